What follows belongs to an exercise in optimizing a design on an open flow for small area, a short achievable clock period and few clock cycles per item; a production flow would make more cautious choices.
At most, simulation tests tie the RTL to the original design; equivalence was not proved.
The runs stand in the order in which they began. Some may have run side by side, so a run need not build on the results above it, and the first need not be the original design.
The series may have gaps, and a smaller design here may also do less where the tests do not look.
The RTL of run 14 was laid out without a check of its function.

`design/flow/run.sh`:
```
#!/bin/bash
# synth_recipe.tcl (not shown) runs the flow's synth.tcl, then flattens the netlist and writes it again
# the make line also repeats each setting of config.mk as NAME=value (left out here)
make -C /OpenROAD-flow-scripts/flow DESIGN_CONFIG=/design/flow/config.mk WORK_HOME=/design/flow/orfs CLKGATE_MAP_FILE= SYNTH_SCRIPT=/design/flow/synth_recipe.tcl finish
```
`design/flow/config.mk`:
```
export PLATFORM = sky130hd
export DESIGN_NAME = murmur_multi
export DESIGN_NICKNAME = murmur_multi
export VERILOG_FILES = /design/flow/design.v
export SDC_FILE = /design/flow/constraint.sdc
export NUM_CORES = 4
export LEC_CHECK = 0
export CAP_MARGIN = 20
export CORE_MARGIN = 2
export CORE_UTILIZATION = 40
export SLEW_MARGIN = 20
```
`design/flow/constraint.sdc`:
```
create_clock -name core_clock -period 8.0 [get_ports {clk}]
set_input_delay 1.6000 -clock core_clock [delete_from_list [all_inputs] [get_ports {clk}]]
set_output_delay 1.6000 -clock core_clock [all_outputs]
set_load 0.01 [all_outputs]
```
`design/flow/design.v`:
```
module murmur (
    input logic clk,
    input logic resetn,
    output logic in_ready,
    input logic [63:0] in_data,
    input logic in_valid,
    input logic in_last_processed,
    input logic [63:0] in_serialnum,
    input logic out_ready,
    output logic [95:0] out_data,
    output logic out_valid,
    output logic out_last_processed,
    output logic [63:0] out_serialnum
);
logic [31:0] h0, h1, h2, h3, h4;
logic [31:0] h2_q;
logic [63:0] data_q;
assign h0 = in_data[31:0] ^ (in_data[31:0] >> 16);
assign h1 = h0 * 32'h85ebca6b;
assign h2 = h1 ^ (h1 >> 13);
always_ff @(posedge clk) begin
    if (~resetn)
        out_valid <= 1'b0;
    else if (out_ready)
        out_valid <= in_valid;
end
always_ff @(posedge clk) begin
    if (out_ready) begin
        h2_q <= h2;
        data_q <= in_data;
        out_last_processed <= in_last_processed;
        out_serialnum <= in_serialnum;
    end
end
assign h3 = h2_q * 32'hc2b2ae35;
assign h4 = h3 ^ (h3 >> 16);
assign in_ready = out_ready;
assign out_data = {h4, data_q};
endmodule
module murmur_multi#(
    parameter NUM_HASHER = 4
)(
    input logic clk,
    input logic resetn,
    output logic [NUM_HASHER-1:0] in_ready,
    input logic [NUM_HASHER-1:0] [63:0] in_data,
    input logic [NUM_HASHER-1:0] in_valid,
    input logic [NUM_HASHER-1:0] in_last_processed,
    input logic [NUM_HASHER-1:0] [63:0] in_serialnum,
    input logic [NUM_HASHER-1:0] out_ready,
    output logic [NUM_HASHER-1:0] [63:0] out_tuple,
    output logic [NUM_HASHER-1:0] [31:0] out_tag,
    output logic [NUM_HASHER-1:0] out_valid,
    output logic [NUM_HASHER-1:0] out_last_processed,
    output logic [NUM_HASHER-1:0] [63:0] out_serialnum
    );
for (genvar i = 0; i < NUM_HASHER; i = i + 1) begin : lane
    logic [95:0] out_data;
    murmur murmur_inst (
            .clk(clk),
            .resetn(resetn),
            .in_ready(in_ready[i]),
            .in_data(in_data[i]),
            .in_valid(in_valid[i]),
            .in_last_processed(in_last_processed[i]),
            .in_serialnum(in_serialnum[i]),
            .out_ready(out_ready[i]),
            .out_valid(out_valid[i]),
            .out_data(out_data),
            .out_last_processed(out_last_processed[i]),
            .out_serialnum(out_serialnum[i])
        );
    assign out_tuple[i] = out_data[63:0];
    assign out_tag[i] = out_data[95:64];
end
endmodule
```
==> metrics.yaml, run 1 <==
cap_violations: 0
grt_pass1_wl_mm: 492
cts_tree: "built"
clock_latency_ns: 0.72
drt-total-wl_mm: 340
fmaxAchievable_ghz: 0.112
synth.most_common_cell: "inv_1"
hpwl_mm: 302
fin_skew_ns: 0
worst_path_most_repeated_cell: "fa_1"
cts_hold_buffers: 0
first_global_vias: 74500
die_h_um: 479
overflow: 0
core_um2: 225000
critPathCaptureType: "output port"
setup_violations: 125
drive_above_1_share_pct: 25.2
status: "complete, but fails checks"
synth-async-reset-ratio_pct: 0
antenna_found_initial: 56
port_buffers: 1177
multi_input_area_um2: 66100
cts_made_buffers: 82
cts_buffer_depth: 3
antenna_left: 0
postSynthCellCount: 7732
holdWs_ns: 0.520
drc: 0
critPathBufInv: 8
synth.avg_cell_area_um2: 11.7
clkTransAtPathRegs_ns: 0.06
hold_path.class: "reg -> reg"
synth_seq_cells: 648
critPathMaxFanout: 3
slowest_stage: "fa_1"
cts_sinks: 648
drt_iter0_drc: 3575
start_util_pct: 40.2
worstSetupPathType: "reg -> out"
setup_ws_ns: -0.934
ys_seq_area_share_pct: 21.5
vias_per_cell: 4.76
syn2layout_area_growth_pct: 40.5
synth_edf_count: 644
max_slew.worst_pin.slew_ns: 1.07
io_pins: 1178
drtPass1Iterations: 5
post-route-min-period_ns: 8.93
cts-root-buf: "clkbuf_16"
dieArea_um2: 230000
fin_crit_sh_pct: 112
nNetsFinal: 14400
yosys_most_used_dff: "edfxtp_1"
routedWlPerCell_um: 24.5
fillers: 19200
required_ns: 6.40
yosys.area.top_type_share_pct: 34.8
maxSlewHeadroom_pct: 28.7
synth_cell_types: 79
final_hold_viol_count: 0
crit_arrival_ns: 7.33
syn-cell-area_um2: 90300
cts.htree.levels: 3
slowest_delay_ns: 0.55
slew_violations: 0
crit_family: "adder cells"
final_util_pct: 56.5
violations: "negative setup slack"
critical_path.startpoint_type: "flop"
synth_commonest_cells: "inv_1 (2398), fa_1 (1569), ha_1 (1512)"
regArea_um2: 19400
ys_top_cells_by_area: "fa_1 (35%), edfxtp_1 (21%), ha_1 (21%)"
track_usage_pct: 29.6
ys_warn_count: 1
placementRows: 174
pre_cts_slack_ns: -0.931
die_x_um: 479
rsz0062_at_grt: "yes"
globalplace.congestion: 0.994
grt_max_degree: 81
via_count: 66200
synth_top_cell_by_area: "fa_1"
==> through the flow <==
step                      TNS, ns  cell area (um^2)  std cells
after floorplan           -0.0625             90500       7732
after global placement    -105.22            118000      13500
after detailed placement  -115.48            118000      13500
after CTS                  -73.62            125000      13800
after global routing       -97.25            127000      13900
final                      -65.58            127000      13900
==> state kept, by name (all words and copies together), names as in the netlist <==
signal                               cells
lane.murmur_inst.data_q                256
lane.murmur_inst.out_serialnum         256
lane.murmur_inst.h2_q                  128
lane.murmur_inst.out_last_processed      4
lane.murmur_inst.out_valid               4
==> routing by layer <==
layer	up-vias	global-route usage, %	share of wire (%)
li1	30100	-	-
met1	33700	35.6	39
met2	1824	50.3	49
met3	490	5.51	5.6
met4	24	15.9	6.2
met5	-	0	0.045
==> kinds of logic after synthesis <==
| logic type | count (synthesis) | share of synthesized area, % |
|---|---|---|
| mux | 4 | 0.0443 |
| flops | 648 | 21.5 |
| xor+xnor | 695 | 6.85 |
| fa+ha+maj | 3082 | 55.7 |
| compound gates | 526 | 3.84 |
| buf+inv | 2416 | 10.1 |
| simple gates | 361 | 1.97 |
==> worst reg2reg max path: stages, from the launching register on <==
cell and delay (ns):
dfxtp_1 0.50, mux2i_1 0.12, nor2b_1 0.11
==> what timing repair did <==
action / in CTS / in global routing
setup endpoints to repair: 129 / 197
pin swaps: 361 / 282
buffers inserted: 192 / 88
resized for setup: 1171 / 359
==> layout by cell type (no fill, tap or decap), types with 63 or more instances in the layout <==
cell type        instances
clkdlybuf4s50_1       1033
nor2_1                 100
a21oi_1                105
edfxtp_1               644
fa_1                  1488
fa_2                    81
xnor2_1                399
ha_4                   135
buf_6                  206
buf_4                 1693
inv_2                   94
xor2_1                 184
inv_1                 2301
clkbuf_16               83
a21o_1                  89
ha_1                  1365
xnor2_2                 63
==> cell type report <==
cell class	count	area share (%)
clock inverter	54	0.467
clock buffer	93	1.67
timing repair buffer	3006	20.4
sequential	648	15.3
inverter	2401	7.11
multi-input combinational	4668	52.0
tap	2992	2.95
antenna	32	0.0631
==> path summary, 6_finish.rpt <==
check / start / end / slack, ns / cells after the start
setup / recovery: lane[2].murmur_inst.h2_q[14] / out_tag[79] / -0.93 / 25
hold / removal: lane[3].murmur_inst.out_valid / lane[3].murmur_inst.out_valid / 0.52 / 2
setup reg to reg: lane[1].murmur_inst.out_valid / lane[1].murmur_inst.out_valid / 7.21 / 2
hold reg to reg: lane[3].murmur_inst.out_valid / lane[3].murmur_inst.out_valid / 0.52 / 2
Testbench counts, summed over its fixed seeds: cycles 12,008, items 48,000.
Power of run 1 is left out: the tool's default activity adds up to more than one toggle a clock period on the data nets, which glitch-free logic cannot reach.
==> run 2, diff against run 1 <==
--- a/design/flow/design.v
+++ b/design/flow/design.v
@@ -16,7 +16,7 @@
 logic [31:0] h2_q;
 logic [63:0] data_q;
 assign h0 = in_data[31:0] ^ (in_data[31:0] >> 16);
-assign h1 = h0 * 32'h85ebca6b;
+murmur_mul1 mul1 (.x(h0), .y(h1));
 assign h2 = h1 ^ (h1 >> 13);
 always_ff @(posedge clk) begin
     if (~resetn)
@@ -32,11 +32,1063 @@
         out_serialnum <= in_serialnum;
     end
 end
-assign h3 = h2_q * 32'hc2b2ae35;
+murmur_mul2 mul2 (.x(h2_q), .y(h3));
 assign h4 = h3 ^ (h3 >> 16);
 assign in_ready = out_ready;
 assign out_data = {h4, data_q};
 endmodule
+module murmur_mul1 (
+    input logic [31:0] x,
+    output logic [31:0] y
+);
+logic [31:0] nx;
+assign nx = ~x;
+logic p_w1;
+logic p_w2;
+logic p_w4;
+logic p_w5;
+logic p_w7;
+logic p_w8;
+logic p_w10;
+logic p_w11;
+logic p_w13;
+logic p_w14;
+logic p_w16;
+logic p_w17;
+logic p_w19;
+logic p_w20;
+logic p_w22;
+logic p_w23;
+logic p_w25;
+logic p_w26;
+logic p_w28;
+logic p_w29;
+logic p_w31;
+logic p_w32;
+logic p_w34;
+logic p_w35;
+logic p_w37;
+logic p_w38;
+logic p_w40;
+logic p_w41;
+logic p_w43;
+logic p_w44;
+logic p_w46;
+logic p_w47;
+logic p_w49;
+logic p_w50;
+logic p_w52;
+logic p_w53;
+logic p_w55;
+logic p_w56;
+logic p_w58;
+logic p_w59;
+logic p_w61;
+logic p_w62;
+logic p_w64;
+logic p_w65;
+logic p_w67;
+logic p_w68;
+logic p_w70;
+logic p_w71;
+logic p_w73;
+logic p_w74;
+logic p_w76;
+logic p_w77;
+logic p_w79;
+logic p_w80;
+logic p_w82;
+logic p_w83;
+logic p_w85;
+logic p_w86;
+logic p_w88;
+logic p_w89;
+logic p_w91;
+logic p_w92;
+logic p_w94;
+logic p_w95;
+logic p_w97;
+logic p_w98;
+logic p_w100;
+logic p_w101;
+logic p_w103;
+logic p_w104;
+logic p_w106;
+logic p_w107;
+logic p_w109;
+logic p_w110;
+logic p_w112;
+logic p_w113;
+logic p_w115;
+logic p_w116;
+logic p_w118;
+logic p_w119;
+logic p_w121;
+logic p_w122;
+logic p_w124;
+logic p_w125;
+logic p_w127;
+logic p_w128;
+logic p_w130;
+logic p_w131;
+logic p_w133;
+logic p_w134;
+logic p_w136;
+logic p_w137;
+logic p_w139;
+logic p_w140;
+logic p_w142;
+logic p_w143;
+logic p_w145;
+logic p_w146;
+logic p_w148;
+logic p_w149;
+logic p_w151;
+logic p_w152;
+logic p_w154;
+logic p_w155;
+logic p_w157;
+logic p_w158;
+logic p_w160;
+logic p_w161;
+logic p_w163;
+logic p_w164;
+logic p_w166;
+logic p_w167;
+logic p_w169;
+logic p_w170;
+logic p_w172;
+logic p_w173;
+logic p_w175;
+logic p_w176;
+logic p_w178;
+logic p_w179;
+logic p_w181;
+logic p_w182;
+logic p_w184;
+logic p_w185;
+logic p_w187;
+logic p_w188;
+logic p_w190;
+logic p_w191;
+logic p_w193;
+logic p_w194;
+logic p_w196;
+logic p_w197;
+logic p_w199;
+logic p_w200;
+logic p_w202;
+logic p_w203;
+logic p_w205;
+logic p_w206;
+logic p_w208;
+logic p_w209;
+logic p_w211;
+logic p_w212;
+logic p_w214;
+logic p_w215;
+logic p_w217;
+logic p_w218;
+logic p_w220;
+logic p_w221;
+logic p_w223;
+logic p_w224;
+logic p_w226;
+logic p_w227;
+logic p_w229;
+logic p_w230;
+logic p_w232;
+logic p_w233;
+logic p_w235;
+logic p_w236;
+logic p_w238;
+logic p_w239;
+logic p_w241;
+logic p_w242;
+logic p_w244;
+logic p_w245;
+logic p_w247;
+logic p_w248;
+logic p_w250;
+logic p_w251;
+logic p_w253;
+logic p_w254;
+logic p_w256;
+logic p_w257;
+logic p_w259;
+logic p_w260;
+logic p_w262;
+logic p_w263;
+logic p_w265;
+logic p_w266;
+logic p_w268;
+logic p_w269;
+logic p_w271;
+logic p_w272;
+logic p_w274;
+logic p_w275;
+logic p_w277;
+logic p_w278;
+logic p_w280;
+logic p_w281;
+logic p_w283;
+logic p_w284;
+logic p_w286;
+logic p_w287;
+logic p_w289;
+logic p_w290;
+logic p_w292;
+logic p_w293;
+logic p_w295;
+logic p_w296;
+logic p_w298;
+logic p_w299;
+logic p_w301;
+logic p_w302;
+logic p_w304;
+logic p_w305;
+logic p_w307;
+logic p_w308;
+logic p_w310;
+logic p_w311;
+logic p_w313;
+logic p_w314;
+logic p_w316;
+logic p_w317;
+logic p_w319;
+logic p_w320;
+logic p_w322;
+logic p_w323;
+logic p_w325;
+logic p_w326;
+logic p_w328;
+logic p_w329;
+logic p_w331;
+logic p_w332;
+logic p_w334;
+logic p_w335;
+logic p_w337;
+logic p_w338;
+logic p_w340;
+logic p_w341;
+logic p_w343;
+logic p_w344;
+logic p_w346;
+logic p_w347;
+logic p_w349;
+logic p_w350;
+logic p_w352;
+logic p_w353;
+logic p_w355;
+logic p_w356;
+logic p_w358;
+logic p_w359;
+logic p_w361;
+logic p_w362;
+logic p_w364;
+logic p_w365;
+logic p_w367;
+logic p_w368;
+logic p_w370;
+logic p_w371;
+logic p_w373;
+logic p_w374;
+logic p_w376;
+logic p_w377;
+logic p_w379;
+logic p_w380;
+logic p_w382;
+logic p_w383;
+logic p_w385;
+logic p_w386;
+logic p_w388;
+logic p_w389;
+logic p_w391;
+logic p_w392;
+logic p_w394;
+logic p_w395;
+logic p_w397;
+logic p_w398;
+logic p_w400;
+logic p_w401;
+logic p_w403;
+logic p_w404;
+logic p_w406;
+logic p_w407;
+logic p_w409;
+logic p_w410;
+logic p_w412;
+logic p_w413;
+logic p_w415;
+logic p_w416;
+logic p_w418;
+logic p_w419;
+logic p_w421;
+logic p_w422;
+logic p_w424;
+logic p_w425;
+logic p_w427;
+logic p_w428;
+logic p_w430;
+logic p_w431;
+logic p_w433;
+logic p_w434;
+logic p_w436;
+logic p_w437;
+logic p_w439;
+logic p_w440;
+logic p_w442;
+logic p_w443;
+logic p_w445;
+logic p_w446;
+logic p_w448;
+logic p_w449;
+logic p_w451;
+logic p_w452;
+logic p_w454;
+logic p_w455;
+logic p_w457;
+logic p_w458;
+logic p_w460;
+logic p_w461;
+logic p_w463;
+logic p_w464;
+logic p_w466;
+logic p_w467;
+logic p_w469;
+logic p_w470;
+logic p_w472;
+logic p_w473;
+logic p_w475;
+logic p_w476;
+murmur_fa p_fa3 (.a(1'b1), .b(nx[2]), .c(nx[0]), .s(p_w1), .co(p_w2));
+murmur_fa p_fa6 (.a(nx[3]), .b(nx[1]), .c(p_w2), .s(p_w4), .co(p_w5));
+murmur_fa p_fa9 (.a(1'b1), .b(nx[4]), .c(nx[2]), .s(p_w7), .co(p_w8));
+murmur_fa p_fa12 (.a(nx[0]), .b(p_w7), .c(p_w5), .s(p_w10), .co(p_w11));
+murmur_fa p_fa15 (.a(nx[5]), .b(nx[3]), .c(nx[1]), .s(p_w13), .co(p_w14));
+murmur_fa p_fa18 (.a(p_w8), .b(p_w13), .c(p_w11), .s(p_w16), .co(p_w17));
+murmur_fa p_fa21 (.a(nx[6]), .b(nx[4]), .c(nx[2]), .s(p_w19), .co(p_w20));
+murmur_fa p_fa24 (.a(p_w14), .b(p_w19), .c(p_w17), .s(p_w22), .co(p_w23));
+murmur_fa p_fa27 (.a(nx[7]), .b(nx[5]), .c(nx[3]), .s(p_w25), .co(p_w26));
+murmur_fa p_fa30 (.a(x[0]), .b(p_w20), .c(p_w25), .s(p_w28), .co(p_w29));
+murmur_fa p_fa33 (.a(nx[8]), .b(nx[6]), .c(nx[4]), .s(p_w31), .co(p_w32));
+murmur_fa p_fa36 (.a(x[1]), .b(p_w26), .c(p_w31), .s(p_w34), .co(p_w35));
+murmur_fa p_fa39 (.a(nx[9]), .b(nx[7]), .c(nx[5]), .s(p_w37), .co(p_w38));
+murmur_fa p_fa42 (.a(x[2]), .b(x[0]), .c(p_w32), .s(p_w40), .co(p_w41));
+murmur_fa p_fa45 (.a(p_w37), .b(p_w35), .c(p_w40), .s(p_w43), .co(p_w44));
+murmur_fa p_fa48 (.a(nx[10]), .b(nx[8]), .c(nx[6]), .s(p_w46), .co(p_w47));
+murmur_fa p_fa51 (.a(x[3]), .b(x[1]), .c(p_w38), .s(p_w49), .co(p_w50));
+murmur_fa p_fa54 (.a(p_w46), .b(p_w41), .c(p_w49), .s(p_w52), .co(p_w53));
+murmur_fa p_fa57 (.a(nx[11]), .b(nx[9]), .c(nx[7]), .s(p_w55), .co(p_w56));
+murmur_fa p_fa60 (.a(x[4]), .b(x[2]), .c(x[0]), .s(p_w58), .co(p_w59));
+murmur_fa p_fa63 (.a(p_w47), .b(p_w55), .c(p_w58), .s(p_w61), .co(p_w62));
+murmur_fa p_fa66 (.a(p_w50), .b(p_w61), .c(p_w53), .s(p_w64), .co(p_w65));
+murmur_fa p_fa69 (.a(nx[12]), .b(nx[10]), .c(nx[8]), .s(p_w67), .co(p_w68));
+murmur_fa p_fa72 (.a(x[5]), .b(x[3]), .c(x[1]), .s(p_w70), .co(p_w71));
+murmur_fa p_fa75 (.a(p_w56), .b(p_w59), .c(p_w67), .s(p_w73), .co(p_w74));
+murmur_fa p_fa78 (.a(p_w70), .b(p_w62), .c(p_w73), .s(p_w76), .co(p_w77));
+murmur_fa p_fa81 (.a(nx[13]), .b(nx[11]), .c(nx[9]), .s(p_w79), .co(p_w80));
+murmur_fa p_fa84 (.a(x[6]), .b(x[4]), .c(x[2]), .s(p_w82), .co(p_w83));
+murmur_fa p_fa87 (.a(p_w68), .b(p_w71), .c(p_w79), .s(p_w85), .co(p_w86));
+murmur_fa p_fa90 (.a(p_w82), .b(p_w74), .c(p_w85), .s(p_w88), .co(p_w89));
+murmur_fa p_fa93 (.a(1'b1), .b(nx[14]), .c(nx[12]), .s(p_w91), .co(p_w92));
+murmur_fa p_fa96 (.a(nx[10]), .b(x[7]), .c(x[5]), .s(p_w94), .co(p_w95));
+murmur_fa p_fa99 (.a(x[3]), .b(nx[0]), .c(p_w80), .s(p_w97), .co(p_w98));
+murmur_fa p_fa102 (.a(p_w83), .b(p_w91), .c(p_w94), .s(p_w100), .co(p_w101));
+murmur_fa p_fa105 (.a(p_w86), .b(p_w97), .c(p_w100), .s(p_w103), .co(p_w104));
+murmur_fa p_fa108 (.a(nx[15]), .b(nx[13]), .c(nx[11]), .s(p_w106), .co(p_w107));
+murmur_fa p_fa111 (.a(x[8]), .b(x[6]), .c(x[4]), .s(p_w109), .co(p_w110));
+murmur_fa p_fa114 (.a(nx[1]), .b(p_w92), .c(p_w95), .s(p_w112), .co(p_w113));
+murmur_fa p_fa117 (.a(p_w106), .b(p_w109), .c(p_w98), .s(p_w115), .co(p_w116));
+murmur_fa p_fa120 (.a(p_w101), .b(p_w112), .c(p_w115), .s(p_w118), .co(p_w119));
+murmur_fa p_fa123 (.a(nx[16]), .b(nx[14]), .c(nx[12]), .s(p_w121), .co(p_w122));
+murmur_fa p_fa126 (.a(x[9]), .b(x[7]), .c(x[5]), .s(p_w124), .co(p_w125));
+murmur_fa p_fa129 (.a(nx[2]), .b(p_w107), .c(p_w110), .s(p_w127), .co(p_w128));
+murmur_fa p_fa132 (.a(p_w121), .b(p_w124), .c(p_w113), .s(p_w130), .co(p_w131));
+murmur_fa p_fa135 (.a(p_w127), .b(p_w116), .c(p_w130), .s(p_w133), .co(p_w134));
+murmur_fa p_fa138 (.a(nx[17]), .b(nx[15]), .c(nx[13]), .s(p_w136), .co(p_w137));
+murmur_fa p_fa141 (.a(x[10]), .b(x[8]), .c(x[6]), .s(p_w139), .co(p_w140));
+murmur_fa p_fa144 (.a(nx[3]), .b(p_w122), .c(p_w125), .s(p_w142), .co(p_w143));
+murmur_fa p_fa147 (.a(p_w136), .b(p_w139), .c(p_w128), .s(p_w145), .co(p_w146));
+murmur_fa p_fa150 (.a(p_w142), .b(p_w131), .c(p_w145), .s(p_w148), .co(p_w149));
+murmur_fa p_fa153 (.a(1'b1), .b(nx[18]), .c(nx[16]), .s(p_w151), .co(p_w152));
+murmur_fa p_fa156 (.a(nx[14]), .b(x[11]), .c(x[9]), .s(p_w154), .co(p_w155));
+murmur_fa p_fa159 (.a(x[7]), .b(nx[4]), .c(nx[0]), .s(p_w157), .co(p_w158));
+murmur_fa p_fa162 (.a(p_w137), .b(p_w140), .c(p_w151), .s(p_w160), .co(p_w161));
+murmur_fa p_fa165 (.a(p_w154), .b(p_w157), .c(p_w143), .s(p_w163), .co(p_w164));
+murmur_fa p_fa168 (.a(p_w160), .b(p_w146), .c(p_w163), .s(p_w166), .co(p_w167));
+murmur_fa p_fa171 (.a(nx[19]), .b(nx[17]), .c(nx[15]), .s(p_w169), .co(p_w170));
+murmur_fa p_fa174 (.a(x[12]), .b(x[10]), .c(x[8]), .s(p_w172), .co(p_w173));
+murmur_fa p_fa177 (.a(nx[5]), .b(nx[1]), .c(p_w152), .s(p_w175), .co(p_w176));
+murmur_fa p_fa180 (.a(p_w155), .b(p_w158), .c(p_w169), .s(p_w178), .co(p_w179));
+murmur_fa p_fa183 (.a(p_w172), .b(p_w161), .c(p_w175), .s(p_w181), .co(p_w182));
+murmur_fa p_fa186 (.a(p_w178), .b(p_w164), .c(p_w181), .s(p_w184), .co(p_w185));
+murmur_fa p_fa189 (.a(1'b1), .b(nx[20]), .c(nx[18]), .s(p_w187), .co(p_w188));
+murmur_fa p_fa192 (.a(nx[16]), .b(x[13]), .c(x[11]), .s(p_w190), .co(p_w191));
+murmur_fa p_fa195 (.a(x[9]), .b(nx[6]), .c(nx[2]), .s(p_w193), .co(p_w194));
+murmur_fa p_fa198 (.a(nx[0]), .b(p_w170), .c(p_w173), .s(p_w196), .co(p_w197));
+murmur_fa p_fa201 (.a(p_w187), .b(p_w190), .c(p_w193), .s(p_w199), .co(p_w200));
+murmur_fa p_fa204 (.a(p_w176), .b(p_w179), .c(p_w196), .s(p_w202), .co(p_w203));
+murmur_fa p_fa207 (.a(p_w199), .b(p_w182), .c(p_w202), .s(p_w205), .co(p_w206));
+murmur_fa p_fa210 (.a(nx[21]), .b(nx[19]), .c(nx[17]), .s(p_w208), .co(p_w209));
+murmur_fa p_fa213 (.a(x[14]), .b(x[12]), .c(x[10]), .s(p_w211), .co(p_w212));
+murmur_fa p_fa216 (.a(nx[7]), .b(nx[3]), .c(nx[1]), .s(p_w214), .co(p_w215));
+murmur_fa p_fa219 (.a(p_w188), .b(p_w191), .c(p_w194), .s(p_w217), .co(p_w218));
+murmur_fa p_fa222 (.a(p_w208), .b(p_w211), .c(p_w214), .s(p_w220), .co(p_w221));
+murmur_fa p_fa225 (.a(p_w197), .b(p_w200), .c(p_w217), .s(p_w223), .co(p_w224));
+murmur_fa p_fa228 (.a(p_w220), .b(p_w203), .c(p_w223), .s(p_w226), .co(p_w227));
+murmur_fa p_fa231 (.a(nx[22]), .b(nx[20]), .c(nx[18]), .s(p_w229), .co(p_w230));
+murmur_fa p_fa234 (.a(x[15]), .b(x[13]), .c(x[11]), .s(p_w232), .co(p_w233));
+murmur_fa p_fa237 (.a(nx[8]), .b(nx[4]), .c(nx[2]), .s(p_w235), .co(p_w236));
+murmur_fa p_fa240 (.a(p_w209), .b(p_w212), .c(p_w215), .s(p_w238), .co(p_w239));
+murmur_fa p_fa243 (.a(p_w229), .b(p_w232), .c(p_w235), .s(p_w241), .co(p_w242));
+murmur_fa p_fa246 (.a(p_w218), .b(p_w221), .c(p_w238), .s(p_w244), .co(p_w245));
+murmur_fa p_fa249 (.a(p_w241), .b(p_w224), .c(p_w244), .s(p_w247), .co(p_w248));
+murmur_fa p_fa252 (.a(nx[23]), .b(nx[21]), .c(nx[19]), .s(p_w250), .co(p_w251));
+murmur_fa p_fa255 (.a(x[16]), .b(x[14]), .c(x[12]), .s(p_w253), .co(p_w254));
+murmur_fa p_fa258 (.a(nx[9]), .b(nx[5]), .c(nx[3]), .s(p_w256), .co(p_w257));
+murmur_fa p_fa261 (.a(p_w230), .b(p_w233), .c(p_w236), .s(p_w259), .co(p_w260));
+murmur_fa p_fa264 (.a(p_w250), .b(p_w253), .c(p_w256), .s(p_w262), .co(p_w263));
+murmur_fa p_fa267 (.a(p_w239), .b(p_w242), .c(p_w259), .s(p_w265), .co(p_w266));
+murmur_fa p_fa270 (.a(p_w262), .b(p_w245), .c(p_w265), .s(p_w268), .co(p_w269));
+murmur_fa p_fa273 (.a(nx[24]), .b(nx[22]), .c(nx[20]), .s(p_w271), .co(p_w272));
+murmur_fa p_fa276 (.a(x[17]), .b(x[15]), .c(x[13]), .s(p_w274), .co(p_w275));
+murmur_fa p_fa279 (.a(nx[10]), .b(nx[6]), .c(nx[4]), .s(p_w277), .co(p_w278));
+murmur_fa p_fa282 (.a(p_w251), .b(p_w254), .c(p_w257), .s(p_w280), .co(p_w281));
+murmur_fa p_fa285 (.a(p_w271), .b(p_w274), .c(p_w277), .s(p_w283), .co(p_w284));
+murmur_fa p_fa288 (.a(p_w260), .b(p_w263), .c(p_w280), .s(p_w286), .co(p_w287));
+murmur_fa p_fa291 (.a(p_w283), .b(p_w266), .c(p_w286), .s(p_w289), .co(p_w290));
+murmur_fa p_fa294 (.a(1'b1), .b(nx[25]), .c(nx[23]), .s(p_w292), .co(p_w293));
+murmur_fa p_fa297 (.a(nx[21]), .b(x[18]), .c(x[16]), .s(p_w295), .co(p_w296));
+murmur_fa p_fa300 (.a(x[14]), .b(nx[11]), .c(nx[7]), .s(p_w298), .co(p_w299));
+murmur_fa p_fa303 (.a(nx[5]), .b(nx[0]), .c(p_w272), .s(p_w301), .co(p_w302));
+murmur_fa p_fa306 (.a(p_w275), .b(p_w278), .c(p_w292), .s(p_w304), .co(p_w305));
+murmur_fa p_fa309 (.a(p_w295), .b(p_w298), .c(p_w281), .s(p_w307), .co(p_w308));
+murmur_fa p_fa312 (.a(p_w284), .b(p_w301), .c(p_w304), .s(p_w310), .co(p_w311));
+murmur_fa p_fa315 (.a(p_w287), .b(p_w307), .c(p_w310), .s(p_w313), .co(p_w314));
+murmur_fa p_fa318 (.a(nx[26]), .b(nx[24]), .c(nx[22]), .s(p_w316), .co(p_w317));
+murmur_fa p_fa321 (.a(x[19]), .b(x[17]), .c(x[15]), .s(p_w319), .co(p_w320));
+murmur_fa p_fa324 (.a(nx[12]), .b(nx[8]), .c(nx[6]), .s(p_w322), .co(p_w323));
+murmur_fa p_fa327 (.a(nx[1]), .b(p_w293), .c(p_w296), .s(p_w325), .co(p_w326));
+murmur_fa p_fa330 (.a(p_w299), .b(p_w316), .c(p_w319), .s(p_w328), .co(p_w329));
+murmur_fa p_fa333 (.a(p_w322), .b(p_w302), .c(p_w305), .s(p_w331), .co(p_w332));
+murmur_fa p_fa336 (.a(p_w325), .b(p_w328), .c(p_w308), .s(p_w334), .co(p_w335));
+murmur_fa p_fa339 (.a(p_w311), .b(p_w331), .c(p_w334), .s(p_w337), .co(p_w338));
+murmur_fa p_fa342 (.a(nx[27]), .b(nx[25]), .c(nx[23]), .s(p_w340), .co(p_w341));
+murmur_fa p_fa345 (.a(x[20]), .b(x[18]), .c(x[16]), .s(p_w343), .co(p_w344));
+murmur_fa p_fa348 (.a(nx[13]), .b(nx[9]), .c(nx[7]), .s(p_w346), .co(p_w347));
+murmur_fa p_fa351 (.a(nx[2]), .b(x[0]), .c(p_w317), .s(p_w349), .co(p_w350));
+murmur_fa p_fa354 (.a(p_w320), .b(p_w323), .c(p_w340), .s(p_w352), .co(p_w353));
+murmur_fa p_fa357 (.a(p_w343), .b(p_w346), .c(p_w326), .s(p_w355), .co(p_w356));
+murmur_fa p_fa360 (.a(p_w329), .b(p_w349), .c(p_w352), .s(p_w358), .co(p_w359));
+murmur_fa p_fa363 (.a(p_w332), .b(p_w355), .c(p_w358), .s(p_w361), .co(p_w362));
+murmur_fa p_fa366 (.a(p_w335), .b(p_w361), .c(p_w338), .s(p_w364), .co(p_w365));
+murmur_fa p_fa369 (.a(nx[28]), .b(nx[26]), .c(nx[24]), .s(p_w367), .co(p_w368));
+murmur_fa p_fa372 (.a(x[21]), .b(x[19]), .c(x[17]), .s(p_w370), .co(p_w371));
+murmur_fa p_fa375 (.a(nx[14]), .b(nx[10]), .c(nx[8]), .s(p_w373), .co(p_w374));
+murmur_fa p_fa378 (.a(nx[3]), .b(x[1]), .c(p_w341), .s(p_w376), .co(p_w377));
+murmur_fa p_fa381 (.a(p_w344), .b(p_w347), .c(p_w367), .s(p_w379), .co(p_w380));
+murmur_fa p_fa384 (.a(p_w370), .b(p_w373), .c(p_w350), .s(p_w382), .co(p_w383));
+murmur_fa p_fa387 (.a(p_w353), .b(p_w376), .c(p_w379), .s(p_w385), .co(p_w386));
+murmur_fa p_fa390 (.a(p_w356), .b(p_w382), .c(p_w359), .s(p_w388), .co(p_w389));
+murmur_fa p_fa393 (.a(p_w385), .b(p_w362), .c(p_w388), .s(p_w391), .co(p_w392));
+murmur_fa p_fa396 (.a(nx[29]), .b(nx[27]), .c(nx[25]), .s(p_w394), .co(p_w395));
+murmur_fa p_fa399 (.a(x[22]), .b(x[20]), .c(x[18]), .s(p_w397), .co(p_w398));
+murmur_fa p_fa402 (.a(nx[15]), .b(nx[11]), .c(nx[9]), .s(p_w400), .co(p_w401));
+murmur_fa p_fa405 (.a(nx[4]), .b(x[2]), .c(p_w368), .s(p_w403), .co(p_w404));
+murmur_fa p_fa408 (.a(p_w371), .b(p_w374), .c(p_w394), .s(p_w406), .co(p_w407));
+murmur_fa p_fa411 (.a(p_w397), .b(p_w400), .c(p_w377), .s(p_w409), .co(p_w410));
+murmur_fa p_fa414 (.a(p_w380), .b(p_w403), .c(p_w406), .s(p_w412), .co(p_w413));
+murmur_fa p_fa417 (.a(p_w383), .b(p_w409), .c(p_w386), .s(p_w415), .co(p_w416));
+murmur_fa p_fa420 (.a(p_w412), .b(p_w389), .c(p_w415), .s(p_w418), .co(p_w419));
+murmur_fa p_fa423 (.a(nx[30]), .b(nx[28]), .c(nx[26]), .s(p_w421), .co(p_w422));
+murmur_fa p_fa426 (.a(x[23]), .b(x[21]), .c(x[19]), .s(p_w424), .co(p_w425));
+murmur_fa p_fa429 (.a(nx[16]), .b(nx[12]), .c(nx[10]), .s(p_w427), .co(p_w428));
+murmur_fa p_fa432 (.a(nx[5]), .b(x[3]), .c(p_w395), .s(p_w430), .co(p_w431));
+murmur_fa p_fa435 (.a(p_w398), .b(p_w401), .c(p_w421), .s(p_w433), .co(p_w434));
+murmur_fa p_fa438 (.a(p_w424), .b(p_w427), .c(p_w404), .s(p_w436), .co(p_w437));
+murmur_fa p_fa441 (.a(p_w407), .b(p_w430), .c(p_w433), .s(p_w439), .co(p_w440));
+murmur_fa p_fa444 (.a(p_w410), .b(p_w436), .c(p_w413), .s(p_w442), .co(p_w443));
+murmur_fa p_fa447 (.a(p_w439), .b(p_w416), .c(p_w442), .s(p_w445), .co(p_w446));
+murmur_fa p_fa450 (.a(nx[31]), .b(nx[29]), .c(nx[27]), .s(p_w448), .co(p_w449));
+murmur_fa p_fa453 (.a(x[24]), .b(x[22]), .c(x[20]), .s(p_w451), .co(p_w452));
+murmur_fa p_fa456 (.a(nx[17]), .b(nx[13]), .c(nx[11]), .s(p_w454), .co(p_w455));
+murmur_fa p_fa459 (.a(nx[6]), .b(x[4]), .c(x[0]), .s(p_w457), .co(p_w458));
+murmur_fa p_fa462 (.a(p_w422), .b(p_w425), .c(p_w428), .s(p_w460), .co(p_w461));
+murmur_fa p_fa465 (.a(p_w448), .b(p_w451), .c(p_w454), .s(p_w463), .co(p_w464));
+murmur_fa p_fa468 (.a(p_w457), .b(p_w431), .c(p_w434), .s(p_w466), .co(p_w467));
+murmur_fa p_fa471 (.a(p_w460), .b(p_w463), .c(p_w437), .s(p_w469), .co(p_w470));
+murmur_fa p_fa474 (.a(p_w440), .b(p_w466), .c(p_w469), .s(p_w472), .co(p_w473));
+murmur_fa p_fa477 (.a(p_w443), .b(p_w472), .c(p_w446), .s(p_w475), .co(p_w476));
+assign y = {p_w475, p_w419, p_w392, p_w391, p_w364, p_w314, p_w290, p_w269, p_w248, p_w227, p_w206, p_w185, p_w167, p_w149, p_w134, p_w119, p_w104, p_w89, p_w77, p_w76, p_w64, p_w44, p_w43, p_w29, p_w28, p_w22, p_w16, p_w10, p_w4, p_w1, nx[1], 1'b1} + {1'b0, p_w445, p_w418, p_w365, 1'b0, p_w337, p_w313, p_w289, p_w268, p_w247, p_w226, p_w205, p_w184, p_w166, p_w148, p_w133, p_w118, p_w103, p_w88, p_w65, 1'b0, p_w52, 1'b0, p_w34, p_w23, 1'b0, 1'b0, 1'b0, 1'b0, 1'b0, 1'b0, nx[0]};
+endmodule
+module murmur_mul2 (
+    input logic [31:0] x,
+    output logic [31:0] y
+);
+logic [31:0] nx;
+assign nx = ~x;
+logic p_w1;
+logic p_w2;
+logic p_w4;
+logic p_w5;
+logic p_w7;
+logic p_w8;
+logic p_w10;
+logic p_w11;
+logic p_w13;
+logic p_w14;
+logic p_w16;
+logic p_w17;
+logic p_w19;
+logic p_w20;
+logic p_w22;
+logic p_w23;
+logic p_w25;
+logic p_w26;
+logic p_w28;
+logic p_w29;
+logic p_w31;
+logic p_w32;
+logic p_w34;
+logic p_w35;
+logic p_w37;
+logic p_w38;
+logic p_w40;
+logic p_w41;
+logic p_w43;
+logic p_w44;
+logic p_w46;
+logic p_w47;
+logic p_w49;
+logic p_w50;
+logic p_w52;
+logic p_w53;
+logic p_w55;
+logic p_w56;
+logic p_w58;
+logic p_w59;
+logic p_w61;
+logic p_w62;
+logic p_w64;
+logic p_w65;
+logic p_w67;
+logic p_w68;
+logic p_w70;
+logic p_w71;
+logic p_w73;
+logic p_w74;
+logic p_w76;
+logic p_w77;
+logic p_w79;
+logic p_w80;
+logic p_w82;
+logic p_w83;
+logic p_w85;
+logic p_w86;
+logic p_w88;
+logic p_w89;
+logic p_w91;
+logic p_w92;
+logic p_w94;
+logic p_w95;
+logic p_w97;
+logic p_w98;
+logic p_w100;
+logic p_w101;
+logic p_w103;
+logic p_w104;
+logic p_w106;
+logic p_w107;
+logic p_w109;
+logic p_w110;
+logic p_w112;
+logic p_w113;
+logic p_w115;
+logic p_w116;
+logic p_w118;
+logic p_w119;
+logic p_w121;
+logic p_w122;
+logic p_w124;
+logic p_w125;
+logic p_w127;
+logic p_w128;
+logic p_w130;
+logic p_w131;
+logic p_w133;
+logic p_w134;
+logic p_w136;
+logic p_w137;
+logic p_w139;
+logic p_w140;
+logic p_w142;
+logic p_w143;
+logic p_w145;
+logic p_w146;
+logic p_w148;
+logic p_w149;
+logic p_w151;
+logic p_w152;
+logic p_w154;
+logic p_w155;
+logic p_w157;
+logic p_w158;
+logic p_w160;
+logic p_w161;
+logic p_w163;
+logic p_w164;
+logic p_w166;
+logic p_w167;
+logic p_w169;
+logic p_w170;
+logic p_w172;
+logic p_w173;
+logic p_w175;
+logic p_w176;
+logic p_w178;
+logic p_w179;
+logic p_w181;
+logic p_w182;
+logic p_w184;
+logic p_w185;
+logic p_w187;
+logic p_w188;
+logic p_w190;
+logic p_w191;
+logic p_w193;
+logic p_w194;
+logic p_w196;
+logic p_w197;
+logic p_w199;
+logic p_w200;
+logic p_w202;
+logic p_w203;
+logic p_w205;
+logic p_w206;
+logic p_w208;
+logic p_w209;
+logic p_w211;
+logic p_w212;
+logic p_w214;
+logic p_w215;
+logic p_w217;
+logic p_w218;
+logic p_w220;
+logic p_w221;
+logic p_w223;
+logic p_w224;
+logic p_w226;
+logic p_w227;
+logic p_w229;
+logic p_w230;
+logic p_w232;
+logic p_w233;
+logic p_w235;
+logic p_w236;
+logic p_w238;
+logic p_w239;
+logic p_w241;
+logic p_w242;
+logic p_w244;
+logic p_w245;
+logic p_w247;
+logic p_w248;
+logic p_w250;
+logic p_w251;
+logic p_w253;
+logic p_w254;
+logic p_w256;
+logic p_w257;
+logic p_w259;
+logic p_w260;
+logic p_w262;
+logic p_w263;
+logic p_w265;
+logic p_w266;
+logic p_w268;
+logic p_w269;
+logic p_w271;
+logic p_w272;
+logic p_w274;
+logic p_w275;
+logic p_w277;
+logic p_w278;
+logic p_w280;
+logic p_w281;
+logic p_w283;
+logic p_w284;
+logic p_w286;
+logic p_w287;
+logic p_w289;
+logic p_w290;
+logic p_w292;
+logic p_w293;
+logic p_w295;
+logic p_w296;
+logic p_w298;
+logic p_w299;
+logic p_w301;
+logic p_w302;
+logic p_w304;
+logic p_w305;
+logic p_w307;
+logic p_w308;
+logic p_w310;
+logic p_w311;
+logic p_w313;
+logic p_w314;
+logic p_w316;
+logic p_w317;
+logic p_w319;
+logic p_w320;
+logic p_w322;
+logic p_w323;
+logic p_w325;
+logic p_w326;
+logic p_w328;
+logic p_w329;
+logic p_w331;
+logic p_w332;
+logic p_w334;
+logic p_w335;
+logic p_w337;
+logic p_w338;
+logic p_w340;
+logic p_w341;
+logic p_w343;
+logic p_w344;
+logic p_w346;
+logic p_w347;
+logic p_w349;
+logic p_w350;
+logic p_w352;
+logic p_w353;
+logic p_w355;
+logic p_w356;
+logic p_w358;
+logic p_w359;
+logic p_w361;
+logic p_w362;
+logic p_w364;
+logic p_w365;
+logic p_w367;
+logic p_w368;
+logic p_w370;
+logic p_w371;
+logic p_w373;
+logic p_w374;
+logic p_w376;
+logic p_w377;
+logic p_w379;
+logic p_w380;
+logic p_w382;
+logic p_w383;
+logic p_w385;
+logic p_w386;
+logic p_w388;
+logic p_w389;
+logic p_w391;
+logic p_w392;
+logic p_w394;
+logic p_w395;
+logic p_w397;
+logic p_w398;
+logic p_w400;
+logic p_w401;
+logic p_w403;
+logic p_w404;
+logic p_w406;
+logic p_w407;
+logic p_w409;
+logic p_w410;
+logic p_w412;
+logic p_w413;
+logic p_w415;
+logic p_w416;
+logic p_w418;
+logic p_w419;
+logic p_w421;
+logic p_w422;
+logic p_w424;
+logic p_w425;
+logic p_w427;
+logic p_w428;
+logic p_w430;
+logic p_w431;
+logic p_w433;
+logic p_w434;
+logic p_w436;
+logic p_w437;
+logic p_w439;
+logic p_w440;
+logic p_w442;
+logic p_w443;
+logic p_w445;
+logic p_w446;
+logic p_w448;
+logic p_w449;
+logic p_w451;
+logic p_w452;
+logic p_w454;
+logic p_w455;
+logic p_w457;
+logic p_w458;
+logic p_w460;
+logic p_w461;
+logic p_w463;
+logic p_w464;
+logic p_w466;
+logic p_w467;
+logic p_w469;
+logic p_w470;
+logic p_w472;
+logic p_w473;
+logic p_w475;
+logic p_w476;
+logic p_w478;
+logic p_w479;
+logic p_w481;
+logic p_w482;
+logic p_w484;
+logic p_w485;
+logic p_w487;
+logic p_w488;
+logic p_w490;
+logic p_w491;
+logic p_w493;
+logic p_w494;
+logic p_w496;
+logic p_w497;
+logic p_w499;
+logic p_w500;
+logic p_w502;
+logic p_w503;
+logic p_w505;
+logic p_w506;
+logic p_w508;
+logic p_w509;
+logic p_w511;
+logic p_w512;
+logic p_w514;
+logic p_w515;
+logic p_w517;
+logic p_w518;
+logic p_w520;
+logic p_w521;
+logic p_w523;
+logic p_w524;
+logic p_w526;
+logic p_w527;
+logic p_w529;
+logic p_w530;
+logic p_w532;
+logic p_w533;
+logic p_w535;
+logic p_w536;
+logic p_w538;
+logic p_w539;
+logic p_w541;
+logic p_w542;
+logic p_w544;
+logic p_w545;
+logic p_w547;
+logic p_w548;
+murmur_fa p_fa3 (.a(1'b1), .b(x[4]), .c(x[2]), .s(p_w1), .co(p_w2));
+murmur_fa p_fa6 (.a(x[5]), .b(x[3]), .c(nx[1]), .s(p_w4), .co(p_w5));
+murmur_fa p_fa9 (.a(x[6]), .b(x[4]), .c(nx[2]), .s(p_w7), .co(p_w8));
+murmur_fa p_fa12 (.a(x[0]), .b(p_w5), .c(p_w7), .s(p_w10), .co(p_w11));
+murmur_fa p_fa15 (.a(x[7]), .b(x[5]), .c(nx[3]), .s(p_w13), .co(p_w14));
+murmur_fa p_fa18 (.a(x[1]), .b(p_w8), .c(p_w13), .s(p_w16), .co(p_w17));
+murmur_fa p_fa21 (.a(x[8]), .b(x[6]), .c(nx[4]), .s(p_w19), .co(p_w20));
+murmur_fa p_fa24 (.a(x[2]), .b(p_w14), .c(p_w19), .s(p_w22), .co(p_w23));
+murmur_fa p_fa27 (.a(1'b1), .b(x[9]), .c(x[7]), .s(p_w25), .co(p_w26));
+murmur_fa p_fa30 (.a(nx[5]), .b(x[3]), .c(nx[0]), .s(p_w28), .co(p_w29));
+murmur_fa p_fa33 (.a(p_w20), .b(p_w25), .c(p_w28), .s(p_w31), .co(p_w32));
+murmur_fa p_fa36 (.a(x[10]), .b(x[8]), .c(nx[6]), .s(p_w34), .co(p_w35));
+murmur_fa p_fa39 (.a(x[4]), .b(nx[1]), .c(p_w26), .s(p_w37), .co(p_w38));
+murmur_fa p_fa42 (.a(p_w29), .b(p_w34), .c(p_w32), .s(p_w40), .co(p_w41));
+murmur_fa p_fa45 (.a(x[11]), .b(x[9]), .c(nx[7]), .s(p_w43), .co(p_w44));
+murmur_fa p_fa48 (.a(x[5]), .b(nx[2]), .c(p_w35), .s(p_w46), .co(p_w47));
+murmur_fa p_fa51 (.a(p_w43), .b(p_w38), .c(p_w46), .s(p_w49), .co(p_w50));
+murmur_fa p_fa54 (.a(1'b1), .b(x[12]), .c(x[10]), .s(p_w52), .co(p_w53));
+murmur_fa p_fa57 (.a(nx[8]), .b(x[6]), .c(nx[3]), .s(p_w55), .co(p_w56));
+murmur_fa p_fa60 (.a(nx[0]), .b(p_w44), .c(p_w52), .s(p_w58), .co(p_w59));
+murmur_fa p_fa63 (.a(p_w55), .b(p_w47), .c(p_w58), .s(p_w61), .co(p_w62));
+murmur_fa p_fa66 (.a(x[13]), .b(x[11]), .c(nx[9]), .s(p_w64), .co(p_w65));
+murmur_fa p_fa69 (.a(x[7]), .b(nx[4]), .c(nx[1]), .s(p_w67), .co(p_w68));
+murmur_fa p_fa72 (.a(p_w53), .b(p_w56), .c(p_w64), .s(p_w70), .co(p_w71));
+murmur_fa p_fa75 (.a(p_w67), .b(p_w59), .c(p_w70), .s(p_w73), .co(p_w74));
+murmur_fa p_fa78 (.a(1'b1), .b(x[14]), .c(x[12]), .s(p_w76), .co(p_w77));
+murmur_fa p_fa81 (.a(nx[10]), .b(x[8]), .c(nx[5]), .s(p_w79), .co(p_w80));
+murmur_fa p_fa84 (.a(nx[2]), .b(nx[0]), .c(p_w65), .s(p_w82), .co(p_w83));
+murmur_fa p_fa87 (.a(p_w68), .b(p_w76), .c(p_w79), .s(p_w85), .co(p_w86));
+murmur_fa p_fa90 (.a(p_w71), .b(p_w82), .c(p_w85), .s(p_w88), .co(p_w89));
+murmur_fa p_fa93 (.a(x[15]), .b(x[13]), .c(nx[11]), .s(p_w91), .co(p_w92));
+murmur_fa p_fa96 (.a(x[9]), .b(nx[6]), .c(nx[3]), .s(p_w94), .co(p_w95));
+murmur_fa p_fa99 (.a(nx[1]), .b(p_w77), .c(p_w80), .s(p_w97), .co(p_w98));
+murmur_fa p_fa102 (.a(p_w91), .b(p_w94), .c(p_w83), .s(p_w100), .co(p_w101));
+murmur_fa p_fa105 (.a(p_w86), .b(p_w97), .c(p_w100), .s(p_w103), .co(p_w104));
+murmur_fa p_fa108 (.a(1'b1), .b(x[16]), .c(x[14]), .s(p_w106), .co(p_w107));
+murmur_fa p_fa111 (.a(nx[12]), .b(x[10]), .c(nx[7]), .s(p_w109), .co(p_w110));
+murmur_fa p_fa114 (.a(nx[4]), .b(nx[2]), .c(nx[0]), .s(p_w112), .co(p_w113));
+murmur_fa p_fa117 (.a(p_w92), .b(p_w95), .c(p_w106), .s(p_w115), .co(p_w116));
+murmur_fa p_fa120 (.a(p_w109), .b(p_w112), .c(p_w98), .s(p_w118), .co(p_w119));
+murmur_fa p_fa123 (.a(p_w115), .b(p_w101), .c(p_w118), .s(p_w121), .co(p_w122));
+murmur_fa p_fa126 (.a(x[17]), .b(x[15]), .c(nx[13]), .s(p_w124), .co(p_w125));
+murmur_fa p_fa129 (.a(x[11]), .b(nx[8]), .c(nx[5]), .s(p_w127), .co(p_w128));
+murmur_fa p_fa132 (.a(nx[3]), .b(nx[1]), .c(p_w107), .s(p_w130), .co(p_w131));
+murmur_fa p_fa135 (.a(p_w110), .b(p_w113), .c(p_w124), .s(p_w133), .co(p_w134));
+murmur_fa p_fa138 (.a(p_w127), .b(p_w116), .c(p_w130), .s(p_w136), .co(p_w137));
+murmur_fa p_fa141 (.a(p_w133), .b(p_w119), .c(p_w136), .s(p_w139), .co(p_w140));
+murmur_fa p_fa144 (.a(x[18]), .b(x[16]), .c(nx[14]), .s(p_w142), .co(p_w143));
+murmur_fa p_fa147 (.a(x[12]), .b(nx[9]), .c(nx[6]), .s(p_w145), .co(p_w146));
+murmur_fa p_fa150 (.a(nx[4]), .b(nx[2]), .c(x[0]), .s(p_w148), .co(p_w149));
+murmur_fa p_fa153 (.a(p_w125), .b(p_w128), .c(p_w142), .s(p_w151), .co(p_w152));
+murmur_fa p_fa156 (.a(p_w145), .b(p_w148), .c(p_w131), .s(p_w154), .co(p_w155));
+murmur_fa p_fa159 (.a(p_w134), .b(p_w151), .c(p_w137), .s(p_w157), .co(p_w158));
+murmur_fa p_fa162 (.a(p_w154), .b(p_w157), .c(p_w140), .s(p_w160), .co(p_w161));
+murmur_fa p_fa165 (.a(x[19]), .b(x[17]), .c(nx[15]), .s(p_w163), .co(p_w164));
+murmur_fa p_fa168 (.a(x[13]), .b(nx[10]), .c(nx[7]), .s(p_w166), .co(p_w167));
+murmur_fa p_fa171 (.a(nx[5]), .b(nx[3]), .c(x[1]), .s(p_w169), .co(p_w170));
+murmur_fa p_fa174 (.a(p_w143), .b(p_w146), .c(p_w149), .s(p_w172), .co(p_w173));
+murmur_fa p_fa177 (.a(p_w163), .b(p_w166), .c(p_w169), .s(p_w175), .co(p_w176));
+murmur_fa p_fa180 (.a(p_w152), .b(p_w172), .c(p_w175), .s(p_w178), .co(p_w179));
+murmur_fa p_fa183 (.a(p_w155), .b(p_w178), .c(p_w158), .s(p_w181), .co(p_w182));
+murmur_fa p_fa186 (.a(1'b1), .b(x[20]), .c(x[18]), .s(p_w184), .co(p_w185));
+murmur_fa p_fa189 (.a(nx[16]), .b(x[14]), .c(nx[11]), .s(p_w187), .co(p_w188));
+murmur_fa p_fa192 (.a(nx[8]), .b(nx[6]), .c(nx[4]), .s(p_w190), .co(p_w191));
+murmur_fa p_fa195 (.a(x[2]), .b(nx[0]), .c(p_w164), .s(p_w193), .co(p_w194));
+murmur_fa p_fa198 (.a(p_w167), .b(p_w170), .c(p_w184), .s(p_w196), .co(p_w197));
+murmur_fa p_fa201 (.a(p_w187), .b(p_w190), .c(p_w173), .s(p_w199), .co(p_w200));
+murmur_fa p_fa204 (.a(p_w176), .b(p_w193), .c(p_w196), .s(p_w202), .co(p_w203));
+murmur_fa p_fa207 (.a(p_w199), .b(p_w179), .c(p_w202), .s(p_w205), .co(p_w206));
+murmur_fa p_fa210 (.a(x[21]), .b(x[19]), .c(nx[17]), .s(p_w208), .co(p_w209));
+murmur_fa p_fa213 (.a(x[15]), .b(nx[12]), .c(nx[9]), .s(p_w211), .co(p_w212));
+murmur_fa p_fa216 (.a(nx[7]), .b(nx[5]), .c(x[3]), .s(p_w214), .co(p_w215));
+murmur_fa p_fa219 (.a(nx[1]), .b(p_w185), .c(p_w188), .s(p_w217), .co(p_w218));
+murmur_fa p_fa222 (.a(p_w191), .b(p_w208), .c(p_w211), .s(p_w220), .co(p_w221));
+murmur_fa p_fa225 (.a(p_w214), .b(p_w194), .c(p_w197), .s(p_w223), .co(p_w224));
+murmur_fa p_fa228 (.a(p_w217), .b(p_w220), .c(p_w200), .s(p_w226), .co(p_w227));
+murmur_fa p_fa231 (.a(p_w203), .b(p_w223), .c(p_w226), .s(p_w229), .co(p_w230));
+murmur_fa p_fa234 (.a(1'b1), .b(x[22]), .c(x[20]), .s(p_w232), .co(p_w233));
+murmur_fa p_fa237 (.a(nx[18]), .b(x[16]), .c(nx[13]), .s(p_w235), .co(p_w236));
+murmur_fa p_fa240 (.a(nx[10]), .b(nx[8]), .c(nx[6]), .s(p_w238), .co(p_w239));
+murmur_fa p_fa243 (.a(x[4]), .b(nx[2]), .c(nx[0]), .s(p_w241), .co(p_w242));
+murmur_fa p_fa246 (.a(p_w209), .b(p_w212), .c(p_w215), .s(p_w244), .co(p_w245));
+murmur_fa p_fa249 (.a(p_w232), .b(p_w235), .c(p_w238), .s(p_w247), .co(p_w248));
+murmur_fa p_fa252 (.a(p_w241), .b(p_w218), .c(p_w221), .s(p_w250), .co(p_w251));
+murmur_fa p_fa255 (.a(p_w244), .b(p_w247), .c(p_w224), .s(p_w253), .co(p_w254));
+murmur_fa p_fa258 (.a(p_w250), .b(p_w227), .c(p_w253), .s(p_w256), .co(p_w257));
+murmur_fa p_fa261 (.a(x[23]), .b(x[21]), .c(nx[19]), .s(p_w259), .co(p_w260));
+murmur_fa p_fa264 (.a(x[17]), .b(nx[14]), .c(nx[11]), .s(p_w262), .co(p_w263));
+murmur_fa p_fa267 (.a(nx[9]), .b(nx[7]), .c(x[5]), .s(p_w265), .co(p_w266));
+murmur_fa p_fa270 (.a(nx[3]), .b(nx[1]), .c(p_w233), .s(p_w268), .co(p_w269));
+murmur_fa p_fa273 (.a(p_w236), .b(p_w239), .c(p_w242), .s(p_w271), .co(p_w272));
+murmur_fa p_fa276 (.a(p_w259), .b(p_w262), .c(p_w265), .s(p_w274), .co(p_w275));
+murmur_fa p_fa279 (.a(p_w245), .b(p_w248), .c(p_w268), .s(p_w277), .co(p_w278));
+murmur_fa p_fa282 (.a(p_w271), .b(p_w274), .c(p_w251), .s(p_w280), .co(p_w281));
+murmur_fa p_fa285 (.a(p_w277), .b(p_w254), .c(p_w280), .s(p_w283), .co(p_w284));
+murmur_fa p_fa288 (.a(1'b1), .b(x[24]), .c(x[22]), .s(p_w286), .co(p_w287));
+murmur_fa p_fa291 (.a(nx[20]), .b(x[18]), .c(nx[15]), .s(p_w289), .co(p_w290));
+murmur_fa p_fa294 (.a(nx[12]), .b(nx[10]), .c(nx[8]), .s(p_w292), .co(p_w293));
+murmur_fa p_fa297 (.a(x[6]), .b(nx[4]), .c(nx[2]), .s(p_w295), .co(p_w296));
+murmur_fa p_fa300 (.a(nx[0]), .b(p_w260), .c(p_w263), .s(p_w298), .co(p_w299));
+murmur_fa p_fa303 (.a(p_w266), .b(p_w286), .c(p_w289), .s(p_w301), .co(p_w302));
+murmur_fa p_fa306 (.a(p_w292), .b(p_w295), .c(p_w269), .s(p_w304), .co(p_w305));
+murmur_fa p_fa309 (.a(p_w272), .b(p_w275), .c(p_w298), .s(p_w307), .co(p_w308));
+murmur_fa p_fa312 (.a(p_w301), .b(p_w278), .c(p_w304), .s(p_w310), .co(p_w311));
+murmur_fa p_fa315 (.a(p_w307), .b(p_w281), .c(p_w310), .s(p_w313), .co(p_w314));
+murmur_fa p_fa318 (.a(x[25]), .b(x[23]), .c(nx[21]), .s(p_w316), .co(p_w317));
+murmur_fa p_fa321 (.a(x[19]), .b(nx[16]), .c(nx[13]), .s(p_w319), .co(p_w320));
+murmur_fa p_fa324 (.a(nx[11]), .b(nx[9]), .c(x[7]), .s(p_w322), .co(p_w323));
+murmur_fa p_fa327 (.a(nx[5]), .b(nx[3]), .c(nx[1]), .s(p_w325), .co(p_w326));
+murmur_fa p_fa330 (.a(p_w287), .b(p_w290), .c(p_w293), .s(p_w328), .co(p_w329));
+murmur_fa p_fa333 (.a(p_w296), .b(p_w316), .c(p_w319), .s(p_w331), .co(p_w332));
+murmur_fa p_fa336 (.a(p_w322), .b(p_w325), .c(p_w299), .s(p_w334), .co(p_w335));
+murmur_fa p_fa339 (.a(p_w302), .b(p_w328), .c(p_w331), .s(p_w337), .co(p_w338));
+murmur_fa p_fa342 (.a(p_w305), .b(p_w308), .c(p_w334), .s(p_w340), .co(p_w341));
+murmur_fa p_fa345 (.a(p_w337), .b(p_w311), .c(p_w340), .s(p_w343), .co(p_w344));
+murmur_fa p_fa348 (.a(x[26]), .b(x[24]), .c(nx[22]), .s(p_w346), .co(p_w347));
+murmur_fa p_fa351 (.a(x[20]), .b(nx[17]), .c(nx[14]), .s(p_w349), .co(p_w350));
+murmur_fa p_fa354 (.a(nx[12]), .b(nx[10]), .c(x[8]), .s(p_w352), .co(p_w353));
+murmur_fa p_fa357 (.a(nx[6]), .b(nx[4]), .c(nx[2]), .s(p_w355), .co(p_w356));
+murmur_fa p_fa360 (.a(x[0]), .b(p_w317), .c(p_w320), .s(p_w358), .co(p_w359));
+murmur_fa p_fa363 (.a(p_w323), .b(p_w326), .c(p_w346), .s(p_w361), .co(p_w362));
+murmur_fa p_fa366 (.a(p_w349), .b(p_w352), .c(p_w355), .s(p_w364), .co(p_w365));
+murmur_fa p_fa369 (.a(p_w329), .b(p_w332), .c(p_w358), .s(p_w367), .co(p_w368));
+murmur_fa p_fa372 (.a(p_w361), .b(p_w364), .c(p_w335), .s(p_w370), .co(p_w371));
+murmur_fa p_fa375 (.a(p_w338), .b(p_w367), .c(p_w341), .s(p_w373), .co(p_w374));
+murmur_fa p_fa378 (.a(p_w370), .b(p_w344), .c(p_w373), .s(p_w376), .co(p_w377));
+murmur_fa p_fa381 (.a(x[27]), .b(x[25]), .c(nx[23]), .s(p_w379), .co(p_w380));
+murmur_fa p_fa384 (.a(x[21]), .b(nx[18]), .c(nx[15]), .s(p_w382), .co(p_w383));
+murmur_fa p_fa387 (.a(nx[13]), .b(nx[11]), .c(x[9]), .s(p_w385), .co(p_w386));
+murmur_fa p_fa390 (.a(nx[7]), .b(nx[5]), .c(nx[3]), .s(p_w388), .co(p_w389));
+murmur_fa p_fa393 (.a(x[1]), .b(p_w347), .c(p_w350), .s(p_w391), .co(p_w392));
+murmur_fa p_fa396 (.a(p_w353), .b(p_w356), .c(p_w379), .s(p_w394), .co(p_w395));
+murmur_fa p_fa399 (.a(p_w382), .b(p_w385), .c(p_w388), .s(p_w397), .co(p_w398));
+murmur_fa p_fa402 (.a(p_w359), .b(p_w362), .c(p_w365), .s(p_w400), .co(p_w401));
+murmur_fa p_fa405 (.a(p_w391), .b(p_w394), .c(p_w397), .s(p_w403), .co(p_w404));
+murmur_fa p_fa408 (.a(p_w368), .b(p_w400), .c(p_w403), .s(p_w406), .co(p_w407));
+murmur_fa p_fa411 (.a(p_w371), .b(p_w406), .c(p_w374), .s(p_w409), .co(p_w410));
+murmur_fa p_fa414 (.a(x[28]), .b(x[26]), .c(nx[24]), .s(p_w412), .co(p_w413));
+murmur_fa p_fa417 (.a(x[22]), .b(nx[19]), .c(nx[16]), .s(p_w415), .co(p_w416));
+murmur_fa p_fa420 (.a(nx[14]), .b(nx[12]), .c(x[10]), .s(p_w418), .co(p_w419));
+murmur_fa p_fa423 (.a(nx[8]), .b(nx[6]), .c(nx[4]), .s(p_w421), .co(p_w422));
+murmur_fa p_fa426 (.a(x[2]), .b(p_w380), .c(p_w383), .s(p_w424), .co(p_w425));
+murmur_fa p_fa429 (.a(p_w386), .b(p_w389), .c(p_w412), .s(p_w427), .co(p_w428));
+murmur_fa p_fa432 (.a(p_w415), .b(p_w418), .c(p_w421), .s(p_w430), .co(p_w431));
+murmur_fa p_fa435 (.a(p_w392), .b(p_w395), .c(p_w398), .s(p_w433), .co(p_w434));
+murmur_fa p_fa438 (.a(p_w424), .b(p_w427), .c(p_w430), .s(p_w436), .co(p_w437));
+murmur_fa p_fa441 (.a(p_w401), .b(p_w404), .c(p_w433), .s(p_w439), .co(p_w440));
+murmur_fa p_fa444 (.a(p_w436), .b(p_w407), .c(p_w439), .s(p_w442), .co(p_w443));
+murmur_fa p_fa447 (.a(x[29]), .b(x[27]), .c(nx[25]), .s(p_w445), .co(p_w446));
+murmur_fa p_fa450 (.a(x[23]), .b(nx[20]), .c(nx[17]), .s(p_w448), .co(p_w449));
+murmur_fa p_fa453 (.a(nx[15]), .b(nx[13]), .c(x[11]), .s(p_w451), .co(p_w452));
+murmur_fa p_fa456 (.a(nx[9]), .b(nx[7]), .c(nx[5]), .s(p_w454), .co(p_w455));
+murmur_fa p_fa459 (.a(x[3]), .b(p_w413), .c(p_w416), .s(p_w457), .co(p_w458));
+murmur_fa p_fa462 (.a(p_w419), .b(p_w422), .c(p_w445), .s(p_w460), .co(p_w461));
+murmur_fa p_fa465 (.a(p_w448), .b(p_w451), .c(p_w454), .s(p_w463), .co(p_w464));
+murmur_fa p_fa468 (.a(p_w425), .b(p_w428), .c(p_w431), .s(p_w466), .co(p_w467));
+murmur_fa p_fa471 (.a(p_w457), .b(p_w460), .c(p_w463), .s(p_w469), .co(p_w470));
+murmur_fa p_fa474 (.a(p_w434), .b(p_w437), .c(p_w466), .s(p_w472), .co(p_w473));
+murmur_fa p_fa477 (.a(p_w469), .b(p_w440), .c(p_w472), .s(p_w475), .co(p_w476));
+murmur_fa p_fa480 (.a(1'b1), .b(x[30]), .c(x[28]), .s(p_w478), .co(p_w479));
+murmur_fa p_fa483 (.a(nx[26]), .b(x[24]), .c(nx[21]), .s(p_w481), .co(p_w482));
+murmur_fa p_fa486 (.a(nx[18]), .b(nx[16]), .c(nx[14]), .s(p_w484), .co(p_w485));
+murmur_fa p_fa489 (.a(x[12]), .b(nx[10]), .c(nx[8]), .s(p_w487), .co(p_w488));
+murmur_fa p_fa492 (.a(nx[6]), .b(x[4]), .c(nx[0]), .s(p_w490), .co(p_w491));
+murmur_fa p_fa495 (.a(p_w446), .b(p_w449), .c(p_w452), .s(p_w493), .co(p_w494));
+murmur_fa p_fa498 (.a(p_w455), .b(p_w478), .c(p_w481), .s(p_w496), .co(p_w497));
+murmur_fa p_fa501 (.a(p_w484), .b(p_w487), .c(p_w490), .s(p_w499), .co(p_w500));
+murmur_fa p_fa504 (.a(p_w458), .b(p_w461), .c(p_w464), .s(p_w502), .co(p_w503));
+murmur_fa p_fa507 (.a(p_w493), .b(p_w496), .c(p_w499), .s(p_w505), .co(p_w506));
+murmur_fa p_fa510 (.a(p_w467), .b(p_w470), .c(p_w502), .s(p_w508), .co(p_w509));
+murmur_fa p_fa513 (.a(p_w505), .b(p_w473), .c(p_w508), .s(p_w511), .co(p_w512));
+murmur_fa p_fa516 (.a(x[31]), .b(x[29]), .c(nx[27]), .s(p_w514), .co(p_w515));
+murmur_fa p_fa519 (.a(x[25]), .b(nx[22]), .c(nx[19]), .s(p_w517), .co(p_w518));
+murmur_fa p_fa522 (.a(nx[17]), .b(nx[15]), .c(x[13]), .s(p_w520), .co(p_w521));
+murmur_fa p_fa525 (.a(nx[11]), .b(nx[9]), .c(nx[7]), .s(p_w523), .co(p_w524));
+murmur_fa p_fa528 (.a(x[5]), .b(nx[1]), .c(p_w479), .s(p_w526), .co(p_w527));
+murmur_fa p_fa531 (.a(p_w482), .b(p_w485), .c(p_w488), .s(p_w529), .co(p_w530));
+murmur_fa p_fa534 (.a(p_w491), .b(p_w514), .c(p_w517), .s(p_w532), .co(p_w533));
+murmur_fa p_fa537 (.a(p_w520), .b(p_w523), .c(p_w494), .s(p_w535), .co(p_w536));
+murmur_fa p_fa540 (.a(p_w497), .b(p_w500), .c(p_w526), .s(p_w538), .co(p_w539));
+murmur_fa p_fa543 (.a(p_w529), .b(p_w532), .c(p_w503), .s(p_w541), .co(p_w542));
+murmur_fa p_fa546 (.a(p_w535), .b(p_w506), .c(p_w538), .s(p_w544), .co(p_w545));
+murmur_fa p_fa549 (.a(p_w541), .b(p_w509), .c(p_w544), .s(p_w547), .co(p_w548));
+assign y = {p_w512, p_w476, p_w443, p_w442, p_w377, p_w376, p_w314, p_w284, p_w257, p_w230, p_w206, p_w205, p_w161, p_w160, p_w122, p_w104, p_w89, p_w74, p_w62, p_w50, p_w41, p_w37, p_w23, p_w17, p_w11, p_w10, p_w2, nx[0], x[3], x[2], x[1], x[0]} + {p_w547, p_w511, p_w475, p_w410, p_w409, 1'b0, p_w343, p_w313, p_w283, p_w256, p_w229, p_w182, p_w181, 1'b0, p_w139, p_w121, p_w103, p_w88, p_w73, p_w61, p_w49, p_w40, p_w31, p_w22, p_w16, 1'b0, p_w4, p_w1, x[1], x[0], 1'b0, 1'b0};
+endmodule
+module murmur_fa (
+    input logic a,
+    input logic b,
+    input logic c,
+    output logic s,
+    output logic co
+);
+assign s = a ^ b ^ c;
+assign co = (a & b) | (a & c) | (b & c);
+endmodule
 module murmur_multi#(
     parameter NUM_HASHER = 4
 )(
--- a/design/flow/config.mk
+++ b/design/flow/config.mk
@@ -9,3 +9,5 @@
 export CORE_MARGIN = 2
 export CORE_UTILIZATION = 40
 export SLEW_MARGIN = 20
+export SYNTH_HIERARCHICAL = 1
+export SYNTH_MINIMUM_KEEP_SIZE = 0
==> metrics.yaml, run 2 <==
clkTransAtPathRegs_ns: 0.06  # about the same
slowest_delay_ns: 0.56  # about the same
cts.htree.levels: 3  # unchanged
critical_path.startpoint_type: "flop"
syn-cell-area_um2: 61000  # -32%
synth-async-reset-ratio_pct: 0  # unchanged
crit_arrival_ns: 6.24  # -1.09 ns
io_pins: 1178  # unchanged
routedWlPerCell_um: 27.0  # +10%
drtPass1Iterations: 6  # +1
synth_xor_area_share_pct: 5.97  # -0.87 points
wl_met3_mm: 15.6  # -18%
worst_path_most_repeated_cell: "fa_1"
synth_top_cell_by_area: "fa_1"
cp.depth: 17  # -32%
synth.most_common_cell: "fa_1"
yosys.area.top_type_share_pct: 45.0  # +10 points
critPathCaptureType: "output port"
crit_family: "adder cells"
placementRows: 143  # -18%
globalplace.congestion: 0.980  # -1.4%
grt_pass1_wl_mm: 305  # -38%
via_count: 40500  # -39%
status: "timing/DRC/antenna clean"
nNetsFinal: 7752  # -46%
antenna_found_initial: 22  # -61%
synth_seq_cells: 648  # unchanged
grt_max_degree: 84  # +3.7%
critPathBufInv: 4  # -4
cts_tree: "built"
clock_latency_ns: 0.68  # -0.04 ns
synth_top_family_by_area: "adder cells"
slowest_stage: "clkdlybuf4s50_1"
maxSlewHeadroom_pct: 26.6  # -2.1 points
hold_depth: 2  # unchanged
reg_top3: "lane.murmur_inst.data_q (256), lane.murmur_inst.out_serialnum (256), lane.murmur_inst.h2_q (128)"
cts_buffer_depth: 3  # unchanged
synth.avg_cell_area_um2: 15.0  # +28%
die_h_um: 394  # -18%
layout_common_cells: "fa_1 (1371), clkdlybuf4s50_1 (1163), edfxtp_1 (644), buf_4 (315), inv_1 (276)"
ys_top_cells_by_area: "fa_1 (45%), edfxtp_1 (32%), xor2_1 (4.0%)"
synth_edf_count: 644  # unchanged
setup_ws_ns: 0.165  # +1.10 ns
drt_iter0_drc: 3035  # -15%
pre_cts_slack_ns: 0.351  # +1.28 ns
drt-total-wl_mm: 209  # -38%
required_ns: 6.40  # about the same
wl_met1_mm: 85.0  # -36%
fin_skew_ns: 0  # unchanged
slew_violations: 0  # unchanged
drc: 0  # unchanged
cts_made_buffers: 77  # -6.1%
synth_commonest_cells: "fa_1 (1372), edfxtp_1 (644), inv_1 (312)"
cap_violations: 0  # unchanged
ys_warn_count: 7  # +6
hold_path.class: "reg -> reg"
worstSetupPathType: "reg -> out"
critPathMaxFanout: 6  # +3
postSynthCellCount: 4076  # -47%
layout_commonest_cell: "fa_1"
die_x_um: 394  # -18%
fmaxAchievable_ghz: 0.128  # +14%
port_buffers: 1177  # unchanged
vias_per_cell: 5.23  # +9.7%
track_usage_pct: 27.0  # -2.6 points
cts-root-buf: "clkbuf_16"
dieArea_um2: 156000  # -32%
core_um2: 152000  # -32%
yosys.area_share.simple_pct: 4.56  # +2.6 points
setup_violations: 0  # -100%
start_util_pct: 40.2  # about the same
final_hold_viol_count: 0  # unchanged
rsz0062_at_grt: "yes"
hpwl_mm: 179  # -40%
synth_fa_ha_area_share_pct: 49.0  # -6.7 points
yosys_most_used_dff: "edfxtp_1"
cts_sinks: 648  # unchanged
first_global_vias: 44300  # -41%
syn2layout_area_growth_pct: 32.1
r2r_cells: 2  # unchanged
overflow: 0  # unchanged
cts_hold_buffers: 0  # unchanged
crit_chain: "clkinvlp_4, buf_4, fa_1, fa_1, fa_1, fa_1, fa_1, fa_1, ha_2, a21o_1, a21oi_1, o211ai_1, a31oi_1, xnor2_1, xor2_1, buf_4, clkdlybuf4s50_1"
synth_compound_area_share_pct: 6.25  # +2.4 points
fin_crit_sh_pct: 97.9  # -14 points
max_slew.worst_pin.slew_ns: 1.10  # +0.0315 ns
post-route-min-period_ns: 7.84  # -1.10 ns
drive_above_1_share_pct: 9.89  # -15 points
synth_cell_types: 63  # -20%
yosys-mux-area-fraction_pct: 0.131  # +0.087 points
antenna_left: 0  # unchanged
ys_seq_area_share_pct: 31.8  # +10 points
met2WireLength_mm: 103  # -38%
top_layer: "met5"
## run 2: stage by stage
step	setup TNS, ns	hold slack (ns)	cell area (um^2)	instances	utilization (%)
6_report	0	0.527	80500	7757	53.1
2_1_floorplan	0	0.538	61200	4128	-
3_5_place_dp	0	0.514	76600	7475	50.5
3_3_place_gp	0	0.504	76600	7475	50.5
5_1_grt	-0.123	0.572	80500	7755	53.1
4_1_cts	0	0.533	79800	7690	52.6
## run 2: repair_timing
item,CTS,global route
gates cloned,0,0
gates resized for setup,40,57
pin swaps,2,8
buffers inserted,73,65
setup endpoints to repair,38,30
## run 2: cells by family (layout without fill, tap and decap cells)
kind of cell	count (synthesis)	after routing
AND/OR/NAND/NOR	536	536
buffers and inverters	344	1941
adder cells (fa/ha/maj)	1564	1564
other	8	62
AO/OA/AOI/OAI	552	552
multiplexers	8	8
XOR/XNOR	416	416
flip-flops	648	648
## run 2: Yosys stat by module, one instance, submodules excluded, excerpt
module       times used  cells
murmur                4    216
murmur_mul2           4    231
murmur_fa          1368      1
murmur_mul1           4    230
## run 2: area by class of cell
type / count / area [um^2]
Clock inverter: 52 / 499
Tap cell: 2030 / 2540
Fill cell: 12900 / 71200
Sequential cell: 648 / 19400
Clock buffer: 90 / 2000
Inverter: 312 / 1280
Timing Repair Buffer: 1487 / 14100
Antenna cell: 2 / 5.00
Multi-Input combinational cell: 3136 / 40700
## run 2: worst paths after layout
kind	start	endpoint	slack, ns
worst max register to register	lane[3].murmur_inst.out_valid	lane[3].murmur_inst.out_valid	7.38
worst min-delay path	lane[0].murmur_inst.out_valid	lane[0].murmur_inst.out_valid	0.53
worst min register to register	lane[0].murmur_inst.out_valid	lane[0].murmur_inst.out_valid	0.53
worst max-delay path	lane[1].murmur_inst.h2_q[9]	out_tag[47]	0.16
## run 2: metal layers
| layer | vias up | track usage (%) |
|---|---|---|
| met5 | - | 0 |
| met4 | 16 | 7.12 |
| met3 | 294 | 5.98 |
| met2 | 1776 | 45.1 |
| met1 | 21500 | 35.7 |
| li1 | 17000 | - |
## run 2: worst reg2reg max path: cells and delay by family (launching register included)
| kind | cells | cell delay (ns) |
|---|---|---|
| simple gates | 1 | 0.06 |
| mux | 1 | 0.13 |
| flops | 1 | 0.32 |
Testbench counts for the RTL of run 2, summed over its fixed seeds: cycles 12,008, items 48,000.
Power of run 2 is left out for the same reason.
==> run 3, diff against run 2 <==
==> design/flow/flow/run.sh (new file) <==
#!/bin/bash
# The standard layout, with plain buf_1 cells as the port buffers (buffer_ports
# otherwise picks clkdlybuf4s50_1 delay cells). Every port is still buffered.
set -euo pipefail
export BUFFER_PORTS_ARGS="-buffer_cell sky130_fd_sc_hd__buf_1"
bash standard.sh > standard.log 2>&1
==> design/flow/standard.sh (new file) <==
#!/bin/bash
# synth_recipe.tcl (not shown) runs the flow's synth.tcl, then flattens the netlist and writes it again
# the make line also repeats each setting of config.mk as NAME=value (left out here)
make -C /OpenROAD-flow-scripts/flow DESIGN_CONFIG=/design/flow/config.mk WORK_HOME=/design/flow/orfs CLKGATE_MAP_FILE= SYNTH_SCRIPT=/design/flow/synth_recipe.tcl "${@:-finish}"
removed: design/flow/run.sh
==> metrics.yaml, run 3 <==
fin_crit_sh_pct: 97.2  # -0.70 points
clkTransAtPathRegs_ns: 0.06  # about the same
synth_commonest_cells: "fa_1 (1372), edfxtp_1 (644), inv_1 (312)"
ys_warn_count: 7  # unchanged
synth_compound_area_share_pct: 6.25  # unchanged
cts_buffer_depth: 3  # unchanged
globalplace.congestion: 0.970  # -1.0%
synth_seq_cells: 648  # unchanged
overflow: 0  # unchanged
vias_per_cell: 5.21  # -0.32%
drt_iter0_drc: 3161  # +4.2%
ys_seq_area_share_pct: 31.8  # unchanged
synth_fa_ha_area_share_pct: 49.0  # unchanged
critPathBufInv: 3  # -1
worst_path_most_repeated_cell: "fa_1"
post_dp_cell_area_um2: 69000  # -10%
slowest_stage: "edfxtp_1"
cts-root-buf: "clkbuf_16"
yosys.area_share.simple_pct: 4.56  # unchanged
die_x_um: 394  # unchanged
drt-total-wl_mm: 201  # -4.1%
rr_endpoint: "lane[1].murmur_inst.out_valid"
final_util_pct: 47.9  # -5.2 points
max_slew.worst_pin.slew_ns: 1.05  # -0.0514 ns
critPathCaptureType: "output port"
min-delay-start: "lane[2].murmur_inst.out_valid"
required_ns: 6.40  # about the same
layout_common_cells: "fa_1 (1372), buf_1 (1171), edfxtp_1 (644), inv_1 (289), xor2_1 (277)"
critPathMaxFanout: 6  # unchanged
r2r_setup_slack_ns: 7.22  # -0.16 ns
synth_edf_count: 644  # unchanged
fillers: 13600  # +5.4%
drive_above_1_share_pct: 8.32  # -1.6 points
cts_made_buffers: 77  # unchanged
drc: 0  # unchanged
hpwl_mm: 172  # -4.2%
dieArea_um2: 156000  # unchanged
synth_top_family_by_area: "adder cells"
start_util_pct: 40.2  # unchanged
hold_end: "lane[2].murmur_inst.out_valid"
track_usage_pct: 25.7  # -1.3 points
cap_violations: 0  # unchanged
port_buffers: 1177  # unchanged
antenna_found_initial: 25  # +14%
synth_top_cell_by_area: "fa_1"
grt_max_degree: 81  # -3.6%
synth_cell_types: 63  # unchanged
io_pins: 1178  # unchanged
cts_tree: "built"
maxSlewHeadroom_pct: 30.0  # +3.4 points
slowest_delay_ns: 0.67  # +0.11 ns
rsz0062_at_grt: "yes"
reg_top3: "lane.murmur_inst.data_q (256), lane.murmur_inst.out_serialnum (256), lane.murmur_inst.h2_q (128)"
crit_arrival_ns: 6.18  # -0.06 ns
cts_hold_buffers: 0  # unchanged
antenna_left: 0  # unchanged
synth.avg_cell_area_um2: 15.0  # unchanged
post-route-min-period_ns: 7.78  # -0.0562 ns
worstSetupPathType: "reg -> out"
crit_chain: "clkinvlp_4, fa_1, fa_1, fa_1, fa_1, fa_1, fa_1, ha_1, o21a_1, o21ai_0, nand2b_1, a31oi_1, xnor2_1, xor2_1, buf_4, buf_1"
synth_xor_area_share_pct: 5.97  # unchanged
clock_latency_ns: 0.70  # +0.02 ns
die_h_um: 394  # unchanged
r2r_start: "lane[1].murmur_inst.out_valid"
cts_sinks: 648  # unchanged
fin_skew_ns: 0  # unchanged
synth.most_common_cell: "fa_1"
crit_family: "adder cells"
design_area_um2: 72700  # -9.8%
critical_path.startpoint_type: "flop"
hold_path.class: "reg -> reg"
setup_violations: 0  # unchanged
nNetsFinal: 7698  # -0.70%
multi_input_area_um2: 40500  # -0.56%
cp.depth: 16  # -1
regArea_um2: 19400  # unchanged
first_global_vias: 43300  # -2.2%
syn2layout_area_growth_pct: 19.1
core_um2: 152000  # unchanged
grt_pass1_wl_mm: 291  # -4.6%
r2r_cells: 2  # unchanged
hold_depth: 2  # unchanged
fmaxAchievable_ghz: 0.129  # +0.72%
yosys-mux-area-fraction_pct: 0.131  # unchanged
yosys_most_used_dff: "edfxtp_1"
cts.htree.levels: 3  # unchanged
postSynthCellCount: 4076  # unchanged
placementRows: 143  # unchanged
drtPass1Iterations: 5  # -1
ys_top_cells_by_area: "fa_1 (45%), edfxtp_1 (32%), xor2_1 (4.0%)"
final_hold_viol_count: 0  # unchanged
synth-async-reset-ratio_pct: 0  # unchanged
yosys.area.top_type_share_pct: 45.0  # unchanged
slew_violations: 0  # unchanged
routedWlPerCell_um: 26.0  # -3.5%
layout_commonest_cell: "fa_1"
status: "timing/DRC/antenna clean"
via_count: 40100  # -0.97%
syn-cell-area_um2: 61000  # unchanged
run 3: cell counts after synthesis:
No cell type changed its count.
run 3: kinds of logic (layout without fill, tap and decap cells):
kind of cell,count (synthesis),in the layout
mux,8,8
simple gates,536,536
buf+inv,344,1886
compound gates,552,552
flops,648,648
other cells,8,67
fa+ha+maj,1564,1564
xor+xnor,416,416
run 3: worst min-delay path, delay by kind of cell (launching register included):
family | cells | cell delay [ns]
muxes | 1 | 0.06
DFF | 1 | 0.32
and+or+nand+nor | 1 | 0.09
run 3: layout make-up:
class | count | share of cell area, %
Inverter | 312 | 1.73
Clock buffer | 86 | 2.70
Clock inverter | 55 | 0.877
Antenna cell | 7 | 0.0241
Sequential cell | 648 | 26.7
Multi-Input combinational cell | 3136 | 55.7
Timing Repair Buffer | 1433 | 8.76
Tap cell | 2030 | 3.50
run 3: Yosys stat by module (local to each module, per instance), excerpt:
module,cells inside,copies in the design,area [um^2]
murmur_mul1,230,4,1510
murmur_fa,1,1368,20.0
murmur,216,4,5330
murmur_mul2,231,4,1570
run 3: through the flow:
step,hold slack [ns],worst slack [ns],instances,setup TNS (ns)
3_5_place_dp,0.502,0.455,7436,0
6_report,0.512,0.221,7707,0
2_1_floorplan,0.538,1.48,4128,0
5_1_grt,0.587,-0.0956,7703,-0.136
4_1_cts,0.517,0.0162,7582,0
3_3_place_gp,0.492,0.514,7436,0
run 3: worst max-delay path by stage:
stage / from / to
3_5_place_dp: lane[1].murmur_inst.h2_q[6] / out_tag[42]
5_1_grt: lane[1].murmur_inst.h2_q[13] / out_tag[45]
3_3_place_gp: lane[1].murmur_inst.h2_q[6] / out_tag[38]
2_1_floorplan: in_data[16] / lane[0].murmur_inst.h2_q[13]
4_1_cts: lane[3].murmur_inst.h2_q[7] / out_tag[111]
6_report: lane[3].murmur_inst.h2_q[0] / out_tag[111]
run 3: metal layers:
metal  track usage, %  up-vias  part of all wire, %
met5                0        -                 0.11
met4             7.82       14                  3.3
met3             6.63      271                  8.4
met2             41.7     1857                   48
met1             34.1    21100                   40
li1                 -    16900                    -
run 3: repair_timing:
action	in CTS	in global routing
hold endpoints to repair	0	0
gates resized for setup	6	24
buffers inserted	5	118
gates cloned	0	0
setup endpoints to repair	6	26
Power of run 3 is left out for the same reason.
==> run 4, diff against run 3 <==
==> design/flow/design.v (replaced) <==
module murmur (
    input logic clk,
    input logic resetn,
    output logic in_ready,
    input logic [63:0] in_data,
    input logic in_valid,
    input logic in_last_processed,
    input logic [63:0] in_serialnum,
    input logic out_ready,
    output logic [95:0] out_data,
    output logic out_valid,
    output logic out_last_processed,
    output logic [63:0] out_serialnum
);
logic [31:0] h0, h1, h2, h3, h4;
logic [31:0] h2_q;
logic [63:0] data_q;
assign h0 = in_data[31:0] ^ (in_data[31:0] >> 16);
murmur_mul1 mul1 (.x(h0), .y(h1));
assign h2 = h1 ^ (h1 >> 13);
always_ff @(posedge clk) begin
    if (~resetn)
        out_valid <= 1'b0;
    else if (out_ready)
        out_valid <= in_valid;
end
always_ff @(posedge clk) begin
    if (out_ready) begin
        h2_q <= h2;
        data_q <= in_data;
        out_last_processed <= in_last_processed;
        out_serialnum <= in_serialnum;
    end
end
murmur_mul2 mul2 (.x(h2_q), .y(h3));
assign h4 = h3 ^ (h3 >> 16);
assign in_ready = out_ready;
assign out_data = {h4, data_q};
endmodule
module murmur_mul1 (
    input logic [31:0] x,
    output logic [31:0] y
);
logic [31:0] nx;
assign nx = ~x;
logic p_w1;
logic p_w2;
logic p_w3;
logic p_w4;
logic p_w6;
logic p_w7;
logic p_w8;
logic p_w9;
logic p_w11;
logic p_w12;
logic p_w14;
logic p_w15;
logic p_w17;
logic p_w18;
logic p_w20;
logic p_w21;
logic p_w23;
logic p_w24;
logic p_w26;
logic p_w27;
logic p_w29;
logic p_w30;
logic p_w32;
logic p_w33;
logic p_w35;
logic p_w36;
logic p_w38;
logic p_w39;
logic p_w41;
logic p_w42;
logic p_w44;
logic p_w45;
logic p_w47;
logic p_w48;
logic p_w50;
logic p_w51;
logic p_w53;
logic p_w54;
logic p_w56;
logic p_w57;
logic p_w59;
logic p_w60;
logic p_w62;
logic p_w63;
logic p_w65;
logic p_w66;
logic p_w68;
logic p_w69;
logic p_w71;
logic p_w72;
logic p_w74;
logic p_w75;
logic p_w77;
logic p_w78;
logic p_w80;
logic p_w81;
logic p_w83;
logic p_w84;
logic p_w86;
logic p_w87;
logic p_w89;
logic p_w90;
logic p_w91;
logic p_w92;
logic p_w94;
logic p_w95;
logic p_w97;
logic p_w98;
logic p_w100;
logic p_w101;
logic p_w103;
logic p_w104;
logic p_w106;
logic p_w107;
logic p_w109;
logic p_w110;
logic p_w112;
logic p_w113;
logic p_w115;
logic p_w116;
logic p_w118;
logic p_w119;
logic p_w121;
logic p_w122;
logic p_w124;
logic p_w125;
logic p_w127;
logic p_w128;
logic p_w130;
logic p_w131;
logic p_w133;
logic p_w134;
logic p_w136;
logic p_w137;
logic p_w139;
logic p_w140;
logic p_w142;
logic p_w143;
logic p_w145;
logic p_w146;
logic p_w148;
logic p_w149;
logic p_w150;
logic p_w151;
logic p_w153;
logic p_w154;
logic p_w156;
logic p_w157;
logic p_w159;
logic p_w160;
logic p_w162;
logic p_w163;
logic p_w165;
logic p_w166;
logic p_w168;
logic p_w169;
logic p_w171;
logic p_w172;
logic p_w174;
logic p_w175;
logic p_w177;
logic p_w178;
logic p_w180;
logic p_w181;
logic p_w183;
logic p_w184;
logic p_w185;
logic p_w186;
logic p_w188;
logic p_w189;
logic p_w191;
logic p_w192;
logic p_w194;
logic p_w195;
logic p_w197;
logic p_w198;
logic p_w200;
logic p_w201;
logic p_w203;
logic p_w204;
logic p_w206;
logic p_w207;
logic p_w209;
logic p_w210;
logic p_w212;
logic p_w213;
logic p_w215;
logic p_w216;
logic p_w218;
logic p_w219;
logic p_w221;
logic p_w222;
logic p_w224;
logic p_w225;
logic p_w227;
logic p_w228;
logic p_w230;
logic p_w231;
logic p_w233;
logic p_w234;
logic p_w236;
logic p_w237;
logic p_w239;
logic p_w240;
logic p_w242;
logic p_w243;
logic p_w245;
logic p_w246;
logic p_w248;
logic p_w249;
logic p_w251;
logic p_w252;
logic p_w254;
logic p_w255;
logic p_w257;
logic p_w258;
logic p_w260;
logic p_w261;
logic p_w263;
logic p_w264;
logic p_w266;
logic p_w267;
logic p_w269;
logic p_w270;
logic p_w272;
logic p_w273;
logic p_w275;
logic p_w276;
logic p_w278;
logic p_w279;
logic p_w281;
logic p_w282;
logic p_w284;
logic p_w285;
logic p_w287;
logic p_w288;
logic p_w289;
logic p_w290;
logic p_w292;
logic p_w293;
logic p_w295;
logic p_w296;
logic p_w298;
logic p_w299;
logic p_w301;
logic p_w302;
logic p_w304;
logic p_w305;
logic p_w307;
logic p_w308;
logic p_w310;
logic p_w311;
logic p_w313;
logic p_w314;
logic p_w316;
logic p_w317;
logic p_w319;
logic p_w320;
logic p_w322;
logic p_w323;
logic p_w325;
logic p_w326;
logic p_w328;
logic p_w329;
logic p_w331;
logic p_w332;
logic p_w334;
logic p_w335;
logic p_w337;
logic p_w338;
logic p_w340;
logic p_w341;
logic p_w343;
logic p_w344;
logic p_w346;
logic p_w347;
logic p_w349;
logic p_w350;
logic p_w352;
logic p_w353;
logic p_w355;
logic p_w356;
logic p_w358;
logic p_w359;
logic p_w361;
logic p_w362;
logic p_w364;
logic p_w365;
logic p_w367;
logic p_w368;
logic p_w370;
logic p_w371;
logic p_w373;
logic p_w374;
logic p_w376;
logic p_w377;
logic p_w379;
logic p_w380;
logic p_w382;
logic p_w383;
logic p_w385;
logic p_w386;
logic p_w388;
logic p_w389;
logic p_w391;
logic p_w392;
logic p_w394;
logic p_w395;
logic p_w397;
logic p_w398;
logic p_w400;
logic p_w401;
logic p_w403;
logic p_w404;
logic p_w406;
logic p_w407;
logic p_w409;
logic p_w410;
logic p_w412;
logic p_w413;
logic p_w415;
logic p_w416;
logic p_w418;
logic p_w419;
logic p_w421;
logic p_w422;
logic p_w424;
logic p_w425;
logic p_w427;
logic p_w428;
logic p_w430;
logic p_w431;
logic p_w433;
logic p_w434;
logic p_w436;
logic p_w437;
logic p_w439;
logic p_w440;
logic p_w442;
logic p_w443;
logic p_w445;
logic p_w446;
logic p_w448;
logic p_w449;
logic p_w451;
logic p_w452;
logic p_w454;
logic p_w455;
logic p_w457;
logic p_w458;
logic p_w460;
logic p_w461;
logic p_w463;
logic p_w464;
logic p_w466;
logic p_w467;
logic p_w469;
logic p_w470;
assign p_w1 = ~(nx[2] ^ nx[0]);
assign p_w2 = nx[2] | nx[0];
murmur_fa p_fa5 (.a(nx[3]), .b(nx[1]), .c(p_w2), .s(p_w3), .co(p_w4));
assign p_w6 = ~(nx[4] ^ nx[2]);
assign p_w7 = nx[4] | nx[2];
murmur_fa p_fa10 (.a(nx[0]), .b(p_w6), .c(p_w4), .s(p_w8), .co(p_w9));
murmur_fa p_fa13 (.a(nx[5]), .b(nx[3]), .c(nx[1]), .s(p_w11), .co(p_w12));
murmur_fa p_fa16 (.a(p_w7), .b(p_w11), .c(p_w9), .s(p_w14), .co(p_w15));
murmur_fa p_fa19 (.a(nx[6]), .b(nx[4]), .c(nx[2]), .s(p_w17), .co(p_w18));
murmur_fa p_fa22 (.a(p_w12), .b(p_w17), .c(p_w15), .s(p_w20), .co(p_w21));
murmur_fa p_fa25 (.a(x[0]), .b(nx[7]), .c(nx[5]), .s(p_w23), .co(p_w24));
murmur_fa p_fa28 (.a(nx[3]), .b(p_w18), .c(p_w23), .s(p_w26), .co(p_w27));
murmur_fa p_fa31 (.a(x[1]), .b(nx[8]), .c(nx[6]), .s(p_w29), .co(p_w30));
murmur_fa p_fa34 (.a(nx[4]), .b(p_w24), .c(p_w29), .s(p_w32), .co(p_w33));
murmur_fa p_fa37 (.a(x[2]), .b(x[0]), .c(nx[9]), .s(p_w35), .co(p_w36));
murmur_fa p_fa40 (.a(nx[7]), .b(nx[5]), .c(p_w30), .s(p_w38), .co(p_w39));
murmur_fa p_fa43 (.a(p_w35), .b(p_w33), .c(p_w38), .s(p_w41), .co(p_w42));
murmur_fa p_fa46 (.a(x[3]), .b(x[1]), .c(nx[10]), .s(p_w44), .co(p_w45));
murmur_fa p_fa49 (.a(nx[8]), .b(nx[6]), .c(p_w36), .s(p_w47), .co(p_w48));
murmur_fa p_fa52 (.a(p_w44), .b(p_w39), .c(p_w47), .s(p_w50), .co(p_w51));
murmur_fa p_fa55 (.a(x[4]), .b(x[2]), .c(x[0]), .s(p_w53), .co(p_w54));
murmur_fa p_fa58 (.a(nx[11]), .b(nx[9]), .c(nx[7]), .s(p_w56), .co(p_w57));
murmur_fa p_fa61 (.a(p_w53), .b(p_w45), .c(p_w56), .s(p_w59), .co(p_w60));
murmur_fa p_fa64 (.a(p_w48), .b(p_w59), .c(p_w51), .s(p_w62), .co(p_w63));
murmur_fa p_fa67 (.a(x[5]), .b(x[3]), .c(x[1]), .s(p_w65), .co(p_w66));
murmur_fa p_fa70 (.a(nx[12]), .b(nx[10]), .c(nx[8]), .s(p_w68), .co(p_w69));
murmur_fa p_fa73 (.a(p_w54), .b(p_w65), .c(p_w57), .s(p_w71), .co(p_w72));
murmur_fa p_fa76 (.a(p_w68), .b(p_w60), .c(p_w71), .s(p_w74), .co(p_w75));
murmur_fa p_fa79 (.a(x[6]), .b(x[4]), .c(x[2]), .s(p_w77), .co(p_w78));
murmur_fa p_fa82 (.a(nx[13]), .b(nx[11]), .c(nx[9]), .s(p_w80), .co(p_w81));
murmur_fa p_fa85 (.a(p_w66), .b(p_w77), .c(p_w69), .s(p_w83), .co(p_w84));
murmur_fa p_fa88 (.a(p_w80), .b(p_w72), .c(p_w83), .s(p_w86), .co(p_w87));
assign p_w89 = ~(x[7] ^ x[5]);
assign p_w90 = x[7] | x[5];
murmur_fa p_fa93 (.a(x[3]), .b(nx[14]), .c(nx[12]), .s(p_w91), .co(p_w92));
murmur_fa p_fa96 (.a(nx[10]), .b(nx[0]), .c(p_w78), .s(p_w94), .co(p_w95));
murmur_fa p_fa99 (.a(p_w89), .b(p_w81), .c(p_w91), .s(p_w97), .co(p_w98));
murmur_fa p_fa102 (.a(p_w94), .b(p_w84), .c(p_w97), .s(p_w100), .co(p_w101));
murmur_fa p_fa105 (.a(x[8]), .b(x[6]), .c(x[4]), .s(p_w103), .co(p_w104));
murmur_fa p_fa108 (.a(nx[15]), .b(nx[13]), .c(nx[11]), .s(p_w106), .co(p_w107));
murmur_fa p_fa111 (.a(nx[1]), .b(p_w90), .c(p_w103), .s(p_w109), .co(p_w110));
murmur_fa p_fa114 (.a(p_w92), .b(p_w106), .c(p_w95), .s(p_w112), .co(p_w113));
murmur_fa p_fa117 (.a(p_w109), .b(p_w98), .c(p_w112), .s(p_w115), .co(p_w116));
murmur_fa p_fa120 (.a(x[9]), .b(x[7]), .c(x[5]), .s(p_w118), .co(p_w119));
murmur_fa p_fa123 (.a(nx[16]), .b(nx[14]), .c(nx[12]), .s(p_w121), .co(p_w122));
murmur_fa p_fa126 (.a(nx[2]), .b(p_w104), .c(p_w118), .s(p_w124), .co(p_w125));
murmur_fa p_fa129 (.a(p_w107), .b(p_w121), .c(p_w110), .s(p_w127), .co(p_w128));
murmur_fa p_fa132 (.a(p_w124), .b(p_w113), .c(p_w127), .s(p_w130), .co(p_w131));
murmur_fa p_fa135 (.a(x[10]), .b(x[8]), .c(x[6]), .s(p_w133), .co(p_w134));
murmur_fa p_fa138 (.a(nx[17]), .b(nx[15]), .c(nx[13]), .s(p_w136), .co(p_w137));
murmur_fa p_fa141 (.a(nx[3]), .b(p_w119), .c(p_w133), .s(p_w139), .co(p_w140));
murmur_fa p_fa144 (.a(p_w122), .b(p_w136), .c(p_w125), .s(p_w142), .co(p_w143));
murmur_fa p_fa147 (.a(p_w139), .b(p_w128), .c(p_w142), .s(p_w145), .co(p_w146));
assign p_w148 = ~(x[11] ^ x[9]);
assign p_w149 = x[11] | x[9];
murmur_fa p_fa152 (.a(x[7]), .b(nx[18]), .c(nx[16]), .s(p_w150), .co(p_w151));
murmur_fa p_fa155 (.a(nx[14]), .b(nx[4]), .c(nx[0]), .s(p_w153), .co(p_w154));
murmur_fa p_fa158 (.a(p_w134), .b(p_w148), .c(p_w137), .s(p_w156), .co(p_w157));
murmur_fa p_fa161 (.a(p_w150), .b(p_w153), .c(p_w140), .s(p_w159), .co(p_w160));
murmur_fa p_fa164 (.a(p_w156), .b(p_w143), .c(p_w159), .s(p_w162), .co(p_w163));
murmur_fa p_fa167 (.a(x[12]), .b(x[10]), .c(x[8]), .s(p_w165), .co(p_w166));
murmur_fa p_fa170 (.a(nx[19]), .b(nx[17]), .c(nx[15]), .s(p_w168), .co(p_w169));
murmur_fa p_fa173 (.a(nx[5]), .b(nx[1]), .c(p_w149), .s(p_w171), .co(p_w172));
murmur_fa p_fa176 (.a(p_w165), .b(p_w151), .c(p_w154), .s(p_w174), .co(p_w175));
murmur_fa p_fa179 (.a(p_w168), .b(p_w171), .c(p_w157), .s(p_w177), .co(p_w178));
murmur_fa p_fa182 (.a(p_w174), .b(p_w160), .c(p_w177), .s(p_w180), .co(p_w181));
assign p_w183 = ~(x[13] ^ x[11]);
assign p_w184 = x[13] | x[11];
murmur_fa p_fa187 (.a(x[9]), .b(nx[20]), .c(nx[18]), .s(p_w185), .co(p_w186));
murmur_fa p_fa190 (.a(nx[16]), .b(nx[6]), .c(nx[2]), .s(p_w188), .co(p_w189));
murmur_fa p_fa193 (.a(nx[0]), .b(p_w166), .c(p_w183), .s(p_w191), .co(p_w192));
murmur_fa p_fa196 (.a(p_w169), .b(p_w185), .c(p_w188), .s(p_w194), .co(p_w195));
murmur_fa p_fa199 (.a(p_w172), .b(p_w191), .c(p_w175), .s(p_w197), .co(p_w198));
murmur_fa p_fa202 (.a(p_w194), .b(p_w178), .c(p_w197), .s(p_w200), .co(p_w201));
murmur_fa p_fa205 (.a(x[14]), .b(x[12]), .c(x[10]), .s(p_w203), .co(p_w204));
murmur_fa p_fa208 (.a(nx[21]), .b(nx[19]), .c(nx[17]), .s(p_w206), .co(p_w207));
murmur_fa p_fa211 (.a(nx[7]), .b(nx[3]), .c(nx[1]), .s(p_w209), .co(p_w210));
murmur_fa p_fa214 (.a(p_w184), .b(p_w203), .c(p_w186), .s(p_w212), .co(p_w213));
murmur_fa p_fa217 (.a(p_w189), .b(p_w206), .c(p_w209), .s(p_w215), .co(p_w216));
murmur_fa p_fa220 (.a(p_w192), .b(p_w195), .c(p_w212), .s(p_w218), .co(p_w219));
murmur_fa p_fa223 (.a(p_w215), .b(p_w198), .c(p_w218), .s(p_w221), .co(p_w222));
murmur_fa p_fa226 (.a(x[15]), .b(x[13]), .c(x[11]), .s(p_w224), .co(p_w225));
murmur_fa p_fa229 (.a(nx[22]), .b(nx[20]), .c(nx[18]), .s(p_w227), .co(p_w228));
murmur_fa p_fa232 (.a(nx[8]), .b(nx[4]), .c(nx[2]), .s(p_w230), .co(p_w231));
murmur_fa p_fa235 (.a(p_w204), .b(p_w224), .c(p_w207), .s(p_w233), .co(p_w234));
murmur_fa p_fa238 (.a(p_w210), .b(p_w227), .c(p_w230), .s(p_w236), .co(p_w237));
murmur_fa p_fa241 (.a(p_w213), .b(p_w216), .c(p_w233), .s(p_w239), .co(p_w240));
murmur_fa p_fa244 (.a(p_w236), .b(p_w219), .c(p_w239), .s(p_w242), .co(p_w243));
murmur_fa p_fa247 (.a(x[16]), .b(x[14]), .c(x[12]), .s(p_w245), .co(p_w246));
murmur_fa p_fa250 (.a(nx[23]), .b(nx[21]), .c(nx[19]), .s(p_w248), .co(p_w249));
murmur_fa p_fa253 (.a(nx[9]), .b(nx[5]), .c(nx[3]), .s(p_w251), .co(p_w252));
murmur_fa p_fa256 (.a(p_w225), .b(p_w245), .c(p_w228), .s(p_w254), .co(p_w255));
murmur_fa p_fa259 (.a(p_w231), .b(p_w248), .c(p_w251), .s(p_w257), .co(p_w258));
murmur_fa p_fa262 (.a(p_w234), .b(p_w237), .c(p_w254), .s(p_w260), .co(p_w261));
murmur_fa p_fa265 (.a(p_w257), .b(p_w240), .c(p_w260), .s(p_w263), .co(p_w264));
murmur_fa p_fa268 (.a(x[17]), .b(x[15]), .c(x[13]), .s(p_w266), .co(p_w267));
murmur_fa p_fa271 (.a(nx[24]), .b(nx[22]), .c(nx[20]), .s(p_w269), .co(p_w270));
murmur_fa p_fa274 (.a(nx[10]), .b(nx[6]), .c(nx[4]), .s(p_w272), .co(p_w273));
murmur_fa p_fa277 (.a(p_w246), .b(p_w266), .c(p_w249), .s(p_w275), .co(p_w276));
murmur_fa p_fa280 (.a(p_w252), .b(p_w269), .c(p_w272), .s(p_w278), .co(p_w279));
murmur_fa p_fa283 (.a(p_w255), .b(p_w258), .c(p_w275), .s(p_w281), .co(p_w282));
murmur_fa p_fa286 (.a(p_w278), .b(p_w261), .c(p_w281), .s(p_w284), .co(p_w285));
assign p_w287 = ~(x[18] ^ x[16]);
assign p_w288 = x[18] | x[16];
murmur_fa p_fa291 (.a(x[14]), .b(nx[25]), .c(nx[23]), .s(p_w289), .co(p_w290));
murmur_fa p_fa294 (.a(nx[21]), .b(nx[11]), .c(nx[7]), .s(p_w292), .co(p_w293));
murmur_fa p_fa297 (.a(nx[5]), .b(nx[0]), .c(p_w267), .s(p_w295), .co(p_w296));
murmur_fa p_fa300 (.a(p_w287), .b(p_w270), .c(p_w273), .s(p_w298), .co(p_w299));
murmur_fa p_fa303 (.a(p_w289), .b(p_w292), .c(p_w295), .s(p_w301), .co(p_w302));
murmur_fa p_fa306 (.a(p_w276), .b(p_w279), .c(p_w298), .s(p_w304), .co(p_w305));
murmur_fa p_fa309 (.a(p_w301), .b(p_w282), .c(p_w304), .s(p_w307), .co(p_w308));
murmur_fa p_fa312 (.a(x[19]), .b(x[17]), .c(x[15]), .s(p_w310), .co(p_w311));
murmur_fa p_fa315 (.a(nx[26]), .b(nx[24]), .c(nx[22]), .s(p_w313), .co(p_w314));
murmur_fa p_fa318 (.a(nx[12]), .b(nx[8]), .c(nx[6]), .s(p_w316), .co(p_w317));
murmur_fa p_fa321 (.a(nx[1]), .b(p_w288), .c(p_w310), .s(p_w319), .co(p_w320));
murmur_fa p_fa324 (.a(p_w290), .b(p_w293), .c(p_w313), .s(p_w322), .co(p_w323));
murmur_fa p_fa327 (.a(p_w316), .b(p_w296), .c(p_w319), .s(p_w325), .co(p_w326));
murmur_fa p_fa330 (.a(p_w299), .b(p_w322), .c(p_w302), .s(p_w328), .co(p_w329));
murmur_fa p_fa333 (.a(p_w325), .b(p_w305), .c(p_w328), .s(p_w331), .co(p_w332));
murmur_fa p_fa336 (.a(x[20]), .b(x[18]), .c(x[16]), .s(p_w334), .co(p_w335));
murmur_fa p_fa339 (.a(x[0]), .b(nx[27]), .c(nx[25]), .s(p_w337), .co(p_w338));
murmur_fa p_fa342 (.a(nx[23]), .b(nx[13]), .c(nx[9]), .s(p_w340), .co(p_w341));
murmur_fa p_fa345 (.a(nx[7]), .b(nx[2]), .c(p_w311), .s(p_w343), .co(p_w344));
murmur_fa p_fa348 (.a(p_w334), .b(p_w314), .c(p_w317), .s(p_w346), .co(p_w347));
murmur_fa p_fa351 (.a(p_w337), .b(p_w340), .c(p_w320), .s(p_w349), .co(p_w350));
murmur_fa p_fa354 (.a(p_w343), .b(p_w323), .c(p_w346), .s(p_w352), .co(p_w353));
murmur_fa p_fa357 (.a(p_w326), .b(p_w349), .c(p_w352), .s(p_w355), .co(p_w356));
murmur_fa p_fa360 (.a(p_w329), .b(p_w355), .c(p_w332), .s(p_w358), .co(p_w359));
murmur_fa p_fa363 (.a(x[21]), .b(x[19]), .c(x[17]), .s(p_w361), .co(p_w362));
murmur_fa p_fa366 (.a(x[1]), .b(nx[28]), .c(nx[26]), .s(p_w364), .co(p_w365));
murmur_fa p_fa369 (.a(nx[24]), .b(nx[14]), .c(nx[10]), .s(p_w367), .co(p_w368));
murmur_fa p_fa372 (.a(nx[8]), .b(nx[3]), .c(p_w335), .s(p_w370), .co(p_w371));
murmur_fa p_fa375 (.a(p_w361), .b(p_w338), .c(p_w341), .s(p_w373), .co(p_w374));
murmur_fa p_fa378 (.a(p_w364), .b(p_w367), .c(p_w344), .s(p_w376), .co(p_w377));
murmur_fa p_fa381 (.a(p_w370), .b(p_w347), .c(p_w373), .s(p_w379), .co(p_w380));
murmur_fa p_fa384 (.a(p_w350), .b(p_w376), .c(p_w353), .s(p_w382), .co(p_w383));
murmur_fa p_fa387 (.a(p_w379), .b(p_w382), .c(p_w356), .s(p_w385), .co(p_w386));
murmur_fa p_fa390 (.a(x[22]), .b(x[20]), .c(x[18]), .s(p_w388), .co(p_w389));
murmur_fa p_fa393 (.a(x[2]), .b(nx[29]), .c(nx[27]), .s(p_w391), .co(p_w392));
murmur_fa p_fa396 (.a(nx[25]), .b(nx[15]), .c(nx[11]), .s(p_w394), .co(p_w395));
murmur_fa p_fa399 (.a(nx[9]), .b(nx[4]), .c(p_w362), .s(p_w397), .co(p_w398));
murmur_fa p_fa402 (.a(p_w388), .b(p_w365), .c(p_w368), .s(p_w400), .co(p_w401));
murmur_fa p_fa405 (.a(p_w391), .b(p_w394), .c(p_w371), .s(p_w403), .co(p_w404));
murmur_fa p_fa408 (.a(p_w397), .b(p_w374), .c(p_w400), .s(p_w406), .co(p_w407));
murmur_fa p_fa411 (.a(p_w377), .b(p_w403), .c(p_w380), .s(p_w409), .co(p_w410));
murmur_fa p_fa414 (.a(p_w406), .b(p_w383), .c(p_w409), .s(p_w412), .co(p_w413));
murmur_fa p_fa417 (.a(x[23]), .b(x[21]), .c(x[19]), .s(p_w415), .co(p_w416));
murmur_fa p_fa420 (.a(x[3]), .b(nx[30]), .c(nx[28]), .s(p_w418), .co(p_w419));
murmur_fa p_fa423 (.a(nx[26]), .b(nx[16]), .c(nx[12]), .s(p_w421), .co(p_w422));
murmur_fa p_fa426 (.a(nx[10]), .b(nx[5]), .c(p_w389), .s(p_w424), .co(p_w425));
murmur_fa p_fa429 (.a(p_w415), .b(p_w392), .c(p_w395), .s(p_w427), .co(p_w428));
murmur_fa p_fa432 (.a(p_w418), .b(p_w421), .c(p_w398), .s(p_w430), .co(p_w431));
murmur_fa p_fa435 (.a(p_w424), .b(p_w401), .c(p_w427), .s(p_w433), .co(p_w434));
murmur_fa p_fa438 (.a(p_w404), .b(p_w430), .c(p_w407), .s(p_w436), .co(p_w437));
murmur_fa p_fa441 (.a(p_w433), .b(p_w410), .c(p_w436), .s(p_w439), .co(p_w440));
murmur_fa p_fa444 (.a(x[24]), .b(x[22]), .c(x[20]), .s(p_w442), .co(p_w443));
murmur_fa p_fa447 (.a(x[4]), .b(x[0]), .c(nx[31]), .s(p_w445), .co(p_w446));
murmur_fa p_fa450 (.a(nx[29]), .b(nx[27]), .c(nx[17]), .s(p_w448), .co(p_w449));
murmur_fa p_fa453 (.a(nx[13]), .b(nx[11]), .c(nx[6]), .s(p_w451), .co(p_w452));
murmur_fa p_fa456 (.a(p_w416), .b(p_w442), .c(p_w419), .s(p_w454), .co(p_w455));
murmur_fa p_fa459 (.a(p_w422), .b(p_w445), .c(p_w448), .s(p_w457), .co(p_w458));
murmur_fa p_fa462 (.a(p_w451), .b(p_w425), .c(p_w428), .s(p_w460), .co(p_w461));
murmur_fa p_fa465 (.a(p_w454), .b(p_w431), .c(p_w457), .s(p_w463), .co(p_w464));
murmur_fa p_fa468 (.a(p_w434), .b(p_w460), .c(p_w463), .s(p_w466), .co(p_w467));
murmur_fa p_fa471 (.a(p_w437), .b(p_w466), .c(p_w440), .s(p_w469), .co(p_w470));
assign y = {p_w469, p_w413, p_w386, p_w385, p_w358, p_w308, p_w285, p_w264, p_w243, p_w222, p_w201, p_w181, p_w163, p_w146, p_w131, p_w116, p_w101, p_w87, p_w75, p_w74, p_w62, p_w42, p_w41, p_w27, p_w26, p_w20, p_w14, p_w8, p_w3, p_w1, nx[1], 1'b1} + {1'b0, p_w439, p_w412, p_w359, 1'b0, p_w331, p_w307, p_w284, p_w263, p_w242, p_w221, p_w200, p_w180, p_w162, p_w145, p_w130, p_w115, p_w100, p_w86, p_w63, 1'b0, p_w50, 1'b0, p_w32, p_w21, 1'b0, 1'b0, 1'b0, 1'b0, 1'b0, 1'b0, nx[0]};
endmodule
module murmur_mul2 (
    input logic [31:0] x,
    output logic [31:0] y
);
logic [31:0] nx;
assign nx = ~x;
logic p_w1;
logic p_w2;
logic p_w3;
logic p_w4;
logic p_w6;
logic p_w7;
logic p_w9;
logic p_w10;
logic p_w12;
logic p_w13;
logic p_w15;
logic p_w16;
logic p_w18;
logic p_w19;
logic p_w21;
logic p_w22;
logic p_w24;
logic p_w25;
logic p_w26;
logic p_w27;
logic p_w29;
logic p_w30;
logic p_w32;
logic p_w33;
logic p_w35;
logic p_w36;
logic p_w38;
logic p_w39;
logic p_w41;
logic p_w42;
logic p_w44;
logic p_w45;
logic p_w47;
logic p_w48;
logic p_w50;
logic p_w51;
logic p_w52;
logic p_w53;
logic p_w55;
logic p_w56;
logic p_w58;
logic p_w59;
logic p_w61;
logic p_w62;
logic p_w64;
logic p_w65;
logic p_w67;
logic p_w68;
logic p_w70;
logic p_w71;
logic p_w73;
logic p_w74;
logic p_w75;
logic p_w76;
logic p_w78;
logic p_w79;
logic p_w81;
logic p_w82;
logic p_w84;
logic p_w85;
logic p_w87;
logic p_w88;
logic p_w90;
logic p_w91;
logic p_w93;
logic p_w94;
logic p_w96;
logic p_w97;
logic p_w99;
logic p_w100;
logic p_w102;
logic p_w103;
logic p_w104;
logic p_w105;
logic p_w107;
logic p_w108;
logic p_w110;
logic p_w111;
logic p_w113;
logic p_w114;
logic p_w116;
logic p_w117;
logic p_w119;
logic p_w120;
logic p_w122;
logic p_w123;
logic p_w125;
logic p_w126;
logic p_w128;
logic p_w129;
logic p_w131;
logic p_w132;
logic p_w134;
logic p_w135;
logic p_w137;
logic p_w138;
logic p_w140;
logic p_w141;
logic p_w143;
logic p_w144;
logic p_w146;
logic p_w147;
logic p_w149;
logic p_w150;
logic p_w152;
logic p_w153;
logic p_w155;
logic p_w156;
logic p_w158;
logic p_w159;
logic p_w161;
logic p_w162;
logic p_w164;
logic p_w165;
logic p_w167;
logic p_w168;
logic p_w170;
logic p_w171;
logic p_w173;
logic p_w174;
logic p_w176;
logic p_w177;
logic p_w179;
logic p_w180;
logic p_w181;
logic p_w182;
logic p_w184;
logic p_w185;
logic p_w187;
logic p_w188;
logic p_w190;
logic p_w191;
logic p_w193;
logic p_w194;
logic p_w196;
logic p_w197;
logic p_w199;
logic p_w200;
logic p_w202;
logic p_w203;
logic p_w205;
logic p_w206;
logic p_w208;
logic p_w209;
logic p_w211;
logic p_w212;
logic p_w214;
logic p_w215;
logic p_w217;
logic p_w218;
logic p_w220;
logic p_w221;
logic p_w223;
logic p_w224;
logic p_w226;
logic p_w227;
logic p_w228;
logic p_w229;
logic p_w231;
logic p_w232;
logic p_w234;
logic p_w235;
logic p_w237;
logic p_w238;
logic p_w240;
logic p_w241;
logic p_w243;
logic p_w244;
logic p_w246;
logic p_w247;
logic p_w249;
logic p_w250;
logic p_w252;
logic p_w253;
logic p_w255;
logic p_w256;
logic p_w258;
logic p_w259;
logic p_w261;
logic p_w262;
logic p_w264;
logic p_w265;
logic p_w267;
logic p_w268;
logic p_w270;
logic p_w271;
logic p_w273;
logic p_w274;
logic p_w276;
logic p_w277;
logic p_w279;
logic p_w280;
logic p_w281;
logic p_w282;
logic p_w284;
logic p_w285;
logic p_w287;
logic p_w288;
logic p_w290;
logic p_w291;
logic p_w293;
logic p_w294;
logic p_w296;
logic p_w297;
logic p_w299;
logic p_w300;
logic p_w302;
logic p_w303;
logic p_w305;
logic p_w306;
logic p_w308;
logic p_w309;
logic p_w311;
logic p_w312;
logic p_w314;
logic p_w315;
logic p_w317;
logic p_w318;
logic p_w320;
logic p_w321;
logic p_w323;
logic p_w324;
logic p_w326;
logic p_w327;
logic p_w329;
logic p_w330;
logic p_w332;
logic p_w333;
logic p_w335;
logic p_w336;
logic p_w338;
logic p_w339;
logic p_w341;
logic p_w342;
logic p_w344;
logic p_w345;
logic p_w347;
logic p_w348;
logic p_w350;
logic p_w351;
logic p_w353;
logic p_w354;
logic p_w356;
logic p_w357;
logic p_w359;
logic p_w360;
logic p_w362;
logic p_w363;
logic p_w365;
logic p_w366;
logic p_w368;
logic p_w369;
logic p_w371;
logic p_w372;
logic p_w374;
logic p_w375;
logic p_w377;
logic p_w378;
logic p_w380;
logic p_w381;
logic p_w383;
logic p_w384;
logic p_w386;
logic p_w387;
logic p_w389;
logic p_w390;
logic p_w392;
logic p_w393;
logic p_w395;
logic p_w396;
logic p_w398;
logic p_w399;
logic p_w401;
logic p_w402;
logic p_w404;
logic p_w405;
logic p_w407;
logic p_w408;
logic p_w410;
logic p_w411;
logic p_w413;
logic p_w414;
logic p_w416;
logic p_w417;
logic p_w419;
logic p_w420;
logic p_w422;
logic p_w423;
logic p_w425;
logic p_w426;
logic p_w428;
logic p_w429;
logic p_w431;
logic p_w432;
logic p_w434;
logic p_w435;
logic p_w437;
logic p_w438;
logic p_w440;
logic p_w441;
logic p_w443;
logic p_w444;
logic p_w446;
logic p_w447;
logic p_w449;
logic p_w450;
logic p_w452;
logic p_w453;
logic p_w455;
logic p_w456;
logic p_w458;
logic p_w459;
logic p_w461;
logic p_w462;
logic p_w464;
logic p_w465;
logic p_w467;
logic p_w468;
logic p_w470;
logic p_w471;
logic p_w472;
logic p_w473;
logic p_w475;
logic p_w476;
logic p_w478;
logic p_w479;
logic p_w481;
logic p_w482;
logic p_w484;
logic p_w485;
logic p_w487;
logic p_w488;
logic p_w490;
logic p_w491;
logic p_w493;
logic p_w494;
logic p_w496;
logic p_w497;
logic p_w499;
logic p_w500;
logic p_w502;
logic p_w503;
logic p_w505;
logic p_w506;
logic p_w508;
logic p_w509;
logic p_w511;
logic p_w512;
logic p_w514;
logic p_w515;
logic p_w517;
logic p_w518;
logic p_w520;
logic p_w521;
logic p_w523;
logic p_w524;
logic p_w526;
logic p_w527;
logic p_w529;
logic p_w530;
logic p_w532;
logic p_w533;
logic p_w535;
logic p_w536;
logic p_w538;
logic p_w539;
assign p_w1 = ~(x[4] ^ x[2]);
assign p_w2 = x[4] | x[2];
murmur_fa p_fa5 (.a(x[5]), .b(x[3]), .c(nx[1]), .s(p_w3), .co(p_w4));
murmur_fa p_fa8 (.a(x[6]), .b(x[4]), .c(x[0]), .s(p_w6), .co(p_w7));
murmur_fa p_fa11 (.a(nx[2]), .b(p_w6), .c(p_w4), .s(p_w9), .co(p_w10));
murmur_fa p_fa14 (.a(x[7]), .b(x[5]), .c(x[1]), .s(p_w12), .co(p_w13));
murmur_fa p_fa17 (.a(nx[3]), .b(p_w7), .c(p_w12), .s(p_w15), .co(p_w16));
murmur_fa p_fa20 (.a(x[8]), .b(x[6]), .c(x[2]), .s(p_w18), .co(p_w19));
murmur_fa p_fa23 (.a(nx[4]), .b(p_w13), .c(p_w18), .s(p_w21), .co(p_w22));
assign p_w24 = ~(x[9] ^ x[7]);
assign p_w25 = x[9] | x[7];
murmur_fa p_fa28 (.a(x[3]), .b(nx[5]), .c(nx[0]), .s(p_w26), .co(p_w27));
murmur_fa p_fa31 (.a(p_w19), .b(p_w24), .c(p_w26), .s(p_w29), .co(p_w30));
murmur_fa p_fa34 (.a(x[10]), .b(x[8]), .c(x[4]), .s(p_w32), .co(p_w33));
murmur_fa p_fa37 (.a(nx[6]), .b(nx[1]), .c(p_w25), .s(p_w35), .co(p_w36));
murmur_fa p_fa40 (.a(p_w32), .b(p_w27), .c(p_w35), .s(p_w38), .co(p_w39));
murmur_fa p_fa43 (.a(x[11]), .b(x[9]), .c(x[5]), .s(p_w41), .co(p_w42));
murmur_fa p_fa46 (.a(nx[7]), .b(nx[2]), .c(p_w33), .s(p_w44), .co(p_w45));
murmur_fa p_fa49 (.a(p_w41), .b(p_w36), .c(p_w44), .s(p_w47), .co(p_w48));
assign p_w50 = ~(x[12] ^ x[10]);
assign p_w51 = x[12] | x[10];
murmur_fa p_fa54 (.a(x[6]), .b(nx[8]), .c(nx[3]), .s(p_w52), .co(p_w53));
murmur_fa p_fa57 (.a(nx[0]), .b(p_w42), .c(p_w50), .s(p_w55), .co(p_w56));
murmur_fa p_fa60 (.a(p_w52), .b(p_w45), .c(p_w55), .s(p_w58), .co(p_w59));
murmur_fa p_fa63 (.a(x[13]), .b(x[11]), .c(x[7]), .s(p_w61), .co(p_w62));
murmur_fa p_fa66 (.a(nx[9]), .b(nx[4]), .c(nx[1]), .s(p_w64), .co(p_w65));
murmur_fa p_fa69 (.a(p_w51), .b(p_w61), .c(p_w53), .s(p_w67), .co(p_w68));
murmur_fa p_fa72 (.a(p_w64), .b(p_w56), .c(p_w67), .s(p_w70), .co(p_w71));
assign p_w73 = ~(x[14] ^ x[12]);
assign p_w74 = x[14] | x[12];
murmur_fa p_fa77 (.a(x[8]), .b(nx[10]), .c(nx[5]), .s(p_w75), .co(p_w76));
murmur_fa p_fa80 (.a(nx[2]), .b(nx[0]), .c(p_w62), .s(p_w78), .co(p_w79));
murmur_fa p_fa83 (.a(p_w73), .b(p_w65), .c(p_w75), .s(p_w81), .co(p_w82));
murmur_fa p_fa86 (.a(p_w78), .b(p_w68), .c(p_w81), .s(p_w84), .co(p_w85));
murmur_fa p_fa89 (.a(x[15]), .b(x[13]), .c(x[9]), .s(p_w87), .co(p_w88));
murmur_fa p_fa92 (.a(nx[11]), .b(nx[6]), .c(nx[3]), .s(p_w90), .co(p_w91));
murmur_fa p_fa95 (.a(nx[1]), .b(p_w74), .c(p_w87), .s(p_w93), .co(p_w94));
murmur_fa p_fa98 (.a(p_w76), .b(p_w90), .c(p_w79), .s(p_w96), .co(p_w97));
murmur_fa p_fa101 (.a(p_w93), .b(p_w82), .c(p_w96), .s(p_w99), .co(p_w100));
assign p_w102 = ~(x[16] ^ x[14]);
assign p_w103 = x[16] | x[14];
murmur_fa p_fa106 (.a(x[10]), .b(nx[12]), .c(nx[7]), .s(p_w104), .co(p_w105));
murmur_fa p_fa109 (.a(nx[4]), .b(nx[2]), .c(nx[0]), .s(p_w107), .co(p_w108));
murmur_fa p_fa112 (.a(p_w88), .b(p_w102), .c(p_w91), .s(p_w110), .co(p_w111));
murmur_fa p_fa115 (.a(p_w104), .b(p_w107), .c(p_w94), .s(p_w113), .co(p_w114));
murmur_fa p_fa118 (.a(p_w110), .b(p_w97), .c(p_w113), .s(p_w116), .co(p_w117));
murmur_fa p_fa121 (.a(x[17]), .b(x[15]), .c(x[11]), .s(p_w119), .co(p_w120));
murmur_fa p_fa124 (.a(nx[13]), .b(nx[8]), .c(nx[5]), .s(p_w122), .co(p_w123));
murmur_fa p_fa127 (.a(nx[3]), .b(nx[1]), .c(p_w103), .s(p_w125), .co(p_w126));
murmur_fa p_fa130 (.a(p_w119), .b(p_w105), .c(p_w108), .s(p_w128), .co(p_w129));
murmur_fa p_fa133 (.a(p_w122), .b(p_w125), .c(p_w111), .s(p_w131), .co(p_w132));
murmur_fa p_fa136 (.a(p_w128), .b(p_w114), .c(p_w131), .s(p_w134), .co(p_w135));
murmur_fa p_fa139 (.a(x[18]), .b(x[16]), .c(x[12]), .s(p_w137), .co(p_w138));
murmur_fa p_fa142 (.a(x[0]), .b(nx[14]), .c(nx[9]), .s(p_w140), .co(p_w141));
murmur_fa p_fa145 (.a(nx[6]), .b(nx[4]), .c(nx[2]), .s(p_w143), .co(p_w144));
murmur_fa p_fa148 (.a(p_w120), .b(p_w137), .c(p_w123), .s(p_w146), .co(p_w147));
murmur_fa p_fa151 (.a(p_w140), .b(p_w143), .c(p_w126), .s(p_w149), .co(p_w150));
murmur_fa p_fa154 (.a(p_w129), .b(p_w146), .c(p_w149), .s(p_w152), .co(p_w153));
murmur_fa p_fa157 (.a(p_w132), .b(p_w152), .c(p_w135), .s(p_w155), .co(p_w156));
murmur_fa p_fa160 (.a(x[19]), .b(x[17]), .c(x[13]), .s(p_w158), .co(p_w159));
murmur_fa p_fa163 (.a(x[1]), .b(nx[15]), .c(nx[10]), .s(p_w161), .co(p_w162));
murmur_fa p_fa166 (.a(nx[7]), .b(nx[5]), .c(nx[3]), .s(p_w164), .co(p_w165));
murmur_fa p_fa169 (.a(p_w138), .b(p_w158), .c(p_w141), .s(p_w167), .co(p_w168));
murmur_fa p_fa172 (.a(p_w144), .b(p_w161), .c(p_w164), .s(p_w170), .co(p_w171));
murmur_fa p_fa175 (.a(p_w147), .b(p_w167), .c(p_w150), .s(p_w173), .co(p_w174));
murmur_fa p_fa178 (.a(p_w170), .b(p_w153), .c(p_w173), .s(p_w176), .co(p_w177));
assign p_w179 = ~(x[20] ^ x[18]);
assign p_w180 = x[20] | x[18];
murmur_fa p_fa183 (.a(x[14]), .b(x[2]), .c(nx[16]), .s(p_w181), .co(p_w182));
murmur_fa p_fa186 (.a(nx[11]), .b(nx[8]), .c(nx[6]), .s(p_w184), .co(p_w185));
murmur_fa p_fa189 (.a(nx[4]), .b(nx[0]), .c(p_w159), .s(p_w187), .co(p_w188));
murmur_fa p_fa192 (.a(p_w179), .b(p_w162), .c(p_w165), .s(p_w190), .co(p_w191));
murmur_fa p_fa195 (.a(p_w181), .b(p_w184), .c(p_w187), .s(p_w193), .co(p_w194));
murmur_fa p_fa198 (.a(p_w168), .b(p_w171), .c(p_w190), .s(p_w196), .co(p_w197));
murmur_fa p_fa201 (.a(p_w193), .b(p_w174), .c(p_w196), .s(p_w199), .co(p_w200));
murmur_fa p_fa204 (.a(x[21]), .b(x[19]), .c(x[15]), .s(p_w202), .co(p_w203));
murmur_fa p_fa207 (.a(x[3]), .b(nx[17]), .c(nx[12]), .s(p_w205), .co(p_w206));
murmur_fa p_fa210 (.a(nx[9]), .b(nx[7]), .c(nx[5]), .s(p_w208), .co(p_w209));
murmur_fa p_fa213 (.a(nx[1]), .b(p_w180), .c(p_w202), .s(p_w211), .co(p_w212));
murmur_fa p_fa216 (.a(p_w182), .b(p_w185), .c(p_w205), .s(p_w214), .co(p_w215));
murmur_fa p_fa219 (.a(p_w208), .b(p_w188), .c(p_w211), .s(p_w217), .co(p_w218));
murmur_fa p_fa222 (.a(p_w191), .b(p_w214), .c(p_w194), .s(p_w220), .co(p_w221));
murmur_fa p_fa225 (.a(p_w217), .b(p_w197), .c(p_w220), .s(p_w223), .co(p_w224));
assign p_w226 = ~(x[22] ^ x[20]);
assign p_w227 = x[22] | x[20];
murmur_fa p_fa230 (.a(x[16]), .b(x[4]), .c(nx[18]), .s(p_w228), .co(p_w229));
murmur_fa p_fa233 (.a(nx[13]), .b(nx[10]), .c(nx[8]), .s(p_w231), .co(p_w232));
murmur_fa p_fa236 (.a(nx[6]), .b(nx[2]), .c(nx[0]), .s(p_w234), .co(p_w235));
murmur_fa p_fa239 (.a(p_w203), .b(p_w226), .c(p_w206), .s(p_w237), .co(p_w238));
murmur_fa p_fa242 (.a(p_w209), .b(p_w228), .c(p_w231), .s(p_w240), .co(p_w241));
murmur_fa p_fa245 (.a(p_w234), .b(p_w212), .c(p_w215), .s(p_w243), .co(p_w244));
murmur_fa p_fa248 (.a(p_w237), .b(p_w240), .c(p_w218), .s(p_w246), .co(p_w247));
murmur_fa p_fa251 (.a(p_w243), .b(p_w221), .c(p_w246), .s(p_w249), .co(p_w250));
murmur_fa p_fa254 (.a(x[23]), .b(x[21]), .c(x[17]), .s(p_w252), .co(p_w253));
murmur_fa p_fa257 (.a(x[5]), .b(nx[19]), .c(nx[14]), .s(p_w255), .co(p_w256));
murmur_fa p_fa260 (.a(nx[11]), .b(nx[9]), .c(nx[7]), .s(p_w258), .co(p_w259));
murmur_fa p_fa263 (.a(nx[3]), .b(nx[1]), .c(p_w227), .s(p_w261), .co(p_w262));
murmur_fa p_fa266 (.a(p_w252), .b(p_w229), .c(p_w232), .s(p_w264), .co(p_w265));
murmur_fa p_fa269 (.a(p_w235), .b(p_w255), .c(p_w258), .s(p_w267), .co(p_w268));
murmur_fa p_fa272 (.a(p_w261), .b(p_w238), .c(p_w241), .s(p_w270), .co(p_w271));
murmur_fa p_fa275 (.a(p_w264), .b(p_w267), .c(p_w244), .s(p_w273), .co(p_w274));
murmur_fa p_fa278 (.a(p_w270), .b(p_w247), .c(p_w273), .s(p_w276), .co(p_w277));
assign p_w279 = ~(x[24] ^ x[22]);
assign p_w280 = x[24] | x[22];
murmur_fa p_fa283 (.a(x[18]), .b(x[6]), .c(nx[20]), .s(p_w281), .co(p_w282));
murmur_fa p_fa286 (.a(nx[15]), .b(nx[12]), .c(nx[10]), .s(p_w284), .co(p_w285));
murmur_fa p_fa289 (.a(nx[8]), .b(nx[4]), .c(nx[2]), .s(p_w287), .co(p_w288));
murmur_fa p_fa292 (.a(nx[0]), .b(p_w253), .c(p_w279), .s(p_w290), .co(p_w291));
murmur_fa p_fa295 (.a(p_w256), .b(p_w259), .c(p_w281), .s(p_w293), .co(p_w294));
murmur_fa p_fa298 (.a(p_w284), .b(p_w287), .c(p_w262), .s(p_w296), .co(p_w297));
murmur_fa p_fa301 (.a(p_w290), .b(p_w265), .c(p_w268), .s(p_w299), .co(p_w300));
murmur_fa p_fa304 (.a(p_w293), .b(p_w296), .c(p_w271), .s(p_w302), .co(p_w303));
murmur_fa p_fa307 (.a(p_w299), .b(p_w274), .c(p_w302), .s(p_w305), .co(p_w306));
murmur_fa p_fa310 (.a(x[25]), .b(x[23]), .c(x[19]), .s(p_w308), .co(p_w309));
murmur_fa p_fa313 (.a(x[7]), .b(nx[21]), .c(nx[16]), .s(p_w311), .co(p_w312));
murmur_fa p_fa316 (.a(nx[13]), .b(nx[11]), .c(nx[9]), .s(p_w314), .co(p_w315));
murmur_fa p_fa319 (.a(nx[5]), .b(nx[3]), .c(nx[1]), .s(p_w317), .co(p_w318));
murmur_fa p_fa322 (.a(p_w280), .b(p_w308), .c(p_w282), .s(p_w320), .co(p_w321));
murmur_fa p_fa325 (.a(p_w285), .b(p_w288), .c(p_w311), .s(p_w323), .co(p_w324));
murmur_fa p_fa328 (.a(p_w314), .b(p_w317), .c(p_w291), .s(p_w326), .co(p_w327));
murmur_fa p_fa331 (.a(p_w294), .b(p_w320), .c(p_w297), .s(p_w329), .co(p_w330));
murmur_fa p_fa334 (.a(p_w323), .b(p_w326), .c(p_w300), .s(p_w332), .co(p_w333));
murmur_fa p_fa337 (.a(p_w329), .b(p_w303), .c(p_w332), .s(p_w335), .co(p_w336));
murmur_fa p_fa340 (.a(x[26]), .b(x[24]), .c(x[20]), .s(p_w338), .co(p_w339));
murmur_fa p_fa343 (.a(x[8]), .b(x[0]), .c(nx[22]), .s(p_w341), .co(p_w342));
murmur_fa p_fa346 (.a(nx[17]), .b(nx[14]), .c(nx[12]), .s(p_w344), .co(p_w345));
murmur_fa p_fa349 (.a(nx[10]), .b(nx[6]), .c(nx[4]), .s(p_w347), .co(p_w348));
murmur_fa p_fa352 (.a(nx[2]), .b(p_w309), .c(p_w338), .s(p_w350), .co(p_w351));
murmur_fa p_fa355 (.a(p_w312), .b(p_w315), .c(p_w318), .s(p_w353), .co(p_w354));
murmur_fa p_fa358 (.a(p_w341), .b(p_w344), .c(p_w347), .s(p_w356), .co(p_w357));
murmur_fa p_fa361 (.a(p_w350), .b(p_w321), .c(p_w324), .s(p_w359), .co(p_w360));
murmur_fa p_fa364 (.a(p_w353), .b(p_w356), .c(p_w327), .s(p_w362), .co(p_w363));
murmur_fa p_fa367 (.a(p_w330), .b(p_w359), .c(p_w362), .s(p_w365), .co(p_w366));
murmur_fa p_fa370 (.a(p_w333), .b(p_w365), .c(p_w336), .s(p_w368), .co(p_w369));
murmur_fa p_fa373 (.a(x[27]), .b(x[25]), .c(x[21]), .s(p_w371), .co(p_w372));
murmur_fa p_fa376 (.a(x[9]), .b(x[1]), .c(nx[23]), .s(p_w374), .co(p_w375));
murmur_fa p_fa379 (.a(nx[18]), .b(nx[15]), .c(nx[13]), .s(p_w377), .co(p_w378));
murmur_fa p_fa382 (.a(nx[11]), .b(nx[7]), .c(nx[5]), .s(p_w380), .co(p_w381));
murmur_fa p_fa385 (.a(nx[3]), .b(p_w339), .c(p_w371), .s(p_w383), .co(p_w384));
murmur_fa p_fa388 (.a(p_w342), .b(p_w345), .c(p_w348), .s(p_w386), .co(p_w387));
murmur_fa p_fa391 (.a(p_w374), .b(p_w377), .c(p_w380), .s(p_w389), .co(p_w390));
murmur_fa p_fa394 (.a(p_w351), .b(p_w383), .c(p_w354), .s(p_w392), .co(p_w393));
murmur_fa p_fa397 (.a(p_w357), .b(p_w386), .c(p_w389), .s(p_w395), .co(p_w396));
murmur_fa p_fa400 (.a(p_w360), .b(p_w392), .c(p_w363), .s(p_w398), .co(p_w399));
murmur_fa p_fa403 (.a(p_w395), .b(p_w366), .c(p_w398), .s(p_w401), .co(p_w402));
murmur_fa p_fa406 (.a(x[28]), .b(x[26]), .c(x[22]), .s(p_w404), .co(p_w405));
murmur_fa p_fa409 (.a(x[10]), .b(x[2]), .c(nx[24]), .s(p_w407), .co(p_w408));
murmur_fa p_fa412 (.a(nx[19]), .b(nx[16]), .c(nx[14]), .s(p_w410), .co(p_w411));
murmur_fa p_fa415 (.a(nx[12]), .b(nx[8]), .c(nx[6]), .s(p_w413), .co(p_w414));
murmur_fa p_fa418 (.a(nx[4]), .b(p_w372), .c(p_w404), .s(p_w416), .co(p_w417));
murmur_fa p_fa421 (.a(p_w375), .b(p_w378), .c(p_w381), .s(p_w419), .co(p_w420));
murmur_fa p_fa424 (.a(p_w407), .b(p_w410), .c(p_w413), .s(p_w422), .co(p_w423));
murmur_fa p_fa427 (.a(p_w384), .b(p_w416), .c(p_w387), .s(p_w425), .co(p_w426));
murmur_fa p_fa430 (.a(p_w390), .b(p_w419), .c(p_w422), .s(p_w428), .co(p_w429));
murmur_fa p_fa433 (.a(p_w393), .b(p_w425), .c(p_w396), .s(p_w431), .co(p_w432));
murmur_fa p_fa436 (.a(p_w428), .b(p_w399), .c(p_w431), .s(p_w434), .co(p_w435));
murmur_fa p_fa439 (.a(x[29]), .b(x[27]), .c(x[23]), .s(p_w437), .co(p_w438));
murmur_fa p_fa442 (.a(x[11]), .b(x[3]), .c(nx[25]), .s(p_w440), .co(p_w441));
murmur_fa p_fa445 (.a(nx[20]), .b(nx[17]), .c(nx[15]), .s(p_w443), .co(p_w444));
murmur_fa p_fa448 (.a(nx[13]), .b(nx[9]), .c(nx[7]), .s(p_w446), .co(p_w447));
murmur_fa p_fa451 (.a(nx[5]), .b(p_w405), .c(p_w437), .s(p_w449), .co(p_w450));
murmur_fa p_fa454 (.a(p_w408), .b(p_w411), .c(p_w414), .s(p_w452), .co(p_w453));
murmur_fa p_fa457 (.a(p_w440), .b(p_w443), .c(p_w446), .s(p_w455), .co(p_w456));
murmur_fa p_fa460 (.a(p_w417), .b(p_w449), .c(p_w420), .s(p_w458), .co(p_w459));
murmur_fa p_fa463 (.a(p_w423), .b(p_w452), .c(p_w455), .s(p_w461), .co(p_w462));
murmur_fa p_fa466 (.a(p_w426), .b(p_w458), .c(p_w429), .s(p_w464), .co(p_w465));
murmur_fa p_fa469 (.a(p_w461), .b(p_w432), .c(p_w464), .s(p_w467), .co(p_w468));
assign p_w470 = ~(x[30] ^ x[28]);
assign p_w471 = x[30] | x[28];
murmur_fa p_fa474 (.a(x[24]), .b(x[12]), .c(x[4]), .s(p_w472), .co(p_w473));
murmur_fa p_fa477 (.a(nx[26]), .b(nx[21]), .c(nx[18]), .s(p_w475), .co(p_w476));
murmur_fa p_fa480 (.a(nx[16]), .b(nx[14]), .c(nx[10]), .s(p_w478), .co(p_w479));
murmur_fa p_fa483 (.a(nx[8]), .b(nx[6]), .c(nx[0]), .s(p_w481), .co(p_w482));
murmur_fa p_fa486 (.a(p_w438), .b(p_w470), .c(p_w472), .s(p_w484), .co(p_w485));
murmur_fa p_fa489 (.a(p_w441), .b(p_w444), .c(p_w447), .s(p_w487), .co(p_w488));
murmur_fa p_fa492 (.a(p_w475), .b(p_w478), .c(p_w481), .s(p_w490), .co(p_w491));
murmur_fa p_fa495 (.a(p_w450), .b(p_w484), .c(p_w453), .s(p_w493), .co(p_w494));
murmur_fa p_fa498 (.a(p_w456), .b(p_w487), .c(p_w490), .s(p_w496), .co(p_w497));
murmur_fa p_fa501 (.a(p_w459), .b(p_w493), .c(p_w462), .s(p_w499), .co(p_w500));
murmur_fa p_fa504 (.a(p_w496), .b(p_w465), .c(p_w499), .s(p_w502), .co(p_w503));
murmur_fa p_fa507 (.a(x[31]), .b(x[29]), .c(x[25]), .s(p_w505), .co(p_w506));
murmur_fa p_fa510 (.a(x[13]), .b(x[5]), .c(nx[27]), .s(p_w508), .co(p_w509));
murmur_fa p_fa513 (.a(nx[22]), .b(nx[19]), .c(nx[17]), .s(p_w511), .co(p_w512));
murmur_fa p_fa516 (.a(nx[15]), .b(nx[11]), .c(nx[9]), .s(p_w514), .co(p_w515));
murmur_fa p_fa519 (.a(nx[7]), .b(nx[1]), .c(p_w471), .s(p_w517), .co(p_w518));
murmur_fa p_fa522 (.a(p_w473), .b(p_w505), .c(p_w476), .s(p_w520), .co(p_w521));
murmur_fa p_fa525 (.a(p_w479), .b(p_w482), .c(p_w508), .s(p_w523), .co(p_w524));
murmur_fa p_fa528 (.a(p_w511), .b(p_w514), .c(p_w485), .s(p_w526), .co(p_w527));
murmur_fa p_fa531 (.a(p_w517), .b(p_w488), .c(p_w491), .s(p_w529), .co(p_w530));
murmur_fa p_fa534 (.a(p_w520), .b(p_w523), .c(p_w526), .s(p_w532), .co(p_w533));
murmur_fa p_fa537 (.a(p_w494), .b(p_w497), .c(p_w529), .s(p_w535), .co(p_w536));
murmur_fa p_fa540 (.a(p_w532), .b(p_w500), .c(p_w535), .s(p_w538), .co(p_w539));
assign y = {p_w503, p_w468, p_w435, p_w402, p_w401, p_w368, p_w306, p_w277, p_w250, p_w224, p_w200, p_w177, p_w176, p_w155, p_w117, p_w100, p_w85, p_w71, p_w59, p_w48, p_w39, p_w30, p_w22, p_w16, p_w15, p_w9, p_w2, nx[0], x[3], x[2], x[1], x[0]} + {p_w538, p_w502, p_w467, p_w434, p_w369, 1'b0, p_w335, p_w305, p_w276, p_w249, p_w223, p_w199, p_w156, 1'b0, p_w134, p_w116, p_w99, p_w84, p_w70, p_w58, p_w47, p_w38, p_w29, p_w21, p_w10, 1'b0, p_w3, p_w1, x[1], x[0], 1'b0, 1'b0};
endmodule
module murmur_fa (
    input logic a,
    input logic b,
    input logic c,
    output logic s,
    output logic co
);
assign s = a ^ b ^ c;
assign co = (a & b) | (a & c) | (b & c);
endmodule
module murmur_multi#(
    parameter NUM_HASHER = 4
)(
    input logic clk,
    input logic resetn,
    output logic [NUM_HASHER-1:0] in_ready,
    input logic [NUM_HASHER-1:0] [63:0] in_data,
    input logic [NUM_HASHER-1:0] in_valid,
    input logic [NUM_HASHER-1:0] in_last_processed,
    input logic [NUM_HASHER-1:0] [63:0] in_serialnum,
    input logic [NUM_HASHER-1:0] out_ready,
    output logic [NUM_HASHER-1:0] [63:0] out_tuple,
    output logic [NUM_HASHER-1:0] [31:0] out_tag,
    output logic [NUM_HASHER-1:0] out_valid,
    output logic [NUM_HASHER-1:0] out_last_processed,
    output logic [NUM_HASHER-1:0] [63:0] out_serialnum
    );
for (genvar i = 0; i < NUM_HASHER; i = i + 1) begin : lane
    logic [95:0] out_data;
    murmur murmur_inst (
            .clk(clk),
            .resetn(resetn),
            .in_ready(in_ready[i]),
            .in_data(in_data[i]),
            .in_valid(in_valid[i]),
            .in_last_processed(in_last_processed[i]),
            .in_serialnum(in_serialnum[i]),
            .out_ready(out_ready[i]),
            .out_valid(out_valid[i]),
            .out_data(out_data),
            .out_last_processed(out_last_processed[i]),
            .out_serialnum(out_serialnum[i])
        );
    assign out_tuple[i] = out_data[63:0];
    assign out_tag[i] = out_data[95:64];
end
endmodule
==> metrics.yaml, run 4 <==
status: "timing/DRC/antenna clean"
cap_violations: 0  # unchanged
synth_xor_area_share_pct: 6.00  # +0.028 points
synth_compound_area_share_pct: 6.92  # +0.67 points
via_count: 40500  # +0.91%
antenna_left: 0  # unchanged
drc: 0  # unchanged
ys_warn_count: 7  # unchanged
fin_skew_ns: 0  # unchanged
final_util_pct: 47.7  # -0.16 points
drtPass1Iterations: 8  # +3
slew_violations: 0  # unchanged
final_hold_viol_count: 0  # unchanged
track_usage_pct: 26.0  # +0.24 points
yosys.area.top_type_share_pct: 42.9  # -2.2 points
core_um2: 152000  # +0.24%
rsz0062_at_grt: "yes"
cts_made_buffers: 76  # -1.3%
post-route-min-period_ns: 7.77  # -0.00709 ns
yosys_most_used_dff: "edfxtp_1"
antenna_found_initial: 18  # -28%
cts_buffer_depth: 3  # unchanged
critPathCaptureType: "output port"
setup_ws_ns: 0.228  # +0.00709 ns
syn2layout_area_growth_pct: 18.4
synth.most_common_cell: "fa_1"
ys_seq_area_share_pct: 31.7  # -0.16 points
drive_above_1_share_pct: 8.37  # +0.049 points
fmaxAchievable_ghz: 0.129  # about the same
io_pins: 1178  # unchanged
first_global_vias: 43500  # +0.45%
worstSetupPathType: "reg -> out"
grt_pass1_wl_mm: 294  # +1.3%
vias_per_cell: 5.20  # -0.15%
drt-total-wl_mm: 205  # +2.0%
clkTransAtPathRegs_ns: 0.06  # about the same
setup-tns-final_ns: 0  # unchanged
cts_sinks: 648  # unchanged
drt_iter0_drc: 3123  # -1.2%
multi_input_area_um2: 40000  # -1.1%
layout_common_cells: "fa_1 (1311), buf_1 (1173), edfxtp_1 (644), inv_1 (377), xor2_1 (278)"
layout_commonest_cell: "fa_1"
yosys-mux-area-fraction_pct: 0.0653  # -0.066 points
placementRows: 143  # unchanged
grt_max_degree: 75  # -7.4%
dieArea_um2: 156000  # +0.49%
yosys.area_share.simple_pct: 4.16  # -0.40 points
syn-cell-area_um2: 61300  # +0.49%
postSynthCellCount: 4240  # +4.0%
crit_arrival_ns: 6.17  # about the same
critical_path.startpoint_type: "flop"
regArea_um2: 19400  # unchanged
hpwl_mm: 177  # +2.9%
die_h_um: 395  # +0.24%
synth_fa_ha_area_share_pct: 48.1  # -0.89 points
maxSlewHeadroom_pct: 37.4  # +7.4 points
critPathMaxFanout: 8  # +2
synth_top_cell_by_area: "fa_1"
synth_edf_count: 644  # unchanged
ys_top_cells_by_area: "fa_1 (43%), edfxtp_1 (32%), ha_1 (5.2%)"
port_buffers: 1177  # unchanged
globalplace.congestion: 0.986  # +1.6%
synth_commonest_cells: "fa_1 (1312), edfxtp_1 (644), inv_1 (416)"
synth_cell_types: 62  # -1.6%
synth_top_family_by_area: "adder cells"
cts_tree: "built"
die_x_um: 395  # +0.24%
fillers: 13800  # +1.1%
required_ns: 6.40  # about the same
reg_top3: "lane.murmur_inst.data_q (256), lane.murmur_inst.out_serialnum (256), lane.murmur_inst.h2_q (128)"
pre_cts_slack_ns: 0.729  # +0.274 ns
synth.avg_cell_area_um2: 14.5  # -3.4%
cts-root-buf: "clkbuf_16"
overflow: 0  # unchanged
routedWlPerCell_um: 26.3  # +0.93%
hold_path.class: "reg -> reg"
max_slew.worst_pin.slew_ns: 0.939  # -0.110 ns
synth-async-reset-ratio_pct: 0  # unchanged
nNetsFinal: 7792  # +1.2%
synth_seq_cells: 648  # unchanged
setup_violations: 0  # unchanged
fin_crit_sh_pct: 97.1  # about the same
start_util_pct: 40.3  # +0.10 points
cts.htree.levels: 3  # unchanged
clock_latency_ns: 0.71  # about the same
## run 4: changes by cell type in the layout (fill, tap and decap cells not counted), sizes merged, moves of 16 or more
cell and change:
inv +83, a21o +16, clkinvlp +18, conb -60, ha +64, fa -60
nand2b -20, a21oi +24, nand2 +28
## run 4: area by class of cell
| class | instances | share of cell area [%] |
|---|---|---|
| multi-input combinational | 3116 | 55.1 |
| tap | 2030 | 3.50 |
| timing repair buffer | 1440 | 8.84 |
| clock buffer | 93 | 2.71 |
| antenna | 3 | 0.0103 |
| sequential | 648 | 26.8 |
| inverter | 416 | 2.35 |
| clock inverter | 43 | 0.726 |
## run 4: routing by layer
| metal | wire [um] | GRT usage, % | up-vias |
|---|---|---|---|
| li1 | - | - | 17200 |
| met2 | 97600 | 41.9 | 1836 |
| met5 | 91 | 0 | - |
| met1 | 81500 | 33.8 | 21100 |
| met4 | 8870 | 9.63 | 14 |
| met3 | 16600 | 6.71 | 315 |
## run 4: kinds of logic after synthesis
kind of cell,Yosys count
AOI/OAI and AO/OA,604
xor gates and xnor gates,420
adders and majority gates,1568
and+or+nand+nor,520
muxes,4
buffers and inverters,476
DFF,648
## run 4: per-module statistics from Yosys, one instance, submodules excluded, excerpt
module / cells / times used / area (um^2) / flops+latches
murmur: 216 / 4 / 5330 / 162
murmur_mul2: 295 / 4 / 1910 / 0
murmur_mul1: 222 / 4 / 1540 / 0
murmur_fa: 1 / 1308 / 20.0 / 0
## run 4: timing repair
action                                  CTS  global route
endpoints found under the setup margin    2            19
hold buffers                              0             0
hold endpoints to repair                  0             0
pin swaps                                 0             1
buffers inserted                          1           193
resized for setup                         4            39
## run 4: worst max-delay path, cell delays in order (launching register included)
cell	delay, ns
edfxtp_1	0.59
clkinvlp_4	0.17
buf_4	0.17
fa_1	0.44
fa_1	0.46
fa_1	0.42
fa_1	0.52
fa_1	0.42
ha_1	0.42
a21o_1	0.20
a21oi_1	0.27
nor2b_1	0.17
nand4_1	0.17
and4_1	0.27
a211oi_1	0.37
xor2_1	0.20
buf_1	0.21
## run 4: stage by stage
| step | hold WS (ns) | cell area (um^2) | cells |
|---|---|---|---|
| 2_1_floorplan | 0.538 | 61300 | 4240 |
| 3_3_place_gp | 0.504 | 68400 | 7456 |
| 3_5_place_dp | 0.517 | 68400 | 7456 |
| 4_1_cts | 0.528 | 71000 | 7593 |
| 5_1_grt | 0.580 | 72600 | 7787 |
| 6_report | 0.524 | 72600 | 7789 |
## run 4: worst paths after layout
check,startpoint,endpoint,slack (ns),cells after the start
worst max-delay path,lane[1].murmur_inst.h2_q[11],out_tag[46],0.23,16
worst min register to register,lane[0].murmur_inst.out_valid,lane[0].murmur_inst.out_valid,0.52,2
worst max register to register,lane[2].murmur_inst.out_valid,lane[2].murmur_inst.out_valid,7.35,2
worst min-delay path,lane[0].murmur_inst.out_valid,lane[0].murmur_inst.out_valid,0.52,2
Testbench counts for the RTL of run 4, summed over its fixed seeds: cycles 12,008, items 48,000.
Power of run 4 is left out for the same reason.
==> run 5, diff against run 4 <==
==> design/flow/design.v: back to that of run 2 <==
--- a/design/flow/config.mk
+++ b/design/flow/config.mk
@@ -7,7 +7,8 @@
 export LEC_CHECK = 0
 export CAP_MARGIN = 20
 export CORE_MARGIN = 2
-export CORE_UTILIZATION = 40
+export CORE_UTILIZATION = 55
+export SETUP_SLACK_MARGIN = 0.8
 export SLEW_MARGIN = 20
 export SYNTH_HIERARCHICAL = 1
 export SYNTH_MINIMUM_KEEP_SIZE = 0
==> metrics.yaml, run 5 <==
nNetsFinal: 7825  # +0.42%
setup-tns-final_ns: 0  # unchanged
synth_top_cell_by_area: "fa_1"
synth-async-reset-ratio_pct: 0  # unchanged
dieArea_um2: 114000  # -27%
clkTransAtPathRegs_ns: 0.06  # about the same
post-route-min-period_ns: 7.21  # -0.561 ns
io_pins: 1178  # unchanged
grt_max_degree: 146  # +95%
drtPass1Iterations: 5  # -3
synth.most_common_cell: "fa_1"
hold_depth: 2  # unchanged
crit_family: "adder cells"
drive_above_1_share_pct: 15.0  # +6.6 points
regArea_um2: 19400  # unchanged
r2r_setup_slack_ns: 7.30  # -0.05 ns
setup_violations: 0  # unchanged
vias_per_cell: 5.77  # +11%
port_buffers: 1177  # unchanged
fmaxAchievable_ghz: 0.139  # +7.8%
drt-total-wl_mm: 217  # +6.1%
rr_endpoint: "lane[0].murmur_inst.out_valid"
cts_tree: "built"
die_x_um: 337  # -15%
ys_warn_count: 7  # unchanged
synth_edf_count: 644  # unchanged
postSynthCellCount: 4076  # -3.9%
hold_path.class: "reg -> reg"
syn2layout_area_growth_pct: 22.0
via_count: 42100  # +4.0%
required_ns: 6.40  # about the same
start_util_pct: 55.3  # +15 points
ys_top_cells_by_area: "fa_1 (45%), edfxtp_1 (32%), xor2_1 (4.0%)"
rsz0062_at_grt: "yes"
r2r_cells: 2  # unchanged
worst_path_most_repeated_cell: "fa_1"
track_usage_pct: 38.5  # +13 points
slowest_stage: "fa_1"
globalplace.congestion: 1.02  # +3.5%
crit_arrival_ns: 5.61  # -0.56 ns
final_hold_viol_count: 0  # unchanged
cts_made_buffers: 72  # -5.3%
antenna_left: 0  # unchanged
fin_skew_ns: 0  # unchanged
hold_end: "lane[3].murmur_inst.out_valid"
grt_pass1_wl_mm: 306  # +3.8%
ys_seq_area_share_pct: 31.8  # +0.16 points
synth_commonest_cells: "fa_1 (1372), edfxtp_1 (644), inv_1 (312)"
drc: 0  # unchanged
hpwl_mm: 185  # +4.6%
multi_input_area_um2: 41800  # +4.5%
drt_iter0_drc: 3690  # +18%
syn-cell-area_um2: 61000  # -0.49%
fin_crit_sh_pct: 90.1  # -7.0 points
slew_violations: 0  # unchanged
min-delay-start: "lane[3].murmur_inst.out_valid"
cap_violations: 0  # unchanged
layout_common_cells: "fa_1 (1306), buf_1 (1148), edfxtp_1 (644), buf_4 (367), xor2_1 (266)"
core_um2: 110000  # -27%
synth.avg_cell_area_um2: 15.0  # +3.5%
critical_path.startpoint_type: "flop"
yosys.area.top_type_share_pct: 45.0  # +2.2 points
antenna_found_initial: 32  # +14
cts_hold_buffers: 0  # unchanged
synth_cell_types: 63  # +1.6%
die_h_um: 337  # -15%
overflow: 0  # unchanged
cts_sinks: 648  # unchanged
clock_latency_ns: 0.67  # -0.04 ns
fillers: 8262  # -40%
critPathCaptureType: "output port"
synth_seq_cells: 648  # unchanged
maxSlewHeadroom_pct: 27.5  # -9.9 points
critPathBufInv: 3  # unchanged
critPathMaxFanout: 6  # -2
first_global_vias: 43700  # +0.35%
routedWlPerCell_um: 29.8  # +13%
r2r_start: "lane[0].murmur_inst.out_valid"
cts.htree.levels: 3  # unchanged
worstSetupPathType: "reg -> out"
crit_chain: "clkinvlp_4, buf_4, fa_1, fa_1, fa_1, fa_1, ha_1, nand2_1, o31ai_1, or3_1, a31oi_1, xnor2_2, xor2_1, buf_1"
status: "timing/DRC/antenna clean"
max_slew.worst_pin.slew_ns: 1.08  # +0.140 ns
layout_commonest_cell: "fa_1"
slowest_delay_ns: 0.52  # -0.07 ns
cts_buffer_depth: 3  # unchanged
yosys_most_used_dff: "edfxtp_1"
cts-root-buf: "clkbuf_16"
placementRows: 122  # -15%
reg_top3: "lane.murmur_inst.data_q (256), lane.murmur_inst.out_serialnum (256), lane.murmur_inst.h2_q (128)"
-- run 5: worst max-delay path by stage --
stage	startpoint	to	slack, ns	depth (start not counted)
finish	lane[3].murmur_inst.h2_q[9]	out_tag[98]	0.79	14
floorplan	in_data[16]	lane[0].murmur_inst.h2_q[13]	1.48	14
detailed placement	in_data[153]	lane[2].murmur_inst.h2_q[17]	0.66	17
global placement	in_data[153]	lane[2].murmur_inst.h2_q[17]	0.71	17
global route	lane[2].murmur_inst.h2_q[5]	out_tag[79]	0.71	16
CTS	lane[3].murmur_inst.h2_q[6]	out_tag[105]	0.76	15
-- run 5: what timing repair did --
item,4_1_cts,5_1_grt
gates resized for setup,174,226
pin swaps,25,69
setup buffers,193,70
endpoints found under the setup margin,88,71
-- run 5: final cells by class --
cell class	count	area share, %
Multi-Input combinational cell	3136	56.2
Sequential cell	648	26.1
Timing Repair Buffer	1565	10.1
Clock buffer	84	2.51
Tap cell	1488	2.50
Inverter	312	1.81
Clock inverter	46	0.736
Antenna cell	21	0.0706
-- run 5: cells by family (layout without fill, tap and decap cells) --
kind of cell	after synthesis	count (layout)	share of synthesized area (%)
buffers and inverters	344	2007	2.22
AOI/OAI and AO/OA	552	552	6.25
and+or+nand+nor	536	536	4.56
xor gates and xnor gates	416	416	5.97
other	8	81	0.0492
adders and majority gates	1564	1564	49.0
muxes	8	8	0.131
DFF	648	648	31.8
-- run 5: modules after synthesis (local to each module, per instance), excerpt --
module,flip-flops and latches,copies in the design,area [um^2],cells inside
murmur,162,4,5330,216
murmur_fa,0,1368,20.0,1
murmur_mul2,0,4,1570,231
murmur_mul1,0,4,1510,230
-- run 5: metal layers --
metal	up-vias	global-route usage, %	part of all wire [%]
met4	8	16.9	5.2
met3	412	15.3	13
met1	22000	51.2	37
met5	-	1.66	0.14
li1	17100	-	-
met2	2579	56.2	45
-- run 5: per-stage QoR --
step | instance area, um^2 | util, % | setup slack, ns | cells | hold slack, ns
6_report | 74400 | 67.4 | 0.789 | 7300 | 0.541
5_1_grt | 74400 | 67.4 | 0.711 | 7291 | 0.566
4_1_cts | 72900 | 66.0 | 0.762 | 7209 | 0.540
3_5_place_dp | 68300 | 61.9 | 0.657 | 6886 | 0.523
3_3_place_gp | 68300 | 61.9 | 0.705 | 6886 | 0.508
2_1_floorplan | 61200 | - | 1.48 | 4128 | 0.538
-- run 5: tightest hold or removal path, delay by kind of cell (launching register included) --
kind | cells | cell delay (ns)
multiplexers | 1 | 0.07
AND/OR/NAND/NOR | 1 | 0.10
flip-flops | 1 | 0.33
Testbench counts for the RTL of run 5, summed over its fixed seeds: cycles 12,008, items 48,000.
Power of run 5 is left out for the same reason.
==> run 6, diff against run 5 <==
--- a/design/flow/config.mk
+++ b/design/flow/config.mk
@@ -8,7 +8,7 @@
 export CAP_MARGIN = 20
 export CORE_MARGIN = 2
 export CORE_UTILIZATION = 55
-export SETUP_SLACK_MARGIN = 0.8
+export SETUP_SLACK_MARGIN = 1.6
 export SLEW_MARGIN = 20
 export SYNTH_HIERARCHICAL = 1
 export SYNTH_MINIMUM_KEEP_SIZE = 0
==> metrics.yaml, run 6 <==
slowest_stage: "edfxtp_1"
setup-tns-final_ns: 0  # unchanged
fmaxAchievable_ghz: 0.140  # +1.1%
drtPass1Iterations: 6  # +1
crit_family: "adder cells"
syn-cell-area_um2: 61000  # unchanged
drc: 0  # unchanged
clkTransAtPathRegs_ns: 0.05  # about the same
synth_edf_count: 644  # unchanged
r2r_start: "lane[2].murmur_inst.out_valid"
ys_seq_area_share_pct: 31.8  # unchanged
routedWlPerCell_um: 30.4  # +2.2%
layout_commonest_cell: "fa_1"
critPathBufInv: 4  # +1
io_pins: 1178  # unchanged
layout_common_cells: "fa_1 (1183), buf_1 (1045), edfxtp_1 (644), buf_4 (508), inv_1 (232)"
via_count: 43600  # +3.4%
fin_skew_ns: 0  # unchanged
postSynthCellCount: 4076  # unchanged
required_ns: 6.40  # about the same
cts_made_buffers: 72  # unchanged
fin_crit_sh_pct: 89.2  # -0.94 points
fillers: 7499  # -9.2%
drive_above_1_share_pct: 25.6  # +11 points
synth-async-reset-ratio_pct: 0  # unchanged
overflow: 0  # unchanged
hold_end: "lane[3].murmur_inst.out_valid"
place_inst: 6884  # -0.029%
synth.avg_cell_area_um2: 15.0  # unchanged
synth_commonest_cells: "fa_1 (1372), edfxtp_1 (644), inv_1 (312)"
setup_violations: 0  # unchanged
slew_violations: 0  # unchanged
synth_cell_types: 63  # unchanged
ys_top_cells_by_area: "fa_1 (45%), edfxtp_1 (32%), xor2_1 (4.0%)"
drt_iter0_drc: 4307  # +17%
worst_path_most_repeated_cell: "fa_2"
globalplace.congestion: 1.05  # +2.8%
placementRows: 122  # unchanged
post-route-min-period_ns: 7.14  # -0.0755 ns
antenna_found_initial: 14  # -56%
r2r_setup_slack_ns: 7.37  # +0.07 ns
grt_pass1_wl_mm: 313  # +2.5%
die_h_um: 337  # unchanged
critPathMaxFanout: 5  # -1
crit_arrival_ns: 5.54  # -0.07 ns
start_util_pct: 55.3  # unchanged
cts.htree.levels: 3  # unchanged
first_global_vias: 44700  # +2.4%
hold_path.class: "reg -> reg"
critical_path.startpoint_type: "flop"
rsz0062_at_grt: "yes"
syn2layout_area_growth_pct: 30.0
cts_buffer_depth: 3  # unchanged
reg_top3: "lane.murmur_inst.data_q (256), lane.murmur_inst.out_serialnum (256), lane.murmur_inst.h2_q (128)"
final_hold_viol_count: 0  # unchanged
instances_no_fill: 7510  # +2.9%
status: "timing/DRC/antenna clean"
clock_latency_ns: 0.66  # about the same
rr_endpoint: "lane[2].murmur_inst.out_valid"
track_usage_pct: 39.4  # +0.92 points
yosys_most_used_dff: "edfxtp_1"
antenna_left: 0  # unchanged
r2r_cells: 2  # unchanged
synth.most_common_cell: "fa_1"
maxSlewHeadroom_pct: 28.4  # +0.83 points
nNetsFinal: 8049  # +2.9%
synth_top_cell_by_area: "fa_1"
synth_seq_cells: 648  # unchanged
max_slew.worst_pin.slew_ns: 1.07  # -0.00470 ns
die_x_um: 337  # unchanged
hpwl_mm: 187  # +0.88%
dieArea_um2: 114000  # unchanged
ys_warn_count: 7  # unchanged
cts-root-buf: "clkbuf_16"
cts_sinks: 648  # unchanged
critPathCaptureType: "output port"
slowest_delay_ns: 0.44  # -0.08 ns
port_buffers: 1177  # unchanged
min-delay-start: "lane[3].murmur_inst.out_valid"
worstSetupPathType: "reg -> out"
grt_max_degree: 143  # -2.1%
hold_depth: 2  # unchanged
drt-total-wl_mm: 228  # +5.1%
cts_tree: "built"
yosys.area.top_type_share_pct: 45.0  # unchanged
vias_per_cell: 5.80  # +0.47%
crit_chain: "clkinvlp_4, buf_4, fa_1, fa_2, fa_2, fa_1, fa_2, fa_2, ha_4, a21o_1, a21oi_2, buf_4, o21ai_2, a21oi_2, xnor2_2, xor2_2, buf_2"
cap_violations: 0  # unchanged
core_um2: 110000  # unchanged
-- run 6: cell count changes in the layout (fill, tap and decap cells not counted), sizes merged --
cell	delta
buf	+218
bufinv	-5
clkbuf	+13
clkinv	-6
clkinvlp	+9
diode	-8
inv	-11
-- run 6: area by class of cell --
cell class                 instances  area [um^2]  share of cell area [%]
inverter                         312         1390                    1.75
clock buffer                      91         1890                    2.39
tap                             1488         1860                    2.35
timing repair buffer            1789        10100                    12.7
antenna                           13         32.5                  0.0410
sequential                       648        19400                    24.5
multi-input combinational       3136        44300                    55.9
clock inverter                    33          349                   0.440
-- run 6: worst max path at each step --
stage                                       startpoint      endpoint  cells past startpoint
after floorplan            lane[3].murmur_inst.h2_q[6]  out_tag[111]                     14
after global placement     lane[3].murmur_inst.h2_q[4]  out_tag[111]                     15
after detailed placement   lane[3].murmur_inst.h2_q[4]  out_tag[111]                     15
after CTS                  lane[3].murmur_inst.h2_q[3]  out_tag[109]                     15
after global routing      lane[3].murmur_inst.h2_q[12]  out_tag[109]                     16
final                     lane[3].murmur_inst.h2_q[12]  out_tag[110]                     17
-- run 6: worst reg2reg max path, stage by stage, from the launching register on --
cell and delay, ns:
dfxtp_1 0.31, mux2i_1 0.14, nor2b_1 0.07
-- run 6: stage by stage --
| stage | utilization [%] | setup slack, ns | hold WS, ns | area (um^2) |
|---|---|---|---|---|
| final | 71.9 | 0.864 | 0.515 | 79300 |
| after global routing | 71.8 | 0.715 | 0.558 | 79300 |
| after CTS | 68.0 | 0.859 | 0.520 | 75100 |
| after detailed placement | 61.9 | 0.552 | 0.503 | 68300 |
| after global placement | 61.9 | 0.649 | 0.502 | 68300 |
| after floorplan | - | 1.59 | 0.538 | 61200 |
-- run 6: metal layers --
layer | vias to the layer above | global-route usage, % | part of all wire (%)
met3 | 528 | 17.8 | 14
met1 | 22800 | 51.6 | 36
met2 | 2732 | 57.1 | 44
met4 | 10 | 17.0 | 5.8
li1 | 17500 | - | -
met5 | - | 0 | 0.029
-- run 6: cell families (layout without fill, tap and decap cells) --
kind of cell    count (synthesis)  count (layout)  synth area share [%]
flops                         648             648                  31.8
other cells                     8              73                0.0492
buf+inv                       344            2225                  2.22
mux                             8               8                 0.131
fa+ha+maj                    1564            1564                  49.0
xor+xnor                      416             416                  5.97
simple gates                  536             536                  4.56
compound gates                552             552                  6.25
-- run 6: what timing repair did --
action,CTS,global route
hold buffers,0,0
gates resized for setup,528,700
setup buffers,288,201
setup endpoints to repair,143,196
pin swaps,179,326
-- run 6: Yosys stat by module, one instance, submodules excluded, a selection --
module       cells  copies in the design  flip-flops and latches
murmur         216                     4                     162
murmur_mul2    231                     4                       0
murmur_mul1    230                     4                       0
murmur_fa        1                  1368                       0
Power of run 6 is left out for the same reason.
==> run 7: too many edits to list; what changed since run 6 <==
design/flow/design.v: 1128 -> 1499 lines; modules unchanged: 3
  murmur_mul1: edited, 485 -> 847 lines, shown in part
  murmur_mul2: edited, 557 -> 566 lines
==> module murmur_mul1, changes in run 7, first 125 of 923 lines <==
@@ -6,64 +6,66 @@
 assign nx = ~x;
 logic p_w1;
 logic p_w2;
+logic p_w3;
 logic p_w4;
-logic p_w5;
+logic p_w6;
 logic p_w7;
 logic p_w8;
-logic p_w10;
+logic p_w9;
 logic p_w11;
-logic p_w13;
+logic p_w12;
 logic p_w14;
-logic p_w16;
+logic p_w15;
 logic p_w17;
-logic p_w19;
+logic p_w18;
 logic p_w20;
-logic p_w22;
+logic p_w21;
 logic p_w23;
-logic p_w25;
+logic p_w24;
 logic p_w26;
-logic p_w28;
+logic p_w27;
 logic p_w29;
-logic p_w31;
+logic p_w30;
 logic p_w32;
-logic p_w34;
+logic p_w33;
 logic p_w35;
-logic p_w37;
+logic p_w36;
 logic p_w38;
-logic p_w40;
+logic p_w39;
 logic p_w41;
-logic p_w43;
+logic p_w42;
 logic p_w44;
-logic p_w46;
+logic p_w45;
 logic p_w47;
-logic p_w49;
+logic p_w48;
 logic p_w50;
-logic p_w52;
+logic p_w51;
 logic p_w53;
-logic p_w55;
+logic p_w54;
 logic p_w56;
-logic p_w58;
+logic p_w57;
 logic p_w59;
-logic p_w61;
+logic p_w60;
 logic p_w62;
-logic p_w64;
+logic p_w63;
 logic p_w65;
-logic p_w67;
+logic p_w66;
 logic p_w68;
-logic p_w70;
+logic p_w69;
 logic p_w71;
-logic p_w73;
+logic p_w72;
 logic p_w74;
-logic p_w76;
+logic p_w75;
 logic p_w77;
-logic p_w79;
+logic p_w78;
 logic p_w80;
-logic p_w82;
+logic p_w81;
 logic p_w83;
-logic p_w85;
+logic p_w84;
 logic p_w86;
-logic p_w88;
+logic p_w87;
 logic p_w89;
+logic p_w90;
 logic p_w91;
 logic p_w92;
 logic p_w94;
@@ -104,98 +106,100 @@
 logic p_w146;
 logic p_w148;
 logic p_w149;
+logic p_w150;
 logic p_w151;
-logic p_w152;
+logic p_w153;
 logic p_w154;
-logic p_w155;
+logic p_w156;
 logic p_w157;
-logic p_w158;
+logic p_w159;
 logic p_w160;
-logic p_w161;
+logic p_w162;
 logic p_w163;
-logic p_w164;
+logic p_w165;
 logic p_w166;
-logic p_w167;
+logic p_w168;
 logic p_w169;
-logic p_w170;
+logic p_w171;
 logic p_w172;
-logic p_w173;
+logic p_w174;
 logic p_w175;
==> module murmur_mul2 as of run 7 <==
module murmur_mul2 (
    input logic [31:0] x,
    output logic [31:0] y
);
logic [31:0] nx;
assign nx = ~x;
logic p_w1;
logic p_w2;
logic p_w3;
logic p_w4;
logic p_w6;
logic p_w7;
logic p_w9;
logic p_w10;
logic p_w12;
logic p_w13;
logic p_w15;
logic p_w16;
logic p_w18;
logic p_w19;
logic p_w21;
logic p_w22;
logic p_w24;
logic p_w25;
logic p_w26;
logic p_w27;
logic p_w29;
logic p_w30;
logic p_w32;
logic p_w33;
logic p_w35;
logic p_w36;
logic p_w38;
logic p_w39;
logic p_w41;
logic p_w42;
logic p_w44;
logic p_w45;
logic p_w47;
logic p_w48;
logic p_w50;
logic p_w51;
logic p_w52;
logic p_w53;
logic p_w55;
logic p_w56;
logic p_w58;
logic p_w59;
logic p_w61;
logic p_w62;
logic p_w64;
logic p_w65;
logic p_w67;
logic p_w68;
logic p_w70;
logic p_w71;
logic p_w73;
logic p_w74;
logic p_w75;
logic p_w76;
logic p_w78;
logic p_w79;
logic p_w81;
logic p_w82;
logic p_w84;
logic p_w85;
logic p_w87;
logic p_w88;
logic p_w90;
logic p_w91;
logic p_w93;
logic p_w94;
logic p_w96;
logic p_w97;
logic p_w99;
logic p_w100;
logic p_w102;
logic p_w103;
logic p_w104;
logic p_w105;
logic p_w107;
logic p_w108;
logic p_w110;
logic p_w111;
logic p_w113;
logic p_w114;
logic p_w116;
logic p_w117;
logic p_w119;
logic p_w120;
logic p_w122;
logic p_w123;
logic p_w125;
logic p_w126;
logic p_w128;
logic p_w129;
logic p_w131;
logic p_w132;
logic p_w134;
logic p_w135;
logic p_w137;
logic p_w138;
logic p_w140;
logic p_w141;
logic p_w143;
logic p_w144;
logic p_w146;
logic p_w147;
logic p_w149;
logic p_w150;
logic p_w152;
logic p_w153;
logic p_w155;
logic p_w156;
logic p_w158;
logic p_w159;
logic p_w161;
logic p_w162;
logic p_w164;
logic p_w165;
logic p_w167;
logic p_w168;
logic p_w170;
logic p_w171;
logic p_w173;
logic p_w174;
logic p_w176;
logic p_w177;
logic p_w179;
logic p_w180;
logic p_w181;
logic p_w182;
logic p_w184;
logic p_w185;
logic p_w187;
logic p_w188;
logic p_w190;
logic p_w191;
logic p_w193;
logic p_w194;
logic p_w196;
logic p_w197;
logic p_w199;
logic p_w200;
logic p_w202;
logic p_w203;
logic p_w205;
logic p_w206;
logic p_w208;
logic p_w209;
logic p_w211;
logic p_w212;
logic p_w214;
logic p_w215;
logic p_w217;
logic p_w218;
logic p_w220;
logic p_w221;
logic p_w223;
logic p_w224;
logic p_w226;
logic p_w227;
logic p_w228;
logic p_w229;
logic p_w231;
logic p_w232;
logic p_w234;
logic p_w235;
logic p_w237;
logic p_w238;
logic p_w240;
logic p_w241;
logic p_w243;
logic p_w244;
logic p_w246;
logic p_w247;
logic p_w249;
logic p_w250;
logic p_w252;
logic p_w253;
logic p_w255;
logic p_w256;
logic p_w258;
logic p_w259;
logic p_w261;
logic p_w262;
logic p_w264;
logic p_w265;
logic p_w267;
logic p_w268;
logic p_w270;
logic p_w271;
logic p_w273;
logic p_w274;
logic p_w276;
logic p_w277;
logic p_w279;
logic p_w280;
logic p_w281;
logic p_w282;
logic p_w284;
logic p_w285;
logic p_w287;
logic p_w288;
logic p_w290;
logic p_w291;
logic p_w293;
logic p_w294;
logic p_w296;
logic p_w297;
logic p_w299;
logic p_w300;
logic p_w302;
logic p_w303;
logic p_w305;
logic p_w306;
logic p_w308;
logic p_w309;
logic p_w311;
logic p_w312;
logic p_w314;
logic p_w315;
logic p_w317;
logic p_w318;
logic p_w320;
logic p_w321;
logic p_w323;
logic p_w324;
logic p_w326;
logic p_w327;
logic p_w329;
logic p_w330;
logic p_w332;
logic p_w333;
logic p_w335;
logic p_w336;
logic p_w338;
logic p_w339;
logic p_w341;
logic p_w342;
logic p_w344;
logic p_w345;
logic p_w347;
logic p_w348;
logic p_w350;
logic p_w351;
logic p_w353;
logic p_w354;
logic p_w356;
logic p_w357;
logic p_w359;
logic p_w360;
logic p_w362;
logic p_w363;
logic p_w365;
logic p_w366;
logic p_w368;
logic p_w369;
logic p_w371;
logic p_w372;
logic p_w374;
logic p_w375;
logic p_w377;
logic p_w378;
logic p_w380;
logic p_w381;
logic p_w383;
logic p_w384;
logic p_w386;
logic p_w387;
logic p_w389;
logic p_w390;
logic p_w392;
logic p_w393;
logic p_w395;
logic p_w396;
logic p_w398;
logic p_w399;
logic p_w401;
logic p_w402;
logic p_w404;
logic p_w405;
logic p_w407;
logic p_w408;
logic p_w410;
logic p_w411;
logic p_w413;
logic p_w414;
logic p_w416;
logic p_w417;
logic p_w419;
logic p_w420;
logic p_w422;
logic p_w423;
logic p_w425;
logic p_w426;
logic p_w428;
logic p_w429;
logic p_w431;
logic p_w432;
logic p_w434;
logic p_w435;
logic p_w437;
logic p_w438;
logic p_w440;
logic p_w441;
logic p_w443;
logic p_w444;
logic p_w446;
logic p_w447;
logic p_w449;
logic p_w450;
logic p_w452;
logic p_w453;
logic p_w455;
logic p_w456;
logic p_w458;
logic p_w459;
logic p_w461;
logic p_w462;
logic p_w464;
logic p_w465;
logic p_w467;
logic p_w468;
logic p_w470;
logic p_w471;
logic p_w472;
logic p_w473;
logic p_w475;
logic p_w476;
logic p_w478;
logic p_w479;
logic p_w481;
logic p_w482;
logic p_w484;
logic p_w485;
logic p_w487;
logic p_w488;
logic p_w490;
logic p_w491;
logic p_w493;
logic p_w494;
logic p_w496;
logic p_w497;
logic p_w499;
logic p_w500;
logic p_w502;
logic p_w503;
logic p_w505;
logic p_w506;
logic p_w508;
logic p_w509;
logic p_w511;
logic p_w512;
logic p_w514;
logic p_w515;
logic p_w517;
logic p_w518;
logic p_w520;
logic p_w521;
logic p_w523;
logic p_w524;
logic p_w526;
logic p_w527;
logic p_w529;
logic p_w530;
logic p_w532;
logic p_w533;
logic p_w535;
logic p_w536;
logic p_w538;
logic p_w539;
assign p_w1 = ~(x[4] ^ x[2]);
assign p_w2 = x[4] | x[2];
murmur_fa p_fa5 (.a(x[5]), .b(x[3]), .c(nx[1]), .s(p_w3), .co(p_w4));
murmur_fa p_fa8 (.a(x[6]), .b(x[4]), .c(x[0]), .s(p_w6), .co(p_w7));
murmur_fa p_fa11 (.a(nx[2]), .b(p_w6), .c(p_w4), .s(p_w9), .co(p_w10));
murmur_fa p_fa14 (.a(x[7]), .b(x[5]), .c(x[1]), .s(p_w12), .co(p_w13));
murmur_fa p_fa17 (.a(nx[3]), .b(p_w7), .c(p_w12), .s(p_w15), .co(p_w16));
murmur_fa p_fa20 (.a(x[8]), .b(x[6]), .c(x[2]), .s(p_w18), .co(p_w19));
murmur_fa p_fa23 (.a(nx[4]), .b(p_w13), .c(p_w18), .s(p_w21), .co(p_w22));
assign p_w24 = ~(x[9] ^ x[7]);
assign p_w25 = x[9] | x[7];
murmur_fa p_fa28 (.a(x[3]), .b(nx[5]), .c(nx[0]), .s(p_w26), .co(p_w27));
murmur_fa p_fa31 (.a(p_w19), .b(p_w24), .c(p_w26), .s(p_w29), .co(p_w30));
murmur_fa p_fa34 (.a(x[10]), .b(x[8]), .c(x[4]), .s(p_w32), .co(p_w33));
murmur_fa p_fa37 (.a(nx[6]), .b(nx[1]), .c(p_w25), .s(p_w35), .co(p_w36));
murmur_fa p_fa40 (.a(p_w32), .b(p_w27), .c(p_w35), .s(p_w38), .co(p_w39));
murmur_fa p_fa43 (.a(x[11]), .b(x[9]), .c(x[5]), .s(p_w41), .co(p_w42));
murmur_fa p_fa46 (.a(nx[7]), .b(nx[2]), .c(p_w33), .s(p_w44), .co(p_w45));
murmur_fa p_fa49 (.a(p_w41), .b(p_w36), .c(p_w44), .s(p_w47), .co(p_w48));
assign p_w50 = ~(x[12] ^ x[10]);
assign p_w51 = x[12] | x[10];
murmur_fa p_fa54 (.a(x[6]), .b(nx[8]), .c(nx[3]), .s(p_w52), .co(p_w53));
murmur_fa p_fa57 (.a(nx[0]), .b(p_w42), .c(p_w50), .s(p_w55), .co(p_w56));
murmur_fa p_fa60 (.a(p_w52), .b(p_w45), .c(p_w55), .s(p_w58), .co(p_w59));
murmur_fa p_fa63 (.a(x[13]), .b(x[11]), .c(x[7]), .s(p_w61), .co(p_w62));
murmur_fa p_fa66 (.a(nx[9]), .b(nx[4]), .c(nx[1]), .s(p_w64), .co(p_w65));
murmur_fa p_fa69 (.a(p_w51), .b(p_w61), .c(p_w53), .s(p_w67), .co(p_w68));
murmur_fa p_fa72 (.a(p_w64), .b(p_w56), .c(p_w67), .s(p_w70), .co(p_w71));
assign p_w73 = ~(x[14] ^ x[12]);
assign p_w74 = x[14] | x[12];
murmur_fa p_fa77 (.a(x[8]), .b(nx[10]), .c(nx[5]), .s(p_w75), .co(p_w76));
murmur_fa p_fa80 (.a(nx[2]), .b(nx[0]), .c(p_w62), .s(p_w78), .co(p_w79));
murmur_fa p_fa83 (.a(p_w73), .b(p_w65), .c(p_w75), .s(p_w81), .co(p_w82));
murmur_fa p_fa86 (.a(p_w78), .b(p_w68), .c(p_w81), .s(p_w84), .co(p_w85));
murmur_fa p_fa89 (.a(x[15]), .b(x[13]), .c(x[9]), .s(p_w87), .co(p_w88));
murmur_fa p_fa92 (.a(nx[11]), .b(nx[6]), .c(nx[3]), .s(p_w90), .co(p_w91));
murmur_fa p_fa95 (.a(nx[1]), .b(p_w74), .c(p_w87), .s(p_w93), .co(p_w94));
murmur_fa p_fa98 (.a(p_w76), .b(p_w90), .c(p_w79), .s(p_w96), .co(p_w97));
murmur_fa p_fa101 (.a(p_w93), .b(p_w82), .c(p_w96), .s(p_w99), .co(p_w100));
assign p_w102 = ~(x[16] ^ x[14]);
assign p_w103 = x[16] | x[14];
murmur_fa p_fa106 (.a(x[10]), .b(nx[12]), .c(nx[7]), .s(p_w104), .co(p_w105));
murmur_fa p_fa109 (.a(nx[4]), .b(nx[2]), .c(nx[0]), .s(p_w107), .co(p_w108));
murmur_fa p_fa112 (.a(p_w88), .b(p_w102), .c(p_w91), .s(p_w110), .co(p_w111));
murmur_fa p_fa115 (.a(p_w104), .b(p_w107), .c(p_w94), .s(p_w113), .co(p_w114));
murmur_fa p_fa118 (.a(p_w110), .b(p_w97), .c(p_w113), .s(p_w116), .co(p_w117));
murmur_fa p_fa121 (.a(x[17]), .b(x[15]), .c(x[11]), .s(p_w119), .co(p_w120));
murmur_fa p_fa124 (.a(nx[13]), .b(nx[8]), .c(nx[5]), .s(p_w122), .co(p_w123));
murmur_fa p_fa127 (.a(nx[3]), .b(nx[1]), .c(p_w103), .s(p_w125), .co(p_w126));
murmur_fa p_fa130 (.a(p_w119), .b(p_w105), .c(p_w108), .s(p_w128), .co(p_w129));
murmur_fa p_fa133 (.a(p_w122), .b(p_w125), .c(p_w111), .s(p_w131), .co(p_w132));
murmur_fa p_fa136 (.a(p_w128), .b(p_w114), .c(p_w131), .s(p_w134), .co(p_w135));
murmur_fa p_fa139 (.a(x[18]), .b(x[16]), .c(x[12]), .s(p_w137), .co(p_w138));
murmur_fa p_fa142 (.a(x[0]), .b(nx[14]), .c(nx[9]), .s(p_w140), .co(p_w141));
murmur_fa p_fa145 (.a(nx[6]), .b(nx[4]), .c(nx[2]), .s(p_w143), .co(p_w144));
murmur_fa p_fa148 (.a(p_w120), .b(p_w137), .c(p_w123), .s(p_w146), .co(p_w147));
murmur_fa p_fa151 (.a(p_w140), .b(p_w143), .c(p_w126), .s(p_w149), .co(p_w150));
murmur_fa p_fa154 (.a(p_w129), .b(p_w146), .c(p_w149), .s(p_w152), .co(p_w153));
murmur_fa p_fa157 (.a(p_w132), .b(p_w152), .c(p_w135), .s(p_w155), .co(p_w156));
murmur_fa p_fa160 (.a(x[19]), .b(x[17]), .c(x[13]), .s(p_w158), .co(p_w159));
murmur_fa p_fa163 (.a(x[1]), .b(nx[15]), .c(nx[10]), .s(p_w161), .co(p_w162));
murmur_fa p_fa166 (.a(nx[7]), .b(nx[5]), .c(nx[3]), .s(p_w164), .co(p_w165));
murmur_fa p_fa169 (.a(p_w138), .b(p_w158), .c(p_w141), .s(p_w167), .co(p_w168));
murmur_fa p_fa172 (.a(p_w144), .b(p_w161), .c(p_w164), .s(p_w170), .co(p_w171));
murmur_fa p_fa175 (.a(p_w147), .b(p_w167), .c(p_w150), .s(p_w173), .co(p_w174));
murmur_fa p_fa178 (.a(p_w170), .b(p_w153), .c(p_w173), .s(p_w176), .co(p_w177));
assign p_w179 = ~(x[20] ^ x[18]);
assign p_w180 = x[20] | x[18];
murmur_fa p_fa183 (.a(x[14]), .b(x[2]), .c(nx[16]), .s(p_w181), .co(p_w182));
murmur_fa p_fa186 (.a(nx[11]), .b(nx[8]), .c(nx[6]), .s(p_w184), .co(p_w185));
murmur_fa p_fa189 (.a(nx[4]), .b(nx[0]), .c(p_w159), .s(p_w187), .co(p_w188));
murmur_fa p_fa192 (.a(p_w179), .b(p_w162), .c(p_w165), .s(p_w190), .co(p_w191));
murmur_fa p_fa195 (.a(p_w181), .b(p_w184), .c(p_w187), .s(p_w193), .co(p_w194));
murmur_fa p_fa198 (.a(p_w168), .b(p_w171), .c(p_w190), .s(p_w196), .co(p_w197));
murmur_fa p_fa201 (.a(p_w193), .b(p_w174), .c(p_w196), .s(p_w199), .co(p_w200));
murmur_fa p_fa204 (.a(x[21]), .b(x[19]), .c(x[15]), .s(p_w202), .co(p_w203));
murmur_fa p_fa207 (.a(x[3]), .b(nx[17]), .c(nx[12]), .s(p_w205), .co(p_w206));
murmur_fa p_fa210 (.a(nx[9]), .b(nx[7]), .c(nx[5]), .s(p_w208), .co(p_w209));
murmur_fa p_fa213 (.a(nx[1]), .b(p_w180), .c(p_w202), .s(p_w211), .co(p_w212));
murmur_fa p_fa216 (.a(p_w182), .b(p_w185), .c(p_w205), .s(p_w214), .co(p_w215));
murmur_fa p_fa219 (.a(p_w208), .b(p_w188), .c(p_w211), .s(p_w217), .co(p_w218));
murmur_fa p_fa222 (.a(p_w191), .b(p_w214), .c(p_w194), .s(p_w220), .co(p_w221));
murmur_fa p_fa225 (.a(p_w217), .b(p_w197), .c(p_w220), .s(p_w223), .co(p_w224));
assign p_w226 = ~(x[22] ^ x[20]);
assign p_w227 = x[22] | x[20];
murmur_fa p_fa230 (.a(x[16]), .b(x[4]), .c(nx[18]), .s(p_w228), .co(p_w229));
murmur_fa p_fa233 (.a(nx[13]), .b(nx[10]), .c(nx[8]), .s(p_w231), .co(p_w232));
murmur_fa p_fa236 (.a(nx[6]), .b(nx[2]), .c(nx[0]), .s(p_w234), .co(p_w235));
murmur_fa p_fa239 (.a(p_w203), .b(p_w226), .c(p_w206), .s(p_w237), .co(p_w238));
murmur_fa p_fa242 (.a(p_w209), .b(p_w228), .c(p_w231), .s(p_w240), .co(p_w241));
murmur_fa p_fa245 (.a(p_w234), .b(p_w212), .c(p_w215), .s(p_w243), .co(p_w244));
murmur_fa p_fa248 (.a(p_w237), .b(p_w240), .c(p_w218), .s(p_w246), .co(p_w247));
murmur_fa p_fa251 (.a(p_w243), .b(p_w221), .c(p_w246), .s(p_w249), .co(p_w250));
murmur_fa p_fa254 (.a(x[23]), .b(x[21]), .c(x[17]), .s(p_w252), .co(p_w253));
murmur_fa p_fa257 (.a(x[5]), .b(nx[19]), .c(nx[14]), .s(p_w255), .co(p_w256));
murmur_fa p_fa260 (.a(nx[11]), .b(nx[9]), .c(nx[7]), .s(p_w258), .co(p_w259));
murmur_fa p_fa263 (.a(nx[3]), .b(nx[1]), .c(p_w227), .s(p_w261), .co(p_w262));
murmur_fa p_fa266 (.a(p_w252), .b(p_w229), .c(p_w232), .s(p_w264), .co(p_w265));
murmur_fa p_fa269 (.a(p_w235), .b(p_w255), .c(p_w258), .s(p_w267), .co(p_w268));
murmur_fa p_fa272 (.a(p_w261), .b(p_w238), .c(p_w241), .s(p_w270), .co(p_w271));
murmur_fa p_fa275 (.a(p_w264), .b(p_w267), .c(p_w244), .s(p_w273), .co(p_w274));
murmur_fa p_fa278 (.a(p_w270), .b(p_w247), .c(p_w273), .s(p_w276), .co(p_w277));
assign p_w279 = ~(x[24] ^ x[22]);
assign p_w280 = x[24] | x[22];
murmur_fa p_fa283 (.a(x[18]), .b(x[6]), .c(nx[20]), .s(p_w281), .co(p_w282));
murmur_fa p_fa286 (.a(nx[15]), .b(nx[12]), .c(nx[10]), .s(p_w284), .co(p_w285));
murmur_fa p_fa289 (.a(nx[8]), .b(nx[4]), .c(nx[2]), .s(p_w287), .co(p_w288));
murmur_fa p_fa292 (.a(nx[0]), .b(p_w253), .c(p_w279), .s(p_w290), .co(p_w291));
murmur_fa p_fa295 (.a(p_w256), .b(p_w259), .c(p_w281), .s(p_w293), .co(p_w294));
murmur_fa p_fa298 (.a(p_w284), .b(p_w287), .c(p_w262), .s(p_w296), .co(p_w297));
murmur_fa p_fa301 (.a(p_w290), .b(p_w265), .c(p_w268), .s(p_w299), .co(p_w300));
murmur_fa p_fa304 (.a(p_w293), .b(p_w296), .c(p_w271), .s(p_w302), .co(p_w303));
murmur_fa p_fa307 (.a(p_w299), .b(p_w274), .c(p_w302), .s(p_w305), .co(p_w306));
murmur_fa p_fa310 (.a(x[25]), .b(x[23]), .c(x[19]), .s(p_w308), .co(p_w309));
murmur_fa p_fa313 (.a(x[7]), .b(nx[21]), .c(nx[16]), .s(p_w311), .co(p_w312));
murmur_fa p_fa316 (.a(nx[13]), .b(nx[11]), .c(nx[9]), .s(p_w314), .co(p_w315));
murmur_fa p_fa319 (.a(nx[5]), .b(nx[3]), .c(nx[1]), .s(p_w317), .co(p_w318));
murmur_fa p_fa322 (.a(p_w280), .b(p_w308), .c(p_w282), .s(p_w320), .co(p_w321));
murmur_fa p_fa325 (.a(p_w285), .b(p_w288), .c(p_w311), .s(p_w323), .co(p_w324));
murmur_fa p_fa328 (.a(p_w314), .b(p_w317), .c(p_w291), .s(p_w326), .co(p_w327));
murmur_fa p_fa331 (.a(p_w294), .b(p_w320), .c(p_w297), .s(p_w329), .co(p_w330));
murmur_fa p_fa334 (.a(p_w323), .b(p_w326), .c(p_w300), .s(p_w332), .co(p_w333));
murmur_fa p_fa337 (.a(p_w329), .b(p_w303), .c(p_w332), .s(p_w335), .co(p_w336));
murmur_fa p_fa340 (.a(x[26]), .b(x[24]), .c(x[20]), .s(p_w338), .co(p_w339));
murmur_fa p_fa343 (.a(x[8]), .b(x[0]), .c(nx[22]), .s(p_w341), .co(p_w342));
murmur_fa p_fa346 (.a(nx[17]), .b(nx[14]), .c(nx[12]), .s(p_w344), .co(p_w345));
murmur_fa p_fa349 (.a(nx[10]), .b(nx[6]), .c(nx[4]), .s(p_w347), .co(p_w348));
murmur_fa p_fa352 (.a(nx[2]), .b(p_w309), .c(p_w338), .s(p_w350), .co(p_w351));
murmur_fa p_fa355 (.a(p_w312), .b(p_w315), .c(p_w318), .s(p_w353), .co(p_w354));
murmur_fa p_fa358 (.a(p_w341), .b(p_w344), .c(p_w347), .s(p_w356), .co(p_w357));
murmur_fa p_fa361 (.a(p_w350), .b(p_w321), .c(p_w324), .s(p_w359), .co(p_w360));
murmur_fa p_fa364 (.a(p_w353), .b(p_w356), .c(p_w327), .s(p_w362), .co(p_w363));
murmur_fa p_fa367 (.a(p_w330), .b(p_w359), .c(p_w362), .s(p_w365), .co(p_w366));
murmur_fa p_fa370 (.a(p_w333), .b(p_w365), .c(p_w336), .s(p_w368), .co(p_w369));
murmur_fa p_fa373 (.a(x[27]), .b(x[25]), .c(x[21]), .s(p_w371), .co(p_w372));
murmur_fa p_fa376 (.a(x[9]), .b(x[1]), .c(nx[23]), .s(p_w374), .co(p_w375));
murmur_fa p_fa379 (.a(nx[18]), .b(nx[15]), .c(nx[13]), .s(p_w377), .co(p_w378));
murmur_fa p_fa382 (.a(nx[11]), .b(nx[7]), .c(nx[5]), .s(p_w380), .co(p_w381));
murmur_fa p_fa385 (.a(nx[3]), .b(p_w339), .c(p_w371), .s(p_w383), .co(p_w384));
murmur_fa p_fa388 (.a(p_w342), .b(p_w345), .c(p_w348), .s(p_w386), .co(p_w387));
murmur_fa p_fa391 (.a(p_w374), .b(p_w377), .c(p_w380), .s(p_w389), .co(p_w390));
murmur_fa p_fa394 (.a(p_w351), .b(p_w383), .c(p_w354), .s(p_w392), .co(p_w393));
murmur_fa p_fa397 (.a(p_w357), .b(p_w386), .c(p_w389), .s(p_w395), .co(p_w396));
murmur_fa p_fa400 (.a(p_w360), .b(p_w392), .c(p_w363), .s(p_w398), .co(p_w399));
murmur_fa p_fa403 (.a(p_w395), .b(p_w366), .c(p_w398), .s(p_w401), .co(p_w402));
murmur_fa p_fa406 (.a(x[28]), .b(x[26]), .c(x[22]), .s(p_w404), .co(p_w405));
murmur_fa p_fa409 (.a(x[10]), .b(x[2]), .c(nx[24]), .s(p_w407), .co(p_w408));
murmur_fa p_fa412 (.a(nx[19]), .b(nx[16]), .c(nx[14]), .s(p_w410), .co(p_w411));
murmur_fa p_fa415 (.a(nx[12]), .b(nx[8]), .c(nx[6]), .s(p_w413), .co(p_w414));
murmur_fa p_fa418 (.a(nx[4]), .b(p_w372), .c(p_w404), .s(p_w416), .co(p_w417));
murmur_fa p_fa421 (.a(p_w375), .b(p_w378), .c(p_w381), .s(p_w419), .co(p_w420));
murmur_fa p_fa424 (.a(p_w407), .b(p_w410), .c(p_w413), .s(p_w422), .co(p_w423));
murmur_fa p_fa427 (.a(p_w384), .b(p_w416), .c(p_w387), .s(p_w425), .co(p_w426));
murmur_fa p_fa430 (.a(p_w390), .b(p_w419), .c(p_w422), .s(p_w428), .co(p_w429));
murmur_fa p_fa433 (.a(p_w393), .b(p_w425), .c(p_w396), .s(p_w431), .co(p_w432));
murmur_fa p_fa436 (.a(p_w428), .b(p_w399), .c(p_w431), .s(p_w434), .co(p_w435));
murmur_fa p_fa439 (.a(x[29]), .b(x[27]), .c(x[23]), .s(p_w437), .co(p_w438));
murmur_fa p_fa442 (.a(x[11]), .b(x[3]), .c(nx[25]), .s(p_w440), .co(p_w441));
murmur_fa p_fa445 (.a(nx[20]), .b(nx[17]), .c(nx[15]), .s(p_w443), .co(p_w444));
murmur_fa p_fa448 (.a(nx[13]), .b(nx[9]), .c(nx[7]), .s(p_w446), .co(p_w447));
murmur_fa p_fa451 (.a(nx[5]), .b(p_w405), .c(p_w437), .s(p_w449), .co(p_w450));
murmur_fa p_fa454 (.a(p_w408), .b(p_w411), .c(p_w414), .s(p_w452), .co(p_w453));
murmur_fa p_fa457 (.a(p_w440), .b(p_w443), .c(p_w446), .s(p_w455), .co(p_w456));
murmur_fa p_fa460 (.a(p_w417), .b(p_w449), .c(p_w420), .s(p_w458), .co(p_w459));
murmur_fa p_fa463 (.a(p_w423), .b(p_w452), .c(p_w455), .s(p_w461), .co(p_w462));
murmur_fa p_fa466 (.a(p_w426), .b(p_w458), .c(p_w429), .s(p_w464), .co(p_w465));
murmur_fa p_fa469 (.a(p_w461), .b(p_w432), .c(p_w464), .s(p_w467), .co(p_w468));
assign p_w470 = ~(x[30] ^ x[28]);
assign p_w471 = x[30] | x[28];
murmur_fa p_fa474 (.a(x[24]), .b(x[12]), .c(x[4]), .s(p_w472), .co(p_w473));
murmur_fa p_fa477 (.a(nx[26]), .b(nx[21]), .c(nx[18]), .s(p_w475), .co(p_w476));
murmur_fa p_fa480 (.a(nx[16]), .b(nx[14]), .c(nx[10]), .s(p_w478), .co(p_w479));
murmur_fa p_fa483 (.a(nx[8]), .b(nx[6]), .c(nx[0]), .s(p_w481), .co(p_w482));
murmur_fa p_fa486 (.a(p_w438), .b(p_w470), .c(p_w472), .s(p_w484), .co(p_w485));
murmur_fa p_fa489 (.a(p_w441), .b(p_w444), .c(p_w447), .s(p_w487), .co(p_w488));
murmur_fa p_fa492 (.a(p_w475), .b(p_w478), .c(p_w481), .s(p_w490), .co(p_w491));
murmur_fa p_fa495 (.a(p_w450), .b(p_w484), .c(p_w453), .s(p_w493), .co(p_w494));
murmur_fa p_fa498 (.a(p_w456), .b(p_w487), .c(p_w490), .s(p_w496), .co(p_w497));
murmur_fa p_fa501 (.a(p_w459), .b(p_w493), .c(p_w462), .s(p_w499), .co(p_w500));
murmur_fa p_fa504 (.a(p_w496), .b(p_w465), .c(p_w499), .s(p_w502), .co(p_w503));
murmur_fa p_fa507 (.a(x[31]), .b(x[29]), .c(x[25]), .s(p_w505), .co(p_w506));
murmur_fa p_fa510 (.a(x[13]), .b(x[5]), .c(nx[27]), .s(p_w508), .co(p_w509));
murmur_fa p_fa513 (.a(nx[22]), .b(nx[19]), .c(nx[17]), .s(p_w511), .co(p_w512));
murmur_fa p_fa516 (.a(nx[15]), .b(nx[11]), .c(nx[9]), .s(p_w514), .co(p_w515));
murmur_fa p_fa519 (.a(nx[7]), .b(nx[1]), .c(p_w471), .s(p_w517), .co(p_w518));
murmur_fa p_fa522 (.a(p_w473), .b(p_w505), .c(p_w476), .s(p_w520), .co(p_w521));
murmur_fa p_fa525 (.a(p_w479), .b(p_w482), .c(p_w508), .s(p_w523), .co(p_w524));
murmur_fa p_fa528 (.a(p_w511), .b(p_w514), .c(p_w485), .s(p_w526), .co(p_w527));
murmur_fa p_fa531 (.a(p_w517), .b(p_w488), .c(p_w491), .s(p_w529), .co(p_w530));
murmur_fa p_fa534 (.a(p_w520), .b(p_w523), .c(p_w526), .s(p_w532), .co(p_w533));
murmur_fa p_fa537 (.a(p_w494), .b(p_w497), .c(p_w529), .s(p_w535), .co(p_w536));
murmur_fa p_fa540 (.a(p_w532), .b(p_w500), .c(p_w535), .s(p_w538), .co(p_w539));
assign y = {p_w503, p_w468, p_w435, p_w402, p_w401, p_w368, p_w306, p_w277, p_w250, p_w224, p_w200, p_w177, p_w176, p_w155, p_w117, p_w100, p_w85, p_w71, p_w59, p_w48, p_w39, p_w30, p_w22, p_w16, p_w15, p_w9, p_w2, nx[0], x[3], x[2], x[1], x[0]} + {p_w538, p_w502, p_w467, p_w434, p_w369, 1'b0, p_w335, p_w305, p_w276, p_w249, p_w223, p_w199, p_w156, 1'b0, p_w134, p_w116, p_w99, p_w84, p_w70, p_w58, p_w47, p_w38, p_w29, p_w21, p_w10, 1'b0, p_w3, p_w1, x[1], x[0], 1'b0, 1'b0};
endmodule
--- a/design/flow/config.mk
+++ b/design/flow/config.mk
@@ -8,7 +8,7 @@
 export CAP_MARGIN = 20
 export CORE_MARGIN = 2
 export CORE_UTILIZATION = 55
-export SETUP_SLACK_MARGIN = 1.6
+export SETUP_SLACK_MARGIN = 0.8
 export SLEW_MARGIN = 20
 export SYNTH_HIERARCHICAL = 1
 export SYNTH_MINIMUM_KEEP_SIZE = 0
==> metrics.yaml, run 7 <==
syn2layout_area_growth_pct: 22.7
synth_edf_count: 644  # unchanged
synth.avg_cell_area_um2: 15.3  # +2.1%
post-route-min-period_ns: 7.36  # +0.222 ns
hpwl_mm: 214  # +15%
ys_seq_area_share_pct: 32.4  # +0.54 points
routedWlPerCell_um: 35.5  # +17%
fmaxAchievable_ghz: 0.136  # -3.0%
hold_path.class: "reg -> reg"
start_util_pct: 55.2  # about the same
grt_max_degree: 163  # +14%
final_hold_viol_count: 0  # unchanged
cts_made_buffers: 72  # unchanged
drt_iter0_drc: 4831  # +12%
cts.htree.levels: 3  # unchanged
drtPass1Iterations: 5  # -1
drt-total-wl_mm: 251  # +9.7%
track_usage_pct: 45.1  # +5.7 points
cts_tree: "built"
fin_skew_ns: 0  # unchanged
globalplace.congestion: 1.25  # +19%
status: "timing/DRC/antenna clean"
critical_path.startpoint_type: "flop"
grt_pass1_wl_mm: 338  # +7.8%
synth.most_common_cell: "fa_1"
clkTransAtPathRegs_ns: 0.06  # about the same
synth-async-reset-ratio_pct: 0  # unchanged
slew_violations: 0  # unchanged
fin_crit_sh_pct: 92.0  # +2.8 points
overflow: 0  # unchanged
postSynthCellCount: 3924  # -3.7%
cts_buffer_depth: 3  # unchanged
placementRows: 121  # -0.82%
port_buffers: 1177  # unchanged
die_h_um: 334  # -0.84%
clock_latency_ns: 0.65  # about the same
r2r_cells: 2  # unchanged
syn-cell-area_um2: 60000  # -1.7%
hold_depth: 2  # unchanged
critPathCaptureType: "output port"
via_count: 41800  # -4.1%
rsz0062_at_grt: "yes"
dieArea_um2: 112000  # -1.7%
worstSetupPathType: "reg -> out"
first_global_vias: 43200  # -3.4%
vias_per_cell: 5.92  # +2.0%
die_x_um: 334  # -0.84%
multi_input_area_um2: 40100  # -9.4%
cts_sinks: 648  # unchanged
maxSlewHeadroom_pct: 26.0  # -2.4 points
synth_commonest_cells: "fa_1 (1360), edfxtp_1 (644), inv_1 (448)"
required_ns: 6.40  # about the same
nNetsFinal: 7711  # -4.2%
synth_cell_types: 56  # -11%
cap_violations: 0  # unchanged
setup_violations: 0  # unchanged
fillers: 7670  # +2.3%
max_slew.worst_pin.slew_ns: 1.11  # +0.0359 ns
critPathMaxFanout: 6  # +1
antenna_found_initial: 53  # +39
drive_above_1_share_pct: 16.4  # -9.2 points
layout_commonest_cell: "fa_1"
regArea_um2: 19400  # unchanged
synth_top_cell_by_area: "fa_1"
crit_arrival_ns: 5.76  # +0.22 ns
setup-tns-final_ns: 0  # unchanged
layout_common_cells: "fa_1 (1280), buf_1 (1139), edfxtp_1 (644), buf_4 (389), inv_1 (378)"
antenna_left: 0  # unchanged
ys_warn_count: 7  # unchanged
core_um2: 109000  # -1.6%
ys_top_cells_by_area: "fa_1 (45%), edfxtp_1 (32%), ha_1 (5.5%)"
yosys_most_used_dff: "edfxtp_1"
synth_seq_cells: 648  # unchanged
yosys.area.top_type_share_pct: 45.4  # +0.37 points
drc: 0  # unchanged
reg_top3: "lane.murmur_inst.data_q (256), lane.murmur_inst.out_serialnum (256), lane.murmur_inst.h2_q (128)"
io_pins: 1178  # unchanged
cts-root-buf: "clkbuf_16"
[run 7: cell count changes after synthesis, moves of 24 or more]
cell      previous run  this run
inv_1              312       448
ha_1               192       264
xnor2_1            136        80
a21oi_1            168       116
o21ai_0             88        48
a31oi_1             44        12
nor2_1             104        72
nand3_1             60        32
nand2b_1            36        12
o211ai_1            28         4
[run 7: logic make-up after synthesis]
kind of cell	Yosys count	synth area share [%]
compound gates	388	4.51
mux	8	0.142
buf+inv	484	3.13
simple gates	404	3.54
flops	648	32.4
xor+xnor	368	5.38
fa+ha+maj	1624	50.9
[run 7: worst max-delay path, cell delays in order, from the launching register on]
cell	delay, ns
edfxtp_1	0.46
buf_6	0.16
fa_2	0.60
fa_1	0.44
fa_2	0.35
fa_1	0.45
fa_1	0.54
ha_4	0.23
a21o_1	0.18
a21o_1	0.16
a41o_1	0.25
nor3b_2	0.30
buf_4	0.17
o21ai_2	0.05
o211ai_1	0.13
xnor2_2	0.15
buf_6	0.16
xor2_1	0.15
buf_2	0.15
[run 7: through the flow]
stage          hold WS [ns]  util, %  setup slack (ns)  std cells  instance area [um^2]
2_1_floorplan         0.538        -              1.39       3924                 60000
3_3_place_gp          0.497     61.4             0.652       6570                 66700
3_5_place_dp          0.511     61.4             0.615       6570                 66700
4_1_cts               0.527     66.3             0.597       6947                 72000
5_1_grt               0.551     67.7             0.567       7052                 73500
6_report              0.523     67.8             0.642       7064                 73600
[run 7: final cells by class]
class / instances / area share, %
inverter: 448 / 2.57
timing repair buffer: 1599 / 10.8
tap: 1414 / 2.41
antenna: 32 / 0.109
sequential: 648 / 26.4
clock buffer: 80 / 2.52
multi-input combinational: 2792 / 54.6
clock inverter: 51 / 0.660
[run 7: layer usage]
layer	track usage, %	wire length (um)
met1	55.9	87800
met2	58.2	98400
met3	36.4	53700
met4	14.3	9720
met5	7.43	870
[run 7: timing repair]
item | in CTS | in global routing
pin swaps | 39 | 105
gates resized for setup | 238 | 202
buffers inserted | 246 | 85
hold buffers | 0 | 0
endpoints found under the setup margin | 90 | 70
[run 7: final timing paths]
kind	startpoint	end	slack, ns
setup / recovery	lane[1].murmur_inst.h2_q[15]	out_tag[47]	0.64
hold / removal	lane[2].murmur_inst.out_valid	lane[2].murmur_inst.out_valid	0.52
setup reg to reg	lane[3].murmur_inst.out_valid	lane[3].murmur_inst.out_valid	7.38
hold reg to reg	lane[2].murmur_inst.out_valid	lane[2].murmur_inst.out_valid	0.52
[run 7: modules after synthesis, one instance, submodules excluded, a selection]
module | area [um^2] | times used | cells | flip-flops and latches
murmur | 5330 | 4 | 216 | 162
murmur_fa | 20.0 | 1308 | 1 | 0
murmur_mul1 | 1310 | 4 | 170 | 0
murmur_mul2 | 1810 | 4 | 268 | 0
Testbench counts for the RTL of run 7, summed over its fixed seeds: cycles 12,008, items 48,000.
Power of run 7 is left out for the same reason.
==> run 8, diff against run 7 <==
--- a/design/flow/config.mk
+++ b/design/flow/config.mk
@@ -7,7 +7,9 @@
 export LEC_CHECK = 0
 export CAP_MARGIN = 20
 export CORE_MARGIN = 2
-export CORE_UTILIZATION = 55
+export CORE_UTILIZATION = 65
+export CTS_BUF_LIST = sky130_fd_sc_hd__clkbuf_8
+export CTS_CLUSTER_SIZE = 30
 export SETUP_SLACK_MARGIN = 0.8
 export SLEW_MARGIN = 20
 export SYNTH_HIERARCHICAL = 1
==> metrics.yaml, run 8 <==
synth_top_family_by_area: "adder cells"
ys_top_cells_by_area: "fa_1 (45%), edfxtp_1 (32%), ha_1 (5.5%)"
status: "did not finish"
synth.most_common_cell: "fa_1"
syn-cell-area_um2: 60000  # unchanged
synth_compound_area_share_pct: 4.51  # unchanged
synth-async-reset-ratio_pct: 0  # unchanged
synth_fa_ha_area_share_pct: 50.9  # unchanged
start_util_pct: 65.5  # +10 points
yosys_most_used_dff: "edfxtp_1"
ys_warn_count: 7  # unchanged
postSynthCellCount: 3924  # unchanged
synth_cell_types: 56  # unchanged
synth_xor_area_share_pct: 5.38  # unchanged
yosys.area.top_type_share_pct: 45.4  # unchanged
yosys-mux-area-fraction_pct: 0.142  # unchanged
die_h_um: 308  # -7.9%
synth_top_cell_by_area: "fa_1"
yosys.area_share.simple_pct: 3.54  # unchanged
placementRows: 111  # -8.3%
ys_seq_area_share_pct: 32.4  # unchanged
stop_stage: "3_2_place_iop"
synth_commonest_cells: "fa_1 (1360), edfxtp_1 (644), inv_1 (448)"
error: "[ERROR PPL-0024] Number of IO pins (1178) exceeds maximum number of available positions (1110). Increase the die perimeter from 1230.86um to 1602.08um."
synth.avg_cell_area_um2: 15.3  # unchanged
die_x_um: 308  # -7.9%
synth_edf_count: 644  # unchanged
synth_seq_cells: 648  # unchanged
==> run 8: cell counts after synthesis <==
No cell type changed its count.
==> run 8: kinds of logic after synthesis <==
group                      count (synthesis)
DFF                                      648
muxes                                      8
adders and majority gates               1624
buffers and inverters                    484
and+or+nand+nor                          404
AOI/OAI and AO/OA                        388
xor gates and xnor gates                 368
==> run 8: Yosys stat by module, one instance, submodules excluded, a selection <==
module	copies in the design	cell area (um^2)
murmur	4	5330
murmur_mul2	4	1810
murmur_mul1	4	1310
murmur_fa	1308	20.0
==> run 9, diff against run 8 <==
--- a/design/flow/config.mk
+++ b/design/flow/config.mk
@@ -7,7 +7,7 @@
 export LEC_CHECK = 0
 export CAP_MARGIN = 20
 export CORE_MARGIN = 2
-export CORE_UTILIZATION = 65
+export CORE_UTILIZATION = 55
 export CTS_BUF_LIST = sky130_fd_sc_hd__clkbuf_8
 export CTS_CLUSTER_SIZE = 30
 export SETUP_SLACK_MARGIN = 0.8
==> metrics.yaml, run 9 <==
antenna_found_initial: 46
hold_path.class: "reg -> reg"
rr_endpoint: "lane[3].murmur_inst.out_valid"
synth_commonest_cells: "fa_1 (1360), edfxtp_1 (644), inv_1 (448)"
drive_above_1_share_pct: 18.9
ys_top_cells_by_area: "fa_1 (45%), edfxtp_1 (32%), ha_1 (5.5%)"
dieArea_um2: 112000
placementRows: 121  # +9.0%
drt-total-wl_mm: 253
port_buffers: 1177
max_slew.worst_pin.slew_ns: 1.16
synth_edf_count: 644  # unchanged
post-route-min-period_ns: 7.34
slew_violations: 0
yosys_most_used_dff: "edfxtp_1"
status: "timing/DRC/antenna clean"
start_util_pct: 55.2  # -10 points
r2r_cells: 2
rsz0062_at_grt: "yes"
yosys.area.top_type_share_pct: 45.4  # unchanged
slowest_delay_ns: 0.59
hpwl_mm: 214
first_global_vias: 43800
pre_cts_slack_ns: 0.615
setup_violations: 0
setup_ws_ns: 0.658
cap_violations: 0
syn2layout_area_growth_pct: 23.6
reg_top3: "lane.murmur_inst.data_q (256), lane.murmur_inst.out_serialnum (256), lane.murmur_inst.h2_q (128)"
grt_max_degree: 163
postSynthCellCount: 3924  # unchanged
required_ns: 6.40
grt_pass1_wl_mm: 340
die_h_um: 334  # +8.6%
drtPass1Iterations: 6
cts_hold_buffers: 0
synth_cell_types: 56  # unchanged
cts_buffer_depth: 3
critical_path.startpoint_type: "flop"
die_x_um: 334  # +8.6%
layout_common_cells: "fa_1 (1240), buf_1 (1128), edfxtp_1 (644), buf_4 (401), inv_1 (400)"
drc: 0
core_um2: 109000
track_usage_pct: 45.4
antenna_left: 0
hold_depth: 2
cts.htree.levels: 3
drt_iter0_drc: 4734
ys_warn_count: 7  # unchanged
cts_made_buffers: 109
vias_per_cell: 5.89
io_pins: 1178
r2r_start: "lane[3].murmur_inst.out_valid"
crit_chain: "clkinvlp_4, buf_6, fa_1, fa_1, fa_2, fa_1, fa_1, ha_4, a21o_1, a21oi_4, mux2_4, a311oi_4, xor2_1, buf_4, buf_6"
synth_seq_cells: 648  # unchanged
cts_tree: "built"
ys_seq_area_share_pct: 32.4  # unchanged
maxSlewHeadroom_pct: 21.8
nNetsFinal: 7777
fin_crit_sh_pct: 91.8
cts_sinks: 648
clkTransAtPathRegs_ns: 0.06
critPathMaxFanout: 3
overflow: 0
fin_skew_ns: 0
synth.most_common_cell: "fa_1"
globalplace.congestion: 1.25
crit_family: "adder cells"
synth-async-reset-ratio_pct: 0  # unchanged
via_count: 42300
synth_top_cell_by_area: "fa_1"
hold_end: "lane[2].murmur_inst.out_valid"
cts-root-buf: "clkbuf_8"
slowest_stage: "fa_1"
routedWlPerCell_um: 35.3
critPathBufInv: 4
clock_latency_ns: 0.78
worst_path_most_repeated_cell: "fa_1"
synth.avg_cell_area_um2: 15.3  # unchanged
crit_arrival_ns: 5.74
setup-tns-final_ns: 0
fmaxAchievable_ghz: 0.136
worstSetupPathType: "reg -> out"
min-delay-start: "lane[2].murmur_inst.out_valid"
syn-cell-area_um2: 60000  # unchanged
critPathCaptureType: "output port"
layout_commonest_cell: "fa_1"
r2r_setup_slack_ns: 7.38
final_hold_viol_count: 0
==> run 9: worst max-delay path by stage <==
| stage | startpoint | endpoint | slack [ns] | cells past startpoint |
|---|---|---|---|---|
| 3_3_place_gp | lane[2].murmur_inst.h2_q[5] | out_tag[78] | 0.65 | 14 |
| 2_1_floorplan | lane[3].murmur_inst.h2_q[8] | out_tag[110] | 1.39 | 13 |
| 3_5_place_dp | lane[1].murmur_inst.h2_q[2] | out_tag[46] | 0.61 | 15 |
| 5_1_grt | lane[0].murmur_inst.h2_q[13] | out_tag[14] | 0.55 | 15 |
| 4_1_cts | lane[2].murmur_inst.h2_q[6] | out_tag[78] | 0.61 | 15 |
| 6_report | lane[1].murmur_inst.h2_q[15] | out_tag[46] | 0.66 | 15 |
==> run 9: modules after synthesis, one instance, submodules excluded, excerpt <==
module / cells inside / cell area [um^2] / flops+latches / times used
murmur: 216 / 5330 / 162 / 4
murmur_fa: 1 / 20.0 / 0 / 1308
murmur_mul1: 170 / 1310 / 0 / 4
murmur_mul2: 268 / 1810 / 0 / 4
==> run 9: per-layer routing <==
metal | global-route usage (%) | wire length (um) | up-vias
met3 | 37.2 | 55100 | 566
li1 | - | - | 16500
met2 | 58.7 | 98900 | 3397
met4 | 15.1 | 10600 | 20
met5 | 7.77 | 1070 | -
met1 | 55.6 | 87400 | 21800
==> run 9: cell type report <==
type	count	area, um^2
repair buffers	1628	8240
inverters	448	1890
flip-flops and latches	648	19400
clock inverters	89	674
clock buffers	110	1510
well taps	1414	1770
diodes	41	103
multi-input cells	2792	40500
fillers	7629	34400
==> run 9: logic make-up after synthesis <==
logic type / after synthesis / synth area share, %
flip-flops: 648 / 32.4
AND/OR/NAND/NOR: 404 / 3.54
adder cells (fa/ha/maj): 1624 / 50.9
multiplexers: 8 / 0.142
buffers and inverters: 484 / 3.13
AO/OA/AOI/OAI: 388 / 4.51
XOR/XNOR: 368 / 5.38
==> run 9: tightest hold or removal path: cells and delay by family (launching register included) <==
family        cells  cell delay [ns]
flops             1             0.32
mux               1             0.07
simple gates      1             0.10
==> run 9: what timing repair did <==
action                                  4_1_cts  5_1_grt
gates cloned                                  0        0
buffers inserted                            276       84
endpoints found under the setup margin      101       79
resized for setup                           364      214
pin swaps                                    89      129
==> run 9: through the flow <==
stage          utilization [%]  instances  area, um^2  hold slack (ns)
4_1_cts                   66.9       7045       72600            0.527
3_3_place_gp              61.4       6570       66700            0.497
5_1_grt                   68.3       7160       74100            0.552
6_report                  68.3       7170       74100            0.527
2_1_floorplan                -       3924       60000            0.538
3_5_place_dp              61.4       6570       66700            0.511
Power of run 9 is left out for the same reason.
==> run 10, diff against run 9 <==
--- a/design/flow/config.mk
+++ b/design/flow/config.mk
@@ -8,9 +8,7 @@
 export CAP_MARGIN = 20
 export CORE_MARGIN = 2
 export CORE_UTILIZATION = 55
-export CTS_BUF_LIST = sky130_fd_sc_hd__clkbuf_8
-export CTS_CLUSTER_SIZE = 30
-export SETUP_SLACK_MARGIN = 0.8
+export SETUP_SLACK_MARGIN = 0.6
 export SLEW_MARGIN = 20
 export SYNTH_HIERARCHICAL = 1
 export SYNTH_MINIMUM_KEEP_SIZE = 0
==> metrics.yaml, run 10 <==
slew_violations: 0  # unchanged
worstSetupPathType: "reg -> out"
setup_violations: 0  # unchanged
antenna_left: 0  # unchanged
track_usage_pct: 44.8  # -0.65 points
synth.avg_cell_area_um2: 15.3  # unchanged
via_count: 41500  # -1.8%
status: "timing/DRC/antenna clean"
synth-async-reset-ratio_pct: 0  # unchanged
critPathBufInv: 4  # unchanged
critical_path.startpoint_type: "flop"
drtPass1Iterations: 6  # unchanged
synth_commonest_cells: "fa_1 (1360), edfxtp_1 (644), inv_1 (448)"
dieArea_um2: 112000  # unchanged
postSynthCellCount: 3924  # unchanged
start_util_pct: 55.2  # unchanged
layout_common_cells: "fa_1 (1339), buf_1 (1160), edfxtp_1 (644), inv_1 (378), buf_4 (332)"
crit_arrival_ns: 5.78  # +0.04 ns
cts-root-buf: "clkbuf_16"
synth_top_cell_by_area: "fa_1"
syn2layout_area_growth_pct: 20.3
worst_path_most_repeated_cell: "fa_1"
hold_path.class: "reg -> reg"
clkTransAtPathRegs_ns: 0.06  # about the same
critPathCaptureType: "output port"
yosys.area.top_type_share_pct: 45.4  # unchanged
drt_iter0_drc: 4887  # +3.2%
die_x_um: 334  # unchanged
clock_latency_ns: 0.65  # -0.13 ns
syn-cell-area_um2: 60000  # unchanged
die_h_um: 334  # unchanged
fmaxAchievable_ghz: 0.136  # -0.49%
cts_tree: "built"
cts.htree.levels: 3  # unchanged
cts_buffer_depth: 3  # unchanged
cts_made_buffers: 72  # -34%
synth_seq_cells: 648  # unchanged
drt-total-wl_mm: 248  # -2.0%
io_pins: 1178  # unchanged
crit_family: "adder cells"
hpwl_mm: 214  # unchanged
drive_above_1_share_pct: 12.8  # -6.0 points
synth_edf_count: 644  # unchanged
maxSlewHeadroom_pct: 25.7  # +3.9 points
nNetsFinal: 7639  # -1.8%
required_ns: 6.40  # about the same
core_um2: 109000  # unchanged
synth.most_common_cell: "fa_1"
overflow: 0  # unchanged
ys_top_cells_by_area: "fa_1 (45%), edfxtp_1 (32%), ha_1 (5.5%)"
slowest_stage: "edfxtp_1"
crit_chain: "buf_4, inv_2, fa_1, fa_1, fa_2, fa_1, fa_1, fa_2, ha_4, and3_4, and2_1, nor2_1, mux2_2, a311oi_2, buf_4, buf_1"
cap_violations: 0  # unchanged
drc: 0  # unchanged
max_slew.worst_pin.slew_ns: 1.11  # -0.0508 ns
post-route-min-period_ns: 7.38  # +0.0359 ns
vias_per_cell: 5.93  # +0.59%
slowest_delay_ns: 0.50  # -0.09 ns
globalplace.congestion: 1.25  # unchanged
critPathMaxFanout: 4  # +1
routedWlPerCell_um: 35.4  # +0.42%
grt_max_degree: 163  # unchanged
final_hold_viol_count: 0  # unchanged
placementRows: 121  # unchanged
setup-tns-final_ns: 0  # unchanged
yosys_most_used_dff: "edfxtp_1"
first_global_vias: 42800  # -2.3%
cts_sinks: 648  # unchanged
cts_hold_buffers: 0  # unchanged
ys_warn_count: 7  # unchanged
antenna_found_initial: 59  # +28%
synth_cell_types: 56  # unchanged
grt_pass1_wl_mm: 335  # -1.4%
fin_crit_sh_pct: 92.2  # +0.45 points
rsz0062_at_grt: "yes"
reg_top3: "lane.murmur_inst.data_q (256), lane.murmur_inst.out_serialnum (256), lane.murmur_inst.h2_q (128)"
fin_skew_ns: 0  # unchanged
port_buffers: 1177  # unchanged
layout_commonest_cell: "fa_1"
ys_seq_area_share_pct: 32.4  # unchanged
-- run 10: cell counts after synthesis --
No cell type changed its count.
-- run 10: layer usage --
| metal | vias to the layer above | GRT usage (%) | wire [um] |
|---|---|---|---|
| met5 | - | 8.12 | 1070 |
| met4 | 38 | 14.1 | 9660 |
| met3 | 490 | 36.4 | 53900 |
| met2 | 3135 | 57.5 | 96200 |
| met1 | 21700 | 55.6 | 87200 |
| li1 | 16200 | - | - |
-- run 10: repair_timing --
item / in CTS / in global routing
setup endpoints to repair: 64 / 52
pin swaps: 8 / 38
resized for setup: 113 / 128
setup buffers: 203 / 56
-- run 10: final timing paths --
check	end	cells past startpoint	slack (ns)	start
worst max-delay path	out_tag[126]	16	0.62	lane[3].murmur_inst.h2_q[19]
worst min-delay path	lane[2].murmur_inst.out_valid	2	0.53	lane[2].murmur_inst.out_valid
worst max register to register	lane[3].murmur_inst.out_valid	2	7.38	lane[3].murmur_inst.out_valid
worst min register to register	lane[2].murmur_inst.out_valid	2	0.53	lane[2].murmur_inst.out_valid
-- run 10: layout make-up --
cell class | count | area (um^2)
Antenna cell | 38 | 95.1
Clock buffer | 80 | 1850
Clock inverter | 51 | 485
Fill cell | 7921 | 36400
Inverter | 448 | 1890
Multi-Input combinational cell | 2792 | 39400
Sequential cell | 648 | 19400
Tap cell | 1414 | 1770
Timing Repair Buffer | 1527 | 7230
-- run 10: per-stage QoR --
stage	worst slack [ns]	instances	hold slack (ns)	area (um^2)	util, %
floorplan	1.39	3924	0.538	60000	-
global placement	0.652	6570	0.497	66700	61.4
detailed placement	0.615	6570	0.511	66700	61.4
CTS	0.540	6904	0.527	71100	65.5
global route	0.503	6989	0.551	72100	66.4
finish	0.622	6998	0.526	72100	66.5
-- run 10: logic make-up after synthesis --
logic type	after synthesis	share of synthesized area, %
AO/OA/AOI/OAI	388	4.51
buffers and inverters	484	3.13
multiplexers	8	0.142
adder cells (fa/ha/maj)	1624	50.9
flip-flops	648	32.4
XOR/XNOR	368	5.38
AND/OR/NAND/NOR	404	3.54
-- run 10: worst reg2reg max path, cell delays in order, from the launching register on --
cell and delay [ns]:
dfxtp_1 0.35, mux2i_1 0.08, nor2b_1 0.13
-- run 10: modules after synthesis (local to each module, per instance), excerpt --
module,times used,flops+latches,cells inside
murmur,4,162,216
murmur_fa,1308,0,1
murmur_mul1,4,0,170
murmur_mul2,4,0,268
Power of run 10 is left out for the same reason.
==> run 11, diff against run 10 <==
--- a/design/flow/config.mk
+++ b/design/flow/config.mk
@@ -12,3 +12,4 @@
 export SLEW_MARGIN = 20
 export SYNTH_HIERARCHICAL = 1
 export SYNTH_MINIMUM_KEEP_SIZE = 0
+export TNS_END_PERCENT = 10
==> metrics.yaml, run 11 <==
status: "timing/DRC/antenna clean"
critPathBufInv: 2  # -2
required_ns: 6.40  # about the same
antenna_left: 0  # unchanged
cts_buffer_depth: 3  # unchanged
critPathCaptureType: "output port"
track_usage_pct: 44.8  # about the same
port_buffers: 1177  # unchanged
synth-async-reset-ratio_pct: 0  # unchanged
synth_top_cell_by_area: "fa_1"
post-route-min-period_ns: 7.46  # +0.0839 ns
grt_pass1_wl_mm: 335  # -0.13%
clkTransAtPathRegs_ns: 0.06  # about the same
first_global_vias: 42800  # -0.14%
synth_edf_count: 644  # unchanged
ys_warn_count: 7  # unchanged
cts_sinks: 648  # unchanged
crit_arrival_ns: 5.86  # +0.08 ns
crit_chain: "buf_4, fa_1, fa_2, fa_1, fa_1, fa_1, ha_1, and2_2, a21oi_1, o21ai_1, a221oi_4, o21ai_2, xor2_1, xor2_1, buf_1"
antenna_found_initial: 58  # -1.7%
post_dp_cell_area_um2: 66700  # unchanged
ys_seq_area_share_pct: 32.4  # unchanged
overflow: 0  # unchanged
crit_family: "adder cells"
syn-cell-area_um2: 60000  # unchanged
start_util_pct: 55.2  # unchanged
slowest_stage: "edfxtp_1"
die_h_um: 334  # unchanged
max_slew.worst_pin.slew_ns: 1.10  # -0.0144 ns
drt-total-wl_mm: 247  # -0.23%
vias_per_cell: 5.90  # -0.47%
worstSetupPathType: "reg -> out"
clock_latency_ns: 0.65  # about the same
fin_skew_ns: 0  # unchanged
core_um2: 109000  # unchanged
yosys_most_used_dff: "edfxtp_1"
drive_above_1_share_pct: 12.2  # -0.63 points
routedWlPerCell_um: 35.4  # -0.17%
cts_tree: "built"
placementRows: 121  # unchanged
maxSlewHeadroom_pct: 26.7  # +0.96 points
globalplace.congestion: 1.25  # unchanged
layout_common_cells: "fa_1 (1348), buf_1 (1165), edfxtp_1 (644), inv_1 (378), buf_4 (330)"
rsz0062_at_grt: "yes"
fillers: 7940  # +0.24%
critPathMaxFanout: 7  # +3
layout_commonest_cell: "fa_1"
yosys.area.top_type_share_pct: 45.4  # unchanged
regArea_um2: 19400  # unchanged
die_x_um: 334  # unchanged
final_util_pct: 66.2  # -0.24 points
setup_violations: 0  # unchanged
grt_max_degree: 163  # unchanged
dieArea_um2: 112000  # unchanged
slowest_delay_ns: 0.51  # about the same
postSynthCellCount: 3924  # unchanged
cts_made_buffers: 72  # unchanged
drtPass1Iterations: 5  # -1
cts-root-buf: "clkbuf_16"
critical_path.startpoint_type: "flop"
via_count: 41300  # -0.53%
fmaxAchievable_ghz: 0.134  # -1.1%
reg_top3: "lane.murmur_inst.data_q (256), lane.murmur_inst.out_serialnum (256), lane.murmur_inst.h2_q (128)"
cts.htree.levels: 3  # unchanged
syn2layout_area_growth_pct: 19.9
setup-tns-final_ns: 0  # unchanged
final_hold_viol_count: 0  # unchanged
hpwl_mm: 214  # unchanged
drt_iter0_drc: 5042  # +3.2%
multi_input_area_um2: 39200  # -0.46%
synth_commonest_cells: "fa_1 (1360), edfxtp_1 (644), inv_1 (448)"
fin_crit_sh_pct: 93.3  # +1.0 points
worst_path_most_repeated_cell: "fa_1"
nNetsFinal: 7632  # -0.092%
ys_top_cells_by_area: "fa_1 (45%), edfxtp_1 (32%), ha_1 (5.5%)"
drc: 0  # unchanged
design_area_um2: 71900  # -0.36%
io_pins: 1178  # unchanged
slew_violations: 0  # unchanged
synth_cell_types: 56  # unchanged
synth.avg_cell_area_um2: 15.3  # unchanged
cap_violations: 0  # unchanged
synth_seq_cells: 648  # unchanged
hold_path.class: "reg -> reg"
holdWs_ns: 0.526  # -0.000312 ns
synth.most_common_cell: "fa_1"
-- run 11: worst paths after layout --
path	from	to	slack, ns	cells after the start
hold / removal	lane[2].murmur_inst.out_valid	lane[2].murmur_inst.out_valid	0.53	2
setup / recovery	lane[1].murmur_inst.h2_q[13]	out_tag[41]	0.54	15
setup reg to reg	lane[3].murmur_inst.out_valid	lane[3].murmur_inst.out_valid	7.38	2
hold reg to reg	lane[2].murmur_inst.out_valid	lane[2].murmur_inst.out_valid	0.53	2
-- run 11: logic make-up after synthesis --
logic type	after synthesis	share of synthesized area (%)
flip-flops	648	32.4
buffers and inverters	484	3.13
XOR/XNOR	368	5.38
AND/OR/NAND/NOR	404	3.54
AO/OA/AOI/OAI	388	4.51
adder cells (fa/ha/maj)	1624	50.9
multiplexers	8	0.142
-- run 11: worst register-to-register path: cells and delay by family, from the launching register on --
| kind | cells | cell delay, ns |
|---|---|---|
| muxes | 1 | 0.08 |
| DFF | 1 | 0.35 |
| and+or+nand+nor | 1 | 0.13 |
-- run 11: per-module statistics from Yosys (local to each module, per instance), excerpt --
module	cells inside	flops+latches	times used	area, um^2
murmur_mul1	170	0	4	1310
murmur_fa	1	0	1308	20.0
murmur_mul2	268	0	4	1810
murmur	216	162	4	5330
-- run 11: cell type report --
| type | count | share of cell area, % |
|---|---|---|
| multi-input combinational | 2792 | 54.6 |
| sequential | 648 | 27.0 |
| timing repair buffer | 1520 | 9.94 |
| inverter | 448 | 2.63 |
| clock buffer | 80 | 2.58 |
| tap | 1414 | 2.46 |
| clock inverter | 51 | 0.675 |
| antenna | 41 | 0.143 |
-- run 11: what timing repair did --
| item | CTS | global route |
|---|---|---|
| endpoints found under the setup margin | 64 | 54 |
| setup buffers | 192 | 60 |
| hold buffers | 0 | 0 |
| pin swaps | 6 | 20 |
| hold endpoints to repair | 0 | 0 |
| gates cloned | 0 | 0 |
| gates resized for setup | 101 | 99 |
-- run 11: metal layers --
metal,vias up,track usage [%],routed length [um]
li1,16100,-,-
met1,21500,55.9,88200
met2,3059,57.5,96000
met3,508,36.0,52800
met4,34,13.7,9390
met5,-,7.82,1010
-- run 11: per-stage QoR --
stage / setup WS (ns) / std cells
3_5_place_dp: 0.615 / 6570
5_1_grt: 0.500 / 6982
3_3_place_gp: 0.652 / 6570
2_1_floorplan: 1.39 / 3924
4_1_cts: 0.540 / 6893
6_report: 0.538 / 6994
Power of run 11 is left out for the same reason.
==> run 12, diff against run 11 <==
--- a/design/flow/config.mk
+++ b/design/flow/config.mk
@@ -7,9 +7,8 @@
 export LEC_CHECK = 0
 export CAP_MARGIN = 20
 export CORE_MARGIN = 2
-export CORE_UTILIZATION = 55
+export CORE_UTILIZATION = 58
 export SETUP_SLACK_MARGIN = 0.6
 export SLEW_MARGIN = 20
 export SYNTH_HIERARCHICAL = 1
 export SYNTH_MINIMUM_KEEP_SIZE = 0
-export TNS_END_PERCENT = 10
==> metrics.yaml, run 12 <==
synth.most_common_cell: "fa_1"
synth_top_cell_by_area: "fa_1"
synth_commonest_cells: "fa_1 (1360), edfxtp_1 (644), inv_1 (448)"
synth_edf_count: 644  # unchanged
stop_stage: "3_2_place_iop"
start_util_pct: 58.7  # +3.4 points
ys_warn_count: 7  # unchanged
yosys_most_used_dff: "edfxtp_1"
synth-async-reset-ratio_pct: 0  # unchanged
yosys.area.top_type_share_pct: 45.4  # unchanged
synth_cell_types: 56  # unchanged
syn-cell-area_um2: 60000  # unchanged
postSynthCellCount: 3924  # unchanged
status: "did not finish"
synth_seq_cells: 648  # unchanged
die_h_um: 326  # -2.6%
ys_seq_area_share_pct: 32.4  # unchanged
ys_top_cells_by_area: "fa_1 (45%), edfxtp_1 (32%), ha_1 (5.5%)"
error: "[ERROR PPL-0024] Number of IO pins (1178) exceeds maximum number of available positions (1174). Increase the die perimeter from 1302.08um to 1602.08um."
placementRows: 117  # -3.3%
die_x_um: 326  # -2.6%
synth.avg_cell_area_um2: 15.3  # unchanged
run 12: Yosys stat by module (local to each module, per instance), excerpt:
module / times used / flops+latches
murmur: 4 / 162
murmur_mul2: 4 / 0
murmur_fa: 1308 / 0
murmur_mul1: 4 / 0
run 12: cell families after synthesis:
family / Yosys count / synth area share (%)
AOI/OAI and AO/OA: 388 / 4.51
xor gates and xnor gates: 368 / 5.38
adders and majority gates: 1624 / 50.9
buffers and inverters: 484 / 3.13
DFF: 648 / 32.4
muxes: 8 / 0.142
and+or+nand+nor: 404 / 3.54
==> run 13, diff against run 12 <==
--- a/design/flow/config.mk
+++ b/design/flow/config.mk
@@ -7,8 +7,9 @@
 export LEC_CHECK = 0
 export CAP_MARGIN = 20
 export CORE_MARGIN = 2
-export CORE_UTILIZATION = 58
-export SETUP_SLACK_MARGIN = 0.6
+export CORE_UTILIZATION = 55
+export SETUP_SLACK_MARGIN = 0.9
 export SLEW_MARGIN = 20
 export SYNTH_HIERARCHICAL = 1
 export SYNTH_MINIMUM_KEEP_SIZE = 0
+export TNS_END_PERCENT = 10
==> metrics.yaml, run 13 <==
core_um2: 109000
via_count: 41800
io_pins: 1178
grt_pass1_wl_mm: 338
ys_top_cells_by_area: "fa_1 (45%), edfxtp_1 (32%), ha_1 (5.5%)"
drc: 0
fin_crit_sh_pct: 91.0
synth_edf_count: 644  # unchanged
synth_top_family_by_area: "adder cells"
crit_arrival_ns: 5.68
cts_tree: "built"
antenna_left: 0
dieArea_um2: 112000
track_usage_pct: 45.1
critical_path.startpoint_type: "flop"
worst_path_most_repeated_cell: "fa_1"
fmaxAchievable_ghz: 0.137
reg_top3: "lane.murmur_inst.data_q (256), lane.murmur_inst.out_serialnum (256), lane.murmur_inst.h2_q (128)"
globalplace.congestion: 1.25
r2r_start: "lane[3].murmur_inst.out_valid"
nNetsFinal: 7674
yosys.area.top_type_share_pct: 45.4  # unchanged
synth.avg_cell_area_um2: 15.3  # unchanged
crit_family: "adder cells"
status: "timing/DRC/antenna clean"
cap_violations: 0
critPathCaptureType: "output port"
critPathMaxFanout: 6
setup-tns-final_ns: 0
post-route-min-period_ns: 7.28
clkTransAtPathRegs_ns: 0.06
max_slew.worst_pin.slew_ns: 1.13
drive_above_1_share_pct: 15.0
first_global_vias: 43300
maxSlewHeadroom_pct: 24.8
grt_max_degree: 163
syn2layout_area_growth_pct: 21.8
cp.depth: 15
die_x_um: 334  # +2.7%
placementRows: 121  # +3.4%
r2r_cells: 2
synth_xor_area_share_pct: 5.38  # unchanged
cts-root-buf: "clkbuf_16"
synth-async-reset-ratio_pct: 0  # unchanged
hpwl_mm: 214
syn-cell-area_um2: 60000  # unchanged
synth.most_common_cell: "fa_1"
final_hold_viol_count: 0
synth_commonest_cells: "fa_1 (1360), edfxtp_1 (644), inv_1 (448)"
setup_violations: 0
crit_chain: "clkinvlp_4, fa_1, fa_2, fa_1, fa_1, fa_1, ha_4, and3_1, and2_2, a221oi_4, nand2_2, a311oi_4, xor2_1, buf_4, buf_6"
critPathBufInv: 3
cts_buffer_depth: 3
die_h_um: 334  # +2.7%
cts.htree.levels: 3
drt-total-wl_mm: 250
fin_skew_ns: 0
slowest_delay_ns: 0.53
routedWlPerCell_um: 35.4
drtPass1Iterations: 6
postSynthCellCount: 3924  # unchanged
vias_per_cell: 5.93
synth_cell_types: 56  # unchanged
hold_depth: 2
required_ns: 6.40
worstSetupPathType: "reg -> out"
start_util_pct: 55.2  # -3.4 points
yosys.area_share.simple_pct: 3.54  # unchanged
layout_common_cells: "fa_1 (1295), buf_1 (1156), edfxtp_1 (644), inv_1 (376), buf_4 (356)"
antenna_found_initial: 57
slowest_stage: "fa_1"
synth_fa_ha_area_share_pct: 50.9  # unchanged
min-delay-start: "lane[2].murmur_inst.out_valid"
yosys-mux-area-fraction_pct: 0.142  # unchanged
layout_commonest_cell: "fa_1"
synth_seq_cells: 648  # unchanged
slew_violations: 0
hold_path.class: "reg -> reg"
synth_compound_area_share_pct: 4.51  # unchanged
clock_latency_ns: 0.66
cts_made_buffers: 72
ys_warn_count: 7  # unchanged
ys_seq_area_share_pct: 32.4  # unchanged
yosys_most_used_dff: "edfxtp_1"
drt_iter0_drc: 4679
overflow: 0
synth_top_cell_by_area: "fa_1"
cts_sinks: 648
startpoint: "lane[1].murmur_inst.h2_q[13]"
port_buffers: 1177
rsz0062_at_grt: "yes"
==> run 13: metal layers <==
metal / wire (um) / track usage [%] / vias up / part of all wire (%)
met2: 97900 / 58.4 / 3329 / 39
li1: - / - / 16200 / -
met4: 9530 / 13.7 / 36 / 3.8
met3: 53000 / 35.9 / 529 / 21
met5: 1170 / 7.56 / - / 0.47
met1: 88100 / 56.4 / 21600 / 35
==> run 13: path summary, 6_finish.rpt <==
path	endpoint	slack (ns)
min	lane[2].murmur_inst.out_valid	0.53
max reg2reg	lane[3].murmur_inst.out_valid	7.38
min reg2reg	lane[2].murmur_inst.out_valid	0.53
max	out_tag[46]	0.72
==> run 13: modules after synthesis (local to each module, per instance), a selection <==
module | cell area, um^2 | flip-flops and latches | cells | copies in the design
murmur | 5330 | 162 | 216 | 4
murmur_fa | 20.0 | 0 | 1 | 1308
murmur_mul1 | 1310 | 0 | 170 | 4
murmur_mul2 | 1810 | 0 | 268 | 4
==> run 13: kinds of logic after synthesis <==
group                      count (synthesis)
AOI/OAI and AO/OA                        388
adders and majority gates               1624
xor gates and xnor gates                 368
and+or+nand+nor                          404
muxes                                      8
DFF                                      648
buffers and inverters                    484
==> run 13: stage by stage <==
stage | hold slack [ns] | utilization (%) | cell area, um^2 | std cells | setup WS [ns]
after global placement | 0.497 | 61.4 | 66700 | 6570 | 0.652
after floorplan | 0.538 | - | 60000 | 3924 | 1.39
after global routing | 0.551 | 67.2 | 73000 | 7025 | 0.617
after detailed placement | 0.511 | 61.4 | 66700 | 6570 | 0.615
after CTS | 0.527 | 66.5 | 72200 | 6955 | 0.736
final | 0.527 | 67.3 | 73000 | 7045 | 0.717
==> run 13: repair_timing <==
item                       in CTS  in global routing
pin swaps                      60                 54
setup endpoints to repair      98                 85
hold buffers                    0                  0
resized for setup             265                104
buffers inserted              254                 40
==> run 13: layout make-up <==
| type | instances | area [um^2] |
|---|---|---|
| fillers | 7776 | 35500 |
| flip-flops and latches | 648 | 19400 |
| well taps | 1414 | 1770 |
| clock buffers | 80 | 1850 |
| repair buffers | 1562 | 7570 |
| multi-input cells | 2792 | 39900 |
| diodes | 50 | 125 |
| clock inverters | 51 | 485 |
| inverters | 448 | 1890 |
==> run 13: tightest hold or removal path, stage by stage, from the launching register on <==
cell and delay (ns):
dfxtp_1 0.33, mux2i_1 0.07, nor2b_1 0.10
Power of run 13 is left out for the same reason.
==> run 14, diff against run 13 <==
--- a/design/flow/design.v
+++ b/design/flow/design.v
@@ -14,6 +14,7 @@
 );
 logic [31:0] h0, h1, h2, h3, h4;
 logic [31:0] h2_q;
+logic [15:0] nh2_q;
 logic [63:0] data_q;
 assign h0 = in_data[31:0] ^ (in_data[31:0] >> 16);
 murmur_mul1 mul1 (.x(h0), .y(h1));
@@ -27,12 +28,13 @@
 always_ff @(posedge clk) begin
     if (out_ready) begin
         h2_q <= h2;
+        nh2_q <= ~h2[15:0];
         data_q <= in_data;
         out_last_processed <= in_last_processed;
         out_serialnum <= in_serialnum;
     end
 end
-murmur_mul2 mul2 (.x(h2_q), .y(h3));
+murmur_mul2 mul2 (.x(h2_q), .nx({~h2_q[31:16], nh2_q}), .y(h3));
 assign h4 = h3 ^ (h3 >> 16);
 assign in_ready = out_ready;
 assign out_data = {h4, data_q};
@@ -886,10 +888,9 @@
 endmodule
 module murmur_mul2 (
     input logic [31:0] x,
+    input logic [31:0] nx,
     output logic [31:0] y
 );
-logic [31:0] nx;
-assign nx = ~x;
 logic p_w1;
 logic p_w2;
 logic p_w3;
@@ -1259,196 +1260,196 @@
 assign p_w1 = ~(x[4] ^ x[2]);
 assign p_w2 = x[4] | x[2];
 murmur_fa p_fa5 (.a(x[5]), .b(x[3]), .c(nx[1]), .s(p_w3), .co(p_w4));
-murmur_fa p_fa8 (.a(x[6]), .b(x[4]), .c(x[0]), .s(p_w6), .co(p_w7));
-murmur_fa p_fa11 (.a(nx[2]), .b(p_w6), .c(p_w4), .s(p_w9), .co(p_w10));
-murmur_fa p_fa14 (.a(x[7]), .b(x[5]), .c(x[1]), .s(p_w12), .co(p_w13));
-murmur_fa p_fa17 (.a(nx[3]), .b(p_w7), .c(p_w12), .s(p_w15), .co(p_w16));
-murmur_fa p_fa20 (.a(x[8]), .b(x[6]), .c(x[2]), .s(p_w18), .co(p_w19));
-murmur_fa p_fa23 (.a(nx[4]), .b(p_w13), .c(p_w18), .s(p_w21), .co(p_w22));
+murmur_fa p_fa8 (.a(x[6]), .b(x[4]), .c(nx[2]), .s(p_w6), .co(p_w7));
+murmur_fa p_fa11 (.a(x[0]), .b(p_w4), .c(p_w6), .s(p_w9), .co(p_w10));
+murmur_fa p_fa14 (.a(x[7]), .b(x[5]), .c(nx[3]), .s(p_w12), .co(p_w13));
+murmur_fa p_fa17 (.a(x[1]), .b(p_w7), .c(p_w12), .s(p_w15), .co(p_w16));
+murmur_fa p_fa20 (.a(x[8]), .b(x[6]), .c(nx[4]), .s(p_w18), .co(p_w19));
+murmur_fa p_fa23 (.a(x[2]), .b(p_w13), .c(p_w18), .s(p_w21), .co(p_w22));
 assign p_w24 = ~(x[9] ^ x[7]);
 assign p_w25 = x[9] | x[7];
-murmur_fa p_fa28 (.a(x[3]), .b(nx[5]), .c(nx[0]), .s(p_w26), .co(p_w27));
+murmur_fa p_fa28 (.a(nx[5]), .b(x[3]), .c(nx[0]), .s(p_w26), .co(p_w27));
 murmur_fa p_fa31 (.a(p_w19), .b(p_w24), .c(p_w26), .s(p_w29), .co(p_w30));
-murmur_fa p_fa34 (.a(x[10]), .b(x[8]), .c(x[4]), .s(p_w32), .co(p_w33));
-murmur_fa p_fa37 (.a(nx[6]), .b(nx[1]), .c(p_w25), .s(p_w35), .co(p_w36));
-murmur_fa p_fa40 (.a(p_w32), .b(p_w27), .c(p_w35), .s(p_w38), .co(p_w39));
-murmur_fa p_fa43 (.a(x[11]), .b(x[9]), .c(x[5]), .s(p_w41), .co(p_w42));
-murmur_fa p_fa46 (.a(nx[7]), .b(nx[2]), .c(p_w33), .s(p_w44), .co(p_w45));
+murmur_fa p_fa34 (.a(x[10]), .b(x[8]), .c(nx[6]), .s(p_w32), .co(p_w33));
+murmur_fa p_fa37 (.a(x[4]), .b(nx[1]), .c(p_w25), .s(p_w35), .co(p_w36));
+murmur_fa p_fa40 (.a(p_w27), .b(p_w32), .c(p_w30), .s(p_w38), .co(p_w39));
+murmur_fa p_fa43 (.a(x[11]), .b(x[9]), .c(nx[7]), .s(p_w41), .co(p_w42));
+murmur_fa p_fa46 (.a(x[5]), .b(nx[2]), .c(p_w33), .s(p_w44), .co(p_w45));
 murmur_fa p_fa49 (.a(p_w41), .b(p_w36), .c(p_w44), .s(p_w47), .co(p_w48));
 assign p_w50 = ~(x[12] ^ x[10]);
 assign p_w51 = x[12] | x[10];
-murmur_fa p_fa54 (.a(x[6]), .b(nx[8]), .c(nx[3]), .s(p_w52), .co(p_w53));
+murmur_fa p_fa54 (.a(nx[8]), .b(x[6]), .c(nx[3]), .s(p_w52), .co(p_w53));
 murmur_fa p_fa57 (.a(nx[0]), .b(p_w42), .c(p_w50), .s(p_w55), .co(p_w56));
 murmur_fa p_fa60 (.a(p_w52), .b(p_w45), .c(p_w55), .s(p_w58), .co(p_w59));
-murmur_fa p_fa63 (.a(x[13]), .b(x[11]), .c(x[7]), .s(p_w61), .co(p_w62));
-murmur_fa p_fa66 (.a(nx[9]), .b(nx[4]), .c(nx[1]), .s(p_w64), .co(p_w65));
-murmur_fa p_fa69 (.a(p_w51), .b(p_w61), .c(p_w53), .s(p_w67), .co(p_w68));
+murmur_fa p_fa63 (.a(x[13]), .b(x[11]), .c(nx[9]), .s(p_w61), .co(p_w62));
+murmur_fa p_fa66 (.a(x[7]), .b(nx[4]), .c(nx[1]), .s(p_w64), .co(p_w65));
+murmur_fa p_fa69 (.a(p_w51), .b(p_w53), .c(p_w61), .s(p_w67), .co(p_w68));
 murmur_fa p_fa72 (.a(p_w64), .b(p_w56), .c(p_w67), .s(p_w70), .co(p_w71));
 assign p_w73 = ~(x[14] ^ x[12]);
 assign p_w74 = x[14] | x[12];
-murmur_fa p_fa77 (.a(x[8]), .b(nx[10]), .c(nx[5]), .s(p_w75), .co(p_w76));
+murmur_fa p_fa77 (.a(nx[10]), .b(x[8]), .c(nx[5]), .s(p_w75), .co(p_w76));
 murmur_fa p_fa80 (.a(nx[2]), .b(nx[0]), .c(p_w62), .s(p_w78), .co(p_w79));
-murmur_fa p_fa83 (.a(p_w73), .b(p_w65), .c(p_w75), .s(p_w81), .co(p_w82));
-murmur_fa p_fa86 (.a(p_w78), .b(p_w68), .c(p_w81), .s(p_w84), .co(p_w85));
-murmur_fa p_fa89 (.a(x[15]), .b(x[13]), .c(x[9]), .s(p_w87), .co(p_w88));
-murmur_fa p_fa92 (.a(nx[11]), .b(nx[6]), .c(nx[3]), .s(p_w90), .co(p_w91));
-murmur_fa p_fa95 (.a(nx[1]), .b(p_w74), .c(p_w87), .s(p_w93), .co(p_w94));
-murmur_fa p_fa98 (.a(p_w76), .b(p_w90), .c(p_w79), .s(p_w96), .co(p_w97));
-murmur_fa p_fa101 (.a(p_w93), .b(p_w82), .c(p_w96), .s(p_w99), .co(p_w100));
+murmur_fa p_fa83 (.a(p_w65), .b(p_w73), .c(p_w75), .s(p_w81), .co(p_w82));
+murmur_fa p_fa86 (.a(p_w68), .b(p_w78), .c(p_w81), .s(p_w84), .co(p_w85));
+murmur_fa p_fa89 (.a(x[15]), .b(x[13]), .c(nx[11]), .s(p_w87), .co(p_w88));
+murmur_fa p_fa92 (.a(x[9]), .b(nx[6]), .c(nx[3]), .s(p_w90), .co(p_w91));
+murmur_fa p_fa95 (.a(nx[1]), .b(p_w74), .c(p_w76), .s(p_w93), .co(p_w94));
+murmur_fa p_fa98 (.a(p_w87), .b(p_w90), .c(p_w79), .s(p_w96), .co(p_w97));
+murmur_fa p_fa101 (.a(p_w82), .b(p_w93), .c(p_w96), .s(p_w99), .co(p_w100));
 assign p_w102 = ~(x[16] ^ x[14]);
 assign p_w103 = x[16] | x[14];
-murmur_fa p_fa106 (.a(x[10]), .b(nx[12]), .c(nx[7]), .s(p_w104), .co(p_w105));
+murmur_fa p_fa106 (.a(nx[12]), .b(x[10]), .c(nx[7]), .s(p_w104), .co(p_w105));
 murmur_fa p_fa109 (.a(nx[4]), .b(nx[2]), .c(nx[0]), .s(p_w107), .co(p_w108));
-murmur_fa p_fa112 (.a(p_w88), .b(p_w102), .c(p_w91), .s(p_w110), .co(p_w111));
+murmur_fa p_fa112 (.a(p_w88), .b(p_w91), .c(p_w102), .s(p_w110), .co(p_w111));
 murmur_fa p_fa115 (.a(p_w104), .b(p_w107), .c(p_w94), .s(p_w113), .co(p_w114));
 murmur_fa p_fa118 (.a(p_w110), .b(p_w97), .c(p_w113), .s(p_w116), .co(p_w117));
-murmur_fa p_fa121 (.a(x[17]), .b(x[15]), .c(x[11]), .s(p_w119), .co(p_w120));
-murmur_fa p_fa124 (.a(nx[13]), .b(nx[8]), .c(nx[5]), .s(p_w122), .co(p_w123));
+murmur_fa p_fa121 (.a(x[17]), .b(x[15]), .c(nx[13]), .s(p_w119), .co(p_w120));
+murmur_fa p_fa124 (.a(x[11]), .b(nx[8]), .c(nx[5]), .s(p_w122), .co(p_w123));
 murmur_fa p_fa127 (.a(nx[3]), .b(nx[1]), .c(p_w103), .s(p_w125), .co(p_w126));
-murmur_fa p_fa130 (.a(p_w119), .b(p_w105), .c(p_w108), .s(p_w128), .co(p_w129));
-murmur_fa p_fa133 (.a(p_w122), .b(p_w125), .c(p_w111), .s(p_w131), .co(p_w132));
+murmur_fa p_fa130 (.a(p_w105), .b(p_w108), .c(p_w119), .s(p_w128), .co(p_w129));
+murmur_fa p_fa133 (.a(p_w122), .b(p_w111), .c(p_w125), .s(p_w131), .co(p_w132));
 murmur_fa p_fa136 (.a(p_w128), .b(p_w114), .c(p_w131), .s(p_w134), .co(p_w135));
-murmur_fa p_fa139 (.a(x[18]), .b(x[16]), .c(x[12]), .s(p_w137), .co(p_w138));
-murmur_fa p_fa142 (.a(x[0]), .b(nx[14]), .c(nx[9]), .s(p_w140), .co(p_w141));
-murmur_fa p_fa145 (.a(nx[6]), .b(nx[4]), .c(nx[2]), .s(p_w143), .co(p_w144));
-murmur_fa p_fa148 (.a(p_w120), .b(p_w137), .c(p_w123), .s(p_w146), .co(p_w147));
+murmur_fa p_fa139 (.a(x[18]), .b(x[16]), .c(nx[14]), .s(p_w137), .co(p_w138));
+murmur_fa p_fa142 (.a(x[12]), .b(nx[9]), .c(nx[6]), .s(p_w140), .co(p_w141));
+murmur_fa p_fa145 (.a(nx[4]), .b(nx[2]), .c(x[0]), .s(p_w143), .co(p_w144));
+murmur_fa p_fa148 (.a(p_w120), .b(p_w123), .c(p_w137), .s(p_w146), .co(p_w147));
 murmur_fa p_fa151 (.a(p_w140), .b(p_w143), .c(p_w126), .s(p_w149), .co(p_w150));
-murmur_fa p_fa154 (.a(p_w129), .b(p_w146), .c(p_w149), .s(p_w152), .co(p_w153));
-murmur_fa p_fa157 (.a(p_w132), .b(p_w152), .c(p_w135), .s(p_w155), .co(p_w156));
-murmur_fa p_fa160 (.a(x[19]), .b(x[17]), .c(x[13]), .s(p_w158), .co(p_w159));
-murmur_fa p_fa163 (.a(x[1]), .b(nx[15]), .c(nx[10]), .s(p_w161), .co(p_w162));
-murmur_fa p_fa166 (.a(nx[7]), .b(nx[5]), .c(nx[3]), .s(p_w164), .co(p_w165));
-murmur_fa p_fa169 (.a(p_w138), .b(p_w158), .c(p_w141), .s(p_w167), .co(p_w168));
-murmur_fa p_fa172 (.a(p_w144), .b(p_w161), .c(p_w164), .s(p_w170), .co(p_w171));
-murmur_fa p_fa175 (.a(p_w147), .b(p_w167), .c(p_w150), .s(p_w173), .co(p_w174));
-murmur_fa p_fa178 (.a(p_w170), .b(p_w153), .c(p_w173), .s(p_w176), .co(p_w177));
+murmur_fa p_fa154 (.a(p_w129), .b(p_w146), .c(p_w132), .s(p_w152), .co(p_w153));
+murmur_fa p_fa157 (.a(p_w149), .b(p_w135), .c(p_w152), .s(p_w155), .co(p_w156));
+murmur_fa p_fa160 (.a(x[19]), .b(x[17]), .c(nx[15]), .s(p_w158), .co(p_w159));
+murmur_fa p_fa163 (.a(x[13]), .b(nx[10]), .c(nx[7]), .s(p_w161), .co(p_w162));
+murmur_fa p_fa166 (.a(nx[5]), .b(nx[3]), .c(x[1]), .s(p_w164), .co(p_w165));
+murmur_fa p_fa169 (.a(p_w138), .b(p_w141), .c(p_w144), .s(p_w167), .co(p_w168));
+murmur_fa p_fa172 (.a(p_w158), .b(p_w161), .c(p_w164), .s(p_w170), .co(p_w171));
+murmur_fa p_fa175 (.a(p_w147), .b(p_w167), .c(p_w170), .s(p_w173), .co(p_w174));
+murmur_fa p_fa178 (.a(p_w150), .b(p_w173), .c(p_w153), .s(p_w176), .co(p_w177));
 assign p_w179 = ~(x[20] ^ x[18]);
 assign p_w180 = x[20] | x[18];
-murmur_fa p_fa183 (.a(x[14]), .b(x[2]), .c(nx[16]), .s(p_w181), .co(p_w182));
-murmur_fa p_fa186 (.a(nx[11]), .b(nx[8]), .c(nx[6]), .s(p_w184), .co(p_w185));
-murmur_fa p_fa189 (.a(nx[4]), .b(nx[0]), .c(p_w159), .s(p_w187), .co(p_w188));
-murmur_fa p_fa192 (.a(p_w179), .b(p_w162), .c(p_w165), .s(p_w190), .co(p_w191));
-murmur_fa p_fa195 (.a(p_w181), .b(p_w184), .c(p_w187), .s(p_w193), .co(p_w194));
-murmur_fa p_fa198 (.a(p_w168), .b(p_w171), .c(p_w190), .s(p_w196), .co(p_w197));
+murmur_fa p_fa183 (.a(x[14]), .b(nx[11]), .c(nx[8]), .s(p_w181), .co(p_w182));
+murmur_fa p_fa186 (.a(nx[6]), .b(nx[4]), .c(x[2]), .s(p_w184), .co(p_w185));
+murmur_fa p_fa189 (.a(nx[0]), .b(nx[16]), .c(p_w159), .s(p_w187), .co(p_w188));
+murmur_fa p_fa192 (.a(p_w162), .b(p_w165), .c(p_w179), .s(p_w190), .co(p_w191));
+murmur_fa p_fa195 (.a(p_w181), .b(p_w184), .c(p_w168), .s(p_w193), .co(p_w194));
+murmur_fa p_fa198 (.a(p_w171), .b(p_w187), .c(p_w190), .s(p_w196), .co(p_w197));
 murmur_fa p_fa201 (.a(p_w193), .b(p_w174), .c(p_w196), .s(p_w199), .co(p_w200));
 murmur_fa p_fa204 (.a(x[21]), .b(x[19]), .c(x[15]), .s(p_w202), .co(p_w203));
-murmur_fa p_fa207 (.a(x[3]), .b(nx[17]), .c(nx[12]), .s(p_w205), .co(p_w206));
-murmur_fa p_fa210 (.a(nx[9]), .b(nx[7]), .c(nx[5]), .s(p_w208), .co(p_w209));
-murmur_fa p_fa213 (.a(nx[1]), .b(p_w180), .c(p_w202), .s(p_w211), .co(p_w212));
-murmur_fa p_fa216 (.a(p_w182), .b(p_w185), .c(p_w205), .s(p_w214), .co(p_w215));
-murmur_fa p_fa219 (.a(p_w208), .b(p_w188), .c(p_w211), .s(p_w217), .co(p_w218));
-murmur_fa p_fa222 (.a(p_w191), .b(p_w214), .c(p_w194), .s(p_w220), .co(p_w221));
-murmur_fa p_fa225 (.a(p_w217), .b(p_w197), .c(p_w220), .s(p_w223), .co(p_w224));
+murmur_fa p_fa207 (.a(nx[12]), .b(nx[9]), .c(nx[7]), .s(p_w205), .co(p_w206));
+murmur_fa p_fa210 (.a(nx[5]), .b(x[3]), .c(nx[1]), .s(p_w208), .co(p_w209));
+murmur_fa p_fa213 (.a(nx[17]), .b(p_w180), .c(p_w182), .s(p_w211), .co(p_w212));
+murmur_fa p_fa216 (.a(p_w185), .b(p_w202), .c(p_w205), .s(p_w214), .co(p_w215));
+murmur_fa p_fa219 (.a(p_w208), .b(p_w188), .c(p_w191), .s(p_w217), .co(p_w218));
+murmur_fa p_fa222 (.a(p_w211), .b(p_w214), .c(p_w194), .s(p_w220), .co(p_w221));
+murmur_fa p_fa225 (.a(p_w197), .b(p_w217), .c(p_w220), .s(p_w223), .co(p_w224));
 assign p_w226 = ~(x[22] ^ x[20]);
 assign p_w227 = x[22] | x[20];
-murmur_fa p_fa230 (.a(x[16]), .b(x[4]), .c(nx[18]), .s(p_w228), .co(p_w229));
-murmur_fa p_fa233 (.a(nx[13]), .b(nx[10]), .c(nx[8]), .s(p_w231), .co(p_w232));
-murmur_fa p_fa236 (.a(nx[6]), .b(nx[2]), .c(nx[0]), .s(p_w234), .co(p_w235));
-murmur_fa p_fa239 (.a(p_w203), .b(p_w226), .c(p_w206), .s(p_w237), .co(p_w238));
-murmur_fa p_fa242 (.a(p_w209), .b(p_w228), .c(p_w231), .s(p_w240), .co(p_w241));
+murmur_fa p_fa230 (.a(x[16]), .b(nx[13]), .c(nx[10]), .s(p_w228), .co(p_w229));
+murmur_fa p_fa233 (.a(nx[8]), .b(nx[6]), .c(x[4]), .s(p_w231), .co(p_w232));
+murmur_fa p_fa236 (.a(nx[2]), .b(nx[0]), .c(nx[18]), .s(p_w234), .co(p_w235));
+murmur_fa p_fa239 (.a(p_w203), .b(p_w206), .c(p_w209), .s(p_w237), .co(p_w238));
+murmur_fa p_fa242 (.a(p_w226), .b(p_w228), .c(p_w231), .s(p_w240), .co(p_w241));
 murmur_fa p_fa245 (.a(p_w234), .b(p_w212), .c(p_w215), .s(p_w243), .co(p_w244));
 murmur_fa p_fa248 (.a(p_w237), .b(p_w240), .c(p_w218), .s(p_w246), .co(p_w247));
 murmur_fa p_fa251 (.a(p_w243), .b(p_w221), .c(p_w246), .s(p_w249), .co(p_w250));
 murmur_fa p_fa254 (.a(x[23]), .b(x[21]), .c(x[17]), .s(p_w252), .co(p_w253));
-murmur_fa p_fa257 (.a(x[5]), .b(nx[19]), .c(nx[14]), .s(p_w255), .co(p_w256));
-murmur_fa p_fa260 (.a(nx[11]), .b(nx[9]), .c(nx[7]), .s(p_w258), .co(p_w259));
-murmur_fa p_fa263 (.a(nx[3]), .b(nx[1]), .c(p_w227), .s(p_w261), .co(p_w262));
-murmur_fa p_fa266 (.a(p_w252), .b(p_w229), .c(p_w232), .s(p_w264), .co(p_w265));
-murmur_fa p_fa269 (.a(p_w235), .b(p_w255), .c(p_w258), .s(p_w267), .co(p_w268));
-murmur_fa p_fa272 (.a(p_w261), .b(p_w238), .c(p_w241), .s(p_w270), .co(p_w271));
+murmur_fa p_fa257 (.a(nx[14]), .b(nx[11]), .c(nx[9]), .s(p_w255), .co(p_w256));
+murmur_fa p_fa260 (.a(nx[7]), .b(x[5]), .c(nx[3]), .s(p_w258), .co(p_w259));
+murmur_fa p_fa263 (.a(nx[1]), .b(nx[19]), .c(p_w227), .s(p_w261), .co(p_w262));
+murmur_fa p_fa266 (.a(p_w229), .b(p_w232), .c(p_w252), .s(p_w264), .co(p_w265));
+murmur_fa p_fa269 (.a(p_w255), .b(p_w258), .c(p_w235), .s(p_w267), .co(p_w268));
+murmur_fa p_fa272 (.a(p_w238), .b(p_w241), .c(p_w261), .s(p_w270), .co(p_w271));
 murmur_fa p_fa275 (.a(p_w264), .b(p_w267), .c(p_w244), .s(p_w273), .co(p_w274));
 murmur_fa p_fa278 (.a(p_w270), .b(p_w247), .c(p_w273), .s(p_w276), .co(p_w277));
 assign p_w279 = ~(x[24] ^ x[22]);
 assign p_w280 = x[24] | x[22];
-murmur_fa p_fa283 (.a(x[18]), .b(x[6]), .c(nx[20]), .s(p_w281), .co(p_w282));
-murmur_fa p_fa286 (.a(nx[15]), .b(nx[12]), .c(nx[10]), .s(p_w284), .co(p_w285));
-murmur_fa p_fa289 (.a(nx[8]), .b(nx[4]), .c(nx[2]), .s(p_w287), .co(p_w288));
-murmur_fa p_fa292 (.a(nx[0]), .b(p_w253), .c(p_w279), .s(p_w290), .co(p_w291));
-murmur_fa p_fa295 (.a(p_w256), .b(p_w259), .c(p_w281), .s(p_w293), .co(p_w294));
+murmur_fa p_fa283 (.a(x[18]), .b(nx[15]), .c(nx[12]), .s(p_w281), .co(p_w282));
+murmur_fa p_fa286 (.a(nx[10]), .b(nx[8]), .c(x[6]), .s(p_w284), .co(p_w285));
+murmur_fa p_fa289 (.a(nx[4]), .b(nx[2]), .c(nx[0]), .s(p_w287), .co(p_w288));
+murmur_fa p_fa292 (.a(nx[20]), .b(p_w253), .c(p_w256), .s(p_w290), .co(p_w291));
+murmur_fa p_fa295 (.a(p_w259), .b(p_w279), .c(p_w281), .s(p_w293), .co(p_w294));
 murmur_fa p_fa298 (.a(p_w284), .b(p_w287), .c(p_w262), .s(p_w296), .co(p_w297));
-murmur_fa p_fa301 (.a(p_w290), .b(p_w265), .c(p_w268), .s(p_w299), .co(p_w300));
-murmur_fa p_fa304 (.a(p_w293), .b(p_w296), .c(p_w271), .s(p_w302), .co(p_w303));
+murmur_fa p_fa301 (.a(p_w265), .b(p_w290), .c(p_w293), .s(p_w299), .co(p_w300));
+murmur_fa p_fa304 (.a(p_w268), .b(p_w271), .c(p_w296), .s(p_w302), .co(p_w303));
 murmur_fa p_fa307 (.a(p_w299), .b(p_w274), .c(p_w302), .s(p_w305), .co(p_w306));
 murmur_fa p_fa310 (.a(x[25]), .b(x[23]), .c(x[19]), .s(p_w308), .co(p_w309));
-murmur_fa p_fa313 (.a(x[7]), .b(nx[21]), .c(nx[16]), .s(p_w311), .co(p_w312));
-murmur_fa p_fa316 (.a(nx[13]), .b(nx[11]), .c(nx[9]), .s(p_w314), .co(p_w315));
-murmur_fa p_fa319 (.a(nx[5]), .b(nx[3]), .c(nx[1]), .s(p_w317), .co(p_w318));
-murmur_fa p_fa322 (.a(p_w280), .b(p_w308), .c(p_w282), .s(p_w320), .co(p_w321));
-murmur_fa p_fa325 (.a(p_w285), .b(p_w288), .c(p_w311), .s(p_w323), .co(p_w324));
+murmur_fa p_fa313 (.a(nx[13]), .b(nx[11]), .c(nx[9]), .s(p_w311), .co(p_w312));
+murmur_fa p_fa316 (.a(x[7]), .b(nx[5]), .c(nx[3]), .s(p_w314), .co(p_w315));
+murmur_fa p_fa319 (.a(nx[1]), .b(nx[21]), .c(nx[16]), .s(p_w317), .co(p_w318));
+murmur_fa p_fa322 (.a(p_w280), .b(p_w282), .c(p_w285), .s(p_w320), .co(p_w321));
+murmur_fa p_fa325 (.a(p_w288), .b(p_w308), .c(p_w311), .s(p_w323), .co(p_w324));
 murmur_fa p_fa328 (.a(p_w314), .b(p_w317), .c(p_w291), .s(p_w326), .co(p_w327));
-murmur_fa p_fa331 (.a(p_w294), .b(p_w320), .c(p_w297), .s(p_w329), .co(p_w330));
-murmur_fa p_fa334 (.a(p_w323), .b(p_w326), .c(p_w300), .s(p_w332), .co(p_w333));
+murmur_fa p_fa331 (.a(p_w294), .b(p_w320), .c(p_w323), .s(p_w329), .co(p_w330));
+murmur_fa p_fa334 (.a(p_w297), .b(p_w326), .c(p_w300), .s(p_w332), .co(p_w333));
 murmur_fa p_fa337 (.a(p_w329), .b(p_w303), .c(p_w332), .s(p_w335), .co(p_w336));
 murmur_fa p_fa340 (.a(x[26]), .b(x[24]), .c(x[20]), .s(p_w338), .co(p_w339));
-murmur_fa p_fa343 (.a(x[8]), .b(x[0]), .c(nx[22]), .s(p_w341), .co(p_w342));
-murmur_fa p_fa346 (.a(nx[17]), .b(nx[14]), .c(nx[12]), .s(p_w344), .co(p_w345));
-murmur_fa p_fa349 (.a(nx[10]), .b(nx[6]), .c(nx[4]), .s(p_w347), .co(p_w348));
-murmur_fa p_fa352 (.a(nx[2]), .b(p_w309), .c(p_w338), .s(p_w350), .co(p_w351));
-murmur_fa p_fa355 (.a(p_w312), .b(p_w315), .c(p_w318), .s(p_w353), .co(p_w354));
-murmur_fa p_fa358 (.a(p_w341), .b(p_w344), .c(p_w347), .s(p_w356), .co(p_w357));
-murmur_fa p_fa361 (.a(p_w350), .b(p_w321), .c(p_w324), .s(p_w359), .co(p_w360));
-murmur_fa p_fa364 (.a(p_w353), .b(p_w356), .c(p_w327), .s(p_w362), .co(p_w363));
+murmur_fa p_fa343 (.a(nx[14]), .b(nx[12]), .c(nx[10]), .s(p_w341), .co(p_w342));
+murmur_fa p_fa346 (.a(x[8]), .b(nx[6]), .c(nx[4]), .s(p_w344), .co(p_w345));
+murmur_fa p_fa349 (.a(nx[2]), .b(x[0]), .c(nx[22]), .s(p_w347), .co(p_w348));
+murmur_fa p_fa352 (.a(nx[17]), .b(p_w309), .c(p_w312), .s(p_w350), .co(p_w351));
+murmur_fa p_fa355 (.a(p_w315), .b(p_w338), .c(p_w341), .s(p_w353), .co(p_w354));
+murmur_fa p_fa358 (.a(p_w344), .b(p_w318), .c(p_w347), .s(p_w356), .co(p_w357));
+murmur_fa p_fa361 (.a(p_w321), .b(p_w324), .c(p_w350), .s(p_w359), .co(p_w360));
+murmur_fa p_fa364 (.a(p_w353), .b(p_w327), .c(p_w356), .s(p_w362), .co(p_w363));
 murmur_fa p_fa367 (.a(p_w330), .b(p_w359), .c(p_w362), .s(p_w365), .co(p_w366));
 murmur_fa p_fa370 (.a(p_w333), .b(p_w365), .c(p_w336), .s(p_w368), .co(p_w369));
 murmur_fa p_fa373 (.a(x[27]), .b(x[25]), .c(x[21]), .s(p_w371), .co(p_w372));
-murmur_fa p_fa376 (.a(x[9]), .b(x[1]), .c(nx[23]), .s(p_w374), .co(p_w375));
-murmur_fa p_fa379 (.a(nx[18]), .b(nx[15]), .c(nx[13]), .s(p_w377), .co(p_w378));
-murmur_fa p_fa382 (.a(nx[11]), .b(nx[7]), .c(nx[5]), .s(p_w380), .co(p_w381));
-murmur_fa p_fa385 (.a(nx[3]), .b(p_w339), .c(p_w371), .s(p_w383), .co(p_w384));
-murmur_fa p_fa388 (.a(p_w342), .b(p_w345), .c(p_w348), .s(p_w386), .co(p_w387));
-murmur_fa p_fa391 (.a(p_w374), .b(p_w377), .c(p_w380), .s(p_w389), .co(p_w390));
-murmur_fa p_fa394 (.a(p_w351), .b(p_w383), .c(p_w354), .s(p_w392), .co(p_w393));
-murmur_fa p_fa397 (.a(p_w357), .b(p_w386), .c(p_w389), .s(p_w395), .co(p_w396));
+murmur_fa p_fa376 (.a(nx[15]), .b(nx[13]), .c(nx[11]), .s(p_w374), .co(p_w375));
+murmur_fa p_fa379 (.a(x[9]), .b(nx[7]), .c(nx[5]), .s(p_w377), .co(p_w378));
+murmur_fa p_fa382 (.a(nx[3]), .b(x[1]), .c(nx[23]), .s(p_w380), .co(p_w381));
+murmur_fa p_fa385 (.a(nx[18]), .b(p_w339), .c(p_w342), .s(p_w383), .co(p_w384));
+murmur_fa p_fa388 (.a(p_w345), .b(p_w371), .c(p_w374), .s(p_w386), .co(p_w387));
+murmur_fa p_fa391 (.a(p_w377), .b(p_w348), .c(p_w380), .s(p_w389), .co(p_w390));
+murmur_fa p_fa394 (.a(p_w351), .b(p_w354), .c(p_w383), .s(p_w392), .co(p_w393));
+murmur_fa p_fa397 (.a(p_w386), .b(p_w357), .c(p_w389), .s(p_w395), .co(p_w396));
 murmur_fa p_fa400 (.a(p_w360), .b(p_w392), .c(p_w363), .s(p_w398), .co(p_w399));
-murmur_fa p_fa403 (.a(p_w395), .b(p_w366), .c(p_w398), .s(p_w401), .co(p_w402));
+murmur_fa p_fa403 (.a(p_w395), .b(p_w398), .c(p_w366), .s(p_w401), .co(p_w402));
 murmur_fa p_fa406 (.a(x[28]), .b(x[26]), .c(x[22]), .s(p_w404), .co(p_w405));
-murmur_fa p_fa409 (.a(x[10]), .b(x[2]), .c(nx[24]), .s(p_w407), .co(p_w408));
-murmur_fa p_fa412 (.a(nx[19]), .b(nx[16]), .c(nx[14]), .s(p_w410), .co(p_w411));
-murmur_fa p_fa415 (.a(nx[12]), .b(nx[8]), .c(nx[6]), .s(p_w413), .co(p_w414));
-murmur_fa p_fa418 (.a(nx[4]), .b(p_w372), .c(p_w404), .s(p_w416), .co(p_w417));
-murmur_fa p_fa421 (.a(p_w375), .b(p_w378), .c(p_w381), .s(p_w419), .co(p_w420));
-murmur_fa p_fa424 (.a(p_w407), .b(p_w410), .c(p_w413), .s(p_w422), .co(p_w423));
-murmur_fa p_fa427 (.a(p_w384), .b(p_w416), .c(p_w387), .s(p_w425), .co(p_w426));
-murmur_fa p_fa430 (.a(p_w390), .b(p_w419), .c(p_w422), .s(p_w428), .co(p_w429));
+murmur_fa p_fa409 (.a(nx[14]), .b(nx[12]), .c(x[10]), .s(p_w407), .co(p_w408));
+murmur_fa p_fa412 (.a(nx[8]), .b(nx[6]), .c(nx[4]), .s(p_w410), .co(p_w411));
+murmur_fa p_fa415 (.a(x[2]), .b(nx[24]), .c(nx[19]), .s(p_w413), .co(p_w414));
+murmur_fa p_fa418 (.a(nx[16]), .b(p_w372), .c(p_w375), .s(p_w416), .co(p_w417));
+murmur_fa p_fa421 (.a(p_w378), .b(p_w404), .c(p_w407), .s(p_w419), .co(p_w420));
+murmur_fa p_fa424 (.a(p_w410), .b(p_w381), .c(p_w413), .s(p_w422), .co(p_w423));
+murmur_fa p_fa427 (.a(p_w384), .b(p_w387), .c(p_w416), .s(p_w425), .co(p_w426));
+murmur_fa p_fa430 (.a(p_w419), .b(p_w390), .c(p_w422), .s(p_w428), .co(p_w429));
 murmur_fa p_fa433 (.a(p_w393), .b(p_w425), .c(p_w396), .s(p_w431), .co(p_w432));
 murmur_fa p_fa436 (.a(p_w428), .b(p_w399), .c(p_w431), .s(p_w434), .co(p_w435));
 murmur_fa p_fa439 (.a(x[29]), .b(x[27]), .c(x[23]), .s(p_w437), .co(p_w438));
-murmur_fa p_fa442 (.a(x[11]), .b(x[3]), .c(nx[25]), .s(p_w440), .co(p_w441));
-murmur_fa p_fa445 (.a(nx[20]), .b(nx[17]), .c(nx[15]), .s(p_w443), .co(p_w444));
-murmur_fa p_fa448 (.a(nx[13]), .b(nx[9]), .c(nx[7]), .s(p_w446), .co(p_w447));
-murmur_fa p_fa451 (.a(nx[5]), .b(p_w405), .c(p_w437), .s(p_w449), .co(p_w450));
-murmur_fa p_fa454 (.a(p_w408), .b(p_w411), .c(p_w414), .s(p_w452), .co(p_w453));
-murmur_fa p_fa457 (.a(p_w440), .b(p_w443), .c(p_w446), .s(p_w455), .co(p_w456));
-murmur_fa p_fa460 (.a(p_w417), .b(p_w449), .c(p_w420), .s(p_w458), .co(p_w459));
-murmur_fa p_fa463 (.a(p_w423), .b(p_w452), .c(p_w455), .s(p_w461), .co(p_w462));
+murmur_fa p_fa442 (.a(nx[15]), .b(nx[13]), .c(x[11]), .s(p_w440), .co(p_w441));
+murmur_fa p_fa445 (.a(nx[9]), .b(nx[7]), .c(nx[5]), .s(p_w443), .co(p_w444));
+murmur_fa p_fa448 (.a(x[3]), .b(nx[25]), .c(nx[20]), .s(p_w446), .co(p_w447));
+murmur_fa p_fa451 (.a(nx[17]), .b(p_w405), .c(p_w408), .s(p_w449), .co(p_w450));
+murmur_fa p_fa454 (.a(p_w411), .b(p_w437), .c(p_w440), .s(p_w452), .co(p_w453));
+murmur_fa p_fa457 (.a(p_w443), .b(p_w414), .c(p_w446), .s(p_w455), .co(p_w456));
+murmur_fa p_fa460 (.a(p_w417), .b(p_w420), .c(p_w449), .s(p_w458), .co(p_w459));
+murmur_fa p_fa463 (.a(p_w452), .b(p_w423), .c(p_w455), .s(p_w461), .co(p_w462));
 murmur_fa p_fa466 (.a(p_w426), .b(p_w458), .c(p_w429), .s(p_w464), .co(p_w465));
 murmur_fa p_fa469 (.a(p_w461), .b(p_w432), .c(p_w464), .s(p_w467), .co(p_w468));
 assign p_w470 = ~(x[30] ^ x[28]);
 assign p_w471 = x[30] | x[28];
-murmur_fa p_fa474 (.a(x[24]), .b(x[12]), .c(x[4]), .s(p_w472), .co(p_w473));
-murmur_fa p_fa477 (.a(nx[26]), .b(nx[21]), .c(nx[18]), .s(p_w475), .co(p_w476));
-murmur_fa p_fa480 (.a(nx[16]), .b(nx[14]), .c(nx[10]), .s(p_w478), .co(p_w479));
-murmur_fa p_fa483 (.a(nx[8]), .b(nx[6]), .c(nx[0]), .s(p_w481), .co(p_w482));
-murmur_fa p_fa486 (.a(p_w438), .b(p_w470), .c(p_w472), .s(p_w484), .co(p_w485));
-murmur_fa p_fa489 (.a(p_w441), .b(p_w444), .c(p_w447), .s(p_w487), .co(p_w488));
-murmur_fa p_fa492 (.a(p_w475), .b(p_w478), .c(p_w481), .s(p_w490), .co(p_w491));
-murmur_fa p_fa495 (.a(p_w450), .b(p_w484), .c(p_w453), .s(p_w493), .co(p_w494));
-murmur_fa p_fa498 (.a(p_w456), .b(p_w487), .c(p_w490), .s(p_w496), .co(p_w497));
+murmur_fa p_fa474 (.a(x[24]), .b(nx[14]), .c(x[12]), .s(p_w472), .co(p_w473));
+murmur_fa p_fa477 (.a(nx[10]), .b(nx[8]), .c(nx[6]), .s(p_w475), .co(p_w476));
+murmur_fa p_fa480 (.a(x[4]), .b(nx[0]), .c(nx[26]), .s(p_w478), .co(p_w479));
+murmur_fa p_fa483 (.a(nx[21]), .b(nx[18]), .c(nx[16]), .s(p_w481), .co(p_w482));
+murmur_fa p_fa486 (.a(p_w438), .b(p_w441), .c(p_w444), .s(p_w484), .co(p_w485));
+murmur_fa p_fa489 (.a(p_w470), .b(p_w472), .c(p_w475), .s(p_w487), .co(p_w488));
+murmur_fa p_fa492 (.a(p_w447), .b(p_w478), .c(p_w481), .s(p_w490), .co(p_w491));
+murmur_fa p_fa495 (.a(p_w450), .b(p_w453), .c(p_w484), .s(p_w493), .co(p_w494));
+murmur_fa p_fa498 (.a(p_w487), .b(p_w456), .c(p_w490), .s(p_w496), .co(p_w497));
 murmur_fa p_fa501 (.a(p_w459), .b(p_w493), .c(p_w462), .s(p_w499), .co(p_w500));
 murmur_fa p_fa504 (.a(p_w496), .b(p_w465), .c(p_w499), .s(p_w502), .co(p_w503));
 murmur_fa p_fa507 (.a(x[31]), .b(x[29]), .c(x[25]), .s(p_w505), .co(p_w506));
-murmur_fa p_fa510 (.a(x[13]), .b(x[5]), .c(nx[27]), .s(p_w508), .co(p_w509));
-murmur_fa p_fa513 (.a(nx[22]), .b(nx[19]), .c(nx[17]), .s(p_w511), .co(p_w512));
-murmur_fa p_fa516 (.a(nx[15]), .b(nx[11]), .c(nx[9]), .s(p_w514), .co(p_w515));
-murmur_fa p_fa519 (.a(nx[7]), .b(nx[1]), .c(p_w471), .s(p_w517), .co(p_w518));
-murmur_fa p_fa522 (.a(p_w473), .b(p_w505), .c(p_w476), .s(p_w520), .co(p_w521));
-murmur_fa p_fa525 (.a(p_w479), .b(p_w482), .c(p_w508), .s(p_w523), .co(p_w524));
-murmur_fa p_fa528 (.a(p_w511), .b(p_w514), .c(p_w485), .s(p_w526), .co(p_w527));
-murmur_fa p_fa531 (.a(p_w517), .b(p_w488), .c(p_w491), .s(p_w529), .co(p_w530));
-murmur_fa p_fa534 (.a(p_w520), .b(p_w523), .c(p_w526), .s(p_w532), .co(p_w533));
-murmur_fa p_fa537 (.a(p_w494), .b(p_w497), .c(p_w529), .s(p_w535), .co(p_w536));
+murmur_fa p_fa510 (.a(nx[15]), .b(x[13]), .c(nx[11]), .s(p_w508), .co(p_w509));
+murmur_fa p_fa513 (.a(nx[9]), .b(nx[7]), .c(x[5]), .s(p_w511), .co(p_w512));
+murmur_fa p_fa516 (.a(nx[1]), .b(nx[27]), .c(nx[22]), .s(p_w514), .co(p_w515));
+murmur_fa p_fa519 (.a(nx[19]), .b(nx[17]), .c(p_w471), .s(p_w517), .co(p_w518));
+murmur_fa p_fa522 (.a(p_w473), .b(p_w476), .c(p_w505), .s(p_w520), .co(p_w521));
+murmur_fa p_fa525 (.a(p_w508), .b(p_w511), .c(p_w479), .s(p_w523), .co(p_w524));
+murmur_fa p_fa528 (.a(p_w482), .b(p_w514), .c(p_w485), .s(p_w526), .co(p_w527));
+murmur_fa p_fa531 (.a(p_w488), .b(p_w517), .c(p_w520), .s(p_w529), .co(p_w530));
+murmur_fa p_fa534 (.a(p_w491), .b(p_w523), .c(p_w494), .s(p_w532), .co(p_w533));
+murmur_fa p_fa537 (.a(p_w526), .b(p_w529), .c(p_w497), .s(p_w535), .co(p_w536));
 murmur_fa p_fa540 (.a(p_w532), .b(p_w500), .c(p_w535), .s(p_w538), .co(p_w539));
-assign y = {p_w503, p_w468, p_w435, p_w402, p_w401, p_w368, p_w306, p_w277, p_w250, p_w224, p_w200, p_w177, p_w176, p_w155, p_w117, p_w100, p_w85, p_w71, p_w59, p_w48, p_w39, p_w30, p_w22, p_w16, p_w15, p_w9, p_w2, nx[0], x[3], x[2], x[1], x[0]} + {p_w538, p_w502, p_w467, p_w434, p_w369, 1'b0, p_w335, p_w305, p_w276, p_w249, p_w223, p_w199, p_w156, 1'b0, p_w134, p_w116, p_w99, p_w84, p_w70, p_w58, p_w47, p_w38, p_w29, p_w21, p_w10, 1'b0, p_w3, p_w1, x[1], x[0], 1'b0, 1'b0};
+assign y = {p_w503, p_w468, p_w435, p_w402, p_w401, p_w368, p_w306, p_w277, p_w250, p_w224, p_w200, p_w199, p_w156, p_w155, p_w117, p_w100, p_w85, p_w71, p_w59, p_w48, p_w39, p_w35, p_w22, p_w16, p_w10, p_w9, p_w2, nx[0], x[3], x[2], x[1], x[0]} + {p_w538, p_w502, p_w467, p_w434, p_w369, 1'b0, p_w335, p_w305, p_w276, p_w249, p_w223, p_w177, p_w176, 1'b0, p_w134, p_w116, p_w99, p_w84, p_w70, p_w58, p_w47, p_w38, p_w29, p_w21, p_w15, 1'b0, p_w3, p_w1, x[1], x[0], 1'b0, 1'b0};
 endmodule
 module murmur_fa (
     input logic a,
==> metrics.yaml, run 14 <==
cts-root-buf: "clkbuf_16"
syn-cell-area_um2: 62000  # +3.4%
grt_pass1_wl_mm: 329  # -2.7%
cts_tree: "built"
reg_top3: "lane.murmur_inst.data_q (256), lane.murmur_inst.out_serialnum (256), lane.murmur_inst.h2_q (128)"
start_util_pct: 55.2  # about the same
wl_met1_mm: 88.3  # +0.19%
fin_skew_ns: 0  # unchanged
met2WireLength_mm: 95.3  # -2.6%
clkTransAtPathRegs_ns: 0.06  # about the same
cap_violations: 0  # unchanged
rsz0062_at_grt: "yes"
worstSetupPathType: "reg -> out"
critical_path.startpoint_type: "flop"
vias_per_cell: 5.77  # -2.7%
top_layer: "met5"
layout_common_cells: "fa_1 (1323), buf_1 (1159), edfxtp_1 (708), inv_1 (507), buf_4 (299)"
port_buffers: 1177  # unchanged
antenna_left: 0  # unchanged
cts_sinks: 712  # +9.9%
startpoint: "lane[3].murmur_inst.h2_q[16]"
die_x_um: 340  # +1.7%
required_ns: 6.40  # about the same
overflow: 0  # unchanged
setup-tns-final_ns: 0  # unchanged
critPathCaptureType: "output port"
wl_met3_mm: 45.9  # -13%
hpwl_mm: 206  # -3.5%
nNetsFinal: 7727  # +0.69%
drt_iter0_drc: 4162  # -11%
slew_violations: 0  # unchanged
final_hold_viol_count: 0  # unchanged
ys_warn_count: 7  # unchanged
r2r_setup_slack_ns: 7.40  # +0.02 ns
antenna_found_initial: 44  # -23%
globalplace.congestion: 1.17  # -6.3%
routedWlPerCell_um: 33.5  # -5.5%
maxSlewHeadroom_pct: 26.2  # +1.4 points
layout_commonest_cell: "fa_1"
cts_hold_buffers: 0  # unchanged
pre_cts_slack_ns: 0.732  # +0.117 ns
r2r_start: "lane[0].murmur_inst.out_valid"
crit_arrival_ns: 5.60  # -0.08 ns
syn2layout_area_growth_pct: 19.5
synth.avg_cell_area_um2: 15.3  # +0.21%
io_pins: 1178  # unchanged
status: "timing/DRC/antenna clean"
placementRows: 123  # +1.7%
core_um2: 112000  # +3.4%
post-route-min-period_ns: 7.20  # -0.0798 ns
max_slew.worst_pin.slew_ns: 1.11  # -0.0206 ns
dieArea_um2: 115000  # +3.3%
drt-total-wl_mm: 240  # -3.9%
r2r_cells: 2  # unchanged
postSynthCellCount: 4048  # +3.2%
setup_violations: 0  # unchanged
cts_made_buffers: 79  # +9.7%
cts.htree.levels: 3  # unchanged
cts_buffer_depth: 3  # unchanged
fmaxAchievable_ghz: 0.139  # +1.1%
drtPass1Iterations: 6  # unchanged
die_h_um: 340  # +1.7%
via_count: 41300  # -1.0%
hold_path.class: "reg -> reg"
first_global_vias: 42700  # -1.3%
setup_ws_ns: 0.796  # +0.0798 ns
rr_endpoint: "lane[0].murmur_inst.out_valid"
critPathMaxFanout: 5  # -1
timing.critical_path.to: "out_tag[109]"
track_usage_pct: 41.9  # -3.2 points
grt_max_degree: 145  # -11%
drive_above_1_share_pct: 11.8  # -3.1 points
fin_crit_sh_pct: 90.0  # -1.0 points
clock_latency_ns: 0.67  # about the same
drc: 0  # unchanged
-- run 14: metrics by stage --
stage,util [%],hold WS [ns],std cells,area [um^2]
floorplan,-,0.538,4048,62000
global placement,61.0,0.498,6738,68500
detailed placement,61.0,0.509,6738,68500
CTS,65.1,0.525,7057,73000
global route,66.0,0.560,7155,74100
finish,66.0,0.526,7163,74100
-- run 14: critical path: stages (launching register included) --
cell and delay [ns]:
edfxtp_1 0.58, buf_4 0.18, inv_1 0.03, ha_1 0.27
inv_1 0.05, fa_1 0.39, fa_1 0.52, fa_1 0.45
fa_1 0.47, ha_4 0.32, nand3_2 0.12, nor4_1 0.35
o21ai_1 0.20, a41oi_2 0.22, xor2_2 0.27, xor2_2 0.29
buf_2 0.20
-- run 14: per-layer routing --
metal / vias up / GRT usage [%]
met5: - / 1.18
met2: 2790 / 54.7
met3: 477 / 28.8
met4: 36 / 14.2
met1: 21600 / 55.2
li1: 16400 / -
-- run 14: worst min path at each step --
stage / from / end / slack [ns] / cells past startpoint
4_1_cts: lane[1].murmur_inst.out_valid / lane[1].murmur_inst.out_valid / 0.53 / 2
5_1_grt: lane[0].murmur_inst.out_valid / lane[0].murmur_inst.out_valid / 0.56 / 2
6_report: lane[2].murmur_inst.out_valid / lane[2].murmur_inst.out_valid / 0.53 / 2
3_3_place_gp: lane[0].murmur_inst.out_valid / lane[0].murmur_inst.out_valid / 0.50 / 2
2_1_floorplan: lane[0].murmur_inst.out_valid / lane[0].murmur_inst.out_valid / 0.54 / 2
3_5_place_dp: lane[2].murmur_inst.out_valid / lane[2].murmur_inst.out_valid / 0.51 / 2
-- run 14: area by class of cell --
cell class,instances,area [um^2]
inverter,508,1910
tap,1500,1880
clock buffer,92,2060
clock inverter,53,611
antenna,18,45.0
timing repair buffer,1492,6990
fill,8257,38100
sequential,712,21300
multi-input combinational,2788,39300
-- run 14: timing repair --
action,in CTS,in global routing
gates cloned,0,0
buffers inserted,174,88
gates resized for setup,78,97
setup endpoints to repair,67,71
pin swaps,24,31
Power of run 14 is left out for the same reason.
==> run 15, diff against run 14 <==
--- a/design/flow/design.v
+++ b/design/flow/design.v
@@ -14,7 +14,6 @@
 );
 logic [31:0] h0, h1, h2, h3, h4;
 logic [31:0] h2_q;
-logic [15:0] nh2_q;
 logic [63:0] data_q;
 assign h0 = in_data[31:0] ^ (in_data[31:0] >> 16);
 murmur_mul1 mul1 (.x(h0), .y(h1));
@@ -28,13 +27,12 @@
 always_ff @(posedge clk) begin
     if (out_ready) begin
         h2_q <= h2;
-        nh2_q <= ~h2[15:0];
         data_q <= in_data;
         out_last_processed <= in_last_processed;
         out_serialnum <= in_serialnum;
     end
 end
-murmur_mul2 mul2 (.x(h2_q), .nx({~h2_q[31:16], nh2_q}), .y(h3));
+murmur_mul2 mul2 (.x(h2_q), .y(h3));
 assign h4 = h3 ^ (h3 >> 16);
 assign in_ready = out_ready;
 assign out_data = {h4, data_q};
@@ -888,9 +886,10 @@
 endmodule
 module murmur_mul2 (
     input logic [31:0] x,
-    input logic [31:0] nx,
     output logic [31:0] y
 );
+logic [31:0] nx;
+assign nx = ~x;
 logic p_w1;
 logic p_w2;
 logic p_w3;
@@ -1257,199 +1256,432 @@
 logic p_w536;
 logic p_w538;
 logic p_w539;
+logic p_w541;
+logic p_w542;
+logic p_w544;
+logic p_w545;
+logic p_w547;
+logic p_w548;
+logic p_w550;
+logic p_w551;
+logic p_w553;
+logic p_w554;
+logic p_w556;
+logic p_w557;
+logic p_w559;
+logic p_w560;
+logic p_w562;
+logic p_w563;
+logic p_w565;
+logic p_w566;
+logic p_w568;
+logic p_w569;
+logic p_w571;
+logic p_w572;
+logic p_w574;
+logic p_w575;
+logic p_w577;
+logic p_w578;
+logic p_w580;
+logic p_w581;
+logic p_w583;
+logic p_w584;
+logic p_w586;
+logic p_w587;
+logic p_w589;
+logic p_w590;
+logic p_w592;
+logic p_w593;
+logic p_w595;
+logic p_w596;
+logic p_w598;
+logic p_w599;
+logic p_w601;
+logic p_w602;
+logic p_w604;
+logic p_w605;
+logic p_w607;
+logic p_w608;
+logic p_w610;
+logic p_w611;
+logic p_w613;
+logic p_w614;
+logic p_w616;
+logic p_w617;
+logic p_w619;
+logic p_w620;
+logic p_w622;
+logic p_w624;
+logic p_w626;
+logic p_w628;
+logic p_w630;
+logic p_w632;
+logic p_w634;
+logic p_w636;
+logic p_w637;
+logic p_w639;
+logic p_w641;
+logic p_w642;
+logic p_w644;
+logic p_w646;
+logic p_w647;
+logic p_w649;
+logic p_w651;
+logic p_w652;
+logic p_w654;
+logic p_w656;
+logic p_w657;
+logic p_w659;
+logic p_w661;
+logic p_w662;
+logic p_w664;
+logic p_w666;
+logic p_w667;
+logic p_w669;
+logic p_w671;
+logic p_w672;
+logic p_w674;
+logic p_w676;
+logic p_w677;
+logic p_w679;
+logic p_w681;
+logic p_w682;
+logic p_w684;
+logic p_w686;
+logic p_w687;
+logic p_w689;
+logic p_w691;
+logic p_w692;
+logic p_w694;
+logic p_w696;
+logic p_w697;
+logic p_w699;
+logic p_w701;
+logic p_w702;
+logic p_w704;
+logic p_w705;
+logic p_w707;
+logic p_w709;
+logic p_w710;
+logic p_w712;
+logic p_w714;
+logic p_w715;
+logic p_w717;
+logic p_w719;
+logic p_w720;
+logic p_w722;
+logic p_w724;
+logic p_w725;
+logic p_w727;
+logic p_w728;
+logic p_w730;
+logic p_w732;
+logic p_w733;
+logic p_w735;
+logic p_w737;
+logic p_w738;
+logic p_w740;
+logic p_w742;
+logic p_w743;
+logic p_w745;
+logic p_w747;
+logic p_w748;
+logic p_w750;
+logic p_w751;
+logic p_w753;
+logic p_w755;
+logic p_w756;
+logic p_w758;
+logic p_w759;
+logic p_w761;
+logic p_w763;
+logic p_w764;
+logic p_w766;
+logic p_w767;
+logic p_w769;
+logic p_w770;
+logic p_w772;
 assign p_w1 = ~(x[4] ^ x[2]);
 assign p_w2 = x[4] | x[2];
 murmur_fa p_fa5 (.a(x[5]), .b(x[3]), .c(nx[1]), .s(p_w3), .co(p_w4));
-murmur_fa p_fa8 (.a(x[6]), .b(x[4]), .c(nx[2]), .s(p_w6), .co(p_w7));
-murmur_fa p_fa11 (.a(x[0]), .b(p_w4), .c(p_w6), .s(p_w9), .co(p_w10));
-murmur_fa p_fa14 (.a(x[7]), .b(x[5]), .c(nx[3]), .s(p_w12), .co(p_w13));
-murmur_fa p_fa17 (.a(x[1]), .b(p_w7), .c(p_w12), .s(p_w15), .co(p_w16));
-murmur_fa p_fa20 (.a(x[8]), .b(x[6]), .c(nx[4]), .s(p_w18), .co(p_w19));
-murmur_fa p_fa23 (.a(x[2]), .b(p_w13), .c(p_w18), .s(p_w21), .co(p_w22));
+murmur_fa p_fa8 (.a(x[6]), .b(x[4]), .c(x[0]), .s(p_w6), .co(p_w7));
+murmur_fa p_fa11 (.a(nx[2]), .b(p_w6), .c(p_w4), .s(p_w9), .co(p_w10));
+murmur_fa p_fa14 (.a(x[7]), .b(x[5]), .c(x[1]), .s(p_w12), .co(p_w13));
+murmur_fa p_fa17 (.a(nx[3]), .b(p_w7), .c(p_w12), .s(p_w15), .co(p_w16));
+murmur_fa p_fa20 (.a(x[8]), .b(x[6]), .c(x[2]), .s(p_w18), .co(p_w19));
+murmur_fa p_fa23 (.a(nx[4]), .b(p_w13), .c(p_w18), .s(p_w21), .co(p_w22));
 assign p_w24 = ~(x[9] ^ x[7]);
 assign p_w25 = x[9] | x[7];
-murmur_fa p_fa28 (.a(nx[5]), .b(x[3]), .c(nx[0]), .s(p_w26), .co(p_w27));
+murmur_fa p_fa28 (.a(x[3]), .b(nx[5]), .c(nx[0]), .s(p_w26), .co(p_w27));
 murmur_fa p_fa31 (.a(p_w19), .b(p_w24), .c(p_w26), .s(p_w29), .co(p_w30));
-murmur_fa p_fa34 (.a(x[10]), .b(x[8]), .c(nx[6]), .s(p_w32), .co(p_w33));
-murmur_fa p_fa37 (.a(x[4]), .b(nx[1]), .c(p_w25), .s(p_w35), .co(p_w36));
-murmur_fa p_fa40 (.a(p_w27), .b(p_w32), .c(p_w30), .s(p_w38), .co(p_w39));
-murmur_fa p_fa43 (.a(x[11]), .b(x[9]), .c(nx[7]), .s(p_w41), .co(p_w42));
-murmur_fa p_fa46 (.a(x[5]), .b(nx[2]), .c(p_w33), .s(p_w44), .co(p_w45));
+murmur_fa p_fa34 (.a(x[10]), .b(x[8]), .c(x[4]), .s(p_w32), .co(p_w33));
+murmur_fa p_fa37 (.a(nx[6]), .b(nx[1]), .c(p_w25), .s(p_w35), .co(p_w36));
+murmur_fa p_fa40 (.a(p_w32), .b(p_w27), .c(p_w35), .s(p_w38), .co(p_w39));
+murmur_fa p_fa43 (.a(x[11]), .b(x[9]), .c(x[5]), .s(p_w41), .co(p_w42));
+murmur_fa p_fa46 (.a(nx[7]), .b(nx[2]), .c(p_w33), .s(p_w44), .co(p_w45));
 murmur_fa p_fa49 (.a(p_w41), .b(p_w36), .c(p_w44), .s(p_w47), .co(p_w48));
 assign p_w50 = ~(x[12] ^ x[10]);
 assign p_w51 = x[12] | x[10];
-murmur_fa p_fa54 (.a(nx[8]), .b(x[6]), .c(nx[3]), .s(p_w52), .co(p_w53));
+murmur_fa p_fa54 (.a(x[6]), .b(nx[8]), .c(nx[3]), .s(p_w52), .co(p_w53));
 murmur_fa p_fa57 (.a(nx[0]), .b(p_w42), .c(p_w50), .s(p_w55), .co(p_w56));
 murmur_fa p_fa60 (.a(p_w52), .b(p_w45), .c(p_w55), .s(p_w58), .co(p_w59));
-murmur_fa p_fa63 (.a(x[13]), .b(x[11]), .c(nx[9]), .s(p_w61), .co(p_w62));
-murmur_fa p_fa66 (.a(x[7]), .b(nx[4]), .c(nx[1]), .s(p_w64), .co(p_w65));
-murmur_fa p_fa69 (.a(p_w51), .b(p_w53), .c(p_w61), .s(p_w67), .co(p_w68));
+murmur_fa p_fa63 (.a(x[13]), .b(x[11]), .c(x[7]), .s(p_w61), .co(p_w62));
+murmur_fa p_fa66 (.a(nx[9]), .b(nx[4]), .c(nx[1]), .s(p_w64), .co(p_w65));
+murmur_fa p_fa69 (.a(p_w51), .b(p_w61), .c(p_w53), .s(p_w67), .co(p_w68));
 murmur_fa p_fa72 (.a(p_w64), .b(p_w56), .c(p_w67), .s(p_w70), .co(p_w71));
 assign p_w73 = ~(x[14] ^ x[12]);
 assign p_w74 = x[14] | x[12];
-murmur_fa p_fa77 (.a(nx[10]), .b(x[8]), .c(nx[5]), .s(p_w75), .co(p_w76));
+murmur_fa p_fa77 (.a(x[8]), .b(nx[10]), .c(nx[5]), .s(p_w75), .co(p_w76));
 murmur_fa p_fa80 (.a(nx[2]), .b(nx[0]), .c(p_w62), .s(p_w78), .co(p_w79));
-murmur_fa p_fa83 (.a(p_w65), .b(p_w73), .c(p_w75), .s(p_w81), .co(p_w82));
-murmur_fa p_fa86 (.a(p_w68), .b(p_w78), .c(p_w81), .s(p_w84), .co(p_w85));
-murmur_fa p_fa89 (.a(x[15]), .b(x[13]), .c(nx[11]), .s(p_w87), .co(p_w88));
-murmur_fa p_fa92 (.a(x[9]), .b(nx[6]), .c(nx[3]), .s(p_w90), .co(p_w91));
-murmur_fa p_fa95 (.a(nx[1]), .b(p_w74), .c(p_w76), .s(p_w93), .co(p_w94));
-murmur_fa p_fa98 (.a(p_w87), .b(p_w90), .c(p_w79), .s(p_w96), .co(p_w97));
-murmur_fa p_fa101 (.a(p_w82), .b(p_w93), .c(p_w96), .s(p_w99), .co(p_w100));
+murmur_fa p_fa83 (.a(p_w73), .b(p_w65), .c(p_w75), .s(p_w81), .co(p_w82));
+murmur_fa p_fa86 (.a(p_w78), .b(p_w68), .c(p_w81), .s(p_w84), .co(p_w85));
+murmur_fa p_fa89 (.a(x[15]), .b(x[13]), .c(x[9]), .s(p_w87), .co(p_w88));
+murmur_fa p_fa92 (.a(nx[11]), .b(nx[6]), .c(nx[3]), .s(p_w90), .co(p_w91));
+murmur_fa p_fa95 (.a(nx[1]), .b(p_w74), .c(p_w87), .s(p_w93), .co(p_w94));
+murmur_fa p_fa98 (.a(p_w76), .b(p_w90), .c(p_w79), .s(p_w96), .co(p_w97));
+murmur_fa p_fa101 (.a(p_w93), .b(p_w82), .c(p_w96), .s(p_w99), .co(p_w100));
 assign p_w102 = ~(x[16] ^ x[14]);
 assign p_w103 = x[16] | x[14];
-murmur_fa p_fa106 (.a(nx[12]), .b(x[10]), .c(nx[7]), .s(p_w104), .co(p_w105));
+murmur_fa p_fa106 (.a(x[10]), .b(nx[12]), .c(nx[7]), .s(p_w104), .co(p_w105));
 murmur_fa p_fa109 (.a(nx[4]), .b(nx[2]), .c(nx[0]), .s(p_w107), .co(p_w108));
-murmur_fa p_fa112 (.a(p_w88), .b(p_w91), .c(p_w102), .s(p_w110), .co(p_w111));
+murmur_fa p_fa112 (.a(p_w88), .b(p_w102), .c(p_w91), .s(p_w110), .co(p_w111));
 murmur_fa p_fa115 (.a(p_w104), .b(p_w107), .c(p_w94), .s(p_w113), .co(p_w114));
 murmur_fa p_fa118 (.a(p_w110), .b(p_w97), .c(p_w113), .s(p_w116), .co(p_w117));
-murmur_fa p_fa121 (.a(x[17]), .b(x[15]), .c(nx[13]), .s(p_w119), .co(p_w120));
-murmur_fa p_fa124 (.a(x[11]), .b(nx[8]), .c(nx[5]), .s(p_w122), .co(p_w123));
+murmur_fa p_fa121 (.a(x[17]), .b(x[15]), .c(x[11]), .s(p_w119), .co(p_w120));
+murmur_fa p_fa124 (.a(nx[13]), .b(nx[8]), .c(nx[5]), .s(p_w122), .co(p_w123));
 murmur_fa p_fa127 (.a(nx[3]), .b(nx[1]), .c(p_w103), .s(p_w125), .co(p_w126));
-murmur_fa p_fa130 (.a(p_w105), .b(p_w108), .c(p_w119), .s(p_w128), .co(p_w129));
-murmur_fa p_fa133 (.a(p_w122), .b(p_w111), .c(p_w125), .s(p_w131), .co(p_w132));
+murmur_fa p_fa130 (.a(p_w119), .b(p_w105), .c(p_w108), .s(p_w128), .co(p_w129));
+murmur_fa p_fa133 (.a(p_w122), .b(p_w125), .c(p_w111), .s(p_w131), .co(p_w132));
 murmur_fa p_fa136 (.a(p_w128), .b(p_w114), .c(p_w131), .s(p_w134), .co(p_w135));
-murmur_fa p_fa139 (.a(x[18]), .b(x[16]), .c(nx[14]), .s(p_w137), .co(p_w138));
-murmur_fa p_fa142 (.a(x[12]), .b(nx[9]), .c(nx[6]), .s(p_w140), .co(p_w141));
-murmur_fa p_fa145 (.a(nx[4]), .b(nx[2]), .c(x[0]), .s(p_w143), .co(p_w144));
-murmur_fa p_fa148 (.a(p_w120), .b(p_w123), .c(p_w137), .s(p_w146), .co(p_w147));
+murmur_fa p_fa139 (.a(x[18]), .b(x[16]), .c(x[12]), .s(p_w137), .co(p_w138));
+murmur_fa p_fa142 (.a(x[0]), .b(nx[14]), .c(nx[9]), .s(p_w140), .co(p_w141));
+murmur_fa p_fa145 (.a(nx[6]), .b(nx[4]), .c(nx[2]), .s(p_w143), .co(p_w144));
+murmur_fa p_fa148 (.a(p_w120), .b(p_w137), .c(p_w123), .s(p_w146), .co(p_w147));
 murmur_fa p_fa151 (.a(p_w140), .b(p_w143), .c(p_w126), .s(p_w149), .co(p_w150));
-murmur_fa p_fa154 (.a(p_w129), .b(p_w146), .c(p_w132), .s(p_w152), .co(p_w153));
-murmur_fa p_fa157 (.a(p_w149), .b(p_w135), .c(p_w152), .s(p_w155), .co(p_w156));
-murmur_fa p_fa160 (.a(x[19]), .b(x[17]), .c(nx[15]), .s(p_w158), .co(p_w159));
-murmur_fa p_fa163 (.a(x[13]), .b(nx[10]), .c(nx[7]), .s(p_w161), .co(p_w162));
-murmur_fa p_fa166 (.a(nx[5]), .b(nx[3]), .c(x[1]), .s(p_w164), .co(p_w165));
-murmur_fa p_fa169 (.a(p_w138), .b(p_w141), .c(p_w144), .s(p_w167), .co(p_w168));
-murmur_fa p_fa172 (.a(p_w158), .b(p_w161), .c(p_w164), .s(p_w170), .co(p_w171));
-murmur_fa p_fa175 (.a(p_w147), .b(p_w167), .c(p_w170), .s(p_w173), .co(p_w174));
-murmur_fa p_fa178 (.a(p_w150), .b(p_w173), .c(p_w153), .s(p_w176), .co(p_w177));
+murmur_fa p_fa154 (.a(p_w129), .b(p_w146), .c(p_w149), .s(p_w152), .co(p_w153));
+murmur_fa p_fa157 (.a(p_w132), .b(p_w152), .c(p_w135), .s(p_w155), .co(p_w156));
+murmur_fa p_fa160 (.a(x[19]), .b(x[17]), .c(x[13]), .s(p_w158), .co(p_w159));
+murmur_fa p_fa163 (.a(x[1]), .b(nx[15]), .c(nx[10]), .s(p_w161), .co(p_w162));
+murmur_fa p_fa166 (.a(nx[7]), .b(nx[5]), .c(nx[3]), .s(p_w164), .co(p_w165));
+murmur_fa p_fa169 (.a(p_w138), .b(p_w158), .c(p_w141), .s(p_w167), .co(p_w168));
+murmur_fa p_fa172 (.a(p_w144), .b(p_w161), .c(p_w164), .s(p_w170), .co(p_w171));
+murmur_fa p_fa175 (.a(p_w147), .b(p_w167), .c(p_w150), .s(p_w173), .co(p_w174));
+murmur_fa p_fa178 (.a(p_w170), .b(p_w153), .c(p_w173), .s(p_w176), .co(p_w177));
 assign p_w179 = ~(x[20] ^ x[18]);
 assign p_w180 = x[20] | x[18];
-murmur_fa p_fa183 (.a(x[14]), .b(nx[11]), .c(nx[8]), .s(p_w181), .co(p_w182));
-murmur_fa p_fa186 (.a(nx[6]), .b(nx[4]), .c(x[2]), .s(p_w184), .co(p_w185));
-murmur_fa p_fa189 (.a(nx[0]), .b(nx[16]), .c(p_w159), .s(p_w187), .co(p_w188));
-murmur_fa p_fa192 (.a(p_w162), .b(p_w165), .c(p_w179), .s(p_w190), .co(p_w191));
-murmur_fa p_fa195 (.a(p_w181), .b(p_w184), .c(p_w168), .s(p_w193), .co(p_w194));
-murmur_fa p_fa198 (.a(p_w171), .b(p_w187), .c(p_w190), .s(p_w196), .co(p_w197));
+murmur_fa p_fa183 (.a(x[14]), .b(x[2]), .c(nx[16]), .s(p_w181), .co(p_w182));
+murmur_fa p_fa186 (.a(nx[11]), .b(nx[8]), .c(nx[6]), .s(p_w184), .co(p_w185));
+murmur_fa p_fa189 (.a(nx[4]), .b(nx[0]), .c(p_w159), .s(p_w187), .co(p_w188));
+murmur_fa p_fa192 (.a(p_w179), .b(p_w162), .c(p_w165), .s(p_w190), .co(p_w191));
+murmur_fa p_fa195 (.a(p_w181), .b(p_w184), .c(p_w187), .s(p_w193), .co(p_w194));
+murmur_fa p_fa198 (.a(p_w168), .b(p_w171), .c(p_w190), .s(p_w196), .co(p_w197));
 murmur_fa p_fa201 (.a(p_w193), .b(p_w174), .c(p_w196), .s(p_w199), .co(p_w200));
 murmur_fa p_fa204 (.a(x[21]), .b(x[19]), .c(x[15]), .s(p_w202), .co(p_w203));
-murmur_fa p_fa207 (.a(nx[12]), .b(nx[9]), .c(nx[7]), .s(p_w205), .co(p_w206));
-murmur_fa p_fa210 (.a(nx[5]), .b(x[3]), .c(nx[1]), .s(p_w208), .co(p_w209));
-murmur_fa p_fa213 (.a(nx[17]), .b(p_w180), .c(p_w182), .s(p_w211), .co(p_w212));
-murmur_fa p_fa216 (.a(p_w185), .b(p_w202), .c(p_w205), .s(p_w214), .co(p_w215));
-murmur_fa p_fa219 (.a(p_w208), .b(p_w188), .c(p_w191), .s(p_w217), .co(p_w218));
-murmur_fa p_fa222 (.a(p_w211), .b(p_w214), .c(p_w194), .s(p_w220), .co(p_w221));
-murmur_fa p_fa225 (.a(p_w197), .b(p_w217), .c(p_w220), .s(p_w223), .co(p_w224));
+murmur_fa p_fa207 (.a(x[3]), .b(nx[17]), .c(nx[12]), .s(p_w205), .co(p_w206));
+murmur_fa p_fa210 (.a(nx[9]), .b(nx[7]), .c(nx[5]), .s(p_w208), .co(p_w209));
+murmur_fa p_fa213 (.a(nx[1]), .b(p_w180), .c(p_w202), .s(p_w211), .co(p_w212));
+murmur_fa p_fa216 (.a(p_w182), .b(p_w185), .c(p_w205), .s(p_w214), .co(p_w215));
+murmur_fa p_fa219 (.a(p_w208), .b(p_w188), .c(p_w211), .s(p_w217), .co(p_w218));
+murmur_fa p_fa222 (.a(p_w191), .b(p_w214), .c(p_w194), .s(p_w220), .co(p_w221));
+murmur_fa p_fa225 (.a(p_w217), .b(p_w197), .c(p_w220), .s(p_w223), .co(p_w224));
 assign p_w226 = ~(x[22] ^ x[20]);
 assign p_w227 = x[22] | x[20];
-murmur_fa p_fa230 (.a(x[16]), .b(nx[13]), .c(nx[10]), .s(p_w228), .co(p_w229));
-murmur_fa p_fa233 (.a(nx[8]), .b(nx[6]), .c(x[4]), .s(p_w231), .co(p_w232));
-murmur_fa p_fa236 (.a(nx[2]), .b(nx[0]), .c(nx[18]), .s(p_w234), .co(p_w235));
-murmur_fa p_fa239 (.a(p_w203), .b(p_w206), .c(p_w209), .s(p_w237), .co(p_w238));
-murmur_fa p_fa242 (.a(p_w226), .b(p_w228), .c(p_w231), .s(p_w240), .co(p_w241));
+murmur_fa p_fa230 (.a(x[16]), .b(x[4]), .c(nx[18]), .s(p_w228), .co(p_w229));
+murmur_fa p_fa233 (.a(nx[13]), .b(nx[10]), .c(nx[8]), .s(p_w231), .co(p_w232));
+murmur_fa p_fa236 (.a(nx[6]), .b(nx[2]), .c(nx[0]), .s(p_w234), .co(p_w235));
+murmur_fa p_fa239 (.a(p_w203), .b(p_w226), .c(p_w206), .s(p_w237), .co(p_w238));
+murmur_fa p_fa242 (.a(p_w209), .b(p_w228), .c(p_w231), .s(p_w240), .co(p_w241));
 murmur_fa p_fa245 (.a(p_w234), .b(p_w212), .c(p_w215), .s(p_w243), .co(p_w244));
 murmur_fa p_fa248 (.a(p_w237), .b(p_w240), .c(p_w218), .s(p_w246), .co(p_w247));
 murmur_fa p_fa251 (.a(p_w243), .b(p_w221), .c(p_w246), .s(p_w249), .co(p_w250));
 murmur_fa p_fa254 (.a(x[23]), .b(x[21]), .c(x[17]), .s(p_w252), .co(p_w253));
-murmur_fa p_fa257 (.a(nx[14]), .b(nx[11]), .c(nx[9]), .s(p_w255), .co(p_w256));
-murmur_fa p_fa260 (.a(nx[7]), .b(x[5]), .c(nx[3]), .s(p_w258), .co(p_w259));
-murmur_fa p_fa263 (.a(nx[1]), .b(nx[19]), .c(p_w227), .s(p_w261), .co(p_w262));
-murmur_fa p_fa266 (.a(p_w229), .b(p_w232), .c(p_w252), .s(p_w264), .co(p_w265));
-murmur_fa p_fa269 (.a(p_w255), .b(p_w258), .c(p_w235), .s(p_w267), .co(p_w268));
-murmur_fa p_fa272 (.a(p_w238), .b(p_w241), .c(p_w261), .s(p_w270), .co(p_w271));
+murmur_fa p_fa257 (.a(x[5]), .b(nx[19]), .c(nx[14]), .s(p_w255), .co(p_w256));
+murmur_fa p_fa260 (.a(nx[11]), .b(nx[9]), .c(nx[7]), .s(p_w258), .co(p_w259));
+murmur_fa p_fa263 (.a(nx[3]), .b(nx[1]), .c(p_w227), .s(p_w261), .co(p_w262));
+murmur_fa p_fa266 (.a(p_w252), .b(p_w229), .c(p_w232), .s(p_w264), .co(p_w265));
+murmur_fa p_fa269 (.a(p_w235), .b(p_w255), .c(p_w258), .s(p_w267), .co(p_w268));
+murmur_fa p_fa272 (.a(p_w261), .b(p_w238), .c(p_w241), .s(p_w270), .co(p_w271));
 murmur_fa p_fa275 (.a(p_w264), .b(p_w267), .c(p_w244), .s(p_w273), .co(p_w274));
 murmur_fa p_fa278 (.a(p_w270), .b(p_w247), .c(p_w273), .s(p_w276), .co(p_w277));
 assign p_w279 = ~(x[24] ^ x[22]);
 assign p_w280 = x[24] | x[22];
-murmur_fa p_fa283 (.a(x[18]), .b(nx[15]), .c(nx[12]), .s(p_w281), .co(p_w282));
-murmur_fa p_fa286 (.a(nx[10]), .b(nx[8]), .c(x[6]), .s(p_w284), .co(p_w285));
-murmur_fa p_fa289 (.a(nx[4]), .b(nx[2]), .c(nx[0]), .s(p_w287), .co(p_w288));
-murmur_fa p_fa292 (.a(nx[20]), .b(p_w253), .c(p_w256), .s(p_w290), .co(p_w291));
-murmur_fa p_fa295 (.a(p_w259), .b(p_w279), .c(p_w281), .s(p_w293), .co(p_w294));
+murmur_fa p_fa283 (.a(x[18]), .b(x[6]), .c(nx[20]), .s(p_w281), .co(p_w282));
+murmur_fa p_fa286 (.a(nx[15]), .b(nx[12]), .c(nx[10]), .s(p_w284), .co(p_w285));
+murmur_fa p_fa289 (.a(nx[8]), .b(nx[4]), .c(nx[2]), .s(p_w287), .co(p_w288));
+murmur_fa p_fa292 (.a(nx[0]), .b(p_w253), .c(p_w279), .s(p_w290), .co(p_w291));
+murmur_fa p_fa295 (.a(p_w256), .b(p_w259), .c(p_w281), .s(p_w293), .co(p_w294));
 murmur_fa p_fa298 (.a(p_w284), .b(p_w287), .c(p_w262), .s(p_w296), .co(p_w297));
-murmur_fa p_fa301 (.a(p_w265), .b(p_w290), .c(p_w293), .s(p_w299), .co(p_w300));
-murmur_fa p_fa304 (.a(p_w268), .b(p_w271), .c(p_w296), .s(p_w302), .co(p_w303));
+murmur_fa p_fa301 (.a(p_w290), .b(p_w265), .c(p_w268), .s(p_w299), .co(p_w300));
+murmur_fa p_fa304 (.a(p_w293), .b(p_w296), .c(p_w271), .s(p_w302), .co(p_w303));
 murmur_fa p_fa307 (.a(p_w299), .b(p_w274), .c(p_w302), .s(p_w305), .co(p_w306));
 murmur_fa p_fa310 (.a(x[25]), .b(x[23]), .c(x[19]), .s(p_w308), .co(p_w309));
-murmur_fa p_fa313 (.a(nx[13]), .b(nx[11]), .c(nx[9]), .s(p_w311), .co(p_w312));
-murmur_fa p_fa316 (.a(x[7]), .b(nx[5]), .c(nx[3]), .s(p_w314), .co(p_w315));
-murmur_fa p_fa319 (.a(nx[1]), .b(nx[21]), .c(nx[16]), .s(p_w317), .co(p_w318));
-murmur_fa p_fa322 (.a(p_w280), .b(p_w282), .c(p_w285), .s(p_w320), .co(p_w321));
-murmur_fa p_fa325 (.a(p_w288), .b(p_w308), .c(p_w311), .s(p_w323), .co(p_w324));
+murmur_fa p_fa313 (.a(x[7]), .b(nx[21]), .c(nx[16]), .s(p_w311), .co(p_w312));
+murmur_fa p_fa316 (.a(nx[13]), .b(nx[11]), .c(nx[9]), .s(p_w314), .co(p_w315));
+murmur_fa p_fa319 (.a(nx[5]), .b(nx[3]), .c(nx[1]), .s(p_w317), .co(p_w318));
+murmur_fa p_fa322 (.a(p_w280), .b(p_w308), .c(p_w282), .s(p_w320), .co(p_w321));
+murmur_fa p_fa325 (.a(p_w285), .b(p_w288), .c(p_w311), .s(p_w323), .co(p_w324));
 murmur_fa p_fa328 (.a(p_w314), .b(p_w317), .c(p_w291), .s(p_w326), .co(p_w327));
-murmur_fa p_fa331 (.a(p_w294), .b(p_w320), .c(p_w323), .s(p_w329), .co(p_w330));
-murmur_fa p_fa334 (.a(p_w297), .b(p_w326), .c(p_w300), .s(p_w332), .co(p_w333));
+murmur_fa p_fa331 (.a(p_w294), .b(p_w320), .c(p_w297), .s(p_w329), .co(p_w330));
+murmur_fa p_fa334 (.a(p_w323), .b(p_w326), .c(p_w300), .s(p_w332), .co(p_w333));
 murmur_fa p_fa337 (.a(p_w329), .b(p_w303), .c(p_w332), .s(p_w335), .co(p_w336));
 murmur_fa p_fa340 (.a(x[26]), .b(x[24]), .c(x[20]), .s(p_w338), .co(p_w339));
-murmur_fa p_fa343 (.a(nx[14]), .b(nx[12]), .c(nx[10]), .s(p_w341), .co(p_w342));
-murmur_fa p_fa346 (.a(x[8]), .b(nx[6]), .c(nx[4]), .s(p_w344), .co(p_w345));
-murmur_fa p_fa349 (.a(nx[2]), .b(x[0]), .c(nx[22]), .s(p_w347), .co(p_w348));
-murmur_fa p_fa352 (.a(nx[17]), .b(p_w309), .c(p_w312), .s(p_w350), .co(p_w351));
-murmur_fa p_fa355 (.a(p_w315), .b(p_w338), .c(p_w341), .s(p_w353), .co(p_w354));
-murmur_fa p_fa358 (.a(p_w344), .b(p_w318), .c(p_w347), .s(p_w356), .co(p_w357));
-murmur_fa p_fa361 (.a(p_w321), .b(p_w324), .c(p_w350), .s(p_w359), .co(p_w360));
-murmur_fa p_fa364 (.a(p_w353), .b(p_w327), .c(p_w356), .s(p_w362), .co(p_w363));
+murmur_fa p_fa343 (.a(x[8]), .b(x[0]), .c(nx[22]), .s(p_w341), .co(p_w342));
+murmur_fa p_fa346 (.a(nx[17]), .b(nx[14]), .c(nx[12]), .s(p_w344), .co(p_w345));
+murmur_fa p_fa349 (.a(nx[10]), .b(nx[6]), .c(nx[4]), .s(p_w347), .co(p_w348));
+murmur_fa p_fa352 (.a(nx[2]), .b(p_w309), .c(p_w338), .s(p_w350), .co(p_w351));
+murmur_fa p_fa355 (.a(p_w312), .b(p_w315), .c(p_w318), .s(p_w353), .co(p_w354));
+murmur_fa p_fa358 (.a(p_w341), .b(p_w344), .c(p_w347), .s(p_w356), .co(p_w357));
+murmur_fa p_fa361 (.a(p_w350), .b(p_w321), .c(p_w324), .s(p_w359), .co(p_w360));
+murmur_fa p_fa364 (.a(p_w353), .b(p_w356), .c(p_w327), .s(p_w362), .co(p_w363));
 murmur_fa p_fa367 (.a(p_w330), .b(p_w359), .c(p_w362), .s(p_w365), .co(p_w366));
 murmur_fa p_fa370 (.a(p_w333), .b(p_w365), .c(p_w336), .s(p_w368), .co(p_w369));
 murmur_fa p_fa373 (.a(x[27]), .b(x[25]), .c(x[21]), .s(p_w371), .co(p_w372));
-murmur_fa p_fa376 (.a(nx[15]), .b(nx[13]), .c(nx[11]), .s(p_w374), .co(p_w375));
-murmur_fa p_fa379 (.a(x[9]), .b(nx[7]), .c(nx[5]), .s(p_w377), .co(p_w378));
-murmur_fa p_fa382 (.a(nx[3]), .b(x[1]), .c(nx[23]), .s(p_w380), .co(p_w381));
-murmur_fa p_fa385 (.a(nx[18]), .b(p_w339), .c(p_w342), .s(p_w383), .co(p_w384));
-murmur_fa p_fa388 (.a(p_w345), .b(p_w371), .c(p_w374), .s(p_w386), .co(p_w387));
-murmur_fa p_fa391 (.a(p_w377), .b(p_w348), .c(p_w380), .s(p_w389), .co(p_w390));
-murmur_fa p_fa394 (.a(p_w351), .b(p_w354), .c(p_w383), .s(p_w392), .co(p_w393));
-murmur_fa p_fa397 (.a(p_w386), .b(p_w357), .c(p_w389), .s(p_w395), .co(p_w396));
+murmur_fa p_fa376 (.a(x[9]), .b(x[1]), .c(nx[23]), .s(p_w374), .co(p_w375));
+murmur_fa p_fa379 (.a(nx[18]), .b(nx[15]), .c(nx[13]), .s(p_w377), .co(p_w378));
+murmur_fa p_fa382 (.a(nx[11]), .b(nx[7]), .c(nx[5]), .s(p_w380), .co(p_w381));
+murmur_fa p_fa385 (.a(nx[3]), .b(p_w339), .c(p_w371), .s(p_w383), .co(p_w384));
+murmur_fa p_fa388 (.a(p_w342), .b(p_w345), .c(p_w348), .s(p_w386), .co(p_w387));
+murmur_fa p_fa391 (.a(p_w374), .b(p_w377), .c(p_w380), .s(p_w389), .co(p_w390));
+murmur_fa p_fa394 (.a(p_w351), .b(p_w383), .c(p_w354), .s(p_w392), .co(p_w393));
+murmur_fa p_fa397 (.a(p_w357), .b(p_w386), .c(p_w389), .s(p_w395), .co(p_w396));
 murmur_fa p_fa400 (.a(p_w360), .b(p_w392), .c(p_w363), .s(p_w398), .co(p_w399));
-murmur_fa p_fa403 (.a(p_w395), .b(p_w398), .c(p_w366), .s(p_w401), .co(p_w402));
+murmur_fa p_fa403 (.a(p_w395), .b(p_w366), .c(p_w398), .s(p_w401), .co(p_w402));
 murmur_fa p_fa406 (.a(x[28]), .b(x[26]), .c(x[22]), .s(p_w404), .co(p_w405));
-murmur_fa p_fa409 (.a(nx[14]), .b(nx[12]), .c(x[10]), .s(p_w407), .co(p_w408));
-murmur_fa p_fa412 (.a(nx[8]), .b(nx[6]), .c(nx[4]), .s(p_w410), .co(p_w411));
-murmur_fa p_fa415 (.a(x[2]), .b(nx[24]), .c(nx[19]), .s(p_w413), .co(p_w414));
-murmur_fa p_fa418 (.a(nx[16]), .b(p_w372), .c(p_w375), .s(p_w416), .co(p_w417));
-murmur_fa p_fa421 (.a(p_w378), .b(p_w404), .c(p_w407), .s(p_w419), .co(p_w420));
-murmur_fa p_fa424 (.a(p_w410), .b(p_w381), .c(p_w413), .s(p_w422), .co(p_w423));
-murmur_fa p_fa427 (.a(p_w384), .b(p_w387), .c(p_w416), .s(p_w425), .co(p_w426));
-murmur_fa p_fa430 (.a(p_w419), .b(p_w390), .c(p_w422), .s(p_w428), .co(p_w429));
+murmur_fa p_fa409 (.a(x[10]), .b(x[2]), .c(nx[24]), .s(p_w407), .co(p_w408));
+murmur_fa p_fa412 (.a(nx[19]), .b(nx[16]), .c(nx[14]), .s(p_w410), .co(p_w411));
+murmur_fa p_fa415 (.a(nx[12]), .b(nx[8]), .c(nx[6]), .s(p_w413), .co(p_w414));
+murmur_fa p_fa418 (.a(nx[4]), .b(p_w372), .c(p_w404), .s(p_w416), .co(p_w417));
+murmur_fa p_fa421 (.a(p_w375), .b(p_w378), .c(p_w381), .s(p_w419), .co(p_w420));
+murmur_fa p_fa424 (.a(p_w407), .b(p_w410), .c(p_w413), .s(p_w422), .co(p_w423));
+murmur_fa p_fa427 (.a(p_w384), .b(p_w416), .c(p_w387), .s(p_w425), .co(p_w426));
+murmur_fa p_fa430 (.a(p_w390), .b(p_w419), .c(p_w422), .s(p_w428), .co(p_w429));
 murmur_fa p_fa433 (.a(p_w393), .b(p_w425), .c(p_w396), .s(p_w431), .co(p_w432));
 murmur_fa p_fa436 (.a(p_w428), .b(p_w399), .c(p_w431), .s(p_w434), .co(p_w435));
 murmur_fa p_fa439 (.a(x[29]), .b(x[27]), .c(x[23]), .s(p_w437), .co(p_w438));
-murmur_fa p_fa442 (.a(nx[15]), .b(nx[13]), .c(x[11]), .s(p_w440), .co(p_w441));
-murmur_fa p_fa445 (.a(nx[9]), .b(nx[7]), .c(nx[5]), .s(p_w443), .co(p_w444));
-murmur_fa p_fa448 (.a(x[3]), .b(nx[25]), .c(nx[20]), .s(p_w446), .co(p_w447));
-murmur_fa p_fa451 (.a(nx[17]), .b(p_w405), .c(p_w408), .s(p_w449), .co(p_w450));
-murmur_fa p_fa454 (.a(p_w411), .b(p_w437), .c(p_w440), .s(p_w452), .co(p_w453));
-murmur_fa p_fa457 (.a(p_w443), .b(p_w414), .c(p_w446), .s(p_w455), .co(p_w456));
-murmur_fa p_fa460 (.a(p_w417), .b(p_w420), .c(p_w449), .s(p_w458), .co(p_w459));
-murmur_fa p_fa463 (.a(p_w452), .b(p_w423), .c(p_w455), .s(p_w461), .co(p_w462));
+murmur_fa p_fa442 (.a(x[11]), .b(x[3]), .c(nx[25]), .s(p_w440), .co(p_w441));
+murmur_fa p_fa445 (.a(nx[20]), .b(nx[17]), .c(nx[15]), .s(p_w443), .co(p_w444));
+murmur_fa p_fa448 (.a(nx[13]), .b(nx[9]), .c(nx[7]), .s(p_w446), .co(p_w447));
+murmur_fa p_fa451 (.a(nx[5]), .b(p_w405), .c(p_w437), .s(p_w449), .co(p_w450));
+murmur_fa p_fa454 (.a(p_w408), .b(p_w411), .c(p_w414), .s(p_w452), .co(p_w453));
+murmur_fa p_fa457 (.a(p_w440), .b(p_w443), .c(p_w446), .s(p_w455), .co(p_w456));
+murmur_fa p_fa460 (.a(p_w417), .b(p_w449), .c(p_w420), .s(p_w458), .co(p_w459));
+murmur_fa p_fa463 (.a(p_w423), .b(p_w452), .c(p_w455), .s(p_w461), .co(p_w462));
 murmur_fa p_fa466 (.a(p_w426), .b(p_w458), .c(p_w429), .s(p_w464), .co(p_w465));
 murmur_fa p_fa469 (.a(p_w461), .b(p_w432), .c(p_w464), .s(p_w467), .co(p_w468));
 assign p_w470 = ~(x[30] ^ x[28]);
 assign p_w471 = x[30] | x[28];
-murmur_fa p_fa474 (.a(x[24]), .b(nx[14]), .c(x[12]), .s(p_w472), .co(p_w473));
-murmur_fa p_fa477 (.a(nx[10]), .b(nx[8]), .c(nx[6]), .s(p_w475), .co(p_w476));
-murmur_fa p_fa480 (.a(x[4]), .b(nx[0]), .c(nx[26]), .s(p_w478), .co(p_w479));
-murmur_fa p_fa483 (.a(nx[21]), .b(nx[18]), .c(nx[16]), .s(p_w481), .co(p_w482));
-murmur_fa p_fa486 (.a(p_w438), .b(p_w441), .c(p_w444), .s(p_w484), .co(p_w485));
-murmur_fa p_fa489 (.a(p_w470), .b(p_w472), .c(p_w475), .s(p_w487), .co(p_w488));
-murmur_fa p_fa492 (.a(p_w447), .b(p_w478), .c(p_w481), .s(p_w490), .co(p_w491));
-murmur_fa p_fa495 (.a(p_w450), .b(p_w453), .c(p_w484), .s(p_w493), .co(p_w494));
-murmur_fa p_fa498 (.a(p_w487), .b(p_w456), .c(p_w490), .s(p_w496), .co(p_w497));
+murmur_fa p_fa474 (.a(x[24]), .b(x[12]), .c(x[4]), .s(p_w472), .co(p_w473));
+murmur_fa p_fa477 (.a(nx[26]), .b(nx[21]), .c(nx[18]), .s(p_w475), .co(p_w476));
+murmur_fa p_fa480 (.a(nx[16]), .b(nx[14]), .c(nx[10]), .s(p_w478), .co(p_w479));
+murmur_fa p_fa483 (.a(nx[8]), .b(nx[6]), .c(nx[0]), .s(p_w481), .co(p_w482));
+murmur_fa p_fa486 (.a(p_w438), .b(p_w470), .c(p_w472), .s(p_w484), .co(p_w485));
+murmur_fa p_fa489 (.a(p_w441), .b(p_w444), .c(p_w447), .s(p_w487), .co(p_w488));
+murmur_fa p_fa492 (.a(p_w475), .b(p_w478), .c(p_w481), .s(p_w490), .co(p_w491));
+murmur_fa p_fa495 (.a(p_w450), .b(p_w484), .c(p_w453), .s(p_w493), .co(p_w494));
+murmur_fa p_fa498 (.a(p_w456), .b(p_w487), .c(p_w490), .s(p_w496), .co(p_w497));
 murmur_fa p_fa501 (.a(p_w459), .b(p_w493), .c(p_w462), .s(p_w499), .co(p_w500));
 murmur_fa p_fa504 (.a(p_w496), .b(p_w465), .c(p_w499), .s(p_w502), .co(p_w503));
 murmur_fa p_fa507 (.a(x[31]), .b(x[29]), .c(x[25]), .s(p_w505), .co(p_w506));
-murmur_fa p_fa510 (.a(nx[15]), .b(x[13]), .c(nx[11]), .s(p_w508), .co(p_w509));
-murmur_fa p_fa513 (.a(nx[9]), .b(nx[7]), .c(x[5]), .s(p_w511), .co(p_w512));
-murmur_fa p_fa516 (.a(nx[1]), .b(nx[27]), .c(nx[22]), .s(p_w514), .co(p_w515));
-murmur_fa p_fa519 (.a(nx[19]), .b(nx[17]), .c(p_w471), .s(p_w517), .co(p_w518));
-murmur_fa p_fa522 (.a(p_w473), .b(p_w476), .c(p_w505), .s(p_w520), .co(p_w521));
-murmur_fa p_fa525 (.a(p_w508), .b(p_w511), .c(p_w479), .s(p_w523), .co(p_w524));
-murmur_fa p_fa528 (.a(p_w482), .b(p_w514), .c(p_w485), .s(p_w526), .co(p_w527));
-murmur_fa p_fa531 (.a(p_w488), .b(p_w517), .c(p_w520), .s(p_w529), .co(p_w530));
-murmur_fa p_fa534 (.a(p_w491), .b(p_w523), .c(p_w494), .s(p_w532), .co(p_w533));
-murmur_fa p_fa537 (.a(p_w526), .b(p_w529), .c(p_w497), .s(p_w535), .co(p_w536));
+murmur_fa p_fa510 (.a(x[13]), .b(x[5]), .c(nx[27]), .s(p_w508), .co(p_w509));
+murmur_fa p_fa513 (.a(nx[22]), .b(nx[19]), .c(nx[17]), .s(p_w511), .co(p_w512));
+murmur_fa p_fa516 (.a(nx[15]), .b(nx[11]), .c(nx[9]), .s(p_w514), .co(p_w515));
+murmur_fa p_fa519 (.a(nx[7]), .b(nx[1]), .c(p_w471), .s(p_w517), .co(p_w518));
+murmur_fa p_fa522 (.a(p_w473), .b(p_w505), .c(p_w476), .s(p_w520), .co(p_w521));
+murmur_fa p_fa525 (.a(p_w479), .b(p_w482), .c(p_w508), .s(p_w523), .co(p_w524));
+murmur_fa p_fa528 (.a(p_w511), .b(p_w514), .c(p_w485), .s(p_w526), .co(p_w527));
+murmur_fa p_fa531 (.a(p_w517), .b(p_w488), .c(p_w491), .s(p_w529), .co(p_w530));
+murmur_fa p_fa534 (.a(p_w520), .b(p_w523), .c(p_w526), .s(p_w532), .co(p_w533));
+murmur_fa p_fa537 (.a(p_w494), .b(p_w497), .c(p_w529), .s(p_w535), .co(p_w536));
 murmur_fa p_fa540 (.a(p_w532), .b(p_w500), .c(p_w535), .s(p_w538), .co(p_w539));
-assign y = {p_w503, p_w468, p_w435, p_w402, p_w401, p_w368, p_w306, p_w277, p_w250, p_w224, p_w200, p_w199, p_w156, p_w155, p_w117, p_w100, p_w85, p_w71, p_w59, p_w48, p_w39, p_w35, p_w22, p_w16, p_w10, p_w9, p_w2, nx[0], x[3], x[2], x[1], x[0]} + {p_w538, p_w502, p_w467, p_w434, p_w369, 1'b0, p_w335, p_w305, p_w276, p_w249, p_w223, p_w177, p_w176, 1'b0, p_w134, p_w116, p_w99, p_w84, p_w70, p_w58, p_w47, p_w38, p_w29, p_w21, p_w15, 1'b0, p_w3, p_w1, x[1], x[0], 1'b0, 1'b0};
+murmur_ha p_ha543 (.a(x[2]), .b(x[0]), .s(p_w542), .co(p_w541));
+murmur_ha p_ha546 (.a(x[3]), .b(x[1]), .s(p_w545), .co(p_w544));
+murmur_ha p_ha549 (.a(nx[0]), .b(p_w1), .s(p_w548), .co(p_w547));
+murmur_ha p_ha552 (.a(p_w2), .b(p_w3), .s(p_w551), .co(p_w550));
+murmur_ha p_ha555 (.a(p_w15), .b(p_w10), .s(p_w554), .co(p_w553));
+murmur_ha p_ha558 (.a(p_w16), .b(p_w21), .s(p_w557), .co(p_w556));
+murmur_ha p_ha561 (.a(p_w22), .b(p_w29), .s(p_w560), .co(p_w559));
+murmur_ha p_ha564 (.a(p_w30), .b(p_w38), .s(p_w563), .co(p_w562));
+murmur_ha p_ha567 (.a(p_w39), .b(p_w47), .s(p_w566), .co(p_w565));
+murmur_ha p_ha570 (.a(p_w48), .b(p_w58), .s(p_w569), .co(p_w568));
+murmur_ha p_ha573 (.a(p_w59), .b(p_w70), .s(p_w572), .co(p_w571));
+murmur_ha p_ha576 (.a(p_w71), .b(p_w84), .s(p_w575), .co(p_w574));
+murmur_ha p_ha579 (.a(p_w85), .b(p_w99), .s(p_w578), .co(p_w577));
+murmur_ha p_ha582 (.a(p_w100), .b(p_w116), .s(p_w581), .co(p_w580));
+murmur_ha p_ha585 (.a(p_w117), .b(p_w134), .s(p_w584), .co(p_w583));
+murmur_ha p_ha588 (.a(p_w176), .b(p_w156), .s(p_w587), .co(p_w586));
+murmur_ha p_ha591 (.a(p_w177), .b(p_w199), .s(p_w590), .co(p_w589));
+murmur_ha p_ha594 (.a(p_w200), .b(p_w223), .s(p_w593), .co(p_w592));
+murmur_ha p_ha597 (.a(p_w224), .b(p_w249), .s(p_w596), .co(p_w595));
+murmur_ha p_ha600 (.a(p_w250), .b(p_w276), .s(p_w599), .co(p_w598));
+murmur_ha p_ha603 (.a(p_w277), .b(p_w305), .s(p_w602), .co(p_w601));
+murmur_ha p_ha606 (.a(p_w306), .b(p_w335), .s(p_w605), .co(p_w604));
+murmur_ha p_ha609 (.a(p_w401), .b(p_w369), .s(p_w608), .co(p_w607));
+murmur_ha p_ha612 (.a(p_w402), .b(p_w434), .s(p_w611), .co(p_w610));
+murmur_ha p_ha615 (.a(p_w435), .b(p_w467), .s(p_w614), .co(p_w613));
+murmur_ha p_ha618 (.a(p_w468), .b(p_w502), .s(p_w617), .co(p_w616));
+murmur_ha p_ha621 (.a(p_w503), .b(p_w538), .s(p_w620), .co(p_w619));
+murmur_g p_gg623 (.gh(1'b0), .ph(x[1]), .gl(1'b0), .g(p_w622));
+murmur_g p_gg625 (.gh(p_w541), .ph(p_w542), .gl(p_w622), .g(p_w624));
+murmur_g p_gg627 (.gh(p_w544), .ph(p_w545), .gl(p_w624), .g(p_w626));
+murmur_g p_gg629 (.gh(p_w547), .ph(p_w548), .gl(p_w626), .g(p_w628));
+murmur_g p_gg631 (.gh(p_w550), .ph(p_w551), .gl(p_w628), .g(p_w630));
+murmur_g p_gg633 (.gh(1'b0), .ph(p_w9), .gl(p_w630), .g(p_w632));
+murmur_g p_gg635 (.gh(p_w553), .ph(p_w554), .gl(p_w632), .g(p_w634));
+murmur_pg p_pg638 (.gh(p_w556), .ph(p_w557), .gl(p_w553), .pl(p_w554), .g(p_w636), .p(p_w637));
+murmur_g p_gg640 (.gh(p_w636), .ph(p_w637), .gl(p_w632), .g(p_w639));
+murmur_pg p_pg643 (.gh(p_w559), .ph(p_w560), .gl(p_w556), .pl(p_w557), .g(p_w641), .p(p_w642));
+murmur_g p_gg645 (.gh(p_w641), .ph(p_w642), .gl(p_w634), .g(p_w644));
+murmur_pg p_pg648 (.gh(p_w562), .ph(p_w563), .gl(p_w559), .pl(p_w560), .g(p_w646), .p(p_w647));
+murmur_g p_gg650 (.gh(p_w646), .ph(p_w647), .gl(p_w639), .g(p_w649));
+murmur_pg p_pg653 (.gh(p_w565), .ph(p_w566), .gl(p_w562), .pl(p_w563), .g(p_w651), .p(p_w652));
+murmur_g p_gg655 (.gh(p_w651), .ph(p_w652), .gl(p_w644), .g(p_w654));
+murmur_pg p_pg658 (.gh(p_w568), .ph(p_w569), .gl(p_w565), .pl(p_w566), .g(p_w656), .p(p_w657));
+murmur_g p_gg660 (.gh(p_w656), .ph(p_w657), .gl(p_w649), .g(p_w659));
+murmur_pg p_pg663 (.gh(p_w571), .ph(p_w572), .gl(p_w568), .pl(p_w569), .g(p_w661), .p(p_w662));
+murmur_g p_gg665 (.gh(p_w661), .ph(p_w662), .gl(p_w654), .g(p_w664));
+murmur_pg p_pg668 (.gh(p_w574), .ph(p_w575), .gl(p_w571), .pl(p_w572), .g(p_w666), .p(p_w667));
+murmur_g p_gg670 (.gh(p_w666), .ph(p_w667), .gl(p_w659), .g(p_w669));
+murmur_pg p_pg673 (.gh(p_w577), .ph(p_w578), .gl(p_w574), .pl(p_w575), .g(p_w671), .p(p_w672));
+murmur_g p_gg675 (.gh(p_w671), .ph(p_w672), .gl(p_w664), .g(p_w674));
+murmur_pg p_pg678 (.gh(p_w580), .ph(p_w581), .gl(p_w671), .pl(p_w672), .g(p_w676), .p(p_w677));
+murmur_g p_gg680 (.gh(p_w676), .ph(p_w677), .gl(p_w664), .g(p_w679));
+murmur_pg p_pg683 (.gh(p_w583), .ph(p_w584), .gl(p_w580), .pl(p_w581), .g(p_w681), .p(p_w682));
+murmur_g p_gg685 (.gh(p_w681), .ph(p_w682), .gl(p_w674), .g(p_w684));
+murmur_pg p_pg688 (.gh(1'b0), .ph(p_w155), .gl(p_w583), .pl(p_w584), .g(p_w686), .p(p_w687));
+murmur_g p_gg690 (.gh(p_w686), .ph(p_w687), .gl(p_w679), .g(p_w689));
+murmur_pg p_pg693 (.gh(p_w586), .ph(p_w587), .gl(1'b0), .pl(p_w155), .g(p_w691), .p(p_w692));
+murmur_g p_gg695 (.gh(p_w691), .ph(p_w692), .gl(p_w684), .g(p_w694));
+murmur_pg p_pg698 (.gh(p_w589), .ph(p_w590), .gl(p_w586), .pl(p_w587), .g(p_w696), .p(p_w697));
+murmur_g p_gg700 (.gh(p_w696), .ph(p_w697), .gl(p_w689), .g(p_w699));
+murmur_pg p_pg703 (.gh(p_w592), .ph(p_w593), .gl(p_w589), .pl(p_w590), .g(p_w701), .p(p_w702));
+murmur_pg p_pg706 (.gh(p_w701), .ph(p_w702), .gl(p_w586), .pl(p_w587), .g(p_w704), .p(p_w705));
+murmur_g p_gg708 (.gh(p_w704), .ph(p_w705), .gl(p_w689), .g(p_w707));
+murmur_pg p_pg711 (.gh(p_w595), .ph(p_w596), .gl(p_w701), .pl(p_w702), .g(p_w709), .p(p_w710));
+murmur_g p_gg713 (.gh(p_w709), .ph(p_w710), .gl(p_w694), .g(p_w712));
+murmur_pg p_pg716 (.gh(p_w598), .ph(p_w599), .gl(p_w595), .pl(p_w596), .g(p_w714), .p(p_w715));
+murmur_g p_gg718 (.gh(p_w714), .ph(p_w715), .gl(p_w707), .g(p_w717));
+murmur_pg p_pg721 (.gh(p_w601), .ph(p_w602), .gl(p_w714), .pl(p_w715), .g(p_w719), .p(p_w720));
+murmur_g p_gg723 (.gh(p_w719), .ph(p_w720), .gl(p_w707), .g(p_w722));
+murmur_pg p_pg726 (.gh(p_w604), .ph(p_w605), .gl(p_w601), .pl(p_w602), .g(p_w724), .p(p_w725));
+murmur_pg p_pg729 (.gh(p_w724), .ph(p_w725), .gl(p_w714), .pl(p_w715), .g(p_w727), .p(p_w728));
+murmur_g p_gg731 (.gh(p_w727), .ph(p_w728), .gl(p_w707), .g(p_w730));
+murmur_pg p_pg734 (.gh(1'b0), .ph(p_w368), .gl(p_w724), .pl(p_w725), .g(p_w732), .p(p_w733));
+murmur_g p_gg736 (.gh(p_w732), .ph(p_w733), .gl(p_w717), .g(p_w735));
+murmur_pg p_pg739 (.gh(p_w607), .ph(p_w608), .gl(1'b0), .pl(p_w368), .g(p_w737), .p(p_w738));
+murmur_g p_gg741 (.gh(p_w737), .ph(p_w738), .gl(p_w730), .g(p_w740));
+murmur_pg p_pg744 (.gh(p_w610), .ph(p_w611), .gl(p_w737), .pl(p_w738), .g(p_w742), .p(p_w743));
+murmur_g p_gg746 (.gh(p_w742), .ph(p_w743), .gl(p_w730), .g(p_w745));
+murmur_pg p_pg749 (.gh(p_w613), .ph(p_w614), .gl(p_w610), .pl(p_w611), .g(p_w747), .p(p_w748));
+murmur_pg p_pg752 (.gh(p_w747), .ph(p_w748), .gl(p_w737), .pl(p_w738), .g(p_w750), .p(p_w751));
+murmur_g p_gg754 (.gh(p_w750), .ph(p_w751), .gl(p_w730), .g(p_w753));
+murmur_pg p_pg757 (.gh(p_w616), .ph(p_w617), .gl(p_w747), .pl(p_w748), .g(p_w755), .p(p_w756));
+murmur_pg p_pg760 (.gh(p_w755), .ph(p_w756), .gl(p_w737), .pl(p_w738), .g(p_w758), .p(p_w759));
+murmur_g p_gg762 (.gh(p_w758), .ph(p_w759), .gl(p_w730), .g(p_w761));
+murmur_pg p_pg765 (.gh(p_w619), .ph(p_w620), .gl(p_w616), .pl(p_w617), .g(p_w763), .p(p_w764));
+murmur_pg p_pg768 (.gh(p_w763), .ph(p_w764), .gl(p_w747), .pl(p_w748), .g(p_w766), .p(p_w767));
+murmur_pg p_pg771 (.gh(p_w766), .ph(p_w767), .gl(p_w737), .pl(p_w738), .g(p_w769), .p(p_w770));
+murmur_g p_gg773 (.gh(p_w769), .ph(p_w770), .gl(p_w730), .g(p_w772));
+assign y = {(p_w620 ^ p_w761), (p_w617 ^ p_w753), (p_w614 ^ p_w745), (p_w611 ^ p_w740), (p_w608 ^ p_w735), (p_w368 ^ p_w730), (p_w605 ^ p_w722), (p_w602 ^ p_w717), (p_w599 ^ p_w712), (p_w596 ^ p_w707), (p_w593 ^ p_w699), (p_w590 ^ p_w694), (p_w587 ^ p_w689), (p_w155 ^ p_w684), (p_w584 ^ p_w679), (p_w581 ^ p_w674), (p_w578 ^ p_w669), (p_w575 ^ p_w664), (p_w572 ^ p_w659), (p_w569 ^ p_w654), (p_w566 ^ p_w649), (p_w563 ^ p_w644), (p_w560 ^ p_w639), (p_w557 ^ p_w634), (p_w554 ^ p_w632), (p_w9 ^ p_w630), (p_w551 ^ p_w628), (p_w548 ^ p_w626), (p_w545 ^ p_w624), (p_w542 ^ p_w622), (x[1] ^ 1'b0), x[0]};
 endmodule
 module murmur_fa (
     input logic a,
@@ -1461,6 +1693,34 @@
 assign s = a ^ b ^ c;
 assign co = (a & b) | (a & c) | (b & c);
 endmodule
+module murmur_ha (
+    input logic a,
+    input logic b,
+    output logic s,
+    output logic co
+);
+assign s = a ^ b;
+assign co = a & b;
+endmodule
+module murmur_pg (
+    input logic gh,
+    input logic ph,
+    input logic gl,
+    input logic pl,
+    output logic g,
+    output logic p
+);
+assign g = gh | (ph & gl);
+assign p = ph & pl;
+endmodule
+module murmur_g (
+    input logic gh,
+    input logic ph,
+    input logic gl,
+    output logic g
+);
+assign g = gh | (ph & gl);
+endmodule
 module murmur_multi#(
     parameter NUM_HASHER = 4
 )(
==> metrics.yaml, run 15 <==
status: "timing/DRC/antenna clean"
critPathMaxFanout: 7  # +2
fmaxAchievable_ghz: 0.141  # +1.5%
yosys_most_used_dff: "edfxtp_1"
synth_edf_count: 644
grt_pass1_wl_mm: 333  # +1.3%
post-route-min-period_ns: 7.10  # -0.104 ns
synth.most_common_cell: "fa_1"
rsz0062_at_grt: "yes"
ys_seq_area_share_pct: 33.0
setup_violations: 0  # unchanged
drc: 0  # unchanged
synth_cell_types: 38
hpwl_mm: 219  # +6.0%
crit_chain: "clkinvlp_4, buf_4, fa_1, fa_1, fa_2, fa_1, fa_1, ha_4, and2_1, and2_1, and2_1, a21o_1, xor2_2, xor2_1, buf_2"
cts_tree: "built"
slew_violations: 0  # unchanged
synth_top_cell_by_area: "fa_1"
worstSetupPathType: "reg -> out"
layout_commonest_cell: "fa_1"
dieArea_um2: 110000  # -5.1%
max_slew.worst_pin.slew_ns: 1.06  # -0.0443 ns
globalplace.congestion: 1.09  # -7.2%
synth_top_family_by_area: "adder cells"
drt-total-wl_mm: 252  # +4.9%
start_util_pct: 55.6  # +0.36 points
cts_sinks: 648  # -9.0%
antenna_left: 0  # unchanged
ys_warn_count: 7  # unchanged
routedWlPerCell_um: 37.2  # +11%
cts_buffer_depth: 3  # unchanged
synth_xor_area_share_pct: 5.72
clkTransAtPathRegs_ns: 0.06  # about the same
die_x_um: 331  # -2.6%
drive_above_1_share_pct: 13.0  # +1.1 points
synth_commonest_cells: "fa_1 (1356), edfxtp_1 (644), inv_1 (420)"
yosys.area_share.simple_pct: 2.27
synth-async-reset-ratio_pct: 0
maxSlewHeadroom_pct: 29.2  # +3.0 points
ys_top_cells_by_area: "fa_1 (46%), edfxtp_1 (33%), ha_1 (5.6%)"
placementRows: 119  # -3.3%
drtPass1Iterations: 5  # -1
synth.avg_cell_area_um2: 16.0  # +4.8%
vias_per_cell: 5.84  # +1.1%
io_pins: 1178  # unchanged
synth_compound_area_share_pct: 4.20
yosys-mux-area-fraction_pct: 0.0681
r2r_setup_slack_ns: 7.34  # -0.06 ns
worst_path_most_repeated_cell: "fa_1"
first_global_vias: 40900  # -4.3%
nNetsFinal: 7418  # -4.0%
synth_fa_ha_area_share_pct: 51.8
crit_arrival_ns: 5.50  # -0.10 ns
fin_crit_sh_pct: 88.7  # -1.3 points
drt_iter0_drc: 4244  # +2.0%
final_hold_viol_count: 0  # unchanged
setup-tns-final_ns: 0  # unchanged
port_buffers: 1177  # unchanged
cts.htree.levels: 3  # unchanged
syn-cell-area_um2: 58800  # -5.2%
slowest_delay_ns: 0.58  # about the same
layout_common_cells: "fa_1 (1318), buf_1 (1156), edfxtp_1 (644), xor2_1 (347), inv_1 (347)"
via_count: 39500  # -4.5%
cap_violations: 0  # unchanged
overflow: 0  # unchanged
antenna_found_initial: 65  # +48%
syn2layout_area_growth_pct: 21.2
cts_made_buffers: 74  # -6.3%
yosys.area.top_type_share_pct: 46.2
critPathCaptureType: "output port"
slowest_stage: "fa_1"
required_ns: 6.40  # about the same
hold_path.class: "reg -> reg"
critical_path.startpoint_type: "flop"
core_um2: 106000  # -5.8%
cts-root-buf: "clkbuf_16"
reg_top3: "lane.murmur_inst.data_q (256), lane.murmur_inst.out_serialnum (256), lane.murmur_inst.h2_q (128)"
die_h_um: 331  # -2.6%
fin_skew_ns: 0  # unchanged
synth_seq_cells: 648
clock_latency_ns: 0.68  # about the same
postSynthCellCount: 3664  # -9.5%
track_usage_pct: 46.6  # +4.7 points
grt_max_degree: 83  # -43%
run 15: changes by cell type in the layout (fill, tap and decap cells not counted), moves of 66 or more:
| cell | previous run | this run |
|---|---|---|
| xnor2_1 | 144 | 16 |
| inv_1 | 507 | 347 |
| and2_1 | 4 | 106 |
| nand2_1 | 120 | 24 |
| clkinvlp_4 | 3 | 69 |
| a21o_1 | 24 | 234 |
| xor2_1 | 203 | 347 |
run 15: what timing repair did:
| action | CTS | global route |
|---|---|---|
| buffers inserted | 196 | 66 |
| endpoints found under the setup margin | 63 | 48 |
| pin swaps | 5 | 30 |
| gates resized for setup | 92 | 118 |
| hold buffers | 0 | 0 |
run 15: layout make-up:
type,count,area [um^2]
antenna,41,103
clock buffer,87,1920
clock inverter,49,502
fill,7824,34500
inverter,420,1810
multi-input combinational,2604,38500
sequential,648,19400
tap,1391,1740
timing repair buffer,1524,7270
run 15: logic make-up after synthesis:
family          Yosys count
compound gates          340
xor+xnor                384
fa+ha+maj              1620
buf+inv                 436
flops                   648
mux                       4
other cells               4
simple gates            228
run 15: worst paths after layout:
| path | start | endpoint | cells after the start |
|---|---|---|---|
| setup reg to reg | lane[0].murmur_inst.out_valid | lane[0].murmur_inst.out_valid | 2 |
| hold / removal | lane[1].murmur_inst.out_valid | lane[1].murmur_inst.out_valid | 2 |
| setup / recovery | lane[1].murmur_inst.h2_q[8] | out_tag[47] | 15 |
| hold reg to reg | lane[1].murmur_inst.out_valid | lane[1].murmur_inst.out_valid | 2 |
run 15: metal layers:
metal	GRT usage [%]	wire (um)	vias to the layer above
met3	34.0	48800	633
met4	27.2	17800	46
met5	4.43	729	-
li1	-	-	15200
met1	55.8	84700	20800
met2	59.8	99700	2808
run 15: worst max-delay path: cells and delay by family, from the launching register on:
family | cells | cell delay, ns
flops | 1 | 0.56
simple gates | 3 | 0.50
buf+inv | 3 | 0.49
compound gates | 1 | 0.20
fa+ha+maj | 6 | 2.66
xor+xnor | 2 | 0.41
run 15: stage by stage:
| step | util [%] | setup slack [ns] | hold slack, ns | cells | instance area, um^2 |
|---|---|---|---|---|---|
| finish | 67.4 | 0.901 | 0.542 | 6764 | 71200 |
| global route | 67.4 | 0.834 | 0.567 | 6751 | 71200 |
| CTS | 66.2 | 0.819 | 0.536 | 6657 | 70000 |
| detailed placement | 62.0 | 0.785 | 0.522 | 6325 | 65600 |
| global placement | 62.0 | 0.890 | 0.505 | 6325 | 65600 |
| floorplan | - | 1.43 | 0.538 | 3688 | 58900 |
run 15: Yosys stat by module (local to each module, per instance), excerpt:
module       cells inside  area [um^2]  copies in the design  flip-flops and latches
murmur                216         5330                     4                     162
murmur_mul1           172         1320                     4                       0
murmur_mul2            90          574                     4                       0
murmur_fa               1         20.0                  1308                       0
murmur_pg               2         13.8                   108                       0
murmur_ha               1         12.5                   108                       0
murmur_g                1         7.51                   120                       0
Testbench counts for the RTL of run 15, summed over its fixed seeds: cycles 12,008, items 48,000.
Power of run 15 is left out for the same reason.
==> run 16, diff against run 15 <==
--- a/design/flow/config.mk
+++ b/design/flow/config.mk
@@ -8,7 +8,7 @@
 export CAP_MARGIN = 20
 export CORE_MARGIN = 2
 export CORE_UTILIZATION = 55
-export SETUP_SLACK_MARGIN = 0.9
+export SETUP_SLACK_MARGIN = 0.6
 export SLEW_MARGIN = 20
 export SYNTH_HIERARCHICAL = 1
 export SYNTH_MINIMUM_KEEP_SIZE = 0
==> metrics.yaml, run 16 <==
slew_violations: 0  # unchanged
ys_warn_count: 7  # unchanged
fin_crit_sh_pct: 92.5  # +3.7 points
antenna_left: 0  # unchanged
synth-async-reset-ratio_pct: 0  # unchanged
cts-root-buf: "clkbuf_16"
die_h_um: 331  # unchanged
syn-cell-area_um2: 58800  # unchanged
slowest_stage: "edfxtp_1"
maxSlewHeadroom_pct: 28.6  # -0.57 points
post_dp_cell_area_um2: 65600  # unchanged
syn2layout_area_growth_pct: 19.0
fillers: 8001  # +2.3%
required_ns: 6.40  # about the same
drt-total-wl_mm: 249  # -1.0%
routedWlPerCell_um: 37.2  # -0.18%
nNetsFinal: 7367  # -0.69%
cts_sinks: 648  # unchanged
synth_commonest_cells: "fa_1 (1356), edfxtp_1 (644), inv_1 (420)"
critPathCaptureType: "output port"
io_pins: 1178  # unchanged
worst_path_most_repeated_cell: "fa_1"
design_area_um2: 70000  # -1.8%
final_hold_viol_count: 0  # unchanged
die_x_um: 331  # unchanged
cts_made_buffers: 74  # unchanged
max_slew.worst_pin.slew_ns: 1.07  # +0.00852 ns
cap_violations: 0  # unchanged
ys_top_cells_by_area: "fa_1 (46%), edfxtp_1 (33%), ha_1 (5.6%)"
critPathMaxFanout: 4  # -3
rsz0062_at_grt: "yes"
start_util_pct: 55.6  # unchanged
setup-tns-final_ns: 0  # unchanged
fmaxAchievable_ghz: 0.135  # -4.0%
clkTransAtPathRegs_ns: 0.06  # about the same
globalplace.congestion: 1.09  # unchanged
layout_commonest_cell: "fa_1"
fin_skew_ns: 0  # unchanged
cts.htree.levels: 3  # unchanged
setup_ws_ns: 0.602  # -0.299 ns
synth.avg_cell_area_um2: 16.0  # unchanged
first_global_vias: 40200  # -1.6%
crit_arrival_ns: 5.80  # +0.30 ns
vias_per_cell: 5.80  # -0.62%
drtPass1Iterations: 6  # +1
yosys_most_used_dff: "edfxtp_1"
cts_buffer_depth: 3  # unchanged
post-route-min-period_ns: 7.40  # +0.299 ns
postSynthCellCount: 3664  # unchanged
drive_above_1_share_pct: 9.45  # -3.5 points
core_um2: 106000  # unchanged
synth_cell_types: 38  # unchanged
status: "timing/DRC/antenna clean"
dieArea_um2: 110000  # unchanged
yosys.area.top_type_share_pct: 46.2  # unchanged
track_usage_pct: 46.2  # -0.42 points
hold_path.class: "reg -> reg"
clock_latency_ns: 0.68  # about the same
overflow: 0  # unchanged
reg_top3: "lane.murmur_inst.data_q (256), lane.murmur_inst.out_serialnum (256), lane.murmur_inst.h2_q (128)"
synth_top_cell_by_area: "fa_1"
setup_violations: 0  # unchanged
slowest_delay_ns: 0.61  # +0.03 ns
grt_pass1_wl_mm: 330  # -0.96%
pre_cts_slack_ns: 0.785  # unchanged
synth.most_common_cell: "fa_1"
drc: 0  # unchanged
hpwl_mm: 219  # unchanged
layout_common_cells: "fa_1 (1356), buf_1 (1173), edfxtp_1 (644), inv_1 (371), xor2_1 (364)"
cts_tree: "built"
placementRows: 119  # unchanged
critical_path.startpoint_type: "flop"
worstSetupPathType: "reg -> out"
drt_iter0_drc: 4174  # -1.6%
crit_chain: "clkinvlp_4, fa_1, fa_1, fa_1, fa_1, fa_1, fa_1, ha_1, and2_1, and2_1, a21o_1, xor2_1, buf_1"
ys_seq_area_share_pct: 33.0  # unchanged
via_count: 38900  # -1.4%
synth_seq_cells: 648  # unchanged
grt_max_degree: 83  # unchanged
port_buffers: 1177  # unchanged
antenna_found_initial: 67  # +3.1%
synth_edf_count: 644  # unchanged
==> run 16: cell type report <==
type / count / area (um^2) / area share (%)
timing repair buffer: 1473 / 6760 / 9.65
sequential: 648 / 19400 / 27.7
multi-input combinational: 2604 / 37800 / 54.0
tap: 1391 / 1740 / 2.49
inverter: 420 / 1760 / 2.52
clock inverter: 49 / 502 / 0.717
clock buffer: 87 / 1920 / 2.75
antenna: 36 / 90.1 / 0.129
==> run 16: layer usage <==
layer / up-vias / share of wire (%) / GRT usage (%)
met2: 2776 / 40 / 59.3
met5: - / 0.37 / 5.87
li1: 15100 / - / -
met3: 573 / 19 / 33.3
met4: 46 / 6.9 / 26.1
met1: 20500 / 34 / 55.8
==> run 16: per-module statistics from Yosys (local to each module, per instance), a selection <==
| module | area, um^2 | flops+latches | cells | times used |
|---|---|---|---|---|
| murmur | 5330 | 162 | 216 | 4 |
| murmur_fa | 20.0 | 0 | 1 | 1308 |
| murmur_g | 7.51 | 0 | 1 | 120 |
| murmur_ha | 12.5 | 0 | 1 | 108 |
| murmur_mul1 | 1320 | 0 | 172 | 4 |
| murmur_mul2 | 574 | 0 | 90 | 4 |
| murmur_pg | 13.8 | 0 | 2 | 108 |
==> run 16: path summary, 6_finish.rpt <==
kind                              endpoint  depth (start not counted)  slack [ns]                           from
max                            out_tag[93]                         13        0.60   lane[2].murmur_inst.h2_q[10]
min          lane[1].murmur_inst.out_valid                          2        0.54  lane[1].murmur_inst.out_valid
max reg2reg  lane[0].murmur_inst.out_valid                          2        7.33  lane[0].murmur_inst.out_valid
min reg2reg  lane[1].murmur_inst.out_valid                          2        0.54  lane[1].murmur_inst.out_valid
==> run 16: cells by family (layout without fill, tap and decap cells) <==
group                    Yosys count  after routing  synth area share, %
AO/OA/AOI/OAI                    340            340                 4.20
XOR/XNOR                         384            384                 5.72
AND/OR/NAND/NOR                  228            228                 2.27
other                              4             64               0.0255
multiplexers                       4              4               0.0681
buffers and inverters            436           2029                 2.89
adder cells (fa/ha/maj)         1620           1620                 51.8
flip-flops                       648            648                 33.0
==> run 16: metrics by stage <==
stage / hold WS (ns) / util [%] / instances
detailed placement: 0.522 / 62.0 / 6325
global placement: 0.505 / 62.0 / 6325
CTS: 0.536 / 65.1 / 6552
finish: 0.544 / 66.2 / 6708
floorplan: 0.538 / - / 3688
global route: 0.567 / 66.2 / 6695
==> run 16: critical path: cells and delay by family, from the launching register on <==
family / cells / cell delay [ns]
compound gates: 1 / 0.18
buf+inv: 2 / 0.64
fa+ha+maj: 7 / 2.97
xor+xnor: 1 / 0.35
simple gates: 2 / 0.37
flops: 1 / 0.61
==> run 16: repair_timing <==
item,4_1_cts,5_1_grt
pin swaps,0,0
hold buffers,0,0
setup endpoints to repair,31,29
buffers inserted,91,120
resized for setup,32,21
Power of run 16 is left out for the same reason.
==> run 17, diff against run 16 <==
--- a/design/flow/config.mk
+++ b/design/flow/config.mk
@@ -8,7 +8,7 @@
 export CAP_MARGIN = 20
 export CORE_MARGIN = 2
 export CORE_UTILIZATION = 55
-export SETUP_SLACK_MARGIN = 0.6
+export SETUP_SLACK_MARGIN = 1.2
 export SLEW_MARGIN = 20
 export SYNTH_HIERARCHICAL = 1
 export SYNTH_MINIMUM_KEEP_SIZE = 0
==> metrics.yaml, run 17 <==
start_util_pct: 55.6  # unchanged
worstSetupPathType: "reg -> out"
first_global_vias: 41200  # +2.4%
dieArea_um2: 110000  # unchanged
syn-cell-area_um2: 58800  # unchanged
postSynthCellCount: 3664  # unchanged
cts_made_buffers: 74  # unchanged
overflow: 0  # unchanged
synth_edf_count: 644  # unchanged
via_count: 39600  # +1.9%
setup_ws_ns: 0.907  # +0.305 ns
yosys.area.top_type_share_pct: 46.2  # unchanged
holdWs_ns: 0.546  # +0.00223 ns
port_buffers: 1177  # unchanged
layout_common_cells: "fa_1 (1288), buf_1 (1154), edfxtp_1 (644), xor2_1 (345), buf_4 (345)"
track_usage_pct: 46.8  # +0.63 points
cts-root-buf: "clkbuf_16"
setup_violations: 0  # unchanged
vias_per_cell: 5.83  # +0.57%
hold_path.class: "reg -> reg"
synth.most_common_cell: "fa_1"
antenna_left: 0  # unchanged
cts_sinks: 648  # unchanged
clock_latency_ns: 0.68  # about the same
post-route-min-period_ns: 7.09  # -0.305 ns
crit_arrival_ns: 5.49  # -0.31 ns
ys_warn_count: 7  # unchanged
antenna_found_initial: 70  # +4.5%
max_slew.worst_pin.slew_ns: 1.07  # -0.000594 ns
io_pins: 1178  # unchanged
grt_max_degree: 83  # unchanged
drtPass1Iterations: 6  # unchanged
final_hold_viol_count: 0  # unchanged
layout_commonest_cell: "fa_1"
required_ns: 6.40  # about the same
maxSlewHeadroom_pct: 28.6  # +0.040 points
setup-tns-final_ns: 0  # unchanged
fin_skew_ns: 0  # unchanged
drt_iter0_drc: 4143  # -0.74%
status: "timing/DRC/antenna clean"
clkTransAtPathRegs_ns: 0.07  # about the same
hold_depth: 2  # unchanged
critPathCaptureType: "output port"
synth_seq_cells: 648  # unchanged
cts.htree.levels: 3  # unchanged
cts_tree: "built"
routedWlPerCell_um: 37.1  # about the same
critical_path.startpoint_type: "flop"
drive_above_1_share_pct: 14.2  # +4.8 points
grt_pass1_wl_mm: 335  # +1.5%
rsz0062_at_grt: "yes"
synth.avg_cell_area_um2: 16.0  # unchanged
die_x_um: 331  # unchanged
critPathMaxFanout: 5  # +1
fmaxAchievable_ghz: 0.141  # +4.3%
cts_buffer_depth: 3  # unchanged
fin_crit_sh_pct: 88.7  # -3.8 points
ys_top_cells_by_area: "fa_1 (46%), edfxtp_1 (33%), ha_1 (5.6%)"
pre_cts_slack_ns: 0.785  # unchanged
drt-total-wl_mm: 252  # +1.2%
die_h_um: 331  # unchanged
core_um2: 106000  # unchanged
cap_violations: 0  # unchanged
syn2layout_area_growth_pct: 22.0
ys_seq_area_share_pct: 33.0  # unchanged
r2r_cells: 2  # unchanged
drc: 0  # unchanged
synth_commonest_cells: "fa_1 (1356), edfxtp_1 (644), inv_1 (420)"
synth_cell_types: 38  # unchanged
placementRows: 119  # unchanged
slew_violations: 0  # unchanged
synth_top_cell_by_area: "fa_1"
reg_top3: "lane.murmur_inst.data_q (256), lane.murmur_inst.out_serialnum (256), lane.murmur_inst.h2_q (128)"
cts_hold_buffers: 0  # unchanged
nNetsFinal: 7445  # +1.1%
yosys_most_used_dff: "edfxtp_1"
hpwl_mm: 219  # unchanged
globalplace.congestion: 1.09  # unchanged
synth-async-reset-ratio_pct: 0  # unchanged
run 17: cell counts after synthesis:
Identical to the previous run, type by type.
run 17: cells by family (layout without fill, tap and decap cells):
logic type	Yosys count	after routing	share of synthesized area, %
buffers and inverters	436	2107	2.89
multiplexers	4	4	0.0681
AO/OA/AOI/OAI	340	340	4.20
XOR/XNOR	384	384	5.72
AND/OR/NAND/NOR	228	228	2.27
flip-flops	648	648	33.0
other	4	74	0.0255
adder cells (fa/ha/maj)	1620	1620	51.8
run 17: per-module statistics from Yosys, one instance, submodules excluded, excerpt:
module	flip-flops and latches	cells	times used
murmur_fa	0	1	1308
murmur_pg	0	2	108
murmur_ha	0	1	108
murmur_mul2	0	90	4
murmur_g	0	1	120
murmur	162	216	4
murmur_mul1	0	172	4
run 17: cell type report:
class | count | area, um^2
clock inverters | 49 | 502
clock buffers | 87 | 1920
multi-input cells | 2604 | 38600
flip-flops and latches | 648 | 19400
well taps | 1391 | 1740
fillers | 7768 | 34000
diodes | 46 | 115
inverters | 420 | 1820
repair buffers | 1551 | 7530
run 17: per-stage QoR:
step / utilization, % / cell area [um^2] / instances
finish: 67.8 / 71700 / 6796
CTS: 67.2 / 71100 / 6718
detailed placement: 62.0 / 65600 / 6325
global route: 67.8 / 71600 / 6774
floorplan: - / 58900 / 3688
global placement: 62.0 / 65600 / 6325
run 17: final timing paths:
check,startpoint,slack [ns],to
max reg2reg,lane[0].murmur_inst.out_valid,7.35,lane[0].murmur_inst.out_valid
min reg2reg,lane[1].murmur_inst.out_valid,0.55,lane[1].murmur_inst.out_valid
max,lane[1].murmur_inst.h2_q[6],0.91,out_tag[47]
min,lane[1].murmur_inst.out_valid,0.55,lane[1].murmur_inst.out_valid
run 17: critical path, cell delays in order (launching register included):
cell	delay, ns
edfxtp_1	0.52
clkinvlp_4	0.19
buf_6	0.17
fa_1	0.52
fa_1	0.49
fa_2	0.38
fa_1	0.49
fa_1	0.56
ha_4	0.22
a21o_1	0.17
a21o_1	0.18
a21o_1	0.15
a21o_1	0.18
xor2_2	0.28
xor2_1	0.17
buf_2	0.15
run 17: layer usage:
layer	track usage, %	up-vias	part of all wire (%)
met4	27.4	44	7.0
li1	-	15200	-
met1	55.7	21000	34
met5	6.39	-	0.33
met2	60.1	2823	40
met3	34.4	595	20
run 17: timing repair:
action / CTS / global route
resized for setup: 216 / 48
setup buffers: 257 / 32
setup endpoints to repair: 96 / 86
pin swaps: 52 / 24
cloned: 0 / 0
Power of run 17 is left out for the same reason.
==> run 18, diff against run 17 <==
--- a/design/flow/config.mk
+++ b/design/flow/config.mk
@@ -8,7 +8,7 @@
 export CAP_MARGIN = 20
 export CORE_MARGIN = 2
 export CORE_UTILIZATION = 55
-export SETUP_SLACK_MARGIN = 1.2
+export SETUP_SLACK_MARGIN = 1.05
 export SLEW_MARGIN = 20
 export SYNTH_HIERARCHICAL = 1
 export SYNTH_MINIMUM_KEEP_SIZE = 0
==> metrics.yaml, run 18 <==
synth_cell_types: 38  # unchanged
cts_sinks: 648  # unchanged
rsz0062_at_grt: "yes"
core_um2: 106000  # unchanged
holdWs_ns: 0.540  # -0.00607 ns
synth_top_cell_by_area: "fa_1"
min-delay-start: "lane[1].murmur_inst.out_valid"
synth_commonest_cells: "fa_1 (1356), edfxtp_1 (644), inv_1 (420)"
track_usage_pct: 46.8  # about the same
fin_crit_sh_pct: 88.7  # about the same
antenna_found_initial: 69  # -1.4%
r2r_cells: 2  # unchanged
antenna_left: 0  # unchanged
nNetsFinal: 7430  # -0.20%
yosys_most_used_dff: "edfxtp_1"
cts-root-buf: "clkbuf_16"
required_ns: 6.40  # about the same
status: "timing/DRC/antenna clean"
hpwl_mm: 219  # unchanged
syn-cell-area_um2: 58800  # unchanged
synth_seq_cells: 648  # unchanged
critPathMaxFanout: 3  # -2
drt-total-wl_mm: 252  # -0.11%
critical_path.startpoint_type: "flop"
cts.htree.levels: 3  # unchanged
synth.most_common_cell: "fa_1"
drc: 0  # unchanged
r2r_setup_slack_ns: 7.34  # about the same
globalplace.congestion: 1.09  # unchanged
drt_iter0_drc: 4111  # -0.77%
grt_max_degree: 83  # unchanged
via_count: 39400  # -0.53%
fin_skew_ns: 0  # unchanged
routedWlPerCell_um: 37.2  # +0.24%
placementRows: 119  # unchanged
reg_top3: "lane.murmur_inst.data_q (256), lane.murmur_inst.out_serialnum (256), lane.murmur_inst.h2_q (128)"
io_pins: 1178  # unchanged
maxSlewHeadroom_pct: 28.4  # -0.25 points
hold_depth: 2  # unchanged
vias_per_cell: 5.82  # -0.18%
drtPass1Iterations: 6  # unchanged
setup_violations: 0  # unchanged
layout_common_cells: "fa_1 (1302), buf_1 (1157), edfxtp_1 (644), xor2_1 (347), inv_1 (344)"
ys_top_cells_by_area: "fa_1 (46%), edfxtp_1 (33%), ha_1 (5.6%)"
worstSetupPathType: "reg -> out"
hold_path.class: "reg -> reg"
die_x_um: 331  # unchanged
rr_endpoint: "lane[0].murmur_inst.out_valid"
synth_edf_count: 644  # unchanged
dieArea_um2: 110000  # unchanged
start_util_pct: 55.6  # unchanged
clock_latency_ns: 0.68  # about the same
fmaxAchievable_ghz: 0.141  # about the same
port_buffers: 1177  # unchanged
cts_buffer_depth: 3  # unchanged
post-route-min-period_ns: 7.09  # +0.00179 ns
cts_tree: "built"
postSynthCellCount: 3664  # unchanged
synth-async-reset-ratio_pct: 0  # unchanged
ys_seq_area_share_pct: 33.0  # unchanged
slew_violations: 0  # unchanged
overflow: 0  # unchanged
clkTransAtPathRegs_ns: 0.07  # about the same
setup-tns-final_ns: 0  # unchanged
first_global_vias: 41200  # +0.053%
drive_above_1_share_pct: 13.6  # -0.62 points
crit_arrival_ns: 5.49  # about the same
cts_made_buffers: 74  # unchanged
cap_violations: 0  # unchanged
synth.avg_cell_area_um2: 16.0  # unchanged
hold_end: "lane[1].murmur_inst.out_valid"
layout_commonest_cell: "fa_1"
final_hold_viol_count: 0  # unchanged
ys_warn_count: 7  # unchanged
syn2layout_area_growth_pct: 21.6
r2r_start: "lane[0].murmur_inst.out_valid"
cts_hold_buffers: 0  # unchanged
critPathCaptureType: "output port"
die_h_um: 331  # unchanged
max_slew.worst_pin.slew_ns: 1.07  # +0.00382 ns
yosys.area.top_type_share_pct: 46.2  # unchanged
grt_pass1_wl_mm: 335  # about the same
run 18: cell counts after synthesis:
No cell type changed its count.
run 18: cell type report:
type                    count  area, um^2
multi-input cells        2604       38600
fillers                  7788       34200
flip-flops and latches    648       19400
repair buffers           1536        7420
clock buffers              87        1920
inverters                 420        1820
well taps                1391        1740
clock inverters            49         502
diodes                     37        92.6
run 18: routing by layer:
| layer | vias to the layer above | track usage, % | share of wire [%] |
|---|---|---|---|
| li1 | 15200 | - | - |
| met1 | 20700 | 55.6 | 33 |
| met2 | 2836 | 59.9 | 40 |
| met3 | 638 | 34.5 | 20 |
| met4 | 56 | 27.8 | 7.2 |
| met5 | - | 6.00 | 0.55 |
run 18: metrics by stage:
step | cells | cell area [um^2] | setup slack, ns | utilization [%]
finish | 6772 | 71500 | 0.905 | 67.6
global route | 6759 | 71400 | 0.808 | 67.6
CTS | 6704 | 70900 | 0.922 | 67.0
detailed placement | 6325 | 65600 | 0.785 | 62.0
global placement | 6325 | 65600 | 0.890 | 62.0
floorplan | 3688 | 58900 | 1.43 | -
run 18: how the worst max path moves through the flow:
stage / startpoint / to / slack (ns) / cells after the start
global placement: in_data[81] / lane[1].murmur_inst.h2_q[6] / 0.89 / 17
floorplan: in_data[16] / lane[0].murmur_inst.h2_q[17] / 1.43 / 15
detailed placement: in_data[24] / lane[0].murmur_inst.h2_q[17] / 0.78 / 16
global route: lane[3].murmur_inst.h2_q[3] / out_tag[109] / 0.81 / 15
finish: lane[0].murmur_inst.h2_q[6] / out_tag[15] / 0.91 / 15
CTS: lane[0].murmur_inst.h2_q[11] / out_tag[12] / 0.92 / 15
run 18: cells by family after synthesis:
kind of cell               count (synthesis)  share of synthesized area (%)
buffers and inverters                    436                           2.89
xor gates and xnor gates                 384                           5.72
and+or+nand+nor                          228                           2.27
AOI/OAI and AO/OA                        340                           4.20
muxes                                      4                         0.0681
other                                      4                         0.0255
DFF                                      648                           33.0
adders and majority gates               1620                           51.8
run 18: Yosys stat by module (local to each module, per instance), a selection:
module | cells | cell area, um^2 | times used
murmur | 216 | 5330 | 4
murmur_mul1 | 172 | 1320 | 4
murmur_mul2 | 90 | 574 | 4
murmur_fa | 1 | 20.0 | 1308
murmur_pg | 2 | 13.8 | 108
murmur_ha | 1 | 12.5 | 108
murmur_g | 1 | 7.51 | 120
run 18: repair_timing:
| item | 4_1_cts | 5_1_grt |
|---|---|---|
| pin swaps | 35 | 18 |
| endpoints found under the setup margin | 81 | 59 |
| setup buffers | 243 | 31 |
| resized for setup | 185 | 52 |
run 18: worst max-delay path, cell delays in order (launching register included):
cell,delay (ns)
edfxtp_1,0.46
clkinvlp_4,0.18
buf_4,0.19
fa_1,0.49
fa_1,0.53
fa_1,0.41
fa_1,0.46
fa_1,0.52
ha_2,0.32
a21o_1,0.19
a21o_1,0.18
a21o_1,0.15
a21o_1,0.17
xor2_2,0.21
xor2_1,0.17
buf_2,0.15
Power of run 18 is left out for the same reason.
==> run 19, diff against run 18 <==
--- a/design/flow/config.mk
+++ b/design/flow/config.mk
@@ -7,8 +7,8 @@
 export LEC_CHECK = 0
 export CAP_MARGIN = 20
 export CORE_MARGIN = 2
-export CORE_UTILIZATION = 55
-export SETUP_SLACK_MARGIN = 1.05
+export CORE_UTILIZATION = 50
+export SETUP_SLACK_MARGIN = 0.9
 export SLEW_MARGIN = 20
 export SYNTH_HIERARCHICAL = 1
 export SYNTH_MINIMUM_KEEP_SIZE = 0
==> metrics.yaml, run 19 <==
fin_skew_ns: 0  # unchanged
ys_seq_area_share_pct: 33.0  # unchanged
dieArea_um2: 120000  # +9.9%
final_hold_viol_count: 0  # unchanged
reg_top3: "lane.murmur_inst.data_q (256), lane.murmur_inst.out_serialnum (256), lane.murmur_inst.h2_q (128)"
cts-root-buf: "clkbuf_16"
die_x_um: 347  # +4.8%
setup-tns-final_ns: 0  # unchanged
rsz0062_at_grt: "yes"
multi_input_area_um2: 38400  # -0.46%
die_h_um: 347  # +4.8%
start_util_pct: 50.5  # -5.1 points
cts_buffer_depth: 3  # unchanged
hpwl_mm: 183  # -16%
cts_hold_buffers: 0  # unchanged
critPathCaptureType: "output port"
fmaxAchievable_ghz: 0.141  # +0.13%
drt-total-wl_mm: 214  # -15%
synth_seq_cells: 648  # unchanged
ys_top_cells_by_area: "fa_1 (46%), edfxtp_1 (33%), ha_1 (5.6%)"
yosys_most_used_dff: "edfxtp_1"
routedWlPerCell_um: 31.0  # -17%
fin_crit_sh_pct: 88.6  # -0.12 points
crit_arrival_ns: 5.49  # about the same
drtPass1Iterations: 5  # -1
synth_cell_types: 38  # unchanged
layout_commonest_cell: "fa_1"
hold_path.class: "reg -> reg"
synth.most_common_cell: "fa_1"
drt_iter0_drc: 2922  # -29%
ys_warn_count: 7  # unchanged
grt_pass1_wl_mm: 301  # -10%
critical_path.startpoint_type: "flop"
cts_made_buffers: 75  # +1.4%
synth_commonest_cells: "fa_1 (1356), edfxtp_1 (644), inv_1 (420)"
layout_common_cells: "fa_1 (1316), buf_1 (1162), edfxtp_1 (644), buf_4 (361), xor2_1 (352)"
fillers: 9202  # +18%
cts_tree: "built"
timing.critical_path.to: "out_tag[110]"
core_um2: 116000  # +10%
synth_edf_count: 644  # unchanged
drc: 0  # unchanged
r2r_cells: 2  # unchanged
first_global_vias: 41100  # -0.23%
placementRows: 125  # +5.0%
rr_endpoint: "lane[2].murmur_inst.out_valid"
required_ns: 6.40  # about the same
syn-cell-area_um2: 58800  # unchanged
antenna_found_initial: 56  # -19%
grt_max_degree: 75  # -9.6%
startpoint: "lane[3].murmur_inst.h2_q[13]"
cap_violations: 0  # unchanged
globalplace.congestion: 1.03  # -5.0%
cts.htree.levels: 3  # unchanged
maxSlewHeadroom_pct: 32.7  # +4.3 points
overflow: 0  # unchanged
synth_top_cell_by_area: "fa_1"
io_pins: 1178  # unchanged
r2r_start: "lane[2].murmur_inst.out_valid"
nNetsFinal: 7453  # +0.31%
synth.avg_cell_area_um2: 16.0  # unchanged
clock_latency_ns: 0.67  # about the same
antenna_left: 0  # unchanged
syn2layout_area_growth_pct: 21.8
drive_above_1_share_pct: 13.2  # -0.45 points
post-route-min-period_ns: 7.09  # -0.00948 ns
vias_per_cell: 5.42  # -6.9%
postSynthCellCount: 3664  # unchanged
r2r_setup_slack_ns: 7.40  # +0.06 ns
status: "timing/DRC/antenna clean"
track_usage_pct: 36.1  # -11 points
clkTransAtPathRegs_ns: 0.06  # about the same
worstSetupPathType: "reg -> out"
critPathMaxFanout: 5  # +2
slew_violations: 0  # unchanged
max_slew.worst_pin.slew_ns: 1.01  # -0.0647 ns
cts_sinks: 648  # unchanged
yosys.area.top_type_share_pct: 46.2  # unchanged
port_buffers: 1177  # unchanged
via_count: 37500  # -5.0%
regArea_um2: 19400  # unchanged
synth-async-reset-ratio_pct: 0  # unchanged
setup_violations: 0  # unchanged
-- run 19: cell counts after synthesis --
Identical to the previous run, type by type.
-- run 19: logic make-up after synthesis --
group	Yosys count	share of synthesized area, %
compound gates	340	4.20
fa+ha+maj	1620	51.8
mux	4	0.0681
simple gates	228	2.27
buf+inv	436	2.89
flops	648	33.0
other cells	4	0.0255
xor+xnor	384	5.72
-- run 19: final cells by class --
cell class	count	area share [%]
antenna	20	0.0699
tap	1524	2.66
multi-input combinational	2604	53.6
clock inverter	44	0.820
timing repair buffer	1558	10.4
sequential	648	27.1
clock buffer	93	2.76
inverter	420	2.53
-- run 19: timing repair --
action                                  CTS  global route
endpoints found under the setup margin   72            43
buffers inserted                        232            57
gates resized for setup                 122            72
pin swaps                                16            20
-- run 19: worst min-delay path by stage --
| stage | start | to | slack [ns] | cells past startpoint |
|---|---|---|---|---|
| after floorplan | lane[0].murmur_inst.out_valid | lane[0].murmur_inst.out_valid | 0.54 | 2 |
| after global placement | lane[2].murmur_inst.out_valid | lane[2].murmur_inst.out_valid | 0.50 | 2 |
| after detailed placement | lane[0].murmur_inst.out_valid | lane[0].murmur_inst.out_valid | 0.50 | 2 |
| after CTS | lane[0].murmur_inst.out_valid | lane[0].murmur_inst.out_valid | 0.52 | 2 |
| after global routing | lane[1].murmur_inst.out_valid | lane[1].murmur_inst.out_valid | 0.55 | 2 |
| final | lane[0].murmur_inst.out_valid | lane[0].murmur_inst.out_valid | 0.51 | 2 |
-- run 19: through the flow --
| stage | cells | utilization [%] | setup slack (ns) | instance area (um^2) | hold WS, ns |
|---|---|---|---|---|---|
| floorplan | 3688 | - | 1.43 | 58900 | 0.538 |
| global placement | 6465 | 56.5 | 0.668 | 65800 | 0.497 |
| detailed placement | 6465 | 56.5 | 0.599 | 65800 | 0.503 |
| CTS | 6834 | 60.8 | 0.841 | 70800 | 0.518 |
| global route | 6901 | 61.5 | 0.734 | 71600 | 0.546 |
| finish | 6911 | 61.5 | 0.915 | 71600 | 0.512 |
-- run 19: per-module statistics from Yosys, one instance, submodules excluded, a selection --
module / times used / flops+latches
murmur: 4 / 162
murmur_mul1: 4 / 0
murmur_pg: 108 / 0
murmur_g: 120 / 0
murmur_ha: 108 / 0
murmur_fa: 1308 / 0
murmur_mul2: 4 / 0
-- run 19: critical path: stages, from the launching register on --
cell	delay [ns]
edfxtp_1	0.51
buf_4	0.20
fa_1	0.42
fa_1	0.39
fa_1	0.48
fa_1	0.54
ha_4	0.23
a21o_1	0.17
a21o_1	0.17
a21o_1	0.18
a21o_1	0.20
a21o_2	0.26
a21o_4	0.25
a21o_1	0.19
xor2_2	0.21
xor2_1	0.23
buf_2	0.18
-- run 19: layer usage --
layer / routed length, um / track usage, % / share of wire [%]
met1: 77600 / 44.3 / 36
met2: 101000 / 57.0 / 47
met3: 19500 / 10.7 / 9.1
met4: 15500 / 21.1 / 7.2
met5: 253 / 0 / 0.12
Power of run 19 is left out for the same reason.
==> run 20, diff against run 19 <==
--- a/design/flow/config.mk
+++ b/design/flow/config.mk
@@ -7,7 +7,8 @@
 export LEC_CHECK = 0
 export CAP_MARGIN = 20
 export CORE_MARGIN = 2
-export CORE_UTILIZATION = 50
+export CORE_UTILIZATION = 55
+export PLACE_DENSITY = 0.5
 export SETUP_SLACK_MARGIN = 0.9
 export SLEW_MARGIN = 20
 export SYNTH_HIERARCHICAL = 1
==> metrics.yaml, run 20 <==
status: "timing/DRC/antenna clean"
startpoint: "lane[2].murmur_inst.h2_q[8]"
core_um2: 106000  # -9.2%
fmaxAchievable_ghz: 0.138  # -2.2%
fin_crit_sh_pct: 90.5  # +2.0 points
synth.avg_cell_area_um2: 16.0  # unchanged
overflow: 0  # unchanged
antenna_found_initial: 72  # +29%
critPathCaptureType: "output port"
globalplace.congestion: 1.04  # about the same
cts_sinks: 648  # unchanged
grt_pass1_wl_mm: 326  # +8.5%
worstSetupPathType: "reg -> out"
synth_edf_count: 644  # unchanged
synth_cell_types: 38  # unchanged
synth-async-reset-ratio_pct: 0  # unchanged
postSynthCellCount: 3664  # unchanged
cts-root-buf: "clkbuf_16"
r2r_start: "lane[2].murmur_inst.out_valid"
nNetsFinal: 7416  # -0.50%
ys_warn_count: 7  # unchanged
synth.most_common_cell: "fa_1"
yosys.area.top_type_share_pct: 46.2  # unchanged
die_h_um: 331  # -4.6%
drt-total-wl_mm: 246  # +15%
drtPass1Iterations: 5  # unchanged
dieArea_um2: 110000  # -9.0%
layout_commonest_cell: "fa_1"
setup_violations: 0  # unchanged
clock_latency_ns: 0.67  # about the same
rsz0062_at_grt: "yes"
via_count: 39400  # +5.1%
setup-tns-final_ns: 0  # unchanged
start_util_pct: 55.6  # +5.1 points
track_usage_pct: 45.4  # +9.3 points
drc: 0  # unchanged
multi_input_area_um2: 38300  # -0.32%
cts_hold_buffers: 0  # unchanged
drt_iter0_drc: 4186  # +43%
cts_buffer_depth: 3  # unchanged
regArea_um2: 19400  # unchanged
drive_above_1_share_pct: 12.3  # -0.84 points
first_global_vias: 40500  # -1.5%
syn-cell-area_um2: 58800  # unchanged
antenna_left: 0  # unchanged
crit_arrival_ns: 5.64  # +0.15 ns
ys_top_cells_by_area: "fa_1 (46%), edfxtp_1 (33%), ha_1 (5.6%)"
max_slew.worst_pin.slew_ns: 1.07  # +0.0621 ns
cap_violations: 0  # unchanged
grt_max_degree: 88  # +17%
io_pins: 1178  # unchanged
die_x_um: 331  # -4.6%
clkTransAtPathRegs_ns: 0.07  # about the same
syn2layout_area_growth_pct: 20.8
vias_per_cell: 5.84  # +7.6%
cts.htree.levels: 3  # unchanged
fin_skew_ns: 0  # unchanged
reg_top3: "lane.murmur_inst.data_q (256), lane.murmur_inst.out_serialnum (256), lane.murmur_inst.h2_q (128)"
post-route-min-period_ns: 7.24  # +0.157 ns
synth_seq_cells: 648  # unchanged
layout_common_cells: "fa_1 (1328), buf_1 (1163), edfxtp_1 (644), inv_1 (351), xor2_1 (349)"
port_buffers: 1177  # unchanged
critical_path.startpoint_type: "flop"
final_hold_viol_count: 0  # unchanged
maxSlewHeadroom_pct: 28.6  # -4.1 points
ys_seq_area_share_pct: 33.0  # unchanged
cts_made_buffers: 74  # -1.3%
slew_violations: 0  # unchanged
synth_commonest_cells: "fa_1 (1356), edfxtp_1 (644), inv_1 (420)"
synth_top_cell_by_area: "fa_1"
fillers: 7817  # -15%
required_ns: 6.40  # about the same
hold_path.class: "reg -> reg"
hpwl_mm: 213  # +16%
cts_tree: "built"
routedWlPerCell_um: 36.4  # +17%
placementRows: 119  # -4.8%
min-delay-start: "lane[0].murmur_inst.out_valid"
yosys_most_used_dff: "edfxtp_1"
critPathMaxFanout: 4  # -1
[run 20: repair_timing]
item,in CTS,in global routing
gates resized for setup,93,80
pin swaps,18,31
endpoints found under the setup margin,74,57
buffers inserted,215,47
[run 20: area by class of cell]
class | count | area share [%]
repair buffers | 1522 | 10.2
diodes | 33 | 0.116
flip-flops and latches | 648 | 27.3
multi-input cells | 2604 | 53.9
clock inverters | 42 | 0.641
well taps | 1391 | 2.45
clock buffers | 91 | 2.80
inverters | 420 | 2.54
[run 20: path summary, 6_finish.rpt]
kind                                                 endpoint  slack (ns)  cells past startpoint
worst max-delay path                              out_tag[78]        0.76                     16
worst min-delay path            lane[0].murmur_inst.out_valid        0.53                      2
worst max register to register  lane[2].murmur_inst.out_valid        7.35                      2
worst min register to register  lane[0].murmur_inst.out_valid        0.53                      2
[run 20: per-module statistics from Yosys (local to each module, per instance), excerpt]
module / copies in the design / cell area, um^2 / cells inside
murmur_mul1: 4 / 1320 / 172
murmur_ha: 108 / 12.5 / 1
murmur: 4 / 5330 / 216
murmur_g: 120 / 7.51 / 1
murmur_fa: 1308 / 20.0 / 1
murmur_mul2: 4 / 574 / 90
murmur_pg: 108 / 13.8 / 2
[run 20: worst max-delay path: stages (launching register included)]
cell,delay [ns]
edfxtp_1,0.55
clkinvlp_4,0.23
buf_4,0.18
fa_1,0.45
fa_2,0.36
fa_1,0.39
fa_1,0.47
fa_1,0.54
ha_4,0.22
and2_1,0.16
and2_1,0.17
a21o_4,0.24
buf_4,0.15
a21o_1,0.16
xor2_1,0.29
xor2_1,0.18
buf_1,0.20
[run 20: cells by family after synthesis]
family | synth area share (%)
AND/OR/NAND/NOR | 2.27
AO/OA/AOI/OAI | 4.20
XOR/XNOR | 5.72
other | 0.0255
multiplexers | 0.0681
flip-flops | 33.0
adder cells (fa/ha/maj) | 51.8
buffers and inverters | 2.89
[run 20: metrics by stage]
step	setup WS, ns	util, %	std cells	hold WS, ns	cell area [um^2]
after floorplan	1.43	-	3688	0.538	58900
after global placement	0.367	62.0	6322	0.500	65500
after detailed placement	0.250	62.0	6322	0.510	65500
after CTS	0.767	66.3	6670	0.525	70100
after global routing	0.700	67.1	6736	0.552	71000
final	0.758	67.2	6751	0.526	71000
[run 20: layer usage]
metal	wire (um)	track usage, %	vias to the layer above
li1	-	-	15100
met1	85100	57.2	20700
met2	98800	59.4	2822
met3	43700	28.9	634
met4	17200	25.0	62
met5	703	2.09	-
Power of run 20 is left out for the same reason.

-- afterwards: timing with drivers on the ports --
In the flow no input, the clock included, has a driving cell. The finished layouts below were timed again as built, in two steps. Step 1 (the two cells are an assumption about what drives the block):
set clk [get_ports {clk}]
set_driving_cell -lib_cell sky130_fd_sc_hd__clkbuf_16 $clk
set_driving_cell -lib_cell sky130_fd_sc_hd__buf_2 [delete_from_list [all_inputs] $clk]
Step 2 moves the port delays by t, midway between the first and last clock arrival at a register: inputs arrive t later, outputs are due t later. That takes back most of the time a late clock gives input paths. a / b / c = ideal ports / drivers / drivers and shift; a / b = the first two.
run	t (ns)	slack for setup (ns)	worst register clock-pin slew, ns
run 1	0.832	-0.934 / -1.040 / -0.644	0.08 / 0.08
run 2	0.772	0.165 / 0.071 / 0.313	0.07 / 0.07
run 3	0.780	0.221 / 0.134 / 0.603	0.07 / 0.07
run 4	0.767	0.228 / 0.143 / 0.910	0.07 / 0.07
run 5	0.736	0.789 / 0.719 / 0.539	0.07 / 0.07
run 6	0.736	0.864 / 0.797 / 1.040	0.06 / 0.06
run 7	0.734	0.642 / 0.557 / 0.671	0.07 / 0.07
run 9	0.875	0.658 / 0.574 / 0.664	0.08 / 0.08
run 10	0.730	0.622 / 0.535 / 0.704	0.07 / 0.07
run 11	0.736	0.538 / 0.452 / 0.690	0.07 / 0.07
run 13	0.740	0.717 / 0.630 / 0.667	0.07 / 0.07
run 14	0.731	0.796 / 0.722 / 0.647	0.08 / 0.08
run 15	0.746	0.901 / 0.817 / 0.680	0.08 / 0.08
run 16	0.749	0.602 / 0.517 / 0.645	0.07 / 0.07
run 17	0.748	0.907 / 0.825 / 0.676	0.07 / 0.07
run 18	0.746	0.905 / 0.819 / 0.646	0.07 / 0.07
run 19	0.760	0.915 / 0.830 / 0.568	0.07 / 0.07
run 20	0.752	0.758 / 0.674 / 0.577	0.07 / 0.07
For run 19, which loses most, drivers alone change the setup slack by -0.085 ns; drivers and shift together by -0.347 ns.
